What follows belongs to an exercise in optimizing a design on an open flow for small area, a short achievable clock period and few clock cycles; a production flow would make more cautious choices. Only simulation tests tie the RTL to the original design; equivalence was not proved. The runs stand in the order in which they began. Some may have run side by side, so a run need not build on the results above it, and the first need not be the original design. Not every run is shown, and edits may drop behaviour that the tests do not exercise.

$ cat design/flow/run.sh
#!/bin/bash
# synth_recipe.tcl (not shown) runs the flow's synth.tcl, then flattens the netlist and writes it again
# the make line also repeats each setting of config.mk as NAME=value (left out here)
make -C /OpenROAD-flow-scripts/flow DESIGN_CONFIG=/design/flow/config.mk WORK_HOME=/design/flow/orfs CLKGATE_MAP_FILE= SYNTH_SCRIPT=/design/flow/synth_recipe.tcl finish
$ cat design/flow/config.mk
export PLATFORM = sky130hd
export DESIGN_NAME = subterranean_lwc
export DESIGN_NICKNAME = subterranean_lwc
export VERILOG_FILES = /design/flow/design.v
export SDC_FILE = /design/flow/constraint.sdc
export NUM_CORES = 4
export LEC_CHECK = 0
export CAP_MARGIN = 20
export CORE_MARGIN = 2
export CORE_UTILIZATION = 40
export SLEW_MARGIN = 20
$ cat design/flow/design.v
`default_nettype    none
module subterranean_round
(
    input wire [256:0] a,
    input wire [32:0] din,
    output wire [256:0] o,
    output wire [31:0] dout
);
wire [256:0] a_after_chi_iota;
wire [256:0] a_after_theta;
assign a_after_chi_iota[0]     = ~(a[0]   ^   ((~a[1])     & a[2]));
assign a_after_chi_iota[254:1] = a[254:1] ^   ((~a[255:2]) & a[256:3]);
assign a_after_chi_iota[255]   = a[255]   ^   ((~a[256])   & a[0]);
assign a_after_chi_iota[256]   = a[256]   ^   ((~a[0])     & a[1]);
assign a_after_theta[12]  = a_after_chi_iota[12]  ^ a_after_chi_iota[15]  ^ a_after_chi_iota[20]  ^ din[0];
assign a_after_theta[56]  = a_after_chi_iota[56]  ^ a_after_chi_iota[59]  ^ a_after_chi_iota[64]  ^ din[1];
assign a_after_theta[90]  = a_after_chi_iota[90]  ^ a_after_chi_iota[93]  ^ a_after_chi_iota[98]  ^ din[2];
assign a_after_theta[163] = a_after_chi_iota[163] ^ a_after_chi_iota[166] ^ a_after_chi_iota[171] ^ din[3];
assign a_after_theta[161] = a_after_chi_iota[161] ^ a_after_chi_iota[164] ^ a_after_chi_iota[169] ^ din[4];
assign a_after_theta[66]  = a_after_chi_iota[66]  ^ a_after_chi_iota[69]  ^ a_after_chi_iota[74]  ^ din[5];
assign a_after_theta[51]  = a_after_chi_iota[51]  ^ a_after_chi_iota[54]  ^ a_after_chi_iota[59]  ^ din[6];
assign a_after_theta[238] = a_after_chi_iota[238] ^ a_after_chi_iota[241] ^ a_after_chi_iota[246] ^ din[7];
assign a_after_theta[254] = a_after_chi_iota[254] ^ a_after_chi_iota[0]   ^ a_after_chi_iota[5]   ^ din[8];
assign a_after_theta[243] = a_after_chi_iota[243] ^ a_after_chi_iota[246] ^ a_after_chi_iota[251] ^ din[9];
assign a_after_theta[106] = a_after_chi_iota[106] ^ a_after_chi_iota[109] ^ a_after_chi_iota[114] ^ din[10];
assign a_after_theta[152] = a_after_chi_iota[152] ^ a_after_chi_iota[155] ^ a_after_chi_iota[160] ^ din[11];
assign a_after_theta[24]  = a_after_chi_iota[24]  ^ a_after_chi_iota[27]  ^ a_after_chi_iota[32]  ^ din[12];
assign a_after_theta[112] = a_after_chi_iota[112] ^ a_after_chi_iota[115] ^ a_after_chi_iota[120] ^ din[13];
assign a_after_theta[180] = a_after_chi_iota[180] ^ a_after_chi_iota[183] ^ a_after_chi_iota[188] ^ din[14];
assign a_after_theta[69]  = a_after_chi_iota[69]  ^ a_after_chi_iota[72]  ^ a_after_chi_iota[77]  ^ din[15];
assign a_after_theta[65]  = a_after_chi_iota[65]  ^ a_after_chi_iota[68]  ^ a_after_chi_iota[73]  ^ din[16];
assign a_after_theta[132] = a_after_chi_iota[132] ^ a_after_chi_iota[135] ^ a_after_chi_iota[140] ^ din[17];
assign a_after_theta[102] = a_after_chi_iota[102] ^ a_after_chi_iota[105] ^ a_after_chi_iota[110] ^ din[18];
assign a_after_theta[219] = a_after_chi_iota[219] ^ a_after_chi_iota[222] ^ a_after_chi_iota[227] ^ din[19];
assign a_after_theta[251] = a_after_chi_iota[251] ^ a_after_chi_iota[254] ^ a_after_chi_iota[2]   ^ din[20];
assign a_after_theta[229] = a_after_chi_iota[229] ^ a_after_chi_iota[232] ^ a_after_chi_iota[237] ^ din[21];
assign a_after_theta[212] = a_after_chi_iota[212] ^ a_after_chi_iota[215] ^ a_after_chi_iota[220] ^ din[22];
assign a_after_theta[47]  = a_after_chi_iota[47]  ^ a_after_chi_iota[50]  ^ a_after_chi_iota[55]  ^ din[23];
assign a_after_theta[48]  = a_after_chi_iota[48]  ^ a_after_chi_iota[51]  ^ a_after_chi_iota[56]  ^ din[24];
assign a_after_theta[224] = a_after_chi_iota[224] ^ a_after_chi_iota[227] ^ a_after_chi_iota[232] ^ din[25];
assign a_after_theta[103] = a_after_chi_iota[103] ^ a_after_chi_iota[106] ^ a_after_chi_iota[111] ^ din[26];
assign a_after_theta[138] = a_after_chi_iota[138] ^ a_after_chi_iota[141] ^ a_after_chi_iota[146] ^ din[27];
assign a_after_theta[130] = a_after_chi_iota[130] ^ a_after_chi_iota[133] ^ a_after_chi_iota[138] ^ din[28];
assign a_after_theta[7]   = a_after_chi_iota[7]   ^ a_after_chi_iota[10]  ^ a_after_chi_iota[15]  ^ din[29];
assign a_after_theta[204] = a_after_chi_iota[204] ^ a_after_chi_iota[207] ^ a_after_chi_iota[212] ^ din[30];
assign a_after_theta[181] = a_after_chi_iota[181] ^ a_after_chi_iota[184] ^ a_after_chi_iota[189] ^ din[31];
assign a_after_theta[245] = a_after_chi_iota[245] ^ a_after_chi_iota[248] ^ a_after_chi_iota[253] ^ din[32];
assign a_after_theta[0] = a_after_chi_iota[0] ^ a_after_chi_iota[3] ^ a_after_chi_iota[8];
assign a_after_theta[36] = a_after_chi_iota[36] ^ a_after_chi_iota[39] ^ a_after_chi_iota[44];
assign a_after_theta[60] = a_after_chi_iota[60] ^ a_after_chi_iota[63] ^ a_after_chi_iota[68];
assign a_after_theta[72] = a_after_chi_iota[72] ^ a_after_chi_iota[75] ^ a_after_chi_iota[80];
assign a_after_theta[84] = a_after_chi_iota[84] ^ a_after_chi_iota[87] ^ a_after_chi_iota[92];
assign a_after_theta[96] = a_after_chi_iota[96] ^ a_after_chi_iota[99] ^ a_after_chi_iota[104];
assign a_after_theta[108] = a_after_chi_iota[108] ^ a_after_chi_iota[111] ^ a_after_chi_iota[116];
assign a_after_theta[120] = a_after_chi_iota[120] ^ a_after_chi_iota[123] ^ a_after_chi_iota[128];
assign a_after_theta[144] = a_after_chi_iota[144] ^ a_after_chi_iota[147] ^ a_after_chi_iota[152];
assign a_after_theta[156] = a_after_chi_iota[156] ^ a_after_chi_iota[159] ^ a_after_chi_iota[164];
assign a_after_theta[168] = a_after_chi_iota[168] ^ a_after_chi_iota[171] ^ a_after_chi_iota[176];
assign a_after_theta[192] = a_after_chi_iota[192] ^ a_after_chi_iota[195] ^ a_after_chi_iota[200];
assign a_after_theta[216] = a_after_chi_iota[216] ^ a_after_chi_iota[219] ^ a_after_chi_iota[224];
assign a_after_theta[228] = a_after_chi_iota[228] ^ a_after_chi_iota[231] ^ a_after_chi_iota[236];
assign a_after_theta[240] = a_after_chi_iota[240] ^ a_after_chi_iota[243] ^ a_after_chi_iota[248];
assign a_after_theta[252] = a_after_chi_iota[252] ^ a_after_chi_iota[255] ^ a_after_chi_iota[3];
assign a_after_theta[19] = a_after_chi_iota[19] ^ a_after_chi_iota[22] ^ a_after_chi_iota[27];
assign a_after_theta[31] = a_after_chi_iota[31] ^ a_after_chi_iota[34] ^ a_after_chi_iota[39];
assign a_after_theta[43] = a_after_chi_iota[43] ^ a_after_chi_iota[46] ^ a_after_chi_iota[51];
assign a_after_theta[55] = a_after_chi_iota[55] ^ a_after_chi_iota[58] ^ a_after_chi_iota[63];
assign a_after_theta[67] = a_after_chi_iota[67] ^ a_after_chi_iota[70] ^ a_after_chi_iota[75];
assign a_after_theta[79] = a_after_chi_iota[79] ^ a_after_chi_iota[82] ^ a_after_chi_iota[87];
assign a_after_theta[91] = a_after_chi_iota[91] ^ a_after_chi_iota[94] ^ a_after_chi_iota[99];
assign a_after_theta[115] = a_after_chi_iota[115] ^ a_after_chi_iota[118] ^ a_after_chi_iota[123];
assign a_after_theta[127] = a_after_chi_iota[127] ^ a_after_chi_iota[130] ^ a_after_chi_iota[135];
assign a_after_theta[139] = a_after_chi_iota[139] ^ a_after_chi_iota[142] ^ a_after_chi_iota[147];
assign a_after_theta[151] = a_after_chi_iota[151] ^ a_after_chi_iota[154] ^ a_after_chi_iota[159];
assign a_after_theta[175] = a_after_chi_iota[175] ^ a_after_chi_iota[178] ^ a_after_chi_iota[183];
assign a_after_theta[187] = a_after_chi_iota[187] ^ a_after_chi_iota[190] ^ a_after_chi_iota[195];
assign a_after_theta[199] = a_after_chi_iota[199] ^ a_after_chi_iota[202] ^ a_after_chi_iota[207];
assign a_after_theta[211] = a_after_chi_iota[211] ^ a_after_chi_iota[214] ^ a_after_chi_iota[219];
assign a_after_theta[223] = a_after_chi_iota[223] ^ a_after_chi_iota[226] ^ a_after_chi_iota[231];
assign a_after_theta[235] = a_after_chi_iota[235] ^ a_after_chi_iota[238] ^ a_after_chi_iota[243];
assign a_after_theta[247] = a_after_chi_iota[247] ^ a_after_chi_iota[250] ^ a_after_chi_iota[255];
assign a_after_theta[2] = a_after_chi_iota[2] ^ a_after_chi_iota[5] ^ a_after_chi_iota[10];
assign a_after_theta[14] = a_after_chi_iota[14] ^ a_after_chi_iota[17] ^ a_after_chi_iota[22];
assign a_after_theta[26] = a_after_chi_iota[26] ^ a_after_chi_iota[29] ^ a_after_chi_iota[34];
assign a_after_theta[38] = a_after_chi_iota[38] ^ a_after_chi_iota[41] ^ a_after_chi_iota[46];
assign a_after_theta[50] = a_after_chi_iota[50] ^ a_after_chi_iota[53] ^ a_after_chi_iota[58];
assign a_after_theta[62] = a_after_chi_iota[62] ^ a_after_chi_iota[65] ^ a_after_chi_iota[70];
assign a_after_theta[74] = a_after_chi_iota[74] ^ a_after_chi_iota[77] ^ a_after_chi_iota[82];
assign a_after_theta[86] = a_after_chi_iota[86] ^ a_after_chi_iota[89] ^ a_after_chi_iota[94];
assign a_after_theta[98] = a_after_chi_iota[98] ^ a_after_chi_iota[101] ^ a_after_chi_iota[106];
assign a_after_theta[110] = a_after_chi_iota[110] ^ a_after_chi_iota[113] ^ a_after_chi_iota[118];
assign a_after_theta[122] = a_after_chi_iota[122] ^ a_after_chi_iota[125] ^ a_after_chi_iota[130];
assign a_after_theta[134] = a_after_chi_iota[134] ^ a_after_chi_iota[137] ^ a_after_chi_iota[142];
assign a_after_theta[146] = a_after_chi_iota[146] ^ a_after_chi_iota[149] ^ a_after_chi_iota[154];
assign a_after_theta[158] = a_after_chi_iota[158] ^ a_after_chi_iota[161] ^ a_after_chi_iota[166];
assign a_after_theta[170] = a_after_chi_iota[170] ^ a_after_chi_iota[173] ^ a_after_chi_iota[178];
assign a_after_theta[182] = a_after_chi_iota[182] ^ a_after_chi_iota[185] ^ a_after_chi_iota[190];
assign a_after_theta[194] = a_after_chi_iota[194] ^ a_after_chi_iota[197] ^ a_after_chi_iota[202];
assign a_after_theta[206] = a_after_chi_iota[206] ^ a_after_chi_iota[209] ^ a_after_chi_iota[214];
assign a_after_theta[218] = a_after_chi_iota[218] ^ a_after_chi_iota[221] ^ a_after_chi_iota[226];
assign a_after_theta[230] = a_after_chi_iota[230] ^ a_after_chi_iota[233] ^ a_after_chi_iota[238];
assign a_after_theta[242] = a_after_chi_iota[242] ^ a_after_chi_iota[245] ^ a_after_chi_iota[250];
assign a_after_theta[9] = a_after_chi_iota[9] ^ a_after_chi_iota[12] ^ a_after_chi_iota[17];
assign a_after_theta[21] = a_after_chi_iota[21] ^ a_after_chi_iota[24] ^ a_after_chi_iota[29];
assign a_after_theta[33] = a_after_chi_iota[33] ^ a_after_chi_iota[36] ^ a_after_chi_iota[41];
assign a_after_theta[45] = a_after_chi_iota[45] ^ a_after_chi_iota[48] ^ a_after_chi_iota[53];
assign a_after_theta[57] = a_after_chi_iota[57] ^ a_after_chi_iota[60] ^ a_after_chi_iota[65];
assign a_after_theta[81] = a_after_chi_iota[81] ^ a_after_chi_iota[84] ^ a_after_chi_iota[89];
assign a_after_theta[93] = a_after_chi_iota[93] ^ a_after_chi_iota[96] ^ a_after_chi_iota[101];
assign a_after_theta[105] = a_after_chi_iota[105] ^ a_after_chi_iota[108] ^ a_after_chi_iota[113];
assign a_after_theta[117] = a_after_chi_iota[117] ^ a_after_chi_iota[120] ^ a_after_chi_iota[125];
assign a_after_theta[129] = a_after_chi_iota[129] ^ a_after_chi_iota[132] ^ a_after_chi_iota[137];
assign a_after_theta[141] = a_after_chi_iota[141] ^ a_after_chi_iota[144] ^ a_after_chi_iota[149];
assign a_after_theta[153] = a_after_chi_iota[153] ^ a_after_chi_iota[156] ^ a_after_chi_iota[161];
assign a_after_theta[165] = a_after_chi_iota[165] ^ a_after_chi_iota[168] ^ a_after_chi_iota[173];
assign a_after_theta[177] = a_after_chi_iota[177] ^ a_after_chi_iota[180] ^ a_after_chi_iota[185];
assign a_after_theta[189] = a_after_chi_iota[189] ^ a_after_chi_iota[192] ^ a_after_chi_iota[197];
assign a_after_theta[201] = a_after_chi_iota[201] ^ a_after_chi_iota[204] ^ a_after_chi_iota[209];
assign a_after_theta[213] = a_after_chi_iota[213] ^ a_after_chi_iota[216] ^ a_after_chi_iota[221];
assign a_after_theta[225] = a_after_chi_iota[225] ^ a_after_chi_iota[228] ^ a_after_chi_iota[233];
assign a_after_theta[237] = a_after_chi_iota[237] ^ a_after_chi_iota[240] ^ a_after_chi_iota[245];
assign a_after_theta[249] = a_after_chi_iota[249] ^ a_after_chi_iota[252] ^ a_after_chi_iota[0];
assign a_after_theta[4] = a_after_chi_iota[4] ^ a_after_chi_iota[7] ^ a_after_chi_iota[12];
assign a_after_theta[16] = a_after_chi_iota[16] ^ a_after_chi_iota[19] ^ a_after_chi_iota[24];
assign a_after_theta[28] = a_after_chi_iota[28] ^ a_after_chi_iota[31] ^ a_after_chi_iota[36];
assign a_after_theta[40] = a_after_chi_iota[40] ^ a_after_chi_iota[43] ^ a_after_chi_iota[48];
assign a_after_theta[52] = a_after_chi_iota[52] ^ a_after_chi_iota[55] ^ a_after_chi_iota[60];
assign a_after_theta[64] = a_after_chi_iota[64] ^ a_after_chi_iota[67] ^ a_after_chi_iota[72];
assign a_after_theta[76] = a_after_chi_iota[76] ^ a_after_chi_iota[79] ^ a_after_chi_iota[84];
assign a_after_theta[88] = a_after_chi_iota[88] ^ a_after_chi_iota[91] ^ a_after_chi_iota[96];
assign a_after_theta[100] = a_after_chi_iota[100] ^ a_after_chi_iota[103] ^ a_after_chi_iota[108];
assign a_after_theta[124] = a_after_chi_iota[124] ^ a_after_chi_iota[127] ^ a_after_chi_iota[132];
assign a_after_theta[136] = a_after_chi_iota[136] ^ a_after_chi_iota[139] ^ a_after_chi_iota[144];
assign a_after_theta[148] = a_after_chi_iota[148] ^ a_after_chi_iota[151] ^ a_after_chi_iota[156];
assign a_after_theta[160] = a_after_chi_iota[160] ^ a_after_chi_iota[163] ^ a_after_chi_iota[168];
assign a_after_theta[172] = a_after_chi_iota[172] ^ a_after_chi_iota[175] ^ a_after_chi_iota[180];
assign a_after_theta[184] = a_after_chi_iota[184] ^ a_after_chi_iota[187] ^ a_after_chi_iota[192];
assign a_after_theta[196] = a_after_chi_iota[196] ^ a_after_chi_iota[199] ^ a_after_chi_iota[204];
assign a_after_theta[208] = a_after_chi_iota[208] ^ a_after_chi_iota[211] ^ a_after_chi_iota[216];
assign a_after_theta[220] = a_after_chi_iota[220] ^ a_after_chi_iota[223] ^ a_after_chi_iota[228];
assign a_after_theta[232] = a_after_chi_iota[232] ^ a_after_chi_iota[235] ^ a_after_chi_iota[240];
assign a_after_theta[244] = a_after_chi_iota[244] ^ a_after_chi_iota[247] ^ a_after_chi_iota[252];
assign a_after_theta[256] = a_after_chi_iota[256] ^ a_after_chi_iota[2] ^ a_after_chi_iota[7];
assign a_after_theta[11] = a_after_chi_iota[11] ^ a_after_chi_iota[14] ^ a_after_chi_iota[19];
assign a_after_theta[23] = a_after_chi_iota[23] ^ a_after_chi_iota[26] ^ a_after_chi_iota[31];
assign a_after_theta[35] = a_after_chi_iota[35] ^ a_after_chi_iota[38] ^ a_after_chi_iota[43];
assign a_after_theta[59] = a_after_chi_iota[59] ^ a_after_chi_iota[62] ^ a_after_chi_iota[67];
assign a_after_theta[71] = a_after_chi_iota[71] ^ a_after_chi_iota[74] ^ a_after_chi_iota[79];
assign a_after_theta[83] = a_after_chi_iota[83] ^ a_after_chi_iota[86] ^ a_after_chi_iota[91];
assign a_after_theta[95] = a_after_chi_iota[95] ^ a_after_chi_iota[98] ^ a_after_chi_iota[103];
assign a_after_theta[107] = a_after_chi_iota[107] ^ a_after_chi_iota[110] ^ a_after_chi_iota[115];
assign a_after_theta[119] = a_after_chi_iota[119] ^ a_after_chi_iota[122] ^ a_after_chi_iota[127];
assign a_after_theta[131] = a_after_chi_iota[131] ^ a_after_chi_iota[134] ^ a_after_chi_iota[139];
assign a_after_theta[143] = a_after_chi_iota[143] ^ a_after_chi_iota[146] ^ a_after_chi_iota[151];
assign a_after_theta[155] = a_after_chi_iota[155] ^ a_after_chi_iota[158] ^ a_after_chi_iota[163];
assign a_after_theta[167] = a_after_chi_iota[167] ^ a_after_chi_iota[170] ^ a_after_chi_iota[175];
assign a_after_theta[179] = a_after_chi_iota[179] ^ a_after_chi_iota[182] ^ a_after_chi_iota[187];
assign a_after_theta[191] = a_after_chi_iota[191] ^ a_after_chi_iota[194] ^ a_after_chi_iota[199];
assign a_after_theta[203] = a_after_chi_iota[203] ^ a_after_chi_iota[206] ^ a_after_chi_iota[211];
assign a_after_theta[215] = a_after_chi_iota[215] ^ a_after_chi_iota[218] ^ a_after_chi_iota[223];
assign a_after_theta[227] = a_after_chi_iota[227] ^ a_after_chi_iota[230] ^ a_after_chi_iota[235];
assign a_after_theta[239] = a_after_chi_iota[239] ^ a_after_chi_iota[242] ^ a_after_chi_iota[247];
assign a_after_theta[6] = a_after_chi_iota[6] ^ a_after_chi_iota[9] ^ a_after_chi_iota[14];
assign a_after_theta[18] = a_after_chi_iota[18] ^ a_after_chi_iota[21] ^ a_after_chi_iota[26];
assign a_after_theta[30] = a_after_chi_iota[30] ^ a_after_chi_iota[33] ^ a_after_chi_iota[38];
assign a_after_theta[42] = a_after_chi_iota[42] ^ a_after_chi_iota[45] ^ a_after_chi_iota[50];
assign a_after_theta[54] = a_after_chi_iota[54] ^ a_after_chi_iota[57] ^ a_after_chi_iota[62];
assign a_after_theta[78] = a_after_chi_iota[78] ^ a_after_chi_iota[81] ^ a_after_chi_iota[86];
assign a_after_theta[114] = a_after_chi_iota[114] ^ a_after_chi_iota[117] ^ a_after_chi_iota[122];
assign a_after_theta[126] = a_after_chi_iota[126] ^ a_after_chi_iota[129] ^ a_after_chi_iota[134];
assign a_after_theta[150] = a_after_chi_iota[150] ^ a_after_chi_iota[153] ^ a_after_chi_iota[158];
assign a_after_theta[162] = a_after_chi_iota[162] ^ a_after_chi_iota[165] ^ a_after_chi_iota[170];
assign a_after_theta[174] = a_after_chi_iota[174] ^ a_after_chi_iota[177] ^ a_after_chi_iota[182];
assign a_after_theta[186] = a_after_chi_iota[186] ^ a_after_chi_iota[189] ^ a_after_chi_iota[194];
assign a_after_theta[198] = a_after_chi_iota[198] ^ a_after_chi_iota[201] ^ a_after_chi_iota[206];
assign a_after_theta[210] = a_after_chi_iota[210] ^ a_after_chi_iota[213] ^ a_after_chi_iota[218];
assign a_after_theta[222] = a_after_chi_iota[222] ^ a_after_chi_iota[225] ^ a_after_chi_iota[230];
assign a_after_theta[234] = a_after_chi_iota[234] ^ a_after_chi_iota[237] ^ a_after_chi_iota[242];
assign a_after_theta[246] = a_after_chi_iota[246] ^ a_after_chi_iota[249] ^ a_after_chi_iota[254];
assign a_after_theta[1] = a_after_chi_iota[1] ^ a_after_chi_iota[4] ^ a_after_chi_iota[9];
assign a_after_theta[13] = a_after_chi_iota[13] ^ a_after_chi_iota[16] ^ a_after_chi_iota[21];
assign a_after_theta[25] = a_after_chi_iota[25] ^ a_after_chi_iota[28] ^ a_after_chi_iota[33];
assign a_after_theta[37] = a_after_chi_iota[37] ^ a_after_chi_iota[40] ^ a_after_chi_iota[45];
assign a_after_theta[49] = a_after_chi_iota[49] ^ a_after_chi_iota[52] ^ a_after_chi_iota[57];
assign a_after_theta[61] = a_after_chi_iota[61] ^ a_after_chi_iota[64] ^ a_after_chi_iota[69];
assign a_after_theta[73] = a_after_chi_iota[73] ^ a_after_chi_iota[76] ^ a_after_chi_iota[81];
assign a_after_theta[85] = a_after_chi_iota[85] ^ a_after_chi_iota[88] ^ a_after_chi_iota[93];
assign a_after_theta[97] = a_after_chi_iota[97] ^ a_after_chi_iota[100] ^ a_after_chi_iota[105];
assign a_after_theta[109] = a_after_chi_iota[109] ^ a_after_chi_iota[112] ^ a_after_chi_iota[117];
assign a_after_theta[121] = a_after_chi_iota[121] ^ a_after_chi_iota[124] ^ a_after_chi_iota[129];
assign a_after_theta[133] = a_after_chi_iota[133] ^ a_after_chi_iota[136] ^ a_after_chi_iota[141];
assign a_after_theta[145] = a_after_chi_iota[145] ^ a_after_chi_iota[148] ^ a_after_chi_iota[153];
assign a_after_theta[157] = a_after_chi_iota[157] ^ a_after_chi_iota[160] ^ a_after_chi_iota[165];
assign a_after_theta[169] = a_after_chi_iota[169] ^ a_after_chi_iota[172] ^ a_after_chi_iota[177];
assign a_after_theta[193] = a_after_chi_iota[193] ^ a_after_chi_iota[196] ^ a_after_chi_iota[201];
assign a_after_theta[205] = a_after_chi_iota[205] ^ a_after_chi_iota[208] ^ a_after_chi_iota[213];
assign a_after_theta[217] = a_after_chi_iota[217] ^ a_after_chi_iota[220] ^ a_after_chi_iota[225];
assign a_after_theta[241] = a_after_chi_iota[241] ^ a_after_chi_iota[244] ^ a_after_chi_iota[249];
assign a_after_theta[253] = a_after_chi_iota[253] ^ a_after_chi_iota[256] ^ a_after_chi_iota[4];
assign a_after_theta[8] = a_after_chi_iota[8] ^ a_after_chi_iota[11] ^ a_after_chi_iota[16];
assign a_after_theta[20] = a_after_chi_iota[20] ^ a_after_chi_iota[23] ^ a_after_chi_iota[28];
assign a_after_theta[32] = a_after_chi_iota[32] ^ a_after_chi_iota[35] ^ a_after_chi_iota[40];
assign a_after_theta[44] = a_after_chi_iota[44] ^ a_after_chi_iota[47] ^ a_after_chi_iota[52];
assign a_after_theta[68] = a_after_chi_iota[68] ^ a_after_chi_iota[71] ^ a_after_chi_iota[76];
assign a_after_theta[80] = a_after_chi_iota[80] ^ a_after_chi_iota[83] ^ a_after_chi_iota[88];
assign a_after_theta[92] = a_after_chi_iota[92] ^ a_after_chi_iota[95] ^ a_after_chi_iota[100];
assign a_after_theta[104] = a_after_chi_iota[104] ^ a_after_chi_iota[107] ^ a_after_chi_iota[112];
assign a_after_theta[116] = a_after_chi_iota[116] ^ a_after_chi_iota[119] ^ a_after_chi_iota[124];
assign a_after_theta[128] = a_after_chi_iota[128] ^ a_after_chi_iota[131] ^ a_after_chi_iota[136];
assign a_after_theta[140] = a_after_chi_iota[140] ^ a_after_chi_iota[143] ^ a_after_chi_iota[148];
assign a_after_theta[164] = a_after_chi_iota[164] ^ a_after_chi_iota[167] ^ a_after_chi_iota[172];
assign a_after_theta[176] = a_after_chi_iota[176] ^ a_after_chi_iota[179] ^ a_after_chi_iota[184];
assign a_after_theta[188] = a_after_chi_iota[188] ^ a_after_chi_iota[191] ^ a_after_chi_iota[196];
assign a_after_theta[200] = a_after_chi_iota[200] ^ a_after_chi_iota[203] ^ a_after_chi_iota[208];
assign a_after_theta[236] = a_after_chi_iota[236] ^ a_after_chi_iota[239] ^ a_after_chi_iota[244];
assign a_after_theta[248] = a_after_chi_iota[248] ^ a_after_chi_iota[251] ^ a_after_chi_iota[256];
assign a_after_theta[3] = a_after_chi_iota[3] ^ a_after_chi_iota[6] ^ a_after_chi_iota[11];
assign a_after_theta[15] = a_after_chi_iota[15] ^ a_after_chi_iota[18] ^ a_after_chi_iota[23];
assign a_after_theta[27] = a_after_chi_iota[27] ^ a_after_chi_iota[30] ^ a_after_chi_iota[35];
assign a_after_theta[39] = a_after_chi_iota[39] ^ a_after_chi_iota[42] ^ a_after_chi_iota[47];
assign a_after_theta[63] = a_after_chi_iota[63] ^ a_after_chi_iota[66] ^ a_after_chi_iota[71];
assign a_after_theta[75] = a_after_chi_iota[75] ^ a_after_chi_iota[78] ^ a_after_chi_iota[83];
assign a_after_theta[87] = a_after_chi_iota[87] ^ a_after_chi_iota[90] ^ a_after_chi_iota[95];
assign a_after_theta[99] = a_after_chi_iota[99] ^ a_after_chi_iota[102] ^ a_after_chi_iota[107];
assign a_after_theta[111] = a_after_chi_iota[111] ^ a_after_chi_iota[114] ^ a_after_chi_iota[119];
assign a_after_theta[123] = a_after_chi_iota[123] ^ a_after_chi_iota[126] ^ a_after_chi_iota[131];
assign a_after_theta[135] = a_after_chi_iota[135] ^ a_after_chi_iota[138] ^ a_after_chi_iota[143];
assign a_after_theta[147] = a_after_chi_iota[147] ^ a_after_chi_iota[150] ^ a_after_chi_iota[155];
assign a_after_theta[159] = a_after_chi_iota[159] ^ a_after_chi_iota[162] ^ a_after_chi_iota[167];
assign a_after_theta[171] = a_after_chi_iota[171] ^ a_after_chi_iota[174] ^ a_after_chi_iota[179];
assign a_after_theta[183] = a_after_chi_iota[183] ^ a_after_chi_iota[186] ^ a_after_chi_iota[191];
assign a_after_theta[195] = a_after_chi_iota[195] ^ a_after_chi_iota[198] ^ a_after_chi_iota[203];
assign a_after_theta[207] = a_after_chi_iota[207] ^ a_after_chi_iota[210] ^ a_after_chi_iota[215];
assign a_after_theta[231] = a_after_chi_iota[231] ^ a_after_chi_iota[234] ^ a_after_chi_iota[239];
assign a_after_theta[255] = a_after_chi_iota[255] ^ a_after_chi_iota[1] ^ a_after_chi_iota[6];
assign a_after_theta[10] = a_after_chi_iota[10] ^ a_after_chi_iota[13] ^ a_after_chi_iota[18];
assign a_after_theta[22] = a_after_chi_iota[22] ^ a_after_chi_iota[25] ^ a_after_chi_iota[30];
assign a_after_theta[34] = a_after_chi_iota[34] ^ a_after_chi_iota[37] ^ a_after_chi_iota[42];
assign a_after_theta[46] = a_after_chi_iota[46] ^ a_after_chi_iota[49] ^ a_after_chi_iota[54];
assign a_after_theta[58] = a_after_chi_iota[58] ^ a_after_chi_iota[61] ^ a_after_chi_iota[66];
assign a_after_theta[70] = a_after_chi_iota[70] ^ a_after_chi_iota[73] ^ a_after_chi_iota[78];
assign a_after_theta[82] = a_after_chi_iota[82] ^ a_after_chi_iota[85] ^ a_after_chi_iota[90];
assign a_after_theta[94] = a_after_chi_iota[94] ^ a_after_chi_iota[97] ^ a_after_chi_iota[102];
assign a_after_theta[118] = a_after_chi_iota[118] ^ a_after_chi_iota[121] ^ a_after_chi_iota[126];
assign a_after_theta[142] = a_after_chi_iota[142] ^ a_after_chi_iota[145] ^ a_after_chi_iota[150];
assign a_after_theta[154] = a_after_chi_iota[154] ^ a_after_chi_iota[157] ^ a_after_chi_iota[162];
assign a_after_theta[166] = a_after_chi_iota[166] ^ a_after_chi_iota[169] ^ a_after_chi_iota[174];
assign a_after_theta[178] = a_after_chi_iota[178] ^ a_after_chi_iota[181] ^ a_after_chi_iota[186];
assign a_after_theta[190] = a_after_chi_iota[190] ^ a_after_chi_iota[193] ^ a_after_chi_iota[198];
assign a_after_theta[202] = a_after_chi_iota[202] ^ a_after_chi_iota[205] ^ a_after_chi_iota[210];
assign a_after_theta[214] = a_after_chi_iota[214] ^ a_after_chi_iota[217] ^ a_after_chi_iota[222];
assign a_after_theta[226] = a_after_chi_iota[226] ^ a_after_chi_iota[229] ^ a_after_chi_iota[234];
assign a_after_theta[250] = a_after_chi_iota[250] ^ a_after_chi_iota[253] ^ a_after_chi_iota[1];
assign a_after_theta[5] = a_after_chi_iota[5] ^ a_after_chi_iota[8] ^ a_after_chi_iota[13];
assign a_after_theta[17] = a_after_chi_iota[17] ^ a_after_chi_iota[20] ^ a_after_chi_iota[25];
assign a_after_theta[29] = a_after_chi_iota[29] ^ a_after_chi_iota[32] ^ a_after_chi_iota[37];
assign a_after_theta[41] = a_after_chi_iota[41] ^ a_after_chi_iota[44] ^ a_after_chi_iota[49];
assign a_after_theta[53] = a_after_chi_iota[53] ^ a_after_chi_iota[56] ^ a_after_chi_iota[61];
assign a_after_theta[77] = a_after_chi_iota[77] ^ a_after_chi_iota[80] ^ a_after_chi_iota[85];
assign a_after_theta[89] = a_after_chi_iota[89] ^ a_after_chi_iota[92] ^ a_after_chi_iota[97];
assign a_after_theta[101] = a_after_chi_iota[101] ^ a_after_chi_iota[104] ^ a_after_chi_iota[109];
assign a_after_theta[113] = a_after_chi_iota[113] ^ a_after_chi_iota[116] ^ a_after_chi_iota[121];
assign a_after_theta[125] = a_after_chi_iota[125] ^ a_after_chi_iota[128] ^ a_after_chi_iota[133];
assign a_after_theta[137] = a_after_chi_iota[137] ^ a_after_chi_iota[140] ^ a_after_chi_iota[145];
assign a_after_theta[149] = a_after_chi_iota[149] ^ a_after_chi_iota[152] ^ a_after_chi_iota[157];
assign a_after_theta[173] = a_after_chi_iota[173] ^ a_after_chi_iota[176] ^ a_after_chi_iota[181];
assign a_after_theta[185] = a_after_chi_iota[185] ^ a_after_chi_iota[188] ^ a_after_chi_iota[193];
assign a_after_theta[197] = a_after_chi_iota[197] ^ a_after_chi_iota[200] ^ a_after_chi_iota[205];
assign a_after_theta[209] = a_after_chi_iota[209] ^ a_after_chi_iota[212] ^ a_after_chi_iota[217];
assign a_after_theta[221] = a_after_chi_iota[221] ^ a_after_chi_iota[224] ^ a_after_chi_iota[229];
assign a_after_theta[233] = a_after_chi_iota[233] ^ a_after_chi_iota[236] ^ a_after_chi_iota[241];
generate
    genvar gen_j;
    for (gen_j = 0; gen_j < 257; gen_j = gen_j + 1) begin: pi_step
        assign o[gen_j] = a_after_theta[(12*gen_j) % 257];
    end
endgenerate
assign dout[0]  = a[1]   ^ a[256];
assign dout[1]  = a[176] ^ a[81];
assign dout[2]  = a[136] ^ a[121];
assign dout[3]  = a[35]  ^ a[222];
assign dout[4]  = a[249] ^ a[8];
assign dout[5]  = a[134] ^ a[123];
assign dout[6]  = a[197] ^ a[60];
assign dout[7]  = a[234] ^ a[23];
assign dout[8]  = a[64]  ^ a[193];
assign dout[9]  = a[213] ^ a[44];
assign dout[10] = a[223] ^ a[34];
assign dout[11] = a[184] ^ a[73];
assign dout[12] = a[2]   ^ a[255];
assign dout[13] = a[95]  ^ a[162];
assign dout[14] = a[15]  ^ a[242];
assign dout[15] = a[70]  ^ a[187];
assign dout[16] = a[241] ^ a[16];
assign dout[17] = a[11]  ^ a[246];
assign dout[18] = a[137] ^ a[120];
assign dout[19] = a[211] ^ a[46];
assign dout[20] = a[128] ^ a[129];
assign dout[21] = a[169] ^ a[88];
assign dout[22] = a[189] ^ a[68];
assign dout[23] = a[111] ^ a[146];
assign dout[24] = a[4]   ^ a[253];
assign dout[25] = a[190] ^ a[67];
assign dout[26] = a[30]  ^ a[227];
assign dout[27] = a[140] ^ a[117];
assign dout[28] = a[225] ^ a[32];
assign dout[29] = a[22]  ^ a[235];
assign dout[30] = a[17]  ^ a[240];
assign dout[31] = a[165] ^ a[92];
endmodule
`default_nettype    none
module subterranean_rounds_simple_1
#(parameter ASYNC_RSTN = 1 
)
(
    input wire clk,
    input wire arstn,
    input wire init,
    input wire [1:0] oper,
    input wire [31:0] din,
    input wire [2:0] din_size,
    input wire din_valid,
    output wire din_ready,
    output wire [31:0] dout,
    output wire [2:0] dout_size,
    output wire dout_valid,
    input wire dout_ready
);
reg int_din_ready;
reg int_dout_valid;
wire [31:0] temp_din_1;
wire [31:0] temp_din_1_xor_dout;
reg [31:0] duplex_din_1;
reg [4:0] duplex_din_1_padding;
wire [32:0] duplex_din_1_padded;
wire [256:0] round_1_a;
wire [32:0]  round_1_din;
wire [256:0] round_1_o;
wire [31:0]  round_1_dout;
reg [31:0] round_1_dout_mask;
reg [256:0] reg_state;
reg [256:0] next_state;
reg [31:0] reg_dout, next_dout;
reg [2:0] reg_dout_size, next_dout_size;
wire din_valid_and_ready;
wire dout_valid_and_ready;
assign din_valid_and_ready = din_valid & int_din_ready;
assign dout_valid_and_ready = int_dout_valid & dout_ready;
always @(posedge clk) begin
    reg_state <= next_state;
    reg_dout <= next_dout;
end
generate
    if (ASYNC_RSTN != 0) begin : use_asynchrnous_reset_zero_enable
        always @(posedge clk or negedge arstn) begin
            if (arstn == 1'b0) begin
                reg_dout_size <= 3'b000;
            end else begin
                reg_dout_size <= next_dout_size;
            end
        end
    end else begin
        always @(posedge clk) begin
            if (arstn == 1'b1) begin
                reg_dout_size <= 3'b000;
            end else begin
                reg_dout_size <= next_dout_size;
            end
        end
    end
endgenerate
always @(*) begin
    if(init == 1'b1) begin
        next_state = 257'h0;
    end else if (din_valid_and_ready == 1'b1) begin
        next_state = round_1_o;
    end else begin
        next_state = reg_state;
    end
end
assign temp_din_1 = din[31:0];
always @(*) begin
    if(((oper == 2'b10) || (oper == 2'b11)) && (din_size[2] != 1'b1)) begin
        case(din_size[1:0])
            2'b00 : begin
                round_1_dout_mask = 32'h00000000;
            end
            2'b01 : begin
                round_1_dout_mask = 32'h000000FF;
            end
            2'b10 : begin
                round_1_dout_mask = 32'h0000FFFF;
            end
            default : begin
                round_1_dout_mask = 32'h00FFFFFF;
            end
        endcase
    end else begin
        round_1_dout_mask = 32'hFFFFFFFF;
    end
end
assign temp_din_1_xor_dout = (round_1_dout ^ temp_din_1) & round_1_dout_mask;
always @(*) begin
    if(oper == 2'b11) begin
        duplex_din_1 = temp_din_1_xor_dout;
    end else begin
        duplex_din_1 = temp_din_1;
    end
end
always @(*) begin
    case(din_size[2:0])
        3'b000 : begin
            duplex_din_1_padding = 5'b00001;
        end
        3'b001 : begin
            duplex_din_1_padding = 5'b00010;
        end
        3'b010 : begin
            duplex_din_1_padding = 5'b00100;
        end
        3'b011 : begin
            duplex_din_1_padding = 5'b01000;
        end
        3'b100 : begin
            duplex_din_1_padding = 5'b10000;
        end
        default : begin
            duplex_din_1_padding = 5'b00000;
        end
    endcase
end
assign duplex_din_1_padded[0]     = duplex_din_1[0]   ^ duplex_din_1_padding[0];
assign duplex_din_1_padded[7:1]   = duplex_din_1[7:1];
assign duplex_din_1_padded[8]     = duplex_din_1[8]   ^ duplex_din_1_padding[1];
assign duplex_din_1_padded[15:9]  = duplex_din_1[15:9];
assign duplex_din_1_padded[16]    = duplex_din_1[16]  ^ duplex_din_1_padding[2];
assign duplex_din_1_padded[23:17] = duplex_din_1[23:17];
assign duplex_din_1_padded[24]    = duplex_din_1[24]  ^ duplex_din_1_padding[3];
assign duplex_din_1_padded[31:25] = duplex_din_1[31:25];
assign duplex_din_1_padded[32]    = duplex_din_1_padding[4];
assign round_1_a = reg_state;
assign round_1_din = duplex_din_1_padded;
subterranean_round
round_1 (
    .a(round_1_a),
    .din(round_1_din),
    .o(round_1_o),
    .dout(round_1_dout)
);
always @(*) begin
    if(reg_dout_size != 3'b000) begin
        int_dout_valid = 1'b1;
    end else begin
        int_dout_valid = 1'b0;
    end
end
always @(*) begin
    if((reg_dout_size != 3'b000) && (dout_valid_and_ready != 1'b1)) begin
        int_din_ready = 1'b0;
    end else begin
        int_din_ready = 1'b1;
    end
end
always @(*) begin
    if(din_valid_and_ready == 1'b1) begin
        next_dout = temp_din_1_xor_dout;
    end else begin
        next_dout = reg_dout;
    end
end
always @(*) begin
    if(din_valid_and_ready == 1'b1) begin
        case(oper)
            2'b01 : begin
                next_dout_size = 3'b100;
            end
            2'b10, 2'b11 : begin
                next_dout_size = din_size;
            end
            default : begin
                next_dout_size = 3'b000;
            end
        endcase
    end else if(dout_valid_and_ready == 1'b1) begin
        next_dout_size = 3'b000;
    end else begin
        next_dout_size = reg_dout_size;
    end
end
assign din_ready  = int_din_ready;
assign dout[31:0] = reg_dout;
assign dout_valid = int_dout_valid;
assign dout_size = reg_dout_size;
endmodule
`default_nettype    none
module subterranean_stream_state_machine
#(parameter ASYNC_RSTN = 1)
(
    input wire clk,
    input wire arstn,
    input wire din_last,
    input wire int_din_valid_and_ready,
    output wire reg_buffer_rst,
    output wire [1:0] reg_buffer_oper,
    output wire reg_buffer_din_oper,
    input wire is_reg_buffer_size_equal_zero,
    input wire is_reg_buffer_size_equal_one,
    input wire is_reg_buffer_size_equal_four,
    input wire reg_buffer_last,
    input wire is_reg_ctr_data_equal_one,
    output wire [2:0] reg_ctr_data_oper,
    input wire [3:0] inst,
    input wire inst_valid_and_ready,
    output wire inst_ready,
    input wire [3:0] reg_inst,
    output wire p_core_init,
    output wire [1:0] sm_p_core_oper,
    output wire [2:0] p_core_din_oper,
    output wire reg_compare_tag_rst,
    output wire reg_compare_tag_enable,
    input wire dout_valid_and_ready,
    output wire [2:0] reg_dout_oper,
    input wire p_core_din_ready
);
reg reg_reg_buffer_rst, next_reg_buffer_rst;
reg [1:0] reg_reg_buffer_oper, next_reg_buffer_oper;
reg reg_reg_buffer_din_oper, next_reg_buffer_din_oper;
reg [2:0] reg_reg_ctr_data_oper, next_reg_ctr_data_oper;
reg reg_inst_ready, next_inst_ready;
reg reg_p_core_init, next_p_core_init;
reg [1:0] reg_sm_p_core_oper, next_sm_p_core_oper;
reg [2:0] reg_p_core_din_oper, next_p_core_din_oper;
reg reg_reg_compare_tag_rst, next_reg_compare_tag_rst;
reg reg_reg_compare_tag_enable, next_reg_compare_tag_enable;
reg [2:0] reg_reg_dout_oper, next_reg_dout_oper;
localparam s_reset = 8'h00, s_idle = 8'h01,
           s_key_0 = 8'h10, s_key_1 = 8'h11, s_key_2 = 8'h12,
           s_enc_dec_0 = 8'h20, s_enc_dec_1 = 8'h21, s_enc_dec_2 = 8'h22, s_enc_dec_3 = 8'h23, s_enc_dec_4 = 8'h24, s_enc_dec_5 = 8'h25, s_enc_dec_6 = 8'h26, s_enc_dec_7 = 8'h27, s_enc_dec_8 = 8'h28, s_enc_dec_9 = 8'h29, s_enc_dec_10 = 8'h2A, s_enc_dec_11 = 8'h2B, s_enc_dec_12 = 8'h2C, s_enc_dec_13 = 8'h2D,
           s_enc_14 = 8'h2E, s_enc_15 = 8'h2F,
           s_dec_13 = 8'h3D, s_dec_14 = 8'h3E, s_dec_15 = 8'h3F,
           s_hash_0 = 8'h40, s_hash_1 = 8'h41, s_hash_2 = 8'h42, s_hash_3 = 8'h43, s_hash_4 = 8'h44, s_hash_5 = 8'h45, s_hash_6 = 8'h46, s_hash_7 = 8'h47, s_hash_8 = 8'h48, s_hash_9 = 8'h49, s_hash_10 = 8'h4A, s_hash_11 = 8'h4B
           ;
reg[7:0] actual_state, next_state;
generate
    if (ASYNC_RSTN != 0) begin : use_asynchrnous_reset_zero_enable
        always @(posedge clk or negedge arstn) begin
            if (arstn == 1'b0) begin
                actual_state <= s_reset;
                reg_reg_buffer_rst <= 1'b1;
                reg_reg_buffer_oper <= 2'b00;
                reg_reg_buffer_din_oper <= 1'b0;
                reg_reg_ctr_data_oper <= 3'b000;
                reg_inst_ready <= 1'b0;
                reg_p_core_init <= 1'b1;
                reg_sm_p_core_oper <= 2'b00;
                reg_p_core_din_oper <= 3'b000;
                reg_reg_compare_tag_rst <= 1'b0;
                reg_reg_compare_tag_enable <= 1'b0;
                reg_reg_dout_oper <= 3'b000;
            end else begin
                actual_state <= next_state;
                reg_reg_buffer_rst <= next_reg_buffer_rst;
                reg_reg_buffer_oper <= next_reg_buffer_oper;
                reg_reg_buffer_din_oper <= next_reg_buffer_din_oper;
                reg_reg_ctr_data_oper <= next_reg_ctr_data_oper;
                reg_inst_ready <= next_inst_ready;
                reg_p_core_init <= next_p_core_init;
                reg_sm_p_core_oper <= next_sm_p_core_oper;
                reg_p_core_din_oper <= next_p_core_din_oper;
                reg_reg_compare_tag_rst <= next_reg_compare_tag_rst;
                reg_reg_compare_tag_enable <= next_reg_compare_tag_enable;
                reg_reg_dout_oper <= next_reg_dout_oper;
            end
        end
    end else begin : use_synchrnous_reset
        always @(posedge clk) begin
            if (arstn == 1'b1) begin
                actual_state <= s_reset;
                reg_reg_buffer_rst <= 1'b1;
                reg_reg_buffer_oper <= 2'b00;
                reg_reg_buffer_din_oper <= 1'b0;
                reg_reg_ctr_data_oper <= 3'b000;
                reg_inst_ready <= 1'b0;
                reg_p_core_init <= 1'b1;
                reg_sm_p_core_oper <= 2'b00;
                reg_p_core_din_oper <= 3'b000;
                reg_reg_compare_tag_rst <= 1'b0;
                reg_reg_compare_tag_enable <= 1'b0;
                reg_reg_dout_oper <= 3'b000;
            end else begin
                actual_state <= next_state;
                reg_reg_buffer_rst <= next_reg_buffer_rst;
                reg_reg_buffer_oper <= next_reg_buffer_oper;
                reg_reg_buffer_din_oper <= next_reg_buffer_din_oper;
                reg_reg_ctr_data_oper <= next_reg_ctr_data_oper;
                reg_inst_ready <= next_inst_ready;
                reg_p_core_init <= next_p_core_init;
                reg_sm_p_core_oper <= next_sm_p_core_oper;
                reg_p_core_din_oper <= next_p_core_din_oper;
                reg_reg_compare_tag_rst <= next_reg_compare_tag_rst;
                reg_reg_compare_tag_enable <= next_reg_compare_tag_enable;
                reg_reg_dout_oper <= next_reg_dout_oper;
            end
        end
    end
endgenerate
always @(*) begin
    next_reg_buffer_rst = 1'b0;
    next_reg_buffer_oper = 2'b00;
    next_reg_buffer_din_oper = 1'b0;
    next_reg_ctr_data_oper = 3'b000;
    next_inst_ready = 1'b0;
    next_p_core_init = 1'b0;
    next_sm_p_core_oper = 2'b00;
    next_p_core_din_oper = 3'b000;
    next_reg_compare_tag_rst = 1'b0;
    next_reg_compare_tag_enable = 1'b0;
    next_reg_dout_oper = 3'b000;
    case(next_state)
        s_reset : begin
            next_reg_buffer_rst = 1'b1;
            next_p_core_init = 1'b1;
        end
        s_idle : begin
            next_inst_ready = 1'b1;
            next_reg_buffer_rst = 1'b1;
        end
        s_hash_0 : begin
            next_p_core_init = 1'b1;
            next_p_core_din_oper = 3'b011;
            next_reg_buffer_oper = 2'b10;
            next_reg_buffer_din_oper = 1'b1;
        end
        s_hash_1 : begin
            next_reg_buffer_oper = 2'b01;
            next_p_core_din_oper = 3'b010;
        end
        s_hash_2 : begin
            next_reg_buffer_oper = 2'b01;
            next_p_core_din_oper = 3'b010;
        end
        s_hash_3 : begin
            next_reg_buffer_oper = 2'b10;
            next_p_core_din_oper = 3'b001;
        end
        s_hash_4 : begin
            next_reg_buffer_oper = 2'b10;
            next_reg_buffer_din_oper = 1'b1;
            next_p_core_din_oper = 3'b001;
        end
        s_hash_5 : begin
            next_reg_buffer_oper = 2'b10;
            next_reg_buffer_din_oper = 1'b1;
            next_p_core_din_oper = 3'b011;
        end
        s_hash_6 : begin
            next_reg_buffer_oper = 2'b10;
            next_p_core_din_oper = 3'b001;
        end
        s_hash_7 : begin
            next_reg_buffer_oper = 2'b10;
            next_p_core_din_oper = 3'b001;
        end
        s_hash_8 : begin
            next_reg_ctr_data_oper = 3'b001;
            next_p_core_din_oper = 3'b001;
        end
        s_hash_9 : begin
            next_reg_ctr_data_oper = 3'b100;
            next_p_core_din_oper = 3'b001;
        end
        s_hash_10 : begin
            next_reg_ctr_data_oper = 3'b010;
            next_p_core_din_oper = 3'b001;
        end
        s_hash_11 : begin
            next_reg_ctr_data_oper = 3'b101;
            next_p_core_din_oper = 3'b001;
            next_sm_p_core_oper = 2'b01;
            next_reg_dout_oper = 3'b010;
        end
        s_key_0 : begin
            next_reg_buffer_oper = 2'b11;
            next_reg_buffer_din_oper = 1'b1;
            next_p_core_din_oper = 3'b011;
        end
        s_key_1 : begin
            next_reg_buffer_rst = 1'b1;
            next_p_core_din_oper = 3'b011;
        end
        s_key_2 : begin
            next_p_core_din_oper = 3'b001;
        end
        s_enc_dec_0 : begin
            next_reg_buffer_oper = 2'b11;
            next_reg_buffer_din_oper = 1'b1;
            next_p_core_din_oper = 3'b011;
        end
        s_enc_dec_1 : begin
            next_reg_buffer_rst = 1'b1;
            next_p_core_din_oper = 3'b011;
        end
        s_enc_dec_2 : begin
            next_p_core_din_oper = 3'b001;
        end
        s_enc_dec_3 : begin
            next_reg_ctr_data_oper = 3'b001;
            next_p_core_din_oper = 3'b001;
        end
        s_enc_dec_4 : begin
            next_reg_ctr_data_oper = 3'b100;
            next_p_core_din_oper = 3'b001;
        end
        s_enc_dec_5 : begin
            next_reg_buffer_rst = 1'b1;
            next_p_core_din_oper = 3'b001;
        end
        s_enc_dec_6 : begin
            next_reg_buffer_oper = 2'b11;
            next_reg_buffer_din_oper = 1'b1;
            next_p_core_din_oper = 3'b011;
        end
        s_enc_dec_7 : begin
            next_reg_buffer_rst = 1'b1;
            next_p_core_din_oper = 3'b011;
        end
        s_enc_dec_8 : begin
            next_p_core_din_oper = 3'b001;
        end
        s_enc_dec_9 : begin
            next_reg_buffer_oper = 2'b11;
            next_reg_buffer_din_oper = 1'b1;
            next_reg_dout_oper = 3'b001;
            next_p_core_din_oper = 3'b011;
            next_sm_p_core_oper = 2'b10;
        end
        s_enc_dec_10 : begin
            next_reg_buffer_oper = 2'b11;
            next_reg_dout_oper = 3'b001;
            next_p_core_din_oper = 3'b011;
            next_sm_p_core_oper = 2'b10;
        end
        s_enc_dec_11 : begin
            next_p_core_din_oper = 3'b001;
            next_reg_dout_oper = 3'b001;
        end
        s_enc_dec_12 : begin
            next_reg_ctr_data_oper = 3'b001;
            next_p_core_din_oper = 3'b001;
            next_reg_dout_oper = 3'b001;
        end
        s_enc_dec_13 : begin
            next_reg_ctr_data_oper = 3'b100;
            next_p_core_din_oper = 3'b001;
        end
        s_enc_14 : begin
            next_p_core_din_oper = 3'b001;
            next_reg_buffer_rst = 1'b1;
            next_reg_ctr_data_oper = 3'b011;
        end
        s_enc_15 : begin
            next_reg_ctr_data_oper = 3'b101;
            next_p_core_din_oper = 3'b001;
            next_sm_p_core_oper = 2'b01;
            next_reg_dout_oper = 3'b010;
        end
        s_dec_13 : begin
            next_p_core_din_oper = 3'b001;
            next_reg_buffer_rst = 1'b1;
            next_reg_compare_tag_rst = 1'b1;
        end
        s_dec_14 : begin
            next_reg_buffer_oper = 2'b11;
            next_reg_buffer_din_oper = 1'b1;
            next_p_core_din_oper = 3'b100;
            next_reg_compare_tag_enable = 1'b1;
            next_sm_p_core_oper = 2'b01;
            next_reg_dout_oper = 3'b100;
        end
        s_dec_15 : begin
            next_p_core_din_oper = 3'b011;
            next_reg_dout_oper = 3'b011;
        end
        default : begin
            ;
        end
    endcase
end
always @(*) begin
    case(actual_state)
        s_reset : begin
            next_state = s_idle;
        end
        s_idle : begin
            if(inst_valid_and_ready == 1'b1) begin
                case(inst)
                    4'b0010, 4'b0011: begin
                        next_state = s_enc_dec_0;
                    end
                    4'b0100, 4'b0111: begin
                        next_state = s_key_0;
                    end
                    4'b1000: begin
                        next_state = s_hash_0;
                    end
                    default : begin
                        next_state = s_reset;
                    end
                endcase
            end else begin
                next_state = s_idle;
            end
        end
        s_hash_0 : begin
            if(int_din_valid_and_ready == 1'b1) begin
                next_state = s_hash_1;
            end else begin
                next_state = s_hash_0;
            end
        end
        s_hash_1 : begin
            if((is_reg_buffer_size_equal_zero == 1'b1) && (reg_buffer_last == 1'b1)) begin
                next_state = s_hash_6;
            end else if((is_reg_buffer_size_equal_one == 1'b1) && (reg_buffer_last == 1'b0)) begin 
                next_state = s_hash_4;
            end else begin
                next_state = s_hash_3;
            end
        end
        s_hash_2 : begin
            if((is_reg_buffer_size_equal_zero == 1'b1) && (reg_buffer_last == 1'b1)) begin
                next_state = s_hash_7;
            end else if((is_reg_buffer_size_equal_one == 1'b1) && (reg_buffer_last == 1'b0)) begin 
                next_state = s_hash_4;
            end else begin
                next_state = s_hash_3;
            end
        end
        s_hash_3 : begin
            if((is_reg_buffer_size_equal_zero == 1'b1) && (reg_buffer_last == 1'b1)) begin
                next_state = s_hash_6;
            end else if((is_reg_buffer_size_equal_zero == 1'b1)) begin
                next_state = s_hash_5;
            end else begin
                next_state = s_hash_2;
            end
        end
        s_hash_4 : begin
            if(int_din_valid_and_ready == 1'b1) begin
                next_state = s_hash_2;
            end else begin
                next_state = s_hash_5;
            end
        end
        s_hash_5 : begin
            if(int_din_valid_and_ready == 1'b1) begin
                next_state = s_hash_2;
            end else begin
                next_state = s_hash_5;
            end
        end
        s_hash_6 : begin
            next_state = s_hash_7;
        end
        s_hash_7 : begin
            next_state = s_hash_8;
        end
        s_hash_8 : begin
            next_state = s_hash_9;
        end
        s_hash_9 : begin
            if(is_reg_ctr_data_equal_one == 1'b1) begin
                next_state = s_hash_10;
            end else begin
                next_state = s_hash_9;
            end
        end
        s_hash_10 : begin
            next_state = s_hash_11;
        end
        s_hash_11 : begin
            if((is_reg_ctr_data_equal_one == 1'b1) && (dout_valid_and_ready == 1'b1)) begin
                next_state = s_reset;
            end else begin
                next_state = s_hash_11;
            end
        end
        s_key_0 : begin
            if((din_last == 1'b1) && (int_din_valid_and_ready == 1'b1)) begin
                next_state = s_key_1;
            end else begin
                next_state = s_key_0;
            end
        end
        s_key_1 : begin
            if((is_reg_buffer_size_equal_four == 1'b1) || (is_reg_buffer_size_equal_zero == 1'b1)) begin
                next_state = s_key_2;
            end else begin
                next_state = s_idle;
            end
        end
        s_key_2 : begin
            next_state = s_idle;
        end
        s_enc_dec_0 : begin
            if((din_last == 1'b1) && (int_din_valid_and_ready == 1'b1)) begin
                next_state = s_enc_dec_1;
            end else begin
                next_state = s_enc_dec_0;
            end
        end
        s_enc_dec_1 : begin
            if((is_reg_buffer_size_equal_four == 1'b1) || (is_reg_buffer_size_equal_zero == 1'b1)) begin
                next_state = s_enc_dec_2;
            end else begin
                next_state = s_enc_dec_3;
            end
        end
        s_enc_dec_2 : begin
            next_state = s_enc_dec_3;
        end
        s_enc_dec_3 : begin
            next_state = s_enc_dec_4;
        end
        s_enc_dec_4 : begin
            if(is_reg_ctr_data_equal_one == 1'b1) begin
                next_state = s_enc_dec_5;
            end else begin
                next_state = s_enc_dec_4;
            end
        end
        s_enc_dec_5 : begin
            next_state = s_enc_dec_6;
        end
        s_enc_dec_6 : begin
            if((din_last == 1'b1) && (int_din_valid_and_ready == 1'b1)) begin
                next_state = s_enc_dec_7;
            end else begin
                next_state = s_enc_dec_6;
            end
        end
        s_enc_dec_7 : begin
            if((is_reg_buffer_size_equal_four == 1'b1) || (is_reg_buffer_size_equal_zero == 1'b1)) begin
                next_state = s_enc_dec_8;
            end else begin
                next_state = s_enc_dec_9;
            end
        end
        s_enc_dec_8 : begin
            next_state = s_enc_dec_9;
        end
        s_enc_dec_9 : begin
            if((din_last == 1'b1) && (int_din_valid_and_ready == 1'b1)) begin
                next_state = s_enc_dec_10;
            end else begin
                next_state = s_enc_dec_9;
            end
        end
        s_enc_dec_10 : begin
            if((is_reg_buffer_size_equal_four == 1'b1) || (is_reg_buffer_size_equal_zero == 1'b1)) begin
                next_state = s_enc_dec_11;
            end else begin
                next_state = s_enc_dec_12;
            end
        end
        s_enc_dec_11 : begin
            next_state = s_enc_dec_12;
        end
        s_enc_dec_12 : begin
            next_state = s_enc_dec_13;
        end
        s_enc_dec_13 : begin
            if(is_reg_ctr_data_equal_one == 1'b1) begin
                if(reg_inst == 4'b0010) begin
                    next_state = s_enc_14;
                end else begin
                    next_state = s_dec_13;
                end
            end else begin
                next_state = s_enc_dec_13;
            end
        end
        s_enc_14 : begin
            next_state = s_enc_15;
        end
        s_enc_15 : begin
            if((is_reg_ctr_data_equal_one == 1'b1) && (dout_valid_and_ready == 1'b1)) begin
                next_state = s_reset;
            end else begin
                next_state = s_enc_15;
            end
        end
        s_dec_13 : begin
            next_state = s_dec_14;
        end
        s_dec_14 : begin
            if((din_last == 1'b1) && (int_din_valid_and_ready == 1'b1)) begin
                next_state = s_dec_15;
            end else begin
                next_state = s_dec_14;
            end
        end
        s_dec_15 : begin
            if(dout_valid_and_ready == 1'b1) begin
                next_state = s_reset;
            end else begin
                next_state = s_dec_15;
            end
        end
        default : begin
            next_state = s_reset;
        end
    endcase
    if((p_core_din_ready == 1'b0) && ((actual_state == s_enc_dec_10) || (actual_state == s_enc_dec_11) || (actual_state == s_enc_dec_12) || (actual_state == s_enc_dec_13) || (actual_state == s_enc_14) || (actual_state == s_dec_13))) begin
        next_state = actual_state;
    end
end
assign reg_buffer_rst = reg_reg_buffer_rst;
assign reg_buffer_oper = reg_reg_buffer_oper;
assign reg_buffer_din_oper = reg_reg_buffer_din_oper;
assign reg_ctr_data_oper = reg_reg_ctr_data_oper;
assign inst_ready = reg_inst_ready;
assign p_core_init = reg_p_core_init;
assign sm_p_core_oper = reg_sm_p_core_oper;
assign p_core_din_oper = reg_p_core_din_oper;
assign reg_compare_tag_rst = reg_reg_compare_tag_rst;
assign reg_compare_tag_enable = reg_reg_compare_tag_enable;
assign reg_dout_oper = reg_reg_dout_oper;
endmodule
`default_nettype    none
module subterranean_stream
#(parameter ASYNC_RSTN = 1,    
parameter G_HASH_SIZE_WORDS = 8,
parameter G_TAG_SIZE_WORDS = 4)
(
    input wire clk,
    input wire arstn,
    input wire [31:0] din,
    input wire [2:0] din_size,
    input wire din_last,
    input wire din_valid,
    output wire din_ready,
    input wire [3:0] inst,
    input wire inst_valid,
    output wire inst_ready,
    output wire [31:0] dout,
    output wire [2:0] dout_size,
    output wire dout_last,
    output wire dout_valid,
    input wire dout_ready
);
reg [3:0] reg_inst, next_inst;
wire int_inst_ready;
wire sm_inst_ready;
reg int_din_ready;
reg int_din_valid;
wire int_din_valid_and_ready;
wire inst_valid_and_ready;
wire dout_valid_and_ready;
reg [31:0] int_dout;
reg [2:0] int_dout_size;
reg int_dout_last;
reg int_dout_valid;
reg [31:0] reg_buffer, next_buffer;
wire reg_buffer_rst;
wire reg_buffer_din_oper;
wire [1:0] reg_buffer_oper;
reg [2:0] reg_buffer_size, next_buffer_size;
reg is_reg_buffer_size_equal_zero, is_reg_buffer_size_equal_one, is_reg_buffer_size_equal_four;
reg reg_buffer_last, next_buffer_last;
reg reg_buffer_din_ready;
reg reg_buffer_dout_valid;
reg reg_buffer_dout_ready;
wire reg_buffer_dout_valid_and_ready;
reg [3:0] reg_ctr_data, next_ctr_data;
wire [2:0] reg_ctr_data_oper;
reg is_reg_ctr_data_equal_one;
wire p_core_din_valid_and_ready;
wire [2:0] p_core_din_oper;
wire [1:0] sm_p_core_oper;
wire p_core_init;
reg [1:0] p_core_oper;
reg [31:0] p_core_din;
reg [2:0] p_core_din_size;
reg p_core_din_valid;
wire p_core_din_ready;
wire [31:0] p_core_dout;
wire [2:0] p_core_dout_size;
wire p_core_dout_valid;
reg p_core_dout_ready;
reg reg_p_core_dout_last, next_p_core_dout_last;
wire [2:0] reg_dout_oper;
reg [31:0] reg_compare_tag, next_compare_tag;
wire reg_compare_tag_rst;
wire reg_compare_tag_enable;
reg is_reg_compare_tag_equal_zero;
assign inst_valid_and_ready = int_inst_ready & inst_valid;
always @(posedge clk) begin
    reg_inst <= next_inst;
end
always @(*) begin
    if((inst_valid_and_ready == 1'b1)) begin
        next_inst = inst;
    end else begin
        next_inst = reg_inst;
    end
end
assign int_din_valid_and_ready = int_din_valid & int_din_ready;
assign reg_buffer_dout_valid_and_ready = reg_buffer_dout_valid & reg_buffer_dout_ready;
always @(posedge clk) begin
    reg_buffer <= next_buffer;
    reg_buffer_size <= next_buffer_size;
    reg_buffer_last <= next_buffer_last;
end
always @(*) begin
    if(reg_buffer_din_oper == 1'b1) begin
        int_din_ready = reg_buffer_din_ready;
        int_din_valid = din_valid;
    end else begin
        int_din_ready = 1'b0;
        int_din_valid = 1'b0;
    end
end
always @(*) begin
    case(reg_buffer_oper)
        2'b01 : begin
            if((reg_buffer_dout_valid_and_ready == 1'b1)) begin
                next_buffer[23:0]  = reg_buffer[31:8];
                next_buffer[31:24] = 8'b0;
            end else begin
                next_buffer = reg_buffer;
            end
        end
        2'b10, 2'b11 : begin
            if((int_din_valid_and_ready == 1'b1)) begin
                case(din_size)
                    3'b000 : begin
                        next_buffer = 32'b0;
                    end
                    3'b001 : begin
                        next_buffer[7:0] = din[7:0];
                        next_buffer[31:8] = 24'b0;
                    end
                    3'b010 : begin
                        next_buffer[15:0] = din[15:0];
                        next_buffer[31:16] = 16'b0;
                    end
                    3'b011 : begin
                        next_buffer[23:0] = din[23:0];
                        next_buffer[31:24] = 8'b0;
                    end
                    default : begin
                        next_buffer = din;
                    end
                endcase
            end else begin
                next_buffer = reg_buffer;
            end
        end
        default : begin
            next_buffer = reg_buffer;
        end
    endcase
end
always @(*) begin
    if(reg_buffer_size == 0) begin
        is_reg_buffer_size_equal_zero = 1'b1;
    end else begin
        is_reg_buffer_size_equal_zero = 1'b0;
    end
end
always @(*) begin
    if(reg_buffer_size == 1) begin
        is_reg_buffer_size_equal_one = 1'b1;
    end else begin
        is_reg_buffer_size_equal_one = 1'b0;
    end
end
always @(*) begin
    if(reg_buffer_size == 4) begin
        is_reg_buffer_size_equal_four = 1'b1;
    end else begin
        is_reg_buffer_size_equal_four = 1'b0;
    end
end
always @(*) begin
    if(reg_buffer_rst == 1'b1) begin
        next_buffer_size = 3'b000;
    end else begin
        case(reg_buffer_oper)
            2'b01 : begin
                if(is_reg_buffer_size_equal_zero == 1'b1) begin
                    next_buffer_size = reg_buffer_size;
                end else begin
                    next_buffer_size = reg_buffer_size - 1;
                end
            end
            2'b10, 2'b11 : begin
                if((int_din_valid_and_ready == 1'b1)) begin
                    next_buffer_size = din_size;
                end else begin
                    if(reg_buffer_dout_valid_and_ready == 1'b1) begin
                        next_buffer_size = 0;
                    end else begin
                        next_buffer_size = reg_buffer_size;
                    end
                end
            end
            default : begin
                next_buffer_size = reg_buffer_size;
            end
        endcase
    end
end
always @(*) begin
    if(reg_buffer_rst == 1'b1) begin
        next_buffer_last = 1'b0;
    end else begin
        case(reg_buffer_oper)
            2'b10,2'b11 : begin
                if((int_din_valid_and_ready == 1'b1)) begin
                    next_buffer_last = din_last;
                end else begin
                    next_buffer_last = reg_buffer_last;
                end
            end
            default : begin
                next_buffer_last = reg_buffer_last;
            end
        endcase
    end
end
always @(*) begin
    if((is_reg_buffer_size_equal_zero == 1'b0)) begin
        reg_buffer_dout_valid = 1'b1;
    end else begin
        reg_buffer_dout_valid = 1'b0;
    end
end
always @(*) begin
    case(reg_buffer_oper)
        2'b01 : begin
            if((is_reg_buffer_size_equal_zero == 1'b1)) begin
                reg_buffer_din_ready = 1'b1;
            end else begin
                reg_buffer_din_ready = 1'b0;
            end
        end
        default : begin
            if((is_reg_buffer_size_equal_zero == 1'b1)) begin
                reg_buffer_din_ready = 1'b1;
            end else begin
                if(reg_buffer_dout_valid_and_ready == 1'b1) begin
                    reg_buffer_din_ready = 1'b1;
                end else begin
                    reg_buffer_din_ready = 1'b0;
                end
            end
        end
    endcase
end
assign p_core_din_valid_and_ready = p_core_din_valid & p_core_din_ready;
always @(*) begin
    case(p_core_din_oper)
        3'b001 : begin
            p_core_din = 32'b0;
            p_core_din_size = 3'b000;
            p_core_din_valid = 1'b1;
            reg_buffer_dout_ready = 1'b0;
        end
        3'b010 : begin
            p_core_din[7:0]  = reg_buffer[7:0];
            p_core_din[31:8] = 24'b0;
            p_core_din_valid = reg_buffer_dout_valid;
            reg_buffer_dout_ready = p_core_din_ready;
            if(is_reg_buffer_size_equal_zero == 1'b1) begin
                p_core_din_size  = 3'b000;
            end else begin
                p_core_din_size  = 3'b001;
            end
        end
        3'b011 : begin
            p_core_din = reg_buffer;
            p_core_din_size = reg_buffer_size;
            p_core_din_valid = reg_buffer_dout_valid;
            reg_buffer_dout_ready = p_core_din_ready;
        end
        3'b100 : begin
            p_core_din = 32'b0;
            p_core_din_size = 3'b000;
            p_core_din_valid = reg_buffer_dout_valid;
            reg_buffer_dout_ready = p_core_dout_valid;
        end
        default : begin
            p_core_din = 32'b0;
            p_core_din_size = 3'b000;
            p_core_din_valid = 1'b0;
            reg_buffer_dout_ready = 1'b0;
        end
    endcase
end
always @(*) begin
    if(sm_p_core_oper[1] == 1'b1) begin
        if(reg_inst[0] == 1'b0) begin
            p_core_oper = 2'b10;
        end else begin
            p_core_oper = 2'b11;
        end
    end else begin
        p_core_oper = sm_p_core_oper;
    end
end
subterranean_rounds_simple_1
#(.ASYNC_RSTN(ASYNC_RSTN))
p_core
(
    .clk(clk),
    .arstn(arstn),
    .init(p_core_init),
    .oper(p_core_oper),
    .din(p_core_din),
    .din_size(p_core_din_size),
    .din_valid(p_core_din_valid),
    .din_ready(p_core_din_ready),
    .dout(p_core_dout),
    .dout_size(p_core_dout_size),
    .dout_valid(p_core_dout_valid),
    .dout_ready(p_core_dout_ready)
);
always @(posedge clk) begin
    reg_p_core_dout_last <= next_p_core_dout_last;
end
always @(*) begin
    if(reg_buffer_rst == 1'b1) begin
        next_p_core_dout_last = 1'b0;
    end else begin
        if((p_core_din_valid_and_ready == 1'b1)) begin
            next_p_core_dout_last = reg_buffer_last;
        end else begin
            next_p_core_dout_last = reg_p_core_dout_last;
        end
    end
end
always @(posedge clk) begin
    reg_ctr_data <= next_ctr_data;
end
always @(*) begin
    case(reg_ctr_data_oper)
        3'b001 : begin
            next_ctr_data = 6;
        end
        3'b010 : begin
            next_ctr_data = G_HASH_SIZE_WORDS;
        end
        3'b011 : begin
            next_ctr_data = G_TAG_SIZE_WORDS;
        end
        3'b100 : begin
            if(p_core_din_ready == 1'b1) begin
                next_ctr_data = reg_ctr_data - 1;
            end else begin
                next_ctr_data = reg_ctr_data;
            end
        end
        3'b101 : begin
            if(dout_valid_and_ready == 1'b1) begin
                next_ctr_data = reg_ctr_data - 1;
            end else begin
                next_ctr_data = reg_ctr_data;
            end
        end
        default : begin
            next_ctr_data = reg_ctr_data;
        end
    endcase
end
always @(*) begin
    if(reg_ctr_data == 1) begin
        is_reg_ctr_data_equal_one = 1'b1;
    end else begin
        is_reg_ctr_data_equal_one = 1'b0;
    end
end
assign dout_valid_and_ready = int_dout_valid & dout_ready;
always @(*) begin
    case(reg_dout_oper)
        3'b001 : begin
            int_dout = p_core_dout;
            int_dout_size = p_core_dout_size;
            int_dout_last = reg_p_core_dout_last;
            int_dout_valid = p_core_dout_valid;
            p_core_dout_ready = dout_ready;
        end
        3'b010 : begin
            int_dout = p_core_dout;
            int_dout_size = p_core_dout_size;
            int_dout_last = is_reg_ctr_data_equal_one;
            int_dout_valid = p_core_dout_valid;
            p_core_dout_ready = dout_ready;
        end
        3'b011 : begin
            int_dout[31:4] = 28'b0;
            int_dout[3:1]  = 3'b111;
            int_dout[0]    = ~is_reg_compare_tag_equal_zero;
            int_dout_size = 3'b001;
            int_dout_last = 1'b1;
            int_dout_valid = 1'b1;
            p_core_dout_ready = 1'b0;
        end
        3'b100 : begin
            int_dout = p_core_dout;
            int_dout_size = p_core_dout_size;
            int_dout_last = is_reg_ctr_data_equal_one;
            int_dout_valid = 1'b0;
            p_core_dout_ready = reg_buffer_dout_valid;
        end
        default : begin
            int_dout = 32'b0;
            int_dout_size = 3'b000;
            int_dout_last = 1'b0;
            int_dout_valid = 1'b0;
            p_core_dout_ready = 1'b1;
        end
    endcase
end
always @(posedge clk) begin
    reg_compare_tag <= next_compare_tag;
end
always @(*) begin
    if(reg_compare_tag_rst == 1'b1) begin
        next_compare_tag = 32'b0;
    end else begin
        if((reg_compare_tag_enable == 1'b1) && (reg_buffer_dout_valid == 1'b1) && (p_core_dout_valid == 1'b1)) begin
            next_compare_tag = reg_compare_tag | (p_core_dout ^ reg_buffer);
        end else begin
            next_compare_tag = reg_compare_tag;
        end
    end
end
always @(*) begin
    if(reg_compare_tag == 32'b0) begin
        is_reg_compare_tag_equal_zero = 1'b1;
    end else begin
        is_reg_compare_tag_equal_zero = 1'b0;
    end
end
subterranean_stream_state_machine
#(.ASYNC_RSTN(ASYNC_RSTN))
state_machine
(
    .clk(clk),
    .arstn(arstn),
    .din_last(din_last),
    .int_din_valid_and_ready(int_din_valid_and_ready),
    .reg_buffer_rst(reg_buffer_rst),
    .reg_buffer_oper(reg_buffer_oper),
    .reg_buffer_din_oper(reg_buffer_din_oper),
    .is_reg_buffer_size_equal_zero(is_reg_buffer_size_equal_zero),
    .is_reg_buffer_size_equal_one(is_reg_buffer_size_equal_one),
    .is_reg_buffer_size_equal_four(is_reg_buffer_size_equal_four),
    .reg_buffer_last(reg_buffer_last),
    .is_reg_ctr_data_equal_one(is_reg_ctr_data_equal_one),
    .reg_ctr_data_oper(reg_ctr_data_oper),
    .inst(inst),
    .inst_valid_and_ready(inst_valid_and_ready),
    .inst_ready(sm_inst_ready),
    .reg_inst(reg_inst),
    .p_core_init(p_core_init),
    .sm_p_core_oper(sm_p_core_oper),
    .p_core_din_oper(p_core_din_oper),
    .reg_compare_tag_rst(reg_compare_tag_rst),
    .reg_compare_tag_enable(reg_compare_tag_enable),
    .dout_valid_and_ready(dout_valid_and_ready),
    .reg_dout_oper(reg_dout_oper),
    .p_core_din_ready(p_core_din_ready)
);
assign dout = int_dout;
assign dout_size = int_dout_size;
assign dout_last = int_dout_last;
assign dout_valid = int_dout_valid;
assign din_ready = int_din_ready;
assign int_inst_ready = sm_inst_ready;
assign inst_ready = int_inst_ready;
endmodule
`default_nettype    none
module subterranean_lwc_buffer_in
#(parameter G_WIDTH = 32
)
(
    input wire clk,
    input wire rst,
    input wire [(G_WIDTH-1):0] din,
    input wire din_valid,
    output wire din_ready,
    output wire [(G_WIDTH-1):0] dout,
    output wire dout_valid,
    input wire dout_ready
);
reg [(G_WIDTH-1):0] reg_data, next_data;
reg reg_data_empty, next_data_empty;
reg int_din_ready;
reg int_dout_valid;
wire din_valid_and_ready;
wire dout_valid_and_ready;
assign din_valid_and_ready = din_valid & int_din_ready;
assign dout_valid_and_ready = int_dout_valid & dout_ready;
always @(posedge clk) begin
    reg_data <= next_data;
    reg_data_empty <= next_data_empty;
end
always @(*) begin
    if(din_valid_and_ready == 1'b1) begin
        next_data = din;
    end else begin
        next_data = reg_data;
    end
end
always @(*) begin
    if(rst == 1'b1) begin
        next_data_empty = 1'b1;
    end else begin
        if((din_valid_and_ready == 1'b1)) begin
            if(dout_valid_and_ready == 1'b0) begin
                next_data_empty = 1'b0;
            end else begin
                next_data_empty = reg_data_empty;
            end
        end else begin
            if(dout_valid_and_ready == 1'b1) begin
                next_data_empty = 1'b1;
            end else begin
                next_data_empty = reg_data_empty;
            end
        end
    end
end
always @(*) begin
    if(reg_data_empty == 1'b1) begin
        int_din_ready = 1'b1;
    end else begin
        if(dout_ready == 1'b1) begin
            int_din_ready = 1'b1;
        end else begin
            int_din_ready = 1'b0;
        end
    end
end
always @(*) begin
    if(reg_data_empty == 1'b0) begin
        int_dout_valid = 1'b1;
    end else begin
        int_dout_valid = 1'b0;
    end
end
assign din_ready = int_din_ready;
assign dout = reg_data;
assign dout_valid = int_dout_valid;
endmodule
`default_nettype    none
module subterranean_lwc_buffer_out
#(parameter G_WIDTH = 32
)
(
    input wire clk,
    input wire rst,
    input wire [(G_WIDTH-1):0] din,
    input wire din_last,
    input wire din_valid,
    output wire din_ready,
    output wire [(G_WIDTH-1):0] dout,
    output wire dout_last,
    output wire dout_valid,
    input wire dout_ready
);
reg [G_WIDTH:0] reg_data, next_data;
reg reg_data_empty, next_data_empty;
reg int_din_ready;
reg int_dout_valid;
wire din_valid_and_ready;
wire dout_valid_and_ready;
assign din_valid_and_ready = din_valid & int_din_ready;
assign dout_valid_and_ready = int_dout_valid & dout_ready;
always @(posedge clk) begin
    reg_data <= next_data;
    reg_data_empty <= next_data_empty;
end
always @(*) begin
    if(rst == 1'b1) begin
        next_data = {(G_WIDTH+1){1'b0}};
    end else begin
        if(din_valid_and_ready == 1'b1) begin
            next_data = {din_last,din};
        end else begin
            next_data = reg_data;
        end
    end
end
always @(*) begin
    if(rst == 1'b1) begin
        next_data_empty = 1'b1;
    end else begin
        if((din_valid_and_ready == 1'b1)) begin
            if(dout_valid_and_ready == 1'b0) begin
                next_data_empty = 1'b0;
            end else begin
                next_data_empty = reg_data_empty;
            end
        end else begin
            if(dout_valid_and_ready == 1'b1) begin
                next_data_empty = 1'b1;
            end else begin
                next_data_empty = reg_data_empty;
            end
        end
    end
end
always @(*) begin
    if(reg_data_empty == 1'b1) begin
        int_din_ready = 1'b1;
    end else begin
        if(dout_ready == 1'b1) begin
            int_din_ready = 1'b1;
        end else begin
            int_din_ready = 1'b0;
        end
    end
end
always @(*) begin
    if(reg_data_empty == 1'b0) begin
        int_dout_valid = 1'b1;
    end else begin
        int_dout_valid = 1'b0;
    end
end
assign din_ready = int_din_ready;
assign dout = reg_data[G_WIDTH-1:0]; 
assign dout_last = reg_data[G_WIDTH];
assign dout_valid = int_dout_valid;
endmodule
`default_nettype    none
module subterranean_lwc_state_machine
#(parameter ASYNC_RSTN = 1,
parameter G_PWIDTH = 32,
parameter G_SWIDTH = 32)
(
    input wire clk,
    input wire rst,
    input wire [(G_PWIDTH-1):(G_PWIDTH-4)] pdi_data,
    input wire pdi_valid_and_ready,
    output wire [1:0] pdi_oper,
    output wire sm_pdi_ready,
    output wire pdi_buffer_rst,
    input wire [(G_SWIDTH-1):(G_SWIDTH-4)] sdi_data,
    input wire sdi_valid_and_ready,
    output wire sdi_oper,
    output wire sm_sdi_ready,
    output wire sdi_buffer_rst,
    output wire reg_buffer_dout_size_enable,
    input wire temp_valid_and_ready,
    output wire [1:0] temp_data_oper,
    output wire sm_temp_ready,
    output wire cipher_din_oper,
    input wire cipher_din_ready,
    input wire cipher_inst_ready,
    input wire cipher_dout_last,
    input wire cipher_dout_valid,
    input wire cipher_dout_ready,
    output wire [1:0] reg_data_size_oper,
    input wire is_reg_data_size_less_equal_four,
    input wire is_reg_data_size_load_zero,
    input wire [3:0] reg_inst,
    output wire reg_inst_enable,
    input wire reg_segment_end_of_type,
    output wire reg_segment_end_of_type_enable,
    input wire do_buffer_din_valid_and_ready,
    output wire do_buffer_rst,
    output wire [2:0] do_buffer_din_type,
    input wire do_valid_and_ready
);
reg [1:0] reg_pdi_oper, next_pdi_oper;
reg reg_sm_pdi_ready, next_sm_pdi_ready;
reg reg_pdi_buffer_rst, next_pdi_buffer_rst;
reg reg_sdi_oper, next_sdi_oper;
reg reg_sm_sdi_ready, next_sm_sdi_ready;
reg reg_sdi_buffer_rst, next_sdi_buffer_rst;
reg reg_reg_buffer_dout_size_enable, next_reg_buffer_dout_size_enable;
reg [1:0] reg_temp_data_oper, next_temp_data_oper;
reg reg_cipher_din_oper, next_cipher_din_oper;
reg reg_sm_temp_ready, next_sm_temp_ready;
reg reg_cipher_inst_valid, next_cipher_inst_valid;
reg [1:0] reg_reg_data_size_oper, next_reg_data_size_oper;
reg reg_reg_inst_enable, next_reg_inst_enable;
reg reg_reg_segment_end_of_type_enable, next_reg_segment_end_of_type_enable;
reg reg_do_buffer_rst, next_do_buffer_rst;
reg [2:0] reg_do_buffer_din_type, next_do_buffer_din_type;
localparam LWC_API_INSTRUCTION_AUTHENTICATED_ENCRYPTION = 4'b0010;
localparam LWC_API_INSTRUCTION_AUTHENTICATED_DECRYPTION = 4'b0011;
localparam LWC_API_INSTRUCTION_LOAD_KEY                 = 4'b0100;
localparam LWC_API_INSTRUCTION_ACTIVATE_KEY             = 4'b0111;
localparam LWC_API_INSTRUCTION_HASH                     = 4'b1000;
localparam s_reset = 12'h000, s_instruction = 12'h001,
           s_key_0 = 12'h100, s_key_1 = 12'h101, s_key_2 = 12'h102, s_key_3 = 12'h103, s_key_4 = 12'h104, s_key_5 = 12'h105,
           s_enc_dec_0 = 12'h200, s_enc_dec_1 = 12'h201, s_enc_dec_2 = 12'h202, s_enc_dec_3 = 12'h203, s_enc_dec_4 = 12'h204, s_enc_dec_5 = 12'h205, s_enc_dec_6 = 12'h206, s_enc_dec_7 = 12'h207, s_enc_dec_8 = 12'h208, s_enc_dec_9 = 12'h209, s_enc_dec_10 = 12'h20A, s_enc_dec_11 = 12'h20B, s_enc_dec_12 = 12'h20C, s_enc_dec_13 = 12'h20D, s_enc_dec_14 = 12'h20E, s_enc_dec_15 = 12'h20F,
           s_enc_16 = 12'h210, s_enc_17 = 12'h211, s_enc_18 = 12'h212, s_enc_19 = 12'h213,
           s_dec_16 = 12'h310, s_dec_17 = 12'h311, s_dec_18 = 12'h312, s_dec_19 = 12'h313, s_dec_20 = 12'h314, s_dec_21 = 12'h315, s_dec_22 = 12'h316,
           s_hash_0 = 12'h400, s_hash_1 = 12'h401, s_hash_2 = 12'h402, s_hash_3 = 12'h403, s_hash_4 = 12'h404, s_hash_5 = 12'h405, s_hash_6 = 12'h406, s_hash_7 = 12'h407, s_hash_8 = 12'h408
           ;
reg[11:0] actual_state, next_state;
generate
    if (ASYNC_RSTN != 0) begin : use_asynchrnous_reset_zero_enable
        always @(posedge clk or negedge rst) begin
            if (rst == 1'b0) begin
                actual_state <= s_reset;
                reg_pdi_oper <= 2'b00;
                reg_sm_pdi_ready <= 1'b0;
                reg_pdi_buffer_rst <= 1'b1;
                reg_sdi_oper <= 1'b0;
                reg_sm_sdi_ready <= 1'b0;
                reg_sdi_buffer_rst <= 1'b1;
                reg_reg_buffer_dout_size_enable <= 1'b0;
                reg_sm_temp_ready <= 1'b0;
                reg_temp_data_oper <= 2'b00;
                reg_cipher_din_oper <= 1'b0;
                reg_reg_data_size_oper <= 2'b00;
                reg_reg_inst_enable <= 1'b0;
                reg_reg_segment_end_of_type_enable <= 1'b0;
                reg_do_buffer_rst <= 1'b1;
                reg_do_buffer_din_type <= 3'b000;
            end else begin
                actual_state <= next_state;
                reg_pdi_oper <= next_pdi_oper;
                reg_sm_pdi_ready <= next_sm_pdi_ready;
                reg_pdi_buffer_rst <= next_pdi_buffer_rst;
                reg_sdi_oper <= next_sdi_oper;
                reg_sm_sdi_ready <= next_sm_sdi_ready;
                reg_sdi_buffer_rst <= next_sdi_buffer_rst;
                reg_reg_buffer_dout_size_enable <= next_reg_buffer_dout_size_enable;
                reg_sm_temp_ready <= next_sm_temp_ready;
                reg_temp_data_oper <= next_temp_data_oper;
                reg_cipher_din_oper <= next_cipher_din_oper;
                reg_reg_data_size_oper <= next_reg_data_size_oper;
                reg_reg_inst_enable <= next_reg_inst_enable;
                reg_reg_segment_end_of_type_enable <= next_reg_segment_end_of_type_enable;
                reg_do_buffer_rst <= next_do_buffer_rst;
                reg_do_buffer_din_type <= next_do_buffer_din_type;
            end
        end
    end else begin : use_synchrnous_reset
        always @(posedge clk) begin
            if (rst == 1'b1) begin
                actual_state <= s_reset;
                reg_pdi_oper <= 2'b00;
                reg_sm_pdi_ready <= 1'b0;
                reg_pdi_buffer_rst <= 1'b1;
                reg_sdi_oper <= 1'b0;
                reg_sm_sdi_ready <= 1'b0;
                reg_sdi_buffer_rst <= 1'b1;
                reg_reg_buffer_dout_size_enable <= 1'b0;
                reg_sm_temp_ready <= 1'b0;
                reg_temp_data_oper <= 2'b00;
                reg_cipher_din_oper <= 1'b0;
                reg_reg_data_size_oper <= 2'b00;
                reg_reg_inst_enable <= 1'b0;
                reg_reg_segment_end_of_type_enable <= 1'b0;
                reg_do_buffer_rst <= 1'b1;
                reg_do_buffer_din_type <= 3'b000;
            end else begin
                actual_state <= next_state;
                reg_pdi_oper <= next_pdi_oper;
                reg_sm_pdi_ready <= next_sm_pdi_ready;
                reg_pdi_buffer_rst <= next_pdi_buffer_rst;
                reg_sdi_oper <= next_sdi_oper;
                reg_sm_sdi_ready <= next_sm_sdi_ready;
                reg_sdi_buffer_rst <= next_sdi_buffer_rst;
                reg_reg_buffer_dout_size_enable <= next_reg_buffer_dout_size_enable;
                reg_sm_temp_ready <= next_sm_temp_ready;
                reg_temp_data_oper <= next_temp_data_oper;
                reg_cipher_din_oper <= next_cipher_din_oper;
                reg_reg_data_size_oper <= next_reg_data_size_oper;
                reg_reg_inst_enable <= next_reg_inst_enable;
                reg_reg_segment_end_of_type_enable <= next_reg_segment_end_of_type_enable;
                reg_do_buffer_rst <= next_do_buffer_rst;
                reg_do_buffer_din_type <= next_do_buffer_din_type;
            end
        end
    end
endgenerate
always @(*) begin
    next_pdi_oper = 2'b00;
    next_sm_pdi_ready = 1'b0;
    next_pdi_buffer_rst = 1'b0;
    next_sdi_oper = 1'b0;
    next_sm_sdi_ready = 1'b0;
    next_sdi_buffer_rst = 1'b0;
    next_reg_buffer_dout_size_enable = 1'b0;
    next_sm_temp_ready = 1'b0;
    next_temp_data_oper = 2'b00;
    next_cipher_din_oper = 1'b0;
    next_reg_inst_enable = 1'b0;
    next_reg_data_size_oper = 2'b00;
    next_reg_segment_end_of_type_enable = 1'b0;
    next_do_buffer_rst = 1'b0;
    next_do_buffer_din_type = 3'b000;
    case(next_state)
        s_reset : begin
            next_pdi_buffer_rst = 1'b1;
            next_sdi_buffer_rst = 1'b1;
            next_do_buffer_rst = 1'b1;
        end
        s_instruction : begin
            next_reg_inst_enable = 1'b1;
            next_do_buffer_din_type = 3'b111;
            next_pdi_oper = 2'b01;
            next_pdi_buffer_rst = 1'b1;
            next_sdi_buffer_rst = 1'b1;
            next_do_buffer_rst = 1'b1;
        end
        s_key_0 : begin
            next_sm_sdi_ready = 1'b1;
            next_temp_data_oper = 2'b11;
            next_do_buffer_din_type = 3'b111;
        end
        s_key_1 : begin
            next_sdi_oper = 1'b1;
            next_sm_temp_ready = 1'b1;
            next_temp_data_oper = 2'b11;
            next_reg_data_size_oper = 2'b01;
            next_reg_segment_end_of_type_enable = 1'b1;
            next_do_buffer_din_type = 3'b111;
        end
        s_key_2 : begin
            next_reg_buffer_dout_size_enable = 1'b1;
            next_temp_data_oper = 2'b11;
            next_sm_temp_ready = 1'b1;
            next_reg_data_size_oper = 2'b01;
            next_reg_segment_end_of_type_enable = 1'b1;
            next_do_buffer_din_type = 3'b111;
        end
        s_key_3 : begin
            next_sdi_oper = 1'b1;
            next_reg_buffer_dout_size_enable = 1'b1;
            next_temp_data_oper = 2'b11;
            next_cipher_din_oper = 1'b1;
            next_reg_data_size_oper = 2'b10;
            next_do_buffer_din_type = 3'b111;
        end
        s_key_4 : begin
            next_temp_data_oper = 2'b11;
            next_cipher_din_oper = 1'b1;
            next_reg_data_size_oper = 2'b10;
            next_do_buffer_din_type = 3'b111;
        end
        s_key_5 : begin
            next_sdi_buffer_rst = 1'b1;
            next_temp_data_oper = 2'b01;
            next_cipher_din_oper = 1'b1;
            next_reg_data_size_oper = 2'b10;
            next_do_buffer_din_type = 3'b111;
        end
        s_enc_dec_0 : begin
            next_pdi_oper = 2'b10;
            next_sm_temp_ready = 1'b1;
            next_temp_data_oper = 2'b10;
            next_reg_data_size_oper = 2'b01;
            next_reg_segment_end_of_type_enable = 1'b1;
            next_do_buffer_din_type = 3'b111;
        end
        s_enc_dec_1 : begin
            next_reg_buffer_dout_size_enable = 1'b1;
            next_temp_data_oper = 2'b10;
            next_sm_temp_ready = 1'b1;
            next_reg_data_size_oper = 2'b01;
            next_reg_segment_end_of_type_enable = 1'b1;
            next_do_buffer_din_type = 3'b111;
        end
        s_enc_dec_2 : begin
            next_pdi_oper = 2'b10;
            next_reg_buffer_dout_size_enable = 1'b1;
            next_temp_data_oper = 2'b10;
            next_cipher_din_oper = 1'b1;
            next_reg_data_size_oper = 2'b10;
            next_do_buffer_din_type = 3'b111;
        end
        s_enc_dec_3 : begin
            next_temp_data_oper = 2'b10;
            next_cipher_din_oper = 1'b1;
            next_reg_data_size_oper = 2'b10;
            next_do_buffer_din_type = 3'b111;
        end
        s_enc_dec_4 : begin
            next_temp_data_oper = 2'b01;
            next_cipher_din_oper = 1'b1;
            next_reg_data_size_oper = 2'b10;
            next_do_buffer_din_type = 3'b111;
        end
        s_enc_dec_5 : begin
            next_pdi_oper = 2'b10;
            next_sm_temp_ready = 1'b1;
            next_temp_data_oper = 2'b10;
            next_reg_data_size_oper = 2'b01;
            next_reg_segment_end_of_type_enable = 1'b1;
            next_do_buffer_din_type = 3'b111;
        end
        s_enc_dec_6 : begin
            next_reg_buffer_dout_size_enable = 1'b1;
            next_temp_data_oper = 2'b10;
            next_sm_temp_ready = 1'b1;
            next_reg_data_size_oper = 2'b01;
            next_reg_segment_end_of_type_enable = 1'b1;
            next_do_buffer_din_type = 3'b111;
        end
        s_enc_dec_7 : begin
            next_pdi_oper = 2'b10;
            next_reg_buffer_dout_size_enable = 1'b1;
            next_temp_data_oper = 2'b10;
            next_cipher_din_oper = 1'b1;
            next_reg_data_size_oper = 2'b10;
            next_do_buffer_din_type = 3'b111;
        end
        s_enc_dec_8 : begin
            next_temp_data_oper = 2'b10;
            next_cipher_din_oper = 1'b1;
            next_reg_data_size_oper = 2'b10;
            next_do_buffer_din_type = 3'b111;
        end
        s_enc_dec_9 : begin
            next_temp_data_oper = 2'b01;
            next_cipher_din_oper = 1'b1;
            next_reg_data_size_oper = 2'b10;
            next_do_buffer_din_type = 3'b111;
        end
        s_enc_dec_10 : begin
            next_pdi_oper = 2'b10;
            next_sm_temp_ready = 1'b1;
            next_temp_data_oper = 2'b10;
            next_reg_data_size_oper = 2'b01;
            next_reg_segment_end_of_type_enable = 1'b1;
            next_do_buffer_din_type = 3'b111;
        end
        s_enc_dec_11 : begin
            next_reg_buffer_dout_size_enable = 1'b1;
            next_temp_data_oper = 2'b10;
            next_sm_temp_ready = 1'b1;
            next_reg_data_size_oper = 2'b01;
            next_reg_segment_end_of_type_enable = 1'b1;
            next_do_buffer_din_type = 3'b010;
        end
        s_enc_dec_12 : begin
            next_pdi_oper = 2'b10;
            next_reg_buffer_dout_size_enable = 1'b1;
            next_temp_data_oper = 2'b10;
            next_cipher_din_oper = 1'b1;
            next_reg_data_size_oper = 2'b10;
        end
        s_enc_dec_13 : begin
            next_temp_data_oper = 2'b10;
            next_cipher_din_oper = 1'b1;
            next_reg_data_size_oper = 2'b10;
        end
        s_enc_dec_14 : begin
            next_temp_data_oper = 2'b01;
            next_cipher_din_oper = 1'b1;
            next_reg_data_size_oper = 2'b10;
            next_do_buffer_din_type = 3'b111;
        end
        s_enc_dec_15 : begin
            next_temp_data_oper = 2'b10;
        end
        s_enc_16 : begin
            next_do_buffer_din_type = 3'b100;
        end
        s_enc_17 : begin
        end
        s_enc_18 : begin
            next_do_buffer_din_type = 3'b101;
        end
        s_enc_19 : begin
            next_do_buffer_din_type = 3'b111;
        end
        s_dec_16 : begin
            next_pdi_oper = 2'b10;
            next_sm_temp_ready = 1'b1;
            next_temp_data_oper = 2'b10;
            next_reg_data_size_oper = 2'b01;
            next_reg_segment_end_of_type_enable = 1'b1;
            next_do_buffer_din_type = 3'b111;
        end
        s_dec_17 : begin
            next_reg_buffer_dout_size_enable = 1'b1;
            next_temp_data_oper = 2'b10;
            next_sm_temp_ready = 1'b1;
            next_reg_data_size_oper = 2'b01;
            next_reg_segment_end_of_type_enable = 1'b1;
            next_do_buffer_din_type = 3'b111;
        end
        s_dec_18 : begin
            next_pdi_oper = 2'b10;
            next_reg_buffer_dout_size_enable = 1'b1;
            next_temp_data_oper = 2'b10;
            next_cipher_din_oper = 1'b1;
            next_reg_data_size_oper = 2'b10;
        end
        s_dec_19 : begin
            next_temp_data_oper = 2'b10;
            next_cipher_din_oper = 1'b1;
            next_reg_data_size_oper = 2'b10;
            next_do_buffer_din_type = 3'b111;
        end
        s_dec_20 : begin
            next_pdi_buffer_rst = 1'b1;
            next_temp_data_oper = 2'b01;
            next_cipher_din_oper = 1'b1;
            next_reg_data_size_oper = 2'b10;
        end
        s_dec_21 : begin
            next_do_buffer_din_type = 3'b110;
        end
        s_dec_22 : begin
            next_do_buffer_din_type = 3'b111;
        end
        s_hash_0 : begin
            next_do_buffer_din_type = 3'b001;
        end
        s_hash_1 : begin
            next_pdi_oper = 2'b10;
            next_sm_temp_ready = 1'b1;
            next_temp_data_oper = 2'b10;
            next_reg_data_size_oper = 2'b01;
            next_reg_segment_end_of_type_enable = 1'b1;
        end
        s_hash_2 : begin
            next_reg_buffer_dout_size_enable = 1'b1;
            next_temp_data_oper = 2'b10;
            next_sm_temp_ready = 1'b1;
            next_reg_data_size_oper = 2'b01;
            next_reg_segment_end_of_type_enable = 1'b1;
            next_do_buffer_din_type = 3'b111;
        end
        s_hash_3 : begin
            next_pdi_oper = 2'b10;
            next_reg_buffer_dout_size_enable = 1'b1;
            next_temp_data_oper = 2'b10;
            next_cipher_din_oper = 1'b1;
            next_reg_data_size_oper = 2'b10;
        end
        s_hash_4 : begin
            next_temp_data_oper = 2'b10;
            next_cipher_din_oper = 1'b1;
            next_reg_data_size_oper = 2'b10;
        end
        s_hash_5 : begin
            next_temp_data_oper = 2'b01;
            next_cipher_din_oper = 1'b1;
            next_reg_data_size_oper = 2'b10;
        end
        s_hash_6 : begin
        end
        s_hash_7 : begin
            next_do_buffer_din_type = 3'b101;
        end
        s_hash_8 : begin
            next_do_buffer_din_type = 3'b111;
        end
        default : begin
            ;
        end
    endcase
end
always @(*) begin
    case(actual_state)
        s_reset : begin
            next_state = s_instruction;
        end
        s_instruction : begin
            if((pdi_valid_and_ready == 1'b1) && (cipher_inst_ready == 1'b1)) begin
                case(pdi_data[(G_PWIDTH-1):(G_PWIDTH-4)])
                    LWC_API_INSTRUCTION_AUTHENTICATED_ENCRYPTION, LWC_API_INSTRUCTION_AUTHENTICATED_DECRYPTION : begin
                        next_state = s_enc_dec_0;
                    end
                    LWC_API_INSTRUCTION_ACTIVATE_KEY : begin
                        next_state = s_key_0;
                    end
                    LWC_API_INSTRUCTION_HASH : begin
                        next_state = s_hash_0;
                    end
                    default : begin
                        next_state = s_reset;
                    end
                endcase
            end else begin
                next_state = s_instruction;
            end
        end
        s_key_0 : begin
            if((sdi_valid_and_ready == 1'b1)) begin
                case(sdi_data[(G_PWIDTH-1):(G_PWIDTH-4)])
                    LWC_API_INSTRUCTION_LOAD_KEY : begin
                        next_state = s_key_1;
                    end
                    default : begin
                        next_state = s_reset;
                    end
                endcase
            end else begin
                next_state = s_key_0;
            end
        end
        s_key_1 : begin
            if(sdi_valid_and_ready == 1'b1) begin
                next_state = s_key_2;
            end else begin
                next_state = s_key_1;
            end
        end
        s_key_2 : begin
            if(is_reg_data_size_load_zero == 1'b1) begin
                next_state = s_key_5;
            end else begin
                next_state = s_key_3;
            end
        end
        s_key_3 : begin
            if((sdi_valid_and_ready == 1'b1) && (is_reg_data_size_less_equal_four == 1'b1)) begin
                next_state = s_key_4;
            end else begin
                next_state = s_key_3;
            end
        end
        s_key_4 : begin
            if((temp_valid_and_ready == 1'b1)) begin
                if(reg_segment_end_of_type == 1'b1) begin
                    next_state = s_instruction;
                end else begin
                    next_state = s_key_1;
                end
            end else begin
                next_state = s_key_4;
            end
        end
        s_key_5 : begin
            if((temp_valid_and_ready == 1'b1)) begin
                next_state = s_instruction;
            end else begin
                next_state = s_key_5;
            end
        end
        s_enc_dec_0 : begin
            if(pdi_valid_and_ready == 1'b1) begin
                next_state = s_enc_dec_1;
            end else begin
                next_state = s_enc_dec_0;
            end
        end
        s_enc_dec_1 : begin
            if(is_reg_data_size_load_zero == 1'b1) begin
                next_state = s_enc_dec_4;
            end else begin
                next_state = s_enc_dec_2;
            end
        end
        s_enc_dec_2 : begin
            if((pdi_valid_and_ready == 1'b1) && (is_reg_data_size_less_equal_four == 1'b1)) begin
                next_state = s_enc_dec_3;
            end else begin
                next_state = s_enc_dec_2;
            end
        end
        s_enc_dec_3 : begin
            if((temp_valid_and_ready == 1'b1)) begin
                if(reg_segment_end_of_type == 1'b1) begin
                    next_state = s_enc_dec_5;
                end else begin
                    next_state = s_enc_dec_0;
                end
            end else begin
                next_state = s_enc_dec_3;
            end
        end
        s_enc_dec_4 : begin
            if(temp_valid_and_ready == 1'b1) begin
                next_state = s_enc_dec_5;
            end else begin
                next_state = s_enc_dec_4;
            end
        end
        s_enc_dec_5 : begin
            if(pdi_valid_and_ready == 1'b1) begin
                next_state = s_enc_dec_6;
            end else begin
                next_state = s_enc_dec_5;
            end
        end
        s_enc_dec_6 : begin
            if(is_reg_data_size_load_zero == 1'b1) begin
                next_state = s_enc_dec_9;
            end else begin
                next_state = s_enc_dec_7;
            end
        end
        s_enc_dec_7 : begin
            if((pdi_valid_and_ready == 1'b1) && (is_reg_data_size_less_equal_four == 1'b1)) begin
                next_state = s_enc_dec_8;
            end else begin
                next_state = s_enc_dec_7;
            end
        end
        s_enc_dec_8 : begin
            if(temp_valid_and_ready == 1'b1) begin
                if(reg_segment_end_of_type == 1'b1) begin
                    next_state = s_enc_dec_10;
                end else begin
                    next_state = s_enc_dec_5;
                end
            end else begin
                next_state = s_enc_dec_8;
            end
        end
        s_enc_dec_9 : begin
            if(cipher_din_ready == 1'b1) begin
                next_state = s_enc_dec_10;
            end else begin
                next_state = s_enc_dec_9;
            end
        end
        s_enc_dec_10 : begin
            if(pdi_valid_and_ready == 1'b1) begin
                next_state = s_enc_dec_11;
            end else begin
                next_state = s_enc_dec_10;
            end
        end
        s_enc_dec_11 : begin
            if(is_reg_data_size_load_zero == 1'b1) begin
                next_state = s_enc_dec_14;
            end else begin
                next_state = s_enc_dec_12;
            end
        end
        s_enc_dec_12 : begin
            if((pdi_valid_and_ready == 1'b1) && (is_reg_data_size_less_equal_four == 1'b1)) begin
                next_state = s_enc_dec_13;
            end else begin
                next_state = s_enc_dec_12;
            end
        end
        s_enc_dec_13 : begin
            if(temp_valid_and_ready == 1'b1) begin
                next_state = s_enc_dec_15;
            end else begin
                next_state = s_enc_dec_13;
            end
        end
        s_enc_dec_14 : begin
            if(cipher_din_ready == 1'b1) begin
                if(reg_inst == LWC_API_INSTRUCTION_AUTHENTICATED_ENCRYPTION) begin
                    next_state = s_enc_16;
                end else begin
                    next_state = s_dec_16;
                end
            end else begin
                next_state = s_enc_dec_14;
            end
        end
        s_enc_dec_15 : begin
            if((cipher_dout_valid == 1'b1) && (cipher_dout_ready == 1'b1)  && (cipher_dout_last == 1'b1)) begin
                if(reg_segment_end_of_type == 1'b1) begin
                    if(reg_inst == LWC_API_INSTRUCTION_AUTHENTICATED_ENCRYPTION) begin
                        next_state = s_enc_16;
                    end else begin
                        next_state = s_dec_16;
                    end
                end else begin
                    next_state = s_enc_dec_10;
                end
            end else begin
                next_state = s_enc_dec_15;
            end
        end
        s_enc_16 : begin
            if(do_buffer_din_valid_and_ready == 1'b1) begin
                next_state = s_enc_17;
            end else begin
                next_state = s_enc_16;
            end
        end
        s_enc_17 : begin
            if((cipher_dout_last == 1'b1) && (cipher_dout_valid == 1'b1) && (cipher_dout_ready == 1'b1)) begin
                next_state = s_enc_18;
            end else begin
                next_state = s_enc_17;
            end
        end
        s_enc_18 : begin
            if(do_buffer_din_valid_and_ready == 1'b1) begin
                next_state = s_enc_19;
            end else begin
                next_state = s_enc_18;
            end
        end
        s_enc_19 : begin
            if(do_valid_and_ready == 1'b1) begin
                next_state = s_reset;
            end else begin
                next_state = s_enc_19;
            end
        end
        s_dec_16 : begin
            if(pdi_valid_and_ready == 1'b1) begin
                next_state = s_dec_17;
            end else begin
                next_state = s_dec_16;
            end
        end
        s_dec_17 : begin
            if(is_reg_data_size_load_zero == 1'b1) begin
                next_state = s_dec_20;
            end else begin
                next_state = s_dec_18;
            end
        end
        s_dec_18 : begin
            if((pdi_valid_and_ready == 1'b1) && (is_reg_data_size_less_equal_four == 1'b1)) begin
                next_state = s_dec_19;
            end else begin
                next_state = s_dec_18;
            end
        end
        s_dec_19 : begin
            if(temp_valid_and_ready == 1'b1) begin
                next_state = s_dec_21;
            end else begin
                next_state = s_dec_19;
            end
        end
        s_dec_20 : begin
            if(cipher_din_ready == 1'b1) begin
                next_state = s_dec_21;
            end else begin
                next_state = s_dec_20;
            end
        end
        s_dec_21 : begin
            if(do_buffer_din_valid_and_ready == 1'b1) begin
                next_state = s_dec_22;
            end else begin
                next_state = s_dec_21;
            end
        end
        s_dec_22 : begin
            if(do_valid_and_ready == 1'b1) begin
                next_state = s_reset;
            end else begin
                next_state = s_dec_22;
            end
        end
        s_hash_0 : begin
            if(do_buffer_din_valid_and_ready == 1'b1) begin
                next_state = s_hash_1;
            end else begin
                next_state = s_hash_0;
            end
        end
        s_hash_1 : begin
            if(pdi_valid_and_ready == 1'b1) begin
                next_state = s_hash_2;
            end else begin
                next_state = s_hash_1;
            end
        end
        s_hash_2 : begin
            if (is_reg_data_size_load_zero == 1'b1) begin 
                next_state = s_hash_5;
            end else begin
                next_state = s_hash_3;
            end
        end
        s_hash_3 : begin
            if((pdi_valid_and_ready == 1'b1) && (is_reg_data_size_less_equal_four == 1'b1)) begin
                next_state = s_hash_4;
            end else begin
                next_state = s_hash_3;
            end
        end
        s_hash_4 : begin
            if((temp_valid_and_ready == 1'b1)) begin
                if(reg_segment_end_of_type == 1'b1) begin
                    next_state = s_hash_6;
                end else begin
                    next_state = s_hash_1;
                end
            end else begin
                next_state = s_hash_4;
            end
        end
        s_hash_5 : begin
            if(cipher_din_ready == 1'b1) begin
                next_state = s_hash_6;
            end else begin
                next_state = s_hash_5;
            end
        end
        s_hash_6 : begin
            if((cipher_dout_last == 1'b1) && (cipher_dout_valid == 1'b1) && (cipher_dout_ready == 1'b1)) begin
                next_state = s_hash_7;
            end else begin
                next_state = s_hash_6;
            end
        end
        s_hash_7 : begin
            if(do_buffer_din_valid_and_ready == 1'b1) begin
                next_state = s_hash_8;
            end else begin
                next_state = s_hash_7;
            end
        end
        s_hash_8 : begin
            if(do_valid_and_ready == 1'b1) begin
                next_state = s_reset;
            end else begin
                next_state = s_hash_8;
            end
        end
        default : begin
            next_state = s_reset;
        end
    endcase
end
assign pdi_oper = reg_pdi_oper;
assign sm_pdi_ready = reg_sm_pdi_ready;
assign pdi_buffer_rst = reg_pdi_buffer_rst;
assign sdi_oper = reg_sdi_oper;
assign sm_sdi_ready = reg_sm_sdi_ready;
assign sdi_buffer_rst = reg_sdi_buffer_rst;
assign reg_buffer_dout_size_enable = reg_reg_buffer_dout_size_enable;
assign temp_data_oper = reg_temp_data_oper;
assign cipher_din_oper = reg_cipher_din_oper;
assign sm_temp_ready = reg_sm_temp_ready;
assign reg_data_size_oper = reg_reg_data_size_oper;
assign reg_inst_enable = reg_reg_inst_enable;
assign reg_segment_end_of_type_enable = reg_reg_segment_end_of_type_enable;
assign do_buffer_rst = reg_do_buffer_rst;
assign do_buffer_din_type = reg_do_buffer_din_type;
endmodule
`default_nettype    none
module subterranean_lwc
#(parameter ASYNC_RSTN = 0,   
parameter G_PWIDTH = 32,
parameter G_SWIDTH = 32,
parameter G_SEGMENT_SIZE_BITS = 16,
parameter G_HASH_SIZE_WORDS = 8,
parameter G_TAG_SIZE_WORDS = 4
)
(
    input wire clk,
    input wire rst,
    input wire [(G_PWIDTH-1):0] pdi_data,
    input wire pdi_valid,
    output wire pdi_ready,
    input wire [(G_SWIDTH-1):0] sdi_data,
    input wire sdi_valid,
    output wire sdi_ready,
    output wire [(G_PWIDTH-1):0] do_data,
    output wire do_valid,
    input wire do_ready,
    output wire do_last
);
wire pdi_valid_and_ready;
wire sdi_valid_and_ready;
wire [(G_PWIDTH-1):0] pdi_buffer_din;
reg pdi_buffer_din_valid;
wire pdi_buffer_din_ready;
wire [(G_PWIDTH-1):0] pdi_buffer_dout;
wire pdi_buffer_dout_valid;
reg  pdi_buffer_dout_ready;
wire pdi_buffer_rst;
reg [2:0] reg_pdi_buffer_dout_size, next_pdi_buffer_dout_size;
reg reg_pdi_buffer_dout_last, next_pdi_buffer_dout_last;
wire [1:0] pdi_oper;
wire sm_pdi_ready;
reg int_pdi_ready;
wire [(G_PWIDTH-1):0] sdi_buffer_din;
reg sdi_buffer_din_valid;
wire sdi_buffer_din_ready;
wire [(G_PWIDTH-1):0] sdi_buffer_dout;
wire sdi_buffer_dout_valid;
reg  sdi_buffer_dout_ready;
wire sdi_buffer_rst;
reg [2:0] reg_sdi_buffer_dout_size, next_sdi_buffer_dout_size;
reg reg_sdi_buffer_dout_last, next_sdi_buffer_dout_last;
wire reg_buffer_dout_size_enable;
wire sdi_oper;
wire sm_sdi_ready;
reg int_sdi_ready;
reg [31:0] temp_data;
reg [2:0] temp_data_size;
reg temp_data_last;
reg temp_valid;
reg temp_ready;
wire sm_temp_ready;
wire [1:0] temp_data_oper;
wire temp_valid_and_ready;
wire cipher_din_oper;
wire [31:0] cipher_din;
wire [2:0] cipher_din_size;
wire cipher_din_last;
reg cipher_din_valid;
wire cipher_din_ready;
wire [3:0] cipher_inst;
reg cipher_inst_valid;
wire cipher_inst_ready;
wire [31:0] cipher_dout;
wire [2:0] cipher_dout_size;
wire cipher_dout_last;
wire cipher_dout_valid;
reg cipher_dout_ready;
reg [(G_SEGMENT_SIZE_BITS-1):0] reg_data_size, next_data_size;
wire [1:0] reg_data_size_oper;
reg is_reg_data_size_less_equal_four;
reg is_reg_data_size_load_zero;
reg [3:0] reg_inst, next_inst;
wire reg_inst_enable;
reg reg_segment_end_of_type, next_segment_end_of_type;
wire reg_segment_end_of_type_enable;
wire do_buffer_din_valid_and_ready;
reg [(G_PWIDTH-1):0] do_buffer_din;
reg do_buffer_din_last;
reg do_buffer_din_valid;
wire do_buffer_din_ready;
wire [(G_PWIDTH-1):0] do_buffer_dout;
wire do_buffer_dout_last;
wire do_buffer_dout_valid;
wire do_buffer_dout_ready;
wire do_buffer_rst;
wire [2:0] do_buffer_din_type;
wire do_valid_and_ready;
assign pdi_valid_and_ready = pdi_valid & int_pdi_ready;
assign sdi_valid_and_ready = sdi_valid & int_sdi_ready;
assign pdi_buffer_din = pdi_data;
always @(*) begin
    case(pdi_oper)
        2'b01 : begin
            int_pdi_ready = cipher_inst_ready;
            cipher_inst_valid = pdi_valid;
            pdi_buffer_din_valid = 1'b0;
        end
        2'b10 : begin
            int_pdi_ready = pdi_buffer_din_ready;
            cipher_inst_valid = 1'b0;
            pdi_buffer_din_valid = pdi_valid;
        end
        default : begin
            int_pdi_ready = sm_pdi_ready;
            cipher_inst_valid = 1'b0;
            pdi_buffer_din_valid = 1'b0;
        end
    endcase
end
subterranean_lwc_buffer_in
#(.G_WIDTH(G_PWIDTH)
)
pdi_buffer
(
    .clk(clk),
    .rst(pdi_buffer_rst),
    .din(pdi_buffer_din),
    .din_valid(pdi_buffer_din_valid),
    .din_ready(pdi_buffer_din_ready),
    .dout(pdi_buffer_dout),
    .dout_valid(pdi_buffer_dout_valid),
    .dout_ready(pdi_buffer_dout_ready)
);
assign sdi_buffer_din = sdi_data;
always @(*) begin
    if(sdi_oper == 1'b1) begin
        int_sdi_ready = sdi_buffer_din_ready;
        sdi_buffer_din_valid = sdi_valid;
    end else begin
        int_sdi_ready = sm_sdi_ready;
        sdi_buffer_din_valid = 1'b0;
    end
end
subterranean_lwc_buffer_in
#(.G_WIDTH(G_SWIDTH)
)
sdi_buffer
(
    .clk(clk),
    .rst(sdi_buffer_rst),
    .din(sdi_buffer_din),
    .din_valid(sdi_buffer_din_valid),
    .din_ready(sdi_buffer_din_ready),
    .dout(sdi_buffer_dout),
    .dout_valid(sdi_buffer_dout_valid),
    .dout_ready(sdi_buffer_dout_ready)
);
always @(posedge clk) begin
    reg_pdi_buffer_dout_size <= next_pdi_buffer_dout_size;
    reg_pdi_buffer_dout_last <= next_pdi_buffer_dout_last;
    reg_sdi_buffer_dout_size <= next_sdi_buffer_dout_size;
    reg_sdi_buffer_dout_last <= next_sdi_buffer_dout_last;
end
always @(*) begin
    if((pdi_buffer_din_valid == 1'b1) && (pdi_buffer_din_ready == 1'b1)) begin
        if((is_reg_data_size_less_equal_four == 1'b1) && (reg_buffer_dout_size_enable == 1'b1) && (reg_segment_end_of_type == 1'b1)) begin
            next_pdi_buffer_dout_size = reg_data_size[2:0];
            next_pdi_buffer_dout_last = 1'b1;
        end else begin
            next_pdi_buffer_dout_size = 3'b100;
            next_pdi_buffer_dout_last = 1'b0;
        end
    end else begin
        next_pdi_buffer_dout_size = reg_pdi_buffer_dout_size;
        next_pdi_buffer_dout_last = reg_pdi_buffer_dout_last;
    end
end
always @(*) begin
    if((sdi_buffer_din_valid == 1'b1) && (sdi_buffer_din_ready == 1'b1)) begin
        if((is_reg_data_size_less_equal_four == 1'b1) && (reg_buffer_dout_size_enable == 1'b1)) begin
            next_sdi_buffer_dout_size = reg_data_size[2:0];
            next_sdi_buffer_dout_last = 1'b1;
        end else begin
            next_sdi_buffer_dout_size = 3'b100;
            next_sdi_buffer_dout_last = 1'b0;
        end
    end else begin
        next_sdi_buffer_dout_size = reg_sdi_buffer_dout_size;
        next_sdi_buffer_dout_last = reg_sdi_buffer_dout_last;
    end
end
assign temp_valid_and_ready = temp_valid & temp_ready;
always @(*) begin
    case(temp_data_oper)
        2'b01 : begin
            temp_data = 32'b0;
            temp_valid = 1'b1;
            temp_data_size = 3'b000; 
            temp_data_last = 1'b1;
            pdi_buffer_dout_ready = 1'b0;
            sdi_buffer_dout_ready = 1'b0;
        end
        2'b10 : begin
            temp_data = pdi_buffer_dout;
            temp_valid = pdi_buffer_dout_valid;
            temp_data_size = reg_pdi_buffer_dout_size;
            temp_data_last = reg_pdi_buffer_dout_last;
            pdi_buffer_dout_ready = temp_ready;
            sdi_buffer_dout_ready = 1'b0;
        end
        2'b11 : begin
            temp_data  = sdi_buffer_dout;
            temp_valid = sdi_buffer_dout_valid;
            temp_data_size = reg_sdi_buffer_dout_size; 
            temp_data_last = reg_sdi_buffer_dout_last;
            sdi_buffer_dout_ready = temp_ready;
            pdi_buffer_dout_ready = 1'b0;
        end
        default : begin
            temp_data = 32'b0;
            temp_valid = 1'b0;
            temp_data_size = 3'b000; 
            temp_data_last = 1'b0;
            pdi_buffer_dout_ready = 1'b0;
            sdi_buffer_dout_ready = 1'b0;
        end
    endcase
end
always @(*) begin
    if(temp_data[(G_SEGMENT_SIZE_BITS-1):0] == 0) begin
        is_reg_data_size_load_zero = 1'b1;
    end else begin
        is_reg_data_size_load_zero = 1'b0;
    end
end
always @(*) begin
    if(cipher_din_oper == 1'b1) begin
        cipher_din_valid = temp_valid;
        temp_ready = cipher_din_ready;
    end else begin
        cipher_din_valid = 1'b0;
        temp_ready = sm_temp_ready;
    end
end
assign cipher_din[7:0]   = temp_data[31:24];
assign cipher_din[15:8]  = temp_data[23:16];
assign cipher_din[23:16] = temp_data[15:8];
assign cipher_din[31:24] = temp_data[7:0];
assign cipher_din_last = temp_data_last;
assign cipher_din_size = temp_data_size;
assign cipher_inst = pdi_data[(G_PWIDTH-1):(G_PWIDTH-4)];
subterranean_stream
#(.ASYNC_RSTN(ASYNC_RSTN),
.G_HASH_SIZE_WORDS(G_HASH_SIZE_WORDS),
.G_TAG_SIZE_WORDS(G_TAG_SIZE_WORDS))
cipher
(
    .clk(clk),
    .arstn(rst),
    .din(cipher_din),
    .din_size(cipher_din_size),
    .din_last(cipher_din_last),
    .din_valid(cipher_din_valid),
    .din_ready(cipher_din_ready),
    .inst(cipher_inst),
    .inst_valid(cipher_inst_valid),
    .inst_ready(cipher_inst_ready),
    .dout(cipher_dout),
    .dout_size(cipher_dout_size),
    .dout_last(cipher_dout_last),
    .dout_valid(cipher_dout_valid),
    .dout_ready(cipher_dout_ready)
);
always @(posedge clk) begin
    reg_data_size <= next_data_size;
end
always @(*) begin
    case(reg_data_size_oper)
        2'b01 : begin
            next_data_size = temp_data[(G_SEGMENT_SIZE_BITS-1):0];
        end
        2'b10 : begin
            if((pdi_valid_and_ready == 1'b1) || (sdi_valid_and_ready == 1'b1)) begin
                if(is_reg_data_size_less_equal_four == 1'b1) begin
                    next_data_size = 0;
                end else begin
                    next_data_size = reg_data_size - 4;
                end
            end else begin
                next_data_size = reg_data_size;
            end
        end
    default : begin
        next_data_size = reg_data_size;
    end
    endcase
end
always @(*) begin
    if(reg_data_size <= 4) begin
        is_reg_data_size_less_equal_four = 1'b1;
    end else begin
        is_reg_data_size_less_equal_four = 1'b0;
    end
end
always @(posedge clk) begin
    reg_inst <= next_inst;
end
always @(*) begin
    if((cipher_inst_valid == 1'b1) && (cipher_inst_ready == 1'b1)) begin
        next_inst = pdi_data[31:28];
    end else begin
        next_inst = reg_inst;
    end
end
always @(posedge clk) begin
    reg_segment_end_of_type <= next_segment_end_of_type;
end
always @(*) begin
    if((temp_valid == 1'b1) && reg_segment_end_of_type_enable == 1'b1) begin
        next_segment_end_of_type = temp_data[25];
    end else begin
        next_segment_end_of_type = reg_segment_end_of_type;
    end
end
assign do_buffer_din_valid_and_ready = do_buffer_din_valid & do_buffer_din_ready;
always @(*) begin
    case(do_buffer_din_type)
        3'b001 : begin
            do_buffer_din[31:28] = 4'b1001;
            do_buffer_din[27:24] = 4'b0011;
            do_buffer_din[23:16] = 8'h00;
            do_buffer_din[15:0]  = G_HASH_SIZE_WORDS*4;
            do_buffer_din_valid  = 1'b1;
            do_buffer_din_last   = 1'b0;
            cipher_dout_ready    = 1'b0;
        end
        3'b010 : begin
            if(reg_inst[0] == 1'b0)begin
                do_buffer_din[31:28] = 4'b0101;
                do_buffer_din[27:24] = {2'b00, temp_data[25], 1'b0};
                do_buffer_din[23:G_SEGMENT_SIZE_BITS]  = {(23+1-G_SEGMENT_SIZE_BITS){1'b0}};
                do_buffer_din[G_SEGMENT_SIZE_BITS-1:0] = temp_data[G_SEGMENT_SIZE_BITS-1:0];
                do_buffer_din_valid  = 1'b1;
                do_buffer_din_last   = 1'b0;
                cipher_dout_ready    = 1'b0;
            end else begin
                do_buffer_din[31:28] = 4'b0100;
                do_buffer_din[27:24] = {2'b00, temp_data[25], temp_data[25]};
                do_buffer_din[23:G_SEGMENT_SIZE_BITS]  = {(23+1-G_SEGMENT_SIZE_BITS){1'b0}};
                do_buffer_din[G_SEGMENT_SIZE_BITS-1:0] = temp_data[G_SEGMENT_SIZE_BITS-1:0];
                do_buffer_din_valid  = 1'b1;
                do_buffer_din_last   = 1'b0;
                cipher_dout_ready    = 1'b0;
            end
        end
        3'b100 : begin
            do_buffer_din[31:28] = 4'b1000;
            do_buffer_din[27:24] = 4'b0011;
            do_buffer_din[23:16] = 8'h00;
            do_buffer_din[15:0]  = G_TAG_SIZE_WORDS*4;
            do_buffer_din_valid  = 1'b1;
            do_buffer_din_last   = 1'b0;
            cipher_dout_ready    = 1'b0;
        end
        3'b101 : begin
            do_buffer_din[31:28] = 4'b1110;
            do_buffer_din[27:24] = 4'b0000;
            do_buffer_din[23:16] = 8'h00;
            do_buffer_din[15:0]  = 16'h0000;
            do_buffer_din_valid  = 1'b1;
            do_buffer_din_last   = 1'b1;
            cipher_dout_ready    = 1'b0;
        end
        3'b110 : begin
            do_buffer_din[31:28] = cipher_dout[3:0];
            do_buffer_din[27:24] = 4'b0000;
            do_buffer_din[23:16] = 8'h00;
            do_buffer_din[15:0]  = 16'h0000;
            do_buffer_din_valid  = cipher_dout_valid;
            do_buffer_din_last   = 1'b1;
            cipher_dout_ready    = do_buffer_din_ready;
        end
        3'b111 : begin
            do_buffer_din = {32{1'b0}};
            do_buffer_din_valid = 1'b0;
            do_buffer_din_last  = 1'b0;
            cipher_dout_ready    = 1'b0;
        end
        default : begin
            do_buffer_din[31:24] = cipher_dout[7:0];
            do_buffer_din[23:16] = cipher_dout[15:8];
            do_buffer_din[15:8]  = cipher_dout[23:16];
            do_buffer_din[7:0]   = cipher_dout[31:24];
            do_buffer_din_valid  = cipher_dout_valid;
            do_buffer_din_last   = cipher_dout_last;
            cipher_dout_ready    = do_buffer_din_ready;
        end
    endcase
end
assign do_buffer_dout_ready = do_ready;
assign do_valid_and_ready = do_buffer_dout_valid & do_ready;
subterranean_lwc_buffer_out
#(.G_WIDTH(G_PWIDTH)
)
do_buffer
(
    .clk(clk),
    .rst(do_buffer_rst),
    .din(do_buffer_din),
    .din_last(do_buffer_din_last),
    .din_valid(do_buffer_din_valid),
    .din_ready(do_buffer_din_ready),
    .dout(do_buffer_dout),
    .dout_last(do_buffer_dout_last),
    .dout_valid(do_buffer_dout_valid),
    .dout_ready(do_buffer_dout_ready)
);
subterranean_lwc_state_machine
#(.ASYNC_RSTN(ASYNC_RSTN),
.G_PWIDTH(G_PWIDTH),
.G_SWIDTH(G_SWIDTH))
state_machine
(
    .clk(clk),
    .rst(rst),
    .pdi_data(pdi_data[(G_PWIDTH-1):(G_PWIDTH-4)]),
    .pdi_valid_and_ready(pdi_valid_and_ready),
    .pdi_oper(pdi_oper),
    .sm_pdi_ready(sm_pdi_ready),
    .pdi_buffer_rst(pdi_buffer_rst),
    .sdi_data(sdi_data[(G_SWIDTH-1):(G_SWIDTH-4)]),
    .sdi_valid_and_ready(sdi_valid_and_ready),
    .sdi_oper(sdi_oper),
    .sm_sdi_ready(sm_sdi_ready),
    .sdi_buffer_rst(sdi_buffer_rst),
    .reg_buffer_dout_size_enable(reg_buffer_dout_size_enable),
    .temp_valid_and_ready(temp_valid_and_ready),
    .temp_data_oper(temp_data_oper),
    .sm_temp_ready(sm_temp_ready),
    .cipher_din_oper(cipher_din_oper),
    .cipher_din_ready(cipher_din_ready),
    .cipher_inst_ready(cipher_inst_ready),
    .cipher_dout_last(cipher_dout_last),
    .cipher_dout_valid(cipher_dout_valid),
    .cipher_dout_ready(cipher_dout_ready),
    .reg_data_size_oper(reg_data_size_oper),
    .is_reg_data_size_less_equal_four(is_reg_data_size_less_equal_four),
    .is_reg_data_size_load_zero(is_reg_data_size_load_zero),
    .reg_inst(reg_inst),
    .reg_inst_enable(reg_inst_enable),
    .reg_segment_end_of_type(reg_segment_end_of_type),
    .reg_segment_end_of_type_enable(reg_segment_end_of_type_enable),
    .do_buffer_din_valid_and_ready(do_buffer_din_valid_and_ready),
    .do_buffer_rst(do_buffer_rst),
    .do_buffer_din_type(do_buffer_din_type),
    .do_valid_and_ready(do_valid_and_ready)
);
assign pdi_ready = int_pdi_ready;
assign sdi_ready = int_sdi_ready;
assign do_data  = do_buffer_dout;
assign do_valid = do_buffer_dout_valid;
assign do_last  = do_buffer_dout_last;
endmodule
$ cat design/flow/constraint.sdc
create_clock -name core_clock -period 5.0 [get_ports {clk}]
set_input_delay 1.0000 -clock core_clock [delete_from_list [all_inputs] [get_ports {clk}]]
set_output_delay 1.0000 -clock core_clock [all_outputs]
set_load 0.01 [all_outputs]
==> run summary, run 1 <==
- Max-slew headroom at the worst pin: 0.411
- Max-slew violation count: 0
- Die W: 293 um
- First-pass GRT wire length: 169000 um
- Vias in the first global route: 25633
- Crit share post-route: 0.968
- Non-filler cells, final: 4948
- First-pass DRT Iterations: 6
- Required @ worst endpoint: 4000 ps
- Fmax: 207 MHz
- EDFF count, synth: 161
- Routed wire length: 114000 um
- Initial Util: 0.405
- Avg Cell Area, Syn: 8.89 um^2
- Worst R2R Path Depth: 16
- CTS Sinks: 544
- Hold path cells: 1
- Clk buf depth: 3
- Worst setup SP type: input port
- Core Rows: 105
- H-tree depth: 2
- Sequential share of the synthesized area: 0.375
- Drt wl/cell: 23.0 um
- Worst-path clk slew: 60 ps
- # port buffers: 104
- Worst EP arrival: 3840 ps
- DIE AREA: 0.0857 mm^2
- Post-synth top cells: xnor2_1, nor2_1, dfxtp_1
- Grt ovf: 0
- Remaining antenna violation count after routing: 0
- Yosys cell types: 94
- RSZ-0062 raised after global routing: no
- Worst-Margin Slew: 882 ps
- Post-Synthesis Net Count: 3837
- # Max-Cap Violations: 0
- DR iter-0 viols: 2277
- Asr flop ratio synth: 0
- Worst Setup End Kind: primary output
- Synth Instances: 3750
- Initial antenna violation count: 0
- Layout Nets: 3913
- Top post-synthesis cells by area: xnor2_1, dfxtp_1, edfxtp_1, a211oi_1, nor2_1
- Dpl cells: 4834
- Via count: 27189
- Count leader, synth: xnor2_1
- Critical path type: in2out
- GR peak layer: met2
- Status: no timing/DRC/antenna violations
- Inserted Diodes: 0
- Layout cells sized above 1: 0.0740
- Synthesis warning total: 7
- Core ar.: 0.0824 mm^2
- Final min period: 4840 ps
- IO Pins: 105
- Clock Latency Late Sink: 670 ps
- Worst hold path type: reg2reg
- Met2 usage: 0.413
- Grt met3 use: 0.0293
- Layout Skew: 74.0 ps
- Postcts setup bufs: 0
- P&R area growth vs syn: 13.8%
- Ys flop type: dfxtp_1
- Synth area leader: xnor2_1
- Crit path max fanout: 8
- RD Place Congestion: 0.949
- Resized Gates After CTS: 0
- Die Span Y: 293 um
- DPL Wire Length: 89000 um
- Largest net degree at the start of global routing: 169
- TritonCTS clock tree: yes
- Met1 Use GR: 0.371
- Hold buffers post-CTS: 0
- DR vias/cell: 5.49
- # DRC: 0
- Fin. Hold Viols: 0
- All-layer global routing usage: 0.259
- TritonCTS buffer count: 60
- Final setup vio count: 0
- Top-area cell type share of the netlist area: 0.231
- Root buf cell: clkbuf_16
- Yosys reg bits: 544
- Synthesized area: 0.0333 mm^2
## critical path, stage by stage
cell and delay [ps]:
clkdlybuf4s50_1 630, or2_0 360, nand3_1 180, a31oi_4 320, o21ai_4 150, nand2_1 220
a31oi_1 130, a21oi_1 250, clkdlybuf4s50_1 600
## kinds of logic (layout without fill, tap and decap cells)
| kind of cell | count (synthesis) | count (layout) | synth area share |
|---|---|---|---|
| flops | 544 | 544 | 0.375 |
| compound gates | 683 | 683 | 0.140 |
| fa+ha+maj | 18 | 18 | 0.00675 |
| buf+inv | 251 | 379 | 0.0289 |
| xor+xnor | 923 | 923 | 0.242 |
| other cells | 1 | 1 | 0.000112 |
| mux | 55 | 55 | 0.0176 |
| simple gates | 1275 | 1275 | 0.189 |
## state kept, by name, summed over array words and instances (netlist names), 3 cells and up
signal / flops
state_machine.actual_state: 8
cipher.reg_buffer_size: 3
state_machine.reg_do_buffer_din_type: 3
cipher.p_core.reg_dout_size: 3
pdi_buffer.reg_data: 32
reg_pdi_buffer_dout_size: 3
reg_inst: 3
cipher.state_machine.actual_state: 8
cipher.reg_ctr_data: 4
cipher.reg_buffer: 32
sdi_buffer.reg_data: 32
cipher.p_core.reg_dout: 32
cipher.state_machine.reg_p_core_din_oper: 3
cipher.state_machine.reg_reg_ctr_data_oper: 3
cipher.p_core.reg_state: 257
do_buffer.reg_data: 33
cipher.reg_compare_tag: 32
reg_data_size: 16
reg_sdi_buffer_dout_size: 3
## worst paths after layout
path / startpoint / to / slack (ps)
min: state_machine.reg_sdi_buffer_rst$_SDFF_PP1_ / sdi_buffer.reg_data_empty$_SDFFE_PP1P_ / 410
max: do_ready / sdi_ready / 160
min reg2reg: state_machine.reg_sdi_buffer_rst$_SDFF_PP1_ / sdi_buffer.reg_data_empty$_SDFFE_PP1P_ / 410
max reg2reg: reg_data_size[3]$_DFFE_PP_ / state_machine.reg_do_buffer_din_type[1]$_SDFF_PP0_ / 510
## stage by stage
step / utilization / hold WS [ps] / TNS [ps] / instance area, um^2 / worst slack, ps
final: 0.461 / 413 / 0 / 37900 / 158
after global routing: 0.461 / 431 / 0 / 37900 / 62.1
after detailed placement: 0.437 / 407 / 0 / 36000 / 9.27
after global placement: 0.437 / 405 / -35.1 / 36000 / -35.1
after floorplan: - / 382 / 0 / 33300 / 170
after CTS: 0.461 / 416 / 0 / 37900 / 187
## placed cells by master, fill, tap and decap left out, types with 94 or more instances in the layout
cell / synthesis / routed
xnor2_1: 879 / 879
clkdlybuf4s50_1: 0 / 104
buf_4: 1 / 94
nor2_1: 517 / 516
nor2b_1: 285 / 284
a21oi_1: 150 / 150
edfxtp_1: 161 / 161
a211oi_1: 281 / 281
nand2_1: 174 / 174
dfxtp_1: 383 / 381
## final cells by class
cell class / instances / area, um^2
Timing Repair Buffer: 208 / 1950
Clock buffer: 80 / 1630
Sequential cell: 544 / 12500
Inverter: 57 / 214
Tap cell: 1070 / 1340
Clock inverter: 34 / 344
Fill cell: 8005 / 44400
Multi-Input combinational cell: 2955 / 20000
## per-layer routing
layer	part of all wire	routed length (um)	up-vias
met5	0	0	-
met4	0.027	3100	0
met3	0.062	7020	155
met2	0.45	50900	865
met1	0.46	52600	13078
li1	-	-	13091
Testbench counts, summed over its fixed seeds: cycles 16,082.
Power of run 1 is not shown: the default activity estimate is doubtful for this run.
==> inputs of run 2 (changes only) <==
==> design/flow/design.v (replaced) <==
`default_nettype    none
module subterranean_round
(
    input wire [256:0] a,
    input wire [32:0] din,
    output wire [256:0] o,
    output wire [31:0] dout
);
wire [256:0] a_after_chi_iota;
wire [256:0] a_after_theta;
assign a_after_chi_iota[0]     = ~(a[0]   ^   ((~a[1])     & a[2]));
assign a_after_chi_iota[254:1] = a[254:1] ^   ((~a[255:2]) & a[256:3]);
assign a_after_chi_iota[255]   = a[255]   ^   ((~a[256])   & a[0]);
assign a_after_chi_iota[256]   = a[256]   ^   ((~a[0])     & a[1]);
assign a_after_theta[12]  = a_after_chi_iota[12]  ^ a_after_chi_iota[15]  ^ a_after_chi_iota[20]  ^ din[0];
assign a_after_theta[56]  = a_after_chi_iota[56]  ^ a_after_chi_iota[59]  ^ a_after_chi_iota[64]  ^ din[1];
assign a_after_theta[90]  = a_after_chi_iota[90]  ^ a_after_chi_iota[93]  ^ a_after_chi_iota[98]  ^ din[2];
assign a_after_theta[163] = a_after_chi_iota[163] ^ a_after_chi_iota[166] ^ a_after_chi_iota[171] ^ din[3];
assign a_after_theta[161] = a_after_chi_iota[161] ^ a_after_chi_iota[164] ^ a_after_chi_iota[169] ^ din[4];
assign a_after_theta[66]  = a_after_chi_iota[66]  ^ a_after_chi_iota[69]  ^ a_after_chi_iota[74]  ^ din[5];
assign a_after_theta[51]  = a_after_chi_iota[51]  ^ a_after_chi_iota[54]  ^ a_after_chi_iota[59]  ^ din[6];
assign a_after_theta[238] = a_after_chi_iota[238] ^ a_after_chi_iota[241] ^ a_after_chi_iota[246] ^ din[7];
assign a_after_theta[254] = a_after_chi_iota[254] ^ a_after_chi_iota[0]   ^ a_after_chi_iota[5]   ^ din[8];
assign a_after_theta[243] = a_after_chi_iota[243] ^ a_after_chi_iota[246] ^ a_after_chi_iota[251] ^ din[9];
assign a_after_theta[106] = a_after_chi_iota[106] ^ a_after_chi_iota[109] ^ a_after_chi_iota[114] ^ din[10];
assign a_after_theta[152] = a_after_chi_iota[152] ^ a_after_chi_iota[155] ^ a_after_chi_iota[160] ^ din[11];
assign a_after_theta[24]  = a_after_chi_iota[24]  ^ a_after_chi_iota[27]  ^ a_after_chi_iota[32]  ^ din[12];
assign a_after_theta[112] = a_after_chi_iota[112] ^ a_after_chi_iota[115] ^ a_after_chi_iota[120] ^ din[13];
assign a_after_theta[180] = a_after_chi_iota[180] ^ a_after_chi_iota[183] ^ a_after_chi_iota[188] ^ din[14];
assign a_after_theta[69]  = a_after_chi_iota[69]  ^ a_after_chi_iota[72]  ^ a_after_chi_iota[77]  ^ din[15];
assign a_after_theta[65]  = a_after_chi_iota[65]  ^ a_after_chi_iota[68]  ^ a_after_chi_iota[73]  ^ din[16];
assign a_after_theta[132] = a_after_chi_iota[132] ^ a_after_chi_iota[135] ^ a_after_chi_iota[140] ^ din[17];
assign a_after_theta[102] = a_after_chi_iota[102] ^ a_after_chi_iota[105] ^ a_after_chi_iota[110] ^ din[18];
assign a_after_theta[219] = a_after_chi_iota[219] ^ a_after_chi_iota[222] ^ a_after_chi_iota[227] ^ din[19];
assign a_after_theta[251] = a_after_chi_iota[251] ^ a_after_chi_iota[254] ^ a_after_chi_iota[2]   ^ din[20];
assign a_after_theta[229] = a_after_chi_iota[229] ^ a_after_chi_iota[232] ^ a_after_chi_iota[237] ^ din[21];
assign a_after_theta[212] = a_after_chi_iota[212] ^ a_after_chi_iota[215] ^ a_after_chi_iota[220] ^ din[22];
assign a_after_theta[47]  = a_after_chi_iota[47]  ^ a_after_chi_iota[50]  ^ a_after_chi_iota[55]  ^ din[23];
assign a_after_theta[48]  = a_after_chi_iota[48]  ^ a_after_chi_iota[51]  ^ a_after_chi_iota[56]  ^ din[24];
assign a_after_theta[224] = a_after_chi_iota[224] ^ a_after_chi_iota[227] ^ a_after_chi_iota[232] ^ din[25];
assign a_after_theta[103] = a_after_chi_iota[103] ^ a_after_chi_iota[106] ^ a_after_chi_iota[111] ^ din[26];
assign a_after_theta[138] = a_after_chi_iota[138] ^ a_after_chi_iota[141] ^ a_after_chi_iota[146] ^ din[27];
assign a_after_theta[130] = a_after_chi_iota[130] ^ a_after_chi_iota[133] ^ a_after_chi_iota[138] ^ din[28];
assign a_after_theta[7]   = a_after_chi_iota[7]   ^ a_after_chi_iota[10]  ^ a_after_chi_iota[15]  ^ din[29];
assign a_after_theta[204] = a_after_chi_iota[204] ^ a_after_chi_iota[207] ^ a_after_chi_iota[212] ^ din[30];
assign a_after_theta[181] = a_after_chi_iota[181] ^ a_after_chi_iota[184] ^ a_after_chi_iota[189] ^ din[31];
assign a_after_theta[245] = a_after_chi_iota[245] ^ a_after_chi_iota[248] ^ a_after_chi_iota[253] ^ din[32];
assign a_after_theta[0] = a_after_chi_iota[0] ^ a_after_chi_iota[3] ^ a_after_chi_iota[8];
assign a_after_theta[36] = a_after_chi_iota[36] ^ a_after_chi_iota[39] ^ a_after_chi_iota[44];
assign a_after_theta[60] = a_after_chi_iota[60] ^ a_after_chi_iota[63] ^ a_after_chi_iota[68];
assign a_after_theta[72] = a_after_chi_iota[72] ^ a_after_chi_iota[75] ^ a_after_chi_iota[80];
assign a_after_theta[84] = a_after_chi_iota[84] ^ a_after_chi_iota[87] ^ a_after_chi_iota[92];
assign a_after_theta[96] = a_after_chi_iota[96] ^ a_after_chi_iota[99] ^ a_after_chi_iota[104];
assign a_after_theta[108] = a_after_chi_iota[108] ^ a_after_chi_iota[111] ^ a_after_chi_iota[116];
assign a_after_theta[120] = a_after_chi_iota[120] ^ a_after_chi_iota[123] ^ a_after_chi_iota[128];
assign a_after_theta[144] = a_after_chi_iota[144] ^ a_after_chi_iota[147] ^ a_after_chi_iota[152];
assign a_after_theta[156] = a_after_chi_iota[156] ^ a_after_chi_iota[159] ^ a_after_chi_iota[164];
assign a_after_theta[168] = a_after_chi_iota[168] ^ a_after_chi_iota[171] ^ a_after_chi_iota[176];
assign a_after_theta[192] = a_after_chi_iota[192] ^ a_after_chi_iota[195] ^ a_after_chi_iota[200];
assign a_after_theta[216] = a_after_chi_iota[216] ^ a_after_chi_iota[219] ^ a_after_chi_iota[224];
assign a_after_theta[228] = a_after_chi_iota[228] ^ a_after_chi_iota[231] ^ a_after_chi_iota[236];
assign a_after_theta[240] = a_after_chi_iota[240] ^ a_after_chi_iota[243] ^ a_after_chi_iota[248];
assign a_after_theta[252] = a_after_chi_iota[252] ^ a_after_chi_iota[255] ^ a_after_chi_iota[3];
assign a_after_theta[19] = a_after_chi_iota[19] ^ a_after_chi_iota[22] ^ a_after_chi_iota[27];
assign a_after_theta[31] = a_after_chi_iota[31] ^ a_after_chi_iota[34] ^ a_after_chi_iota[39];
assign a_after_theta[43] = a_after_chi_iota[43] ^ a_after_chi_iota[46] ^ a_after_chi_iota[51];
assign a_after_theta[55] = a_after_chi_iota[55] ^ a_after_chi_iota[58] ^ a_after_chi_iota[63];
assign a_after_theta[67] = a_after_chi_iota[67] ^ a_after_chi_iota[70] ^ a_after_chi_iota[75];
assign a_after_theta[79] = a_after_chi_iota[79] ^ a_after_chi_iota[82] ^ a_after_chi_iota[87];
assign a_after_theta[91] = a_after_chi_iota[91] ^ a_after_chi_iota[94] ^ a_after_chi_iota[99];
assign a_after_theta[115] = a_after_chi_iota[115] ^ a_after_chi_iota[118] ^ a_after_chi_iota[123];
assign a_after_theta[127] = a_after_chi_iota[127] ^ a_after_chi_iota[130] ^ a_after_chi_iota[135];
assign a_after_theta[139] = a_after_chi_iota[139] ^ a_after_chi_iota[142] ^ a_after_chi_iota[147];
assign a_after_theta[151] = a_after_chi_iota[151] ^ a_after_chi_iota[154] ^ a_after_chi_iota[159];
assign a_after_theta[175] = a_after_chi_iota[175] ^ a_after_chi_iota[178] ^ a_after_chi_iota[183];
assign a_after_theta[187] = a_after_chi_iota[187] ^ a_after_chi_iota[190] ^ a_after_chi_iota[195];
assign a_after_theta[199] = a_after_chi_iota[199] ^ a_after_chi_iota[202] ^ a_after_chi_iota[207];
assign a_after_theta[211] = a_after_chi_iota[211] ^ a_after_chi_iota[214] ^ a_after_chi_iota[219];
assign a_after_theta[223] = a_after_chi_iota[223] ^ a_after_chi_iota[226] ^ a_after_chi_iota[231];
assign a_after_theta[235] = a_after_chi_iota[235] ^ a_after_chi_iota[238] ^ a_after_chi_iota[243];
assign a_after_theta[247] = a_after_chi_iota[247] ^ a_after_chi_iota[250] ^ a_after_chi_iota[255];
assign a_after_theta[2] = a_after_chi_iota[2] ^ a_after_chi_iota[5] ^ a_after_chi_iota[10];
assign a_after_theta[14] = a_after_chi_iota[14] ^ a_after_chi_iota[17] ^ a_after_chi_iota[22];
assign a_after_theta[26] = a_after_chi_iota[26] ^ a_after_chi_iota[29] ^ a_after_chi_iota[34];
assign a_after_theta[38] = a_after_chi_iota[38] ^ a_after_chi_iota[41] ^ a_after_chi_iota[46];
assign a_after_theta[50] = a_after_chi_iota[50] ^ a_after_chi_iota[53] ^ a_after_chi_iota[58];
assign a_after_theta[62] = a_after_chi_iota[62] ^ a_after_chi_iota[65] ^ a_after_chi_iota[70];
assign a_after_theta[74] = a_after_chi_iota[74] ^ a_after_chi_iota[77] ^ a_after_chi_iota[82];
assign a_after_theta[86] = a_after_chi_iota[86] ^ a_after_chi_iota[89] ^ a_after_chi_iota[94];
assign a_after_theta[98] = a_after_chi_iota[98] ^ a_after_chi_iota[101] ^ a_after_chi_iota[106];
assign a_after_theta[110] = a_after_chi_iota[110] ^ a_after_chi_iota[113] ^ a_after_chi_iota[118];
assign a_after_theta[122] = a_after_chi_iota[122] ^ a_after_chi_iota[125] ^ a_after_chi_iota[130];
assign a_after_theta[134] = a_after_chi_iota[134] ^ a_after_chi_iota[137] ^ a_after_chi_iota[142];
assign a_after_theta[146] = a_after_chi_iota[146] ^ a_after_chi_iota[149] ^ a_after_chi_iota[154];
assign a_after_theta[158] = a_after_chi_iota[158] ^ a_after_chi_iota[161] ^ a_after_chi_iota[166];
assign a_after_theta[170] = a_after_chi_iota[170] ^ a_after_chi_iota[173] ^ a_after_chi_iota[178];
assign a_after_theta[182] = a_after_chi_iota[182] ^ a_after_chi_iota[185] ^ a_after_chi_iota[190];
assign a_after_theta[194] = a_after_chi_iota[194] ^ a_after_chi_iota[197] ^ a_after_chi_iota[202];
assign a_after_theta[206] = a_after_chi_iota[206] ^ a_after_chi_iota[209] ^ a_after_chi_iota[214];
assign a_after_theta[218] = a_after_chi_iota[218] ^ a_after_chi_iota[221] ^ a_after_chi_iota[226];
assign a_after_theta[230] = a_after_chi_iota[230] ^ a_after_chi_iota[233] ^ a_after_chi_iota[238];
assign a_after_theta[242] = a_after_chi_iota[242] ^ a_after_chi_iota[245] ^ a_after_chi_iota[250];
assign a_after_theta[9] = a_after_chi_iota[9] ^ a_after_chi_iota[12] ^ a_after_chi_iota[17];
assign a_after_theta[21] = a_after_chi_iota[21] ^ a_after_chi_iota[24] ^ a_after_chi_iota[29];
assign a_after_theta[33] = a_after_chi_iota[33] ^ a_after_chi_iota[36] ^ a_after_chi_iota[41];
assign a_after_theta[45] = a_after_chi_iota[45] ^ a_after_chi_iota[48] ^ a_after_chi_iota[53];
assign a_after_theta[57] = a_after_chi_iota[57] ^ a_after_chi_iota[60] ^ a_after_chi_iota[65];
assign a_after_theta[81] = a_after_chi_iota[81] ^ a_after_chi_iota[84] ^ a_after_chi_iota[89];
assign a_after_theta[93] = a_after_chi_iota[93] ^ a_after_chi_iota[96] ^ a_after_chi_iota[101];
assign a_after_theta[105] = a_after_chi_iota[105] ^ a_after_chi_iota[108] ^ a_after_chi_iota[113];
assign a_after_theta[117] = a_after_chi_iota[117] ^ a_after_chi_iota[120] ^ a_after_chi_iota[125];
assign a_after_theta[129] = a_after_chi_iota[129] ^ a_after_chi_iota[132] ^ a_after_chi_iota[137];
assign a_after_theta[141] = a_after_chi_iota[141] ^ a_after_chi_iota[144] ^ a_after_chi_iota[149];
assign a_after_theta[153] = a_after_chi_iota[153] ^ a_after_chi_iota[156] ^ a_after_chi_iota[161];
assign a_after_theta[165] = a_after_chi_iota[165] ^ a_after_chi_iota[168] ^ a_after_chi_iota[173];
assign a_after_theta[177] = a_after_chi_iota[177] ^ a_after_chi_iota[180] ^ a_after_chi_iota[185];
assign a_after_theta[189] = a_after_chi_iota[189] ^ a_after_chi_iota[192] ^ a_after_chi_iota[197];
assign a_after_theta[201] = a_after_chi_iota[201] ^ a_after_chi_iota[204] ^ a_after_chi_iota[209];
assign a_after_theta[213] = a_after_chi_iota[213] ^ a_after_chi_iota[216] ^ a_after_chi_iota[221];
assign a_after_theta[225] = a_after_chi_iota[225] ^ a_after_chi_iota[228] ^ a_after_chi_iota[233];
assign a_after_theta[237] = a_after_chi_iota[237] ^ a_after_chi_iota[240] ^ a_after_chi_iota[245];
assign a_after_theta[249] = a_after_chi_iota[249] ^ a_after_chi_iota[252] ^ a_after_chi_iota[0];
assign a_after_theta[4] = a_after_chi_iota[4] ^ a_after_chi_iota[7] ^ a_after_chi_iota[12];
assign a_after_theta[16] = a_after_chi_iota[16] ^ a_after_chi_iota[19] ^ a_after_chi_iota[24];
assign a_after_theta[28] = a_after_chi_iota[28] ^ a_after_chi_iota[31] ^ a_after_chi_iota[36];
assign a_after_theta[40] = a_after_chi_iota[40] ^ a_after_chi_iota[43] ^ a_after_chi_iota[48];
assign a_after_theta[52] = a_after_chi_iota[52] ^ a_after_chi_iota[55] ^ a_after_chi_iota[60];
assign a_after_theta[64] = a_after_chi_iota[64] ^ a_after_chi_iota[67] ^ a_after_chi_iota[72];
assign a_after_theta[76] = a_after_chi_iota[76] ^ a_after_chi_iota[79] ^ a_after_chi_iota[84];
assign a_after_theta[88] = a_after_chi_iota[88] ^ a_after_chi_iota[91] ^ a_after_chi_iota[96];
assign a_after_theta[100] = a_after_chi_iota[100] ^ a_after_chi_iota[103] ^ a_after_chi_iota[108];
assign a_after_theta[124] = a_after_chi_iota[124] ^ a_after_chi_iota[127] ^ a_after_chi_iota[132];
assign a_after_theta[136] = a_after_chi_iota[136] ^ a_after_chi_iota[139] ^ a_after_chi_iota[144];
assign a_after_theta[148] = a_after_chi_iota[148] ^ a_after_chi_iota[151] ^ a_after_chi_iota[156];
assign a_after_theta[160] = a_after_chi_iota[160] ^ a_after_chi_iota[163] ^ a_after_chi_iota[168];
assign a_after_theta[172] = a_after_chi_iota[172] ^ a_after_chi_iota[175] ^ a_after_chi_iota[180];
assign a_after_theta[184] = a_after_chi_iota[184] ^ a_after_chi_iota[187] ^ a_after_chi_iota[192];
assign a_after_theta[196] = a_after_chi_iota[196] ^ a_after_chi_iota[199] ^ a_after_chi_iota[204];
assign a_after_theta[208] = a_after_chi_iota[208] ^ a_after_chi_iota[211] ^ a_after_chi_iota[216];
assign a_after_theta[220] = a_after_chi_iota[220] ^ a_after_chi_iota[223] ^ a_after_chi_iota[228];
assign a_after_theta[232] = a_after_chi_iota[232] ^ a_after_chi_iota[235] ^ a_after_chi_iota[240];
assign a_after_theta[244] = a_after_chi_iota[244] ^ a_after_chi_iota[247] ^ a_after_chi_iota[252];
assign a_after_theta[256] = a_after_chi_iota[256] ^ a_after_chi_iota[2] ^ a_after_chi_iota[7];
assign a_after_theta[11] = a_after_chi_iota[11] ^ a_after_chi_iota[14] ^ a_after_chi_iota[19];
assign a_after_theta[23] = a_after_chi_iota[23] ^ a_after_chi_iota[26] ^ a_after_chi_iota[31];
assign a_after_theta[35] = a_after_chi_iota[35] ^ a_after_chi_iota[38] ^ a_after_chi_iota[43];
assign a_after_theta[59] = a_after_chi_iota[59] ^ a_after_chi_iota[62] ^ a_after_chi_iota[67];
assign a_after_theta[71] = a_after_chi_iota[71] ^ a_after_chi_iota[74] ^ a_after_chi_iota[79];
assign a_after_theta[83] = a_after_chi_iota[83] ^ a_after_chi_iota[86] ^ a_after_chi_iota[91];
assign a_after_theta[95] = a_after_chi_iota[95] ^ a_after_chi_iota[98] ^ a_after_chi_iota[103];
assign a_after_theta[107] = a_after_chi_iota[107] ^ a_after_chi_iota[110] ^ a_after_chi_iota[115];
assign a_after_theta[119] = a_after_chi_iota[119] ^ a_after_chi_iota[122] ^ a_after_chi_iota[127];
assign a_after_theta[131] = a_after_chi_iota[131] ^ a_after_chi_iota[134] ^ a_after_chi_iota[139];
assign a_after_theta[143] = a_after_chi_iota[143] ^ a_after_chi_iota[146] ^ a_after_chi_iota[151];
assign a_after_theta[155] = a_after_chi_iota[155] ^ a_after_chi_iota[158] ^ a_after_chi_iota[163];
assign a_after_theta[167] = a_after_chi_iota[167] ^ a_after_chi_iota[170] ^ a_after_chi_iota[175];
assign a_after_theta[179] = a_after_chi_iota[179] ^ a_after_chi_iota[182] ^ a_after_chi_iota[187];
assign a_after_theta[191] = a_after_chi_iota[191] ^ a_after_chi_iota[194] ^ a_after_chi_iota[199];
assign a_after_theta[203] = a_after_chi_iota[203] ^ a_after_chi_iota[206] ^ a_after_chi_iota[211];
assign a_after_theta[215] = a_after_chi_iota[215] ^ a_after_chi_iota[218] ^ a_after_chi_iota[223];
assign a_after_theta[227] = a_after_chi_iota[227] ^ a_after_chi_iota[230] ^ a_after_chi_iota[235];
assign a_after_theta[239] = a_after_chi_iota[239] ^ a_after_chi_iota[242] ^ a_after_chi_iota[247];
assign a_after_theta[6] = a_after_chi_iota[6] ^ a_after_chi_iota[9] ^ a_after_chi_iota[14];
assign a_after_theta[18] = a_after_chi_iota[18] ^ a_after_chi_iota[21] ^ a_after_chi_iota[26];
assign a_after_theta[30] = a_after_chi_iota[30] ^ a_after_chi_iota[33] ^ a_after_chi_iota[38];
assign a_after_theta[42] = a_after_chi_iota[42] ^ a_after_chi_iota[45] ^ a_after_chi_iota[50];
assign a_after_theta[54] = a_after_chi_iota[54] ^ a_after_chi_iota[57] ^ a_after_chi_iota[62];
assign a_after_theta[78] = a_after_chi_iota[78] ^ a_after_chi_iota[81] ^ a_after_chi_iota[86];
assign a_after_theta[114] = a_after_chi_iota[114] ^ a_after_chi_iota[117] ^ a_after_chi_iota[122];
assign a_after_theta[126] = a_after_chi_iota[126] ^ a_after_chi_iota[129] ^ a_after_chi_iota[134];
assign a_after_theta[150] = a_after_chi_iota[150] ^ a_after_chi_iota[153] ^ a_after_chi_iota[158];
assign a_after_theta[162] = a_after_chi_iota[162] ^ a_after_chi_iota[165] ^ a_after_chi_iota[170];
assign a_after_theta[174] = a_after_chi_iota[174] ^ a_after_chi_iota[177] ^ a_after_chi_iota[182];
assign a_after_theta[186] = a_after_chi_iota[186] ^ a_after_chi_iota[189] ^ a_after_chi_iota[194];
assign a_after_theta[198] = a_after_chi_iota[198] ^ a_after_chi_iota[201] ^ a_after_chi_iota[206];
assign a_after_theta[210] = a_after_chi_iota[210] ^ a_after_chi_iota[213] ^ a_after_chi_iota[218];
assign a_after_theta[222] = a_after_chi_iota[222] ^ a_after_chi_iota[225] ^ a_after_chi_iota[230];
assign a_after_theta[234] = a_after_chi_iota[234] ^ a_after_chi_iota[237] ^ a_after_chi_iota[242];
assign a_after_theta[246] = a_after_chi_iota[246] ^ a_after_chi_iota[249] ^ a_after_chi_iota[254];
assign a_after_theta[1] = a_after_chi_iota[1] ^ a_after_chi_iota[4] ^ a_after_chi_iota[9];
assign a_after_theta[13] = a_after_chi_iota[13] ^ a_after_chi_iota[16] ^ a_after_chi_iota[21];
assign a_after_theta[25] = a_after_chi_iota[25] ^ a_after_chi_iota[28] ^ a_after_chi_iota[33];
assign a_after_theta[37] = a_after_chi_iota[37] ^ a_after_chi_iota[40] ^ a_after_chi_iota[45];
assign a_after_theta[49] = a_after_chi_iota[49] ^ a_after_chi_iota[52] ^ a_after_chi_iota[57];
assign a_after_theta[61] = a_after_chi_iota[61] ^ a_after_chi_iota[64] ^ a_after_chi_iota[69];
assign a_after_theta[73] = a_after_chi_iota[73] ^ a_after_chi_iota[76] ^ a_after_chi_iota[81];
assign a_after_theta[85] = a_after_chi_iota[85] ^ a_after_chi_iota[88] ^ a_after_chi_iota[93];
assign a_after_theta[97] = a_after_chi_iota[97] ^ a_after_chi_iota[100] ^ a_after_chi_iota[105];
assign a_after_theta[109] = a_after_chi_iota[109] ^ a_after_chi_iota[112] ^ a_after_chi_iota[117];
assign a_after_theta[121] = a_after_chi_iota[121] ^ a_after_chi_iota[124] ^ a_after_chi_iota[129];
assign a_after_theta[133] = a_after_chi_iota[133] ^ a_after_chi_iota[136] ^ a_after_chi_iota[141];
assign a_after_theta[145] = a_after_chi_iota[145] ^ a_after_chi_iota[148] ^ a_after_chi_iota[153];
assign a_after_theta[157] = a_after_chi_iota[157] ^ a_after_chi_iota[160] ^ a_after_chi_iota[165];
assign a_after_theta[169] = a_after_chi_iota[169] ^ a_after_chi_iota[172] ^ a_after_chi_iota[177];
assign a_after_theta[193] = a_after_chi_iota[193] ^ a_after_chi_iota[196] ^ a_after_chi_iota[201];
assign a_after_theta[205] = a_after_chi_iota[205] ^ a_after_chi_iota[208] ^ a_after_chi_iota[213];
assign a_after_theta[217] = a_after_chi_iota[217] ^ a_after_chi_iota[220] ^ a_after_chi_iota[225];
assign a_after_theta[241] = a_after_chi_iota[241] ^ a_after_chi_iota[244] ^ a_after_chi_iota[249];
assign a_after_theta[253] = a_after_chi_iota[253] ^ a_after_chi_iota[256] ^ a_after_chi_iota[4];
assign a_after_theta[8] = a_after_chi_iota[8] ^ a_after_chi_iota[11] ^ a_after_chi_iota[16];
assign a_after_theta[20] = a_after_chi_iota[20] ^ a_after_chi_iota[23] ^ a_after_chi_iota[28];
assign a_after_theta[32] = a_after_chi_iota[32] ^ a_after_chi_iota[35] ^ a_after_chi_iota[40];
assign a_after_theta[44] = a_after_chi_iota[44] ^ a_after_chi_iota[47] ^ a_after_chi_iota[52];
assign a_after_theta[68] = a_after_chi_iota[68] ^ a_after_chi_iota[71] ^ a_after_chi_iota[76];
assign a_after_theta[80] = a_after_chi_iota[80] ^ a_after_chi_iota[83] ^ a_after_chi_iota[88];
assign a_after_theta[92] = a_after_chi_iota[92] ^ a_after_chi_iota[95] ^ a_after_chi_iota[100];
assign a_after_theta[104] = a_after_chi_iota[104] ^ a_after_chi_iota[107] ^ a_after_chi_iota[112];
assign a_after_theta[116] = a_after_chi_iota[116] ^ a_after_chi_iota[119] ^ a_after_chi_iota[124];
assign a_after_theta[128] = a_after_chi_iota[128] ^ a_after_chi_iota[131] ^ a_after_chi_iota[136];
assign a_after_theta[140] = a_after_chi_iota[140] ^ a_after_chi_iota[143] ^ a_after_chi_iota[148];
assign a_after_theta[164] = a_after_chi_iota[164] ^ a_after_chi_iota[167] ^ a_after_chi_iota[172];
assign a_after_theta[176] = a_after_chi_iota[176] ^ a_after_chi_iota[179] ^ a_after_chi_iota[184];
assign a_after_theta[188] = a_after_chi_iota[188] ^ a_after_chi_iota[191] ^ a_after_chi_iota[196];
assign a_after_theta[200] = a_after_chi_iota[200] ^ a_after_chi_iota[203] ^ a_after_chi_iota[208];
assign a_after_theta[236] = a_after_chi_iota[236] ^ a_after_chi_iota[239] ^ a_after_chi_iota[244];
assign a_after_theta[248] = a_after_chi_iota[248] ^ a_after_chi_iota[251] ^ a_after_chi_iota[256];
assign a_after_theta[3] = a_after_chi_iota[3] ^ a_after_chi_iota[6] ^ a_after_chi_iota[11];
assign a_after_theta[15] = a_after_chi_iota[15] ^ a_after_chi_iota[18] ^ a_after_chi_iota[23];
assign a_after_theta[27] = a_after_chi_iota[27] ^ a_after_chi_iota[30] ^ a_after_chi_iota[35];
assign a_after_theta[39] = a_after_chi_iota[39] ^ a_after_chi_iota[42] ^ a_after_chi_iota[47];
assign a_after_theta[63] = a_after_chi_iota[63] ^ a_after_chi_iota[66] ^ a_after_chi_iota[71];
assign a_after_theta[75] = a_after_chi_iota[75] ^ a_after_chi_iota[78] ^ a_after_chi_iota[83];
assign a_after_theta[87] = a_after_chi_iota[87] ^ a_after_chi_iota[90] ^ a_after_chi_iota[95];
assign a_after_theta[99] = a_after_chi_iota[99] ^ a_after_chi_iota[102] ^ a_after_chi_iota[107];
assign a_after_theta[111] = a_after_chi_iota[111] ^ a_after_chi_iota[114] ^ a_after_chi_iota[119];
assign a_after_theta[123] = a_after_chi_iota[123] ^ a_after_chi_iota[126] ^ a_after_chi_iota[131];
assign a_after_theta[135] = a_after_chi_iota[135] ^ a_after_chi_iota[138] ^ a_after_chi_iota[143];
assign a_after_theta[147] = a_after_chi_iota[147] ^ a_after_chi_iota[150] ^ a_after_chi_iota[155];
assign a_after_theta[159] = a_after_chi_iota[159] ^ a_after_chi_iota[162] ^ a_after_chi_iota[167];
assign a_after_theta[171] = a_after_chi_iota[171] ^ a_after_chi_iota[174] ^ a_after_chi_iota[179];
assign a_after_theta[183] = a_after_chi_iota[183] ^ a_after_chi_iota[186] ^ a_after_chi_iota[191];
assign a_after_theta[195] = a_after_chi_iota[195] ^ a_after_chi_iota[198] ^ a_after_chi_iota[203];
assign a_after_theta[207] = a_after_chi_iota[207] ^ a_after_chi_iota[210] ^ a_after_chi_iota[215];
assign a_after_theta[231] = a_after_chi_iota[231] ^ a_after_chi_iota[234] ^ a_after_chi_iota[239];
assign a_after_theta[255] = a_after_chi_iota[255] ^ a_after_chi_iota[1] ^ a_after_chi_iota[6];
assign a_after_theta[10] = a_after_chi_iota[10] ^ a_after_chi_iota[13] ^ a_after_chi_iota[18];
assign a_after_theta[22] = a_after_chi_iota[22] ^ a_after_chi_iota[25] ^ a_after_chi_iota[30];
assign a_after_theta[34] = a_after_chi_iota[34] ^ a_after_chi_iota[37] ^ a_after_chi_iota[42];
assign a_after_theta[46] = a_after_chi_iota[46] ^ a_after_chi_iota[49] ^ a_after_chi_iota[54];
assign a_after_theta[58] = a_after_chi_iota[58] ^ a_after_chi_iota[61] ^ a_after_chi_iota[66];
assign a_after_theta[70] = a_after_chi_iota[70] ^ a_after_chi_iota[73] ^ a_after_chi_iota[78];
assign a_after_theta[82] = a_after_chi_iota[82] ^ a_after_chi_iota[85] ^ a_after_chi_iota[90];
assign a_after_theta[94] = a_after_chi_iota[94] ^ a_after_chi_iota[97] ^ a_after_chi_iota[102];
assign a_after_theta[118] = a_after_chi_iota[118] ^ a_after_chi_iota[121] ^ a_after_chi_iota[126];
assign a_after_theta[142] = a_after_chi_iota[142] ^ a_after_chi_iota[145] ^ a_after_chi_iota[150];
assign a_after_theta[154] = a_after_chi_iota[154] ^ a_after_chi_iota[157] ^ a_after_chi_iota[162];
assign a_after_theta[166] = a_after_chi_iota[166] ^ a_after_chi_iota[169] ^ a_after_chi_iota[174];
assign a_after_theta[178] = a_after_chi_iota[178] ^ a_after_chi_iota[181] ^ a_after_chi_iota[186];
assign a_after_theta[190] = a_after_chi_iota[190] ^ a_after_chi_iota[193] ^ a_after_chi_iota[198];
assign a_after_theta[202] = a_after_chi_iota[202] ^ a_after_chi_iota[205] ^ a_after_chi_iota[210];
assign a_after_theta[214] = a_after_chi_iota[214] ^ a_after_chi_iota[217] ^ a_after_chi_iota[222];
assign a_after_theta[226] = a_after_chi_iota[226] ^ a_after_chi_iota[229] ^ a_after_chi_iota[234];
assign a_after_theta[250] = a_after_chi_iota[250] ^ a_after_chi_iota[253] ^ a_after_chi_iota[1];
assign a_after_theta[5] = a_after_chi_iota[5] ^ a_after_chi_iota[8] ^ a_after_chi_iota[13];
assign a_after_theta[17] = a_after_chi_iota[17] ^ a_after_chi_iota[20] ^ a_after_chi_iota[25];
assign a_after_theta[29] = a_after_chi_iota[29] ^ a_after_chi_iota[32] ^ a_after_chi_iota[37];
assign a_after_theta[41] = a_after_chi_iota[41] ^ a_after_chi_iota[44] ^ a_after_chi_iota[49];
assign a_after_theta[53] = a_after_chi_iota[53] ^ a_after_chi_iota[56] ^ a_after_chi_iota[61];
assign a_after_theta[77] = a_after_chi_iota[77] ^ a_after_chi_iota[80] ^ a_after_chi_iota[85];
assign a_after_theta[89] = a_after_chi_iota[89] ^ a_after_chi_iota[92] ^ a_after_chi_iota[97];
assign a_after_theta[101] = a_after_chi_iota[101] ^ a_after_chi_iota[104] ^ a_after_chi_iota[109];
assign a_after_theta[113] = a_after_chi_iota[113] ^ a_after_chi_iota[116] ^ a_after_chi_iota[121];
assign a_after_theta[125] = a_after_chi_iota[125] ^ a_after_chi_iota[128] ^ a_after_chi_iota[133];
assign a_after_theta[137] = a_after_chi_iota[137] ^ a_after_chi_iota[140] ^ a_after_chi_iota[145];
assign a_after_theta[149] = a_after_chi_iota[149] ^ a_after_chi_iota[152] ^ a_after_chi_iota[157];
assign a_after_theta[173] = a_after_chi_iota[173] ^ a_after_chi_iota[176] ^ a_after_chi_iota[181];
assign a_after_theta[185] = a_after_chi_iota[185] ^ a_after_chi_iota[188] ^ a_after_chi_iota[193];
assign a_after_theta[197] = a_after_chi_iota[197] ^ a_after_chi_iota[200] ^ a_after_chi_iota[205];
assign a_after_theta[209] = a_after_chi_iota[209] ^ a_after_chi_iota[212] ^ a_after_chi_iota[217];
assign a_after_theta[221] = a_after_chi_iota[221] ^ a_after_chi_iota[224] ^ a_after_chi_iota[229];
assign a_after_theta[233] = a_after_chi_iota[233] ^ a_after_chi_iota[236] ^ a_after_chi_iota[241];
generate
    genvar gen_j;
    for (gen_j = 0; gen_j < 257; gen_j = gen_j + 1) begin: pi_step
        assign o[gen_j] = a_after_theta[(12*gen_j) % 257];
    end
endgenerate
assign dout[0]  = a[1]   ^ a[256];
assign dout[1]  = a[176] ^ a[81];
assign dout[2]  = a[136] ^ a[121];
assign dout[3]  = a[35]  ^ a[222];
assign dout[4]  = a[249] ^ a[8];
assign dout[5]  = a[134] ^ a[123];
assign dout[6]  = a[197] ^ a[60];
assign dout[7]  = a[234] ^ a[23];
assign dout[8]  = a[64]  ^ a[193];
assign dout[9]  = a[213] ^ a[44];
assign dout[10] = a[223] ^ a[34];
assign dout[11] = a[184] ^ a[73];
assign dout[12] = a[2]   ^ a[255];
assign dout[13] = a[95]  ^ a[162];
assign dout[14] = a[15]  ^ a[242];
assign dout[15] = a[70]  ^ a[187];
assign dout[16] = a[241] ^ a[16];
assign dout[17] = a[11]  ^ a[246];
assign dout[18] = a[137] ^ a[120];
assign dout[19] = a[211] ^ a[46];
assign dout[20] = a[128] ^ a[129];
assign dout[21] = a[169] ^ a[88];
assign dout[22] = a[189] ^ a[68];
assign dout[23] = a[111] ^ a[146];
assign dout[24] = a[4]   ^ a[253];
assign dout[25] = a[190] ^ a[67];
assign dout[26] = a[30]  ^ a[227];
assign dout[27] = a[140] ^ a[117];
assign dout[28] = a[225] ^ a[32];
assign dout[29] = a[22]  ^ a[235];
assign dout[30] = a[17]  ^ a[240];
assign dout[31] = a[165] ^ a[92];
endmodule
`default_nettype    none
module subterranean_lwc
#(parameter ASYNC_RSTN = 0,
parameter G_PWIDTH = 32,
parameter G_SWIDTH = 32,
parameter G_SEGMENT_SIZE_BITS = 16,
parameter G_HASH_SIZE_WORDS = 8,
parameter G_TAG_SIZE_WORDS = 4
)
(
    input wire clk,
    input wire rst,
    input wire [(G_PWIDTH-1):0] pdi_data,
    input wire pdi_valid,
    output wire pdi_ready,
    input wire [(G_SWIDTH-1):0] sdi_data,
    input wire sdi_valid,
    output wire sdi_ready,
    output wire [(G_PWIDTH-1):0] do_data,
    output wire do_valid,
    input wire do_ready,
    output wire do_last
);
localparam P_IDLE = 4'd0,  P_NHDR = 4'd1,  P_NDAT = 4'd2,  P_AHDR = 4'd3,
           P_ADAT = 4'd4,  P_PHDR = 4'd5,  P_PDAT = 4'd6,  P_TAG  = 4'd7,
           P_THDR = 4'd8,  P_TDAT = 4'd9,  P_SQ   = 4'd10, P_STAT = 4'd11,
           P_HHDR = 4'd12, P_HDAT = 4'd13;
function [31:0] bswap(input [31:0] x);
    bswap = {x[7:0], x[15:8], x[23:16], x[31:24]};
endfunction
reg [3:0] ph;
reg [256:0] st;
reg [4:0] nr;           
reg [3:0] cnt;          
reg [15:0] len;         
reg eot;
reg dec;
reg fail;
reg [1:0] bidx;         
reg [1:0] sph;          
reg [1:0] kcnt;
reg kact;               
reg [32:0] o0, o1;
reg v0, v1;
wire wr_ok = ~v1;
wire nz = (nr == 5'd0);
wire lastw = (len[15:3] == 13'd0) && ((len[2:0] == 3'd0) || (len[2] == 1'b0) || (len[1:0] == 2'b00));
wire [2:0] wsize = lastw ? len[2:0] : 3'd4;
reg pdi_rdy;
always @(*) begin
    case (ph)
        P_IDLE : pdi_rdy = wr_ok;
        P_NHDR : pdi_rdy = 1'b1;
        P_NDAT : pdi_rdy = ~kact & nz;
        P_AHDR : pdi_rdy = 1'b1;
        P_ADAT : pdi_rdy = nz;
        P_PHDR : pdi_rdy = wr_ok;
        P_PDAT : pdi_rdy = nz & wr_ok;
        P_THDR : pdi_rdy = 1'b1;
        P_TDAT : pdi_rdy = nz;
        P_HHDR : pdi_rdy = 1'b1;
        P_HDAT : pdi_rdy = nz & (bidx == (wsize[1:0] - 2'd1));
        default: pdi_rdy = 1'b0;
    endcase
end
wire sdi_rdy = (sph != 2'd2) | (kact & nz);
wire ptake = pdi_valid & pdi_rdy;
wire stake = sdi_valid & sdi_rdy;
wire key_abs = stake & (sph == 2'd2);
wire n_abs = ptake & (ph == P_NDAT);
wire a_abs = ptake & (ph == P_ADAT);
wire p_abs = ptake & (ph == P_PDAT);
wire t_abs = ptake & (ph == P_TDAT);
wire h_abs = pdi_valid & nz & (ph == P_HDAT);
wire sq_go = nz & wr_ok & (ph == P_SQ);
wire [31:0] z;
wire [256:0] st_next;
reg [32:0] din;
wire [31:0] src = key_abs ? sdi_data : pdi_data;
wire [31:0] src_c = bswap(src);
wire [2:0] dsize = (key_abs | n_abs | t_abs) ? 3'd4 : wsize;
reg [31:0] mask;
always @(*) begin
    case (dsize)
        3'd0 : mask = 32'h00000000;
        3'd1 : mask = 32'h000000FF;
        3'd2 : mask = 32'h0000FFFF;
        3'd3 : mask = 32'h00FFFFFF;
        default : mask = 32'hFFFFFFFF;
    endcase
end
wire [31:0] x = src_c & mask;
wire [31:0] y = (z ^ x) & mask;
reg [7:0] hbyte;
always @(*) begin
    case (bidx)
        2'd0 : hbyte = pdi_data[31:24];
        2'd1 : hbyte = pdi_data[23:16];
        2'd2 : hbyte = pdi_data[15:8];
        default : hbyte = pdi_data[7:0];
    endcase
end
always @(*) begin
    if (key_abs | n_abs | a_abs | p_abs) begin
        din[31:0] = (p_abs & dec) ? y : x;
        din[32] = 1'b0;
        case (dsize)
            3'd0 : din[0]  = din[0]  ^ 1'b1;
            3'd1 : din[8]  = din[8]  ^ 1'b1;
            3'd2 : din[16] = din[16] ^ 1'b1;
            3'd3 : din[24] = din[24] ^ 1'b1;
            default : din[32] = 1'b1;
        endcase
    end else if (h_abs) begin
        din = {24'd0, 1'b1, hbyte};
    end else begin
        din = 33'd1;
    end
end
subterranean_round round (
    .a(st),
    .din(din),
    .o(st_next),
    .dout(z)
);
wire do_round = ~nz | key_abs | n_abs | a_abs | p_abs | t_abs | h_abs | sq_go;
wire init = ptake & (ph == P_IDLE) & ((pdi_data[31:28] == 4'h7) | (pdi_data[31:28] == 4'h8));
always @(posedge clk) begin
    if (init)
        st <= 257'd0;
    else if (do_round)
        st <= st_next;
end
reg push;
reg [32:0] pw;
always @(*) begin
    push = 1'b0;
    pw = 33'd0;
    case (ph)
        P_IDLE : begin
            push = ptake & (pdi_data[31:28] == 4'h8);
            pw = {1'b0, 4'h9, 4'h3, 8'h00, 16'd32};
        end
        P_PHDR : begin
            push = ptake;
            pw = {1'b0, dec ? 4'h4 : 4'h5, 2'b00, pdi_data[25], dec & pdi_data[25], 8'h00, pdi_data[15:0]};
        end
        P_PDAT : begin
            push = p_abs;
            pw = {lastw & eot, bswap(y)};
        end
        P_TAG : begin
            push = wr_ok;
            pw = {1'b0, 32'h83000010};
        end
        P_SQ : begin
            push = sq_go;
            pw = {cnt == 4'd1, bswap(z)};
        end
        P_STAT : begin
            push = wr_ok;
            pw = {1'b1, fail ? 4'hF : 4'hE, 28'd0};
        end
        default : ;
    endcase
end
wire pop = v0 & do_ready;
always @(posedge clk) begin
    if (rst) begin
        v0 <= 1'b0;
        v1 <= 1'b0;
    end else begin
        if (v1) begin
            if (pop) begin
                v1 <= 1'b0;
            end
        end else if (push) begin
            if (v0 & ~pop) v1 <= 1'b1;
            else v0 <= 1'b1;
        end else if (pop) begin
            v0 <= 1'b0;
        end
    end
end
always @(posedge clk) begin
    if (v1) begin
        if (pop) o0 <= o1;
    end else if (push) begin
        if (v0 & ~pop) o1 <= pw;
        else o0 <= pw;
    end
end
wire [4:0] nr_dec = nz ? 5'd0 : (nr - 5'd1);
always @(posedge clk) begin
    if (rst) begin
        ph <= P_IDLE;
        nr <= 5'd0;
        sph <= 2'd0;
        kact <= 1'b0;
    end else begin
        nr <= nr_dec;
        if (stake) begin
            case (sph)
                2'd0 : sph <= 2'd1;
                2'd1 : begin sph <= 2'd2; kcnt <= 2'd0; end
                default : begin
                    kcnt <= kcnt + 2'd1;
                    if (kcnt == 2'd3) begin
                        sph <= 2'd0;
                        kact <= 1'b0;
                        nr <= 5'd1;
                    end
                end
            endcase
        end
        case (ph)
            P_IDLE : if (ptake) begin
                case (pdi_data[31:28])
                    4'h7 : kact <= 1'b1;
                    4'h2, 4'h3 : begin
                        dec <= pdi_data[28];
                        fail <= 1'b0;
                        ph <= P_NHDR;
                    end
                    4'h8 : begin
                        fail <= 1'b0;
                        ph <= P_HHDR;
                    end
                    default : ;
                endcase
            end
            P_NHDR : if (ptake) begin
                cnt <= 4'd4;
                ph <= P_NDAT;
            end
            P_NDAT : if (ptake) begin
                cnt <= cnt - 4'd1;
                if (cnt == 4'd1) begin
                    nr <= 5'd9;
                    ph <= P_AHDR;
                end
            end
            P_AHDR : if (ptake) begin
                len <= pdi_data[15:0];
                eot <= pdi_data[25];
                if (pdi_data[15:0] == 16'd0) begin
                    nr <= nr_dec + 5'd1;
                    ph <= P_PHDR;
                end else
                    ph <= P_ADAT;
            end
            P_ADAT : if (ptake) begin
                len <= len - 16'd4;
                if (lastw) begin
                    if (eot) begin
                        if (wsize == 3'd4) nr <= 5'd1;
                        ph <= P_PHDR;
                    end else
                        ph <= P_AHDR;
                end
            end
            P_PHDR : if (ptake) begin
                len <= pdi_data[15:0];
                eot <= pdi_data[25];
                if (pdi_data[15:0] == 16'd0) begin
                    nr <= nr_dec + 5'd9;
                    ph <= dec ? P_THDR : P_TAG;
                end else
                    ph <= P_PDAT;
            end
            P_PDAT : if (ptake) begin
                len <= len - 16'd4;
                if (lastw) begin
                    if (eot) begin
                        nr <= (wsize == 3'd4) ? 5'd9 : 5'd8;
                        ph <= dec ? P_THDR : P_TAG;
                    end else
                        ph <= P_PHDR;
                end
            end
            P_TAG : if (wr_ok) begin
                cnt <= 4'd4;
                ph <= P_SQ;
            end
            P_THDR : if (ptake) begin
                cnt <= 4'd4;
                ph <= P_TDAT;
            end
            P_TDAT : if (ptake) begin
                if ((y != 32'd0) && (cnt != 4'd1)) fail <= 1'b1;
                cnt <= cnt - 4'd1;
                if (cnt == 4'd1) ph <= P_STAT;
            end
            P_SQ : if (sq_go) begin
                cnt <= cnt - 4'd1;
                if (cnt == 4'd1) ph <= P_STAT;
            end
            P_STAT : if (wr_ok) begin
                ph <= P_IDLE;
            end
            P_HHDR : if (ptake) begin
                len <= pdi_data[15:0];
                eot <= pdi_data[25];
                bidx <= 2'd0;
                if (pdi_data[15:0] == 16'd0) begin
                    nr <= nr_dec + 5'd10;
                    cnt <= 4'd8;
                    ph <= P_SQ;
                end else
                    ph <= P_HDAT;
            end
            P_HDAT : if (h_abs) begin
                nr <= 5'd1;
                bidx <= bidx + 2'd1;
                if (ptake) begin
                    bidx <= 2'd0;
                    len <= len - 16'd4;
                    if (lastw) begin
                        if (eot) begin
                            nr <= 5'd11;
                            cnt <= 4'd8;
                            ph <= P_SQ;
                        end else
                            ph <= P_HHDR;
                    end
                end
            end
            default : ph <= P_IDLE;
        endcase
    end
end
assign pdi_ready = pdi_rdy;
assign sdi_ready = sdi_rdy;
assign do_data = o0[31:0];
assign do_last = o0[32];
assign do_valid = v0;
endmodule
==> run 2 against run 1 <==
Compared with the run above: still clean on timing, DRC and antenna; area after synthesis fell by 23%; final cell count fell by 23%; sequential share of layout area fell by 4.9 points; critical path depth rose by 2; critical endpoint is now pdi_ready.
==> run summary, run 2 <==
- Status: no timing/DRC/antenna violations (unchanged)
- Avg Cell Area, Syn: 9.01 um^2 (was 8.89 um^2)
- Yosys cell types: 86 (was 94)
- Setup TNS Final: 0 ps (unchanged)
- Ys flop type: dfxtp_1 (unchanged)
- All-layer global routing usage: 0.275 (was 0.259)
- # DRC: 0 (unchanged)
- Clock Latency Late Sink: 600 ps (was 670 ps)
- Worst-path clk slew: 60 ps (about the same)
- Crit path max fanout: 18 (was 8)
- Sequential share of the synthesized area: 0.320 (was 0.375)
- Max reg flops: 257 (unchanged)
- RD Place Congestion: 0.973 (was 0.949)
- Grt ovf: 0 (unchanged)
- Worst-Margin Slew: 1130 ps (was 882 ps)
- Layout Nets: 3000 (was 3913)
- Worst hold path type: reg2reg (unchanged)
- DR vias/cell: 5.61 (was 5.49)
- H-tree depth: 2 (unchanged)
- Top-area cell type share of the netlist area: 0.276 (was 0.231)
- Largest net degree at the start of global routing: 107 (was 169)
- Max-slew violation count: 0 (unchanged)
- Synthesis warning total: 1 (was 7)
- Synth Instances: 2853 (was 3750)
- Max-slew headroom at the worst pin: 0.244 (was 0.411)
- Die Span Y: 258 um (was 293 um)
- Root buf cell: clkbuf_16 (unchanged)
- Drt wl/cell: 24.6 um (was 23.0 um)
- Initial antenna violation count: 2 (was 0)
- First-pass DRT Iterations: 8 (was 6)
- Crit share post-route: 0.979 (was 0.968)
- Worst EP arrival: 3900 ps (was 3840 ps)
- Via count: 21319 (was 27189)
- Initial Util: 0.406 (was 0.405)
- P&R area growth vs syn: 14.1% (was 13.8%)
- Post-Synthesis Net Count: 2935 (was 3837)
- Vias in the first global route: 20009 (was 25633)
- Core Rows: 92 (was 105)
- EDFF count, synth: 93 (was 161)
- Top Registers: st: 257 flops, o0: 33 flops, o1: 33 flops (was cipher.p_core.reg_state: 257 flops, do_buffer.reg_data: 33 flops)
- Critical path type: reg2out (was in2out)
- Yosys reg bits: 364 (was 544)
- Fin. Hold Viols: 0 (unchanged)
- Synth area leader: xnor2_1 (unchanged)
- Worst Setup End Kind: primary output (unchanged)
- Die W: 258 um (was 293 um)
- Layout Skew: 30.2 ps (was 74.0 ps)
- CTS Sinks: 364 (was 544)
- Routed wire length: 93400 um (was 114000 um)
- Count leader, synth: xnor2_1 (unchanged)
- Clk buf depth: 3 (unchanged)
- Post-synth top cells: xnor2_1, nor2_1, dfxtp_1 (unchanged)
- First-pass GRT wire length: 136000 um (was 169000 um)
- Synthesized area: 0.0257 mm^2 (was 0.0333 mm^2)
- Required @ worst endpoint: 4000 ps (about the same)
- Fill count: 6113 (was 8005)
- DR iter-0 viols: 2272 (was 2277)
- Commonest non-fill, non-tap cell in the layout: xnor2_1 (unchanged)
- Most frequent cells in the layout: xnor2_1, nor2_1, dfxtp_1, nor2b_1, a211oi_1 (unchanged)
- TritonCTS clock tree: yes (unchanged)
- Worst setup SP type: flop (was input port)
- Core ar.: 0.0633 mm^2 (was 0.0824 mm^2)
- Asr flop ratio synth: 0 (unchanged)
- Top post-synthesis cells by area: xnor2_1, dfxtp_1, edfxtp_1, a211oi_1, nor2b_1 (was xnor2_1, dfxtp_1, edfxtp_1, a211oi_1, nor2_1)
- Final setup vio count: 0 (unchanged)
- # Max-Cap Violations: 0 (unchanged)
- Remaining antenna violation count after routing: 0 (unchanged)
- # port buffers: 104 (unchanged)
- Final min period: 4900 ps (was 4840 ps)
- IO Pins: 105 (unchanged)
- Layout cells sized above 1: 0.0782 (was 0.0740)
- TritonCTS buffer count: 44 (was 60)
- Fmax: 204 MHz (was 207 MHz)
- Largest Register: st (was cipher.p_core.reg_state)
- DPL Wire Length: 74100 um (was 89000 um)
- DIE AREA: 0.0663 mm^2 (was 0.0857 mm^2)
[run 2: cell type report]
cell class	count	area (um^2)	area share
diodes	2	5.00	0.000171
clock buffers	51	1200	0.0409
clock inverters	31	429	0.0146
inverters	21	86.3	0.00294
multi-input cells	2322	16800	0.571
flip-flops and latches	364	8220	0.280
well taps	846	1060	0.0361
repair buffers	165	1590	0.0541
[run 2: per-layer routing]
metal	GRT usage	vias to the layer above	wire, um
li1	-	9957	-
met1	0.408	10275	43400
met2	0.396	920	38600
met3	0.0417	167	7380
met4	0.112	0	4080
met5	0	-	0
[run 2: path summary, 6_finish.rpt]
kind	start	to	slack, ps	depth (start not counted)
min	st[203]$_SDFFE_PP0P_	st[203]$_SDFFE_PP0P_	540	2
min reg2reg	st[203]$_SDFFE_PP0P_	st[203]$_SDFFE_PP0P_	540	2
max	len[6]$_DFFE_PP_	pdi_ready	100	11
max reg2reg	len[6]$_DFFE_PP_	st[161]$_SDFFE_PP0P_	760	14
[run 2: worst max-delay path, stage by stage (launching register included)]
cell	delay, ps
edfxtp_1	470
nor4_4	380
and3_1	270
and2_1	200
nand2_1	70
ha_1	310
xnor2_1	140
o22ai_1	190
o211ai_1	120
o21a_2	340
inv_8	190
clkdlybuf4s50_1	610
[run 2: cell families after synthesis]
| family | Yosys count | synth area share |
|---|---|---|
| fa+ha+maj | 13 | 0.00632 |
| simple gates | 818 | 0.162 |
| flops | 364 | 0.320 |
| compound gates | 533 | 0.150 |
| buf+inv | 167 | 0.0309 |
| mux | 69 | 0.0286 |
| xor+xnor | 889 | 0.303 |
[run 2: timing repair]
item,CTS,global route
endpoints found under the hold margin,0,0
pin swaps,0,1
resized for setup,2,1
endpoints found under the setup margin,1,1
hold buffers,0,0
buffers inserted,0,2
[run 2: through the flow]
step / worst slack, ps / util / hold slack, ps / instances / area [um^2]
detailed placement: 379 / 0.437 / 525 / 3716 / 27700
CTS: 120 / 0.463 / 532 / 3798 / 29300
global placement: 320 / 0.437 / 514 / 3716 / 27700
floorplan: 173 / - / 466 / 2853 / 25700
global route: -6.56 / 0.463 / 552 / 3801 / 29300
finish: 104 / 0.463 / 538 / 3802 / 29300
Testbench counts for the RTL of run 2, summed over its fixed seeds: cycles 13,485.
Power of run 2 is left out: the tool's default activity adds up to more than one toggle a clock period on the data nets, which glitch-free logic cannot reach.
==> inputs of run 3 (changes only) <==
--- a/design/flow/config.mk
+++ b/design/flow/config.mk
@@ -6,6 +6,8 @@
 export NUM_CORES = 4
 export LEC_CHECK = 0
+export ABC_CLOCK_PERIOD_IN_PS = 2000
 export CAP_MARGIN = 20
 export CORE_MARGIN = 2
 export CORE_UTILIZATION = 40
+export SETUP_SLACK_MARGIN = 3.0
 export SLEW_MARGIN = 20
==> run 3 against run 2 <==
Compared with the run above: synthesized cell count unchanged; sequential cell count unchanged; maximum frequency increased by 25%; count of clock-buffer cells in the layout decreased by 3; register-to-register slack improved by 360 ps; highest routed layer unchanged; global-route usage increased by 2.0 points; still clean; non-clock buffer count increased by 209; final cell count increased by 5.7%; worst setup slack improved by 990 ps.
==> run summary, run 3 <==
- Worst R2R Path Depth: 18 (was 14)
- Fmax: 256 MHz (was 204 MHz)
- Synthesized area: 0.0257 mm^2 (unchanged)
- Compound-Gate Fraction of Synth Area: 0.150 (unchanged)
- Largest net degree at the start of global routing: 77 (was 107)
- H-tree depth: 2 (unchanged)
- Via count: 23715 (was 21319)
- Die W: 258 um (unchanged)
- Hold_sp: o1[32]$_DFFE_PP_ (was st[203]$_SDFFE_PP0P_)
- Worst setup margin: 1100 ps (was 104 ps)
- First-pass GRT wire length: 145000 um (was 136000 um)
- Max-slew violation count: 0 (unchanged)
- Worst hold path type: reg2reg (unchanged)
- Layout cells sized above 1: 0.229 (was 0.0782)
- Yosys cell types: 86 (unchanged)
- DIE AREA: 0.0663 mm^2 (unchanged)
- Worst EP arrival: 2900 ps (was 3900 ps)
- Hold worst-path end: o0[32]$_DFFE_PP_ (was st[203]$_SDFFE_PP0P_)
- Required @ worst endpoint: 4000 ps (about the same)
- Layout Nets: 3218 (was 3000)
- Sequential share of the synthesized area: 0.320 (unchanged)
- Die Span Y: 258 um (unchanged)
- Top-area cell type share of the netlist area: 0.276 (unchanged)
- RSZ-0062 raised after global routing: yes
- P&R area growth vs syn: 33.5% (was 14.1%)
- Final min period: 3900 ps (was 4900 ps)
- Hold buffers post-CTS: 0 (unchanged)
- Initial antenna violation count: 3 (was 2)
- CTS Sinks: 364 (unchanged)
- Drt wl/cell: 27.7 um (was 24.6 um)
- DR iter-0 viols: 3043 (was 2272)
- Clock Latency Late Sink: 610 ps (was 600 ps)
- Max reg flops: 257 (unchanged)
- Count leader, synth: xnor2_1 (unchanged)
- Post-synth top cells: xnor2_1, nor2_1, dfxtp_1 (unchanged)
- Post-Synth XOR/XNOR Area: 0.303 (unchanged)
- Core ar.: 0.0633 mm^2 (unchanged)
- TritonCTS clock tree: yes (unchanged)
- Design area: 0.0343 mm^2 (was 0.0293 mm^2)
- IO Pins: 105 (unchanged)
- Simple-Gate Fraction of Synth Area: 0.162 (unchanged)
- Crit path max fanout: 3 (was 18)
- Post-synthesis adder-cell area fraction: 0.00632 (unchanged)
- # Max-Cap Violations: 0 (unchanged)
- TritonCTS buffer count: 42 (was 44)
- Hold path cells: 2 (unchanged)
- Ys flop type: dfxtp_1 (unchanged)
- Status: no timing/DRC/antenna violations (unchanged)
- Critical path type: reg2out (unchanged)
- Post-Synthesis Net Count: 2935 (unchanged)
- Root buf cell: clkbuf_16 (unchanged)
- Avg Cell Area, Syn: 9.01 um^2 (unchanged)
- RD Place Congestion: 0.976 (was 0.973)
- First-pass DRT Iterations: 5 (was 8)
- Synthesis warning total: 1 (unchanged)
- Top post-synthesis cells by area: xnor2_1, dfxtp_1, edfxtp_1, a211oi_1, nor2b_1 (unchanged)
- Vias in the first global route: 21059 (was 20009)
- Final setup vio count: 0 (unchanged)
- Grt ovf: 0 (unchanged)
- CP startpoint: len[5]$_DFFE_PP_ (was len[6]$_DFFE_PP_)
- Synth area leader: xnor2_1 (unchanged)
- Fin. Hold Viols: 0 (unchanged)
- R2r startpoint: len[5]$_DFFE_PP_ (was len[6]$_DFFE_PP_)
- Synth Instances: 2853 (unchanged)
- R2R Path End: o0[0]$_DFFE_PP_ (was st[161]$_SDFFE_PP0P_)
- Crit share post-route: 0.781 (was 0.979)
- Setup TNS Final: 0 ps (unchanged)
- Dpl cell area: 0.0279 mm^2 (was 0.0277 mm^2)
- Top Registers: st: 257 flops, o0: 33 flops, o1: 33 flops (unchanged)
- Reg2Reg Setup Slack: 1120 ps (was 760 ps)
- Layout Skew: 48.7 ps (was 30.2 ps)
- Worst-Margin Slew: 1100 ps (was 1130 ps)
- All-layer global routing usage: 0.295 (was 0.275)
- Mux cell area share after synthesis: 0.0286 (unchanged)
- Core Rows: 92 (unchanged)
- DPL Wire Length: 74700 um (was 74100 um)
- Worst setup SP type: flop (unchanged)
- Largest Register: st (unchanged)
- EDFF count, synth: 93 (unchanged)
- Worst Setup Slack post-DPL: 489 ps (was 379 ps)
- Most frequent cells in the layout: xnor2_1, dfxtp_1, nor2b_1, nor2_1, a211oi_1 (was xnor2_1, nor2_1, dfxtp_1, nor2b_1, a211oi_1)
- Max-slew headroom at the worst pin: 0.257 (was 0.244)
- Clk buf depth: 3 (unchanged)
- Asr flop ratio synth: 0 (unchanged)
- DR vias/cell: 5.90 (was 5.61)
- Yosys reg bits: 364 (unchanged)
- Routed wire length: 111000 um (was 93400 um)
- Remaining antenna violation count after routing: 0 (unchanged)
- # port buffers: 104 (unchanged)
- Worst Setup End Kind: primary output (unchanged)
- Commonest non-fill, non-tap cell in the layout: xnor2_1 (unchanged)
- Worst-path clk slew: 60 ps (about the same)
- Fill count: 5571 (was 6113)
- Main combinational cell family by area after synthesis: XOR/XNOR gates (unchanged)
- Initial Util: 0.406 (unchanged)
- # DRC: 0 (unchanged)
[run 3: critical path, stage by stage (launching register included)]
cell      delay, ps
edfxtp_1        450
nor4_4          330
and3_4          250
and2_4          160
nand2_2          70
ha_4            260
xnor2_2         140
o22ai_2         120
o211ai_1        120
o21a_2          260
inv_8            70
buf_6           100
[run 3: worst max path at each step]
stage | endpoint | slack, ps | cells after the start
2_1_floorplan | o0[0]$_DFFE_PP_ | 980 | 14
3_3_place_gp | fail$_DFFE_PP_ | 590 | 10
3_5_place_dp | fail$_DFFE_PP_ | 490 | 10
4_1_cts | pdi_ready | 1070 | 11
5_1_grt | pdi_ready | 1030 | 11
6_report | pdi_ready | 1100 | 11
[run 3: cell type report]
type	count	area [um^2]	share of cell area
inverter	21	88.8	0.00259
clock buffer	48	1110	0.0324
multi-input combinational	2333	18500	0.539
timing repair buffer	374	4950	0.144
clock inverter	30	387	0.0113
sequential	364	8240	0.240
antenna	2	5.00	0.000146
tap	846	1060	0.0308
[run 3: stage by stage]
step	hold WS [ps]	std cells	utilization
CTS	534	3869	0.488
global placement	521	3710	0.441
global route	547	4017	0.542
finish	539	4018	0.542
floorplan	465	2853	-
detailed placement	520	3710	0.441
[run 3: repair_timing]
item                                    4_1_cts  5_1_grt
buffers inserted                             58       72
gates cloned                                 23       75
resized for setup                           266      291
endpoints found under the setup margin      482      482
pin swaps                                    25       27
[run 3: kinds of logic after synthesis]
| group | count (synthesis) |
|---|---|
| flops | 364 |
| xor+xnor | 889 |
| mux | 69 |
| fa+ha+maj | 13 |
| simple gates | 818 |
| compound gates | 533 |
| buf+inv | 167 |
[run 3: per-layer routing]
metal / GRT usage / vias up / routed length (um)
li1: - / 10431 / -
met1: 0.432 / 11629 / 47500
met2: 0.426 / 1427 / 46800
met3: 0.0552 / 228 / 12200
met4: 0.112 / 0 / 4710
met5: 0 / - / 0
Power of run 3 is left out for the same reason.
==> run 4: too many edits to list; what changed since run 3 <==
design/flow/design.v: 647 -> 691 lines; modules unchanged: 1
  subterranean_lwc: edited, 336 -> 380 lines, shown in part
==> module subterranean_lwc, changes in run 4, first 68 of 558 lines <==
@@ -31,6 +31,9 @@
 reg [256:0] st;
 reg [4:0] nr;           
+reg nz;                 
 reg [3:0] cnt;          
 reg [15:0] len;         
+reg lastw;              
+reg [2:0] wsize;        
 reg eot;
 reg dec;
@@ -42,41 +45,280 @@
 reg [32:0] o0, o1;
 reg v0, v1;
+reg prdy, srdy;         
+reg m_key;              
+reg m_word;             
+reg m_hash;             
+reg m_sq;               
+reg m_t;                
+reg dfull;              
+reg [3:0] ph_n;
+reg [4:0] nr_n;
+reg [3:0] cnt_n;
+reg [15:0] len_n;
+reg eot_n, dec_n, fail_n, kact_n;
+reg [1:0] bidx_n, sph_n, kcnt_n;
+reg push;
+reg [32:0] pw;
+wire ptake = pdi_valid & prdy;
+wire stake = sdi_valid & srdy;
+wire [4:0] nr_dec = nz ? 5'd0 : (nr - 5'd1);
 wire wr_ok = ~v1;
-wire nz = (nr == 5'd0);
-wire lastw = (len[15:3] == 13'd0) && ((len[2:0] == 3'd0) || (len[2] == 1'b0) || (len[1:0] == 2'b00));
-wire [2:0] wsize = lastw ? len[2:0] : 3'd4;
-reg pdi_rdy;
+wire pop = v0 & do_ready;
+wire [31:0] z;
+wire [31:0] y;
 always @(*) begin
+    ph_n = ph;
+    nr_n = nr_dec;
+    cnt_n = cnt;
+    len_n = len;
+    eot_n = eot;
+    dec_n = dec;
+    fail_n = fail;
+    kact_n = kact;
+    bidx_n = bidx;
+    sph_n = sph;
+    kcnt_n = kcnt;
+    push = 1'b0;
+    pw = 33'd0;
+    if (stake) begin
+        case (sph)
+            2'd0 : sph_n = 2'd1;
+            2'd1 : begin sph_n = 2'd2; kcnt_n = 2'd0; end
+            default : begin
+                kcnt_n = kcnt + 2'd1;
+                if (kcnt == 2'd3) begin
+                    sph_n = 2'd0;
+                    kact_n = 1'b0;
+                    nr_n = 5'd1;
+                end
+            end
+        endcase
+    end
     case (ph)
==> run 4 against run 3 <==
Compared with the run above: still clean; maximum frequency is 35% higher; cell area grew 7.7%; worst setup slack gained 1000 ps; critical path depth is 3 lower; die area up 1.5%; critical endpoint is now prdy$_SDFF_PP0_.
==> run summary, run 4 <==
- Remaining antenna violation count after routing: 0 (unchanged)
- Worst setup SP type: flop (unchanged)
- Min Hold Slack: 529 ps (was 539 ps)
- Worst EP arrival: 3350 ps (was 2900 ps)
- Synth area leader: xnor2_1 (unchanged)
- Via count: 24200 (was 23715)
- Avg Cell Area, Syn: 8.91 um^2 (was 9.01 um^2)
- Hold buffers post-CTS: 0 (unchanged)
- Layout cells sized above 1: 0.331 (was 0.229)
- DR iter-0 viols: 2961 (was 3043)
- Most used cell, CP: or4_4
- Worst Setup End Kind: flop (was primary output)
- TritonCTS clock tree: yes (unchanged)
- Core Rows: 93 (was 92)
- Crit-path slowest cell: dfxtp_1 (was edfxtp_1)
- Die Span Y: 259 um (was 258 um)
- Required @ worst endpoint: 5470 ps (was 4000 ps)
- Crit share post-route: 0.576 (was 0.781)
- Worst hold path type: reg2reg (unchanged)
- Status: no timing/DRC/antenna violations (unchanged)
- RD Place Congestion: 0.984 (was 0.976)
- Post-Synthesis Net Count: 3010 (was 2935)
- EDFF count, synth: 75 (was 93)
- First-pass GRT wire length: 149000 um (was 145000 um)
- Max-slew violation count: 0 (unchanged)
- Setup TNS Final: 0 ps (unchanged)
- RSZ-0062 raised after global routing: yes (unchanged)
- Largest net degree at the start of global routing: 85 (was 77)
- Initial Util: 0.405 (was 0.406)
- Top-area cell type share of the netlist area: 0.279 (was 0.276)
- Top Registers: st: 257 flops, o0: 33 flops, o1: 33 flops (unchanged)
- # port buffers: 104 (unchanged)
- Worst-Margin Slew: 857 ps (was 1100 ps)
- Synth Instances: 2929 (was 2853)
- CTS Sinks: 377 (was 364)
- Drt wl/cell: 26.3 um (was 27.7 um)
- Design area: 0.0370 mm^2 (was 0.0343 mm^2)
- CP peak stage delay: 670 ps (was 450 ps)
- Synthesis warning total: 1 (unchanged)
- Max-slew headroom at the worst pin: 0.429 (was 0.257)
- All-layer global routing usage: 0.296 (was 0.295)
- TritonCTS buffer count: 46 (was 42)
- Clock Latency Late Sink: 610 ps (about the same)
- IO Pins: 105 (unchanged)
- Crit-path leading delay family: simple AND/OR/NAND/NOR gates (unchanged)
- H-tree depth: 2 (unchanged)
- DIE AREA: 0.0673 mm^2 (was 0.0663 mm^2)
- Crit path max fanout: 7 (was 3)
- Final min period: 2880 ps (was 3900 ps)
- Final core occ: 0.573 (was 0.542)
- Fill count: 5478 (was 5571)
- Count leader, synth: xnor2_1 (unchanged)
- Fin. Hold Viols: 0 (unchanged)
- DPL Wire Length: 76500 um (was 74700 um)
- Core ar.: 0.0645 mm^2 (was 0.0633 mm^2)
- # Max-Cap Violations: 0 (unchanged)
- Fmax: 347 MHz (was 256 MHz)
- P&R area growth vs syn: 41.6% (was 33.5%)
- Most frequent cells in the layout: xnor2_1, nor2_1, dfxtp_1, nor2b_1, a211oi_2 (was xnor2_1, dfxtp_1, nor2b_1, nor2_1, a211oi_1)
- First-pass DRT Iterations: 7 (was 5)
- Layout Skew: 37.0 ps (was 48.7 ps)
- Initial antenna violation count: 3 (unchanged)
- DR vias/cell: 5.82 (was 5.90)
- Critical path type: reg2reg (was reg2out)
- Worst-path clk slew: 70 ps (was 60 ps)
- Critical Path, Cell by Cell: nand2_2 -> o22ai_4 -> a211oi_2 -> or4_4 -> or4_4 -> nor3b_2 -> a21o_1 -> a311oi_2 (was nor4_4 -> and3_4 -> and2_4 -> nand2_2 -> ha_4 -> xnor2_2 -> o22ai_2 -> o211ai_1 -> o21a_2 -> inv_8 -> buf_6)
- Die W: 259 um (was 258 um)
- Vias in the first global route: 22042 (was 21059)
- Worst path buffer plus inverter count: 0 (was 2)
- Yosys reg bits: 377 (was 364)
- Ys flop type: dfxtp_1 (unchanged)
- Asr flop ratio synth: 0 (unchanged)
- Post-synth top cells: xnor2_1, nor2_1, dfxtp_1 (unchanged)
- Grt ovf: 0 (unchanged)
- Synthesized area: 0.0261 mm^2 (was 0.0257 mm^2)
- Max reg flops: 257 (unchanged)
- Commonest non-fill, non-tap cell in the layout: xnor2_1 (unchanged)
- Top post-synthesis cells by area: xnor2_1, dfxtp_1, edfxtp_1, a211oi_1, nor2b_1 (unchanged)
- Dpl cell area: 0.0295 mm^2 (was 0.0279 mm^2)
- Routed wire length: 109000 um (was 111000 um)
- Largest Register: st (unchanged)
- Layout Nets: 3350 (was 3218)
- Yosys cell types: 91 (was 86)
- Clk buf depth: 3 (unchanged)
- Root buf cell: clkbuf_16 (unchanged)
- Sequential share of the synthesized area: 0.318 (was 0.320)
- # DRC: 0 (unchanged)
- Final setup vio count: 0 (unchanged)
-- run 4: tightest hold or removal path, delay by kind of cell (launching register included) --
kind,cells,cell delay (ps)
DFF,1,320
AOI/OAI and AO/OA,2,160
-- run 4: path summary, 6_finish.rpt --
path,depth (start not counted),slack [ps],endpoint,startpoint
max,8,2120,prdy$_SDFF_PP0_,m_hash$_SDFF_PP0_
min,2,530,sph[0]$_SDFF_PP0_,sph[0]$_SDFF_PP0_
max reg2reg,8,2120,prdy$_SDFF_PP0_,m_hash$_SDFF_PP0_
min reg2reg,2,530,sph[0]$_SDFF_PP0_,sph[0]$_SDFF_PP0_
-- run 4: cells by family after synthesis --
family / after synthesis / synth area share
AND/OR/NAND/NOR: 859 / 0.168
adder cells (fa/ha/maj): 14 / 0.00652
XOR/XNOR: 909 / 0.305
flip-flops: 377 / 0.318
buffers and inverters: 188 / 0.0295
multiplexers: 75 / 0.0304
AO/OA/AOI/OAI: 507 / 0.142
-- run 4: cell type report --
class | count | area (um^2) | area share
Multi-Input combinational cell | 2365 | 20900 | 0.564
Sequential cell | 377 | 8350 | 0.226
Timing Repair Buffer | 440 | 4940 | 0.134
Clock buffer | 55 | 1250 | 0.0337
Tap cell | 855 | 1070 | 0.0289
Clock inverter | 28 | 357 | 0.00965
Inverter | 39 | 150 | 0.00406
Antenna cell | 1 | 2.50 | 0.0000677
-- run 4: what timing repair did --
action,CTS,global route
setup endpoints to repair,479,451
buffers inserted,117,115
cloned,7,39
pin swaps,66,152
resized for setup,576,381
-- run 4: routing by layer --
metal	track usage	vias to the layer above	routed length, um
met1	0.441	11875	47800
met4	0.0779	0	4180
li1	-	10779	-
met2	0.443	1307	46200
met3	0.0449	239	11200
met5	0	-	0
-- run 4: metrics by stage --
step | setup slack [ps] | std cells
finish | 2120 | 4160
floorplan | 1760 | 2929
CTS | 2240 | 4005
global placement | 704 | 3798
global route | 2070 | 4160
detailed placement | 721 | 3798
Testbench counts for the RTL of run 4, summed over its fixed seeds: cycles 13,493.
Power of run 4 is left out for the same reason.
==> inputs of run 5 (changes only) <==
--- a/design/flow/design.v
+++ b/design/flow/design.v
@@ -335,5 +335,5 @@
            P_ADAT = 4'd4,  P_PHDR = 4'd5,  P_PDAT = 4'd6,  P_TAG  = 4'd7,
            P_THDR = 4'd8,  P_TDAT = 4'd9,  P_SQ   = 4'd10, P_STAT = 4'd11,
-           P_HHDR = 4'd12, P_HDAT = 4'd13;
+           P_HHDR = 4'd12, P_HDAT = 4'd13, P_INST = 4'd14;
 function [31:0] bswap(input [31:0] x);
     bswap = {x[7:0], x[15:8], x[23:16], x[31:24]};
@@ -354,4 +354,6 @@
 reg [1:0] kcnt;
 reg kact;               
+reg hfirst;             
+reg pv, pc;             
 reg [32:0] o0, o1;
 reg v0, v1;
@@ -367,5 +369,5 @@
 reg [3:0] cnt_n;
 reg [15:0] len_n;
-reg eot_n, dec_n, fail_n, kact_n;
+reg eot_n, dec_n, fail_n, kact_n, hfirst_n;
 reg [1:0] bidx_n, sph_n, kcnt_n;
 reg push;
@@ -373,4 +375,5 @@
 wire ptake = pdi_valid & prdy;
 wire stake = sdi_valid & srdy;
+wire qpush = (pdi_valid & pv) | pc;
 wire [4:0] nr_dec = nz ? 5'd0 : (nr - 5'd1);
 wire wr_ok = ~v1;
@@ -387,4 +390,5 @@
     fail_n = fail;
     kact_n = kact;
+    hfirst_n = hfirst;
     bidx_n = bidx;
     sph_n = sph;
@@ -408,20 +412,19 @@
     case (ph)
         P_IDLE : if (ptake) begin
+            fail_n = 1'b0;
+            hfirst_n = 1'b1;
             case (pdi_data[31:28])
-                4'h7 : kact_n = 1'b1;
-                4'h2, 4'h3 : begin
-                    dec_n = pdi_data[28];
-                    fail_n = 1'b0;
-                    ph_n = P_NHDR;
-                end
-                4'h8 : begin
-                    fail_n = 1'b0;
-                    ph_n = P_HHDR;
-                    push = 1'b1;
-                    pw = {1'b0, 4'h9, 4'h3, 8'h00, 16'd32};
+                4'h7 : begin
+                    kact_n = 1'b1;
+                    ph_n = P_INST;
                 end
+                4'h8 : ph_n = P_HHDR;
                 default : ;
             endcase
         end
+        P_INST : if (ptake) begin
+            dec_n = pdi_data[28];
+            ph_n = P_NHDR;
+        end
         P_NHDR : if (ptake) begin
             cnt_n = 4'd4;
@@ -504,4 +507,9 @@
         end
         P_HHDR : if (ptake) begin
+            hfirst_n = 1'b0;
+            if (hfirst) begin
+                push = 1'b1;
+                pw = {1'b0, 4'h9, 4'h3, 8'h00, 16'd32};
+            end
             len_n = pdi_data[15:0];
             eot_n = pdi_data[25];
@@ -539,5 +547,5 @@
     if (v1) begin
         if (pop) v1_n = 1'b0;
-    end else if (push) begin
+    end else if (qpush) begin
         if (v0 & ~pop) v1_n = 1'b1;
         else v0_n = 1'b1;
@@ -558,6 +566,6 @@
     m_sq_n = 1'b0;
     case (ph_n)
-        P_IDLE : prdy_n = wr_ok_n;
-        P_NHDR, P_AHDR, P_THDR, P_HHDR : prdy_n = 1'b1;
+        P_IDLE, P_INST, P_NHDR, P_AHDR, P_THDR : prdy_n = 1'b1;
+        P_HHDR : prdy_n = wr_ok_n;
         P_NDAT : begin prdy_n = ~kact_n & nz_n; m_word_n = prdy_n; end
         P_ADAT : begin prdy_n = nz_n; m_word_n = prdy_n; end
@@ -571,4 +579,6 @@
 end
 wire srdy_n = (sph_n != 2'd2) | (kact_n & nz_n);
+wire pv_n = prdy_n & ((ph_n == P_PHDR) | (ph_n == P_PDAT) | ((ph_n == P_HHDR) & hfirst_n));
+wire pc_n = m_sq_n | (((ph_n == P_TAG) | (ph_n == P_STAT)) & wr_ok_n);
 wire m_key_n = (sph_n == 2'd2) & kact_n & nz_n;
 wire m_t_n = (ph_n == P_TDAT) & nz_n;
@@ -589,4 +599,6 @@
         m_hash <= 1'b0;
         m_sq <= 1'b0;
+        pv <= 1'b0;
+        pc <= 1'b0;
         m_t <= 1'b0;
         dfull <= 1'b0;
@@ -605,4 +617,6 @@
         m_hash <= m_hash_n;
         m_sq <= m_sq_n;
+        pv <= pv_n;
+        pc <= pc_n;
         m_t <= m_t_n;
         dfull <= dfull_n;
@@ -619,9 +633,10 @@
     bidx <= bidx_n;
     kcnt <= kcnt_n;
+    hfirst <= hfirst_n;
 end
 always @(posedge clk) begin
     if (v1) begin
         if (pop) o0 <= o1;
-    end else if (push) begin
+    end else if (qpush) begin
         if (v0 & ~pop) o1 <= pw;
         else o0 <= pw;
@@ -677,5 +692,5 @@
 );
 wire do_round = ~nz | (sdi_valid & m_key) | (pdi_valid & (m_word | m_hash | m_t)) | m_sq;
-wire init = ptake & (ph == P_IDLE) & ((pdi_data[31:28] == 4'h7) | (pdi_data[31:28] == 4'h8));
+wire init = ptake & (ph == P_IDLE);
 always @(posedge clk) begin
     if (init)
==> run 5 against run 4 <==
Compared with the run above: routed wire length rose by 6.1%; synthesized cell count increased by 2.0%; critical endpoint is now pv$_SDFF_PP0_; maximum frequency fell by 6.9%; final cell count is 0.79% higher; non-clock buffer count down 35; die area up 0.37%; via count up 2.7%; worst setup slack got worse by 210 ps; critical path type unchanged; count of clock-buffer cells in the layout is 6 higher; critical path depth rose by 2; register-to-register slack got worse by 210 ps; global-route usage rose by 1.4 points; highest routed layer is now met5.
==> run summary, run 5 <==
- Synthesized area: 0.0262 mm^2 (was 0.0261 mm^2)
- # DRC: 0 (unchanged)
- Routed wire length: 116000 um (was 109000 um)
- Worst hold path type: reg2reg (unchanged)
- Fin. Hold Viols: 0 (unchanged)
- Top post-synthesis cells by area: xnor2_1, dfxtp_1, edfxtp_1, a211oi_1, nor2b_1 (unchanged)
- Drt wl/cell: 27.7 um (was 26.3 um)
- Layout Nets: 3381 (was 3350)
- EDFF count, synth: 75 (unchanged)
- Worst Setup End Kind: flop (unchanged)
- Worst EP arrival: 3610 ps (was 3350 ps)
- Yosys cell types: 77 (was 91)
- Layout cells sized above 1: 0.327 (was 0.331)
- # Max-Cap Violations: 0 (unchanged)
- H-tree depth: 2 (unchanged)
- Clk buf depth: 3 (unchanged)
- First-pass DRT Iterations: 6 (was 7)
- # port buffers: 104 (unchanged)
- Ys flop type: dfxtp_1 (unchanged)
- Required @ worst endpoint: 5520 ps (was 5470 ps)
- IO Pins: 105 (unchanged)
- Die Span Y: 260 um (was 259 um)
- Asr flop ratio synth: 0 (unchanged)
- Fill count: 5468 (was 5478)
- Max reg flops: 257 (unchanged)
- Avg Cell Area, Syn: 8.77 um^2 (was 8.91 um^2)
- Die W: 260 um (was 259 um)
- Count leader, synth: xnor2_1 (unchanged)
- Worst-Margin Slew: 902 ps (was 857 ps)
- Critical path type: reg2reg (unchanged)
- CTS Sinks: 380 (was 377)
- Max-slew violation count: 0 (unchanged)
- Final setup vio count: 0 (unchanged)
- Most frequent cells in the layout: xnor2_1, dfxtp_1, nor2b_1, nor2_1, buf_4 (was xnor2_1, nor2_1, dfxtp_1, nor2b_1, a211oi_2)
- DIE AREA: 0.0676 mm^2 (was 0.0673 mm^2)
- Sequential share of the synthesized area: 0.319 (was 0.318)
- Grt ovf: 0 (unchanged)
- Setup TNS Final: 0 ps (unchanged)
- P&R area growth vs syn: 41.8% (was 41.6%)
- Core Rows: 93 (unchanged)
- Root buf cell: clkbuf_16 (unchanged)
- Commonest non-fill, non-tap cell in the layout: xnor2_1 (unchanged)
- TritonCTS clock tree: yes (unchanged)
- Top Registers: st: 257 flops, o0: 33 flops, o1: 33 flops (unchanged)
- Clock Latency Late Sink: 630 ps (was 610 ps)
- All-layer global routing usage: 0.311 (was 0.296)
- Largest Register: st (unchanged)
- Via count: 24846 (was 24200)
- Top-area cell type share of the netlist area: 0.278 (was 0.279)
- Crit share post-route: 0.619 (was 0.576)
- DR iter-0 viols: 3092 (was 2961)
- Synthesis warning total: 1 (unchanged)
- DR vias/cell: 5.93 (was 5.82)
- Worst setup SP type: flop (unchanged)
- Synth Instances: 2988 (was 2929)
- RSZ-0062 raised after global routing: yes (unchanged)
- Layout Skew: 44.1 ps (was 37.0 ps)
- Status: no timing/DRC/antenna violations (unchanged)
- Core ar.: 0.0646 mm^2 (was 0.0645 mm^2)
- Worst-path clk slew: 60 ps (was 70 ps)
- Initial antenna violation count: 3 (unchanged)
- Initial Util: 0.406 (was 0.405)
- Post-synth top cells: xnor2_1, nor2_1, dfxtp_1 (unchanged)
- Hold buffers post-CTS: 0 (unchanged)
- Final min period: 3090 ps (was 2880 ps)
- TritonCTS buffer count: 46 (unchanged)
- Synth area leader: xnor2_1 (unchanged)
- Fmax: 323 MHz (was 347 MHz)
- Crit path max fanout: 7 (unchanged)
- Max-slew headroom at the worst pin: 0.397 (was 0.429)
- First-pass GRT wire length: 155000 um (was 149000 um)
- Post-Synthesis Net Count: 3069 (was 3010)
- Remaining antenna violation count after routing: 0 (unchanged)
- DPL Wire Length: 76700 um (was 76500 um)
- Largest net degree at the start of global routing: 64 (was 85)
- Yosys reg bits: 380 (was 377)
- Vias in the first global route: 22580 (was 22042)
- RD Place Congestion: 0.973 (was 0.984)
[run 5: cell types whose count changed in the layout (fill, tap and decap cells not counted), moves of 12 or more]
| cell | previous run | this run |
|---|---|---|
| nor2_2 | 18 | 48 |
| clkdlybuf4s50_1 | 6 | 18 |
| a211oi_2 | 246 | 134 |
| nor2_1 | 308 | 252 |
| a21oi_1 | 32 | 45 |
| a211oi_1 | 15 | 123 |
| nand2_4 | 4 | 16 |
| buf_12 | 40 | 24 |
| xnor2_1 | 778 | 760 |
| dlygate4sd2_1 | 34 | 21 |
| nor2_4 | 22 | 84 |
| buf_8 | 21 | 9 |
[run 5: cell type report]
type | count | area (um^2) | share of cell area
Multi-Input combinational cell | 2435 | 21400 | 0.576
Antenna cell | 1 | 2.50 | 0.0000673
Tap cell | 855 | 1070 | 0.0288
Sequential cell | 380 | 8410 | 0.226
Timing Repair Buffer | 405 | 4550 | 0.122
Clock buffer | 61 | 1310 | 0.0352
Clock inverter | 24 | 309 | 0.00832
Inverter | 32 | 120 | 0.00323
[run 5: layer usage]
layer	vias to the layer above	wire (um)	global-route usage
met2	1345	48500	0.449
met4	2	4830	0.101
met3	259	12000	0.0538
met1	12353	50800	0.462
met5	-	13	0
li1	10887	-	-
[run 5: final timing paths]
check                  startpoint                    to  slack (ps)  cells after the start
max              ph[2]$_SDFF_PP0_         pv$_SDFF_PP0_        1910                     10
min          st[238]$_SDFFE_PP0P_  st[238]$_SDFFE_PP0P_         530                      2
max reg2reg      ph[2]$_SDFF_PP0_         pv$_SDFF_PP0_        1910                     10
min reg2reg  st[238]$_SDFFE_PP0P_  st[238]$_SDFFE_PP0P_         530                      2
[run 5: repair_timing]
action / in CTS / in global routing
gates cloned: 18 / 34
endpoints found under the setup margin: 481 / 459
setup buffers: 124 / 72
pin swaps: 125 / 162
resized for setup: 589 / 388
[run 5: cells by family after synthesis]
kind of cell               synth area share
AOI/OAI and AO/OA                     0.143
xor gates and xnor gates              0.304
adders and majority gates           0.00573
buffers and inverters                0.0263
DFF                                   0.319
muxes                                0.0291
and+or+nand+nor                       0.173
[run 5: worst max-delay path, cell delays in order (launching register included)]
cell	delay (ps)
dfxtp_4	370
buf_12	140
a21o_1	190
a221o_1	370
or3_4	380
a211o_1	300
nor4_2	250
nand4_1	260
a21o_1	270
o211a_1	250
a211oi_2	240
[run 5: per-stage QoR]
| stage | hold slack, ps | instance area [um^2] | worst slack [ps] | utilization | instances |
|---|---|---|---|---|---|
| final | 533 | 37200 | 1910 | 0.575 | 4193 |
| after global routing | 557 | 37200 | 1780 | 0.575 | 4192 |
| after CTS | 532 | 34100 | 1970 | 0.528 | 4086 |
| after detailed placement | 524 | 29400 | 537 | 0.456 | 3859 |
| after global placement | 508 | 29400 | 461 | 0.456 | 3859 |
| after floorplan | 488 | 28000 | 1870 | - | 2988 |
Testbench counts for the RTL of run 5, summed over its fixed seeds: cycles 13,493.
Power of run 5 is left out for the same reason.
==> inputs of run 6 (changes only) <==
--- a/design/flow/design.v
+++ b/design/flow/design.v
@@ -351,4 +351,5 @@
 reg fail;
 reg [1:0] bidx;         
+reg hlast;              
 reg [1:0] sph;          
 reg [1:0] kcnt;
@@ -369,5 +370,5 @@
 reg [3:0] cnt_n;
 reg [15:0] len_n;
-reg eot_n, dec_n, fail_n, kact_n, hfirst_n;
+reg eot_n, dec_n, fail_n, kact_n, hfirst_n, nz_n, hlast_n;
 reg [1:0] bidx_n, sph_n, kcnt_n;
 reg push;
@@ -384,4 +385,6 @@
     ph_n = ph;
     nr_n = nr_dec;
+    nz_n = (nr[4:1] == 4'd0);
+    hlast_n = hlast;
     cnt_n = cnt;
     len_n = len;
@@ -406,4 +409,5 @@
                     kact_n = 1'b0;
                     nr_n = 5'd1;
+                    nz_n = 1'b0;
                 end
             end
@@ -435,4 +439,5 @@
             if (cnt == 4'd1) begin
                 nr_n = 5'd9;
+                nz_n = 1'b0;
                 ph_n = P_AHDR;
             end
@@ -443,4 +448,5 @@
             if (pdi_data[15:0] == 16'd0) begin
                 nr_n = nr_dec + 5'd1;
+                nz_n = 1'b0;
                 ph_n = P_PHDR;
             end else
@@ -451,5 +457,5 @@
             if (lastw) begin
                 if (eot) begin
-                    if (wsize == 3'd4) nr_n = 5'd1;
+                    if (wsize == 3'd4) begin nr_n = 5'd1; nz_n = 1'b0; end
                     ph_n = P_PHDR;
                 end else
@@ -464,4 +470,5 @@
             if (pdi_data[15:0] == 16'd0) begin
                 nr_n = nr_dec + 5'd9;
+                nz_n = 1'b0;
                 ph_n = dec ? P_THDR : P_TAG;
             end else
@@ -475,4 +482,5 @@
                 if (eot) begin
                     nr_n = (wsize == 3'd4) ? 5'd9 : 5'd8;
+                    nz_n = 1'b0;
                     ph_n = dec ? P_THDR : P_TAG;
                 end else
@@ -515,6 +523,8 @@
             eot_n = pdi_data[25];
             bidx_n = 2'd0;
+            hlast_n = (pdi_data[15:0] == 16'd1);
             if (pdi_data[15:0] == 16'd0) begin
                 nr_n = nr_dec + 5'd10;
+                nz_n = 1'b0;
                 cnt_n = 4'd8;
                 ph_n = P_SQ;
@@ -524,11 +534,15 @@
         P_HDAT : if (pdi_valid & m_hash) begin
             nr_n = 5'd1;
+            nz_n = 1'b0;
             bidx_n = bidx + 2'd1;
+            hlast_n = ((bidx + 3'd2) == wsize);
             if (ptake) begin
                 bidx_n = 2'd0;
+                hlast_n = (len == 16'd5);
                 len_n = len - 16'd4;
                 if (lastw) begin
                     if (eot) begin
                         nr_n = 5'd11;
+                        nz_n = 1'b0;
                         cnt_n = 4'd8;
                         ph_n = P_SQ;
@@ -554,8 +568,6 @@
     end
 end
-wire nz_n = (nr_n == 5'd0);
 wire lastw_n = (len_n[15:3] == 13'd0) && ((len_n[2] == 1'b0) || (len_n[1:0] == 2'b00));
 wire [2:0] wsize_n = lastw_n ? len_n[2:0] : 3'd4;
-wire hlast_n = (bidx_n == (wsize_n[1:0] - 2'd1));
 wire wr_ok_n = ~v1_n;
 reg prdy_n, m_word_n, m_hash_n, m_sq_n;
@@ -632,4 +644,5 @@
     fail <= fail_n;
     bidx <= bidx_n;
+    hlast <= hlast_n;
     kcnt <= kcnt_n;
     hfirst <= hfirst_n;
--- a/design/flow/config.mk
+++ b/design/flow/config.mk
@@ -12,2 +12,3 @@
 export SETUP_SLACK_MARGIN = 3.0
 export SLEW_MARGIN = 20
+export TNS_END_PERCENT = 5
==> run 6 against run 5 <==
Compared with the run above: still clean; maximum frequency down 0.30%; cell area down 15%; core utilization down 8.8 points; clock skew down 2.8 ps; area after synthesis down 0.42%.
==> run summary, run 6 <==
- Clk buf depth: 3 (unchanged)
- Worst-Margin Slew: 901 ps (was 902 ps)
- Root buf cell: clkbuf_16 (unchanged)
- # Max-Cap Violations: 0 (unchanged)
- Avg Cell Area, Syn: 8.84 um^2 (was 8.77 um^2)
- Ys flop type: dfxtp_1 (unchanged)
- Core ar.: 0.0645 mm^2 (was 0.0646 mm^2)
- Top post-synthesis cells by area: xnor2_1, dfxtp_1, edfxtp_1, a211oi_1, nor2b_1 (unchanged)
- Clock Latency Late Sink: 610 ps (was 630 ps)
- Post-Synthesis Net Count: 3034 (was 3069)
- Hold buffers post-CTS: 0 (unchanged)
- Synth Instances: 2952 (was 2988)
- Yosys reg bits: 381 (was 380)
- Top Registers: st: 257 flops, o0: 33 flops, o1: 33 flops (unchanged)
- DPL Wire Length: 73900 um (was 76700 um)
- RD Place Congestion: 0.988 (was 0.973)
- Layout Skew: 41.3 ps (was 44.1 ps)
- Worst hold path type: reg2reg (unchanged)
- Worst-path clk slew: 60 ps (about the same)
- Sequential share of the synthesized area: 0.322 (was 0.319)
- H-tree depth: 2 (unchanged)
- Synth area leader: xnor2_1 (unchanged)
- Yosys cell types: 79 (was 77)
- Post-synth top cells: xnor2_1, nor2_1, dfxtp_1 (unchanged)
- Critical path type: in2reg (was reg2reg)
- Die W: 259 um (was 260 um)
- Layout Nets: 3160 (was 3381)
- DIE AREA: 0.0673 mm^2 (was 0.0676 mm^2)
- Grt ovf: 0 (unchanged)
- Count leader, synth: xnor2_1 (unchanged)
- Die Span Y: 259 um (was 260 um)
- Synthesized area: 0.0261 mm^2 (was 0.0262 mm^2)
- Crit path max fanout: 3 (was 7)
- Most used cell, CP: buf_6 (was a21o_1)
- Dpl cells: 3815 (was 3859)
- CP peak stage delay: 530 ps (was 380 ps)
- Vias in the first global route: 21096 (was 22580)
- P&R area growth vs syn: 20.4% (was 41.8%)
- Largest net degree at the start of global routing: 91 (was 64)
- Crit share post-route: 0.621 (was 0.619)
- Drt wl/cell: 25.4 um (was 27.7 um)
- Fmax: 322 MHz (was 323 MHz)
- Final min period: 3100 ps (was 3090 ps)
- Largest Register: st (unchanged)
- DR iter-0 viols: 2813 (was 3092)
- Initial Util: 0.405 (was 0.406)
- First-pass DRT Iterations: 9 (was 6)
- Layout cells sized above 1: 0.121 (was 0.327)
- Initial antenna violation count: 7 (was 3)
- Max-slew violation count: 0 (unchanged)
- Worst EP arrival: 3650 ps (was 3610 ps)
- Critical Path, Cell by Cell: buf_6 -> buf_6 -> or4_4 -> or3_4 -> or4_4 -> a31oi_4 -> buf_4 -> buf_6 -> o211a_4 -> o21ai_2 -> a211oi_2 -> or2_4 (was buf_12 -> a21o_1 -> a221o_1 -> or3_4 -> a211o_1 -> nor4_2 -> nand4_1 -> a21o_1 -> o211a_1 -> a211oi_2)
- Fill count: 6096 (was 5468)
- # port buffers: 104 (unchanged)
- Final setup vio count: 0 (unchanged)
- Required @ worst endpoint: 5550 ps (was 5520 ps)
- Top-area cell type share of the netlist area: 0.282 (was 0.278)
- First-pass GRT wire length: 145000 um (was 155000 um)
- All-layer global routing usage: 0.292 (was 0.311)
- Synthesis warning total: 1 (unchanged)
- Max-slew headroom at the worst pin: 0.395 (was 0.397)
- Remaining antenna violation count after routing: 0 (unchanged)
- Asr flop ratio synth: 0 (unchanged)
- Design area: 0.0314 mm^2 (was 0.0372 mm^2)
- Via count: 22743 (was 24846)
- Crit-path slowest cell: or4_4 (was or3_4)
- TritonCTS buffer count: 46 (unchanged)
- Routed wire length: 101000 um (was 116000 um)
- CTS Sinks: 381 (was 380)
- Final core occ: 0.487 (was 0.575)
- Worst setup SP type: input port (was flop)
- Core Rows: 93 (unchanged)
- Commonest non-fill, non-tap cell in the layout: xnor2_1 (unchanged)
- Max reg flops: 257 (unchanged)
- # DRC: 0 (unchanged)
- Setup TNS Final: 0 ps (unchanged)
- Dpl cell area: 0.0281 mm^2 (was 0.0294 mm^2)
- DR vias/cell: 5.73 (was 5.93)
- Worst Setup End Kind: flop (unchanged)
- Status: no timing/DRC/antenna violations (unchanged)
- Non-filler cells, final: 3972 (was 4193)
- EDFF count, synth: 77 (was 75)
- IO Pins: 105 (unchanged)
- TritonCTS clock tree: yes (unchanged)
- Most frequent cells in the layout: xnor2_1, nor2_1, dfxtp_1, nor2b_1, a211oi_1 (was xnor2_1, dfxtp_1, nor2b_1, nor2_1, buf_4)
- Fin. Hold Viols: 0 (unchanged)
- RSZ-0062 raised after global routing: yes (unchanged)
## run 6: worst max-delay path, delay by kind of cell
| family | cells | cell delay [ps] |
|---|---|---|
| AO/OA/AOI/OAI | 4 | 700 |
| buffers and inverters | 4 | 420 |
| AND/OR/NAND/NOR | 4 | 1540 |
## run 6: worst paths after layout
kind                     from               end  slack [ps]  cells past startpoint
min            len[0]$_DFF_P_    len[0]$_DFF_P_         510                      1
max               pdi_data[8]  dfull$_SDFF_PP0_        1900                     12
max reg2reg  ph[0]$_SDFF_PP0_   prdy$_SDFF_PP0_        2160                      9
min reg2reg    len[0]$_DFF_P_    len[0]$_DFF_P_         510                      1
## run 6: area by class of cell
| type | instances | area, um^2 | share of cell area |
|---|---|---|---|
| diodes | 2 | 5.00 | 0.000159 |
| clock inverters | 26 | 304 | 0.00968 |
| well taps | 855 | 1070 | 0.0341 |
| clock buffers | 59 | 1300 | 0.0415 |
| flip-flops and latches | 381 | 8430 | 0.268 |
| multi-input cells | 2397 | 17800 | 0.567 |
| repair buffers | 225 | 2400 | 0.0764 |
| inverters | 27 | 103 | 0.00327 |
## run 6: stage by stage
step	hold WS, ps	setup WS (ps)
global route	552	1840
floorplan	450	1600
global placement	482	573
CTS	510	1880
detailed placement	498	631
finish	511	1900
## run 6: cells by family (layout without fill, tap and decap cells)
group | after synthesis | after routing | synth area share
flip-flops | 381 | 381 | 0.322
AND/OR/NAND/NOR | 889 | 890 | 0.172
XOR/XNOR | 903 | 903 | 0.303
adder cells (fa/ha/maj) | 14 | 14 | 0.00662
buffers and inverters | 175 | 337 | 0.0252
multiplexers | 70 | 70 | 0.0286
AO/OA/AOI/OAI | 520 | 520 | 0.143
other | 0 | 2 | 0
## run 6: layer usage
layer,routed length [um],GRT usage
met1,45400,0.427
met5,13,0
met2,41900,0.426
met4,3940,0.102
met3,9580,0.0523
## run 6: repair_timing
| item | 4_1_cts | 5_1_grt |
|---|---|---|
| pin swaps | 34 | 34 |
| setup endpoints to repair | 482 | 441 |
| gates cloned | 12 | 0 |
| gates resized for setup | 162 | 85 |
| buffers inserted | 35 | 23 |
Testbench counts for the RTL of run 6, summed over its fixed seeds: cycles 13,493.
Power of run 6 is not shown: the default activity estimate is doubtful for this run.
==> inputs of run 7 (changes only) <==
--- a/design/flow/config.mk
+++ b/design/flow/config.mk
@@ -6,9 +6,9 @@
 export NUM_CORES = 4
 export LEC_CHECK = 0
-export ABC_CLOCK_PERIOD_IN_PS = 2000
+export ABC_CLOCK_PERIOD_IN_PS = 2500
 export CAP_MARGIN = 20
 export CORE_MARGIN = 2
 export CORE_UTILIZATION = 40
-export SETUP_SLACK_MARGIN = 3.0
+export SETUP_SLACK_MARGIN = 2.4
 export SLEW_MARGIN = 20
 export TNS_END_PERCENT = 5
==> run 7 against run 6 <==
Compared with the run above: register-to-register slack worse by 170 ps; count of clock-buffer cells in the layout unchanged; critical path depth down 4; first-iteration DRC count down 6.9%; sequential share of layout area up 0.93 points; still clean; routed wire length down 5.1%; die area unchanged; critical endpoint is now fail$_DFFE_PP_.
==> run summary, run 7 <==
- DIE AREA: 0.0673 mm^2 (unchanged)
- Top-area cell type share of the netlist area: 0.282 (unchanged)
- DR iter-0 viols: 2618 (was 2813)
- Crit path max fanout: 5 (was 3)
- Routed wire length: 95800 um (was 101000 um)
- Yosys reg bits: 381 (unchanged)
- DR vias/cell: 5.63 (was 5.73)
- # Max-Cap Violations: 0 (unchanged)
- H-tree depth: 2 (unchanged)
- Most frequent cells in the layout: xnor2_1, nor2_1, dfxtp_1, nor2b_1, a211oi_1 (unchanged)
- RD Place Congestion: 0.988 (unchanged)
- Fill count: 6209 (was 6096)
- IO Pins: 105 (unchanged)
- Layout Skew: 36.8 ps (was 41.3 ps)
- Commonest non-fill, non-tap cell in the layout: xnor2_1 (unchanged)
- Synthesis warning total: 1 (unchanged)
- Status: no timing/DRC/antenna violations (unchanged)
- Sequential share of the synthesized area: 0.322 (unchanged)
- Root buf cell: clkbuf_16 (unchanged)
- Top Registers: st: 257 flops, o0: 33 flops, o1: 33 flops (unchanged)
- Worst EP arrival: 3510 ps (was 3650 ps)
- Inserted Diodes: 0 (was 2)
- Asr flop ratio synth: 0 (unchanged)
- Via count: 22119 (was 22743)
- Min Hold Slack: 513 ps (was 511 ps)
- RSZ-0062 raised after global routing: yes (unchanged)
- Max reg flops: 257 (unchanged)
- Die W: 259 um (unchanged)
- TritonCTS clock tree: yes (unchanged)
- Fmax: 319 MHz (was 322 MHz)
- Grt ovf: 0 (unchanged)
- Top post-synthesis cells by area: xnor2_1, dfxtp_1, edfxtp_1, a211oi_1, nor2b_1 (unchanged)
- Core ar.: 0.0645 mm^2 (unchanged)
- Yosys cell types: 79 (unchanged)
- Design area: 0.0303 mm^2 (was 0.0314 mm^2)
- Worst-Margin Slew: 1070 ps (was 901 ps)
- Dpl cells: 3815 (unchanged)
- Non-filler cells, final: 3932 (was 3972)
- Clock Latency Late Sink: 610 ps (about the same)
- Synth area leader: xnor2_1 (unchanged)
- Largest Register: st (unchanged)
- Critical path type: in2reg (unchanged)
- Max-slew violation count: 0 (unchanged)
- Footprint of the multi-input gates: 0.0173 mm^2 (was 0.0178 mm^2)
- Drt wl/cell: 24.4 um (was 25.4 um)
- Max-slew headroom at the worst pin: 0.285 (was 0.395)
- Final min period: 3130 ps (was 3100 ps)
- # DRC: 0 (unchanged)
- Layout Nets: 3122 (was 3160)
- P&R area growth vs syn: 16.2% (was 20.4%)
- Initial antenna violation count: 6 (was 7)
- Core Rows: 93 (unchanged)
- Post-synth top cells: xnor2_1, nor2_1, dfxtp_1 (unchanged)
- Clk buf depth: 3 (unchanged)
- Dpl cell area: 0.0281 mm^2 (unchanged)
- Reg area: 0.00842 mm^2 (was 0.00843 mm^2)
- Ys flop type: dfxtp_1 (unchanged)
- TritonCTS buffer count: 46 (unchanged)
- Required @ worst endpoint: 5380 ps (was 5550 ps)
- Final setup vio count: 0 (unchanged)
- First-pass DRT Iterations: 6 (was 9)
- Largest net degree at the start of global routing: 182 (was 91)
- Avg Cell Area, Syn: 8.84 um^2 (unchanged)
- Layout cells sized above 1: 0.0868 (was 0.121)
- Crit share post-route: 0.627 (was 0.621)
- CTS Sinks: 381 (unchanged)
- First-pass GRT wire length: 139000 um (was 145000 um)
- Worst-path clk slew: 60 ps (about the same)
- Setup TNS Final: 0 ps (unchanged)
- All-layer global routing usage: 0.278 (was 0.292)
- Die Span Y: 259 um (unchanged)
- Post-Synthesis Net Count: 3034 (unchanged)
- Synthesized area: 0.0261 mm^2 (unchanged)
- Initial Util: 0.405 (unchanged)
- Synth Instances: 2952 (unchanged)
- DPL Wire Length: 73900 um (unchanged)
- EDFF count, synth: 77 (unchanged)
- Vias in the first global route: 20528 (was 21096)
- Worst setup SP type: input port (unchanged)
- Fin. Hold Viols: 0 (unchanged)
- # port buffers: 104 (unchanged)
- Worst hold path type: reg2reg (unchanged)
- Remaining antenna violation count after routing: 0 (unchanged)
- Worst Setup End Kind: flop (unchanged)
- Count leader, synth: xnor2_1 (unchanged)
-- run 7: path summary, 6_finish.rpt --
kind	startpoint	endpoint	slack, ps	depth (start not counted)
worst max register to register	st[60]$_SDFFE_PP0P_	fail$_DFFE_PP_	1990	7
worst min-delay path	len[0]$_DFF_P_	len[0]$_DFF_P_	510	1
worst max-delay path	pdi_data[25]	fail$_DFFE_PP_	1870	8
worst min register to register	len[0]$_DFF_P_	len[0]$_DFF_P_	510	1
-- run 7: logic make-up after synthesis --
family	count (synthesis)	share of synthesized area
adder cells (fa/ha/maj)	14	0.00662
AO/OA/AOI/OAI	520	0.143
flip-flops	381	0.322
XOR/XNOR	903	0.303
AND/OR/NAND/NOR	889	0.172
multiplexers	70	0.0286
buffers and inverters	175	0.0252
-- run 7: per-layer routing --
layer,share of wire,global-route usage
met1,0.46,0.408
met2,0.42,0.409
met3,0.085,0.0476
met4,0.038,0.0959
met5,0.00014,0
-- run 7: worst max-delay path, cell delays in order --
cell and delay (ps):
clkdlybuf4s50_1 710, mux2i_2 450, xnor2_1 150, nor3_1 360
nand3_1 120, a211oi_1 250, o21ai_0 190, a31o_2 280
-- run 7: final cells by class --
class,count,area share
Timing Repair Buffer,188,0.0592
Clock buffer,59,0.0429
Clock inverter,26,0.0100
Inverter,27,0.00338
Multi-Input combinational cell,2396,0.572
Tap cell,855,0.0353
Sequential cell,381,0.277
-- run 7: timing repair --
action                                 4_1_cts  5_1_grt
resized for setup                           91       25
buffers inserted                            22        9
hold buffers                                 0        0
gates cloned                                 1        0
setup endpoints to repair                  408       74
pin swaps                                   21       16
endpoints found under the hold margin        0        0
-- run 7: per-stage QoR --
stage | worst slack [ps] | util
after floorplan | 1600 | -
after global placement | 573 | 0.436
after detailed placement | 631 | 0.436
after CTS | 1880 | 0.468
after global routing | 1820 | 0.470
final | 1870 | 0.470
Power of run 7 is not shown: the default activity estimate is doubtful for this run.
==> inputs of run 8 (changes only) <==
--- a/design/flow/design.v
+++ b/design/flow/design.v
@@ -339,5 +339,5 @@
     bswap = {x[7:0], x[15:8], x[23:16], x[31:24]};
 endfunction
-reg [3:0] ph;
+reg [14:0] ph;          
 reg [256:0] st;
 reg [4:0] nr;           
@@ -366,5 +366,5 @@
 reg m_t;                
 reg dfull;              
-reg [3:0] ph_n;
+reg [14:0] ph_n;
 reg [4:0] nr_n;
 reg [3:0] cnt_n;
@@ -414,6 +414,5 @@
         endcase
     end
-    case (ph)
-        P_IDLE : if (ptake) begin
+        if (ph[P_IDLE] & ptake) begin
             fail_n = 1'b0;
             hfirst_n = 1'b1;
@@ -421,27 +420,27 @@
                 4'h7 : begin
                     kact_n = 1'b1;
-                    ph_n = P_INST;
+                    begin ph_n[P_IDLE] = 1'b0; ph_n[P_INST] = 1'b1; end
                 end
-                4'h8 : ph_n = P_HHDR;
+                4'h8 : begin ph_n[P_IDLE] = 1'b0; ph_n[P_HHDR] = 1'b1; end
                 default : ;
             endcase
         end
-        P_INST : if (ptake) begin
+        if (ph[P_INST] & ptake) begin
             dec_n = pdi_data[28];
-            ph_n = P_NHDR;
+            begin ph_n[P_INST] = 1'b0; ph_n[P_NHDR] = 1'b1; end
         end
-        P_NHDR : if (ptake) begin
+        if (ph[P_NHDR] & ptake) begin
             cnt_n = 4'd4;
-            ph_n = P_NDAT;
+            begin ph_n[P_NHDR] = 1'b0; ph_n[P_NDAT] = 1'b1; end
         end
-        P_NDAT : if (ptake) begin
+        if (ph[P_NDAT] & ptake) begin
             cnt_n = cnt - 4'd1;
             if (cnt == 4'd1) begin
                 nr_n = 5'd9;
                 nz_n = 1'b0;
-                ph_n = P_AHDR;
+                begin ph_n[P_NDAT] = 1'b0; ph_n[P_AHDR] = 1'b1; end
             end
         end
-        P_AHDR : if (ptake) begin
+        if (ph[P_AHDR] & ptake) begin
             len_n = pdi_data[15:0];
             eot_n = pdi_data[25];
@@ -449,19 +448,19 @@
                 nr_n = nr_dec + 5'd1;
                 nz_n = 1'b0;
-                ph_n = P_PHDR;
+                begin ph_n[P_AHDR] = 1'b0; ph_n[P_PHDR] = 1'b1; end
             end else
-                ph_n = P_ADAT;
+                begin ph_n[P_AHDR] = 1'b0; ph_n[P_ADAT] = 1'b1; end
         end
-        P_ADAT : if (ptake) begin
+        if (ph[P_ADAT] & ptake) begin
             len_n = len - 16'd4;
             if (lastw) begin
                 if (eot) begin
                     if (wsize == 3'd4) begin nr_n = 5'd1; nz_n = 1'b0; end
-                    ph_n = P_PHDR;
+                    begin ph_n[P_ADAT] = 1'b0; ph_n[P_PHDR] = 1'b1; end
                 end else
-                    ph_n = P_AHDR;
+                    begin ph_n[P_ADAT] = 1'b0; ph_n[P_AHDR] = 1'b1; end
             end
         end
-        P_PHDR : if (ptake) begin
+        if (ph[P_PHDR] & ptake) begin
             push = 1'b1;
             pw = {1'b0, dec ? 4'h4 : 4'h5, 2'b00, pdi_data[25], dec & pdi_data[25], 8'h00, pdi_data[15:0]};
@@ -471,9 +470,10 @@
                 nr_n = nr_dec + 5'd9;
                 nz_n = 1'b0;
-                ph_n = dec ? P_THDR : P_TAG;
+                ph_n[P_PHDR] = 1'b0;
+                if (dec) ph_n[P_THDR] = 1'b1; else ph_n[P_TAG] = 1'b1;
             end else
-                ph_n = P_PDAT;
+                begin ph_n[P_PHDR] = 1'b0; ph_n[P_PDAT] = 1'b1; end
         end
-        P_PDAT : if (ptake) begin
+        if (ph[P_PDAT] & ptake) begin
             push = 1'b1;
             pw = {lastw & eot, bswap(y)};
@@ -483,36 +483,37 @@
                     nr_n = (wsize == 3'd4) ? 5'd9 : 5'd8;
                     nz_n = 1'b0;
-                    ph_n = dec ? P_THDR : P_TAG;
+                    ph_n[P_PDAT] = 1'b0;
+                    if (dec) ph_n[P_THDR] = 1'b1; else ph_n[P_TAG] = 1'b1;
                 end else
-                    ph_n = P_PHDR;
+                    begin ph_n[P_PDAT] = 1'b0; ph_n[P_PHDR] = 1'b1; end
             end
         end
-        P_TAG : if (wr_ok) begin
+        if (ph[P_TAG] & wr_ok) begin
             push = 1'b1;
             pw = {1'b0, 32'h83000010};
             cnt_n = 4'd4;
-            ph_n = P_SQ;
+            begin ph_n[P_TAG] = 1'b0; ph_n[P_SQ] = 1'b1; end
         end
-        P_THDR : if (ptake) begin
+        if (ph[P_THDR] & ptake) begin
             cnt_n = 4'd4;
-            ph_n = P_TDAT;
+            begin ph_n[P_THDR] = 1'b0; ph_n[P_TDAT] = 1'b1; end
         end
-        P_TDAT : if (ptake) begin
+        if (ph[P_TDAT] & ptake) begin
             if ((y != 32'd0) && (cnt != 4'd1)) fail_n = 1'b1;
             cnt_n = cnt - 4'd1;
-            if (cnt == 4'd1) ph_n = P_STAT;
+            if (cnt == 4'd1) begin ph_n[P_TDAT] = 1'b0; ph_n[P_STAT] = 1'b1; end
         end
-        P_SQ : if (m_sq) begin
+        if (ph[P_SQ] & m_sq) begin
             push = 1'b1;
             pw = {cnt == 4'd1, bswap(z)};
             cnt_n = cnt - 4'd1;
-            if (cnt == 4'd1) ph_n = P_STAT;
+            if (cnt == 4'd1) begin ph_n[P_SQ] = 1'b0; ph_n[P_STAT] = 1'b1; end
         end
-        P_STAT : if (wr_ok) begin
+        if (ph[P_STAT] & wr_ok) begin
             push = 1'b1;
             pw = {1'b1, fail ? 4'hF : 4'hE, 28'd0};
-            ph_n = P_IDLE;
+            begin ph_n[P_STAT] = 1'b0; ph_n[P_IDLE] = 1'b1; end
         end
-        P_HHDR : if (ptake) begin
+        if (ph[P_HHDR] & ptake) begin
             hfirst_n = 1'b0;
             if (hfirst) begin
@@ -528,9 +529,9 @@
                 nz_n = 1'b0;
                 cnt_n = 4'd8;
-                ph_n = P_SQ;
+                begin ph_n[P_HHDR] = 1'b0; ph_n[P_SQ] = 1'b1; end
             end else
-                ph_n = P_HDAT;
+                begin ph_n[P_HHDR] = 1'b0; ph_n[P_HDAT] = 1'b1; end
         end
-        P_HDAT : if (pdi_valid & m_hash) begin
+        if (ph[P_HDAT] & pdi_valid & m_hash) begin
             nr_n = 5'd1;
             nz_n = 1'b0;
@@ -546,12 +547,10 @@
                         nz_n = 1'b0;
                         cnt_n = 4'd8;
-                        ph_n = P_SQ;
+                        begin ph_n[P_HDAT] = 1'b0; ph_n[P_SQ] = 1'b1; end
                     end else
-                        ph_n = P_HHDR;
+                        begin ph_n[P_HDAT] = 1'b0; ph_n[P_HHDR] = 1'b1; end
                 end
             end
         end
-        default : ph_n = P_IDLE;
-    endcase
 end
 reg v0_n, v1_n;
@@ -577,26 +576,23 @@
     m_hash_n = 1'b0;
     m_sq_n = 1'b0;
-    case (ph_n)
-        P_IDLE, P_INST, P_NHDR, P_AHDR, P_THDR : prdy_n = 1'b1;
-        P_HHDR : prdy_n = wr_ok_n;
-        P_NDAT : begin prdy_n = ~kact_n & nz_n; m_word_n = prdy_n; end
-        P_ADAT : begin prdy_n = nz_n; m_word_n = prdy_n; end
-        P_PHDR : prdy_n = wr_ok_n;
-        P_PDAT : begin prdy_n = nz_n & wr_ok_n; m_word_n = prdy_n; end
-        P_TDAT : prdy_n = nz_n;
-        P_SQ   : m_sq_n = nz_n & wr_ok_n;
-        P_HDAT : begin prdy_n = nz_n & hlast_n; m_hash_n = nz_n; end
-        default : ;
-    endcase
+    prdy_n = ph_n[P_IDLE] | ph_n[P_INST] | ph_n[P_NHDR] | ph_n[P_AHDR] | ph_n[P_THDR]
+           | ((ph_n[P_HHDR] | ph_n[P_PHDR]) & wr_ok_n)
+           | (ph_n[P_NDAT] & ~kact_n & nz_n)
+           | ((ph_n[P_ADAT] | ph_n[P_TDAT]) & nz_n)
+           | (ph_n[P_PDAT] & nz_n & wr_ok_n)
+           | (ph_n[P_HDAT] & nz_n & hlast_n);
+    m_word_n = ((ph_n[P_NDAT] & ~kact_n) | ph_n[P_ADAT] | (ph_n[P_PDAT] & wr_ok_n)) & nz_n;
+    m_hash_n = ph_n[P_HDAT] & nz_n;
+    m_sq_n = ph_n[P_SQ] & nz_n & wr_ok_n;
 end
 wire srdy_n = (sph_n != 2'd2) | (kact_n & nz_n);
-wire pv_n = prdy_n & ((ph_n == P_PHDR) | (ph_n == P_PDAT) | ((ph_n == P_HHDR) & hfirst_n));
-wire pc_n = m_sq_n | (((ph_n == P_TAG) | (ph_n == P_STAT)) & wr_ok_n);
+wire pv_n = prdy_n & (ph_n[P_PHDR] | ph_n[P_PDAT] | (ph_n[P_HHDR] & hfirst_n));
+wire pc_n = m_sq_n | ((ph_n[P_TAG] | ph_n[P_STAT]) & wr_ok_n);
 wire m_key_n = (sph_n == 2'd2) & kact_n & nz_n;
-wire m_t_n = (ph_n == P_TDAT) & nz_n;
-wire dfull_n = m_key_n | (ph_n == P_NDAT) | (ph_n == P_TDAT);
+wire m_t_n = ph_n[P_TDAT] & nz_n;
+wire dfull_n = m_key_n | ph_n[P_NDAT] | ph_n[P_TDAT];
 always @(posedge clk) begin
     if (rst) begin
-        ph <= P_IDLE;
+        ph <= 15'd1 << P_IDLE;
         nr <= 5'd0;
         nz <= 1'b1;
@@ -683,5 +679,5 @@
 always @(*) begin
     if (m_key | m_word) begin
-        din[31:0] = (dec & (ph == P_PDAT)) ? y : x;
+        din[31:0] = (dec & ph[P_PDAT]) ? y : x;
         din[32] = 1'b0;
         case (dsize)
@@ -705,5 +701,5 @@
 );
 wire do_round = ~nz | (sdi_valid & m_key) | (pdi_valid & (m_word | m_hash | m_t)) | m_sq;
-wire init = ptake & (ph == P_IDLE);
+wire init = ptake & ph[P_IDLE];
 always @(posedge clk) begin
     if (init)
--- a/design/flow/config.mk
+++ b/design/flow/config.mk
@@ -6,9 +6,9 @@
 export NUM_CORES = 4
 export LEC_CHECK = 0
-export ABC_CLOCK_PERIOD_IN_PS = 2500
+export ABC_CLOCK_PERIOD_IN_PS = 2000
 export CAP_MARGIN = 20
 export CORE_MARGIN = 2
 export CORE_UTILIZATION = 40
-export SETUP_SLACK_MARGIN = 2.4
+export SETUP_SLACK_MARGIN = 3.0
 export SLEW_MARGIN = 20
 export TNS_END_PERCENT = 5
==> run 8 against run 7 <==
Compared with the run above: routed wire length is 7.5% higher; clock skew is 1.7 ps higher; sequential cell count is 11 higher; first-iteration DRC count is 2.0% higher; via count is 7.9% higher; hold slack worse by 14 ps; maximum frequency is 21% higher; sequential share of layout area is 1.8 points lower; core utilization is 2.7 points higher.
==> run summary, run 8 <==
- Via count: 23871 (was 22119)
- First-pass GRT wire length: 142000 um (was 139000 um)
- Worst hold path type: reg2reg (unchanged)
- Crit-path slowest cell: clkdlybuf4s50_1 (unchanged)
- Fin. Hold Viols: 0 (unchanged)
- IO Pins: 105 (unchanged)
- Final min period: 2580 ps (was 3130 ps)
- Post-synth top cells: xnor2_1, nor2_1, dfxtp_1 (unchanged)
- Root buf cell: clkbuf_16 (unchanged)
- Inserted Diodes: 0 (unchanged)
- Hold worst-path end: o0[18]$_DFFE_PP_ (was len[0]$_DFF_P_)
- DR iter-0 viols: 2671 (was 2618)
- Layout Nets: 3354 (was 3122)
- Top-area cell type share of the netlist area: 0.273 (was 0.282)
- Crit share post-route: 0.516 (was 0.627)
- Setup TNS Final: 0 ps (unchanged)
- Final setup vio count: 0 (unchanged)
- Largest net degree at the start of global routing: 139 (was 182)
- Worst-path clk slew: 60 ps (about the same)
- Sequential share of the synthesized area: 0.319 (was 0.322)
- Drt wl/cell: 24.6 um (was 24.4 um)
- Max reg flops: 257 (unchanged)
- Layout cells sized above 1: 0.138 (was 0.0868)
- Grt ovf: 0 (unchanged)
- Clock Latency Late Sink: 610 ps (about the same)
- Reg2Reg Setup Slack: 2430 ps (was 1990 ps)
- R2r startpoint: len[3]$_DFF_P_ (was st[60]$_SDFFE_PP0P_)
- CTS Sinks: 392 (was 381)
- Vias in the first global route: 21397 (was 20528)
- Yosys cell types: 83 (was 79)
- Worst Setup End Kind: primary output (was flop)
- Initial antenna violation count: 0 (was 6)
- Fill count: 6237 (was 6209)
- Commonest non-fill, non-tap cell in the layout: xnor2_1 (unchanged)
- Layout Skew: 38.4 ps (was 36.8 ps)
- Clk buf depth: 3 (unchanged)
- Status: no timing/DRC/antenna violations (unchanged)
- Routed wire length: 103000 um (was 95800 um)
- Core ar.: 0.0668 mm^2 (was 0.0645 mm^2)
- Max-slew headroom at the worst pin: 0.371 (was 0.285)
- Remaining antenna violation count after routing: 0 (unchanged)
- CP peak stage delay: 570 ps (was 710 ps)
- Die W: 263 um (was 259 um)
- Worst EP arrival: 1580 ps (was 3510 ps)
- H-tree depth: 2 (unchanged)
- Footprint of the multi-input gates: 0.0185 mm^2 (was 0.0173 mm^2)
- Synth Instances: 3106 (was 2952)
- # DRC: 0 (unchanged)
- Required @ worst endpoint: 4000 ps (was 5380 ps)
- RSZ-0062 raised after global routing: yes (unchanged)
- Hold_sp: o1[18]$_DFFE_PP_ (was len[0]$_DFF_P_)
- P&R area growth vs syn: 23.7% (was 16.2%)
- Crit path max fanout: 1 (was 5)
- GR peak layer: met2 (unchanged)
- Top Registers: st: 257 flops, o0: 33 flops, o1: 33 flops (unchanged)
- Met1 Use GR: 0.394 (was 0.408)
- # port buffers: 104 (unchanged)
- Initial Util: 0.402 (was 0.405)
- Worst path buffer plus inverter count: 1 (unchanged)
- TritonCTS buffer count: 47 (was 46)
- Grt met3 use: 0.0431 (was 0.0476)
- Largest Register: st (unchanged)
- Worst R2R Path Depth: 11 (was 7)
- EDFF count, synth: 72 (was 77)
- Hold path cells: 2 (was 1)
- DR vias/cell: 5.71 (was 5.63)
- Top post-synthesis cells by area: xnor2_1, dfxtp_1, edfxtp_1, a211oi_1, nor2b_1 (unchanged)
- Critical path type: reg2out (was in2reg)
- DIE AREA: 0.0693 mm^2 (was 0.0673 mm^2)
- Asr flop ratio synth: 0 (unchanged)
- Critical Path, Cell by Cell: clkdlybuf4s50_1 (was clkdlybuf4s50_1 -> mux2i_2 -> xnor2_1 -> nor3_1 -> nand3_1 -> a211oi_1 -> o21ai_0 -> a31o_2)
- # Max-Cap Violations: 0 (unchanged)
- Count leader, synth: xnor2_1 (unchanged)
- Hold buffers post-CTS: 0 (unchanged)
- Crit-path leading delay family: buffers and inverters (was compound AO/OA/AOI/OAI gates)
- Core Rows: 95 (was 93)
- Met2 usage: 0.408 (was 0.409)
- Most frequent cells in the layout: xnor2_1, nor2_1, dfxtp_1, nor2b_1, a211oi_1 (unchanged)
- Fmax: 387 MHz (was 319 MHz)
- Worst setup SP type: flop (was input port)
- Synthesis warning total: 1 (unchanged)
- Ys flop type: dfxtp_1 (unchanged)
- Worst-Margin Slew: 942 ps (was 1070 ps)
- Synthesized area: 0.0269 mm^2 (was 0.0261 mm^2)
- Yosys reg bits: 392 (was 381)
- Avg Cell Area, Syn: 8.65 um^2 (was 8.84 um^2)
- DPL Wire Length: 72100 um (was 73900 um)
- TritonCTS clock tree: yes (unchanged)
- First-pass DRT Iterations: 7 (was 6)
- Synth area leader: xnor2_1 (unchanged)
- Reg area: 0.00861 mm^2 (was 0.00842 mm^2)
- Max-slew violation count: 0 (unchanged)
- Die Span Y: 263 um (was 259 um)
- All-layer global routing usage: 0.272 (was 0.278)
- Post-Synthesis Net Count: 3188 (was 3034)
- R2R Path End: wsize[0]$_SDFF_PN0_ (was fail$_DFFE_PP_)
- RD Place Congestion: 0.983 (was 0.988)
==> run 8: changes by cell type after synthesis, moves of 10 or more <==
cell	delta
nor3b_1	-12
dfxtp_1	+16
mux2_2	-22
nor3_1	-13
buf_2	+44
nand2_1	+11
a221o_1	-10
clkbuf_1	-29
nor2_1	+87
a21oi_1	+28
o31ai_1	+29
==> run 8: metrics by stage <==
step           utilization  setup WS, ps  hold slack [ps]  instance area, um^2  instances
2_1_floorplan            -          2090              445                26900       3106
3_3_place_gp         0.431          1070              501                28800       3965
3_5_place_dp         0.431          1030              500                28800       3965
4_1_cts              0.476          2370              492                31800       4123
5_1_grt              0.498          2340              531                33200       4183
6_report             0.498          2420              499                33200       4183
==> run 8: what timing repair did <==
action / 4_1_cts / 5_1_grt
setup endpoints to repair: 485 / 454
buffers inserted: 64 / 36
pin swaps: 46 / 26
gates cloned: 7 / 24
gates resized for setup: 213 / 160
==> run 8: cells by family (layout without fill, tap and decap cells) <==
logic type,after synthesis,after routing,synth area share
simple gates,973,974,0.178
fa+ha+maj,14,14,0.00643
xor+xnor,901,901,0.294
mux,57,57,0.0219
compound gates,580,580,0.152
buf+inv,189,392,0.0298
flops,392,392,0.319
==> run 8: final cells by class <==
class	instances	area share
Timing Repair Buffer	281	0.0985
Tap cell	873	0.0329
Clock buffer	66	0.0410
Clock inverter	21	0.00794
Inverter	24	0.00279
Sequential cell	392	0.259
Multi-Input combinational cell	2526	0.558
==> run 8: per-layer routing <==
metal	part of all wire	routed length, um
met3	0.099	10200
met2	0.42	43400
met1	0.44	44900
met5	0	0
met4	0.044	4500
==> run 8: worst max path at each step <==
| stage | to | cells past startpoint | startpoint | slack [ps] |
|---|---|---|---|---|
| 2_1_floorplan | o1[0]$_DFFE_PP_ | 4 | pdi_valid | 2090 |
| 3_3_place_gp | wsize[2]$_SDFF_PN1_ | 9 | pdi_valid | 1070 |
| 3_5_place_dp | o0[25]$_DFFE_PP_ | 7 | pdi_valid | 1030 |
| 4_1_cts | wsize[2]$_SDFF_PN1_ | 9 | len[3]$_DFF_P_ | 2370 |
| 5_1_grt | wsize[1]$_SDFF_PN0_ | 9 | len[5]$_DFF_P_ | 2340 |
| 6_report | do_data[11] | 1 | o0[11]$_DFFE_PP_ | 2420 |
Testbench counts for the RTL of run 8, summed over its fixed seeds: cycles 13,493.
Power of run 8 is not shown: the default activity estimate is doubtful for this run.
==> inputs of run 9 (changes only) <==
--- a/design/flow/config.mk
+++ b/design/flow/config.mk
@@ -6,9 +6,9 @@
 export NUM_CORES = 4
 export LEC_CHECK = 0
-export ABC_CLOCK_PERIOD_IN_PS = 2000
+export ABC_CLOCK_PERIOD_IN_PS = 2500
 export CAP_MARGIN = 20
 export CORE_MARGIN = 2
 export CORE_UTILIZATION = 40
-export SETUP_SLACK_MARGIN = 3.0
+export SETUP_SLACK_MARGIN = 2.4
 export SLEW_MARGIN = 20
 export TNS_END_PERCENT = 5
==> run 9 against run 8 <==
Compared with the run above: area after synthesis stayed put; first-iteration DRC count is 8.5% lower; critical path depth is 6 higher; still clean; hold slack worse by 0.74 ps; maximum frequency is 4.9% lower; count of clock-buffer cells in the layout stayed put; synthesized cell count stayed put; sequential cell count stayed put; die area stayed put; register-to-register slack worse by 70 ps; core utilization is 3.0 points lower.
==> run summary, run 9 <==
- Status: no timing/DRC/antenna violations (unchanged)
- Clock Latency Late Sink: 600 ps (was 610 ps)
- Hold path cells: 2 (unchanged)
- Routed wl met2: 40000 um (was 43400 um)
- Die Span Y: 263 um (unchanged)
- Synthesis warning total: 1 (unchanged)
- Largest Register: st (unchanged)
- Worst R2R Path Depth: 8 (was 11)
- Remaining antenna violation count after routing: 0 (unchanged)
- DPL Wire Length: 72100 um (unchanged)
- Fmax: 368 MHz (was 387 MHz)
- Top Registers: st: 257 flops, o0: 33 flops, o1: 33 flops (unchanged)
- Crit share post-route: 0.543 (was 0.516)
- Inserted Diodes: 0 (unchanged)
- Required @ worst endpoint: 5490 ps (was 4000 ps)
- IO Pins: 105 (unchanged)
- EDFF count, synth: 72 (unchanged)
- Worst hold path type: reg2reg (unchanged)
- Synth area leader: xnor2_1 (unchanged)
- First-pass DRT Iterations: 10 (was 7)
- Synth Instances: 3106 (unchanged)
- Clk buf depth: 3 (unchanged)
- Met3 wire length: 8090 um (was 10200 um)
- Via count: 22657 (was 23871)
- Die W: 263 um (unchanged)
- Worst-Margin Slew: 939 ps (was 942 ps)
- Worst setup SP type: input port (was flop)
- DR iter-0 viols: 2444 (was 2671)
- Top sig layer: met4 (unchanged)
- Top post-synthesis cells by area: xnor2_1, dfxtp_1, edfxtp_1, a211oi_1, nor2b_1 (unchanged)
- Vias in the first global route: 20940 (was 21397)
- Max-slew headroom at the worst pin: 0.373 (was 0.371)
- # Max-Cap Violations: 0 (unchanged)
- Initial antenna violation count: 0 (unchanged)
- Count leader, synth: xnor2_1 (unchanged)
- Crit path max fanout: 4 (was 1)
- Synthesized area: 0.0269 mm^2 (unchanged)
- DIE AREA: 0.0693 mm^2 (unchanged)
- Critical Path, Cell by Cell: clkdlybuf4s50_1 -> mux2i_2 -> xnor2_1 -> nand3_1 -> nor4b_1 -> o22ai_1 -> o31a_1 (was clkdlybuf4s50_1)
- Ys flop type: dfxtp_1 (unchanged)
- Worst Setup End Kind: flop (was primary output)
- Post-synth top cells: xnor2_1, nor2_1, dfxtp_1 (unchanged)
- H-tree depth: 2 (unchanged)
- Drt wl/cell: 23.2 um (was 24.6 um)
- Crit-path slowest cell: clkdlybuf4s50_1 (unchanged)
- Footprint of the multi-input gates: 0.0180 mm^2 (was 0.0185 mm^2)
- Fin. Hold Viols: 0 (unchanged)
- # port buffers: 104 (unchanged)
- RD Place Congestion: 0.983 (unchanged)
- Yosys reg bits: 392 (unchanged)
- Yosys cell types: 83 (unchanged)
- Largest net degree at the start of global routing: 139 (unchanged)
- Layout cells sized above 1: 0.0898 (was 0.138)
- Post-Synthesis Net Count: 3188 (unchanged)
- Hold buffers post-CTS: 0 (unchanged)
- Core Rows: 95 (unchanged)
- P&R area growth vs syn: 16.4% (was 23.7%)
- DRT met1 WL: 43300 um (was 44900 um)
- Setup TNS Final: 0 ps (unchanged)
- Max-slew violation count: 0 (unchanged)
- Avg Cell Area, Syn: 8.65 um^2 (unchanged)
- # DRC: 0 (unchanged)
- Routed wire length: 94800 um (was 103000 um)
- First-pass GRT wire length: 139000 um (was 142000 um)
- Core ar.: 0.0668 mm^2 (unchanged)
- DR vias/cell: 5.54 (was 5.71)
- Max reg flops: 257 (unchanged)
- Critical path type: in2reg (was reg2out)
- TritonCTS clock tree: yes (unchanged)
- CP peak stage delay: 600 ps (was 570 ps)
- All-layer global routing usage: 0.266 (was 0.272)
- Commonest non-fill, non-tap cell in the layout: xnor2_1 (unchanged)
- Worst EP arrival: 3200 ps (was 1580 ps)
- Root buf cell: clkbuf_16 (unchanged)
- Initial Util: 0.402 (unchanged)
- RSZ-0062 raised after global routing: yes (unchanged)
- Top-area cell type share of the netlist area: 0.273 (unchanged)
- Grt ovf: 0 (unchanged)
- Sequential share of the synthesized area: 0.319 (unchanged)
- CTS Sinks: 392 (unchanged)
- Fill count: 6476 (was 6237)
- Layout Skew: 36.5 ps (was 38.4 ps)
- Most frequent cells in the layout: xnor2_1, nor2_1, dfxtp_1, nor2b_1, a211oi_1 (unchanged)
- Worst-path clk slew: 60 ps (about the same)
- Reg area: 0.00860 mm^2 (was 0.00861 mm^2)
- Final min period: 2720 ps (was 2580 ps)
- TritonCTS buffer count: 47 (unchanged)
- Asr flop ratio synth: 0 (unchanged)
- Layout Nets: 3262 (was 3354)
- Final setup vio count: 0 (unchanged)
==> run 9: path summary, 6_finish.rpt <==
| check | from | to | slack, ps |
|---|---|---|---|
| worst max-delay path | pdi_data[17] | fail$_DFF_P_ | 2280 |
| worst max register to register | cnt[0]$_DFF_P_ | pc$_SDFF_PP0_ | 2360 |
| worst min register to register | o1[18]$_DFFE_PP_ | o0[18]$_DFFE_PP_ | 500 |
| worst min-delay path | o1[18]$_DFFE_PP_ | o0[18]$_DFFE_PP_ | 500 |
==> run 9: what timing repair did <==
action                                 CTS  global route
buffers inserted                        27             9
endpoints found under the hold margin    0             0
pin swaps                               15            17
setup endpoints to repair              259            44
resized for setup                       84            66
gates cloned                             3             0
==> run 9: kinds of logic (layout without fill, tap and decap cells) <==
family,Yosys count,count (layout),share of synthesized area
XOR/XNOR,901,901,0.294
AND/OR/NAND/NOR,973,974,0.178
AO/OA/AOI/OAI,580,580,0.152
adder cells (fa/ha/maj),14,14,0.00643
buffers and inverters,189,300,0.0298
multiplexers,57,57,0.0219
flip-flops,392,392,0.319
==> run 9: layer usage <==
layer,global-route usage,vias up
met5,0,-
met4,0.0910,0
met3,0.0438,166
met2,0.397,953
met1,0.385,10708
li1,-,10830
==> run 9: per-stage QoR <==
step | setup slack, ps | utilization | instance area (um^2) | cells | hold slack [ps]
3_3_place_gp | 1070 | 0.431 | 28800 | 3965 | 501
5_1_grt | 2260 | 0.468 | 31300 | 4091 | 531
6_report | 2280 | 0.468 | 31300 | 4091 | 498
4_1_cts | 2310 | 0.463 | 30900 | 4082 | 492
2_1_floorplan | 2090 | - | 26900 | 3106 | 445
3_5_place_dp | 1030 | 0.431 | 28800 | 3965 | 500
==> run 9: area by class of cell <==
class / instances / area share
clock inverter: 21 / 0.00845
inverter: 24 / 0.00296
clock buffer: 66 / 0.0435
tap: 873 / 0.0349
multi-input combinational: 2526 / 0.574
sequential: 392 / 0.275
timing repair buffer: 189 / 0.0605
==> run 9: critical path: cells and delay by family <==
| kind | cells | cell delay (ps) |
|---|---|---|
| buffers and inverters | 1 | 600 |
| muxes | 1 | 440 |
| AOI/OAI and AO/OA | 2 | 450 |
| xor gates and xnor gates | 1 | 180 |
| and+or+nand+nor | 2 | 530 |
Power of run 9 is not shown: the default activity estimate is doubtful for this run.
==> inputs of run 10 (changes only) <==
--- a/design/flow/design.v
+++ b/design/flow/design.v
@@ -356,4 +356,5 @@
 reg kact;               
 reg hfirst;             
+reg spend;              
 reg pv, pc;             
 reg [32:0] o0, o1;
@@ -370,5 +371,5 @@
 reg [3:0] cnt_n;
 reg [15:0] len_n;
-reg eot_n, dec_n, fail_n, kact_n, hfirst_n, nz_n, hlast_n;
+reg eot_n, dec_n, fail_n, kact_n, hfirst_n, nz_n, hlast_n, spend_n;
 reg [1:0] bidx_n, sph_n, kcnt_n;
 reg push;
@@ -394,4 +395,5 @@
     kact_n = kact;
     hfirst_n = hfirst;
+    spend_n = spend;
     bidx_n = bidx;
     sph_n = sph;
@@ -415,5 +417,4 @@
     end
         if (ph[P_IDLE] & ptake) begin
-            fail_n = 1'b0;
             hfirst_n = 1'b1;
             case (pdi_data[31:28])
@@ -428,4 +429,5 @@
         if (ph[P_INST] & ptake) begin
             dec_n = pdi_data[28];
+            fail_n = 1'b0;
             begin ph_n[P_INST] = 1'b0; ph_n[P_NHDR] = 1'b1; end
         end
@@ -502,5 +504,5 @@
             if ((y != 32'd0) && (cnt != 4'd1)) fail_n = 1'b1;
             cnt_n = cnt - 4'd1;
-            if (cnt == 4'd1) begin ph_n[P_TDAT] = 1'b0; ph_n[P_STAT] = 1'b1; end
+            if (cnt == 4'd1) begin ph_n[P_TDAT] = 1'b0; ph_n[P_IDLE] = 1'b1; spend_n = 1'b1; end
         end
         if (ph[P_SQ] & m_sq) begin
@@ -508,10 +510,10 @@
             pw = {cnt == 4'd1, bswap(z)};
             cnt_n = cnt - 4'd1;
-            if (cnt == 4'd1) begin ph_n[P_SQ] = 1'b0; ph_n[P_STAT] = 1'b1; end
+            if (cnt == 4'd1) begin ph_n[P_SQ] = 1'b0; ph_n[P_IDLE] = 1'b1; spend_n = 1'b1; end
         end
-        if (ph[P_STAT] & wr_ok) begin
-            push = 1'b1;
+        if (spend & wr_ok) begin
             pw = {1'b1, fail ? 4'hF : 4'hE, 28'd0};
-            begin ph_n[P_STAT] = 1'b0; ph_n[P_IDLE] = 1'b1; end
+            spend_n = 1'b0;
+            fail_n = 1'b0;
         end
         if (ph[P_HHDR] & ptake) begin
@@ -577,5 +579,5 @@
     m_sq_n = 1'b0;
     prdy_n = ph_n[P_IDLE] | ph_n[P_INST] | ph_n[P_NHDR] | ph_n[P_AHDR] | ph_n[P_THDR]
-           | ((ph_n[P_HHDR] | ph_n[P_PHDR]) & wr_ok_n)
+           | ((ph_n[P_HHDR] | ph_n[P_PHDR]) & wr_ok_n & ~spend_n)
            | (ph_n[P_NDAT] & ~kact_n & nz_n)
            | ((ph_n[P_ADAT] | ph_n[P_TDAT]) & nz_n)
@@ -588,5 +590,5 @@
 wire srdy_n = (sph_n != 2'd2) | (kact_n & nz_n);
 wire pv_n = prdy_n & (ph_n[P_PHDR] | ph_n[P_PDAT] | (ph_n[P_HHDR] & hfirst_n));
-wire pc_n = m_sq_n | ((ph_n[P_TAG] | ph_n[P_STAT]) & wr_ok_n);
+wire pc_n = m_sq_n | ((ph_n[P_TAG] | spend_n) & wr_ok_n);
 wire m_key_n = (sph_n == 2'd2) & kact_n & nz_n;
 wire m_t_n = ph_n[P_TDAT] & nz_n;
@@ -599,4 +601,6 @@
         sph <= 2'd0;
         kact <= 1'b0;
+        spend <= 1'b0;
+        fail <= 1'b0;
         v0 <= 1'b0;
         v1 <= 1'b0;
@@ -617,4 +621,6 @@
         sph <= sph_n;
         kact <= kact_n;
+        spend <= spend_n;
+        fail <= fail_n;
         v0 <= v0_n;
         v1 <= v1_n;
@@ -638,5 +644,4 @@
     eot <= eot_n;
     dec <= dec_n;
-    fail <= fail_n;
     bidx <= bidx_n;
     hlast <= hlast_n;
==> design/flow/flow/run.sh (new file) <==
#!/bin/bash
# The standard layout, except that the port buffers are plain buffers
# (buffer_ports otherwise picks a delay cell, clkdlybuf4s50_1, for them).
set -euo pipefail
export BUFFER_PORTS_ARGS="-buffer_cell sky130_fd_sc_hd__buf_4"
bash standard.sh finish > make_finish.log 2>&1
==> design/flow/standard.sh (new file) <==
#!/bin/bash
# synth_recipe.tcl (not shown) runs the flow's synth.tcl, then flattens the netlist and writes it again
# the make line also repeats each setting of config.mk as NAME=value (left out here)
make -C /OpenROAD-flow-scripts/flow DESIGN_CONFIG=/design/flow/config.mk WORK_HOME=/design/flow/orfs CLKGATE_MAP_FILE= SYNTH_SCRIPT=/design/flow/synth_recipe.tcl "${@:-finish}"
removed: design/flow/run.sh
==> run 10 against run 9 <==
Compared with the run above: worst setup slack got worse by 180 ps; synthesized cell count up 0.42%; count of clock-buffer cells in the layout up 5; core utilization fell by 0.39 points.
==> run summary, run 10 <==
- Final setup vio count: 0 (unchanged)
- # port buffers: 104 (unchanged)
- Max-slew headroom at the worst pin: 0.294 (was 0.373)
- Most used cell, CP: or4_4
- Largest net degree at the start of global routing: 198 (was 139)
- Layout Skew: 43.6 ps (was 36.5 ps)
- First-pass DRT Iterations: 6 (was 10)
- Commonest non-fill, non-tap cell in the layout: xnor2_1 (unchanged)
- DIE AREA: 0.0688 mm^2 (was 0.0693 mm^2)
- Post-synth top cells: xnor2_1, nor2_1, dfxtp_1 (unchanged)
- All-layer global routing usage: 0.266 (about the same)
- Final min period: 2890 ps (was 2720 ps)
- Asr flop ratio synth: 0 (unchanged)
- Drt wl/cell: 23.2 um (about the same)
- Critical Path, Cell by Cell: or4_4 -> o41ai_4 -> o2111ai_1 -> and2_4 -> or4b_4 -> or4_4 -> or3_1 (was clkdlybuf4s50_1 -> mux2i_2 -> xnor2_1 -> nand3_1 -> nor4b_1 -> o22ai_1 -> o31a_1)
- Setup TNS Final: 0 ps (unchanged)
- Status: no timing/DRC/antenna violations (unchanged)
- Top post-synthesis cells by area: xnor2_1, dfxtp_1, edfxtp_1, a211oi_1, nor2b_1 (unchanged)
- Fin. Hold Viols: 0 (unchanged)
- Worst hold path type: reg2reg (unchanged)
- Sequential share of the synthesized area: 0.321 (was 0.319)
- Worst Setup End Kind: flop (unchanged)
- Ys flop type: dfxtp_1 (unchanged)
- Layout cells sized above 1: 0.104 (was 0.0898)
- TritonCTS clock tree: yes (unchanged)
- Fill count: 6501 (was 6476)
- Fmax: 346 MHz (was 368 MHz)
- Synthesis warning total: 1 (unchanged)
- Largest Register: st (unchanged)
- Die W: 262 um (was 263 um)
- Die Span Y: 262 um (was 263 um)
- H-tree depth: 2 (unchanged)
- Synth area leader: xnor2_1 (unchanged)
- Max reg flops: 257 (unchanged)
- Clk buf depth: 3 (unchanged)
- Count leader, synth: xnor2_1 (unchanged)
- Layout Nets: 3249 (was 3262)
- RD Place Congestion: 0.963 (was 0.983)
- EDFF count, synth: 72 (unchanged)
- Vias in the first global route: 20697 (was 20940)
- Crit-path slowest cell: or4_4 (was clkdlybuf4s50_1)
- Worst-Margin Slew: 1060 ps (was 939 ps)
- Most frequent cells in the layout: xnor2_1, nor2_1, dfxtp_1, nor2b_1, a211oi_1 (unchanged)
- RSZ-0062 raised after global routing: yes (unchanged)
- IO Pins: 105 (unchanged)
- Grt ovf: 0 (unchanged)
- Hold buffers post-CTS: 0 (unchanged)
- Crit path max fanout: 4 (unchanged)
- Required @ worst endpoint: 5460 ps (was 5490 ps)
- Worst-path clk slew: 60 ps (about the same)
- DR vias/cell: 5.51 (was 5.54)
- DPL Wire Length: 72000 um (was 72100 um)
- Core ar.: 0.0659 mm^2 (was 0.0668 mm^2)
- CP peak stage delay: 570 ps (was 600 ps)
- Post-Synthesis Net Count: 3201 (was 3188)
- Initial antenna violation count: 1 (was 0)
- # Max-Cap Violations: 0 (unchanged)
- Top Registers: st: 257 flops, o0: 33 flops, o1: 33 flops (unchanged)
- Synthesized area: 0.0267 mm^2 (was 0.0269 mm^2)
- Root buf cell: clkbuf_16 (unchanged)
- Worst EP arrival: 3350 ps (was 3200 ps)
- Worst setup SP type: flop (was input port)
- First-pass GRT wire length: 140000 um (was 139000 um)
- Avg Cell Area, Syn: 8.56 um^2 (was 8.65 um^2)
- Synth Instances: 3119 (was 3106)
- Core Rows: 94 (was 95)
- Initial Util: 0.405 (was 0.402)
- Inserted Diodes: 0 (unchanged)
- Clock Latency Late Sink: 610 ps (was 600 ps)
- # DRC: 0 (unchanged)
- CTS Sinks: 392 (unchanged)
- Routed wire length: 94400 um (was 94800 um)
- TritonCTS buffer count: 47 (unchanged)
- P&R area growth vs syn: 14.5% (was 16.4%)
- Via count: 22426 (was 22657)
- Max-slew violation count: 0 (unchanged)
- Remaining antenna violation count after routing: 0 (unchanged)
- Crit share post-route: 0.579 (was 0.543)
- Yosys reg bits: 392 (unchanged)
- Critical path type: reg2reg (was in2reg)
- Top-area cell type share of the netlist area: 0.278 (was 0.273)
- Yosys cell types: 76 (was 83)
- DR iter-0 viols: 2857 (was 2444)
[run 10: cell count changes in the layout (fill, tap and decap cells not counted), sizes merged, moves of 9 or more]
cell           change
clkdlybuf4s50     -93
buf               +71
o21ai             +13
xnor2              +9
and3               -9
nor2              +11
a31oi             +12
inv                +9
a21oi             +10
[run 10: logic make-up (layout without fill, tap and decap cells)]
kind of cell / after synthesis / count (layout) / synth area share
AND/OR/NAND/NOR: 978 / 979 / 0.177
AO/OA/AOI/OAI: 586 / 586 / 0.151
buffers and inverters: 191 / 276 / 0.0277
XOR/XNOR: 913 / 913 / 0.300
flip-flops: 392 / 392 / 0.321
adder cells (fa/ha/maj): 13 / 13 / 0.00609
multiplexers: 46 / 46 / 0.0177
[run 10: what timing repair did]
action / in CTS / in global routing
endpoints found under the hold margin: 0 / 0
setup buffers: 21 / 6
endpoints found under the setup margin: 182 / 77
gates cloned: 0 / 1
pin swaps: 6 / 3
resized for setup: 76 / 21
[run 10: final cells by class]
class                      count  area, um^2  share of cell area
inverter                      33         124             0.00405
multi-input combinational   2537       17800               0.583
tap                          864        1080              0.0354
clock buffer                  71        1420              0.0464
sequential                   392        8610               0.282
clock inverter                16         208             0.00680
timing repair buffer         156        1300              0.0426
[run 10: stage by stage]
step	setup slack [ps]	instance area [um^2]	hold WS, ps	cells	utilization
after global placement	1120	28200	477	3953	0.429
after global routing	2040	30600	518	4069	0.464
after detailed placement	1100	28200	482	3953	0.429
after CTS	2110	30400	498	4061	0.461
final	2110	30600	501	4069	0.464
after floorplan	1910	26800	453	3119	-
[run 10: worst max-delay path, delay by kind of cell (launching register included)]
family          cells  cell delay (ps)
simple gates        5             2000
compound gates      2              380
flops               1              350
[run 10: final timing paths]
check | cells past startpoint | slack, ps | end | startpoint
hold / removal | 1 | 500 | cnt[3]$_DFF_P_ | cnt[3]$_DFF_P_
setup reg to reg | 7 | 2110 | wsize[2]$_SDFF_PN1_ | len[3]$_DFF_P_
setup / recovery | 7 | 2110 | wsize[2]$_SDFF_PN1_ | len[3]$_DFF_P_
hold reg to reg | 1 | 500 | cnt[3]$_DFF_P_ | cnt[3]$_DFF_P_
[run 10: routing by layer]
layer / wire length [um] / track usage / share of wire / up-vias
met4: 3070 / 0.0765 / 0.032 / 0
met5: 0 / 0 / 0 / -
met3: 7380 / 0.0457 / 0.078 / 160
li1: - / - / - / 10753
met1: 43500 / 0.387 / 0.46 / 10631
met2: 40500 / 0.402 / 0.43 / 882
Testbench counts for the RTL of run 10, summed over its fixed seeds: cycles 13,309.
Power of run 10 is not shown: the default activity estimate is doubtful for this run.
==> inputs of run 11 (changes only) <==
--- a/design/flow/config.mk
+++ b/design/flow/config.mk
@@ -6,9 +6,9 @@
 export NUM_CORES = 4
 export LEC_CHECK = 0
-export ABC_CLOCK_PERIOD_IN_PS = 2500
+export ABC_CLOCK_PERIOD_IN_PS = 2000
 export CAP_MARGIN = 20
 export CORE_MARGIN = 2
 export CORE_UTILIZATION = 40
-export SETUP_SLACK_MARGIN = 2.4
+export SETUP_SLACK_MARGIN = 2.9
 export SLEW_MARGIN = 20
 export TNS_END_PERCENT = 5
==> run 11 against run 10 <==
Compared with the run above: still clean; global-route usage grew 0.085 points; worst setup slack worse by 58 ps; highest routed layer unchanged; largest cell class unchanged; register-to-register slack lost 60 ps; count of clock-buffer cells in the layout decreased by 4; first-iteration DRC count shrank 16%; area after synthesis is the same; hold slack got worse by 1.6 ps; synthesized cell count stayed put; sequential cell count is the same; routed wire length increased by 1.4%; final cell count is 0.42% higher.
==> run summary, run 11 <==
- Status: no timing/DRC/antenna violations (unchanged)
- Core ar.: 0.0659 mm^2 (unchanged)
- Count leader, synth: xnor2_1 (unchanged)
- Commonest non-fill, non-tap cell in the layout: xnor2_1 (unchanged)
- Worst EP arrival: 3440 ps (was 3350 ps)
- Most used cell, CP: or4_4 (unchanged)
- Initial antenna violation count: 1 (unchanged)
- Crit path max fanout: 4 (unchanged)
- Asr flop ratio synth: 0 (unchanged)
- First-pass GRT wire length: 140000 um (about the same)
- Ys flop type: dfxtp_1 (unchanged)
- TritonCTS buffer count: 47 (unchanged)
- Top Registers: st: 257 flops, o0: 33 flops, o1: 33 flops (unchanged)
- # DRC: 0 (unchanged)
- Core Rows: 94 (unchanged)
- Worst-path clk slew: 60 ps (about the same)
- Setup TNS Final: 0 ps (unchanged)
- Final min period: 2950 ps (was 2890 ps)
- DPL Wire Length: 71800 um (was 72000 um)
- Crit-path leading delay family: simple AND/OR/NAND/NOR gates (unchanged)
- Worst Setup End Kind: flop (unchanged)
- # Max-Cap Violations: 0 (unchanged)
- CTS Sinks: 392 (unchanged)
- CP peak stage delay: 570 ps (about the same)
- Worst-Margin Slew: 1060 ps (about the same)
- Hold buffers post-CTS: 0 (unchanged)
- Drt wl/cell: 23.4 um (was 23.2 um)
- DR iter-0 viols: 2396 (was 2857)
- Synth Instances: 3119 (unchanged)
- Inserted Diodes: 0 (unchanged)
- Clock Latency Late Sink: 620 ps (was 610 ps)
- Worst hold path type: reg2reg (unchanged)
- Required @ worst endpoint: 5490 ps (was 5460 ps)
- Post-Synthesis Net Count: 3201 (unchanged)
- Largest net degree at the start of global routing: 139 (was 198)
- Met1 Use GR: 0.380 (was 0.387)
- Yosys cell types: 76 (unchanged)
- Layout Skew: 46.9 ps (was 43.6 ps)
- Root buf cell: clkbuf_16 (unchanged)
- RD Place Congestion: 0.985 (was 0.963)
- Grt ovf: 0 (unchanged)
- Die Span Y: 262 um (unchanged)
- Clk buf depth: 3 (unchanged)
- Die W: 262 um (unchanged)
- Via count: 22774 (was 22426)
- Max-slew headroom at the worst pin: 0.287 (was 0.294)
- DIE AREA: 0.0688 mm^2 (unchanged)
- Synth area leader: xnor2_1 (unchanged)
- EDFF count, synth: 72 (unchanged)
- TritonCTS clock tree: yes (unchanged)
- Most frequent cells in the layout: xnor2_1, nor2_1, dfxtp_1, nor2b_1, a211oi_1 (unchanged)
- Crit share post-route: 0.590 (was 0.579)
- Worst setup SP type: flop (unchanged)
- H-tree depth: 2 (unchanged)
- Avg Cell Area, Syn: 8.56 um^2 (unchanged)
- # port buffers: 104 (unchanged)
- Routed wire length: 95800 um (was 94400 um)
- Sequential share of the synthesized area: 0.321 (unchanged)
- Fin. Hold Viols: 0 (unchanged)
- Layout cells sized above 1: 0.118 (was 0.104)
- Max-slew violation count: 0 (unchanged)
- RSZ-0062 raised after global routing: yes (unchanged)
- Top post-synthesis cells by area: xnor2_1, dfxtp_1, edfxtp_1, a211oi_1, nor2b_1 (unchanged)
- Largest Register: st (unchanged)
- Top-area cell type share of the netlist area: 0.278 (unchanged)
- Final setup vio count: 0 (unchanged)
- Remaining antenna violation count after routing: 0 (unchanged)
- Yosys reg bits: 392 (unchanged)
- DR vias/cell: 5.57 (was 5.51)
- Fill count: 6363 (was 6501)
- Met2 usage: 0.398 (was 0.402)
- Max reg flops: 257 (unchanged)
- Post-synth top cells: xnor2_1, nor2_1, dfxtp_1 (unchanged)
- P&R area growth vs syn: 16.4% (was 14.5%)
- Critical Path, Cell by Cell: or4_4 -> o41ai_4 -> o2111ai_1 -> and2_4 -> or4b_4 -> or4_4 -> or3_1 (unchanged)
- GR peak layer: met2 (unchanged)
- Crit-path slowest cell: or4_4 (unchanged)
- Synthesized area: 0.0267 mm^2 (unchanged)
- Initial Util: 0.405 (unchanged)
- Grt met3 use: 0.0532 (was 0.0457)
- Synthesis warning total: 1 (unchanged)
- All-layer global routing usage: 0.267 (was 0.266)
- Critical path type: reg2reg (unchanged)
- First-pass DRT Iterations: 6 (unchanged)
- Fmax: 339 MHz (was 346 MHz)
- Vias in the first global route: 20740 (was 20697)
- Layout Nets: 3267 (was 3249)
- IO Pins: 105 (unchanged)
- Worst path buffer plus inverter count: 0 (unchanged)
[run 11: cell counts after synthesis]
No cell type changed its count.
[run 11: path summary, 6_finish.rpt]
kind,from,endpoint,slack [ps],depth (start not counted)
setup / recovery,len[5]$_DFF_P_,wsize[2]$_SDFF_PN1_,2050,7
hold reg to reg,o1[12]$_DFFE_PP_,o0[12]$_DFFE_PP_,500,2
setup reg to reg,len[5]$_DFF_P_,wsize[2]$_SDFF_PN1_,2050,7
hold / removal,o1[12]$_DFFE_PP_,o0[12]$_DFFE_PP_,500,2
[run 11: per-layer routing]
| layer | vias to the layer above | share of wire |
|---|---|---|
| met5 | - | 0 |
| met4 | 0 | 0.041 |
| met3 | 189 | 0.090 |
| met2 | 1003 | 0.43 |
| met1 | 10785 | 0.44 |
| li1 | 10797 | - |
[run 11: what timing repair did]
action,in CTS,in global routing
pin swaps,11,7
gates cloned,2,2
gates resized for setup,105,60
buffers inserted,26,13
endpoints found under the setup margin,446,319
[run 11: logic make-up (layout without fill, tap and decap cells)]
logic type / Yosys count / in the layout / share of synthesized area
AND/OR/NAND/NOR: 978 / 979 / 0.177
XOR/XNOR: 913 / 913 / 0.300
AO/OA/AOI/OAI: 586 / 586 / 0.151
flip-flops: 392 / 392 / 0.321
buffers and inverters: 191 / 293 / 0.0277
multiplexers: 46 / 46 / 0.0177
adder cells (fa/ha/maj): 13 / 13 / 0.00609
[run 11: cell type report]
class	count	area [um^2]	share of cell area
inverter	33	128	0.00411
clock inverter	19	265	0.00853
clock buffer	67	1350	0.0435
multi-input combinational	2537	18000	0.581
tap	864	1080	0.0348
timing repair buffer	174	1610	0.0518
sequential	392	8600	0.277
[run 11: worst min-delay path, cell delays in order, from the launching register on]
cell and delay (ps):
edfxtp_1 320, nand2_1 50, o31ai_1 50
[run 11: stage by stage]
stage	util	area [um^2]	worst slack, ps	cells	hold slack [ps]
floorplan	-	26800	1910	3119	453
global placement	0.429	28300	1100	3956	482
detailed placement	0.429	28300	1080	3956	489
CTS	0.466	30700	2090	4070	497
global route	0.472	31100	1960	4086	542
finish	0.472	31100	2050	4086	499
Power of run 11 is not shown: the default activity estimate is doubtful for this run.
==> inputs of run 12 (changes only) <==
--- a/design/flow/design.v
+++ b/design/flow/design.v
@@ -371,4 +371,6 @@
 reg [3:0] cnt_n;
 reg [15:0] len_n;
+reg lastw_n;
+reg [2:0] wsize_n;
 reg eot_n, dec_n, fail_n, kact_n, hfirst_n, nz_n, hlast_n, spend_n;
 reg [1:0] bidx_n, sph_n, kcnt_n;
@@ -383,4 +385,8 @@
 wire [31:0] z;
 wire [31:0] y;
+wire hdr_le4 = (pdi_data[15:3] == 13'd0) && ((pdi_data[2] == 1'b0) || (pdi_data[1:0] == 2'b00));
+wire [2:0] hdr_ws = hdr_le4 ? pdi_data[2:0] : 3'd4;
+wire len_le8 = (len[15:4] == 12'd0) && ((len[3] == 1'b0) || (len[2:0] == 3'b000));
+wire [2:0] len_ws = len_le8 ? (len[2:0] ^ 3'b100) : 3'd4;
 always @(*) begin
     ph_n = ph;
@@ -390,4 +396,6 @@
     cnt_n = cnt;
     len_n = len;
+    lastw_n = lastw;
+    wsize_n = wsize;
     eot_n = eot;
     dec_n = dec;
@@ -446,4 +454,6 @@
         if (ph[P_AHDR] & ptake) begin
             len_n = pdi_data[15:0];
+            lastw_n = hdr_le4;
+            wsize_n = hdr_ws;
             eot_n = pdi_data[25];
             if (pdi_data[15:0] == 16'd0) begin
@@ -456,4 +466,6 @@
         if (ph[P_ADAT] & ptake) begin
             len_n = len - 16'd4;
+                lastw_n = len_le8;
+                wsize_n = len_ws;
             if (lastw) begin
                 if (eot) begin
@@ -468,4 +480,6 @@
             pw = {1'b0, dec ? 4'h4 : 4'h5, 2'b00, pdi_data[25], dec & pdi_data[25], 8'h00, pdi_data[15:0]};
             len_n = pdi_data[15:0];
+            lastw_n = hdr_le4;
+            wsize_n = hdr_ws;
             eot_n = pdi_data[25];
             if (pdi_data[15:0] == 16'd0) begin
@@ -481,4 +495,6 @@
             pw = {lastw & eot, bswap(y)};
             len_n = len - 16'd4;
+                lastw_n = len_le8;
+                wsize_n = len_ws;
             if (lastw) begin
                 if (eot) begin
@@ -502,5 +518,5 @@
         end
         if (ph[P_TDAT] & ptake) begin
-            if ((y != 32'd0) && (cnt != 4'd1)) fail_n = 1'b1;
+            if ((bswap(pdi_data) != z) && (cnt != 4'd1)) fail_n = 1'b1;
             cnt_n = cnt - 4'd1;
             if (cnt == 4'd1) begin ph_n[P_TDAT] = 1'b0; ph_n[P_IDLE] = 1'b1; spend_n = 1'b1; end
@@ -524,4 +540,6 @@
             end
             len_n = pdi_data[15:0];
+            lastw_n = hdr_le4;
+            wsize_n = hdr_ws;
             eot_n = pdi_data[25];
             bidx_n = 2'd0;
@@ -544,4 +562,6 @@
                 hlast_n = (len == 16'd5);
                 len_n = len - 16'd4;
+                lastw_n = len_le8;
+                wsize_n = len_ws;
                 if (lastw) begin
                     if (eot) begin
@@ -569,6 +589,4 @@
     end
 end
-wire lastw_n = (len_n[15:3] == 13'd0) && ((len_n[2] == 1'b0) || (len_n[1:0] == 2'b00));
-wire [2:0] wsize_n = lastw_n ? len_n[2:0] : 3'd4;
 wire wr_ok_n = ~v1_n;
 reg prdy_n, m_word_n, m_hash_n, m_sq_n;
--- a/design/flow/config.mk
+++ b/design/flow/config.mk
@@ -6,9 +6,9 @@
 export NUM_CORES = 4
 export LEC_CHECK = 0
-export ABC_CLOCK_PERIOD_IN_PS = 2000
+export ABC_CLOCK_PERIOD_IN_PS = 2500
 export CAP_MARGIN = 20
 export CORE_MARGIN = 2
 export CORE_UTILIZATION = 40
-export SETUP_SLACK_MARGIN = 2.9
+export SETUP_SLACK_MARGIN = 2.4
 export SLEW_MARGIN = 20
 export TNS_END_PERCENT = 5
==> run 12 against run 11 <==
Compared with the run above: highest routed layer unchanged; sequential share of layout area grew 0.80 points; worst setup slack gained 250 ps; cell area shrank 2.9%; synthesized cell count grew 1.5%; area after synthesis grew 1.4%; first-iteration DRC count shrank 0.71%; non-clock buffer count shrank 46.
==> run summary, run 12 <==
- Clk buf depth: 3 (unchanged)
- Root buf cell: clkbuf_16 (unchanged)
- Crit path max fanout: 5 (was 4)
- Max-slew violation count: 0 (unchanged)
- Final core occ: 0.450 (was 0.472)
- Setup TNS Final: 0 ps (unchanged)
- Max-slew headroom at the worst pin: 0.314 (was 0.287)
- Critical Path, Cell by Cell: xor2_2 -> xnor2_1 -> nand4_1 -> nor4_1 -> a211oi_1 -> a21oi_1 -> nor3_1 (was or4_4 -> o41ai_4 -> o2111ai_1 -> and2_4 -> or4b_4 -> or4_4 -> or3_1)
- Synthesized area: 0.0271 mm^2 (was 0.0267 mm^2)
- Reg area: 0.00860 mm^2 (about the same)
- Fill count: 6702 (was 6363)
- H-tree depth: 2 (unchanged)
- Worst-path clk slew: 60 ps (about the same)
- Worst hold path type: reg2reg (unchanged)
- Critical path type: reg2reg (unchanged)
- Post-Synthesis Net Count: 3249 (was 3201)
- Largest net degree at the start of global routing: 169 (was 139)
- Non-filler cells, final: 4083 (was 4086)
- # Max-Cap Violations: 0 (unchanged)
- DR iter-0 viols: 2379 (was 2396)
- Post-synth top cells: xnor2_1, nor2_1, dfxtp_1 (unchanged)
- Initial antenna violation count: 0 (was 1)
- Ys flop type: dfxtp_1 (unchanged)
- Top-area cell type share of the netlist area: 0.272 (was 0.278)
- Die Span Y: 264 um (was 262 um)
- Design area: 0.0302 mm^2 (was 0.0311 mm^2)
- Inserted Diodes: 0 (unchanged)
- DPL Wire Length: 72500 um (was 71800 um)
- First-pass GRT wire length: 139000 um (was 140000 um)
- Worst EP arrival: 3180 ps (was 3440 ps)
- Dpl cells: 3994 (was 3956)
- CP peak stage delay: 660 ps (was 570 ps)
- Footprint of the multi-input gates: 0.0179 mm^2 (was 0.0180 mm^2)
- Count leader, synth: xnor2_1 (unchanged)
- Commonest non-fill, non-tap cell in the layout: xnor2_1 (unchanged)
- RD Place Congestion: 0.955 (was 0.985)
- Final setup vio count: 0 (unchanged)
- Crit share post-route: 0.539 (was 0.590)
- Core Rows: 95 (was 94)
- Vias in the first global route: 21266 (was 20740)
- Final min period: 2700 ps (was 2950 ps)
- Fin. Hold Viols: 0 (unchanged)
- Crit-path slowest cell: nor4_1 (was or4_4)
- Layout cells sized above 1: 0.0844 (was 0.118)
- First-pass DRT Iterations: 9 (was 6)
- Largest Register: st (unchanged)
- Clock Latency Late Sink: 640 ps (was 620 ps)
- Required @ worst endpoint: 5490 ps (about the same)
- Sequential share of the synthesized area: 0.317 (was 0.321)
- DR vias/cell: 5.62 (was 5.57)
- Dpl cell area: 0.0285 mm^2 (was 0.0283 mm^2)
- Worst Setup End Kind: flop (unchanged)
- Synthesis warning total: 1 (unchanged)
- # DRC: 0 (unchanged)
- Routed wire length: 95200 um (was 95800 um)
- Yosys cell types: 83 (was 76)
- Hold buffers post-CTS: 0 (unchanged)
- Most frequent cells in the layout: xnor2_1, nor2_1, dfxtp_1, nor2b_1, a211oi_1 (unchanged)
- Worst path buffer plus inverter count: 0 (unchanged)
- Status: no timing/DRC/antenna violations (unchanged)
- Layout Skew: 59.5 ps (was 46.9 ps)
- CTS Sinks: 392 (unchanged)
- Drt wl/cell: 23.3 um (was 23.4 um)
- All-layer global routing usage: 0.264 (was 0.267)
- Avg Cell Area, Syn: 8.55 um^2 (was 8.56 um^2)
- Layout Nets: 3255 (was 3267)
- # port buffers: 104 (unchanged)
- Top post-synthesis cells by area: xnor2_1, dfxtp_1, edfxtp_1, a211oi_1, nor2b_1 (unchanged)
- Remaining antenna violation count after routing: 0 (unchanged)
- Crit-path leading delay family: simple AND/OR/NAND/NOR gates (unchanged)
- Worst setup SP type: flop (unchanged)
- Max reg flops: 257 (unchanged)
- RSZ-0062 raised after global routing: yes (unchanged)
- Worst-Margin Slew: 1030 ps (was 1060 ps)
- IO Pins: 105 (unchanged)
- Synth Instances: 3167 (was 3119)
- P&R area growth vs syn: 11.5% (was 16.4%)
- Die W: 264 um (was 262 um)
- Synth area leader: xnor2_1 (unchanged)
- Top Registers: st: 257 flops, o0: 33 flops, o1: 33 flops (unchanged)
- EDFF count, synth: 74 (was 72)
- TritonCTS buffer count: 47 (unchanged)
- Grt ovf: 0 (unchanged)
- Asr flop ratio synth: 0 (unchanged)
- TritonCTS clock tree: yes (unchanged)
- Fmax: 371 MHz (was 339 MHz)
- DIE AREA: 0.0698 mm^2 (was 0.0688 mm^2)
- Via count: 22928 (was 22774)
- Yosys reg bits: 392 (unchanged)
- Core ar.: 0.0670 mm^2 (was 0.0659 mm^2)
- Initial Util: 0.404 (was 0.405)
-- run 12: tightest hold or removal path: stages, from the launching register on --
cell and delay (ps):
dfxtp_1 320, a221oi_2 60, nand2_1 60
-- run 12: cell type report --
class,count,area share
well taps,873,0.0362
multi-input cells,2582,0.591
flip-flops and latches,392,0.285
clock buffers,68,0.0443
repair buffers,128,0.0341
clock inverters,18,0.00667
inverters,22,0.00274
-- run 12: cell families after synthesis --
| family | count (synthesis) | synth area share |
|---|---|---|
| AND/OR/NAND/NOR | 992 | 0.181 |
| adder cells (fa/ha/maj) | 13 | 0.00601 |
| buffers and inverters | 194 | 0.0292 |
| flip-flops | 392 | 0.317 |
| XOR/XNOR | 919 | 0.297 |
| multiplexers | 47 | 0.0180 |
| AO/OA/AOI/OAI | 610 | 0.151 |
-- run 12: stage by stage --
step	hold WS [ps]	setup slack (ps)
after detailed placement	460	1120
final	469	2300
after CTS	474	2330
after floorplan	439	2240
after global routing	488	2260
after global placement	454	1240
-- run 12: routing by layer --
| metal | up-vias | GRT usage | part of all wire |
|---|---|---|---|
| met5 | - | 0 | 0 |
| met4 | 0 | 0.128 | 0.053 |
| met3 | 205 | 0.0371 | 0.074 |
| met2 | 973 | 0.408 | 0.44 |
| met1 | 10914 | 0.360 | 0.44 |
| li1 | 10836 | - | - |
-- run 12: repair_timing --
action	in CTS	in global routing
hold endpoints to repair	0	0
buffers inserted	0	1
gates cloned	0	2
endpoints found under the setup margin	112	183
pin swaps	0	3
gates resized for setup	13	20
-- run 12: worst paths after layout --
kind / startpoint / to / depth (start not counted) / slack [ps]
setup reg to reg: st[81]$_SDFFE_PP0P_ / fail$_SDFF_PP0_ / 7 / 2300
hold reg to reg: hlast$_DFF_P_ / hlast$_DFF_P_ / 2 / 470
setup / recovery: st[81]$_SDFFE_PP0P_ / fail$_SDFF_PP0_ / 7 / 2300
hold / removal: hlast$_DFF_P_ / hlast$_DFF_P_ / 2 / 470
Testbench counts for the RTL of run 12, summed over its fixed seeds: cycles 13,309.
Power of run 12 is not shown: the default activity estimate is doubtful for this run.
==> inputs of run 13 (changes only) <==
--- a/design/flow/config.mk
+++ b/design/flow/config.mk
@@ -10,4 +10,6 @@
 export CORE_MARGIN = 2
 export CORE_UTILIZATION = 40
+export CTS_CLUSTER_DIAMETER = 100
+export CTS_CLUSTER_SIZE = 30
 export SETUP_SLACK_MARGIN = 2.4
 export SLEW_MARGIN = 20
==> run 13 against run 12 <==
Compared with the run above: critical path depth rose by 2; synthesized cell count is the same; routed wire length shrank 1.9%; hold slack improved by 16 ps; die area did not move; final cell count fell by 1.1%; core utilization down 1.2 points; maximum frequency grew 1.8%; via count is 1.7% lower; cell area decreased by 2.6%; sequential share of layout area grew 0.76 points.
==> run summary, run 13 <==
- Status: no timing/DRC/antenna violations (unchanged)
- Worst Setup Slack post-DPL: 1120 ps (unchanged)
- Met2 usage: 0.405 (was 0.408)
- Clk buf depth: 3 (unchanged)
- Ys flop type: dfxtp_1 (unchanged)
- Crit share post-route: 0.530 (was 0.539)
- Compound-Gate Fraction of Synth Area: 0.151 (unchanged)
- TritonCTS buffer count: 22 (was 47)
- DR vias/cell: 5.59 (was 5.62)
- Die Span Y: 264 um (unchanged)
- Count leader, synth: xnor2_1 (unchanged)
- Core Rows: 95 (unchanged)
- Post-Synthesis Net Count: 3249 (unchanged)
- Synth Instances: 3167 (unchanged)
- Dpl cell area: 0.0285 mm^2 (unchanged)
- Mux cell area share after synthesis: 0.0180 (unchanged)
- Fin. Hold Viols: 0 (unchanged)
- Yosys cell types: 83 (unchanged)
- Synthesis warning total: 1 (unchanged)
- Fill count: 6789 (was 6702)
- Final min period: 2650 ps (was 2700 ps)
- EDFF count, synth: 74 (unchanged)
- First-pass DRT Iterations: 6 (was 9)
- Yosys reg bits: 392 (unchanged)
- Main combinational cell family by area after synthesis: XOR/XNOR gates (unchanged)
- Max reg flops: 257 (unchanged)
- Avg Cell Area, Syn: 8.55 um^2 (unchanged)
- Top Registers: st: 257 flops, o0: 33 flops, o1: 33 flops (unchanged)
- H-tree depth: 1 (was 2)
- Simple-Gate Fraction of Synth Area: 0.181 (unchanged)
- Commonest non-fill, non-tap cell in the layout: xnor2_1 (unchanged)
- Worst hold path type: reg2reg (unchanged)
- First-pass GRT wire length: 137000 um (was 139000 um)
- Grt ovf: 0 (unchanged)
- Root buf cell: clkbuf_16 (unchanged)
- Max-slew violation count: 0 (unchanged)
- Top post-synthesis cells by area: xnor2_1, dfxtp_1, edfxtp_1, a211oi_1, nor2b_1 (unchanged)
- Design area: 0.0294 mm^2 (was 0.0302 mm^2)
- Die W: 264 um (unchanged)
- Post-synthesis adder-cell area fraction: 0.00601 (unchanged)
- Top-area cell type share of the netlist area: 0.272 (unchanged)
- Most frequent cells in the layout: xnor2_1, nor2_1, dfxtp_1, nor2b_1, a211oi_1 (unchanged)
- Required @ worst endpoint: 5530 ps (was 5490 ps)
- All-layer global routing usage: 0.259 (was 0.264)
- Asr flop ratio synth: 0 (unchanged)
- DIE AREA: 0.0698 mm^2 (unchanged)
- # DRC: 0 (unchanged)
- IO Pins: 105 (unchanged)
- DPL Wire Length: 72500 um (unchanged)
- Core ar.: 0.0670 mm^2 (unchanged)
- DR iter-0 viols: 2207 (was 2379)
- Worst Setup End Kind: flop (unchanged)
- Initial antenna violation count: 2 (was 0)
- Layout Nets: 3229 (was 3255)
- Largest net degree at the start of global routing: 169 (unchanged)
- Crit path max fanout: 28 (was 5)
- Largest Register: st (unchanged)
- Worst setup margin: 2350 ps (was 2300 ps)
- Setup TNS Final: 0 ps (unchanged)
- Initial Util: 0.404 (unchanged)
- Layout Skew: 43.1 ps (was 59.5 ps)
- Post-Synth XOR/XNOR Area: 0.297 (unchanged)
- Remaining antenna violation count after routing: 0 (unchanged)
- TritonCTS clock tree: yes (unchanged)
- Drt wl/cell: 23.1 um (was 23.3 um)
- Critical path type: in2reg (was reg2reg)
- Worst-Margin Slew: 1030 ps (about the same)
- RD Place Congestion: 0.955 (unchanged)
- Routed wire length: 93400 um (was 95200 um)
- Synthesized area: 0.0271 mm^2 (unchanged)
- Final setup vio count: 0 (unchanged)
- Post-synth top cells: xnor2_1, nor2_1, dfxtp_1 (unchanged)
- Fmax: 377 MHz (was 371 MHz)
- Synth area leader: xnor2_1 (unchanged)
- Worst setup SP type: input port (was flop)
- # port buffers: 104 (unchanged)
- Vias in the first global route: 20939 (was 21266)
- Worst-path clk slew: 120 ps (was 60 ps)
- P&R area growth vs syn: 8.64% (was 11.5%)
- Clock Latency Late Sink: 600 ps (was 640 ps)
- Layout cells sized above 1: 0.0749 (was 0.0844)
- Max-slew headroom at the worst pin: 0.309 (was 0.314)
- Met1 Use GR: 0.361 (was 0.360)
- GR peak layer: met2 (unchanged)
- Grt met3 use: 0.0265 (was 0.0371)
- Via count: 22549 (was 22928)
- CTS Sinks: 392 (unchanged)
- Worst EP arrival: 3180 ps (about the same)
- RSZ-0062 raised after global routing: yes (unchanged)
- # Max-Cap Violations: 0 (unchanged)
- Sequential share of the synthesized area: 0.317 (unchanged)
- Final core occ: 0.439 (was 0.450)
## run 13: path summary, 6_finish.rpt
| path | start | endpoint | slack [ps] | depth (start not counted) |
|---|---|---|---|---|
| worst max-delay path | pdi_valid | pv$_SDFF_PP0_ | 2350 | 9 |
| worst min-delay path | hlast$_DFF_P_ | hlast$_DFF_P_ | 490 | 2 |
| worst min register to register | hlast$_DFF_P_ | hlast$_DFF_P_ | 490 | 2 |
| worst max register to register | st[22]$_SDFFE_PP0P_ | o0[5]$_DFFE_PP_ | 2430 | 7 |
## run 13: repair_timing
action / 4_1_cts / 5_1_grt
resized for setup: 8 / 24
setup endpoints to repair: 122 / 178
cloned: 0 / 1
hold buffers: 0 / 0
setup buffers: 0 / 1
pin swaps: 0 / 1
## run 13: through the flow
| step | instances | hold WS, ps |
|---|---|---|
| after global placement | 3994 | 454 |
| after floorplan | 3167 | 439 |
| after detailed placement | 3994 | 460 |
| after CTS | 4034 | 488 |
| final | 4037 | 486 |
| after global routing | 4036 | 503 |
## run 13: kinds of logic (layout without fill, tap and decap cells)
family	Yosys count	count (layout)
other	0	1
AOI/OAI and AO/OA	610	610
DFF	392	392
adders and majority gates	13	13
buffers and inverters	194	190
xor gates and xnor gates	919	919
and+or+nand+nor	992	992
muxes	47	47
## run 13: worst max-delay path, stage by stage
cell	delay (ps)
buf_4	220
nand2_4	240
nor2_4	170
buf_4	280
nand4_1	230
a222oi_1	460
nor4_1	140
a311o_1	360
o21ai_2	60
## run 13: layer usage
metal,up-vias,routed length [um]
met5,-,13
met4,2,4780
met3,176,6680
met2,886,40700
met1,10740,41200
li1,10745,-
## run 13: final cells by class
type / count / area [um^2] / share of cell area
Sequential cell: 392 / 8600 / 0.292
Antenna cell: 1 / 2.50 / 0.0000851
Timing Repair Buffer: 128 / 1030 / 0.0349
Multi-Input combinational cell: 2581 / 17800 / 0.607
Tap cell: 873 / 1090 / 0.0371
Clock inverter: 16 / 213 / 0.00723
Clock buffer: 24 / 558 / 0.0190
Inverter: 22 / 82.6 / 0.00281
Power of run 13 is not shown: the default activity estimate is doubtful for this run.
==> inputs of run 14 (changes only) <==
--- a/design/flow/design.v
+++ b/design/flow/design.v
@@ -352,4 +352,12 @@
 reg [1:0] bidx;         
 reg hlast;              
+reg [3:0] bsel;         
+reg [3:0] bsel_n;
+reg [3:0] mb;           
+reg [3:0] mp;           
+reg ms;                 
+reg dsel;               
+reg kw;                 
+reg [4:0] padv;         
 reg [1:0] sph;          
 reg [1:0] kcnt;
@@ -405,4 +413,5 @@
     spend_n = spend;
     bidx_n = bidx;
+    bsel_n = bsel;
     sph_n = sph;
     kcnt_n = kcnt;
@@ -437,5 +446,4 @@
         if (ph[P_INST] & ptake) begin
             dec_n = pdi_data[28];
-            fail_n = 1'b0;
             begin ph_n[P_INST] = 1'b0; ph_n[P_NHDR] = 1'b1; end
         end
@@ -458,5 +466,5 @@
             eot_n = pdi_data[25];
             if (pdi_data[15:0] == 16'd0) begin
-                nr_n = nr_dec + 5'd1;
+                nr_n = nz ? 5'd1 : nr;
                 nz_n = 1'b0;
                 begin ph_n[P_AHDR] = 1'b0; ph_n[P_PHDR] = 1'b1; end
@@ -484,5 +492,5 @@
             eot_n = pdi_data[25];
             if (pdi_data[15:0] == 16'd0) begin
-                nr_n = nr_dec + 5'd9;
+                nr_n = nz ? 5'd9 : (nr + 5'd8);
                 nz_n = 1'b0;
                 ph_n[P_PHDR] = 1'b0;
@@ -544,7 +552,8 @@
             eot_n = pdi_data[25];
             bidx_n = 2'd0;
+            bsel_n = 4'b0001;
             hlast_n = (pdi_data[15:0] == 16'd1);
             if (pdi_data[15:0] == 16'd0) begin
-                nr_n = nr_dec + 5'd10;
+                nr_n = nz ? 5'd10 : (nr + 5'd9);
                 nz_n = 1'b0;
                 cnt_n = 4'd8;
@@ -557,7 +566,9 @@
             nz_n = 1'b0;
             bidx_n = bidx + 2'd1;
+            bsel_n = {bsel[2:0], bsel[3]};
             hlast_n = ((bidx + 3'd2) == wsize);
             if (ptake) begin
                 bidx_n = 2'd0;
+                bsel_n = 4'b0001;
                 hlast_n = (len == 16'd5);
                 len_n = len - 16'd4;
@@ -612,4 +623,22 @@
 wire m_t_n = ph_n[P_TDAT] & nz_n;
 wire dfull_n = m_key_n | ph_n[P_NDAT] | ph_n[P_TDAT];
+wire [2:0] dsize_n = dfull_n ? 3'd4 : wsize_n;
+wire [3:0] mb_n = {dsize_n == 3'd4, dsize_n >= 3'd3, dsize_n >= 3'd2, dsize_n >= 3'd1};
+wire [3:0] mp_n = m_key_n ? 4'b0000 : mb_n;
+reg [4:0] padv_n;
+always @(*) begin
+    if (m_key_n | m_word_n) begin
+        case (dsize_n)
+            3'd0 : padv_n = 5'b00001;
+            3'd1 : padv_n = 5'b00010;
+            3'd2 : padv_n = 5'b00100;
+            3'd3 : padv_n = 5'b01000;
+            default : padv_n = 5'b10000;
+        endcase
+    end else if (m_hash_n)
+        padv_n = 5'b00010;
+    else
+        padv_n = 5'b00001;
+end
 always @(posedge clk) begin
     if (rst) begin
@@ -663,4 +692,11 @@
     dec <= dec_n;
     bidx <= bidx_n;
+    bsel <= bsel_n;
+    mb <= mb_n;
+    mp <= mp_n;
+    ms <= m_key_n;
+    dsel <= dec_n & ph_n[P_PDAT];
+    kw <= m_key_n | m_word_n;
+    padv <= padv_n;
     hlast <= hlast_n;
     kcnt <= kcnt_n;
@@ -677,43 +713,17 @@
 wire [256:0] st_next;
 reg [32:0] din;
-wire [31:0] src_c = bswap(m_key ? sdi_data : pdi_data);
-wire [2:0] dsize = dfull ? 3'd4 : wsize;
-reg [31:0] mask;
-always @(*) begin
-    case (dsize)
-        3'd0 : mask = 32'h00000000;
-        3'd1 : mask = 32'h000000FF;
-        3'd2 : mask = 32'h0000FFFF;
-        3'd3 : mask = 32'h00FFFFFF;
-        default : mask = 32'hFFFFFFFF;
-    endcase
-end
-wire [31:0] x = src_c & mask;
+wire [31:0] mask = {{8{mb[3]}}, {8{mb[2]}}, {8{mb[1]}}, {8{mb[0]}}};
+wire [31:0] x = (bswap(pdi_data) & {{8{mp[3]}}, {8{mp[2]}}, {8{mp[1]}}, {8{mp[0]}}})
+              | (bswap(sdi_data) & {32{ms}});
 assign y = (z ^ x) & mask;
-reg [7:0] hbyte;
+wire [7:0] hbyte = (pdi_data[31:24] & {8{bsel[0]}}) | (pdi_data[23:16] & {8{bsel[1]}})
+                 | (pdi_data[15:8] & {8{bsel[2]}}) | (pdi_data[7:0] & {8{bsel[3]}});
 always @(*) begin
-    case (bidx)
-        2'd0 : hbyte = pdi_data[31:24];
-        2'd1 : hbyte = pdi_data[23:16];
-        2'd2 : hbyte = pdi_data[15:8];
-        default : hbyte = pdi_data[7:0];
-    endcase
-end
-always @(*) begin
-    if (m_key | m_word) begin
-        din[31:0] = (dec & ph[P_PDAT]) ? y : x;
-        din[32] = 1'b0;
-        case (dsize)
-            3'd0 : din[0]  = din[0]  ^ 1'b1;
-            3'd1 : din[8]  = din[8]  ^ 1'b1;
-            3'd2 : din[16] = din[16] ^ 1'b1;
-            3'd3 : din[24] = din[24] ^ 1'b1;
-            default : din[32] = 1'b1;
-        endcase
-    end else if (m_hash) begin
-        din = {24'd0, 1'b1, hbyte};
-    end else begin
-        din = 33'd1;
-    end
+    din[31:0] = ((dsel ? y : x) & {32{kw}}) | {24'd0, hbyte & {8{m_hash}}};
+    din[32] = padv[4];
+    din[0] = din[0] | padv[0];
+    din[8] = din[8] | padv[1];
+    din[16] = din[16] | padv[2];
+    din[24] = din[24] | padv[3];
 end
 subterranean_round round (
--- a/design/flow/config.mk
+++ b/design/flow/config.mk
@@ -11,5 +11,5 @@
 export CORE_UTILIZATION = 40
 export CTS_CLUSTER_DIAMETER = 100
-export CTS_CLUSTER_SIZE = 30
+export CTS_CLUSTER_SIZE = 24
 export SETUP_SLACK_MARGIN = 2.4
 export SLEW_MARGIN = 20
==> run 14 against run 13 <==
Compared with the run above: area after synthesis grew 0.13%; highest routed layer is now met4; maximum frequency shrank 4.4%; critical path depth shrank 3; largest cell class unchanged; worst setup slack lost 120 ps; synthesized cell count shrank 0.88%; critical endpoint is now st[1]$_SDFFE_PP0P_; final cell count shrank 0.32%; cell area grew 0.56%.
==> run summary, run 14 <==
- Status: no timing/DRC/antenna violations (unchanged)
- All-layer global routing usage: 0.258 (was 0.259)
- Layout Skew: 35.9 ps (was 43.1 ps)
- Required @ worst endpoint: 5520 ps (was 5530 ps)
- Initial antenna violation count: 0 (was 2)
- Setup TNS Final: 0 ps (unchanged)
- Avg Cell Area, Syn: 8.64 um^2 (was 8.55 um^2)
- Drt wl/cell: 23.0 um (was 23.1 um)
- Critical path type: reg2reg (was in2reg)
- Hold path cells: 2 (unchanged)
- Synthesis warning total: 1 (unchanged)
- # port buffers: 104 (unchanged)
- Fmax: 361 MHz (was 377 MHz)
- Die Span Y: 264 um (about the same)
- Post-synth top cells: xnor2_1, nor2_1, dfxtp_1 (unchanged)
- CTS Sinks: 411 (was 392)
- Yosys cell types: 73 (was 83)
- Final min period: 2770 ps (was 2650 ps)
- P&R area growth vs syn: 9.11% (was 8.64%)
- Synth Instances: 3139 (was 3167)
- Routed wire length: 92600 um (was 93400 um)
- Crit-path slowest cell: a2111oi_0 (was a222oi_1)
- Hold_sp: st[0]$_SDFFE_PP0P_ (was hlast$_DFF_P_)
- Clock Latency Late Sink: 600 ps (about the same)
- Worst hold path type: reg2reg (unchanged)
- DIE AREA: 0.0699 mm^2 (was 0.0698 mm^2)
- RD Place Congestion: 0.943 (was 0.955)
- TritonCTS buffer count: 23 (was 22)
- Asr flop ratio synth: 0 (unchanged)
- R2R Path End: st[1]$_SDFFE_PP0P_ (was o0[5]$_DFFE_PP_)
- Clk buf depth: 3 (unchanged)
- CP peak stage delay: 990 ps (was 460 ps)
- Synth area leader: xnor2_1 (unchanged)
- Max-slew headroom at the worst pin: 0.253 (was 0.309)
- Final setup vio count: 0 (unchanged)
- RSZ-0062 raised after global routing: yes (unchanged)
- Inserted Diodes: 0 (was 1)
- Grt ovf: 0 (unchanged)
- Commonest non-fill, non-tap cell in the layout: xnor2_1 (unchanged)
- Reg2Reg Setup Slack: 2230 ps (was 2430 ps)
- Count leader, synth: xnor2_1 (unchanged)
- DPL Wire Length: 72300 um (was 72500 um)
- Remaining antenna violation count after routing: 0 (unchanged)
- Crit share post-route: 0.554 (was 0.530)
- Worst Setup End Kind: flop (unchanged)
- Worst-Margin Slew: 1090 ps (was 1030 ps)
- Critical Path, Cell by Cell: a22oi_1 -> nand3_1 -> o21ai_0 -> a2111oi_0 -> xnor2_1 -> a21oi_1 (was buf_4 -> nand2_4 -> nor2_4 -> buf_4 -> nand4_1 -> a222oi_1 -> nor4_1 -> a311o_1 -> o21ai_2)
- Crit path max fanout: 16 (was 28)
- Hold worst-path end: st[0]$_SDFFE_PP0P_ (was hlast$_DFF_P_)
- # DRC: 0 (unchanged)
- Post-Synthesis Net Count: 3217 (was 3249)
- Layout cells sized above 1: 0.0755 (was 0.0749)
- DR iter-0 viols: 2881 (was 2207)
- Max reg flops: 257 (unchanged)
- First-pass GRT wire length: 137000 um (about the same)
- TritonCTS clock tree: yes (unchanged)
- Worst setup SP type: flop (was input port)
- Max-slew violation count: 0 (unchanged)
- Dpl cell area: 0.0286 mm^2 (was 0.0285 mm^2)
- # Max-Cap Violations: 0 (unchanged)
- Worst EP arrival: 3290 ps (was 3180 ps)
- Yosys reg bits: 411 (was 392)
- Top-area cell type share of the netlist area: 0.268 (was 0.272)
- Core Rows: 95 (unchanged)
- Vias in the first global route: 20775 (was 20939)
- Synthesized area: 0.0271 mm^2 (about the same)
- EDFF count, synth: 77 (was 74)
- Die W: 264 um (about the same)
- Fill count: 6694 (was 6789)
- Most frequent cells in the layout: xnor2_1, nor2_1, dfxtp_1, nor2b_1, a211oi_1 (unchanged)
- IO Pins: 105 (unchanged)
- Worst-path clk slew: 100 ps (was 120 ps)
- Root buf cell: clkbuf_16 (unchanged)
- R2r startpoint: ms$_DFF_P_ (was st[22]$_SDFFE_PP0P_)
- Layout Nets: 3215 (was 3229)
- Sequential share of the synthesized area: 0.332 (was 0.317)
- H-tree depth: 1 (unchanged)
- Design area: 0.0296 mm^2 (was 0.0294 mm^2)
- First-pass DRT Iterations: 6 (unchanged)
- Largest net degree at the start of global routing: 177 (was 169)
- Core ar.: 0.0672 mm^2 (was 0.0670 mm^2)
- Initial Util: 0.404 (about the same)
- Largest Register: st (unchanged)
- Ys flop type: dfxtp_1 (unchanged)
- Top post-synthesis cells by area: xnor2_1, dfxtp_1, edfxtp_1, a211oi_1, nor2b_1 (unchanged)
- Hold buffers post-CTS: 0 (unchanged)
- Fin. Hold Viols: 0 (unchanged)
- Worst R2R Path Depth: 6 (was 7)
- Via count: 22630 (was 22549)
- Top Registers: st: 257 flops, o0: 33 flops, o1: 33 flops (unchanged)
- DR vias/cell: 5.62 (was 5.59)
run 14: cell types whose count changed in the layout (fill, tap and decap cells not counted), moves of 12 or more:
cell     delta
buf_4      +14
xnor2_1    -12
nor2_1     -28
nand3_1    +14
o21ai_0    -19
nor4_1     -12
dfxtp_1    +15
a22oi_1    +57
mux2i_1    -30
run 14: timing repair:
item | in CTS | in global routing
resized for setup | 6 | 36
pin swaps | 1 | 9
buffers inserted | 3 | 9
setup endpoints to repair | 261 | 236
cloned | 0 | 0
run 14: worst max-delay path by stage:
| stage | from | to | slack (ps) |
|---|---|---|---|
| 4_1_cts | cnt[1]$_DFF_P_ | padv[1]$_DFF_P_ | 2230 |
| 2_1_floorplan | pdi_valid | o1[0]$_DFFE_PP_ | 2100 |
| 3_3_place_gp | sdi_valid | padv[1]$_DFF_P_ | 1530 |
| 6_report | ms$_DFF_P_ | st[1]$_SDFFE_PP0P_ | 2230 |
| 5_1_grt | pdi_data[14] | pc$_SDFF_PP0_ | 2160 |
| 3_5_place_dp | sdi_valid | padv[1]$_DFF_P_ | 1530 |
run 14: layout make-up:
class	instances	area, um^2	area share
Sequential cell	411	9010	0.305
Tap cell	873	1090	0.0369
Clock buffer	31	626	0.0212
Inverter	16	60.1	0.00203
Timing Repair Buffer	142	1110	0.0375
Clock inverter	8	109	0.00368
Multi-Input combinational cell	2543	17600	0.594
run 14: cells by family (layout without fill, tap and decap cells):
family          Yosys count  count (layout)  share of synthesized area
compound gates          661             661                      0.166
flops                   411             411                      0.332
xor+xnor                897             897                      0.290
buf+inv                 185             197                     0.0262
fa+ha+maj                 9               9                    0.00415
mux                      14              14                    0.00568
simple gates            962             962                      0.176
run 14: per-layer routing:
metal,vias to the layer above,GRT usage,share of wire,routed length [um]
met5,-,0,0,0
met4,0,0.0903,0.042,3880
met3,170,0.0343,0.077,7160
met2,956,0.397,0.43,39700
met1,10739,0.370,0.45,41800
li1,10765,-,-,-
run 14: worst max-delay path, delay by kind of cell, from the launching register on:
kind	cells	cell delay (ps)
compound gates	4	1560
xor+xnor	1	180
flops	1	810
simple gates	1	150
run 14: stage by stage:
| stage | utilization | cells | setup slack [ps] | hold slack (ps) |
|---|---|---|---|---|
| 2_1_floorplan | - | 3139 | 2100 | 455 |
| 3_3_place_gp | 0.426 | 3973 | 1530 | 472 |
| 3_5_place_dp | 0.426 | 3973 | 1530 | 487 |
| 4_1_cts | 0.437 | 4015 | 2230 | 503 |
| 5_1_grt | 0.440 | 4024 | 2160 | 519 |
| 6_report | 0.440 | 4024 | 2230 | 502 |
Testbench counts for the RTL of run 14, summed over its fixed seeds: cycles 13,309.
Power of run 14 is not shown: the default activity estimate is doubtful for this run.
==> inputs of run 15 (changes only) <==
--- a/design/flow/config.mk
+++ b/design/flow/config.mk
@@ -6,5 +6,5 @@
 export NUM_CORES = 4
 export LEC_CHECK = 0
-export ABC_CLOCK_PERIOD_IN_PS = 2500
+export ABC_CLOCK_PERIOD_IN_PS = 2000
 export CAP_MARGIN = 20
 export CORE_MARGIN = 2
@@ -12,5 +12,5 @@
 export CTS_CLUSTER_DIAMETER = 100
 export CTS_CLUSTER_SIZE = 24
-export SETUP_SLACK_MARGIN = 2.4
+export SETUP_SLACK_MARGIN = 2.8
 export SLEW_MARGIN = 20
 export TNS_END_PERCENT = 5
==> run 15 against run 14 <==
Compared with the run above: die area unchanged; cell area increased by 1.3%; count of clock-buffer cells in the layout unchanged; routed wire length increased by 0.51%; final cell count increased by 0.35%; core utilization increased by 0.56 points; clock skew increased by 3.2 ps; via count increased by 0.23%; sequential cell count unchanged; maximum frequency increased by 8.8%; non-clock buffer count increased by 14; global-route usage increased by 0.077 points.
==> run summary, run 15 <==
- Yosys cell types: 73 (unchanged)
- Max-slew headroom at the worst pin: 0.349 (was 0.253)
- Worst-Margin Slew: 969 ps (was 1090 ps)
- Drt wl/cell: 23.0 um (about the same)
- All-layer global routing usage: 0.259 (was 0.258)
- Post-Synthesis Net Count: 3217 (unchanged)
- Critical path type: reg2reg (unchanged)
- Worst-path clk slew: 100 ps (about the same)
- First-pass DRT Iterations: 6 (unchanged)
- Synthesized area: 0.0271 mm^2 (unchanged)
- Worst hold path type: reg2reg (unchanged)
- R2r startpoint: st[240]$_SDFFE_PP0P_ (was ms$_DFF_P_)
- IO Pins: 105 (unchanged)
- Crit-path slowest cell: xor2_1 (was a2111oi_0)
- Setup TNS Final: 0 ps (unchanged)
- Layout cells sized above 1: 0.0875 (was 0.0755)
- Top-area cell type share of the netlist area: 0.268 (unchanged)
- First-pass GRT wire length: 138000 um (was 137000 um)
- Top Registers: st: 257 flops, o0: 33 flops, o1: 33 flops (unchanged)
- Initial antenna violation count: 2 (was 0)
- CP peak stage delay: 660 ps (was 990 ps)
- Synthesis warning total: 1 (unchanged)
- Fill count: 6668 (was 6694)
- TritonCTS clock tree: yes (unchanged)
- DR vias/cell: 5.62 (about the same)
- Avg Cell Area, Syn: 8.64 um^2 (unchanged)
- # Max-Cap Violations: 0 (unchanged)
- Core ar.: 0.0672 mm^2 (unchanged)
- Hold worst-path end: st[0]$_SDFFE_PP0P_ (unchanged)
- Hold path cells: 2 (unchanged)
- Die W: 264 um (unchanged)
- RD Place Congestion: 0.943 (unchanged)
- Worst setup SP type: flop (unchanged)
- Core Rows: 95 (unchanged)
- Max-slew violation count: 0 (unchanged)
- Yosys reg bits: 411 (unchanged)
- Worst Setup End Kind: flop (unchanged)
- Asr flop ratio synth: 0 (unchanged)
- Top post-synthesis cells by area: xnor2_1, dfxtp_1, edfxtp_1, a211oi_1, nor2b_1 (unchanged)
- TritonCTS buffer count: 23 (unchanged)
- RSZ-0062 raised after global routing: yes (unchanged)
- Remaining antenna violation count after routing: 0 (unchanged)
- Dpl cells: 3973 (unchanged)
- Via count: 22682 (was 22630)
- Status: no timing/DRC/antenna violations (unchanged)
- DPL Wire Length: 72300 um (unchanged)
- R2R Path End: fail$_SDFFE_PP0P_ (was st[1]$_SDFFE_PP0P_)
- Die Span Y: 264 um (unchanged)
- Worst EP arrival: 3010 ps (was 3290 ps)
- # port buffers: 104 (unchanged)
- Clk buf depth: 3 (unchanged)
- CTS Sinks: 411 (unchanged)
- Hold_sp: st[0]$_SDFFE_PP0P_ (unchanged)
- Crit share post-route: 0.509 (was 0.554)
- Initial Util: 0.404 (unchanged)
- Worst Setup Slack post-DPL: 1530 ps (unchanged)
- Synth Instances: 3139 (unchanged)
- Non-filler cells, final: 4038 (was 4024)
- Critical Path, Cell by Cell: xor2_1 -> xnor2_1 -> nand4_1 -> nor4_1 -> a211oi_1 -> nor2_1 -> nor3_1 (was a22oi_1 -> nand3_1 -> o21ai_0 -> a2111oi_0 -> xnor2_1 -> a21oi_1)
- H-tree depth: 1 (unchanged)
- Crit path max fanout: 5 (was 16)
- DR iter-0 viols: 2756 (was 2881)
- Fin. Hold Viols: 0 (unchanged)
- Max reg flops: 257 (unchanged)
- Root buf cell: clkbuf_16 (unchanged)
- Layout Nets: 3229 (was 3215)
- Final setup vio count: 0 (unchanged)
- Vias in the first global route: 20953 (was 20775)
- Crit-path leading delay family: simple AND/OR/NAND/NOR gates (was compound AO/OA/AOI/OAI gates)
- Ys flop type: dfxtp_1 (unchanged)
- Most frequent cells in the layout: xnor2_1, nor2_1, dfxtp_1, nor2b_1, a211oi_1 (unchanged)
- Sequential share of the synthesized area: 0.332 (unchanged)
- Largest net degree at the start of global routing: 177 (unchanged)
- Hold buffers post-CTS: 0 (unchanged)
- Inserted Diodes: 0 (unchanged)
- Final min period: 2550 ps (was 2770 ps)
- # DRC: 0 (unchanged)
- Synth area leader: xnor2_1 (unchanged)
- Post-synth top cells: xnor2_1, nor2_1, dfxtp_1 (unchanged)
- EDFF count, synth: 77 (unchanged)
- Layout Skew: 39.0 ps (was 35.9 ps)
- Routed wire length: 93000 um (was 92600 um)
- Reg2Reg Setup Slack: 2450 ps (was 2230 ps)
- Worst path buffer plus inverter count: 0 (unchanged)
- Required @ worst endpoint: 5460 ps (was 5520 ps)
- Commonest non-fill, non-tap cell in the layout: xnor2_1 (unchanged)
- Worst setup margin: 2450 ps (was 2230 ps)
- Grt ovf: 0 (unchanged)
- Worst R2R Path Depth: 7 (was 6)
- Fmax: 393 MHz (was 361 MHz)
- Clock Latency Late Sink: 610 ps (was 600 ps)
- Largest Register: st (unchanged)
- P&R area growth vs syn: 10.5% (was 9.11%)
- DIE AREA: 0.0699 mm^2 (unchanged)
- Count leader, synth: xnor2_1 (unchanged)
==> run 15: cells by family (layout without fill, tap and decap cells) <==
group,count (synthesis),after routing,synth area share
adders and majority gates,9,9,0.00415
and+or+nand+nor,962,962,0.176
AOI/OAI and AO/OA,661,661,0.166
DFF,411,411,0.332
muxes,14,14,0.00568
buffers and inverters,185,211,0.0262
xor gates and xnor gates,897,897,0.290
==> run 15: area by class of cell <==
class | instances | area (um^2) | share of cell area
Multi-Input combinational cell | 2543 | 17700 | 0.592
Sequential cell | 411 | 9020 | 0.301
Timing Repair Buffer | 156 | 1330 | 0.0442
Tap cell | 873 | 1090 | 0.0365
Clock buffer | 31 | 626 | 0.0209
Clock inverter | 8 | 109 | 0.00363
Inverter | 16 | 63.8 | 0.00213
==> run 15: worst register-to-register path: stages (launching register included) <==
cell and delay (ps):
dfxtp_1 470, xor2_1 660, xnor2_1 190, nand4_1 150, nor4_1 630, a211oi_1 150, nor2_1 120, nor3_1 50
==> run 15: how the worst max path moves through the flow <==
stage / end / start / cells past startpoint
after floorplan: o1[0]$_DFFE_PP_ / pdi_valid / 4
after global placement: padv[1]$_DFF_P_ / sdi_valid / 8
after detailed placement: padv[1]$_DFF_P_ / sdi_valid / 8
after CTS: padv[1]$_DFF_P_ / len[15]$_DFF_P_ / 7
after global routing: padv[1]$_DFF_P_ / len[15]$_DFF_P_ / 7
final: fail$_SDFFE_PP0P_ / st[240]$_SDFFE_PP0P_ / 7
==> run 15: what timing repair did <==
action                                  in CTS  in global routing
setup buffers                               12                 14
endpoints found under the setup margin     359                316
pin swaps                                   10                 14
resized for setup                           49                 51
==> run 15: stage by stage <==
stage | hold slack [ps] | area (um^2) | utilization
after floorplan | 455 | 27200 | -
after global placement | 472 | 28600 | 0.426
after detailed placement | 487 | 28600 | 0.426
after CTS | 503 | 29600 | 0.441
after global routing | 524 | 30000 | 0.446
final | 504 | 30000 | 0.446
==> run 15: routing by layer <==
layer	track usage	wire length, um	vias up
li1	-	-	10768
met1	0.370	41800	10783
met2	0.399	40100	963
met3	0.0361	7370	166
met4	0.0915	3720	2
met5	0	9	-
Power of run 15 is not shown: the default activity estimate is doubtful for this run.
--- run 16: outline of the changes from run 15 ---
design/flow/design.v: 748 -> 771 lines; modules unchanged: 1
  subterranean_lwc: edited, 437 -> 460 lines, shown in part
==> module subterranean_lwc, changes in run 16, first 61 of 268 lines <==
@@ -42,5 +42,4 @@
 reg hlast;              
 reg [3:0] bsel;         
-reg [3:0] bsel_n;
 reg [3:0] mb;           
 reg [3:0] mp;           
@@ -64,17 +63,6 @@
 reg m_t;                
 reg dfull;              
-reg [14:0] ph_n;
-reg [4:0] nr_n;
-reg [3:0] cnt_n;
-reg [15:0] len_n;
-reg lastw_n;
-reg [2:0] wsize_n;
-reg eot_n, dec_n, fail_n, kact_n, hfirst_n, nz_n, hlast_n, spend_n;
-reg [1:0] bidx_n, sph_n, kcnt_n;
-reg push;
-reg [32:0] pw;
-wire ptake = pdi_valid & prdy;
+localparam NSW = 89;
 wire stake = sdi_valid & srdy;
-wire qpush = (pdi_valid & pv) | pc;
 wire [4:0] nr_dec = nz ? 5'd0 : (nr - 5'd1);
 wire wr_ok = ~v1;
@@ -86,5 +74,23 @@
 wire len_le8 = (len[15:4] == 12'd0) && ((len[3] == 1'b0) || (len[2:0] == 3'b000));
 wire [2:0] len_ws = len_le8 ? (len[2:0] ^ 3'b100) : 3'd4;
-always @(*) begin
+function [NSW-1:0] nsf(input pvin);
+    reg tk, qp;
+    reg [14:0] ph_n;
+    reg [4:0] nr_n;
+    reg [3:0] cnt_n;
+    reg [15:0] len_n;
+    reg lastw_n;
+    reg [2:0] wsize_n;
+    reg eot_n, dec_n, fail_n, kact_n, hfirst_n, nz_n, hlast_n, spend_n;
+    reg [1:0] bidx_n, sph_n, kcnt_n;
+    reg [3:0] bsel_n;
+    reg v0_n, v1_n, wr_ok_n;
+    reg prdy_n, m_word_n, m_hash_n, m_sq_n, srdy_n, pv_n, pc_n, m_key_n, m_t_n, dfull_n, dsel_n, kw_n;
+    reg [2:0] dsize_n;
+    reg [3:0] mb_n, mp_n;
+    reg [4:0] padv_n;
+    begin
+    tk = pvin & prdy;
+    qp = (pvin & pv) | pc;
     ph_n = ph;
     nr_n = nr_dec;
@@ -105,6 +111,4 @@
     sph_n = sph;
     kcnt_n = kcnt;
-    push = 1'b0;
-    pw = 33'd0;
     if (stake) begin
         case (sph)
@@ -122,5 +126,5 @@
         endcase
     end
-        if (ph[P_IDLE] & ptake) begin
==> run 16 against run 15 <==
Compared with the run above: hold slack improved by 3.5 ps; synthesized cell count is 2.9% higher; sequential cell count is the same; cell area is 6.0% higher; sequential share of layout area fell by 0.81 points; count of clock-buffer cells in the layout unchanged; critical path type unchanged; register-to-register slack hardly changed.
==> run summary, run 16 <==
- Final min period: 2560 ps (was 2550 ps)
- DR iter-0 viols: 2858 (was 2756)
- Compound-Gate Fraction of Synth Area: 0.170 (was 0.166)
- Fill count: 6826 (was 6668)
- Sequential share of the synthesized area: 0.329 (was 0.332)
- Worst setup margin: 2440 ps (was 2450 ps)
- Top-area cell type share of the netlist area: 0.267 (was 0.268)
- CP peak stage delay: 520 ps (was 660 ps)
- Inserted Diodes: 0 (unchanged)
- Remaining antenna violation count after routing: 0 (unchanged)
- First-pass GRT wire length: 146000 um (was 138000 um)
- Layout Skew: 25.3 ps (was 39.0 ps)
- Critical path type: reg2reg (unchanged)
- Clk buf depth: 3 (unchanged)
- DIE AREA: 0.0725 mm^2 (was 0.0699 mm^2)
- Post-Synthesis Net Count: 3308 (was 3217)
- Yosys reg bits: 411 (unchanged)
- Synthesis warning total: 1 (unchanged)
- All-layer global routing usage: 0.262 (was 0.259)
- Post-synth top cells: xnor2_1, nor2_1, dfxtp_1 (unchanged)
- Crit-path leading delay family: simple AND/OR/NAND/NOR gates (unchanged)
- Layout cells sized above 1: 0.113 (was 0.0875)
- Largest Register: st (unchanged)
- Post-synthesis adder-cell area fraction: 0.00400 (was 0.00415)
- Max reg flops: 257 (unchanged)
- Max-slew violation count: 0 (unchanged)
- Worst-Margin Slew: 1050 ps (was 969 ps)
- First-pass DRT Iterations: 5 (was 6)
- Routed wire length: 100000 um (was 93000 um)
- Setup TNS Final: 0 ps (unchanged)
- Crit share post-route: 0.512 (was 0.509)
- Fin. Hold Viols: 0 (unchanged)
- Grt ovf: 0 (unchanged)
- Final setup vio count: 0 (unchanged)
- Critical Path, Cell by Cell: buf_4 -> nand2_1 -> o21ai_0 -> a211oi_1 -> nor3_1 -> mux2_2 (was xor2_1 -> xnor2_1 -> nand4_1 -> nor4_1 -> a211oi_1 -> nor2_1 -> nor3_1)
- Worst-path clk slew: 100 ps (about the same)
- Worst Setup End Kind: flop (unchanged)
- Max-slew headroom at the worst pin: 0.294 (was 0.349)
- P&R area growth vs syn: 12.9% (was 10.5%)
- DPL Wire Length: 74700 um (was 72300 um)
- Initial Util: 0.403 (was 0.404)
- Post-Synth XOR/XNOR Area: 0.279 (was 0.290)
- Initial antenna violation count: 0 (was 2)
- Simple-Gate Fraction of Synth Area: 0.176 (about the same)
- Design area: 0.0317 mm^2 (was 0.0300 mm^2)
- TritonCTS buffer count: 23 (unchanged)
- DR vias/cell: 5.72 (was 5.62)
- Ys flop type: dfxtp_1 (unchanged)
- Fmax: 391 MHz (was 393 MHz)
- Footprint of the multi-input gates: 0.0187 mm^2 (was 0.0177 mm^2)
- Non-filler cells, final: 4208 (was 4038)
- Commonest non-fill, non-tap cell in the layout: xnor2_1 (unchanged)
- Vias in the first global route: 21794 (was 20953)
- H-tree depth: 1 (unchanged)
- TritonCTS clock tree: yes (unchanged)
- Mux cell area share after synthesis: 0.0125 (was 0.00568)
- Core Rows: 97 (was 95)
- Reg area: 0.00930 mm^2 (was 0.00902 mm^2)
- # port buffers: 104 (unchanged)
- # DRC: 0 (unchanged)
- CTS Sinks: 411 (unchanged)
- Avg Cell Area, Syn: 8.71 um^2 (was 8.64 um^2)
- RD Place Congestion: 0.984 (was 0.943)
- Die Span Y: 269 um (was 264 um)
- Status: no timing/DRC/antenna violations (unchanged)
- Worst EP arrival: 3020 ps (was 3010 ps)
- Largest net degree at the start of global routing: 133 (was 177)
- Via count: 24065 (was 22682)
- EDFF count, synth: 102 (was 77)
- Synthesized area: 0.0281 mm^2 (was 0.0271 mm^2)
- Required @ worst endpoint: 5460 ps (about the same)
- Drt wl/cell: 23.8 um (was 23.0 um)
- Core ar.: 0.0698 mm^2 (was 0.0672 mm^2)
- Top Registers: st: 257 flops, o0: 33 flops, o1: 33 flops (unchanged)
- RSZ-0062 raised after global routing: yes (unchanged)
- Synth Instances: 3230 (was 3139)
- IO Pins: 105 (unchanged)
- Worst setup SP type: flop (unchanged)
- # Max-Cap Violations: 0 (unchanged)
- Dpl cell area: 0.0296 mm^2 (was 0.0286 mm^2)
- Most frequent cells in the layout: xnor2_1, nor2_1, dfxtp_1, nor2b_1, a211oi_1 (unchanged)
- Crit-path slowest cell: dfxtp_2 (was xor2_1)
- Root buf cell: clkbuf_16 (unchanged)
- Main combinational cell family by area after synthesis: XOR/XNOR gates (unchanged)
- Synth area leader: xnor2_1 (unchanged)
- Dpl cells: 4107 (was 3973)
- Layout Nets: 3333 (was 3229)
- Die W: 269 um (was 264 um)
- Count leader, synth: xnor2_1 (unchanged)
- Crit path max fanout: 28 (was 5)
- Top post-synthesis cells by area: xnor2_1, dfxtp_1, edfxtp_1, a211oi_1, nor2b_1 (unchanged)
- Clock Latency Late Sink: 600 ps (was 610 ps)
- Worst path buffer plus inverter count: 1 (was 0)
- Worst Setup Slack post-DPL: 1650 ps (was 1530 ps)
- Worst hold path type: reg2reg (unchanged)
- Asr flop ratio synth: 0 (unchanged)
- Yosys cell types: 83 (was 73)
==> run 16: through the flow <==
step | hold WS (ps) | utilization
global route | 522 | 0.455
finish | 507 | 0.455
floorplan | 458 | -
CTS | 516 | 0.444
global placement | 485 | 0.424
detailed placement | 489 | 0.424
==> run 16: timing repair <==
item / CTS / global route
hold endpoints to repair: 0 / 0
hold buffers: 0 / 0
gates resized for setup: 83 / 95
setup buffers: 39 / 16
setup endpoints to repair: 376 / 362
pin swaps: 24 / 22
cloned: 2 / 6
==> run 16: path summary, 6_finish.rpt <==
check	end	slack (ps)	start	cells past startpoint
max	o0[7]$_DFFE_PP_	2440	ph[6]$_SDFFE_PP0P_	6
min	nr[2]$_SDFF_PP0_	510	nz$_SDFF_PP1_	1
max reg2reg	o0[7]$_DFFE_PP_	2440	ph[6]$_SDFFE_PP0P_	6
min reg2reg	nr[2]$_SDFF_PP0_	510	nz$_SDFF_PP1_	1
==> run 16: layer usage <==
metal  vias up  routed length, um  global-route usage
met1     11573              44900               0.381
met3       153               8760              0.0410
met5         -                  0                   0
met2      1111              43100               0.396
li1      11228                  -                   -
met4         0               3630              0.0841
==> run 16: final cells by class <==
class                           count  share of cell area
Clock buffer                       31              0.0191
Sequential cell                   411               0.293
Inverter                           29             0.00343
Clock inverter                      7             0.00264
Timing Repair Buffer              188              0.0563
Multi-Input combinational cell   2602               0.589
Tap cell                          940              0.0371
==> run 16: cell families after synthesis <==
kind of cell,count (synthesis)
AO/OA/AOI/OAI,683
adder cells (fa/ha/maj),9
XOR/XNOR,895
buffers and inverters,217
flip-flops,411
multiplexers,33
AND/OR/NAND/NOR,982
==> run 16: worst register-to-register path, stage by stage (launching register included) <==
cell	delay (ps)
dfxtp_2	520
buf_4	400
nand2_1	350
o21ai_0	300
a211oi_1	100
nor3_1	480
mux2_2	270
Testbench counts for the RTL of run 16, summed over its fixed seeds: cycles 13,309.
Power of run 16 is not shown: the default activity estimate is doubtful for this run.
==> inputs of run 17 (changes only) <==
==> design/flow/design.v: back to that of run 14 <==
--- a/design/flow/config.mk
+++ b/design/flow/config.mk
@@ -9,7 +9,8 @@
 export CAP_MARGIN = 20
 export CORE_MARGIN = 2
-export CORE_UTILIZATION = 40
+export CORE_UTILIZATION = 60
 export CTS_CLUSTER_DIAMETER = 100
 export CTS_CLUSTER_SIZE = 24
+export PLACE_DENSITY = 0.72
 export SETUP_SLACK_MARGIN = 2.8
 export SLEW_MARGIN = 20
==> run 17 against run 16 <==
Compared with the run above: still clean; worst setup slack lost 51 ps; sequential share of layout area up 1.3 points; first-iteration DRC count decreased by 5.6%; final cell count decreased by 11%; core utilization increased by 21 points; count of clock-buffer cells in the layout fell by 1; area after synthesis down 3.6%; synthesized cell count shrank 2.8%; global-route usage is 13 points higher; non-clock buffer count decreased by 32; sequential cell count unchanged; routed wire length down 5.7%; largest cell class unchanged.
==> run summary, run 17 <==
- Worst-path clk slew: 100 ps (about the same)
- Ys flop type: dfxtp_1 (unchanged)
- Synth area leader: xnor2_1 (unchanged)
- EDFF count, synth: 77 (was 102)
- Post-Synthesis Net Count: 3217 (was 3308)
- Synthesized area: 0.0271 mm^2 (was 0.0281 mm^2)
- Count leader, synth: xnor2_1 (unchanged)
- TritonCTS buffer count: 21 (was 23)
- # DRC: 0 (unchanged)
- # Max-Cap Violations: 0 (unchanged)
- Drt wl/cell: 25.2 um (was 23.8 um)
- Final setup vio count: 0 (unchanged)
- Layout Skew: 27.4 ps (was 25.3 ps)
- All-layer global routing usage: 0.390 (was 0.262)
- First-pass DRT Iterations: 6 (was 5)
- IO Pins: 105 (unchanged)
- Worst EP arrival: 3050 ps (was 3020 ps)
- Routed wire length: 94700 um (was 100000 um)
- Asr flop ratio synth: 0 (unchanged)
- First-pass GRT wire length: 138000 um (was 146000 um)
- Initial Util: 0.610 (was 0.403)
- Core Rows: 77 (was 97)
- H-tree depth: 1 (unchanged)
- TritonCTS clock tree: yes (unchanged)
- Layout Nets: 3230 (was 3333)
- Synthesis warning total: 1 (unchanged)
- Via count: 23330 (was 24065)
- Die W: 217 um (was 269 um)
- Root buf cell: clkbuf_16 (unchanged)
- DIE AREA: 0.0469 mm^2 (was 0.0725 mm^2)
- Top post-synthesis cells by area: xnor2_1, dfxtp_1, edfxtp_1, a211oi_1, nor2b_1 (unchanged)
- DR vias/cell: 6.21 (was 5.72)
- DPL Wire Length: 72200 um (was 74700 um)
- Synth Instances: 3139 (was 3230)
- Crit share post-route: 0.522 (was 0.512)
- Status: no timing/DRC/antenna violations (unchanged)
- RSZ-0062 raised after global routing: yes (unchanged)
- Core ar.: 0.0444 mm^2 (was 0.0698 mm^2)
- Max reg flops: 257 (unchanged)
- Worst hold path type: reg2reg (unchanged)
- Grt ovf: 0 (unchanged)
- Layout cells sized above 1: 0.0876 (was 0.113)
- Sequential share of the synthesized area: 0.332 (was 0.329)
- Required @ worst endpoint: 5430 ps (was 5460 ps)
- Clk buf depth: 3 (unchanged)
- Vias in the first global route: 21916 (was 21794)
- Top-area cell type share of the netlist area: 0.268 (was 0.267)
- Worst Setup End Kind: flop (unchanged)
- Largest net degree at the start of global routing: 229 (was 133)
- Crit path max fanout: 5 (was 28)
- Post-synth top cells: xnor2_1, nor2_1, dfxtp_1 (unchanged)
- Initial antenna violation count: 1 (was 0)
- Fmax: 383 MHz (was 391 MHz)
- Setup TNS Final: 0 ps (unchanged)
- Most frequent cells in the layout: xnor2_1, nor2_1, dfxtp_1, nor2b_1, a211oi_1 (unchanged)
- Final min period: 2610 ps (was 2560 ps)
- Commonest non-fill, non-tap cell in the layout: xnor2_1 (unchanged)
- Die Span Y: 217 um (was 269 um)
- Remaining antenna violation count after routing: 0 (unchanged)
- Hold buffers post-CTS: 0 (unchanged)
- Max-slew headroom at the worst pin: 0.0586 (was 0.294)
- Max-slew violation count: 0 (unchanged)
- Clock Latency Late Sink: 580 ps (was 600 ps)
- Avg Cell Area, Syn: 8.64 um^2 (was 8.71 um^2)
- Fin. Hold Viols: 0 (unchanged)
- Yosys cell types: 73 (was 83)
- P&R area growth vs syn: 8.83% (was 12.9%)
- Yosys reg bits: 411 (unchanged)
- # port buffers: 104 (unchanged)
- DR iter-0 viols: 2697 (was 2858)
- Critical path type: reg2reg (unchanged)
- Worst-Margin Slew: 1410 ps (was 1050 ps)
- Worst setup SP type: flop (unchanged)
- RD Place Congestion: 0.999 (was 0.984)
- CTS Sinks: 411 (unchanged)
- Fill count: 3727 (was 6826)
- Top Registers: st: 257 flops, o0: 33 flops, o1: 33 flops (unchanged)
- Largest Register: st (unchanged)
-- run 17: cell type report --
type                       count  area [um^2]  area share
tap                          592          741      0.0251
multi-input combinational   2546        17800       0.602
clock buffer                  30          581      0.0197
inverter                      16         60.1     0.00204
antenna                        1         2.50   0.0000848
sequential                   411         9030       0.306
clock inverter                 3         21.3    0.000721
timing repair buffer         156         1310      0.0445
-- run 17: cells by family after synthesis --
kind of cell	after synthesis	share of synthesized area
xor gates and xnor gates	897	0.290
buffers and inverters	185	0.0262
DFF	411	0.332
adders and majority gates	9	0.00415
muxes	14	0.00568
AOI/OAI and AO/OA	661	0.166
and+or+nand+nor	962	0.176
-- run 17: final timing paths --
check                                          from           endpoint  slack (ps)  cells past startpoint
worst max register to register  st[81]$_SDFFE_PP0P_  fail$_SDFFE_PP0P_        2390                      7
worst max-delay path            st[81]$_SDFFE_PP0P_  fail$_SDFFE_PP0P_        2390                      7
worst min register to register     ph[7]$_SDFF_PP0_   ph[7]$_SDFF_PP0_         510                      1
worst min-delay path               ph[7]$_SDFF_PP0_   ph[7]$_SDFF_PP0_         510                      1
-- run 17: critical path, cell delays in order, from the launching register on --
cell	delay, ps
dfxtp_1	510
xor2_1	760
xnor2_1	220
nand4_1	130
nor4_1	480
a211oi_1	180
nor2_1	130
nor3_1	60
-- run 17: per-stage QoR --
step	instance area [um^2]	std cells	setup slack, ps	util	hold WS, ps
floorplan	27200	3139	2100	-	455
global placement	28200	3686	1420	0.635	472
detailed placement	28200	3686	1340	0.635	483
CTS	29000	3727	2400	0.654	507
global route	29500	3754	2340	0.664	531
finish	29500	3755	2390	0.664	509
-- run 17: timing repair --
action	in CTS	in global routing
gates cloned	1	4
setup buffers	7	23
setup endpoints to repair	397	352
gates resized for setup	50	57
pin swaps	11	15
-- run 17: layer usage --
| layer | vias to the layer above | track usage | wire [um] |
|---|---|---|---|
| met3 | 265 | 0.0439 | 7370 |
| met4 | 0 | 0.258 | 7530 |
| met1 | 11127 | 0.490 | 37000 |
| met5 | - | 0 | 0 |
| li1 | 10812 | - | - |
| met2 | 1126 | 0.634 | 42700 |
Testbench counts for the RTL of run 17, summed over its fixed seeds: cycles 13,309.
Power of run 17 is not shown: the default activity estimate is doubtful for this run.
==> inputs of run 18 (changes only) <==
--- a/design/flow/design.v
+++ b/design/flow/design.v
@@ -365,4 +365,6 @@
 reg hfirst;             
 reg spend;              
+reg hpend;              
+reg pinst_v, pinst_h;   
 reg pv, pc;             
 reg [32:0] o0, o1;
@@ -381,8 +383,6 @@
 reg lastw_n;
 reg [2:0] wsize_n;
-reg eot_n, dec_n, fail_n, kact_n, hfirst_n, nz_n, hlast_n, spend_n;
+reg eot_n, dec_n, fail_n, kact_n, hfirst_n, nz_n, hlast_n, spend_n, hpend_n, pinst_v_n, pinst_h_n, nxt, nxh;
 reg [1:0] bidx_n, sph_n, kcnt_n;
-reg push;
-reg [32:0] pw;
 wire ptake = pdi_valid & prdy;
 wire stake = sdi_valid & srdy;
@@ -412,10 +412,11 @@
     hfirst_n = hfirst;
     spend_n = spend;
+    hpend_n = hpend;
+    pinst_v_n = pinst_v;
+    pinst_h_n = pinst_h;
     bidx_n = bidx;
     bsel_n = bsel;
     sph_n = sph;
     kcnt_n = kcnt;
-    push = 1'b0;
-    pw = 33'd0;
     if (stake) begin
         case (sph)
@@ -485,6 +486,4 @@
         end
         if (ph[P_PHDR] & ptake) begin
-            push = 1'b1;
-            pw = {1'b0, dec ? 4'h4 : 4'h5, 2'b00, pdi_data[25], dec & pdi_data[25], 8'h00, pdi_data[15:0]};
             len_n = pdi_data[15:0];
             lastw_n = hdr_le4;
@@ -500,6 +499,4 @@
         end
         if (ph[P_PDAT] & ptake) begin
-            push = 1'b1;
-            pw = {lastw & eot, bswap(y)};
             len_n = len - 16'd4;
                 lastw_n = len_le8;
@@ -516,6 +513,4 @@
         end
         if (ph[P_TAG] & wr_ok) begin
-            push = 1'b1;
-            pw = {1'b0, 32'h83000010};
             cnt_n = 4'd4;
             begin ph_n[P_TAG] = 1'b0; ph_n[P_SQ] = 1'b1; end
@@ -530,21 +525,32 @@
             if (cnt == 4'd1) begin ph_n[P_TDAT] = 1'b0; ph_n[P_IDLE] = 1'b1; spend_n = 1'b1; end
         end
+        nxt = pinst_v | (ptake & ((pdi_data[31:28] == 4'h7) | (pdi_data[31:28] == 4'h8)));
+        nxh = pinst_v ? pinst_h : (pdi_data[31:28] == 4'h8);
+        if (ph[P_SQ] & ptake) begin
+            pinst_v_n = nxt;
+            pinst_h_n = nxh;
+        end
         if (ph[P_SQ] & m_sq) begin
-            push = 1'b1;
-            pw = {cnt == 4'd1, bswap(z)};
             cnt_n = cnt - 4'd1;
-            if (cnt == 4'd1) begin ph_n[P_SQ] = 1'b0; ph_n[P_IDLE] = 1'b1; spend_n = 1'b1; end
+            if (cnt == 4'd1) begin
+                ph_n[P_SQ] = 1'b0;
+                spend_n = 1'b1;
+                pinst_v_n = 1'b0;
+                if (nxt) begin
+                    hfirst_n = 1'b1;
+                    if (nxh) ph_n[P_HHDR] = 1'b1;
+                    else begin ph_n[P_INST] = 1'b1; kact_n = 1'b1; end
+                end else
+                    ph_n[P_IDLE] = 1'b1;
+            end
         end
         if (spend & wr_ok) begin
-            pw = {1'b1, fail ? 4'hF : 4'hE, 28'd0};
             spend_n = 1'b0;
             fail_n = 1'b0;
-        end
+        end else if (hpend & wr_ok)
+            hpend_n = 1'b0;
         if (ph[P_HHDR] & ptake) begin
             hfirst_n = 1'b0;
-            if (hfirst) begin
-                push = 1'b1;
-                pw = {1'b0, 4'h9, 4'h3, 8'h00, 16'd32};
-            end
+            if (hfirst) hpend_n = 1'b1;
             len_n = pdi_data[15:0];
             lastw_n = hdr_le4;
@@ -587,4 +593,20 @@
         end
 end
+reg [32:0] pw;
+always @(*) begin
+    pw = 33'd0;
+    if (spend)
+        pw = {1'b1, fail ? 4'hF : 4'hE, 28'd0};
+    else if (hpend)
+        pw = {1'b0, 4'h9, 4'h3, 8'h00, 16'd32};
+    else if (ph[P_PHDR])
+        pw = {1'b0, dec ? 4'h4 : 4'h5, 2'b00, pdi_data[25], dec & pdi_data[25], 8'h00, pdi_data[15:0]};
+    else if (ph[P_PDAT])
+        pw = {lastw & eot, bswap(y)};
+    else if (ph[P_TAG])
+        pw = {1'b0, 32'h83000010};
+    else if (ph[P_SQ])
+        pw = {cnt == 4'd1, bswap(z)};
+end
 reg v0_n, v1_n;
 always @(*) begin
@@ -607,6 +629,6 @@
     m_hash_n = 1'b0;
     m_sq_n = 1'b0;
-    prdy_n = ph_n[P_IDLE] | ph_n[P_INST] | ph_n[P_NHDR] | ph_n[P_AHDR] | ph_n[P_THDR]
-           | ((ph_n[P_HHDR] | ph_n[P_PHDR]) & wr_ok_n & ~spend_n)
+    prdy_n = (ph_n[P_SQ] & ~pinst_v_n) | ph_n[P_IDLE] | ph_n[P_INST] | ph_n[P_NHDR] | ph_n[P_AHDR] | ph_n[P_THDR]
+           | ph_n[P_HHDR] | (ph_n[P_PHDR] & wr_ok_n & ~spend_n & ~hpend_n)
            | (ph_n[P_NDAT] & ~kact_n & nz_n)
            | ((ph_n[P_ADAT] | ph_n[P_TDAT]) & nz_n)
@@ -615,29 +637,25 @@
     m_word_n = ((ph_n[P_NDAT] & ~kact_n) | ph_n[P_ADAT] | (ph_n[P_PDAT] & wr_ok_n)) & nz_n;
     m_hash_n = ph_n[P_HDAT] & nz_n;
-    m_sq_n = ph_n[P_SQ] & nz_n & wr_ok_n;
+    m_sq_n = ph_n[P_SQ] & nz_n & wr_ok_n & ~spend_n & ~hpend_n;
 end
 wire srdy_n = (sph_n != 2'd2) | (kact_n & nz_n);
-wire pv_n = prdy_n & (ph_n[P_PHDR] | ph_n[P_PDAT] | (ph_n[P_HHDR] & hfirst_n));
-wire pc_n = m_sq_n | ((ph_n[P_TAG] | spend_n) & wr_ok_n);
+wire pv_n = prdy_n & (ph_n[P_PHDR] | ph_n[P_PDAT]);
+wire pc_n = m_sq_n | ((ph_n[P_TAG] | spend_n | hpend_n) & wr_ok_n);
 wire m_key_n = (sph_n == 2'd2) & kact_n & nz_n;
 wire m_t_n = ph_n[P_TDAT] & nz_n;
-wire dfull_n = m_key_n | ph_n[P_NDAT] | ph_n[P_TDAT];
+wire kabs_n = (sph_n == 2'd2) & kact_n;
+wire dfull_n = kabs_n | ph_n[P_NDAT];
 wire [2:0] dsize_n = dfull_n ? 3'd4 : wsize_n;
 wire [3:0] mb_n = {dsize_n == 3'd4, dsize_n >= 3'd3, dsize_n >= 3'd2, dsize_n >= 3'd1};
-wire [3:0] mp_n = m_key_n ? 4'b0000 : mb_n;
+wire [3:0] mp_n = kabs_n ? 4'b0000 : mb_n;
 reg [4:0] padv_n;
 always @(*) begin
-    if (m_key_n | m_word_n) begin
-        case (dsize_n)
-            3'd0 : padv_n = 5'b00001;
-            3'd1 : padv_n = 5'b00010;
-            3'd2 : padv_n = 5'b00100;
-            3'd3 : padv_n = 5'b01000;
-            default : padv_n = 5'b10000;
-        endcase
-    end else if (m_hash_n)
-        padv_n = 5'b00010;
-    else
-        padv_n = 5'b00001;
+    case (dsize_n)
+        3'd0 : padv_n = 5'b00001;
+        3'd1 : padv_n = 5'b00010;
+        3'd2 : padv_n = 5'b00100;
+        3'd3 : padv_n = 5'b01000;
+        default : padv_n = 5'b10000;
+    endcase
 end
 always @(posedge clk) begin
@@ -649,4 +667,6 @@
         kact <= 1'b0;
         spend <= 1'b0;
+        hpend <= 1'b0;
+        pinst_v <= 1'b0;
         fail <= 1'b0;
         v0 <= 1'b0;
@@ -669,4 +689,6 @@
         kact <= kact_n;
         spend <= spend_n;
+        hpend <= hpend_n;
+        pinst_v <= pinst_v_n;
         fail <= fail_n;
         v0 <= v0_n;
@@ -695,5 +717,5 @@
     mb <= mb_n;
     mp <= mp_n;
-    ms <= m_key_n;
+    ms <= kabs_n;
     dsel <= dec_n & ph_n[P_PDAT];
     kw <= m_key_n | m_word_n;
@@ -702,4 +724,5 @@
     kcnt <= kcnt_n;
     hfirst <= hfirst_n;
+    pinst_h <= pinst_h_n;
 end
 always @(posedge clk) begin
@@ -721,9 +744,9 @@
 always @(*) begin
     din[31:0] = ((dsel ? y : x) & {32{kw}}) | {24'd0, hbyte & {8{m_hash}}};
-    din[32] = padv[4];
-    din[0] = din[0] | padv[0];
-    din[8] = din[8] | padv[1];
-    din[16] = din[16] | padv[2];
-    din[24] = din[24] | padv[3];
+    din[32] = kw & padv[4];
+    din[0] = din[0] | (kw ? padv[0] : ~m_hash);
+    din[8] = din[8] | (kw ? padv[1] : m_hash);
+    din[16] = din[16] | (kw & padv[2]);
+    din[24] = din[24] | (kw & padv[3]);
 end
 subterranean_round round (
@@ -734,5 +757,7 @@
 );
 wire do_round = ~nz | (sdi_valid & m_key) | (pdi_valid & (m_word | m_hash | m_t)) | m_sq;
-wire init = ptake & ph[P_IDLE];
+wire init = (ptake & ph[P_IDLE])
+          | (ph[P_SQ] & m_sq & (cnt == 4'd1)
+             & (pinst_v | (ptake & ((pdi_data[31:28] == 4'h7) | (pdi_data[31:28] == 4'h8)))));
 always @(posedge clk) begin
     if (init)
--- a/design/flow/config.mk
+++ b/design/flow/config.mk
@@ -9,8 +9,7 @@
 export CAP_MARGIN = 20
 export CORE_MARGIN = 2
-export CORE_UTILIZATION = 60
+export CORE_UTILIZATION = 40
 export CTS_CLUSTER_DIAMETER = 100
 export CTS_CLUSTER_SIZE = 24
-export PLACE_DENSITY = 0.72
 export SETUP_SLACK_MARGIN = 2.8
 export SLEW_MARGIN = 20
==> run 18 against run 17 <==
Compared with the run above: still clean on timing, DRC and antenna; sequential share of layout area shrank 1.7 points; final cell count grew 9.4%; non-clock buffer count grew 42.
==> run summary, run 18 <==
- Grt ovf: 0 (unchanged)
- Worst path buffer plus inverter count: 2 (was 0)
- CTS Sinks: 414 (was 411)
- Top post-synthesis cells by area: dfxtp_1, xnor2_1, edfxtp_1, a211oi_1, xor2_1 (was xnor2_1, dfxtp_1, edfxtp_1, a211oi_1, nor2b_1)
- Crit-path leading delay family: simple AND/OR/NAND/NOR gates (was XOR/XNOR gates)
- Yosys reg bits: 414 (was 411)
- IO Pins: 105 (unchanged)
- Post-synthesis adder-cell area fraction: 0.00411 (was 0.00415)
- P&R area growth vs syn: 14.7% (was 8.83%)
- Initial Util: 0.402 (was 0.610)
- Clk buf depth: 3 (unchanged)
- RSZ-0062 raised after global routing: yes (unchanged)
- Hold path cells: 2 (was 1)
- Routed wire length: 100000 um (was 94700 um)
- Post-synth top cells: xnor2_1, nor2_1, dfxtp_1 (unchanged)
- Final setup vio count: 0 (unchanged)
- DIE AREA: 0.0707 mm^2 (was 0.0469 mm^2)
- DPL Wire Length: 74500 um (was 72200 um)
- Critical path type: in2reg (was reg2reg)
- Fmax: 369 MHz (was 383 MHz)
- Worst-path clk slew: 90 ps (was 100 ps)
- TritonCTS buffer count: 24 (was 21)
- Worst R2R Path Depth: 8 (was 7)
- Worst setup SP type: input port (was flop)
- Max-slew violation count: 0 (unchanged)
- All-layer global routing usage: 0.276 (was 0.390)
- First-pass GRT wire length: 147000 um (was 138000 um)
- EDFF count, synth: 78 (was 77)
- H-tree depth: 1 (unchanged)
- Synthesized area: 0.0274 mm^2 (was 0.0271 mm^2)
- Simple-Gate Fraction of Synth Area: 0.172 (was 0.176)
- Compound-Gate Fraction of Synth Area: 0.166 (about the same)
- Worst-Margin Slew: 1030 ps (was 1410 ps)
- Via count: 23526 (was 23330)
- RD Place Congestion: 0.989 (was 0.999)
- Clock Latency Late Sink: 610 ps (was 580 ps)
- Largest net degree at the start of global routing: 134 (was 229)
- Core ar.: 0.0682 mm^2 (was 0.0444 mm^2)
- Final min period: 2710 ps (was 2610 ps)
- Count leader, synth: xnor2_1 (unchanged)
- DR vias/cell: 5.73 (was 6.21)
- Routed wl met2: 43000 um (was 42700 um)
- Drt wl/cell: 24.4 um (was 25.2 um)
- Synthesis warning total: 1 (unchanged)
- Worst EP arrival: 3170 ps (was 3050 ps)
- CP peak stage delay: 630 ps (was 760 ps)
- Post-Synth XOR/XNOR Area: 0.287 (was 0.290)
- # DRC: 0 (unchanged)
- Asr flop ratio synth: 0 (unchanged)
- Initial antenna violation count: 1 (unchanged)
- Layout Nets: 3291 (was 3230)
- Number of cells on the critical path: 8 (was 7)
- Root buf cell: clkbuf_16 (unchanged)
- Met3 wire length: 9580 um (was 7370 um)
- Top Registers: st: 257 flops, o0: 33 flops, o1: 33 flops (unchanged)
- # port buffers: 104 (unchanged)
- Yosys cell types: 79 (was 73)
- Worst Setup Slack post-DPL: 1550 ps (was 1340 ps)
- Remaining antenna violation count after routing: 0 (unchanged)
- Commonest non-fill, non-tap cell in the layout: xnor2_1 (unchanged)
- Avg Cell Area, Syn: 8.69 um^2 (was 8.64 um^2)
- Setup TNS Final: 0 ps (unchanged)
- Mux cell area share after synthesis: 0.0122 (was 0.00568)
- DRT met1 WL: 43400 um (was 37000 um)
- Post-Synthesis Net Count: 3236 (was 3217)
- Required @ worst endpoint: 5470 ps (was 5430 ps)
- Layout cells sized above 1: 0.114 (was 0.0876)
- Largest Register: st (unchanged)
- Critical Path, Cell by Cell: buf_6 -> or4_4 -> or4_4 -> buf_6 -> o311ai_4 -> or3_1 -> a211o_1 -> o22ai_1 (was xor2_1 -> xnor2_1 -> nand4_1 -> nor4_1 -> a211oi_1 -> nor2_1 -> nor3_1)
- Ys flop type: dfxtp_1 (unchanged)
- Layout Skew: 50.3 ps (was 27.4 ps)
- Reg2Reg Setup Slack: 2450 ps (was 2390 ps)
- Vias in the first global route: 21818 (was 21916)
- Inserted Diodes: 0 (was 1)
- Die Span Y: 266 um (was 217 um)
- Worst hold path type: reg2reg (unchanged)
- # Max-Cap Violations: 0 (unchanged)
- Synth Instances: 3158 (was 3139)
- Status: no timing/DRC/antenna violations (unchanged)
- Fin. Hold Viols: 0 (unchanged)
- Top sig layer: met5 (was met4)
- Worst setup margin: 2290 ps (was 2390 ps)
- Synth area leader: dfxtp_1 (was xnor2_1)
- Max-slew headroom at the worst pin: 0.313 (was 0.0586)
- Sequential share of the synthesized area: 0.331 (was 0.332)
- Fill count: 6656 (was 3727)
- Crit path max fanout: 7 (was 5)
- Max reg flops: 257 (unchanged)
- Main combinational cell family by area after synthesis: XOR/XNOR gates (unchanged)
- Top-area cell type share of the netlist area: 0.245 (was 0.268)
- DR iter-0 viols: 2580 (was 2697)
- TritonCTS clock tree: yes (unchanged)
- Core Rows: 96 (was 77)
- Crit share post-route: 0.541 (was 0.522)
- First-pass DRT Iterations: 6 (unchanged)
- Die W: 266 um (was 217 um)
- Crit-path slowest cell: or4_4 (was xor2_1)
- Most frequent cells in the layout: xnor2_1, nor2_1, dfxtp_1, a211oi_1, buf_4 (was xnor2_1, nor2_1, dfxtp_1, nor2b_1, a211oi_1)
- Worst Setup End Kind: flop (unchanged)
## run 18: stage by stage
stage / area (um^2) / hold WS (ps) / cells / util
after global routing: 31500 / 515 / 4109 / 0.461
after floorplan: 27500 / 440 / 3158 / -
after detailed placement: 29000 / 460 / 4001 / 0.425
after global placement: 29000 / 451 / 4001 / 0.425
after CTS: 31100 / 484 / 4100 / 0.455
final: 31500 / 481 / 4109 / 0.461
## run 18: repair_timing
| action | in CTS | in global routing |
|---|---|---|
| pin swaps | 24 | 19 |
| cloned | 12 | 2 |
| resized for setup | 110 | 57 |
| endpoints found under the setup margin | 402 | 399 |
| setup buffers | 47 | 7 |
| hold buffers | 0 | 0 |
| endpoints found under the hold margin | 0 | 0 |
## run 18: area by class of cell
type                       count  area, um^2  area share
multi-input combinational   2547       18200       0.579
sequential                   414        9100       0.289
timing repair buffer         198        2110      0.0670
tap                          882        1100      0.0351
clock buffer                  33         697      0.0222
clock inverter                 7         121     0.00386
inverter                      28         109     0.00346
## run 18: worst register-to-register path, delay by kind of cell, from the launching register on
kind	cells	cell delay [ps]
DFF	1	480
AOI/OAI and AO/OA	3	1170
and+or+nand+nor	3	340
buffers and inverters	2	460
## run 18: per-layer routing
layer	global-route usage	vias to the layer above
li1	-	10993
met1	0.387	11292
met2	0.422	1058
met3	0.0475	181
met4	0.106	2
met5	0	-
## run 18: worst paths after layout
kind,startpoint,endpoint
worst min-delay path,hfirst$_SDFF_PP0_,hfirst$_SDFF_PP0_
worst min register to register,hfirst$_SDFF_PP0_,hfirst$_SDFF_PP0_
worst max register to register,ph[5]$_SDFF_PP0_,mb[3]$_DFF_P_
worst max-delay path,pdi_data[10],pv$_SDFF_PP0_
## run 18: logic make-up (layout without fill, tap and decap cells)
group,count (synthesis),after routing
AO/OA/AOI/OAI,657,657
XOR/XNOR,895,895
adder cells (fa/ha/maj),9,9
buffers and inverters,198,266
flip-flops,414,414
multiplexers,32,32
AND/OR/NAND/NOR,953,954
Testbench counts for the RTL of run 18, summed over its fixed seeds: cycles 13,182.
Power of run 18 is not shown: the default activity estimate is doubtful for this run.
==> inputs of run 19 (changes only) <==
--- a/design/flow/config.mk
+++ b/design/flow/config.mk
@@ -6,5 +6,5 @@
 export NUM_CORES = 4
 export LEC_CHECK = 0
-export ABC_CLOCK_PERIOD_IN_PS = 2000
+export ABC_CLOCK_PERIOD_IN_PS = 1800
 export CAP_MARGIN = 20
 export CORE_MARGIN = 2
@@ -12,5 +12,5 @@
 export CTS_CLUSTER_DIAMETER = 100
 export CTS_CLUSTER_SIZE = 24
-export SETUP_SLACK_MARGIN = 2.8
+export SETUP_SLACK_MARGIN = 3.2
 export SLEW_MARGIN = 20
 export TNS_END_PERCENT = 5
==> run 19 against run 18 <==
Compared with the run above: largest cell class unchanged; clock skew is 1.3 ps higher; register-to-register slack better by 20 ps; synthesized cell count unchanged; via count rose by 1.3%; critical path type unchanged; still clean on timing, DRC and antenna; worst setup slack improved by 41 ps.
==> run summary, run 19 <==
- Asr flop ratio synth: 0 (unchanged)
- Layout cells sized above 1: 0.142 (was 0.114)
- Initial Util: 0.402 (unchanged)
- EDFF count, synth: 78 (unchanged)
- Clock Latency Late Sink: 610 ps (about the same)
- Vias in the first global route: 21829 (was 21818)
- Count leader, synth: xnor2_1 (unchanged)
- Worst EP arrival: 3160 ps (was 3170 ps)
- CP peak stage delay: 630 ps (about the same)
- Critical Path, Cell by Cell: buf_12 -> or4_4 -> or4_4 -> buf_6 -> o311ai_4 -> buf_4 -> buf_6 -> a21o_1 -> a21oi_2 (was buf_6 -> or4_4 -> or4_4 -> buf_6 -> o311ai_4 -> or3_1 -> a211o_1 -> o22ai_1)
- Layout Nets: 3318 (was 3291)
- RSZ-0062 raised after global routing: yes (unchanged)
- First-pass DRT Iterations: 6 (unchanged)
- TritonCTS buffer count: 24 (unchanged)
- Worst-Margin Slew: 1040 ps (was 1030 ps)
- Core Rows: 96 (unchanged)
- Post-synth top cells: xnor2_1, nor2_1, dfxtp_1 (unchanged)
- Final setup vio count: 0 (unchanged)
- Synthesis warning total: 1 (unchanged)
- Avg Cell Area, Syn: 8.69 um^2 (unchanged)
- Core ar.: 0.0682 mm^2 (unchanged)
- Synthesized area: 0.0274 mm^2 (unchanged)
- Setup TNS Final: 0 ps (unchanged)
- Ys flop type: dfxtp_1 (unchanged)
- CTS Sinks: 414 (unchanged)
- Critical path type: in2reg (unchanged)
- Layout Skew: 51.6 ps (was 50.3 ps)
- Crit-path leading delay family: simple AND/OR/NAND/NOR gates (unchanged)
- Yosys cell types: 79 (unchanged)
- Design area: 0.0323 mm^2 (was 0.0315 mm^2)
- Footprint of the multi-input gates: 0.0186 mm^2 (was 0.0182 mm^2)
- IO Pins: 105 (unchanged)
- Yosys reg bits: 414 (unchanged)
- Hold path cells: 2 (unchanged)
- Worst path buffer plus inverter count: 4 (was 2)
- Reg area: 0.00918 mm^2 (was 0.00910 mm^2)
- Crit path max fanout: 6 (was 7)
- Via count: 23823 (was 23526)
- Root buf cell: clkbuf_16 (unchanged)
- Fill count: 6536 (was 6656)
- All-layer global routing usage: 0.278 (was 0.276)
- Dpl cells: 4001 (unchanged)
- Hold buffers post-CTS: 0 (unchanged)
- Fin. Hold Viols: 0 (unchanged)
- Reg2Reg Setup Slack: 2470 ps (was 2450 ps)
- DR iter-0 viols: 2877 (was 2580)
- Non-filler cells, final: 4136 (was 4109)
- Max-slew headroom at the worst pin: 0.307 (was 0.313)
- Dpl cell area: 0.0290 mm^2 (unchanged)
- Top Registers: st: 257 flops, o0: 33 flops, o1: 33 flops (unchanged)
- Top-area cell type share of the netlist area: 0.245 (unchanged)
- Inserted Diodes: 0 (unchanged)
- Die W: 266 um (unchanged)
- R2R Path End: pv$_SDFF_PP0_ (was mb[3]$_DFF_P_)
- Required @ worst endpoint: 5490 ps (was 5470 ps)
- R2r startpoint: kcnt[0]$_SDFFCE_PP0P_ (was ph[5]$_SDFF_PP0_)
- First-pass GRT wire length: 148000 um (was 147000 um)
- Fmax: 375 MHz (was 369 MHz)
- Crit share post-route: 0.533 (was 0.541)
- Worst hold path type: reg2reg (unchanged)
- Grt ovf: 0 (unchanged)
- Routed wire length: 102000 um (was 100000 um)
- DR vias/cell: 5.76 (was 5.73)
- Drt wl/cell: 24.6 um (was 24.4 um)
- Status: no timing/DRC/antenna violations (unchanged)
- Post-Synthesis Net Count: 3236 (unchanged)
- DPL Wire Length: 74500 um (unchanged)
- Remaining antenna violation count after routing: 0 (unchanged)
- Clk buf depth: 3 (unchanged)
- Final min period: 2670 ps (was 2710 ps)
- Die Span Y: 266 um (unchanged)
- CP startpoint: pdi_data[2] (was pdi_data[10])
- Commonest non-fill, non-tap cell in the layout: xnor2_1 (unchanged)
- Max reg flops: 257 (unchanged)
- Max-slew violation count: 0 (unchanged)
- Number of cells on the critical path: 9 (was 8)
- Worst R2R Path Depth: 7 (was 8)
- RD Place Congestion: 0.989 (unchanged)
- Most frequent cells in the layout: xnor2_1, nor2_1, dfxtp_1, a211oi_1, buf_4 (unchanged)
- # port buffers: 104 (unchanged)
- # DRC: 0 (unchanged)
- CP Capture Point: nr[4]$_SDFF_PP0_ (was pv$_SDFF_PP0_)
- Worst setup SP type: input port (unchanged)
- Synth area leader: dfxtp_1 (unchanged)
- Crit-path slowest cell: or4_4 (unchanged)
- Initial antenna violation count: 1 (unchanged)
- # Max-Cap Violations: 0 (unchanged)
- Largest Register: st (unchanged)
- H-tree depth: 1 (unchanged)
- P&R area growth vs syn: 17.7% (was 14.7%)
- Worst Setup End Kind: flop (unchanged)
- TritonCTS clock tree: yes (unchanged)
- Largest net degree at the start of global routing: 134 (unchanged)
- Worst-path clk slew: 100 ps (was 90 ps)
- Synth Instances: 3158 (unchanged)
- Sequential share of the synthesized area: 0.331 (unchanged)
- Top post-synthesis cells by area: dfxtp_1, xnor2_1, edfxtp_1, a211oi_1, xor2_1 (unchanged)
- DIE AREA: 0.0707 mm^2 (unchanged)
## run 19: cell types whose count changed in the layout (fill, tap and decap cells not counted), sizes merged
cell,delta
buf,+25
bufbuf,+2
## run 19: worst reg2reg max path, cell delays in order (launching register included)
cell	delay, ps
edfxtp_1	400
ha_1	250
nand4_1	280
o21ai_0	400
o21bai_4	330
or3_4	420
a211o_1	280
o22ai_1	100
## run 19: what timing repair did
| item | 4_1_cts | 5_1_grt |
|---|---|---|
| setup buffers | 45 | 30 |
| pin swaps | 25 | 35 |
| gates cloned | 17 | 3 |
| setup endpoints to repair | 475 | 504 |
| gates resized for setup | 116 | 173 |
## run 19: area by class of cell
class | instances | share of cell area
clock buffers | 33 | 0.0216
clock inverters | 7 | 0.00376
inverters | 28 | 0.00337
multi-input cells | 2547 | 0.577
flip-flops and latches | 414 | 0.284
well taps | 882 | 0.0342
repair buffers | 225 | 0.0759
## run 19: layer usage
layer  GRT usage  wire length [um]
met1       0.393             43500
met2       0.426             44100
met3      0.0462              9800
met4       0.101              4490
met5           0                11
## run 19: how the worst min path moves through the flow
stage                     slack, ps         startpoint                 to
after CTS                       480  hfirst$_SDFF_PP0_  hfirst$_SDFF_PP0_
after floorplan                 440  hfirst$_SDFF_PP0_  hfirst$_SDFF_PP0_
after detailed placement        460  hfirst$_SDFF_PP0_  hfirst$_SDFF_PP0_
final                           490  hfirst$_SDFF_PP0_  hfirst$_SDFF_PP0_
after global placement          450  fail$_SDFFE_PP0P_  fail$_SDFFE_PP0P_
after global routing            520  hfirst$_SDFF_PP0_  hfirst$_SDFF_PP0_
## run 19: cell families after synthesis
kind of cell,count (synthesis),synth area share
and+or+nand+nor,953,0.172
xor gates and xnor gates,895,0.287
AOI/OAI and AO/OA,657,0.166
DFF,414,0.331
muxes,32,0.0122
adders and majority gates,9,0.00411
buffers and inverters,198,0.0275
## run 19: per-stage QoR
stage	hold WS, ps	worst slack (ps)	utilization
final	490	2330	0.473
after global routing	515	2290	0.473
after global placement	451	1550	0.425
after CTS	484	2370	0.457
after detailed placement	460	1550	0.425
after floorplan	440	1920	-
Power of run 19 is not shown: the default activity estimate is doubtful for this run.
==> inputs of run 20 (changes only) <==
--- a/design/flow/design.v
+++ b/design/flow/design.v
@@ -525,5 +525,5 @@
             if (cnt == 4'd1) begin ph_n[P_TDAT] = 1'b0; ph_n[P_IDLE] = 1'b1; spend_n = 1'b1; end
         end
-        nxt = pinst_v | (ptake & ((pdi_data[31:28] == 4'h7) | (pdi_data[31:28] == 4'h8)));
+        nxt = pinst_v | ptake;
         nxh = pinst_v ? pinst_h : (pdi_data[31:28] == 4'h8);
         if (ph[P_SQ] & ptake) begin
@@ -757,7 +757,5 @@
 );
 wire do_round = ~nz | (sdi_valid & m_key) | (pdi_valid & (m_word | m_hash | m_t)) | m_sq;
-wire init = (ptake & ph[P_IDLE])
-          | (ph[P_SQ] & m_sq & (cnt == 4'd1)
-             & (pinst_v | (ptake & ((pdi_data[31:28] == 4'h7) | (pdi_data[31:28] == 4'h8)))));
+wire init = (ptake & ph[P_IDLE]) | (ph[P_SQ] & m_sq & (cnt == 4'd1) & (pinst_v | ptake));
 always @(posedge clk) begin
     if (init)
--- a/design/flow/config.mk
+++ b/design/flow/config.mk
@@ -6,5 +6,5 @@
 export NUM_CORES = 4
 export LEC_CHECK = 0
-export ABC_CLOCK_PERIOD_IN_PS = 1800
+export ABC_CLOCK_PERIOD_IN_PS = 2000
 export CAP_MARGIN = 20
 export CORE_MARGIN = 2
@@ -12,5 +12,5 @@
 export CTS_CLUSTER_DIAMETER = 100
 export CTS_CLUSTER_SIZE = 24
-export SETUP_SLACK_MARGIN = 3.2
+export SETUP_SLACK_MARGIN = 2.8
 export SLEW_MARGIN = 20
 export TNS_END_PERCENT = 5
==> run 20 against run 19 <==
Compared with the run above: maximum frequency is 16% higher; highest routed layer is now met4; sequential share of layout area increased by 0.49 points; register-to-register slack improved by 250 ps; area after synthesis rose by 3.2%; largest cell class unchanged; global-route usage fell by 1.5 points; hold slack got worse by 1.6 ps; routed wire length decreased by 1.6%; critical path depth fell by 2; clock skew is 18 ps lower.
==> run summary, run 20 <==
- TritonCTS buffer count: 26 (was 24)
- CP Capture Point: prdy$_SDFF_PP0_ (was nr[4]$_SDFF_PP0_)
- # DRC: 0 (unchanged)
- Commonest non-fill, non-tap cell in the layout: xnor2_1 (unchanged)
- Post-synth top cells: xnor2_1, nor2_1, dfxtp_1 (unchanged)
- Crit path max fanout: 8 (was 6)
- Layout Nets: 3272 (was 3318)
- DRT met1 WL: 43200 um (was 43500 um)
- Clock Latency Late Sink: 630 ps (was 610 ps)
- Worst hold path type: reg2reg (unchanged)
- Core Rows: 97 (was 96)
- Avg Cell Area, Syn: 8.84 um^2 (was 8.69 um^2)
- RSZ-0062 raised after global routing: yes (unchanged)
- Remaining antenna violation count after routing: 0 (unchanged)
- Worst Setup End Kind: flop (unchanged)
- R2r startpoint: st[197]$_SDFFE_PP0P_ (was kcnt[0]$_SDFFCE_PP0P_)
- Worst-path clk slew: 90 ps (was 100 ps)
- CTS Sinks: 414 (unchanged)
- Grt ovf: 0 (unchanged)
- Synth Instances: 3201 (was 3158)
- Root buf cell: clkbuf_16 (unchanged)
- Vias in the first global route: 21831 (was 21829)
- # port buffers: 104 (unchanged)
- All-layer global routing usage: 0.263 (was 0.278)
- Final setup vio count: 0 (unchanged)
- TritonCTS clock tree: yes (unchanged)
- IO Pins: 105 (unchanged)
- Reg2Reg Setup Slack: 2720 ps (was 2470 ps)
- Ys flop type: dfxtp_1 (unchanged)
- Inserted Diodes: 0 (unchanged)
- Initial Util: 0.404 (was 0.402)
- Top sig layer: met4 (was met5)
- EDFF count, synth: 78 (unchanged)
- Yosys reg bits: 414 (unchanged)
- Status: no timing/DRC/antenna violations (unchanged)
- Setup TNS Final: 0 ps (unchanged)
- DR vias/cell: 5.65 (was 5.76)
- Via count: 23467 (was 23823)
- Largest net degree at the start of global routing: 182 (was 134)
- DIE AREA: 0.0729 mm^2 (was 0.0707 mm^2)
- Worst setup SP type: input port (unchanged)
- Required @ worst endpoint: 5490 ps (about the same)
- Count leader, synth: xnor2_1 (unchanged)
- Worst-Margin Slew: 1020 ps (was 1040 ps)
- Synthesis warning total: 1 (unchanged)
- Initial antenna violation count: 1 (unchanged)
- R2R Path End: st[197]$_SDFFE_PP0P_ (was pv$_SDFF_PP0_)
- First-pass DRT Iterations: 6 (unchanged)
- Yosys cell types: 98 (was 79)
- Drt wl/cell: 24.2 um (was 24.6 um)
- Fin. Hold Viols: 0 (unchanged)
- Top-area cell type share of the netlist area: 0.238 (was 0.245)
- Top post-synthesis cells by area: dfxtp_1, xnor2_1, edfxtp_1, a211oi_1, nor2_1 (was dfxtp_1, xnor2_1, edfxtp_1, a211oi_1, xor2_1)
- Final min period: 2310 ps (was 2670 ps)
- Synth area leader: dfxtp_1 (unchanged)
- Die W: 270 um (was 266 um)
- Layout cells sized above 1: 0.100 (was 0.142)
- Max reg flops: 257 (unchanged)
- H-tree depth: 1 (unchanged)
- DPL Wire Length: 74300 um (was 74500 um)
- Max-slew violation count: 0 (unchanged)
- RD Place Congestion: 0.946 (was 0.989)
- CP startpoint: pdi_data[11] (was pdi_data[2])
- Routed wl met2: 44900 um (was 44100 um)
- Worst EP arrival: 2800 ps (was 3160 ps)
- First-pass GRT wire length: 145000 um (was 148000 um)
- Layout Skew: 33.7 ps (was 51.6 ps)
- Sequential share of the synthesized area: 0.320 (was 0.331)
- Critical path type: in2reg (unchanged)
- Core ar.: 0.0700 mm^2 (was 0.0682 mm^2)
- # Max-Cap Violations: 0 (unchanged)
- Clk buf depth: 3 (unchanged)
- Top Registers: st: 257 flops, o0: 33 flops, o1: 33 flops (unchanged)
- P&R area growth vs syn: 10.9% (was 17.7%)
- Fmax: 434 MHz (was 375 MHz)
- Most frequent cells in the layout: xnor2_1, nor2_1, dfxtp_1, a211oi_1, nor2b_1 (was xnor2_1, nor2_1, dfxtp_1, a211oi_1, buf_4)
- Post-Synthesis Net Count: 3279 (was 3236)
- Max-slew headroom at the worst pin: 0.317 (was 0.307)
- Die Span Y: 270 um (was 266 um)
- Largest Register: st (unchanged)
- Asr flop ratio synth: 0 (unchanged)
- Hold buffers post-CTS: 0 (unchanged)
- Met3 wire length: 7340 um (was 9800 um)
- Routed wire length: 100000 um (was 102000 um)
- Synthesized area: 0.0283 mm^2 (was 0.0274 mm^2)
- Crit share post-route: 0.461 (was 0.533)
- DR iter-0 viols: 2729 (was 2877)
- Worst R2R Path Depth: 5 (was 7)
[run 20: cell count changes in the layout (fill, tap and decap cells not counted), sizes merged, moves of 15 or more]
cell | before | now
xor2 | 161 | 134
nand3b | 3 | 22
o21ai | 59 | 76
o221ai | 6 | 23
mux2i | 21 | 6
a21boi | 6 | 21
buf | 216 | 158
xnor3 | 2 | 22
o22ai | 75 | 49
nand2 | 149 | 113
[run 20: cell families after synthesis]
family | synth area share
muxes | 0.00968
adders and majority gates | 0.00398
and+or+nand+nor | 0.174
buffers and inverters | 0.0354
AOI/OAI and AO/OA | 0.170
DFF | 0.320
xor gates and xnor gates | 0.287
[run 20: area by class of cell]
class | instances | area (um^2)
fill | 6894 | 38600
multi-input combinational | 2562 | 18600
sequential | 414 | 9090
timing repair buffer | 162 | 1560
tap | 940 | 1180
clock buffer | 32 | 704
clock inverter | 14 | 198
inverter | 28 | 123
[run 20: worst min-delay path by stage]
stage | startpoint | end | cells after the start
3_5_place_dp | hfirst$_SDFF_PP0_ | hfirst$_SDFF_PP0_ | 2
6_report | hfirst$_SDFF_PP0_ | hfirst$_SDFF_PP0_ | 2
3_3_place_gp | hfirst$_SDFF_PP0_ | hfirst$_SDFF_PP0_ | 2
4_1_cts | fail$_SDFFE_PP0P_ | fail$_SDFFE_PP0P_ | 2
5_1_grt | hfirst$_SDFF_PP0_ | hfirst$_SDFF_PP0_ | 2
2_1_floorplan | hfirst$_SDFF_PP0_ | hfirst$_SDFF_PP0_ | 2
[run 20: timing repair]
action | in CTS | in global routing
gates cloned | 5 | 4
endpoints found under the setup margin | 393 | 341
gates resized for setup | 74 | 43
setup buffers | 16 | 15
pin swaps | 10 | 10
[run 20: stage by stage]
stage | hold slack, ps | setup WS, ps | cell area [um^2] | util | cells
2_1_floorplan | 441 | 1980 | 28300 | - | 3201
3_3_place_gp | 461 | 1540 | 29600 | 0.423 | 4066
3_5_place_dp | 469 | 1500 | 29600 | 0.423 | 4066
4_1_cts | 488 | 2700 | 31000 | 0.443 | 4133
5_1_grt | 516 | 2650 | 31400 | 0.448 | 4152
6_report | 488 | 2690 | 31400 | 0.448 | 4152
[run 20: layer usage]
layer	vias up	GRT usage
li1	11053	-
met1	11148	0.364
met2	1059	0.414
met3	207	0.0313
met4	0	0.111
met5	-	0
[run 20: worst max-delay path: stages]
cell and delay [ps]:
buf_4 180, nor3_1 350, and4_4 390, a31oi_1 170
o221a_2 340, nand2b_1 250, o22ai_1 100
Testbench counts for the RTL of run 20, summed over its fixed seeds: cycles 13,182.
Power of run 20 is not shown: the default activity estimate is doubtful for this run.
==> inputs of run 21 (changes only) <==
==> design/flow/flow/run.sh (replaced) <==
#!/bin/bash
# The standard layout, except that the port buffers are plain buffers
# (buffer_ports otherwise picks a delay cell, clkdlybuf4s50_1, for them).
set -euo pipefail
export BUFFER_PORTS_ARGS="-buffer_cell sky130_fd_sc_hd__buf_2"
bash standard.sh finish > make_finish.log 2>&1
--- a/design/flow/config.mk
+++ b/design/flow/config.mk
@@ -12,5 +12,5 @@
 export CTS_CLUSTER_DIAMETER = 100
 export CTS_CLUSTER_SIZE = 24
-export SETUP_SLACK_MARGIN = 2.8
+export SETUP_SLACK_MARGIN = 2.6
 export SLEW_MARGIN = 20
 export TNS_END_PERCENT = 5
==> run 21 against run 20 <==
Compared with the run above: largest cell class unchanged; worst setup slack worse by 110 ps; critical endpoint is now mp[1]$_SDFF_PP0_; sequential share of layout area up 0.77 points; area after synthesis unchanged; still clean.
==> run summary, run 21 <==
- Status: no timing/DRC/antenna violations (unchanged)
- Core ar.: 0.0700 mm^2 (unchanged)
- Crit share post-route: 0.484 (was 0.461)
- Required @ worst endpoint: 5470 ps (was 5490 ps)
- RSZ-0062 raised after global routing: yes (unchanged)
- Top-area cell type share of the netlist area: 0.238 (unchanged)
- Max-slew violation count: 0 (unchanged)
- Commonest non-fill, non-tap cell in the layout: xnor2_1 (unchanged)
- CTS Sinks: 414 (unchanged)
- Synth Instances: 3201 (unchanged)
- Worst Setup End Kind: flop (unchanged)
- First-pass GRT wire length: 142000 um (was 145000 um)
- Fin. Hold Viols: 0 (unchanged)
- Hold buffers post-CTS: 0 (unchanged)
- Via count: 23202 (was 23467)
- Worst EP arrival: 2890 ps (was 2800 ps)
- P&R area growth vs syn: 7.95% (was 10.9%)
- DR vias/cell: 5.62 (was 5.65)
- Die W: 270 um (unchanged)
- Layout cells sized above 1: 0.0835 (was 0.100)
- DR iter-0 viols: 2449 (was 2729)
- Root buf cell: clkbuf_16 (unchanged)
- Min Hold Slack: 485 ps (was 488 ps)
- Clk buf depth: 3 (unchanged)
- Layout Nets: 3247 (was 3272)
- Grt ovf: 0 (unchanged)
- Vias in the first global route: 21604 (was 21831)
- Core Rows: 97 (unchanged)
- Crit path max fanout: 6 (was 8)
- TritonCTS buffer count: 24 (was 26)
- Sequential share of the synthesized area: 0.320 (unchanged)
- Dpl cell area: 0.0294 mm^2 (was 0.0296 mm^2)
- # port buffers: 104 (unchanged)
- # DRC: 0 (unchanged)
- DIE AREA: 0.0729 mm^2 (unchanged)
- Remaining antenna violation count after routing: 0 (unchanged)
- Worst hold path type: reg2reg (unchanged)
- Layout Skew: 53.4 ps (was 33.7 ps)
- Top Registers: st: 257 flops, o0: 33 flops, o1: 33 flops (unchanged)
- Max reg flops: 257 (unchanged)
- Count leader, synth: xnor2_1 (unchanged)
- Final min period: 2420 ps (was 2310 ps)
- Yosys reg bits: 414 (unchanged)
- Initial antenna violation count: 2 (was 1)
- Most frequent cells in the layout: xnor2_1, nor2_1, dfxtp_1, a211oi_1, nor2b_1 (unchanged)
- Max-slew headroom at the worst pin: 0.362 (was 0.317)
- Post-Synthesis Net Count: 3279 (unchanged)
- Worst setup SP type: input port (unchanged)
- Post-synth top cells: xnor2_1, nor2_1, dfxtp_1 (unchanged)
- Final setup vio count: 0 (unchanged)
- Avg Cell Area, Syn: 8.84 um^2 (unchanged)
- Synthesis warning total: 1 (unchanged)
- Worst-path clk slew: 100 ps (was 90 ps)
- Synthesized area: 0.0283 mm^2 (unchanged)
- H-tree depth: 1 (unchanged)
- Worst-Margin Slew: 955 ps (was 1020 ps)
- Synth area leader: dfxtp_1 (unchanged)
- Clock Latency Late Sink: 620 ps (was 630 ps)
- Ys flop type: dfxtp_1 (unchanged)
- IO Pins: 105 (unchanged)
- Routed wire length: 96800 um (was 100000 um)
- Critical path type: in2reg (unchanged)
- First-pass DRT Iterations: 8 (was 6)
- Asr flop ratio synth: 0 (unchanged)
- Initial Util: 0.404 (unchanged)
- Largest net degree at the start of global routing: 161 (was 182)
- Die Span Y: 270 um (unchanged)
- EDFF count, synth: 78 (unchanged)
- Largest Register: st (unchanged)
- # Max-Cap Violations: 0 (unchanged)
- Drt wl/cell: 23.5 um (was 24.2 um)
- TritonCTS clock tree: yes (unchanged)
- Design area: 0.0306 mm^2 (was 0.0314 mm^2)
- Fmax: 413 MHz (was 434 MHz)
- Setup TNS Final: 0 ps (unchanged)
- DPL Wire Length: 74400 um (was 74300 um)
- Yosys cell types: 98 (unchanged)
- Top post-synthesis cells by area: dfxtp_1, xnor2_1, edfxtp_1, a211oi_1, nor2_1 (unchanged)
- RD Place Congestion: 0.968 (was 0.946)
- All-layer global routing usage: 0.255 (was 0.263)
==> run 21: layout make-up <==
| cell class | count | area, um^2 |
|---|---|---|
| clock inverter | 8 | 105 |
| fill | 6961 | 39500 |
| inverter | 28 | 116 |
| multi-input combinational | 2562 | 18400 |
| tap | 940 | 1180 |
| antenna | 1 | 2.50 |
| clock buffer | 33 | 697 |
| timing repair buffer | 139 | 956 |
| sequential | 414 | 9080 |
==> run 21: final timing paths <==
kind	from	endpoint	slack [ps]	depth (start not counted)
max	pdi_data[29]	mp[1]$_SDFF_PP0_	2580	8
min	hfirst$_SDFF_PP0_	hfirst$_SDFF_PP0_	480	2
max reg2reg	cnt[0]$_DFF_P_	pv$_SDFF_PP0_	2610	6
min reg2reg	hfirst$_SDFF_PP0_	hfirst$_SDFF_PP0_	480	2
==> run 21: through the flow <==
step | utilization | cells | setup WS (ps)
3_5_place_dp | 0.420 | 4071 | 1340
4_1_cts | 0.433 | 4113 | 2480
3_3_place_gp | 0.420 | 4070 | 1430
2_1_floorplan | - | 3201 | 1980
6_report | 0.436 | 4125 | 2580
5_1_grt | 0.436 | 4124 | 2520
==> run 21: timing repair <==
action	4_1_cts	5_1_grt
setup endpoints to repair	289	232
pin swaps	0	7
buffers inserted	1	9
cloned	0	2
resized for setup	23	39
==> run 21: cell families (layout without fill, tap and decap cells) <==
kind of cell | after synthesis | in the layout | synth area share
compound gates | 685 | 685 | 0.170
xor+xnor | 892 | 892 | 0.287
fa+ha+maj | 9 | 9 | 0.00398
buf+inv | 225 | 208 | 0.0354
flops | 414 | 414 | 0.320
mux | 25 | 25 | 0.00968
other cells | 0 | 1 | 0
simple gates | 951 | 951 | 0.174
==> run 21: critical path: stages <==
cell and delay (ps):
clkbuf_4 190, nor4b_4 300, mux2i_2 140, a221o_2 510, a211oi_4 340, o21a_4 230, buf_4 120, a21oi_1 50
==> run 21: per-layer routing <==
metal / vias up / global-route usage / routed length (um)
li1: 10976 / - / -
met1: 11143 / 0.355 / 42200
met2: 906 / 0.395 / 42700
met3: 175 / 0.0290 / 6950
met4: 2 / 0.117 / 4930
met5: - / 0 / 12
Power of run 21 is not shown: the default activity estimate is doubtful for this run.
==> inputs of run 22 (changes only) <==
--- a/design/flow/design.v
+++ b/design/flow/design.v
@@ -383,5 +383,5 @@
 reg lastw_n;
 reg [2:0] wsize_n;
-reg eot_n, dec_n, fail_n, kact_n, hfirst_n, nz_n, hlast_n, spend_n, hpend_n, pinst_v_n, pinst_h_n, nxt, nxh;
+reg eot_n, dec_n, fail_n, kact_n, hfirst_n, hlast_n, spend_n, hpend_n, pinst_v_n, pinst_h_n, nxt, nxh;
 reg [1:0] bidx_n, sph_n, kcnt_n;
 wire ptake = pdi_valid & prdy;
@@ -400,5 +400,4 @@
     ph_n = ph;
     nr_n = nr_dec;
-    nz_n = (nr[4:1] == 4'd0);
     hlast_n = hlast;
     cnt_n = cnt;
@@ -429,5 +428,4 @@
                     kact_n = 1'b0;
                     nr_n = 5'd1;
-                    nz_n = 1'b0;
                 end
             end
@@ -457,5 +455,4 @@
             if (cnt == 4'd1) begin
                 nr_n = 5'd9;
-                nz_n = 1'b0;
                 begin ph_n[P_NDAT] = 1'b0; ph_n[P_AHDR] = 1'b1; end
             end
@@ -468,5 +465,4 @@
             if (pdi_data[15:0] == 16'd0) begin
                 nr_n = nz ? 5'd1 : nr;
-                nz_n = 1'b0;
                 begin ph_n[P_AHDR] = 1'b0; ph_n[P_PHDR] = 1'b1; end
             end else
@@ -479,5 +475,5 @@
             if (lastw) begin
                 if (eot) begin
-                    if (wsize == 3'd4) begin nr_n = 5'd1; nz_n = 1'b0; end
+                    if (wsize == 3'd4) nr_n = 5'd1;
                     begin ph_n[P_ADAT] = 1'b0; ph_n[P_PHDR] = 1'b1; end
                 end else
@@ -492,5 +488,4 @@
             if (pdi_data[15:0] == 16'd0) begin
                 nr_n = nz ? 5'd9 : (nr + 5'd8);
-                nz_n = 1'b0;
                 ph_n[P_PHDR] = 1'b0;
                 if (dec) ph_n[P_THDR] = 1'b1; else ph_n[P_TAG] = 1'b1;
@@ -505,5 +500,4 @@
                 if (eot) begin
                     nr_n = (wsize == 3'd4) ? 5'd9 : 5'd8;
-                    nz_n = 1'b0;
                     ph_n[P_PDAT] = 1'b0;
                     if (dec) ph_n[P_THDR] = 1'b1; else ph_n[P_TAG] = 1'b1;
@@ -562,5 +556,4 @@
             if (pdi_data[15:0] == 16'd0) begin
                 nr_n = nz ? 5'd10 : (nr + 5'd9);
-                nz_n = 1'b0;
                 cnt_n = 4'd8;
                 begin ph_n[P_HHDR] = 1'b0; ph_n[P_SQ] = 1'b1; end
@@ -570,5 +563,4 @@
         if (ph[P_HDAT] & pdi_valid & m_hash) begin
             nr_n = 5'd1;
-            nz_n = 1'b0;
             bidx_n = bidx + 2'd1;
             bsel_n = {bsel[2:0], bsel[3]};
@@ -584,5 +576,4 @@
                     if (eot) begin
                         nr_n = 5'd11;
-                        nz_n = 1'b0;
                         cnt_n = 4'd8;
                         begin ph_n[P_HDAT] = 1'b0; ph_n[P_SQ] = 1'b1; end
@@ -593,4 +584,12 @@
         end
 end
+wire hdr0 = (pdi_data[15:0] == 16'd0);
+wire nz_n = (nr[4:1] == 4'd0)
+          & ~(stake & (sph == 2'd2) & (kcnt == 2'd3))
+          & ~(ptake & ((ph[P_NDAT] & (cnt == 4'd1))
+                     | ((ph[P_AHDR] | ph[P_PHDR] | ph[P_HHDR]) & hdr0)
+                     | (ph[P_ADAT] & lastw & eot & (wsize == 3'd4))
+                     | (ph[P_PDAT] & lastw & eot)))
+          & ~(ph[P_HDAT] & pdi_valid & m_hash);
 reg [32:0] pw;
 always @(*) begin
@@ -640,5 +639,5 @@
 end
 wire srdy_n = (sph_n != 2'd2) | (kact_n & nz_n);
-wire pv_n = prdy_n & (ph_n[P_PHDR] | ph_n[P_PDAT]);
+wire pv_n = (ph_n[P_PHDR] & wr_ok_n & ~spend_n & ~hpend_n) | (ph_n[P_PDAT] & nz_n & wr_ok_n);
 wire pc_n = m_sq_n | ((ph_n[P_TAG] | spend_n | hpend_n) & wr_ok_n);
 wire m_key_n = (sph_n == 2'd2) & kact_n & nz_n;
==> design/flow/flow/run.sh (replaced) <==
#!/bin/bash
# The standard layout, except that the port buffers are plain buffers
# (buffer_ports otherwise picks a delay cell, clkdlybuf4s50_1, for them).
set -euo pipefail
export BUFFER_PORTS_ARGS="-buffer_cell sky130_fd_sc_hd__buf_4"
bash standard.sh finish > make_finish.log 2>&1
--- a/design/flow/config.mk
+++ b/design/flow/config.mk
@@ -12,5 +12,5 @@
 export CTS_CLUSTER_DIAMETER = 100
 export CTS_CLUSTER_SIZE = 24
-export SETUP_SLACK_MARGIN = 2.6
+export SETUP_SLACK_MARGIN = 2.8
 export SLEW_MARGIN = 20
 export TNS_END_PERCENT = 5
==> run 22 against run 21 <==
Compared with the run above: still clean on timing, DRC and antenna; count of clock-buffer cells in the layout is 4 lower; die area decreased by 0.20%; sequential share of layout area shrank 0.78 points; synthesized cell count is 1.1% higher; sequential cell count unchanged; via count up 2.4%; clock skew fell by 7.6 ps; first-iteration DRC count fell by 0.65%; worst setup slack better by 65 ps; critical path type is now reg2reg; largest cell class unchanged; highest routed layer is now met4.
==> run summary, run 22 <==
- Worst Setup Slack post-DPL: 1750 ps (was 1340 ps)
- Reg2Reg Setup Slack: 2650 ps (was 2610 ps)
- Inserted Diodes: 0 (was 1)
- Initial antenna violation count: 0 (was 2)
- Yosys reg bits: 414 (unchanged)
- R2R Path End: o0[16]$_DFFE_PP_ (was pv$_SDFF_PP0_)
- Crit-path leading delay family: compound AO/OA/AOI/OAI gates (unchanged)
- Required @ worst endpoint: 5370 ps (was 5470 ps)
- Mux cell area share after synthesis: 0.0147 (was 0.00968)
- Worst setup margin: 2650 ps (was 2580 ps)
- Core Rows: 97 (unchanged)
- Synth Instances: 3235 (was 3201)
- Worst Setup End Kind: flop (unchanged)
- Synthesized area: 0.0283 mm^2 (about the same)
- Worst setup SP type: flop (was input port)
- Yosys cell types: 82 (was 98)
- DIE AREA: 0.0728 mm^2 (was 0.0729 mm^2)
- Top-area cell type share of the netlist area: 0.238 (about the same)
- Post-synth top cells: xnor2_1, nor2_1, dfxtp_1 (unchanged)
- RD Place Congestion: 0.957 (was 0.968)
- RSZ-0062 raised after global routing: yes (unchanged)
- TritonCTS clock tree: yes (unchanged)
- All-layer global routing usage: 0.268 (was 0.255)
- GR peak layer: met2 (unchanged)
- Met1 Use GR: 0.370 (was 0.355)
- DPL Wire Length: 75700 um (was 74400 um)
- Max reg flops: 257 (unchanged)
- Main combinational cell family by area after synthesis: XOR/XNOR gates (unchanged)
- Post-Synthesis Net Count: 3313 (was 3279)
- Non-filler cells, final: 4183 (was 4125)
- Crit path max fanout: 31 (was 6)
- H-tree depth: 1 (unchanged)
- Final core occ: 0.449 (was 0.436)
- Simple-Gate Fraction of Synth Area: 0.176 (was 0.174)
- Critical Path, Cell by Cell: buf_4 -> a22oi_1 -> and2_1 -> o21ai_0 -> a21oi_1 -> mux2_2 (was clkbuf_4 -> nor4b_4 -> mux2i_2 -> a221o_2 -> a211oi_4 -> o21a_4 -> buf_4 -> a21oi_1)
- Hold worst-path end: fail$_SDFFE_PP0P_ (was hfirst$_SDFF_PP0_)
- Dpl cells: 4100 (was 4071)
- Crit-path slowest cell: dfxtp_1 (was a221o_2)
- Final min period: 2350 ps (was 2420 ps)
- # Max-Cap Violations: 0 (unchanged)
- Fmax: 425 MHz (was 413 MHz)
- Post-synthesis adder-cell area fraction: 0.00434 (was 0.00398)
- Ys flop type: dfxtp_1 (unchanged)
- Most frequent cells in the layout: xnor2_1, nor2_1, dfxtp_1, a211oi_1, nor2b_1 (unchanged)
- Initial Util: 0.403 (was 0.404)
- Setup TNS Final: 0 ps (unchanged)
- Top Registers: st: 257 flops, o0: 33 flops, o1: 33 flops (unchanged)
- First-pass GRT wire length: 148000 um (was 142000 um)
- Max-slew headroom at the worst pin: 0.438 (was 0.362)
- Worst EP arrival: 2720 ps (was 2890 ps)
- First-pass DRT Iterations: 5 (was 8)
- Worst hold path type: reg2reg (unchanged)
- Clock Latency Late Sink: 610 ps (was 620 ps)
- Remaining antenna violation count after routing: 0 (unchanged)
- Commonest non-fill, non-tap cell in the layout: xnor2_1 (unchanged)
- Routed wire length: 102000 um (was 96800 um)
- Sequential share of the synthesized area: 0.321 (was 0.320)
- Worst path buffer plus inverter count: 1 (was 2)
- Crit share post-route: 0.471 (was 0.484)
- Max-slew violation count: 0 (unchanged)
- Largest Register: st (unchanged)
- Root buf cell: clkbuf_16 (unchanged)
- R2r startpoint: ms$_DFF_P_ (was cnt[0]$_DFF_P_)
- Die Span Y: 270 um (about the same)
- Vias in the first global route: 22015 (was 21604)
- CP peak stage delay: 420 ps (was 510 ps)
- Drt wl/cell: 24.4 um (was 23.5 um)
- # port buffers: 104 (unchanged)
- Post-Synth XOR/XNOR Area: 0.286 (was 0.287)
- Met2 usage: 0.423 (was 0.395)
- # DRC: 0 (unchanged)
- Critical path type: reg2reg (was in2reg)
- Asr flop ratio synth: 0 (unchanged)
- Synth area leader: dfxtp_1 (unchanged)
- Worst-path clk slew: 100 ps (about the same)
- Compound-Gate Fraction of Synth Area: 0.166 (was 0.170)
- Synthesis warning total: 1 (unchanged)
- Layout Nets: 3308 (was 3247)
- Top post-synthesis cells by area: dfxtp_1, xnor2_1, edfxtp_1, a211oi_1, nor2_1 (unchanged)
- DR vias/cell: 5.68 (was 5.62)
- P&R area growth vs syn: 11.2% (was 7.95%)
- Hold buffers post-CTS: 0 (unchanged)
- Fin. Hold Viols: 0 (unchanged)
- DR iter-0 viols: 2433 (was 2449)
- IO Pins: 105 (unchanged)
- TritonCTS buffer count: 23 (was 24)
- Worst-Margin Slew: 837 ps (was 955 ps)
- Core ar.: 0.0700 mm^2 (unchanged)
- Count leader, synth: xnor2_1 (unchanged)
- Grt met3 use: 0.0362 (was 0.0290)
- Avg Cell Area, Syn: 8.73 um^2 (was 8.84 um^2)
- Worst R2R Path Depth: 6 (unchanged)
- CTS Sinks: 414 (unchanged)
- Hold_sp: fail$_SDFFE_PP0P_ (was hfirst$_SDFF_PP0_)
- Grt ovf: 0 (unchanged)
- Layout Skew: 45.8 ps (was 53.4 ps)
- Clk buf depth: 3 (unchanged)
- Status: no timing/DRC/antenna violations (unchanged)
- EDFF count, synth: 78 (unchanged)
- Final setup vio count: 0 (unchanged)
- Die W: 270 um (about the same)
- Layout cells sized above 1: 0.0965 (was 0.0835)
- Hold path cells: 2 (unchanged)
- Via count: 23766 (was 23202)
- Largest net degree at the start of global routing: 205 (was 161)
## run 22: logic make-up after synthesis
kind of cell               count (synthesis)
buffers and inverters                    227
AOI/OAI and AO/OA                        692
xor gates and xnor gates                 887
adders and majority gates                 10
DFF                                      414
and+or+nand+nor                          966
muxes                                     39
## run 22: layout make-up
type	count	area, um^2
fillers	6983	38600
multi-input cells	2596	18600
flip-flops and latches	414	9090
repair buffers	167	1730
well taps	940	1180
clock buffers	29	598
clock inverters	9	126
inverters	28	105
## run 22: worst max-delay path by stage
stage                         from              endpoint  slack, ps  cells past startpoint
floorplan                pdi_valid       o1[0]$_DFFE_PP_       2110                      4
global placement         pdi_valid  st[169]$_SDFFE_PP0P_       1810                      6
detailed placement       pdi_valid      mp[3]$_SDFF_PP0_       1750                      8
CTS                 cnt[1]$_DFF_P_       prdy$_SDFF_PP0_       2720                      8
global route        cnt[1]$_DFF_P_       prdy$_SDFF_PP0_       2610                      8
finish                  ms$_DFF_P_      o0[16]$_DFFE_PP_       2650                      6
## run 22: routing by layer
metal | part of all wire | vias up
li1 | - | 11104
met1 | 0.43 | 11487
met2 | 0.44 | 982
met3 | 0.074 | 193
met4 | 0.051 | 0
met5 | 0 | -
## run 22: worst min-delay path: stages (launching register included)
cell and delay [ps]:
dfxtp_1 310, inv_1 60, a221oi_1 70
## run 22: per-stage QoR
| step | area (um^2) | hold WS (ps) |
|---|---|---|
| finish | 31400 | 482 |
| floorplan | 28300 | 440 |
| global route | 31400 | 520 |
| global placement | 29600 | 461 |
| detailed placement | 29600 | 473 |
| CTS | 31000 | 487 |
## run 22: what timing repair did
item | in CTS | in global routing
setup endpoints to repair | 432 | 332
hold endpoints to repair | 0 | 0
cloned | 9 | 6
gates resized for setup | 55 | 41
buffers inserted | 14 | 15
pin swaps | 5 | 12
Testbench counts for the RTL of run 22, summed over its fixed seeds: cycles 13,182.
Power of run 22 is not shown: the default activity estimate is doubtful for this run.
==> inputs of run 23 (changes only) <==
--- a/design/flow/config.mk
+++ b/design/flow/config.mk
@@ -12,5 +12,5 @@
 export CTS_CLUSTER_DIAMETER = 100
 export CTS_CLUSTER_SIZE = 24
-export SETUP_SLACK_MARGIN = 2.8
+export SETUP_SLACK_MARGIN = 2.6
 export SLEW_MARGIN = 20
-export TNS_END_PERCENT = 5
+export TNS_END_PERCENT = 2
==> run 23 against run 22 <==
Compared with the run above: hold slack improved by 0.75 ps; critical endpoint is now o0[4]$_DFFE_PP_; first-iteration DRC count increased by 0.25%; sequential cell count unchanged; die area unchanged; largest cell class unchanged; clock skew increased by 3.2 ps; cell area decreased by 2.2%.
==> run summary, run 23 <==
- Critical path type: reg2reg (unchanged)
- # port buffers: 104 (unchanged)
- CP peak stage delay: 730 ps (was 420 ps)
- Most frequent cells in the layout: xnor2_1, nor2_1, dfxtp_1, a211oi_1, nor2b_1 (unchanged)
- # DRC: 0 (unchanged)
- Die W: 270 um (unchanged)
- Worst path buffer plus inverter count: 0 (was 1)
- Top-area cell type share of the netlist area: 0.238 (unchanged)
- Met2 usage: 0.416 (was 0.423)
- Grt met3 use: 0.0307 (was 0.0362)
- Drt wl/cell: 23.7 um (was 24.4 um)
- Status: no timing/DRC/antenna violations (unchanged)
- Avg Cell Area, Syn: 8.73 um^2 (unchanged)
- First-pass DRT Iterations: 6 (was 5)
- Hold path cells: 2 (unchanged)
- DR iter-0 viols: 2439 (was 2433)
- Core ar.: 0.0700 mm^2 (unchanged)
- Inserted Diodes: 0 (unchanged)
- H-tree depth: 1 (unchanged)
- GR peak layer: met2 (unchanged)
- CTS Sinks: 414 (unchanged)
- Grt ovf: 0 (unchanged)
- Final setup vio count: 0 (unchanged)
- Post-synth top cells: xnor2_1, nor2_1, dfxtp_1 (unchanged)
- Hold_sp: fail$_SDFFE_PP0P_ (unchanged)
- Yosys cell types: 82 (unchanged)
- Fill count: 7053 (was 6983)
- Worst-path clk slew: 90 ps (was 100 ps)
- Synthesized area: 0.0283 mm^2 (unchanged)
- Via count: 23291 (was 23766)
- Worst setup SP type: flop (unchanged)
- Vias in the first global route: 21746 (was 22015)
- Final core occ: 0.439 (was 0.449)
- Layout Nets: 3275 (was 3308)
- IO Pins: 105 (unchanged)
- Top post-synthesis cells by area: dfxtp_1, xnor2_1, edfxtp_1, a211oi_1, nor2_1 (unchanged)
- Reg2Reg Setup Slack: 2450 ps (was 2650 ps)
- Clock Latency Late Sink: 610 ps (about the same)
- Ys flop type: dfxtp_1 (unchanged)
- Worst EP arrival: 2900 ps (was 2720 ps)
- Max-slew violation count: 0 (unchanged)
- Root buf cell: clkbuf_16 (unchanged)
- Worst Setup End Kind: flop (unchanged)
- P&R area growth vs syn: 8.78% (was 11.2%)
- Synthesis warning total: 1 (unchanged)
- Layout Skew: 49.0 ps (was 45.8 ps)
- RD Place Congestion: 0.957 (unchanged)
- Count leader, synth: xnor2_1 (unchanged)
- Final min period: 2550 ps (was 2350 ps)
- Dpl cell area: 0.0296 mm^2 (unchanged)
- Commonest non-fill, non-tap cell in the layout: xnor2_1 (unchanged)
- DPL Wire Length: 75700 um (unchanged)
- Met1 Use GR: 0.368 (was 0.370)
- Layout cells sized above 1: 0.0757 (was 0.0965)
- Synth Instances: 3235 (unchanged)
- Crit path max fanout: 5 (was 31)
- Core Rows: 97 (unchanged)
- Clk buf depth: 3 (unchanged)
- Largest Register: st (unchanged)
- Most used cell, CP: a21oi_1
- DIE AREA: 0.0728 mm^2 (unchanged)
- Crit-path leading delay family: XOR/XNOR gates (was compound AO/OA/AOI/OAI gates)
- Top Registers: st: 257 flops, o0: 33 flops, o1: 33 flops (unchanged)
- R2R Path End: o0[4]$_DFFE_PP_ (was o0[16]$_DFFE_PP_)
- R2r startpoint: st[32]$_SDFFE_PP0P_ (was ms$_DFF_P_)
- Max reg flops: 257 (unchanged)
- Worst R2R Path Depth: 6 (unchanged)
- Routed wire length: 98300 um (was 102000 um)
- Asr flop ratio synth: 0 (unchanged)
- Crit-path slowest cell: xor2_1 (was dfxtp_1)
- Remaining antenna violation count after routing: 0 (unchanged)
- First-pass GRT wire length: 146000 um (was 148000 um)
- Fmax: 391 MHz (was 425 MHz)
- Sequential share of the synthesized area: 0.321 (unchanged)
- Worst hold path type: reg2reg (unchanged)
- All-layer global routing usage: 0.264 (was 0.268)
- Initial antenna violation count: 0 (unchanged)
- Number of cells on the critical path: 6 (unchanged)
- Hold worst-path end: fail$_SDFFE_PP0P_ (unchanged)
- Largest net degree at the start of global routing: 205 (unchanged)
- Max-slew headroom at the worst pin: 0.370 (was 0.438)
- DR vias/cell: 5.61 (was 5.68)
- Fin. Hold Viols: 0 (unchanged)
- Yosys reg bits: 414 (unchanged)
- Critical Path, Cell by Cell: xor2_1 -> xnor2_1 -> a21oi_1 -> nor3_1 -> a21oi_1 -> o31ai_1 (was buf_4 -> a22oi_1 -> and2_1 -> o21ai_0 -> a21oi_1 -> mux2_2)
- Initial Util: 0.403 (unchanged)
- Post-Synthesis Net Count: 3313 (unchanged)
- # Max-Cap Violations: 0 (unchanged)
- RSZ-0062 raised after global routing: yes (unchanged)
- TritonCTS buffer count: 23 (unchanged)
- Required @ worst endpoint: 5350 ps (was 5370 ps)
- Die Span Y: 270 um (unchanged)
- Worst-Margin Slew: 946 ps (was 837 ps)
- Setup TNS Final: 0 ps (unchanged)
- Crit share post-route: 0.511 (was 0.471)
- EDFF count, synth: 78 (unchanged)
- Design area: 0.0307 mm^2 (was 0.0314 mm^2)
- TritonCTS clock tree: yes (unchanged)
- Synth area leader: dfxtp_1 (unchanged)
run 23: changes by cell type in the layout (fill, tap and decap cells not counted), moves of 4 or more:
| cell | previous run | this run |
|---|---|---|
| xnor2_1 | 730 | 734 |
| buf_4 | 137 | 122 |
| buf_12 | 10 | 3 |
| buf_16 | 10 | 4 |
| dfxtp_2 | 11 | 4 |
| dfxtp_1 | 323 | 330 |
| clkbuf_16 | 28 | 23 |
| xnor2_2 | 4 | 0 |
run 23: logic make-up after synthesis:
kind of cell,share of synthesized area
buf+inv,0.0325
simple gates,0.176
xor+xnor,0.286
flops,0.321
mux,0.0147
fa+ha+maj,0.00434
compound gates,0.166
run 23: how the worst max path moves through the flow:
stage	from	endpoint	slack [ps]
2_1_floorplan	pdi_valid	o1[0]$_DFFE_PP_	2110
3_3_place_gp	pdi_valid	st[169]$_SDFFE_PP0P_	1810
3_5_place_dp	pdi_valid	mp[3]$_SDFF_PP0_	1750
4_1_cts	prdy$_SDFF_PP0_	padv[2]$_DFF_P_	2440
5_1_grt	st[70]$_SDFFE_PP0P_	st[134]$_SDFFE_PP0P_	2440
6_report	st[32]$_SDFFE_PP0P_	o0[4]$_DFFE_PP_	2450
run 23: final cells by class:
| type | instances | area, um^2 | share of cell area |
|---|---|---|---|
| multi-input combinational | 2595 | 18400 | 0.599 |
| sequential | 414 | 9080 | 0.295 |
| timing repair buffer | 135 | 1250 | 0.0406 |
| tap | 940 | 1180 | 0.0383 |
| clock buffer | 29 | 598 | 0.0195 |
| clock inverter | 9 | 126 | 0.00411 |
| inverter | 28 | 105 | 0.00342 |
run 23: metal layers:
layer	share of wire	vias to the layer above
met4	0.046	0
met1	0.44	11104
met2	0.44	957
met5	0	-
li1	-	11052
met3	0.076	178
run 23: stage by stage:
step | worst slack (ps) | cells | hold slack [ps]
floorplan | 2110 | 3235 | 440
global placement | 1810 | 4100 | 461
detailed placement | 1750 | 4100 | 473
CTS | 2440 | 4144 | 487
global route | 2440 | 4150 | 520
finish | 2450 | 4150 | 483
run 23: what timing repair did:
item,in CTS,in global routing
pin swaps,1,1
endpoints found under the setup margin,325,305
gates resized for setup,23,15
gates cloned,5,1
buffers inserted,1,4
hold buffers,0,0
run 23: worst reg2reg max path: cells and delay by family, from the launching register on:
kind                      cells  cell delay [ps]
AOI/OAI and AO/OA             3              760
and+or+nand+nor               1               60
xor gates and xnor gates      2              890
DFF                           1              600
Power of run 23 is not shown: the default activity estimate is doubtful for this run.
==> inputs of run 24 (changes only) <==
--- a/design/flow/design.v
+++ b/design/flow/design.v
@@ -350,5 +350,4 @@
 reg dec;
 reg fail;
-reg [1:0] bidx;         
 reg hlast;              
 reg [3:0] bsel;         
@@ -384,5 +383,5 @@
 reg [2:0] wsize_n;
 reg eot_n, dec_n, fail_n, kact_n, hfirst_n, hlast_n, spend_n, hpend_n, pinst_v_n, pinst_h_n, nxt, nxh;
-reg [1:0] bidx_n, sph_n, kcnt_n;
+reg [1:0] sph_n, kcnt_n;
 wire ptake = pdi_valid & prdy;
 wire stake = sdi_valid & srdy;
@@ -414,5 +413,4 @@
     pinst_v_n = pinst_v;
     pinst_h_n = pinst_h;
-    bidx_n = bidx;
     bsel_n = bsel;
     sph_n = sph;
@@ -551,5 +549,4 @@
             wsize_n = hdr_ws;
             eot_n = pdi_data[25];
-            bidx_n = 2'd0;
             bsel_n = 4'b0001;
             hlast_n = (pdi_data[15:0] == 16'd1);
@@ -563,9 +560,7 @@
         if (ph[P_HDAT] & pdi_valid & m_hash) begin
             nr_n = 5'd1;
-            bidx_n = bidx + 2'd1;
             bsel_n = {bsel[2:0], bsel[3]};
-            hlast_n = ((bidx + 3'd2) == wsize);
+            hlast_n = (bsel[0] & (wsize == 3'd2)) | (bsel[1] & (wsize == 3'd3)) | (bsel[2] & (wsize == 3'd4));
             if (ptake) begin
-                bidx_n = 2'd0;
                 bsel_n = 4'b0001;
                 hlast_n = (len == 16'd5);
@@ -712,5 +707,4 @@
     eot <= eot_n;
     dec <= dec_n;
-    bidx <= bidx_n;
     bsel <= bsel_n;
     mb <= mb_n;
--- a/design/flow/config.mk
+++ b/design/flow/config.mk
@@ -12,5 +12,5 @@
 export CTS_CLUSTER_DIAMETER = 100
 export CTS_CLUSTER_SIZE = 24
-export SETUP_SLACK_MARGIN = 2.6
+export SETUP_SLACK_MARGIN = 2.8
 export SLEW_MARGIN = 20
-export TNS_END_PERCENT = 2
+export TNS_END_PERCENT = 5
==> run 24 against run 23 <==
Compared with the run above: area after synthesis down 3.5%; synthesized cell count down 2.9%; count of clock-buffer cells in the layout up 1; worst setup slack worse by 11 ps; non-clock buffer count up 11; cell area down 2.1%; largest cell class unchanged; critical path depth up 4; highest routed layer unchanged; register-to-register slack better by 40 ps; hold slack better by 11 ps; sequential cell count down 2; still clean; critical path type is now in2reg; core utilization up 0.83 points.
==> run summary, run 24 <==
- Initial antenna violation count: 1 (was 0)
- RSZ-0062 raised after global routing: yes (unchanged)
- Reg2Reg Setup Slack: 2490 ps (was 2450 ps)
- Core ar.: 0.0673 mm^2 (was 0.0700 mm^2)
- Grt met3 use: 0.0447 (was 0.0307)
- Clock Latency Late Sink: 610 ps (about the same)
- Via count: 22454 (was 23291)
- R2r startpoint: st[95]$_SDFFE_PP0P_ (was st[32]$_SDFFE_PP0P_)
- Crit share post-route: 0.513 (was 0.511)
- TritonCTS clock tree: yes (unchanged)
- Asr flop ratio synth: 0 (unchanged)
- Clk buf depth: 3 (unchanged)
- Final min period: 2570 ps (was 2550 ps)
- Max reg flops: 257 (unchanged)
- Hold buffers post-CTS: 0 (unchanged)
- Sequential share of the synthesized area: 0.331 (was 0.321)
- EDFF count, synth: 76 (was 78)
- DR iter-0 viols: 2468 (was 2439)
- TritonCTS buffer count: 25 (was 23)
- Drt wl/cell: 23.2 um (was 23.7 um)
- Setup TNS Final: 0 ps (unchanged)
- Top Registers: st: 257 flops, o0: 33 flops, o1: 33 flops (unchanged)
- P&R area growth vs syn: 10.4% (was 8.78%)
- Core Rows: 95 (was 97)
- Initial Util: 0.405 (was 0.403)
- GR peak layer: met2 (unchanged)
- Max-slew violation count: 0 (unchanged)
- Most frequent cells in the layout: xnor2_1, nor2_1, dfxtp_1, nor2b_1, a211oi_1 (was xnor2_1, nor2_1, dfxtp_1, a211oi_1, nor2b_1)
- Synth Instances: 3141 (was 3235)
- Ys flop type: dfxtp_1 (unchanged)
- Routed wire length: 93800 um (was 98300 um)
- Met2 usage: 0.396 (was 0.416)
- Hold worst-path end: fail$_SDFFE_PP0P_ (unchanged)
- Worst setup SP type: input port (was flop)
- H-tree depth: 1 (unchanged)
- Worst R2R Path Depth: 7 (was 6)
- Post-synth top cells: xnor2_1, nor2_1, dfxtp_1 (unchanged)
- Required @ worst endpoint: 5500 ps (was 5350 ps)
- Inserted Diodes: 0 (unchanged)
- Worst Setup End Kind: flop (unchanged)
- Fmax: 390 MHz (was 391 MHz)
- Crit path max fanout: 4 (was 5)
- Worst-path clk slew: 100 ps (was 90 ps)
- Synthesis warning total: 1 (unchanged)
- All-layer global routing usage: 0.257 (was 0.264)
- DIE AREA: 0.0702 mm^2 (was 0.0728 mm^2)
- # Max-Cap Violations: 0 (unchanged)
- Layout cells sized above 1: 0.0925 (was 0.0757)
- Avg Cell Area, Syn: 8.68 um^2 (was 8.73 um^2)
- Worst setup margin: 2430 ps (was 2450 ps)
- Hold_sp: fail$_SDFFE_PP0P_ (unchanged)
- Hold path cells: 2 (unchanged)
- DR vias/cell: 5.56 (was 5.61)
- R2R Path End: fail$_SDFFE_PP0P_ (was o0[4]$_DFFE_PP_)
- Largest Register: st (unchanged)
- Final core occ: 0.447 (was 0.439)
- Met1 Use GR: 0.365 (was 0.368)
- Post-Synthesis Net Count: 3219 (was 3313)
- # port buffers: 104 (unchanged)
- Layout Skew: 40.9 ps (was 49.0 ps)
- Worst hold path type: reg2reg (unchanged)
- Count leader, synth: xnor2_1 (unchanged)
- Status: no timing/DRC/antenna violations (unchanged)
- Die W: 265 um (was 270 um)
- First-pass GRT wire length: 136000 um (was 146000 um)
- Max-slew headroom at the worst pin: 0.346 (was 0.370)
- Top post-synthesis cells by area: xnor2_1, dfxtp_1, edfxtp_1, a211oi_1, nor2b_1 (was dfxtp_1, xnor2_1, edfxtp_1, a211oi_1, nor2_1)
- Layout Nets: 3226 (was 3275)
- Worst Setup Slack post-DPL: 1370 ps (was 1750 ps)
- Yosys cell types: 86 (was 82)
- Critical path type: in2reg (was reg2reg)
- Die Span Y: 265 um (was 270 um)
- DPL Wire Length: 71900 um (was 75700 um)
- Worst-Margin Slew: 979 ps (was 946 ps)
- # DRC: 0 (unchanged)
- CTS Sinks: 412 (was 414)
- First-pass DRT Iterations: 5 (was 6)
- Grt ovf: 0 (unchanged)
- Root buf cell: clkbuf_16 (unchanged)
- Synth area leader: xnor2_1 (was dfxtp_1)
- Remaining antenna violation count after routing: 0 (unchanged)
- Largest net degree at the start of global routing: 191 (was 205)
- Yosys reg bits: 412 (was 414)
- Top-area cell type share of the netlist area: 0.268 (was 0.238)
- Vias in the first global route: 20740 (was 21746)
- Final setup vio count: 0 (unchanged)
- Synthesized area: 0.0273 mm^2 (was 0.0283 mm^2)
- Fin. Hold Viols: 0 (unchanged)
- RD Place Congestion: 0.954 (was 0.957)
- IO Pins: 105 (unchanged)
- Worst EP arrival: 3060 ps (was 2900 ps)
- Commonest non-fill, non-tap cell in the layout: xnor2_1 (unchanged)
==> run 24: cell types whose count changed in the layout (fill, tap and decap cells not counted), moves of 13 or more <==
| cell | before | now |
|---|---|---|
| nand2b_1 | 143 | 14 |
| nand3b_1 | 23 | 4 |
| xnor3_1 | 22 | 0 |
| xnor2_1 | 734 | 834 |
| xor2_1 | 129 | 47 |
| nor2b_1 | 153 | 270 |
| o21ai_0 | 83 | 62 |
| nand3_1 | 22 | 39 |
| o22ai_1 | 66 | 53 |
==> run 24: logic make-up (layout without fill, tap and decap cells) <==
| logic type | count (synthesis) | count (layout) | share of synthesized area |
|---|---|---|---|
| simple gates | 964 | 965 | 0.176 |
| xor+xnor | 884 | 884 | 0.284 |
| compound gates | 632 | 632 | 0.158 |
| flops | 412 | 412 | 0.331 |
| buf+inv | 203 | 227 | 0.0320 |
| mux | 37 | 37 | 0.0145 |
| fa+ha+maj | 9 | 9 | 0.00413 |
==> run 24: layer usage <==
metal  wire length [um]  vias to the layer above
li1                   -                    10753
met1              41800                    10621
met2              40500                      949
met3               8480                      131
met4               3030                        0
met5                  0                        -
==> run 24: worst max-delay path, cell delays in order <==
cell and delay (ps):
buf_12 100, or4_4 540, nor4_4 280, buf_4 180
a21oi_2 60, o311a_1 300, or2_4 260, clkinv_4 70
nand3_4 70, and4_1 200
==> run 24: cell type report <==
| type | count | area, um^2 |
|---|---|---|
| fillers | 6671 | 37200 |
| multi-input cells | 2527 | 17700 |
| flip-flops and latches | 412 | 9020 |
| repair buffers | 146 | 1280 |
| well taps | 873 | 1090 |
| clock buffers | 30 | 654 |
| clock inverters | 15 | 161 |
| inverters | 36 | 144 |
==> run 24: through the flow <==
step                      hold slack, ps  cell area, um^2  cells
after floorplan                      441            27300   3141
after global placement               476            28600   3968
after detailed placement             481            28600   3968
after CTS                            495            29900   4033
after global routing                 521            30100   4039
final                                494            30100   4039
==> run 24: how the worst max path moves through the flow <==
stage	depth (start not counted)	to	slack (ps)	startpoint
after floorplan	9	mp[3]$_SDFF_PP0_	1970	pdi_data[9]
after global placement	7	mb[0]$_DFF_P_	1430	pdi_valid
after detailed placement	7	mb[0]$_DFF_P_	1370	pdi_valid
after CTS	5	st[197]$_SDFFE_PP0P_	2450	st[60]$_SDFFE_PP0P_
after global routing	10	mp[3]$_SDFF_PP0_	2370	pdi_data[6]
final	10	mp[3]$_SDFF_PP0_	2430	pdi_data[6]
==> run 24: what timing repair did <==
action	CTS	global route
cloned	1	2
resized for setup	60	31
pin swaps	23	3
buffers inserted	19	4
setup endpoints to repair	416	397
Testbench counts for the RTL of run 24, summed over its fixed seeds: cycles 13,182.
Power of run 24 is not shown: the default activity estimate is doubtful for this run.
==> inputs of run 25 (changes only) <==
--- a/design/flow/config.mk
+++ b/design/flow/config.mk
@@ -6,4 +6,5 @@
 export NUM_CORES = 4
 export LEC_CHECK = 0
+export ABC_AREA = 1
 export ABC_CLOCK_PERIOD_IN_PS = 2000
 export CAP_MARGIN = 20
==> run 25 against run 24 <==
Compared with the run above: sequential cell count unchanged; clock skew grew 8.6 ps; critical path type is now reg2reg; non-clock buffer count grew 15; maximum frequency grew 6.7%; critical path depth fell by 3; worst setup slack improved by 160 ps; sequential share of layout area down 2.0 points; area after synthesis increased by 6.5%; via count increased by 19%; count of clock-buffer cells in the layout rose by 1; largest cell class unchanged.
==> run summary, run 25 <==
- Status: no timing/DRC/antenna violations (unchanged)
- Avg Cell Area, Syn: 6.98 um^2 (was 8.68 um^2)
- RSZ-0062 raised after global routing: yes (unchanged)
- Synth Instances: 4161 (was 3141)
- R2R Path End: st[70]$_SDFFE_PP0P_ (was fail$_SDFFE_PP0P_)
- Worst hold path type: reg2reg (unchanged)
- Core Rows: 98 (was 95)
- Asr flop ratio synth: 0 (unchanged)
- Critical path type: reg2reg (was in2reg)
- DPL Wire Length: 84500 um (was 71900 um)
- Via count: 26695 (was 22454)
- Critical Path, Cell by Cell: buf_4 -> inv_1 -> nand2_1 -> nand3_1 -> and2_1 -> o21ai_1 -> inv_1 (was buf_12 -> or4_4 -> nor4_4 -> buf_4 -> a21oi_2 -> o311a_1 -> or2_4 -> clkinv_4 -> nand3_4 -> and4_1)
- Worst path buffer plus inverter count: 3 (unchanged)
- CTS Sinks: 412 (unchanged)
- TritonCTS buffer count: 25 (unchanged)
- Sequential share of the synthesized area: 0.310 (was 0.331)
- Vias in the first global route: 24156 (was 20740)
- Hold buffers post-CTS: 0 (unchanged)
- Most frequent cells in the layout: nand2_1, inv_1, xor2_1, a21oi_1, dfxtp_1 (was xnor2_1, nor2_1, dfxtp_1, nor2b_1, a211oi_1)
- Count leader, synth: nand2_1 (was xnor2_1)
- Worst R2R Path Depth: 7 (unchanged)
- Largest net degree at the start of global routing: 153 (was 191)
- # DRC: 0 (unchanged)
- Max reg flops: 257 (unchanged)
- Initial antenna violation count: 6 (was 1)
- Yosys cell types: 52 (was 86)
- Worst-path clk slew: 100 ps (about the same)
- Die W: 273 um (was 265 um)
- Required @ worst endpoint: 5540 ps (was 5500 ps)
- Worst Setup End Kind: flop (unchanged)
- Worst setup SP type: flop (was input port)
- Synth area leader: dfxtp_1 (was xnor2_1)
- Post-synth top cells: nand2_1, inv_1, xor2_1 (was xnor2_1, nor2_1, dfxtp_1)
- Crit path max fanout: 51 (was 4)
- TritonCTS clock tree: yes (unchanged)
- Layout Nets: 4294 (was 3226)
- Most used cell, CP: inv_1
- Inserted Diodes: 0 (unchanged)
- Crit-path leading delay family: buffers and inverters (was simple AND/OR/NAND/NOR gates)
- Die Span Y: 273 um (was 265 um)
- Layout cells sized above 1: 0.0742 (was 0.0925)
- Fmax: 416 MHz (was 390 MHz)
- Top-area cell type share of the netlist area: 0.232 (was 0.268)
- Commonest non-fill, non-tap cell in the layout: nand2_1 (was xnor2_1)
- Setup TNS Final: 0 ps (unchanged)
- P&R area growth vs syn: 10.8% (was 10.4%)
- Worst EP arrival: 2940 ps (was 3060 ps)
- IO Pins: 105 (unchanged)
- RD Place Congestion: 1.00 (was 0.954)
- First-pass GRT wire length: 157000 um (was 136000 um)
- Initial Util: 0.405 (about the same)
- Post-Synthesis Net Count: 4239 (was 3219)
- # port buffers: 104 (unchanged)
- Clock Latency Late Sink: 630 ps (was 610 ps)
- Largest Register: st (unchanged)
- Number of cells on the critical path: 7 (was 10)
- Max-slew violation count: 0 (unchanged)
- Drt wl/cell: 21.0 um (was 23.2 um)
- CP Capture Point: st[70]$_SDFFE_PP0P_ (was mp[3]$_SDFF_PP0_)
- H-tree depth: 1 (unchanged)
- Final min period: 2400 ps (was 2570 ps)
- R2r startpoint: dsel$_DFF_P_ (was st[95]$_SDFFE_PP0P_)
- Dpl cells: 5102 (was 3968)
- Crit share post-route: 0.481 (was 0.513)
- Reg2Reg Setup Slack: 2600 ps (was 2490 ps)
- Layout Skew: 49.6 ps (was 40.9 ps)
- Worst-Margin Slew: 832 ps (was 979 ps)
- Routed wire length: 109000 um (was 93800 um)
- Root buf cell: clkbuf_16 (unchanged)
- EDFF count, synth: 76 (unchanged)
- Yosys reg bits: 412 (unchanged)
- Non-filler cells, final: 5183 (was 4039)
- DIE AREA: 0.0747 mm^2 (was 0.0702 mm^2)
- Clk buf depth: 3 (unchanged)
- CP peak stage delay: 480 ps (was 540 ps)
- Synthesis warning total: 1 (unchanged)
- Grt ovf: 0 (unchanged)
- DR vias/cell: 5.15 (was 5.56)
- Fin. Hold Viols: 0 (unchanged)
- Fill count: 7473 (was 6671)
- Top post-synthesis cells by area: dfxtp_1, xor2_1, nand2_1, inv_1, xnor2_1 (was xnor2_1, dfxtp_1, edfxtp_1, a211oi_1, nor2b_1)
- DR iter-0 viols: 3223 (was 2468)
- Crit-path slowest cell: inv_1 (was or4_4)
- Final setup vio count: 0 (unchanged)
- Remaining antenna violation count after routing: 0 (unchanged)
- Synthesized area: 0.0290 mm^2 (was 0.0273 mm^2)
- # Max-Cap Violations: 0 (unchanged)
- Max-slew headroom at the worst pin: 0.442 (was 0.346)
- All-layer global routing usage: 0.279 (was 0.257)
- First-pass DRT Iterations: 6 (was 5)
- CP startpoint: dsel$_DFF_P_ (was pdi_data[6])
- Ys flop type: dfxtp_1 (unchanged)
- Core ar.: 0.0716 mm^2 (was 0.0673 mm^2)
- Top Registers: st: 257 flops, o0: 33 flops, o1: 33 flops (unchanged)
[run 25: changes by cell type in the layout (fill, tap and decap cells not counted), sizes merged, moves of 19 or more]
| cell | previous run | this run |
|---|---|---|
| inv | 44 | 748 |
| o31ai | 25 | 0 |
| nand2 | 125 | 839 |
| a22oi | 58 | 4 |
| mux2 | 19 | 0 |
| a21oi | 98 | 340 |
| and2 | 26 | 4 |
| nand3 | 41 | 129 |
| nor2 | 378 | 222 |
| a211oi | 239 | 1 |
| xor2 | 49 | 516 |
| o21ai | 74 | 343 |
| xnor2 | 835 | 287 |
| nor2b | 270 | 0 |
[run 25: worst register-to-register path: stages (launching register included)]
cell	delay [ps]
dfxtp_2	330
buf_4	460
inv_1	520
nand2_1	180
nand3_1	360
and2_1	320
o21ai_1	120
inv_1	50
[run 25: worst min path at each step]
stage / startpoint / endpoint / cells after the start
final: fail$_SDFFE_PP0P_ / fail$_SDFFE_PP0P_ / 2
after global routing: fail$_SDFFE_PP0P_ / fail$_SDFFE_PP0P_ / 2
after CTS: fail$_SDFFE_PP0P_ / fail$_SDFFE_PP0P_ / 2
after detailed placement: fail$_SDFFE_PP0P_ / fail$_SDFFE_PP0P_ / 2
after global placement: fail$_SDFFE_PP0P_ / fail$_SDFFE_PP0P_ / 2
after floorplan: fail$_SDFFE_PP0P_ / fail$_SDFFE_PP0P_ / 2
[run 25: through the flow]
stage	instance area, um^2	setup WS [ps]	utilization	hold slack [ps]
2_1_floorplan	29100	2690	-	431
3_3_place_gp	30600	1790	0.427	450
3_5_place_dp	30600	1730	0.427	453
4_1_cts	31700	2690	0.442	467
5_1_grt	32200	2600	0.449	502
6_report	32200	2600	0.449	467
[run 25: kinds of logic (layout without fill, tap and decap cells)]
family,after synthesis,after routing,synth area share
flip-flops,412,412,0.310
AND/OR/NAND/NOR,1263,1264,0.180
buffers and inverters,891,962,0.121
AO/OA/AOI/OAI,783,783,0.142
XOR/XNOR,803,803,0.242
adder cells (fa/ha/maj),9,9,0.00388
[run 25: timing repair]
action | in CTS | in global routing
hold endpoints to repair | 0 | 0
buffers inserted | 7 | 25
pin swaps | 3 | 6
cloned | 2 | 3
setup endpoints to repair | 336 | 259
resized for setup | 26 | 56
[run 25: routing by layer]
layer,up-vias,GRT usage,part of all wire
li1,12989,-,-
met1,12379,0.383,0.43
met2,1129,0.438,0.44
met3,190,0.0441,0.086
met4,8,0.104,0.042
met5,-,0,0.00052
[run 25: area by class of cell]
| cell class | instances | area [um^2] | area share |
|---|---|---|---|
| Multi-Input combinational cell | 2859 | 16800 | 0.522 |
| Sequential cell | 412 | 9020 | 0.280 |
| Inverter | 755 | 2910 | 0.0906 |
| Timing Repair Buffer | 161 | 1380 | 0.0428 |
| Tap cell | 950 | 1190 | 0.0370 |
| Clock buffer | 31 | 658 | 0.0205 |
| Clock inverter | 13 | 206 | 0.00642 |
| Timing Repair inverter | 2 | 16.3 | 0.000506 |
Power of run 25 is not shown: the default activity estimate is doubtful for this run.
==> inputs of run 26 (changes only) <==
--- a/design/flow/design.v
+++ b/design/flow/design.v
@@ -353,10 +353,7 @@
 reg [3:0] bsel;         
 reg [3:0] bsel_n;
-reg [3:0] mb;           
-reg [3:0] mp;           
 reg ms;                 
 reg dsel;               
 reg kw;                 
-reg [4:0] padv;         
 reg [1:0] sph;          
 reg [1:0] kcnt;
@@ -377,5 +374,4 @@
 reg dfull;              
 reg [14:0] ph_n;
-reg [4:0] nr_n;
 reg [3:0] cnt_n;
 reg [15:0] len_n;
@@ -388,4 +384,5 @@
 wire qpush = (pdi_valid & pv) | pc;
 wire [4:0] nr_dec = nz ? 5'd0 : (nr - 5'd1);
+wire hdr0 = (pdi_data[15:0] == 16'd0);
 wire wr_ok = ~v1;
 wire pop = v0 & do_ready;
@@ -398,5 +395,4 @@
 always @(*) begin
     ph_n = ph;
-    nr_n = nr_dec;
     hlast_n = hlast;
     cnt_n = cnt;
@@ -425,5 +421,4 @@
                     sph_n = 2'd0;
                     kact_n = 1'b0;
-                    nr_n = 5'd1;
                 end
             end
@@ -452,5 +447,4 @@
             cnt_n = cnt - 4'd1;
             if (cnt == 4'd1) begin
-                nr_n = 5'd9;
                 begin ph_n[P_NDAT] = 1'b0; ph_n[P_AHDR] = 1'b1; end
             end
@@ -462,5 +456,4 @@
             eot_n = pdi_data[25];
             if (pdi_data[15:0] == 16'd0) begin
-                nr_n = nz ? 5'd1 : nr;
                 begin ph_n[P_AHDR] = 1'b0; ph_n[P_PHDR] = 1'b1; end
             end else
@@ -473,5 +466,4 @@
             if (lastw) begin
                 if (eot) begin
-                    if (wsize == 3'd4) nr_n = 5'd1;
                     begin ph_n[P_ADAT] = 1'b0; ph_n[P_PHDR] = 1'b1; end
                 end else
@@ -485,5 +477,4 @@
             eot_n = pdi_data[25];
             if (pdi_data[15:0] == 16'd0) begin
-                nr_n = nz ? 5'd9 : (nr + 5'd8);
                 ph_n[P_PHDR] = 1'b0;
                 if (dec) ph_n[P_THDR] = 1'b1; else ph_n[P_TAG] = 1'b1;
@@ -497,5 +488,4 @@
             if (lastw) begin
                 if (eot) begin
-                    nr_n = (wsize == 3'd4) ? 5'd9 : 5'd8;
                     ph_n[P_PDAT] = 1'b0;
                     if (dec) ph_n[P_THDR] = 1'b1; else ph_n[P_TAG] = 1'b1;
@@ -552,5 +542,4 @@
             hlast_n = (pdi_data[15:0] == 16'd1);
             if (pdi_data[15:0] == 16'd0) begin
-                nr_n = nz ? 5'd10 : (nr + 5'd9);
                 cnt_n = 4'd8;
                 begin ph_n[P_HHDR] = 1'b0; ph_n[P_SQ] = 1'b1; end
@@ -559,5 +548,4 @@
         end
         if (ph[P_HDAT] & pdi_valid & m_hash) begin
-            nr_n = 5'd1;
             bsel_n = {bsel[2:0], bsel[3]};
             hlast_n = (bsel[0] & (wsize == 3'd2)) | (bsel[1] & (wsize == 3'd3)) | (bsel[2] & (wsize == 3'd4));
@@ -570,5 +558,4 @@
                 if (lastw) begin
                     if (eot) begin
-                        nr_n = 5'd11;
                         cnt_n = 4'd8;
                         begin ph_n[P_HDAT] = 1'b0; ph_n[P_SQ] = 1'b1; end
@@ -579,12 +566,23 @@
         end
 end
-wire hdr0 = (pdi_data[15:0] == 16'd0);
-wire nz_n = (nr[4:1] == 4'd0)
-          & ~(stake & (sph == 2'd2) & (kcnt == 2'd3))
-          & ~(ptake & ((ph[P_NDAT] & (cnt == 4'd1))
-                     | ((ph[P_AHDR] | ph[P_PHDR] | ph[P_HHDR]) & hdr0)
-                     | (ph[P_ADAT] & lastw & eot & (wsize == 3'd4))
-                     | (ph[P_PDAT] & lastw & eot)))
-          & ~(ph[P_HDAT] & pdi_valid & m_hash);
+wire keylast = stake & (sph == 2'd2) & (kcnt == 2'd3);
+wire habs = ph[P_HDAT] & pdi_valid & m_hash;
+wire nr_set = keylast | habs
+            | (ptake & ((ph[P_NDAT] & (cnt == 4'd1))
+                      | ((ph[P_AHDR] | ph[P_PHDR] | ph[P_HHDR]) & hdr0)
+                      | (ph[P_ADAT] & lastw & eot & (wsize == 3'd4))
+                      | (ph[P_PDAT] & lastw & eot)));
+wire [4:0] nr_n =
+      ({5{keylast}} & 5'd1)
+    | ({5{ptake & ph[P_NDAT] & (cnt == 4'd1)}} & 5'd9)
+    | ({5{ptake & ph[P_AHDR] & hdr0}} & (nz ? 5'd1 : nr))
+    | ({5{ptake & ph[P_ADAT] & lastw & eot & (wsize == 3'd4)}} & 5'd1)
+    | ({5{ptake & ph[P_PHDR] & hdr0}} & (nz ? 5'd9 : (nr + 5'd8)))
+    | ({5{ptake & ph[P_PDAT] & lastw & eot}} & ((wsize == 3'd4) ? 5'd9 : 5'd8))
+    | ({5{ptake & ph[P_HHDR] & hdr0}} & (nz ? 5'd10 : (nr + 5'd9)))
+    | ({5{habs & ~(ptake & lastw & eot)}} & 5'd1)
+    | ({5{habs & ptake & lastw & eot}} & 5'd11)
+    | ({5{~nr_set}} & nr_dec);
+wire nz_n = (nr[4:1] == 4'd0) & ~nr_set;
 reg [32:0] pw;
 always @(*) begin
@@ -640,17 +638,4 @@
 wire kabs_n = (sph_n == 2'd2) & kact_n;
 wire dfull_n = kabs_n | ph_n[P_NDAT];
-wire [2:0] dsize_n = dfull_n ? 3'd4 : wsize_n;
-wire [3:0] mb_n = {dsize_n == 3'd4, dsize_n >= 3'd3, dsize_n >= 3'd2, dsize_n >= 3'd1};
-wire [3:0] mp_n = kabs_n ? 4'b0000 : mb_n;
-reg [4:0] padv_n;
-always @(*) begin
-    case (dsize_n)
-        3'd0 : padv_n = 5'b00001;
-        3'd1 : padv_n = 5'b00010;
-        3'd2 : padv_n = 5'b00100;
-        3'd3 : padv_n = 5'b01000;
-        default : padv_n = 5'b10000;
-    endcase
-end
 always @(posedge clk) begin
     if (rst) begin
@@ -708,10 +693,7 @@
     dec <= dec_n;
     bsel <= bsel_n;
-    mb <= mb_n;
-    mp <= mp_n;
     ms <= kabs_n;
     dsel <= dec_n & ph_n[P_PDAT];
     kw <= m_key_n | m_word_n;
-    padv <= padv_n;
     hlast <= hlast_n;
     kcnt <= kcnt_n;
@@ -729,4 +711,17 @@
 wire [256:0] st_next;
 reg [32:0] din;
+wire [2:0] dsize = dfull ? 3'd4 : wsize;
+wire [3:0] mb = {dsize == 3'd4, dsize >= 3'd3, dsize >= 3'd2, dsize >= 3'd1};
+wire [3:0] mp = ms ? 4'b0000 : mb;
+reg [4:0] padv;         
+always @(*) begin
+    case (dsize)
+        3'd0 : padv = 5'b00001;
+        3'd1 : padv = 5'b00010;
+        3'd2 : padv = 5'b00100;
+        3'd3 : padv = 5'b01000;
+        default : padv = 5'b10000;
+    endcase
+end
 wire [31:0] mask = {{8{mb[3]}}, {8{mb[2]}}, {8{mb[1]}}, {8{mb[0]}}};
 wire [31:0] x = (bswap(pdi_data) & {{8{mp[3]}}, {8{mp[2]}}, {8{mp[1]}}, {8{mp[0]}}})
--- a/design/flow/config.mk
+++ b/design/flow/config.mk
@@ -6,5 +6,4 @@
 export NUM_CORES = 4
 export LEC_CHECK = 0
-export ABC_AREA = 1
 export ABC_CLOCK_PERIOD_IN_PS = 2000
 export CAP_MARGIN = 20
==> run 26 against run 25 <==
Compared with the run above: critical path depth is 2 lower; final cell count fell by 22%; cell area is 5.0% lower; maximum frequency rose by 5.2%; register-to-register slack improved by 120 ps; synthesized cell count decreased by 24%; critical endpoint is now o0[8]$_DFFE_PP_; via count fell by 15%; clock skew decreased by 3.6 ps; still clean on timing, DRC and antenna; area after synthesis down 6.0%.
==> run summary, run 26 <==
- Initial antenna violation count: 0 (was 6)
- Hold path cells: 2 (unchanged)
- Core Rows: 95 (was 98)
- Final min period: 2290 ps (was 2400 ps)
- Worst hold path type: reg2reg (unchanged)
- Critical path type: reg2reg (unchanged)
- DPL Wire Length: 69400 um (was 84500 um)
- First-pass GRT wire length: 135000 um (was 157000 um)
- Yosys cell types: 74 (was 52)
- Layout cells sized above 1: 0.108 (was 0.0742)
- Yosys reg bits: 400 (was 412)
- TritonCTS clock tree: yes (unchanged)
- DIE AREA: 0.0703 mm^2 (was 0.0747 mm^2)
- Worst-Margin Slew: 813 ps (was 832 ps)
- Worst R2R Path Depth: 5 (was 7)
- Asr flop ratio synth: 0 (unchanged)
- Reg area: 0.00880 mm^2 (was 0.00902 mm^2)
- Sequential share of the synthesized area: 0.321 (was 0.310)
- H-tree depth: 1 (unchanged)
- Vias in the first global route: 20460 (was 24156)
- Ys flop type: dfxtp_1 (unchanged)
- Synth area leader: xnor2_1 (was dfxtp_1)
- # port buffers: 104 (unchanged)
- Max reg flops: 257 (unchanged)
- Post-synth top cells: xnor2_1, nor2_1, dfxtp_1 (was nand2_1, inv_1, xor2_1)
- Required @ worst endpoint: 5350 ps (was 5540 ps)
- Top-area cell type share of the netlist area: 0.282 (was 0.232)
- All-layer global routing usage: 0.253 (was 0.279)
- Dpl cell area: 0.0286 mm^2 (was 0.0306 mm^2)
- Largest Register: st (unchanged)
- Synth Instances: 3144 (was 4161)
- # DRC: 0 (unchanged)
- Via count: 22596 (was 26695)
- Max-slew violation count: 0 (unchanged)
- Hold buffers post-CTS: 0 (unchanged)
- Post-Synthesis Net Count: 3222 (was 4239)
- Avg Cell Area, Syn: 8.68 um^2 (was 6.98 um^2)
- Commonest non-fill, non-tap cell in the layout: xnor2_1 (was nand2_1)
- TritonCTS buffer count: 25 (unchanged)
- RD Place Congestion: 0.940 (was 1.00)
- Synthesis warning total: 1 (unchanged)
- Die W: 265 um (was 273 um)
- Worst EP arrival: 2630 ps (was 2940 ps)
- Remaining antenna violation count after routing: 0 (unchanged)
- Synthesized area: 0.0273 mm^2 (was 0.0290 mm^2)
- EDFF count, synth: 76 (unchanged)
- Design area: 0.0306 mm^2 (was 0.0322 mm^2)
- Max-slew headroom at the worst pin: 0.454 (was 0.442)
- Top post-synthesis cells by area: xnor2_1, dfxtp_1, edfxtp_1, a211oi_1, nor2b_1 (was dfxtp_1, xor2_1, nand2_1, inv_1, xnor2_1)
- Setup TNS Final: 0 ps (unchanged)
- Layout Skew: 46.0 ps (was 49.6 ps)
- Top Registers: st: 257 flops, o0: 33 flops, o1: 33 flops (unchanged)
- Clock Latency Late Sink: 620 ps (was 630 ps)
- First-pass DRT Iterations: 6 (unchanged)
- Hold_sp: hfirst$_SDFF_PP0_ (was fail$_SDFFE_PP0P_)
- DR iter-0 viols: 2424 (was 3223)
- Worst setup SP type: flop (unchanged)
- CP Capture Point: o0[8]$_DFFE_PP_ (was st[70]$_SDFFE_PP0P_)
- Fmax: 437 MHz (was 416 MHz)
- Drt wl/cell: 23.4 um (was 21.0 um)
- Layout Nets: 3221 (was 4294)
- Inserted Diodes: 0 (unchanged)
- RSZ-0062 raised after global routing: yes (unchanged)
- Grt ovf: 0 (unchanged)
- Final setup vio count: 0 (unchanged)
- Reg2Reg Setup Slack: 2710 ps (was 2600 ps)
- Fin. Hold Viols: 0 (unchanged)
- R2R Path End: o0[8]$_DFFE_PP_ (was st[70]$_SDFFE_PP0P_)
- Crit path max fanout: 5 (was 51)
- CTS Sinks: 400 (was 412)
- Worst Setup End Kind: flop (unchanged)
- Footprint of the multi-input gates: 0.0182 mm^2 (was 0.0168 mm^2)
- Root buf cell: clkbuf_16 (unchanged)
- Initial Util: 0.405 (about the same)
- Crit share post-route: 0.457 (was 0.481)
- IO Pins: 105 (unchanged)
- R2r startpoint: st[16]$_SDFFE_PP0P_ (was dsel$_DFF_P_)
- Routed wire length: 94300 um (was 109000 um)
- Core ar.: 0.0674 mm^2 (was 0.0716 mm^2)
- Most frequent cells in the layout: xnor2_1, nor2_1, dfxtp_1, nor2b_1, a211oi_1 (was nand2_1, inv_1, xor2_1, a21oi_1, dfxtp_1)
- CP startpoint: st[16]$_SDFFE_PP0P_ (was dsel$_DFF_P_)
- Die Span Y: 265 um (was 273 um)
- DR vias/cell: 5.60 (was 5.15)
- Largest net degree at the start of global routing: 250 (was 153)
- Status: no timing/DRC/antenna violations (unchanged)
- Clk buf depth: 3 (unchanged)
- Count leader, synth: xnor2_1 (was nand2_1)
- Fill count: 6639 (was 7473)
- P&R area growth vs syn: 12.0% (was 10.8%)
- # Max-Cap Violations: 0 (unchanged)
- Worst-path clk slew: 110 ps (was 100 ps)
[run 26: changes by cell type in the layout (fill, tap and decap cells not counted), sizes merged, moves of 273 or more]
cell | previous run | this run
nor2b | 0 | 279
o21ai | 343 | 70
nand2 | 839 | 102
xor2 | 516 | 54
inv | 748 | 33
xnor2 | 287 | 880
[run 26: stage by stage]
stage                     setup WS (ps)  std cells   util  hold WS [ps]
after CTS                          2620       4003  0.443           482
after detailed placement           1750       3945  0.425           461
final                              2710       4033  0.454           479
after floorplan                    2240       3144      -           440
after global routing               2660       4033  0.454           515
after global placement             1820       3945  0.425           451
[run 26: what timing repair did]
item,4_1_cts,5_1_grt
gates resized for setup,55,96
buffers inserted,12,25
pin swaps,5,23
endpoints found under the setup margin,361,299
cloned,2,5
hold endpoints to repair,0,0
[run 26: cell type report]
class / instances / area share
Multi-Input combinational cell: 2529 / 0.596
Inverter: 23 / 0.00295
Timing Repair Buffer: 164 / 0.0507
Sequential cell: 400 / 0.288
Tap cell: 873 / 0.0357
Clock inverter: 14 / 0.00532
Clock buffer: 30 / 0.0218
[run 26: per-layer routing]
metal / global-route usage / up-vias / share of wire
met5: 0 / - / 0
met1: 0.366 / 10823 / 0.45
met4: 0.0913 / 0 / 0.042
li1: - / 10715 / -
met3: 0.0272 / 163 / 0.072
met2: 0.390 / 895 / 0.43
[run 26: worst max-delay path, cell delays in order, from the launching register on]
cell and delay, ps:
dfxtp_1 490, xor2_1 590, xor2_1 210, o21ai_0 90
mux2i_1 530, o31ai_1 120
[run 26: worst min path at each step]
stage / endpoint / slack [ps]
2_1_floorplan: hfirst$_SDFF_PP0_ / 440
3_3_place_gp: hfirst$_SDFF_PP0_ / 450
3_5_place_dp: hfirst$_SDFF_PP0_ / 460
4_1_cts: hfirst$_SDFF_PP0_ / 480
5_1_grt: hfirst$_SDFF_PP0_ / 520
6_report: hfirst$_SDFF_PP0_ / 480
[run 26: cell families (layout without fill, tap and decap cells)]
group | Yosys count | in the layout | share of synthesized area
AO/OA/AOI/OAI | 581 | 581 | 0.147
XOR/XNOR | 934 | 934 | 0.300
adder cells (fa/ha/maj) | 9 | 9 | 0.00413
buffers and inverters | 216 | 231 | 0.0316
flip-flops | 400 | 400 | 0.321
multiplexers | 65 | 65 | 0.0248
AND/OR/NAND/NOR | 939 | 940 | 0.172
Testbench counts for the RTL of run 26, summed over its fixed seeds: cycles 13,182.
Power of run 26 is not shown: the default activity estimate is doubtful for this run.
==> inputs of run 27 (changes only) <==
--- a/design/flow/config.mk
+++ b/design/flow/config.mk
@@ -12,5 +12,5 @@
 export CTS_CLUSTER_DIAMETER = 100
 export CTS_CLUSTER_SIZE = 24
-export SETUP_SLACK_MARGIN = 2.8
+export SETUP_SLACK_MARGIN = 3.0
 export SLEW_MARGIN = 20
 export TNS_END_PERCENT = 5
==> run 27 against run 26 <==
Compared with the run above: sequential cell count is the same; clock skew grew 8.0 ps; cell area grew 3.0%; first-iteration DRC count grew 3.2%; via count grew 2.2%; count of clock-buffer cells in the layout is the same; core utilization grew 1.3 points; global-route usage grew 1.3 points; register-to-register slack gained 30 ps; synthesized cell count is the same; routed wire length grew 3.8%; area after synthesis is the same; highest routed layer unchanged.
==> run summary, run 27 <==
- Crit-path leading delay family: XOR/XNOR gates (unchanged)
- DIE AREA: 0.0703 mm^2 (unchanged)
- Worst-Margin Slew: 828 ps (was 813 ps)
- Drt wl/cell: 24.1 um (was 23.4 um)
- Most frequent cells in the layout: xnor2_1, nor2_1, nor2b_1, dfxtp_1, a211oi_1 (was xnor2_1, nor2_1, dfxtp_1, nor2b_1, a211oi_1)
- Synth area leader: xnor2_1 (unchanged)
- Worst-path clk slew: 110 ps (about the same)
- DR vias/cell: 5.68 (was 5.60)
- Post-synth top cells: xnor2_1, nor2_1, dfxtp_1 (unchanged)
- Worst setup margin: 2750 ps (was 2710 ps)
- First-pass GRT wire length: 141000 um (was 135000 um)
- Ys flop type: dfxtp_1 (unchanged)
- Critical Path, Cell by Cell: nor2b_1 -> xnor2_1 -> xnor2_1 -> xnor2_1 -> xnor2_1 -> a211oi_1 (was xor2_1 -> xor2_1 -> o21ai_0 -> mux2i_1 -> o31ai_1)
- Avg Cell Area, Syn: 8.68 um^2 (unchanged)
- Grt ovf: 0 (unchanged)
- Clock Latency Late Sink: 630 ps (was 620 ps)
- IO Pins: 105 (unchanged)
- Fin. Hold Viols: 0 (unchanged)
- Status: no timing/DRC/antenna violations (unchanged)
- Root buf cell: clkbuf_16 (unchanged)
- Max-slew violation count: 0 (unchanged)
- Worst setup SP type: flop (unchanged)
- Yosys reg bits: 400 (unchanged)
- Final setup vio count: 0 (unchanged)
- Vias in the first global route: 21150 (was 20460)
- Synthesized area: 0.0273 mm^2 (unchanged)
- Worst Setup Slack post-DPL: 1750 ps (unchanged)
- Largest net degree at the start of global routing: 130 (was 250)
- Worst EP arrival: 2780 ps (was 2630 ps)
- # DRC: 0 (unchanged)
- Initial Util: 0.405 (unchanged)
- Sequential share of the synthesized area: 0.321 (unchanged)
- Critical path type: reg2reg (unchanged)
- Layout Skew: 54.0 ps (was 46.0 ps)
- Top Registers: st: 257 flops, o0: 33 flops, o1: 33 flops (unchanged)
- Asr flop ratio synth: 0 (unchanged)
- Synth Instances: 3144 (unchanged)
- Top post-synthesis cells by area: xnor2_1, dfxtp_1, edfxtp_1, a211oi_1, nor2b_1 (unchanged)
- CP peak stage delay: 630 ps (was 590 ps)
- P&R area growth vs syn: 15.3% (was 12.0%)
- All-layer global routing usage: 0.267 (was 0.253)
- Fmax: 443 MHz (was 437 MHz)
- Crit-path slowest cell: xnor2_1 (was xor2_1)
- TritonCTS buffer count: 25 (unchanged)
- RSZ-0062 raised after global routing: yes (unchanged)
- Initial antenna violation count: 0 (unchanged)
- Largest Register: st (unchanged)
- Yosys cell types: 74 (unchanged)
- Count leader, synth: xnor2_1 (unchanged)
- # Max-Cap Violations: 0 (unchanged)
- Worst hold path type: reg2reg (unchanged)
- DPL Wire Length: 69400 um (unchanged)
- Reg2Reg Setup Slack: 2750 ps (was 2710 ps)
- Remaining antenna violation count after routing: 0 (unchanged)
- Post-Synthesis Net Count: 3222 (unchanged)
- Crit share post-route: 0.451 (was 0.457)
- Die W: 265 um (unchanged)
- Top-area cell type share of the netlist area: 0.282 (unchanged)
- Layout Nets: 3251 (was 3221)
- # port buffers: 104 (unchanged)
- EDFF count, synth: 76 (unchanged)
- DR iter-0 viols: 2502 (was 2424)
- Setup TNS Final: 0 ps (unchanged)
- Commonest non-fill, non-tap cell in the layout: xnor2_1 (unchanged)
- First-pass DRT Iterations: 8 (was 6)
- TritonCTS clock tree: yes (unchanged)
- RD Place Congestion: 0.940 (unchanged)
- Hold buffers post-CTS: 0 (unchanged)
- Crit path max fanout: 4 (was 5)
- H-tree depth: 1 (unchanged)
- Worst Setup End Kind: flop (unchanged)
- Synthesis warning total: 1 (unchanged)
- Most used cell, CP: xnor2_1 (was xor2_1)
- Max-slew headroom at the worst pin: 0.444 (was 0.454)
- Final min period: 2250 ps (was 2290 ps)
- Core ar.: 0.0674 mm^2 (unchanged)
- Via count: 23092 (was 22596)
- Layout cells sized above 1: 0.139 (was 0.108)
- CTS Sinks: 400 (unchanged)
- Core Rows: 95 (unchanged)
- Die Span Y: 265 um (unchanged)
- Max reg flops: 257 (unchanged)
- Routed wire length: 97900 um (was 94300 um)
- Required @ worst endpoint: 5530 ps (was 5350 ps)
- Clk buf depth: 3 (unchanged)
- Worst path buffer plus inverter count: 0 (unchanged)
run 27: cells by family (layout without fill, tap and decap cells):
kind of cell    after synthesis  count (layout)  share of synthesized area
simple gates                939             941                      0.172
flops                       400             400                      0.321
compound gates              581             581                      0.147
buf+inv                     216             260                     0.0316
xor+xnor                    934             934                      0.300
mux                          65              65                     0.0248
other cells                   0               1                          0
fa+ha+maj                     9               9                    0.00413
run 27: stage by stage:
| step | hold slack (ps) | utilization | cells | area, um^2 |
|---|---|---|---|---|
| 6_report | 478 | 0.467 | 4064 | 31500 |
| 3_3_place_gp | 451 | 0.425 | 3945 | 28600 |
| 5_1_grt | 515 | 0.467 | 4063 | 31500 |
| 2_1_floorplan | 440 | - | 3144 | 27300 |
| 4_1_cts | 482 | 0.456 | 4042 | 30700 |
| 3_5_place_dp | 461 | 0.425 | 3945 | 28600 |
run 27: worst paths after layout:
| path | startpoint | end | cells past startpoint |
|---|---|---|---|
| worst min-delay path | hfirst$_SDFF_PP0_ | hfirst$_SDFF_PP0_ | 2 |
| worst max register to register | st[107]$_SDFFE_PP0P_ | st[223]$_SDFFE_PP0P_ | 6 |
| worst min register to register | hfirst$_SDFF_PP0_ | hfirst$_SDFF_PP0_ | 2 |
| worst max-delay path | st[107]$_SDFFE_PP0P_ | st[223]$_SDFFE_PP0P_ | 6 |
run 27: layout make-up:
class	count	area, um^2
Timing Repair Buffer	193	1990
Multi-Input combinational cell	2530	18600
Fill cell	6503	35900
Sequential cell	400	8860
Clock inverter	14	163
Antenna cell	1	2.50
Tap cell	873	1090
Inverter	23	93.8
Clock buffer	30	666
run 27: layer usage:
| metal | GRT usage | vias to the layer above | share of wire |
|---|---|---|---|
| met5 | 0 | - | 0 |
| li1 | - | 10780 | - |
| met3 | 0.0334 | 193 | 0.081 |
| met2 | 0.412 | 1012 | 0.43 |
| met4 | 0.0997 | 0 | 0.044 |
| met1 | 0.380 | 11107 | 0.44 |
run 27: worst min-delay path, stage by stage (launching register included):
cell	delay, ps
dfxtp_1	340
nor2_1	50
nor2_1	70
run 27: what timing repair did:
item	CTS	global route
endpoints found under the setup margin	416	385
gates resized for setup	152	107
buffers inserted	42	16
cloned	11	5
endpoints found under the hold margin	0	0
pin swaps	24	16
Power of run 27 is not shown: the default activity estimate is doubtful for this run.
==> inputs of run 28 (changes only) <==
--- a/design/flow/config.mk
+++ b/design/flow/config.mk
@@ -12,5 +12,5 @@
 export CTS_CLUSTER_DIAMETER = 100
 export CTS_CLUSTER_SIZE = 24
-export SETUP_SLACK_MARGIN = 3.0
+export SETUP_SLACK_MARGIN = 2.65
 export SLEW_MARGIN = 20
 export TNS_END_PERCENT = 5
==> run 28 against run 27 <==
Compared with the run above: register-to-register slack worse by 230 ps; die area unchanged; still clean on timing, DRC and antenna; cell area down 4.8%; area after synthesis unchanged; largest cell class unchanged; count of clock-buffer cells in the layout unchanged; synthesized cell count unchanged; critical path type unchanged.
==> run summary, run 28 <==
- Status: no timing/DRC/antenna violations (unchanged)
- Vias in the first global route: 20196 (was 21150)
- Synth area leader: xnor2_1 (unchanged)
- All-layer global routing usage: 0.250 (was 0.267)
- Initial Util: 0.405 (unchanged)
- DIE AREA: 0.0703 mm^2 (unchanged)
- Reg area: 0.00879 mm^2 (was 0.00886 mm^2)
- Post-synth top cells: xnor2_1, nor2_1, dfxtp_1 (unchanged)
- Synthesized area: 0.0273 mm^2 (unchanged)
- Dpl cells: 3945 (unchanged)
- # Max-Cap Violations: 0 (unchanged)
- EDFF count, synth: 76 (unchanged)
- Die Span Y: 265 um (unchanged)
- Crit path max fanout: 5 (was 4)
- RSZ-0062 raised after global routing: yes (unchanged)
- # port buffers: 104 (unchanged)
- CTS Sinks: 400 (unchanged)
- First-pass GRT wire length: 133000 um (was 141000 um)
- Most used cell, CP: xnor2_1 (unchanged)
- Synthesis warning total: 1 (unchanged)
- Final setup vio count: 0 (unchanged)
- Max-slew violation count: 0 (unchanged)
- Footprint of the multi-input gates: 0.0180 mm^2 (was 0.0186 mm^2)
- Worst-Margin Slew: 1130 ps (was 828 ps)
- Yosys reg bits: 400 (unchanged)
- Top post-synthesis cells by area: xnor2_1, dfxtp_1, edfxtp_1, a211oi_1, nor2b_1 (unchanged)
- Most frequent cells in the layout: xnor2_1, nor2_1, dfxtp_1, nor2b_1, a211oi_1 (was xnor2_1, nor2_1, nor2b_1, dfxtp_1, a211oi_1)
- DPL Wire Length: 69400 um (unchanged)
- H-tree depth: 1 (unchanged)
- CP peak stage delay: 680 ps (was 630 ps)
- Crit-path slowest cell: o311ai_1 (was xnor2_1)
- Crit-path leading delay family: compound AO/OA/AOI/OAI gates (was XOR/XNOR gates)
- Drt wl/cell: 22.7 um (was 24.1 um)
- Crit share post-route: 0.497 (was 0.451)
- Fin. Hold Viols: 0 (unchanged)
- Initial antenna violation count: 0 (unchanged)
- Remaining antenna violation count after routing: 0 (unchanged)
- Avg Cell Area, Syn: 8.68 um^2 (unchanged)
- DR vias/cell: 5.55 (was 5.68)
- TritonCTS buffer count: 25 (unchanged)
- Layout cells sized above 1: 0.0875 (was 0.139)
- Die W: 265 um (unchanged)
- Grt ovf: 0 (unchanged)
- Largest Register: st (unchanged)
- TritonCTS clock tree: yes (unchanged)
- Core Rows: 95 (unchanged)
- Ys flop type: dfxtp_1 (unchanged)
- Setup TNS Final: 0 ps (unchanged)
- Inserted Diodes: 0 (was 1)
- IO Pins: 105 (unchanged)
- Worst Setup End Kind: flop (unchanged)
- Worst hold path type: reg2reg (unchanged)
- # DRC: 0 (unchanged)
- Layout Nets: 3192 (was 3251)
- DR iter-0 viols: 2313 (was 2502)
- Critical path type: reg2reg (unchanged)
- Count leader, synth: xnor2_1 (unchanged)
- Hold buffers post-CTS: 0 (unchanged)
- Via count: 22231 (was 23092)
- P&R area growth vs syn: 9.80% (was 15.3%)
- Required @ worst endpoint: 5540 ps (was 5530 ps)
- Synth Instances: 3144 (unchanged)
- Routed wire length: 91100 um (was 97900 um)
- Core ar.: 0.0674 mm^2 (unchanged)
- Fmax: 402 MHz (was 443 MHz)
- Clk buf depth: 3 (unchanged)
- Worst EP arrival: 3020 ps (was 2780 ps)
- Max reg flops: 257 (unchanged)
- Fill count: 6688 (was 6503)
- Post-Synthesis Net Count: 3222 (unchanged)
- Final min period: 2490 ps (was 2250 ps)
- First-pass DRT Iterations: 6 (was 8)
- Critical Path, Cell by Cell: xnor2_1 -> nand2b_1 -> xor2_1 -> o311ai_1 -> xnor2_1 -> a211oi_1 (was nor2b_1 -> xnor2_1 -> xnor2_1 -> xnor2_1 -> xnor2_1 -> a211oi_1)
- Top Registers: st: 257 flops, o0: 33 flops, o1: 33 flops (unchanged)
- Layout Skew: 44.9 ps (was 54.0 ps)
- Root buf cell: clkbuf_16 (unchanged)
- Commonest non-fill, non-tap cell in the layout: xnor2_1 (unchanged)
- Design area: 0.0300 mm^2 (was 0.0315 mm^2)
- Worst-path clk slew: 100 ps (was 110 ps)
- Worst path buffer plus inverter count: 0 (unchanged)
- Dpl cell area: 0.0286 mm^2 (unchanged)
- Top-area cell type share of the netlist area: 0.282 (unchanged)
- Non-filler cells, final: 4004 (was 4064)
- Yosys cell types: 74 (unchanged)
- Sequential share of the synthesized area: 0.321 (unchanged)
- Asr flop ratio synth: 0 (unchanged)
- Max-slew headroom at the worst pin: 0.248 (was 0.444)
- Largest net degree at the start of global routing: 259 (was 130)
- Worst setup SP type: flop (unchanged)
- Clock Latency Late Sink: 610 ps (was 630 ps)
- RD Place Congestion: 0.940 (unchanged)
## run 28: cell type report
| cell class | count | area share |
|---|---|---|
| clock buffers | 30 | 0.0222 |
| well taps | 873 | 0.0365 |
| repair buffers | 136 | 0.0396 |
| inverters | 23 | 0.00288 |
| clock inverters | 14 | 0.00543 |
| flip-flops and latches | 400 | 0.293 |
| multi-input cells | 2528 | 0.600 |
## run 28: metal layers
metal	global-route usage	wire, um	vias up
met4	0.0849	3290	0
met3	0.0253	6000	148
met1	0.364	42100	10613
met5	0	0	-
li1	-	-	10672
met2	0.385	39700	798
## run 28: kinds of logic (layout without fill, tap and decap cells)
kind of cell             count (synthesis)  count (layout)  share of synthesized area
multiplexers                            65              65                     0.0248
XOR/XNOR                               934             934                      0.300
AND/OR/NAND/NOR                        939             939                      0.172
flip-flops                             400             400                      0.321
adder cells (fa/ha/maj)                  9               9                    0.00413
buffers and inverters                  216             203                     0.0316
AO/OA/AOI/OAI                          581             581                      0.147
## run 28: what timing repair did
| action | CTS | global route |
|---|---|---|
| pin swaps | 2 | 12 |
| setup buffers | 5 | 8 |
| gates cloned | 1 | 1 |
| endpoints found under the setup margin | 334 | 304 |
| gates resized for setup | 30 | 48 |
## run 28: tightest hold or removal path, stage by stage, from the launching register on
cell     delay, ps
dfxtp_1        340
nor2_1          50
nor2_1          70
## run 28: worst paths after layout
check,startpoint,to,slack (ps),cells after the start
min,hfirst$_SDFF_PP0_,hfirst$_SDFF_PP0_,480,2
max reg2reg,st[123]$_SDFFE_PP0P_,st[134]$_SDFFE_PP0P_,2510,6
min reg2reg,hfirst$_SDFF_PP0_,hfirst$_SDFF_PP0_,480,2
max,st[123]$_SDFFE_PP0P_,st[134]$_SDFFE_PP0P_,2510,6
## run 28: metrics by stage
stage | setup slack [ps] | utilization | hold slack (ps)
floorplan | 2240 | - | 440
global placement | 1820 | 0.425 | 451
finish | 2510 | 0.445 | 479
CTS | 2560 | 0.440 | 482
detailed placement | 1750 | 0.425 | 461
global route | 2530 | 0.445 | 515
Power of run 28 is not shown: the default activity estimate is doubtful for this run.
==> inputs of run 29 (changes only) <==
==> design/flow/flow/run.sh (replaced) <==
#!/bin/bash
# The standard layout, except that the port buffers are plain buffers
# (buffer_ports otherwise picks a delay cell, clkdlybuf4s50_1, for them).
set -euo pipefail
export BUFFER_PORTS_ARGS="-buffer_cell sky130_fd_sc_hd__buf_2"
bash standard.sh finish > make_finish.log 2>&1
--- a/design/flow/config.mk
+++ b/design/flow/config.mk
@@ -12,5 +12,5 @@
 export CTS_CLUSTER_DIAMETER = 100
 export CTS_CLUSTER_SIZE = 24
-export SETUP_SLACK_MARGIN = 2.65
+export SETUP_SLACK_MARGIN = 2.8
 export SLEW_MARGIN = 20
 export TNS_END_PERCENT = 5
==> run 29 against run 28 <==
Compared with the run above: still clean on timing, DRC and antenna; die area unchanged; worst setup slack gained 110 ps; sequential cell count unchanged; sequential share of layout area is 0.28 points lower; critical path depth rose by 2; via count is 0.45% higher; non-clock buffer count up 24; clock skew is 19 ps lower; count of clock-buffer cells in the layout is the same; first-iteration DRC count is 5.1% lower; cell area rose by 1.2%; routed wire length up 1.2%.
==> run summary, run 29 <==
- Worst Setup End Kind: flop (unchanged)
- Via count: 22332 (was 22231)
- Top-area cell type share of the netlist area: 0.282 (unchanged)
- Avg Cell Area, Syn: 8.68 um^2 (unchanged)
- # Max-Cap Violations: 0 (unchanged)
- Non-filler cells, final: 4032 (was 4004)
- TritonCTS clock tree: yes (unchanged)
- Dpl cells: 3964 (was 3945)
- Worst-Margin Slew: 966 ps (was 1130 ps)
- Count leader, synth: xnor2_1 (unchanged)
- Remaining antenna violation count after routing: 0 (unchanged)
- Worst setup SP type: input port (was flop)
- Required @ worst endpoint: 5510 ps (was 5540 ps)
- Synth Instances: 3144 (unchanged)
- Asr flop ratio synth: 0 (unchanged)
- RD Place Congestion: 0.961 (was 0.940)
- Synthesized area: 0.0273 mm^2 (unchanged)
- Critical path type: in2reg (was reg2reg)
- Inserted Diodes: 0 (unchanged)
- # DRC: 0 (unchanged)
- Fin. Hold Viols: 0 (unchanged)
- Crit share post-route: 0.476 (was 0.497)
- Synthesis warning total: 1 (unchanged)
- Synth area leader: xnor2_1 (unchanged)
- Fill count: 6622 (was 6688)
- Final setup vio count: 0 (unchanged)
- Initial Util: 0.405 (unchanged)
- Core Rows: 95 (unchanged)
- Post-synth top cells: xnor2_1, nor2_1, dfxtp_1 (unchanged)
- All-layer global routing usage: 0.255 (was 0.250)
- Initial antenna violation count: 1 (was 0)
- Layout Nets: 3219 (was 3192)
- RSZ-0062 raised after global routing: yes (unchanged)
- Worst hold path type: reg2reg (unchanged)
- Crit path max fanout: 7 (was 5)
- Hold_sp: hfirst$_SDFF_PP0_ (unchanged)
- Ys flop type: dfxtp_1 (unchanged)
- Clock Latency Late Sink: 610 ps (about the same)
- Hold buffers post-CTS: 0 (unchanged)
- DIE AREA: 0.0703 mm^2 (unchanged)
- R2r startpoint: st[56]$_SDFFE_PP0P_ (was st[123]$_SDFFE_PP0P_)
- Root buf cell: clkbuf_16 (unchanged)
- Die W: 265 um (unchanged)
- Worst-path clk slew: 90 ps (was 100 ps)
- Max-slew headroom at the worst pin: 0.351 (was 0.248)
- Hold worst-path end: hfirst$_SDFF_PP0_ (unchanged)
- Sequential share of the synthesized area: 0.321 (unchanged)
- Worst EP arrival: 2890 ps (was 3020 ps)
- Top Registers: st: 257 flops, o0: 33 flops, o1: 33 flops (unchanged)
- DR vias/cell: 5.54 (was 5.55)
- Reg2Reg Setup Slack: 2630 ps (was 2510 ps)
- DPL Wire Length: 71800 um (was 69400 um)
- Largest net degree at the start of global routing: 87 (was 259)
- Routed wire length: 92200 um (was 91100 um)
- Layout Skew: 25.6 ps (was 44.9 ps)
- Worst R2R Path Depth: 6 (unchanged)
- Fmax: 420 MHz (was 402 MHz)
- Vias in the first global route: 20417 (was 20196)
- R2R Path End: st[111]$_SDFFE_PP0P_ (was st[134]$_SDFFE_PP0P_)
- Commonest non-fill, non-tap cell in the layout: xnor2_1 (unchanged)
- Core ar.: 0.0674 mm^2 (unchanged)
- Reg area: 0.00880 mm^2 (was 0.00879 mm^2)
- TritonCTS buffer count: 27 (was 25)
- First-pass GRT wire length: 135000 um (was 133000 um)
- # port buffers: 104 (unchanged)
- Status: no timing/DRC/antenna violations (unchanged)
- Post-Synthesis Net Count: 3222 (unchanged)
- Drt wl/cell: 22.9 um (was 22.7 um)
- Footprint of the multi-input gates: 0.0182 mm^2 (was 0.0180 mm^2)
- First-pass DRT Iterations: 6 (unchanged)
- Clk buf depth: 3 (unchanged)
- DR iter-0 viols: 2195 (was 2313)
- Hold path cells: 2 (unchanged)
- Max reg flops: 257 (unchanged)
- Largest Register: st (unchanged)
- Max-slew violation count: 0 (unchanged)
- Most frequent cells in the layout: xnor2_1, nor2_1, dfxtp_1, nor2b_1, a211oi_1 (unchanged)
- Final min period: 2380 ps (was 2490 ps)
- Yosys reg bits: 400 (unchanged)
- CTS Sinks: 400 (unchanged)
- Yosys cell types: 74 (unchanged)
- P&R area growth vs syn: 11.1% (was 9.80%)
- Layout cells sized above 1: 0.106 (was 0.0875)
- Grt ovf: 0 (unchanged)
- EDFF count, synth: 76 (unchanged)
- Top post-synthesis cells by area: xnor2_1, dfxtp_1, edfxtp_1, a211oi_1, nor2b_1 (unchanged)
- H-tree depth: 1 (unchanged)
- Setup TNS Final: 0 ps (unchanged)
- IO Pins: 105 (unchanged)
- Die Span Y: 265 um (unchanged)
## run 29: what timing repair did
item                                    CTS  global route
pin swaps                                 2            15
gates resized for setup                  57           102
buffers inserted                          6            12
endpoints found under the setup margin  363           308
cloned                                    1             2
## run 29: worst max-delay path by stage
stage | startpoint | to | cells after the start
5_1_grt | pdi_data[13] | pc$_SDFF_PP0_ | 8
2_1_floorplan | pdi_valid | o1[0]$_DFFE_PP_ | 3
3_3_place_gp | pdi_valid | st[79]$_SDFFE_PP0P_ | 6
4_1_cts | prdy$_SDFF_PP0_ | pdi_ready | 1
6_report | pdi_data[13] | pc$_SDFF_PP0_ | 8
3_5_place_dp | pdi_valid | len[4]$_DFF_P_ | 8
## run 29: stage by stage
step | util | hold WS [ps] | setup WS, ps | area (um^2)
final | 0.450 | 482 | 2620 | 30300
after global routing | 0.450 | 517 | 2530 | 30300
after CTS | 0.442 | 481 | 2670 | 29800
after detailed placement | 0.424 | 461 | 1760 | 28600
after global placement | 0.424 | 452 | 1730 | 28500
after floorplan | - | 440 | 2240 | 27300
## run 29: layout make-up
class	count	share of cell area
Multi-Input combinational cell	2529	0.600
Sequential cell	400	0.290
Timing Repair Buffer	160	0.0407
Tap cell	873	0.0360
Clock buffer	30	0.0230
Clock inverter	17	0.00697
Inverter	23	0.00297
## run 29: worst max-delay path: stages
cell and delay [ps]:
buf_4 180, nor4_4 310, nand4_1 280, nor3_4 360, a21oi_2 120, o21a_2 180
nand2b_1 170, a311oi_2 280
## run 29: cells by family (layout without fill, tap and decap cells)
| family | after synthesis | after routing | synth area share |
|---|---|---|---|
| AND/OR/NAND/NOR | 939 | 940 | 0.172 |
| XOR/XNOR | 934 | 934 | 0.300 |
| AO/OA/AOI/OAI | 581 | 581 | 0.147 |
| flip-flops | 400 | 400 | 0.321 |
| buffers and inverters | 216 | 230 | 0.0316 |
| multiplexers | 65 | 65 | 0.0248 |
| adder cells (fa/ha/maj) | 9 | 9 | 0.00413 |
## run 29: per-layer routing
metal | track usage | vias to the layer above | share of wire
li1 | - | 10720 | -
met1 | 0.366 | 10655 | 0.46
met2 | 0.400 | 830 | 0.44
met3 | 0.0266 | 125 | 0.065
met4 | 0.0821 | 2 | 0.034
met5 | 0 | - | 0.00020
Power of run 29 is not shown: the default activity estimate is doubtful for this run.
==> inputs of run 30 (changes only) <==
==> design/flow/flow/run.sh (replaced) <==
#!/bin/bash
# The standard layout, except that the port buffers are plain buffers
# (buffer_ports otherwise picks a delay cell, clkdlybuf4s50_1, for them).
set -euo pipefail
export BUFFER_PORTS_ARGS="-buffer_cell sky130_fd_sc_hd__buf_4"
bash standard.sh finish > make_finish.log 2>&1
--- a/design/flow/config.mk
+++ b/design/flow/config.mk
@@ -6,5 +6,5 @@
 export NUM_CORES = 4
 export LEC_CHECK = 0
-export ABC_CLOCK_PERIOD_IN_PS = 2000
+export ABC_CLOCK_PERIOD_IN_PS = 2300
 export CAP_MARGIN = 20
 export CORE_MARGIN = 2
==> run 30 against run 29 <==
Compared with the run above: sequential cell count unchanged; die area is the same; final cell count is essentially flat; critical path type is now reg2reg.
==> run summary, run 30 <==
- Status: no timing/DRC/antenna violations (unchanged)
- Worst setup SP type: flop (was input port)
- Fin. Hold Viols: 0 (unchanged)
- Largest net degree at the start of global routing: 250 (was 87)
- Hold buffers post-CTS: 0 (unchanged)
- DRT met1 WL: 42700 um (was 42500 um)
- Max-slew headroom at the worst pin: 0.454 (was 0.351)
- Drt wl/cell: 23.4 um (was 22.9 um)
- DIE AREA: 0.0703 mm^2 (unchanged)
- H-tree depth: 1 (unchanged)
- Top sig layer: met4 (was met5)
- Final core occ: 0.454 (was 0.450)
- Worst path buffer plus inverter count: 0 (was 1)
- Synth area leader: xnor2_1 (unchanged)
- Layout Nets: 3221 (was 3219)
- TritonCTS buffer count: 25 (was 27)
- Ys flop type: dfxtp_1 (unchanged)
- RD Place Congestion: 0.940 (was 0.961)
- RSZ-0062 raised after global routing: yes (unchanged)
- Top Registers: st: 257 flops, o0: 33 flops, o1: 33 flops (unchanged)
- Top post-synthesis cells by area: xnor2_1, dfxtp_1, edfxtp_1, a211oi_1, nor2b_1 (unchanged)
- Yosys cell types: 74 (unchanged)
- Post-Synthesis Net Count: 3222 (unchanged)
- Hold_sp: hfirst$_SDFF_PP0_ (unchanged)
- Remaining antenna violation count after routing: 0 (unchanged)
- Commonest non-fill, non-tap cell in the layout: xnor2_1 (unchanged)
- Layout cells sized above 1: 0.108 (was 0.106)
- EDFF count, synth: 76 (unchanged)
- Largest Register: st (unchanged)
- Synthesized area: 0.0273 mm^2 (unchanged)
- P&R area growth vs syn: 12.0% (was 11.1%)
- Max-slew violation count: 0 (unchanged)
- DPL Wire Length: 69400 um (was 71800 um)
- Core ar.: 0.0674 mm^2 (unchanged)
- Worst setup margin: 2710 ps (was 2620 ps)
- Inserted Diodes: 0 (unchanged)
- Required @ worst endpoint: 5350 ps (was 5510 ps)
- Footprint of the multi-input gates: 0.0182 mm^2 (about the same)
- First-pass GRT wire length: 135000 um (about the same)
- Crit-path slowest cell: xor2_1 (was nor3_4)
- TritonCTS clock tree: yes (unchanged)
- Worst-path clk slew: 110 ps (was 90 ps)
- Worst hold path type: reg2reg (unchanged)
- Count leader, synth: xnor2_1 (unchanged)
- Routed wire length: 94300 um (was 92200 um)
- IO Pins: 105 (unchanged)
- Fill count: 6639 (was 6622)
- Max reg flops: 257 (unchanged)
- Critical path type: reg2reg (was in2reg)
- Critical Path, Cell by Cell: xor2_1 -> xor2_1 -> o21ai_0 -> mux2i_1 -> o31ai_1 (was buf_4 -> nor4_4 -> nand4_1 -> nor3_4 -> a21oi_2 -> o21a_2 -> nand2b_1 -> a311oi_2)
- Root buf cell: clkbuf_16 (unchanged)
- Routed wl met2: 40900 um (was 40600 um)
- Crit share post-route: 0.457 (was 0.476)
- Clock Latency Late Sink: 620 ps (was 610 ps)
- Crit-path leading delay family: XOR/XNOR gates (was simple AND/OR/NAND/NOR gates)
- Via count: 22596 (was 22332)
- Top-area cell type share of the netlist area: 0.282 (unchanged)
- Worst Setup End Kind: flop (unchanged)
- Worst EP arrival: 2630 ps (was 2890 ps)
- Die W: 265 um (unchanged)
- Most used cell, CP: xor2_1
- Grt ovf: 0 (unchanged)
- First-pass DRT Iterations: 6 (unchanged)
- Synthesis warning total: 1 (unchanged)
- Clk buf depth: 3 (unchanged)
- Reg area: 0.00880 mm^2 (about the same)
- Die Span Y: 265 um (unchanged)
- Fmax: 437 MHz (was 420 MHz)
- DR iter-0 viols: 2424 (was 2195)
- Setup TNS Final: 0 ps (unchanged)
- DR vias/cell: 5.60 (was 5.54)
- Met3 wire length: 6750 um (was 5980 um)
- All-layer global routing usage: 0.253 (was 0.255)
- Most frequent cells in the layout: xnor2_1, nor2_1, dfxtp_1, nor2b_1, a211oi_1 (unchanged)
- Asr flop ratio synth: 0 (unchanged)
- Yosys reg bits: 400 (unchanged)
- Synth Instances: 3144 (unchanged)
- Worst-Margin Slew: 813 ps (was 966 ps)
- Core Rows: 95 (unchanged)
- CP startpoint: st[16]$_SDFFE_PP0P_ (was pdi_data[13])
- Final min period: 2290 ps (was 2380 ps)
- Post-synth top cells: xnor2_1, nor2_1, dfxtp_1 (unchanged)
- Initial Util: 0.405 (unchanged)
- # Max-Cap Violations: 0 (unchanged)
- CP peak stage delay: 590 ps (was 360 ps)
- Initial antenna violation count: 0 (was 1)
- Layout Skew: 46.0 ps (was 25.6 ps)
- Worst Setup Slack post-DPL: 1750 ps (was 1760 ps)
- Final setup vio count: 0 (unchanged)
- CTS Sinks: 400 (unchanged)
- # DRC: 0 (unchanged)
- R2r startpoint: st[16]$_SDFFE_PP0P_ (was st[56]$_SDFFE_PP0P_)
- Sequential share of the synthesized area: 0.321 (unchanged)
- # port buffers: 104 (unchanged)
- Vias in the first global route: 20460 (was 20417)
- Avg Cell Area, Syn: 8.68 um^2 (unchanged)
- Crit path max fanout: 5 (was 7)
run 30: cell counts after synthesis:
Identical to the previous run, type by type.
run 30: per-stage QoR:
| step | std cells | instance area [um^2] | hold slack (ps) |
|---|---|---|---|
| 2_1_floorplan | 3144 | 27300 | 440 |
| 3_3_place_gp | 3945 | 28600 | 451 |
| 3_5_place_dp | 3945 | 28600 | 461 |
| 4_1_cts | 4003 | 29900 | 482 |
| 5_1_grt | 4033 | 30600 | 515 |
| 6_report | 4033 | 30600 | 479 |
run 30: worst paths after layout:
check,end,slack [ps],cells after the start
setup / recovery,o0[8]$_DFFE_PP_,2710,5
hold / removal,hfirst$_SDFF_PP0_,480,2
hold reg to reg,hfirst$_SDFF_PP0_,480,2
setup reg to reg,o0[8]$_DFFE_PP_,2710,5
run 30: kinds of logic after synthesis:
| family | count (synthesis) | synth area share |
|---|---|---|
| simple gates | 939 | 0.172 |
| buf+inv | 216 | 0.0316 |
| xor+xnor | 934 | 0.300 |
| mux | 65 | 0.0248 |
| flops | 400 | 0.321 |
| compound gates | 581 | 0.147 |
| fa+ha+maj | 9 | 0.00413 |
run 30: timing repair:
action / CTS / global route
gates cloned: 2 / 5
buffers inserted: 12 / 25
resized for setup: 55 / 96
pin swaps: 5 / 23
endpoints found under the setup margin: 361 / 299
run 30: area by class of cell:
class / instances / share of cell area
Clock buffer: 30 / 0.0218
Clock inverter: 14 / 0.00532
Inverter: 23 / 0.00295
Multi-Input combinational cell: 2529 / 0.596
Sequential cell: 400 / 0.288
Tap cell: 873 / 0.0357
Timing Repair Buffer: 164 / 0.0507
run 30: worst min-delay path, cell delays in order (launching register included):
cell and delay, ps:
dfxtp_1 340, nor2_1 50, nor2_1 70
run 30: layer usage:
layer | GRT usage | vias up
met5 | 0 | -
met4 | 0.0913 | 0
met3 | 0.0272 | 163
met2 | 0.390 | 895
met1 | 0.366 | 10823
li1 | - | 10715
Power of run 30 is not shown: the default activity estimate is doubtful for this run.
==> inputs of run 31 (changes only) <==
--- a/design/flow/config.mk
+++ b/design/flow/config.mk
@@ -6,5 +6,5 @@
 export NUM_CORES = 4
 export LEC_CHECK = 0
-export ABC_CLOCK_PERIOD_IN_PS = 2300
+export ABC_CLOCK_PERIOD_IN_PS = 2000
 export CAP_MARGIN = 20
 export CORE_MARGIN = 2
@@ -12,4 +12,5 @@
 export CTS_CLUSTER_DIAMETER = 100
 export CTS_CLUSTER_SIZE = 24
+export PLACE_DENSITY = 0.75
 export SETUP_SLACK_MARGIN = 2.8
 export SLEW_MARGIN = 20
==> run 31 against run 30 <==
Compared with the run above: worst setup slack better by 27 ps; sequential cell count unchanged; clock skew is 1.5 ps lower; maximum frequency rose by 1.2%; first-iteration DRC count is 13% higher; cell area decreased by 0.11%; final cell count fell by 0.17%; count of clock-buffer cells in the layout fell by 1; die area stayed put; via count grew 2.2%; register-to-register slack better by 30 ps; critical path type unchanged; largest cell class unchanged.
==> run summary, run 31 <==
- Post-Synthesis Net Count: 3222 (unchanged)
- # Max-Cap Violations: 0 (unchanged)
- # DRC: 0 (unchanged)
- P&R area growth vs syn: 11.9% (was 12.0%)
- Fmax: 443 MHz (was 437 MHz)
- Final min period: 2260 ps (was 2290 ps)
- First-pass DRT Iterations: 6 (unchanged)
- Max-slew headroom at the worst pin: 0.520 (was 0.454)
- Drt wl/cell: 22.5 um (was 23.4 um)
- Status: no timing/DRC/antenna violations (unchanged)
- First-pass GRT wire length: 133000 um (was 135000 um)
- Fin. Hold Viols: 0 (unchanged)
- Worst setup SP type: flop (unchanged)
- Asr flop ratio synth: 0 (unchanged)
- DR iter-0 viols: 2747 (was 2424)
- Remaining antenna violation count after routing: 0 (unchanged)
- Inserted Diodes: 0 (unchanged)
- Root buf cell: clkbuf_16 (unchanged)
- Top post-synthesis cells by area: xnor2_1, dfxtp_1, edfxtp_1, a211oi_1, nor2b_1 (unchanged)
- Yosys cell types: 74 (unchanged)
- DIE AREA: 0.0703 mm^2 (unchanged)
- Sequential share of the synthesized area: 0.321 (unchanged)
- Synthesis warning total: 1 (unchanged)
- Die Span Y: 265 um (unchanged)
- Worst-Margin Slew: 719 ps (was 813 ps)
- CP peak stage delay: 520 ps (was 590 ps)
- Final setup vio count: 0 (unchanged)
- Worst-path clk slew: 110 ps (about the same)
- Routed wire length: 90800 um (was 94300 um)
- Reg2Reg Setup Slack: 2740 ps (was 2710 ps)
- Crit path max fanout: 16 (was 5)
- Dpl cell area: 0.0287 mm^2 (was 0.0286 mm^2)
- Largest net degree at the start of global routing: 103 (was 250)
- Top-area cell type share of the netlist area: 0.282 (unchanged)
- Fill count: 6379 (was 6639)
- RD Place Congestion: 0.999 (was 0.940)
- Count leader, synth: xnor2_1 (unchanged)
- Ys flop type: dfxtp_1 (unchanged)
- DR vias/cell: 5.74 (was 5.60)
- TritonCTS buffer count: 22 (was 25)
- Via count: 23092 (was 22596)
- DPL Wire Length: 67200 um (was 69400 um)
- Worst hold path type: reg2reg (unchanged)
- Grt ovf: 0 (unchanged)
- Commonest non-fill, non-tap cell in the layout: xnor2_1 (unchanged)
- Yosys reg bits: 400 (unchanged)
- Vias in the first global route: 21471 (was 20460)
- Crit-path slowest cell: or3_4 (was xor2_1)
- Required @ worst endpoint: 5490 ps (was 5350 ps)
- Clock Latency Late Sink: 590 ps (was 620 ps)
- Clk buf depth: 3 (unchanged)
- TritonCTS clock tree: yes (unchanged)
- Hold buffers post-CTS: 0 (unchanged)
- Core ar.: 0.0674 mm^2 (unchanged)
- Synth area leader: xnor2_1 (unchanged)
- Top Registers: st: 257 flops, o0: 33 flops, o1: 33 flops (unchanged)
- Dpl cells: 3950 (was 3945)
- Initial antenna violation count: 1 (was 0)
- Layout Skew: 44.5 ps (was 46.0 ps)
- Most frequent cells in the layout: xnor2_1, nor2_1, dfxtp_1, nor2b_1, a211oi_1 (unchanged)
- Critical Path, Cell by Cell: or3_4 -> a22oi_1 -> nor2_1 -> o21ai_1 -> xnor2_1 -> a211oi_1 (was xor2_1 -> xor2_1 -> o21ai_0 -> mux2i_1 -> o31ai_1)
- Max reg flops: 257 (unchanged)
- CTS Sinks: 400 (unchanged)
- Crit share post-route: 0.452 (was 0.457)
- Layout Nets: 3220 (was 3221)
- Avg Cell Area, Syn: 8.68 um^2 (unchanged)
- Initial Util: 0.405 (unchanged)
- IO Pins: 105 (unchanged)
- Post-synth top cells: xnor2_1, nor2_1, dfxtp_1 (unchanged)
- All-layer global routing usage: 0.245 (was 0.253)
- Critical path type: reg2reg (unchanged)
- RSZ-0062 raised after global routing: yes (unchanged)
- Max-slew violation count: 0 (unchanged)
- Min Hold Slack: 485 ps (was 479 ps)
- Worst Setup End Kind: flop (unchanged)
- # port buffers: 104 (unchanged)
- Synth Instances: 3144 (unchanged)
- Setup TNS Final: 0 ps (unchanged)
- Largest Register: st (unchanged)
- EDFF count, synth: 76 (unchanged)
- H-tree depth: 1 (unchanged)
- Synthesized area: 0.0273 mm^2 (unchanged)
- Design area: 0.0305 mm^2 (was 0.0306 mm^2)
- Die W: 265 um (unchanged)
- Non-filler cells, final: 4026 (was 4033)
- Core Rows: 95 (unchanged)
- Layout cells sized above 1: 0.108 (about the same)
- Worst EP arrival: 2750 ps (was 2630 ps)
[run 31: changes by cell type in the layout (fill, tap and decap cells not counted), sizes merged]
cell,before,now
bufinv,0,1
nor3b,21,20
bufbuf,0,2
clkbuf,34,32
o21ai,70,71
buf,160,161
inv,33,24
[run 31: path summary, 6_finish.rpt]
check	start	cells past startpoint	endpoint
setup / recovery	wsize[1]$_DFF_P_	6	st[2]$_SDFFE_PP0P_
hold / removal	hfirst$_SDFF_PP0_	2	hfirst$_SDFF_PP0_
setup reg to reg	wsize[1]$_DFF_P_	6	st[2]$_SDFFE_PP0P_
hold reg to reg	hfirst$_SDFF_PP0_	2	hfirst$_SDFF_PP0_
[run 31: metal layers]
| layer | wire length (um) | part of all wire | GRT usage |
|---|---|---|---|
| met1 | 37600 | 0.41 | 0.333 |
| met2 | 39500 | 0.44 | 0.378 |
| met3 | 8450 | 0.093 | 0.0359 |
| met4 | 5130 | 0.057 | 0.126 |
| met5 | 13 | 0.00014 | 0 |
[run 31: critical path, delay by kind of cell (launching register included)]
family | cells | cell delay, ps
AO/OA/AOI/OAI | 3 | 1000
flip-flops | 1 | 410
XOR/XNOR | 1 | 140
AND/OR/NAND/NOR | 2 | 610
[run 31: metrics by stage]
stage,worst slack [ps],util
after floorplan,2240,-
after global placement,1560,0.425
after detailed placement,1430,0.425
after CTS,2670,0.441
after global routing,2650,0.453
final,2740,0.453
[run 31: kinds of logic (layout without fill, tap and decap cells)]
logic type,after synthesis,after routing,share of synthesized area
DFF,400,400,0.321
muxes,65,65,0.0248
buffers and inverters,216,224,0.0316
AOI/OAI and AO/OA,581,582,0.147
xor gates and xnor gates,934,934,0.300
adders and majority gates,9,9,0.00413
and+or+nand+nor,939,939,0.172
[run 31: area by class of cell]
cell class / instances / area (um^2) / area share
Multi-Input combinational cell: 2529 / 18300 / 0.599
Inverter: 23 / 93.8 / 0.00307
Clock buffer: 29 / 598 / 0.0196
Clock inverter: 6 / 88.8 / 0.00291
Sequential cell: 400 / 8810 / 0.288
Timing Repair Buffer: 166 / 1560 / 0.0509
Tap cell: 873 / 1090 / 0.0358
[run 31: timing repair]
item                                    4_1_cts  5_1_grt
endpoints found under the setup margin      363      255
pin swaps                                     5       20
gates cloned                                  4        3
gates resized for setup                      47      113
buffers inserted                              9       25
Power of run 31 is not shown: the default activity estimate is doubtful for this run.
==> inputs of run 32 (changes only) <==
--- a/design/flow/config.mk
+++ b/design/flow/config.mk
@@ -12,5 +12,5 @@
 export CTS_CLUSTER_DIAMETER = 100
 export CTS_CLUSTER_SIZE = 24
-export PLACE_DENSITY = 0.75
+export PLACE_DENSITY = 0.88
 export SETUP_SLACK_MARGIN = 2.8
 export SLEW_MARGIN = 20
==> run 32 against run 31 <==
Compared with the run above: still clean; count of clock-buffer cells in the layout grew 1; non-clock buffer count shrank 10; first-iteration DRC count grew 8.2%; global-route usage shrank 0.29 points; maximum frequency shrank 5.3%; sequential cell count is the same; routed wire length shrank 1.5%; sequential share of layout area grew 0.14 points; critical endpoint is now st[88]$_SDFFE_PP0P_.
==> run summary, run 32 <==
- Status: no timing/DRC/antenna violations (unchanged)
- Worst-Margin Slew: 870 ps (was 719 ps)
- TritonCTS buffer count: 22 (unchanged)
- Worst hold path type: reg2reg (unchanged)
- Required @ worst endpoint: 5450 ps (was 5490 ps)
- Ys flop type: dfxtp_1 (unchanged)
- # DRC: 0 (unchanged)
- Worst EP arrival: 2830 ps (was 2750 ps)
- Core ar.: 0.0674 mm^2 (unchanged)
- Layout Skew: 31.9 ps (was 44.5 ps)
- Fill count: 6195 (was 6379)
- Max reg flops: 257 (unchanged)
- Post-Synthesis Net Count: 3222 (unchanged)
- Most frequent cells in the layout: xnor2_1, nor2_1, dfxtp_1, nor2b_1, a211oi_1 (unchanged)
- Fin. Hold Viols: 0 (unchanged)
- Via count: 23440 (was 23092)
- Drt wl/cell: 22.3 um (was 22.5 um)
- Count leader, synth: xnor2_1 (unchanged)
- Layout Nets: 3209 (was 3220)
- Worst-path clk slew: 100 ps (was 110 ps)
- Initial Util: 0.405 (unchanged)
- Hold buffers post-CTS: 0 (unchanged)
- Worst Setup End Kind: flop (unchanged)
- Max-slew headroom at the worst pin: 0.417 (was 0.520)
- Die W: 265 um (unchanged)
- RD Place Congestion: 1.00 (was 0.999)
- Dpl cell area: 0.0287 mm^2 (about the same)
- H-tree depth: 1 (unchanged)
- Crit share post-route: 0.477 (was 0.452)
- Clock Latency Late Sink: 590 ps (about the same)
- Routed wl met2: 38700 um (was 39500 um)
- Vias in the first global route: 21957 (was 21471)
- RSZ-0062 raised after global routing: yes (unchanged)
- # Max-Cap Violations: 0 (unchanged)
- First-pass DRT Iterations: 6 (unchanged)
- Remaining antenna violation count after routing: 0 (unchanged)
- Asr flop ratio synth: 0 (unchanged)
- Largest Register: st (unchanged)
- All-layer global routing usage: 0.242 (was 0.245)
- Min Hold Slack: 481 ps (was 485 ps)
- Fmax: 419 MHz (was 443 MHz)
- Grt ovf: 0 (unchanged)
- Routed wire length: 89400 um (was 90800 um)
- DPL Wire Length: 66800 um (was 67200 um)
- DR iter-0 viols: 2972 (was 2747)
- Critical path type: reg2reg (unchanged)
- Synthesized area: 0.0273 mm^2 (unchanged)
- IO Pins: 105 (unchanged)
- Layout cells sized above 1: 0.103 (was 0.108)
- DIE AREA: 0.0703 mm^2 (unchanged)
- TritonCTS clock tree: yes (unchanged)
- Synthesis warning total: 1 (unchanged)
- Top Registers: st: 257 flops, o0: 33 flops, o1: 33 flops (unchanged)
- Crit path max fanout: 99 (was 16)
- Top post-synthesis cells by area: xnor2_1, dfxtp_1, edfxtp_1, a211oi_1, nor2b_1 (unchanged)
- Sequential share of the synthesized area: 0.321 (unchanged)
- CTS Sinks: 400 (unchanged)
- Final setup vio count: 0 (unchanged)
- EDFF count, synth: 76 (unchanged)
- Commonest non-fill, non-tap cell in the layout: xnor2_1 (unchanged)
- Reg area: 0.00880 mm^2 (was 0.00881 mm^2)
- Clk buf depth: 3 (unchanged)
- Final min period: 2390 ps (was 2260 ps)
- Design area: 0.0303 mm^2 (was 0.0305 mm^2)
- Yosys cell types: 74 (unchanged)
- Avg Cell Area, Syn: 8.68 um^2 (unchanged)
- Largest net degree at the start of global routing: 101 (was 103)
- Synth area leader: xnor2_1 (unchanged)
- Post-synth top cells: xnor2_1, nor2_1, dfxtp_1 (unchanged)
- Die Span Y: 265 um (unchanged)
- Synth Instances: 3144 (unchanged)
- Initial antenna violation count: 3 (was 1)
- Setup TNS Final: 0 ps (unchanged)
- Met3 wire length: 9740 um (was 8450 um)
- Reg2Reg Setup Slack: 2610 ps (was 2740 ps)
- Worst setup SP type: flop (unchanged)
- Core Rows: 95 (unchanged)
- DRT met1 WL: 35100 um (was 37600 um)
- Top-area cell type share of the netlist area: 0.282 (unchanged)
- Footprint of the multi-input gates: 0.0182 mm^2 (was 0.0183 mm^2)
- # port buffers: 104 (unchanged)
- Top sig layer: met5 (unchanged)
- Max-slew violation count: 0 (unchanged)
- Root buf cell: clkbuf_16 (unchanged)
- Yosys reg bits: 400 (unchanged)
- P&R area growth vs syn: 11.2% (was 11.9%)
- First-pass GRT wire length: 133000 um (about the same)
- DR vias/cell: 5.83 (was 5.74)
-- run 32: path summary, 6_finish.rpt --
path / from / endpoint / depth (start not counted)
max: m_hash$_SDFF_PP0_ / st[88]$_SDFFE_PP0P_ / 5
min: hfirst$_SDFF_PP0_ / hfirst$_SDFF_PP0_ / 2
min reg2reg: hfirst$_SDFF_PP0_ / hfirst$_SDFF_PP0_ / 2
max reg2reg: m_hash$_SDFF_PP0_ / st[88]$_SDFFE_PP0P_ / 5
-- run 32: metrics by stage --
stage / setup WS [ps] / util / instances
6_report: 2610 / 0.450 / 4018
5_1_grt: 2630 / 0.450 / 4018
4_1_cts: 2650 / 0.440 / 3992
3_5_place_dp: 1790 / 0.425 / 3947
3_3_place_gp: 1840 / 0.425 / 3947
2_1_floorplan: 2240 / - / 3144
-- run 32: layout make-up --
class	instances	share of cell area
antenna	1	0.0000825
clock buffer	30	0.0202
clock inverter	7	0.00313
inverter	23	0.00297
multi-input combinational	2528	0.599
sequential	400	0.290
tap	873	0.0360
timing repair buffer	156	0.0485
-- run 32: cell families (layout without fill, tap and decap cells) --
group,Yosys count,after routing,synth area share
XOR/XNOR,934,934,0.300
adder cells (fa/ha/maj),9,9,0.00413
flip-flops,400,400,0.321
multiplexers,65,65,0.0248
AND/OR/NAND/NOR,939,939,0.172
other,0,1,0
AO/OA/AOI/OAI,581,581,0.147
buffers and inverters,216,216,0.0316
-- run 32: layer usage --
layer / vias to the layer above / track usage
li1: 10681 / -
met1: 11118 / 0.313
met2: 1342 / 0.374
met3: 295 / 0.0544
met4: 4 / 0.131
met5: - / 0
-- run 32: critical path, stage by stage (launching register included) --
cell,delay [ps]
dfxtp_2,430
o31ai_1,360
nand4b_1,220
buf_12,250
bufbuf_16,430
a211oi_1,420
-- run 32: timing repair --
item / CTS / global route
cloned: 2 / 2
hold endpoints to repair: 0 / 0
pin swaps: 3 / 18
resized for setup: 37 / 104
endpoints found under the setup margin: 359 / 283
buffers inserted: 6 / 23
Power of run 32 is not shown: the default activity estimate is doubtful for this run.
==> inputs of run 33 (changes only) <==
--- a/design/flow/config.mk
+++ b/design/flow/config.mk
@@ -9,8 +9,8 @@
 export CAP_MARGIN = 20
 export CORE_MARGIN = 2
-export CORE_UTILIZATION = 40
+export CORE_UTILIZATION = 55
 export CTS_CLUSTER_DIAMETER = 100
 export CTS_CLUSTER_SIZE = 24
-export PLACE_DENSITY = 0.88
+export PLACE_DENSITY = 0.75
 export SETUP_SLACK_MARGIN = 2.8
 export SLEW_MARGIN = 20
==> run 33 against run 32 <==
Compared with the run above: still clean on timing, DRC and antenna; die area fell by 27%; area after synthesis stayed put; synthesized cell count unchanged.
==> run summary, run 33 <==
- Asr flop ratio synth: 0 (unchanged)
- Remaining antenna violation count after routing: 0 (unchanged)
- Crit share post-route: 0.478 (was 0.477)
- # Max-Cap Violations: 0 (unchanged)
- Drt wl/cell: 25.7 um (was 22.3 um)
- Sequential share of the synthesized area: 0.321 (unchanged)
- Mux cell area share after synthesis: 0.0248 (unchanged)
- Inserted Diodes: 0 (was 1)
- Final min period: 2390 ps (about the same)
- Clk buf depth: 3 (unchanged)
- Count leader, synth: xnor2_1 (unchanged)
- Post-synthesis adder-cell area fraction: 0.00413 (unchanged)
- Die W: 227 um (was 265 um)
- Root buf cell: clkbuf_16 (unchanged)
- DPL Wire Length: 72900 um (was 66800 um)
- Worst setup SP type: input port (was flop)
- Worst Setup Slack post-DPL: 1510 ps (was 1790 ps)
- Met2 usage: 0.545 (was 0.374)
- Grt ovf: 0 (unchanged)
- Synth Instances: 3144 (unchanged)
- Top post-synthesis cells by area: xnor2_1, dfxtp_1, edfxtp_1, a211oi_1, nor2b_1 (unchanged)
- RD Place Congestion: 1.00 (about the same)
- First-pass DRT Iterations: 6 (unchanged)
- Layout Nets: 3212 (was 3209)
- Min Hold Slack: 492 ps (was 481 ps)
- Post-Synth XOR/XNOR Area: 0.300 (unchanged)
- DR vias/cell: 6.18 (was 5.83)
- Avg Cell Area, Syn: 8.68 um^2 (unchanged)
- Worst-Margin Slew: 898 ps (was 870 ps)
- Worst path buffer plus inverter count: 1 (was 2)
- Critical Path, Cell by Cell: buf_4 -> nor4_4 -> nand4_1 -> nor3_4 -> a21oi_4 -> o21a_1 -> nand2b_1 -> a311oi_1 (was o31ai_1 -> nand4b_1 -> buf_12 -> bufbuf_16 -> a211oi_1)
- Fill count: 4258 (was 6195)
- Die Span Y: 227 um (was 265 um)
- Main combinational cell family by area after synthesis: XOR/XNOR gates (unchanged)
- Met1 Use GR: 0.535 (was 0.313)
- Ys flop type: dfxtp_1 (unchanged)
- Worst EP arrival: 2860 ps (was 2830 ps)
- Grt met3 use: 0.0622 (was 0.0544)
- GR peak layer: met2 (unchanged)
- Setup TNS Final: 0 ps (unchanged)
- Worst-path clk slew: 100 ps (about the same)
- Fin. Hold Viols: 0 (unchanged)
- Top Registers: st: 257 flops, o0: 33 flops, o1: 33 flops (unchanged)
- Crit-path slowest cell: nor3_4 (was dfxtp_2)
- # port buffers: 104 (unchanged)
- All-layer global routing usage: 0.373 (was 0.242)
- DIE AREA: 0.0514 mm^2 (was 0.0703 mm^2)
- Crit path max fanout: 8 (was 99)
- TritonCTS clock tree: yes (unchanged)
- Initial antenna violation count: 0 (was 3)
- Clock Latency Late Sink: 570 ps (was 590 ps)
- Initial Util: 0.558 (was 0.405)
- Critical path type: in2reg (was reg2reg)
- TritonCTS buffer count: 21 (was 22)
- H-tree depth: 1 (unchanged)
- Worst Setup End Kind: flop (unchanged)
- Core Rows: 81 (was 95)
- DR iter-0 viols: 2823 (was 2972)
- CP peak stage delay: 390 ps (was 430 ps)
- Largest net degree at the start of global routing: 115 (was 101)
- Routed wire length: 98000 um (was 89400 um)
- Vias in the first global route: 21636 (was 21957)
- Design area: 0.0301 mm^2 (was 0.0303 mm^2)
- Post-synth top cells: xnor2_1, nor2_1, dfxtp_1 (unchanged)
- Layout Skew: 25.0 ps (was 31.9 ps)
- Largest Register: st (unchanged)
- CTS Sinks: 400 (unchanged)
- Compound-Gate Fraction of Synth Area: 0.147 (unchanged)
- Fmax: 419 MHz (about the same)
- RSZ-0062 raised after global routing: yes (unchanged)
- P&R area growth vs syn: 10.4% (was 11.2%)
- Worst setup margin: 2610 ps (about the same)
- Yosys reg bits: 400 (unchanged)
- Final setup vio count: 0 (unchanged)
- Status: no timing/DRC/antenna violations (unchanged)
- Post-Synthesis Net Count: 3222 (unchanged)
- EDFF count, synth: 76 (unchanged)
- Reg area: 0.00882 mm^2 (was 0.00880 mm^2)
- Footprint of the multi-input gates: 0.0183 mm^2 (was 0.0182 mm^2)
- Most frequent cells in the layout: xnor2_1, nor2_1, dfxtp_1, nor2b_1, a211oi_1 (unchanged)
- # DRC: 0 (unchanged)
- Worst hold path type: reg2reg (unchanged)
- Max-slew violation count: 0 (unchanged)
- Layout cells sized above 1: 0.107 (was 0.103)
- Yosys cell types: 74 (unchanged)
- Top-area cell type share of the netlist area: 0.282 (unchanged)
- Dpl cell area: 0.0283 mm^2 (was 0.0287 mm^2)
- Synthesized area: 0.0273 mm^2 (unchanged)
- Core ar.: 0.0490 mm^2 (was 0.0674 mm^2)
- First-pass GRT wire length: 142000 um (was 133000 um)
- Synthesis warning total: 1 (unchanged)
- Commonest non-fill, non-tap cell in the layout: xnor2_1 (unchanged)
- Max reg flops: 257 (unchanged)
- Via count: 23540 (was 23440)
- Synth area leader: xnor2_1 (unchanged)
- Crit-path leading delay family: simple AND/OR/NAND/NOR gates (was compound AO/OA/AOI/OAI gates)
- Required @ worst endpoint: 5480 ps (was 5450 ps)
- IO Pins: 105 (unchanged)
- Max-slew headroom at the worst pin: 0.397 (was 0.417)
- Simple-Gate Fraction of Synth Area: 0.172 (unchanged)
run 33: routing by layer:
metal	share of wire	routed length (um)
met4	0.051	5040
met5	0	0
met2	0.42	41000
met3	0.11	10300
met1	0.42	41600
run 33: final timing paths:
kind	from	endpoint	slack, ps	cells after the start
min reg2reg	hfirst$_SDFF_PP0_	hfirst$_SDFF_PP0_	490	2
min	hfirst$_SDFF_PP0_	hfirst$_SDFF_PP0_	490	2
max reg2reg	cnt[1]$_DFF_P_	m_sq$_SDFF_PP0_	2670	8
max	pdi_data[10]	pc$_SDFF_PP0_	2610	8
run 33: timing repair:
item                       CTS  global route
buffers inserted            13            19
pin swaps                   10             6
resized for setup           74            81
setup endpoints to repair  375           309
gates cloned                 5             3
hold buffers                 0             0
run 33: cell families (layout without fill, tap and decap cells):
kind of cell | Yosys count | count (layout)
flops | 400 | 400
xor+xnor | 934 | 934
simple gates | 939 | 940
compound gates | 581 | 581
mux | 65 | 65
fa+ha+maj | 9 | 9
buf+inv | 216 | 214
run 33: metrics by stage:
stage	util	cells
2_1_floorplan	-	3144
3_3_place_gp	0.579	3735
3_5_place_dp	0.579	3735
4_1_cts	0.604	3785
5_1_grt	0.616	3807
6_report	0.616	3807
run 33: worst min-delay path: cells and delay by family (launching register included):
kind | cells | cell delay [ps]
and+or+nand+nor | 2 | 120
DFF | 1 | 340
run 33: area by class of cell:
| class | instances | area share |
|---|---|---|
| flip-flops and latches | 400 | 0.293 |
| clock buffers | 27 | 0.0182 |
| multi-input cells | 2529 | 0.608 |
| repair buffers | 159 | 0.0490 |
| clock inverters | 5 | 0.00158 |
| well taps | 664 | 0.0276 |
| inverters | 23 | 0.00311 |
Power of run 33 is not shown: the default activity estimate is doubtful for this run.

-- re-timing with driven ports --
How much do the figures lean on ideal ports? The routed layouts below were timed once more, with nothing changed but the port constraints.
Step 1 (the two cells are an assumption about what drives the block):
set clk [get_ports {clk}]
set_driving_cell -lib_cell sky130_fd_sc_hd__clkbuf_16 $clk
set_driving_cell -lib_cell sky130_fd_sc_hd__buf_2 [delete_from_list [all_inputs] $clk]
Step 2 adds t to the input delays and takes it off the output delays; t is the mean of the earliest and latest rising clock arrival at the registers after step 1. Input paths then give back, and output paths get back, about the clock's delay inside the block.
a / b / c = ideal / step 1 / step 2; a / b = the first two.
run	t, ns	slack for setup (ns)	pins driven straight from the clock port
run 1	0.702	0.158 / 0.116 / -0.067	1
run 2	0.652	0.104 / 0.040 / 0.273	1
run 3	0.657	1.097 / 1.029 / 0.647	1
run 4	0.655	2.118 / 2.118 / 1.525	1
run 5	0.670	1.906 / 1.906 / 1.269	1
run 6	0.657	1.896 / 1.927 / 1.270	1
run 7	0.657	1.865 / 1.904 / 1.248	1
run 8	0.659	2.418 / 2.348 / 1.834	1
run 9	0.653	2.285 / 2.322 / 1.670	1
run 10	0.659	2.106 / 2.106 / 1.515	1
run 11	0.664	2.048 / 2.048 / 1.514	1
run 12	0.679	2.303 / 2.303 / 1.740	1
run 13	0.643	2.350 / 2.389 / 1.746	1
run 14	0.639	2.229 / 2.229 / 1.729	1
run 15	0.645	2.453 / 2.453 / 1.882	1
run 16	0.645	2.440 / 2.440 / 1.925	1
run 17	0.629	2.389 / 2.389 / 1.842	1
run 18	0.649	2.293 / 2.309 / 1.660	1
run 19	0.652	2.334 / 2.351 / 1.699	1
run 20	0.672	2.695 / 2.643 / 2.058	1
run 21	0.656	2.580 / 2.551 / 1.967	1
run 22	0.651	2.646 / 2.646 / 2.084	1
run 23	0.649	2.446 / 2.446 / 1.894	1
run 24	0.657	2.434 / 2.442 / 1.785	1
run 25	0.676	2.595 / 2.595 / 1.966	1
run 26	0.661	2.714 / 2.690 / 2.079	1
run 27	0.668	2.745 / 2.745 / 2.133	1
run 28	0.659	2.515 / 2.515 / 1.956	1
run 29	0.668	2.620 / 2.627 / 1.987	1
run 30	0.661	2.714 / 2.690 / 2.079	1
run 31	0.630	2.740 / 2.709 / 2.141	1
run 32	0.637	2.613 / 2.613 / 2.065	1
run 33	0.621	2.612 / 2.647 / 2.026	1
Met with ideal ports but missed after step 2: setup timing in run 1. The setup slack of run 24, which loses most, moves by +0.008 ns with the drivers and by -0.649 ns with both steps.
